What follows belongs to an exercise in optimizing a design on an open flow for small area, a short achievable clock period and few clock cycles per item; a production flow would make more cautious choices.
At most, simulation tests tie the RTL to the original design; equivalence was not proved.
The runs stand in the order in which they began. Some may have run side by side, so a run need not build on the results above it, and the first need not be the original design.
The series may have gaps, and a smaller design here may also do less where the tests do not look.
Only the layout flow was run in runs 3 to 6; the RTL was not checked for function there.

<file path="flow/run.sh">
#!/bin/bash
# synth_recipe.tcl (not shown) runs the flow's synth.tcl, then flattens the netlist and writes it again
# the make line also repeats each setting of config.mk as NAME=value (left out here)
make -C /OpenROAD-flow-scripts/flow DESIGN_CONFIG=/design/flow/config.mk WORK_HOME=/design/flow/orfs CLKGATE_MAP_FILE= SYNTH_SCRIPT=/design/flow/synth_recipe.tcl finish
</file>
<file path="flow/config.mk">
export PLATFORM = sky130hd
export DESIGN_NAME = circ
export DESIGN_NICKNAME = circ
export VERILOG_FILES = /design/flow/design.v
export SDC_FILE = /design/flow/constraint.sdc
export NUM_CORES = 4
export LEC_CHECK = 0
export CAP_MARGIN = 20
export CORE_MARGIN = 2
export CORE_UTILIZATION = 40
export SLEW_MARGIN = 20
</file>
<file path="flow/constraint.sdc">
create_clock -name core_clock -period 80.0 [get_ports {clk}]
set_input_delay 16.0000 -clock core_clock [delete_from_list [all_inputs] [get_ports {clk}]]
set_output_delay 16.0000 -clock core_clock [all_outputs]
set_load 0.01 [all_outputs]
</file>
<file path="flow/design.v">
`timescale 1ns/10ps
module circ(clk, reset, pushin, Xin, Rin, pushout, Yout);
input clk,reset,pushin;
input [23:0] Xin,Rin;
output pushout;
output [23:0] Yout;
reg [23:0] Xl,Rl;
reg V1;
reg [47:0] X2,R2,diff,Diff;
reg V2;
reg V3;
reg [24:0] res;
reg [26:0] rv;
always @(posedge(clk) or posedge(reset)) begin
  if(reset) begin
    V1<=0;
    Xl<=0;
    Rl<=0;
  end else begin
    V1<= pushin;
    Xl<= Xin;
    Rl<= Rin;
  end
end
always @(posedge(clk) or posedge(reset)) begin
  if(reset) begin
    V2 <= 0;
    X2 <= 0;
    R2 <= 0;
  end else begin
    V2 <= V1;
    X2 <= Xl*Xl;
    R2 <= Rl*Rl;
  end
end
always @(posedge(clk) or posedge(reset)) begin
 if(reset) begin
  V3 <= 0;
  Diff <= 0;
 end else begin
  V3 <= V2;
  Diff <= R2-X2;
 end
end
integer ix;
always @(*) begin
 res=0;
 rv=0;
 diff=Diff;
 for(ix=0; ix < 24; ix=ix+1) begin 
   rv = { rv[24:0], diff[47:46] };
   diff={ diff[45:0],2'b0};
   if( { 1'b0,res[23:0],2'b1 } <= rv ) begin
     rv=rv - { 1'b0,res[23:0],2'b1 };
     res = { res[23:0],1'b1 };
   end else res= { res[23:0],1'b0 };
 end
end
assign pushout=V3;
assign Yout = res[23:0];
endmodule
</file>
==> results of run 1 <==
==> cell usage in the layout, fill, tap and decap left out, drive strengths merged, types with 125 or more instances in the layout <==
cell	synthesis	final
inv	1429	1433
dfrtp	193	193
nor3	125	125
xor2	161	161
buf	54	271
nand2b	129	129
nor2	434	435
xnor2	308	308
o21ai	409	409
a21o	255	255
ha	925	925
a21oi	616	616
o21bai	126	126
nand2	546	547
and2	372	372
fa	845	845
==> logic make-up (layout without fill, tap and decap cells) <==
group	after synthesis	after routing
AND/OR/NAND/NOR	2183	2186
multiplexers	98	98
adder cells (fa/ha/maj)	1770	1770
XOR/XNOR	470	470
other	1	5
AO/OA/AOI/OAI	1994	1994
buffers and inverters	1719	1813
flip-flops	193	193
==> repair_timing <==
action / 4_1_cts / 5_1_grt
setup endpoints to repair: 1 / 3
gates resized for setup: 21 / 178
gates cloned: 2 / 6
hold buffers: 0 / 0
endpoints found under the hold margin: 0 / 0
pin swaps: 2 / 31
buffers inserted: 8 / 46
==> routing by layer <==
| layer | track usage (%) | vias to the layer above |
|---|---|---|
| li1 | - | 28200 |
| met1 | 32.9 | 29700 |
| met2 | 45.0 | 1906 |
| met3 | 2.62 | 432 |
| met4 | 8.63 | 2 |
| met5 | 0 | - |
==> sequential cells by signal (all words and copies together), names as in the netlist <==
name  flops
V1        1
X2       47
V2        1
R2       47
Diff     48
V3        1
Xl       24
Rl       24
==> cell type report <==
| cell class | count | area [µm²] | share of cell area (%) |
|---|---|---|---|
| Sequential cell | 193 | 4830 | 6.40 |
| Multi-Input combinational cell | 6521 | 58800 | 77.9 |
| Timing Repair Buffer | 348 | 2940 | 3.90 |
| Tap cell | 2310 | 2890 | 3.83 |
| Timing Repair inverter | 1 | 7.51 | 0.00994 |
| Inverter | 1432 | 5430 | 7.19 |
| Clock buffer | 19 | 453 | 0.600 |
| Clock inverter | 13 | 154 | 0.204 |
| Antenna cell | 2 | 5.00 | 0.00663 |
==> metrics by stage <==
step	hold WS (ns)	util (%)	cell area, µm²	setup TNS, ns
6_report	0.353	43.9	75500	0
5_1_grt	0.360	43.9	75500	-0.277
4_1_cts	0.357	43.3	74400	0
3_5_place_dp	0.337	42.8	73700	-2.08
3_3_place_gp	0.334	42.8	73700	-0.710
2_1_floorplan	0.331	-	69600	0
==> worst paths after layout <==
kind                                    startpoint                to  slack, ns
worst max-delay path            Diff[45]$_DFF_PP0_           Yout[0]       4.42
worst min-delay path                  V1$_DFF_PP0_      V2$_DFF_PP0_       0.35
worst max register to register     Rl[7]$_DFF_PP0_  R2[47]$_DFF_PP0_      68.20
worst min register to register        V1$_DFF_PP0_      V2$_DFF_PP0_       0.35
max in group asynchronous                    reset  Xl[16]$_DFF_PP0_      62.64
min in group asynchronous                    reset   Rl[2]$_DFF_PP0_      15.93
==> critical path: cells and delay by family, from the launching register on <==
kind / cells / cell delay [ns]
AO/OA/AOI/OAI: 134 / 21.36
XOR/XNOR: 8 / 1.47
adder cells (fa/ha/maj): 23 / 7.71
buffers and inverters: 45 / 6.52
flip-flops: 1 / 0.44
multiplexers: 4 / 0.77
AND/OR/NAND/NOR: 125 / 20.64
==> results.yml, run 1 <==
outcome:
  outcome: "finished clean"
sta:
  maxSlewHeadroom_pct: 26.5
  setup_viol: 0
  fmax_mhz: 13.2
  worst_pin_slew_ns: 1.07
  final_hold_viol_count: 0
  skew_ns: 0.0209
  min_period_ns: 75.58
  timing.final.crit_share_pct: 94.5
  post_route_worst_setup_slack_ns: 4.42
  timing_max_transition_violations_final: 0
route:
  route.detailed.vias_per_inst: 5.56
  drt_pass_1_iters: 8
  routed_wire_length_per_instance_um: 21.1
  antenna_violating_nets_post_route: 0
  drt-met1-wl_um: 97000
  post-route-drc-count: 0
  top_signal_layer_used: "met5"
  wirelength_um: 229000
  met3_routed_wl_um: 11400
  drt-initial-drc-count: 4077
  dr_wl_met2_um: 112000
  routed-via-count: 60300
yosys:
  main_combinational_cell_family_by_area_after_synthesis: "adder cells"
  synthDominantCellAreaShare_pct: 24.3
  synth-simple-area-share_pct: 16.4
  synth_seq_cells: 193
  xor_and_xnor_area_share_after_synthesis_pct: 5.95
  synthesis.instances: 8428
  synth-edff-count: 0
  ys_top_cells_by_count: "1,417 x sky130_fd_sc_hd__inv_1, 925 x sky130_fd_sc_hd__ha_1, 845 x sky130_fd_sc_hd__fa_1, 610 x sky130_fd_sc_hd__a21oi_1, 540 x sky130_fd_sc_hd__nand2_1"
  dominantRegCellSynth: "sky130_fd_sc_hd__dfrtp_1"
  netlist_top_cells_area: "sky130_fd_sc_hd__fa_1 24%, sky130_fd_sc_hd__ha_1 17%, sky130_fd_sc_hd__inv_1 7.7%"
  post_synth_num_cell_types: 131
  post_synth_fa_ha_maj_area_fraction_pct: 41.0
  postSynthAreaPerCell_um2: 8.25
  compound_gate_portion_of_the_synthesized_area_pct: 18.8
  yosys.cell_count.top_type: "sky130_fd_sc_hd__inv_1"
  seq_area_frac_synth_pct: 6.95
  netlist.top_cell.by_area: "sky130_fd_sc_hd__fa_1"
  mappedNetlistArea_um2: 69500
  postSynth.asyncResetShare_pct: 100
  synth_mux_area_share_pct: 1.48
  synth.yosys.warnings: 1
clock_network:
  number_of_sinks_on_the_clock_net: 193
  htree_levels: 4
  max-clock-path-buffers: 2
  tritoncts: "yes"
  clockRootBuffer: "sky130_fd_sc_hd__clkbuf_16"
  clk-insertion-delay-late_ns: 0.54
  path_clk_slew_ns: 0.09
  cts-buffers-inserted: 17
global_routing:
  grt_first_pass_wirelength_um: 354000
  first_global_vias: 61400
  globalRouteOverflowTotal: 0
  grt_start_max_net_pins: 78
  grt_use_total_pct: 25.7
  antenna_found_initial: 9
final_layout:
  layout.nets: 10300
  final_cells: 10800
  nFillCells: 17200
  drive_above_1_share_pct: 7.01
  areaGrowthSynthToFinish_pct: 8.67
floorplan:
  chipHeight_um: 421
  boundaryPins: 76
  fp.dieArea_um2: 177000
  floorplan.core_area_um2: 172000
  placement_rows: 152
  initial_core_util_pct: 40.4
  die-width_um: 421
critical_path:
  timing.critical_path.from_type: "register"
  path_max_fanout: 34
  worst-endpoint-required_ns: 64.00
  criticalPathCategory: "register to primary output"
  cp.arrival_ns: 59.58
  crit_path_frequent_cell: "sky130_fd_sc_hd__a21oi_1"
  timing.critical_path.slowest_cell_delay_ns: 0.60
  timing.critical_path.slowest_stage_cell: "sky130_fd_sc_hd__or4_4"
  r2r_cells: 54
  critical_path.endpoint_type: "primary output"
place:
  place_hpwl_um: 182000
  dpl.cell_count: 10700
  gp_congestion: 0.984
  detailedPlace.worstSlack_ns: -2.08
  portBuffers: 75
flow_run:
  timing.max_cap.violations: 0
hold_path:
  min_delay_path_depth: 0
  hp-class: "register to register"
Testbench counts, summed over its fixed seeds: cycles 160,024, items 160,000.
Power of run 1 is not shown: default switching activity piles up to over one toggle a cycle in this logic, so the estimate is an artifact.
==> run 2: changes to the inputs <==
==> flow/design.v (replaced) <==
module circ(clk, reset, pushin, Xin, Rin, pushout, Yout);
  input clk, reset, pushin;
  input [23:0] Xin, Rin;
  output pushout;
  output [23:0] Yout;
  reg [5:0] v;
  always @(posedge clk or posedge reset)
    if (reset) v <= 0;
    else v <= {v[4:0], pushin};
  assign pushout = v[5];
  reg [23:0] X, R;
  always @(posedge clk) begin X <= Xin; R <= Rin; end
  wire p1 = R[0];
  wire p2 = ~X[0];
  wire p3 = (R[0] & R[1]);
  wire p4 = ~(X[0] & X[1]);
  wire p5 = R[1];
  wire p6 = ~X[1];
  wire p7 = (R[0] & R[2]);
  wire p8 = ~(X[0] & X[2]);
  wire p9 = (R[0] & R[3]);
  wire p10 = ~(X[0] & X[3]);
  wire p11 = (R[1] & R[2]);
  wire p12 = ~(X[1] & X[2]);
  wire p13 = R[2];
  wire p14 = ~X[2];
  wire p15 = (R[0] & R[4]);
  wire p16 = ~(X[0] & X[4]);
  wire p17 = (R[1] & R[3]);
  wire p18 = ~(X[1] & X[3]);
  wire p19 = (R[0] & R[5]);
  wire p20 = ~(X[0] & X[5]);
  wire p21 = (R[1] & R[4]);
  wire p22 = ~(X[1] & X[4]);
  wire p23 = (R[2] & R[3]);
  wire p24 = ~(X[2] & X[3]);
  wire p25 = R[3];
  wire p26 = ~X[3];
  wire p27 = (R[0] & R[6]);
  wire p28 = ~(X[0] & X[6]);
  wire p29 = (R[1] & R[5]);
  wire p30 = ~(X[1] & X[5]);
  wire p31 = (R[2] & R[4]);
  wire p32 = ~(X[2] & X[4]);
  wire p33 = (R[0] & R[7]);
  wire p34 = ~(X[0] & X[7]);
  wire p35 = (R[1] & R[6]);
  wire p36 = ~(X[1] & X[6]);
  wire p37 = (R[2] & R[5]);
  wire p38 = ~(X[2] & X[5]);
  wire p39 = (R[3] & R[4]);
  wire p40 = ~(X[3] & X[4]);
  wire p41 = R[4];
  wire p42 = ~X[4];
  wire p43 = (R[0] & R[8]);
  wire p44 = ~(X[0] & X[8]);
  wire p45 = (R[1] & R[7]);
  wire p46 = ~(X[1] & X[7]);
  wire p47 = (R[2] & R[6]);
  wire p48 = ~(X[2] & X[6]);
  wire p49 = (R[3] & R[5]);
  wire p50 = ~(X[3] & X[5]);
  wire p51 = (R[0] & R[9]);
  wire p52 = ~(X[0] & X[9]);
  wire p53 = (R[1] & R[8]);
  wire p54 = ~(X[1] & X[8]);
  wire p55 = (R[2] & R[7]);
  wire p56 = ~(X[2] & X[7]);
  wire p57 = (R[3] & R[6]);
  wire p58 = ~(X[3] & X[6]);
  wire p59 = (R[4] & R[5]);
  wire p60 = ~(X[4] & X[5]);
  wire p61 = R[5];
  wire p62 = ~X[5];
  wire p63 = (R[0] & R[10]);
  wire p64 = ~(X[0] & X[10]);
  wire p65 = (R[1] & R[9]);
  wire p66 = ~(X[1] & X[9]);
  wire p67 = (R[2] & R[8]);
  wire p68 = ~(X[2] & X[8]);
  wire p69 = (R[3] & R[7]);
  wire p70 = ~(X[3] & X[7]);
  wire p71 = (R[4] & R[6]);
  wire p72 = ~(X[4] & X[6]);
  wire p73 = (R[0] & R[11]);
  wire p74 = ~(X[0] & X[11]);
  wire p75 = (R[1] & R[10]);
  wire p76 = ~(X[1] & X[10]);
  wire p77 = (R[2] & R[9]);
  wire p78 = ~(X[2] & X[9]);
  wire p79 = (R[3] & R[8]);
  wire p80 = ~(X[3] & X[8]);
  wire p81 = (R[4] & R[7]);
  wire p82 = ~(X[4] & X[7]);
  wire p83 = (R[5] & R[6]);
  wire p84 = ~(X[5] & X[6]);
  wire p85 = R[6];
  wire p86 = ~X[6];
  wire p87 = (R[0] & R[12]);
  wire p88 = ~(X[0] & X[12]);
  wire p89 = (R[1] & R[11]);
  wire p90 = ~(X[1] & X[11]);
  wire p91 = (R[2] & R[10]);
  wire p92 = ~(X[2] & X[10]);
  wire p93 = (R[3] & R[9]);
  wire p94 = ~(X[3] & X[9]);
  wire p95 = (R[4] & R[8]);
  wire p96 = ~(X[4] & X[8]);
  wire p97 = (R[5] & R[7]);
  wire p98 = ~(X[5] & X[7]);
  wire p99 = (R[0] & R[13]);
  wire p100 = ~(X[0] & X[13]);
  wire p101 = (R[1] & R[12]);
  wire p102 = ~(X[1] & X[12]);
  wire p103 = (R[2] & R[11]);
  wire p104 = ~(X[2] & X[11]);
  wire p105 = (R[3] & R[10]);
  wire p106 = ~(X[3] & X[10]);
  wire p107 = (R[4] & R[9]);
  wire p108 = ~(X[4] & X[9]);
  wire p109 = (R[5] & R[8]);
  wire p110 = ~(X[5] & X[8]);
  wire p111 = (R[6] & R[7]);
  wire p112 = ~(X[6] & X[7]);
  wire p113 = R[7];
  wire p114 = ~X[7];
  wire p115 = (R[0] & R[14]);
  wire p116 = ~(X[0] & X[14]);
  wire p117 = (R[1] & R[13]);
  wire p118 = ~(X[1] & X[13]);
  wire p119 = (R[2] & R[12]);
  wire p120 = ~(X[2] & X[12]);
  wire p121 = (R[3] & R[11]);
  wire p122 = ~(X[3] & X[11]);
  wire p123 = (R[4] & R[10]);
  wire p124 = ~(X[4] & X[10]);
  wire p125 = (R[5] & R[9]);
  wire p126 = ~(X[5] & X[9]);
  wire p127 = (R[6] & R[8]);
  wire p128 = ~(X[6] & X[8]);
  wire p129 = (R[0] & R[15]);
  wire p130 = ~(X[0] & X[15]);
  wire p131 = (R[1] & R[14]);
  wire p132 = ~(X[1] & X[14]);
  wire p133 = (R[2] & R[13]);
  wire p134 = ~(X[2] & X[13]);
  wire p135 = (R[3] & R[12]);
  wire p136 = ~(X[3] & X[12]);
  wire p137 = (R[4] & R[11]);
  wire p138 = ~(X[4] & X[11]);
  wire p139 = (R[5] & R[10]);
  wire p140 = ~(X[5] & X[10]);
  wire p141 = (R[6] & R[9]);
  wire p142 = ~(X[6] & X[9]);
  wire p143 = (R[7] & R[8]);
  wire p144 = ~(X[7] & X[8]);
  wire p145 = R[8];
  wire p146 = ~X[8];
  wire p147 = (R[0] & R[16]);
  wire p148 = ~(X[0] & X[16]);
  wire p149 = (R[1] & R[15]);
  wire p150 = ~(X[1] & X[15]);
  wire p151 = (R[2] & R[14]);
  wire p152 = ~(X[2] & X[14]);
  wire p153 = (R[3] & R[13]);
  wire p154 = ~(X[3] & X[13]);
  wire p155 = (R[4] & R[12]);
  wire p156 = ~(X[4] & X[12]);
  wire p157 = (R[5] & R[11]);
  wire p158 = ~(X[5] & X[11]);
  wire p159 = (R[6] & R[10]);
  wire p160 = ~(X[6] & X[10]);
  wire p161 = (R[7] & R[9]);
  wire p162 = ~(X[7] & X[9]);
  wire p163 = (R[0] & R[17]);
  wire p164 = ~(X[0] & X[17]);
  wire p165 = (R[1] & R[16]);
  wire p166 = ~(X[1] & X[16]);
  wire p167 = (R[2] & R[15]);
  wire p168 = ~(X[2] & X[15]);
  wire p169 = (R[3] & R[14]);
  wire p170 = ~(X[3] & X[14]);
  wire p171 = (R[4] & R[13]);
  wire p172 = ~(X[4] & X[13]);
  wire p173 = (R[5] & R[12]);
  wire p174 = ~(X[5] & X[12]);
  wire p175 = (R[6] & R[11]);
  wire p176 = ~(X[6] & X[11]);
  wire p177 = (R[7] & R[10]);
  wire p178 = ~(X[7] & X[10]);
  wire p179 = (R[8] & R[9]);
  wire p180 = ~(X[8] & X[9]);
  wire p181 = R[9];
  wire p182 = ~X[9];
  wire p183 = (R[0] & R[18]);
  wire p184 = ~(X[0] & X[18]);
  wire p185 = (R[1] & R[17]);
  wire p186 = ~(X[1] & X[17]);
  wire p187 = (R[2] & R[16]);
  wire p188 = ~(X[2] & X[16]);
  wire p189 = (R[3] & R[15]);
  wire p190 = ~(X[3] & X[15]);
  wire p191 = (R[4] & R[14]);
  wire p192 = ~(X[4] & X[14]);
  wire p193 = (R[5] & R[13]);
  wire p194 = ~(X[5] & X[13]);
  wire p195 = (R[6] & R[12]);
  wire p196 = ~(X[6] & X[12]);
  wire p197 = (R[7] & R[11]);
  wire p198 = ~(X[7] & X[11]);
  wire p199 = (R[8] & R[10]);
  wire p200 = ~(X[8] & X[10]);
  wire p201 = (R[0] & R[19]);
  wire p202 = ~(X[0] & X[19]);
  wire p203 = (R[1] & R[18]);
  wire p204 = ~(X[1] & X[18]);
  wire p205 = (R[2] & R[17]);
  wire p206 = ~(X[2] & X[17]);
  wire p207 = (R[3] & R[16]);
  wire p208 = ~(X[3] & X[16]);
  wire p209 = (R[4] & R[15]);
  wire p210 = ~(X[4] & X[15]);
  wire p211 = (R[5] & R[14]);
  wire p212 = ~(X[5] & X[14]);
  wire p213 = (R[6] & R[13]);
  wire p214 = ~(X[6] & X[13]);
  wire p215 = (R[7] & R[12]);
  wire p216 = ~(X[7] & X[12]);
  wire p217 = (R[8] & R[11]);
  wire p218 = ~(X[8] & X[11]);
  wire p219 = (R[9] & R[10]);
  wire p220 = ~(X[9] & X[10]);
  wire p221 = R[10];
  wire p222 = ~X[10];
  wire p223 = (R[0] & R[20]);
  wire p224 = ~(X[0] & X[20]);
  wire p225 = (R[1] & R[19]);
  wire p226 = ~(X[1] & X[19]);
  wire p227 = (R[2] & R[18]);
  wire p228 = ~(X[2] & X[18]);
  wire p229 = (R[3] & R[17]);
  wire p230 = ~(X[3] & X[17]);
  wire p231 = (R[4] & R[16]);
  wire p232 = ~(X[4] & X[16]);
  wire p233 = (R[5] & R[15]);
  wire p234 = ~(X[5] & X[15]);
  wire p235 = (R[6] & R[14]);
  wire p236 = ~(X[6] & X[14]);
  wire p237 = (R[7] & R[13]);
  wire p238 = ~(X[7] & X[13]);
  wire p239 = (R[8] & R[12]);
  wire p240 = ~(X[8] & X[12]);
  wire p241 = (R[9] & R[11]);
  wire p242 = ~(X[9] & X[11]);
  wire p243 = (R[0] & R[21]);
  wire p244 = ~(X[0] & X[21]);
  wire p245 = (R[1] & R[20]);
  wire p246 = ~(X[1] & X[20]);
  wire p247 = (R[2] & R[19]);
  wire p248 = ~(X[2] & X[19]);
  wire p249 = (R[3] & R[18]);
  wire p250 = ~(X[3] & X[18]);
  wire p251 = (R[4] & R[17]);
  wire p252 = ~(X[4] & X[17]);
  wire p253 = (R[5] & R[16]);
  wire p254 = ~(X[5] & X[16]);
  wire p255 = (R[6] & R[15]);
  wire p256 = ~(X[6] & X[15]);
  wire p257 = (R[7] & R[14]);
  wire p258 = ~(X[7] & X[14]);
  wire p259 = (R[8] & R[13]);
  wire p260 = ~(X[8] & X[13]);
  wire p261 = (R[9] & R[12]);
  wire p262 = ~(X[9] & X[12]);
  wire p263 = (R[10] & R[11]);
  wire p264 = ~(X[10] & X[11]);
  wire p265 = R[11];
  wire p266 = ~X[11];
  wire p267 = (R[0] & R[22]);
  wire p268 = ~(X[0] & X[22]);
  wire p269 = (R[1] & R[21]);
  wire p270 = ~(X[1] & X[21]);
  wire p271 = (R[2] & R[20]);
  wire p272 = ~(X[2] & X[20]);
  wire p273 = (R[3] & R[19]);
  wire p274 = ~(X[3] & X[19]);
  wire p275 = (R[4] & R[18]);
  wire p276 = ~(X[4] & X[18]);
  wire p277 = (R[5] & R[17]);
  wire p278 = ~(X[5] & X[17]);
  wire p279 = (R[6] & R[16]);
  wire p280 = ~(X[6] & X[16]);
  wire p281 = (R[7] & R[15]);
  wire p282 = ~(X[7] & X[15]);
  wire p283 = (R[8] & R[14]);
  wire p284 = ~(X[8] & X[14]);
  wire p285 = (R[9] & R[13]);
  wire p286 = ~(X[9] & X[13]);
  wire p287 = (R[10] & R[12]);
  wire p288 = ~(X[10] & X[12]);
  wire p289 = (R[0] & R[23]);
  wire p290 = ~(X[0] & X[23]);
  wire p291 = (R[1] & R[22]);
  wire p292 = ~(X[1] & X[22]);
  wire p293 = (R[2] & R[21]);
  wire p294 = ~(X[2] & X[21]);
  wire p295 = (R[3] & R[20]);
  wire p296 = ~(X[3] & X[20]);
  wire p297 = (R[4] & R[19]);
  wire p298 = ~(X[4] & X[19]);
  wire p299 = (R[5] & R[18]);
  wire p300 = ~(X[5] & X[18]);
  wire p301 = (R[6] & R[17]);
  wire p302 = ~(X[6] & X[17]);
  wire p303 = (R[7] & R[16]);
  wire p304 = ~(X[7] & X[16]);
  wire p305 = (R[8] & R[15]);
  wire p306 = ~(X[8] & X[15]);
  wire p307 = (R[9] & R[14]);
  wire p308 = ~(X[9] & X[14]);
  wire p309 = (R[10] & R[13]);
  wire p310 = ~(X[10] & X[13]);
  wire p311 = (R[11] & R[12]);
  wire p312 = ~(X[11] & X[12]);
  wire p313 = R[12];
  wire p314 = ~X[12];
  wire p315 = (R[1] & R[23]);
  wire p316 = ~(X[1] & X[23]);
  wire p317 = (R[2] & R[22]);
  wire p318 = ~(X[2] & X[22]);
  wire p319 = (R[3] & R[21]);
  wire p320 = ~(X[3] & X[21]);
  wire p321 = (R[4] & R[20]);
  wire p322 = ~(X[4] & X[20]);
  wire p323 = (R[5] & R[19]);
  wire p324 = ~(X[5] & X[19]);
  wire p325 = (R[6] & R[18]);
  wire p326 = ~(X[6] & X[18]);
  wire p327 = (R[7] & R[17]);
  wire p328 = ~(X[7] & X[17]);
  wire p329 = (R[8] & R[16]);
  wire p330 = ~(X[8] & X[16]);
  wire p331 = (R[9] & R[15]);
  wire p332 = ~(X[9] & X[15]);
  wire p333 = (R[10] & R[14]);
  wire p334 = ~(X[10] & X[14]);
  wire p335 = (R[11] & R[13]);
  wire p336 = ~(X[11] & X[13]);
  wire p337 = (R[2] & R[23]);
  wire p338 = ~(X[2] & X[23]);
  wire p339 = (R[3] & R[22]);
  wire p340 = ~(X[3] & X[22]);
  wire p341 = (R[4] & R[21]);
  wire p342 = ~(X[4] & X[21]);
  wire p343 = (R[5] & R[20]);
  wire p344 = ~(X[5] & X[20]);
  wire p345 = (R[6] & R[19]);
  wire p346 = ~(X[6] & X[19]);
  wire p347 = (R[7] & R[18]);
  wire p348 = ~(X[7] & X[18]);
  wire p349 = (R[8] & R[17]);
  wire p350 = ~(X[8] & X[17]);
  wire p351 = (R[9] & R[16]);
  wire p352 = ~(X[9] & X[16]);
  wire p353 = (R[10] & R[15]);
  wire p354 = ~(X[10] & X[15]);
  wire p355 = (R[11] & R[14]);
  wire p356 = ~(X[11] & X[14]);
  wire p357 = (R[12] & R[13]);
  wire p358 = ~(X[12] & X[13]);
  wire p359 = R[13];
  wire p360 = ~X[13];
  wire p361 = (R[3] & R[23]);
  wire p362 = ~(X[3] & X[23]);
  wire p363 = (R[4] & R[22]);
  wire p364 = ~(X[4] & X[22]);
  wire p365 = (R[5] & R[21]);
  wire p366 = ~(X[5] & X[21]);
  wire p367 = (R[6] & R[20]);
  wire p368 = ~(X[6] & X[20]);
  wire p369 = (R[7] & R[19]);
  wire p370 = ~(X[7] & X[19]);
  wire p371 = (R[8] & R[18]);
  wire p372 = ~(X[8] & X[18]);
  wire p373 = (R[9] & R[17]);
  wire p374 = ~(X[9] & X[17]);
  wire p375 = (R[10] & R[16]);
  wire p376 = ~(X[10] & X[16]);
  wire p377 = (R[11] & R[15]);
  wire p378 = ~(X[11] & X[15]);
  wire p379 = (R[12] & R[14]);
  wire p380 = ~(X[12] & X[14]);
  wire p381 = (R[4] & R[23]);
  wire p382 = ~(X[4] & X[23]);
  wire p383 = (R[5] & R[22]);
  wire p384 = ~(X[5] & X[22]);
  wire p385 = (R[6] & R[21]);
  wire p386 = ~(X[6] & X[21]);
  wire p387 = (R[7] & R[20]);
  wire p388 = ~(X[7] & X[20]);
  wire p389 = (R[8] & R[19]);
  wire p390 = ~(X[8] & X[19]);
  wire p391 = (R[9] & R[18]);
  wire p392 = ~(X[9] & X[18]);
  wire p393 = (R[10] & R[17]);
  wire p394 = ~(X[10] & X[17]);
  wire p395 = (R[11] & R[16]);
  wire p396 = ~(X[11] & X[16]);
  wire p397 = (R[12] & R[15]);
  wire p398 = ~(X[12] & X[15]);
  wire p399 = (R[13] & R[14]);
  wire p400 = ~(X[13] & X[14]);
  wire p401 = R[14];
  wire p402 = ~X[14];
  wire p403 = (R[5] & R[23]);
  wire p404 = ~(X[5] & X[23]);
  wire p405 = (R[6] & R[22]);
  wire p406 = ~(X[6] & X[22]);
  wire p407 = (R[7] & R[21]);
  wire p408 = ~(X[7] & X[21]);
  wire p409 = (R[8] & R[20]);
  wire p410 = ~(X[8] & X[20]);
  wire p411 = (R[9] & R[19]);
  wire p412 = ~(X[9] & X[19]);
  wire p413 = (R[10] & R[18]);
  wire p414 = ~(X[10] & X[18]);
  wire p415 = (R[11] & R[17]);
  wire p416 = ~(X[11] & X[17]);
  wire p417 = (R[12] & R[16]);
  wire p418 = ~(X[12] & X[16]);
  wire p419 = (R[13] & R[15]);
  wire p420 = ~(X[13] & X[15]);
  wire p421 = (R[6] & R[23]);
  wire p422 = ~(X[6] & X[23]);
  wire p423 = (R[7] & R[22]);
  wire p424 = ~(X[7] & X[22]);
  wire p425 = (R[8] & R[21]);
  wire p426 = ~(X[8] & X[21]);
  wire p427 = (R[9] & R[20]);
  wire p428 = ~(X[9] & X[20]);
  wire p429 = (R[10] & R[19]);
  wire p430 = ~(X[10] & X[19]);
  wire p431 = (R[11] & R[18]);
  wire p432 = ~(X[11] & X[18]);
  wire p433 = (R[12] & R[17]);
  wire p434 = ~(X[12] & X[17]);
  wire p435 = (R[13] & R[16]);
  wire p436 = ~(X[13] & X[16]);
  wire p437 = (R[14] & R[15]);
  wire p438 = ~(X[14] & X[15]);
  wire p439 = R[15];
  wire p440 = ~X[15];
  wire p441 = (R[7] & R[23]);
  wire p442 = ~(X[7] & X[23]);
  wire p443 = (R[8] & R[22]);
  wire p444 = ~(X[8] & X[22]);
  wire p445 = (R[9] & R[21]);
  wire p446 = ~(X[9] & X[21]);
  wire p447 = (R[10] & R[20]);
  wire p448 = ~(X[10] & X[20]);
  wire p449 = (R[11] & R[19]);
  wire p450 = ~(X[11] & X[19]);
  wire p451 = (R[12] & R[18]);
  wire p452 = ~(X[12] & X[18]);
  wire p453 = (R[13] & R[17]);
  wire p454 = ~(X[13] & X[17]);
  wire p455 = (R[14] & R[16]);
  wire p456 = ~(X[14] & X[16]);
  wire p457 = (R[8] & R[23]);
  wire p458 = ~(X[8] & X[23]);
  wire p459 = (R[9] & R[22]);
  wire p460 = ~(X[9] & X[22]);
  wire p461 = (R[10] & R[21]);
  wire p462 = ~(X[10] & X[21]);
  wire p463 = (R[11] & R[20]);
  wire p464 = ~(X[11] & X[20]);
  wire p465 = (R[12] & R[19]);
  wire p466 = ~(X[12] & X[19]);
  wire p467 = (R[13] & R[18]);
  wire p468 = ~(X[13] & X[18]);
  wire p469 = (R[14] & R[17]);
  wire p470 = ~(X[14] & X[17]);
  wire p471 = (R[15] & R[16]);
  wire p472 = ~(X[15] & X[16]);
  wire p473 = R[16];
  wire p474 = ~X[16];
  wire p475 = (R[9] & R[23]);
  wire p476 = ~(X[9] & X[23]);
  wire p477 = (R[10] & R[22]);
  wire p478 = ~(X[10] & X[22]);
  wire p479 = (R[11] & R[21]);
  wire p480 = ~(X[11] & X[21]);
  wire p481 = (R[12] & R[20]);
  wire p482 = ~(X[12] & X[20]);
  wire p483 = (R[13] & R[19]);
  wire p484 = ~(X[13] & X[19]);
  wire p485 = (R[14] & R[18]);
  wire p486 = ~(X[14] & X[18]);
  wire p487 = (R[15] & R[17]);
  wire p488 = ~(X[15] & X[17]);
  wire p489 = (R[10] & R[23]);
  wire p490 = ~(X[10] & X[23]);
  wire p491 = (R[11] & R[22]);
  wire p492 = ~(X[11] & X[22]);
  wire p493 = (R[12] & R[21]);
  wire p494 = ~(X[12] & X[21]);
  wire p495 = (R[13] & R[20]);
  wire p496 = ~(X[13] & X[20]);
  wire p497 = (R[14] & R[19]);
  wire p498 = ~(X[14] & X[19]);
  wire p499 = (R[15] & R[18]);
  wire p500 = ~(X[15] & X[18]);
  wire p501 = (R[16] & R[17]);
  wire p502 = ~(X[16] & X[17]);
  wire p503 = R[17];
  wire p504 = ~X[17];
  wire p505 = (R[11] & R[23]);
  wire p506 = ~(X[11] & X[23]);
  wire p507 = (R[12] & R[22]);
  wire p508 = ~(X[12] & X[22]);
  wire p509 = (R[13] & R[21]);
  wire p510 = ~(X[13] & X[21]);
  wire p511 = (R[14] & R[20]);
  wire p512 = ~(X[14] & X[20]);
  wire p513 = (R[15] & R[19]);
  wire p514 = ~(X[15] & X[19]);
  wire p515 = (R[16] & R[18]);
  wire p516 = ~(X[16] & X[18]);
  wire p517 = (R[12] & R[23]);
  wire p518 = ~(X[12] & X[23]);
  wire p519 = (R[13] & R[22]);
  wire p520 = ~(X[13] & X[22]);
  wire p521 = (R[14] & R[21]);
  wire p522 = ~(X[14] & X[21]);
  wire p523 = (R[15] & R[20]);
  wire p524 = ~(X[15] & X[20]);
  wire p525 = (R[16] & R[19]);
  wire p526 = ~(X[16] & X[19]);
  wire p527 = (R[17] & R[18]);
  wire p528 = ~(X[17] & X[18]);
  wire p529 = R[18];
  wire p530 = ~X[18];
  wire p531 = (R[13] & R[23]);
  wire p532 = ~(X[13] & X[23]);
  wire p533 = (R[14] & R[22]);
  wire p534 = ~(X[14] & X[22]);
  wire p535 = (R[15] & R[21]);
  wire p536 = ~(X[15] & X[21]);
  wire p537 = (R[16] & R[20]);
  wire p538 = ~(X[16] & X[20]);
  wire p539 = (R[17] & R[19]);
  wire p540 = ~(X[17] & X[19]);
  wire p541 = (R[14] & R[23]);
  wire p542 = ~(X[14] & X[23]);
  wire p543 = (R[15] & R[22]);
  wire p544 = ~(X[15] & X[22]);
  wire p545 = (R[16] & R[21]);
  wire p546 = ~(X[16] & X[21]);
  wire p547 = (R[17] & R[20]);
  wire p548 = ~(X[17] & X[20]);
  wire p549 = (R[18] & R[19]);
  wire p550 = ~(X[18] & X[19]);
  wire p551 = R[19];
  wire p552 = ~X[19];
  wire p553 = (R[15] & R[23]);
  wire p554 = ~(X[15] & X[23]);
  wire p555 = (R[16] & R[22]);
  wire p556 = ~(X[16] & X[22]);
  wire p557 = (R[17] & R[21]);
  wire p558 = ~(X[17] & X[21]);
  wire p559 = (R[18] & R[20]);
  wire p560 = ~(X[18] & X[20]);
  wire p561 = (R[16] & R[23]);
  wire p562 = ~(X[16] & X[23]);
  wire p563 = (R[17] & R[22]);
  wire p564 = ~(X[17] & X[22]);
  wire p565 = (R[18] & R[21]);
  wire p566 = ~(X[18] & X[21]);
  wire p567 = (R[19] & R[20]);
  wire p568 = ~(X[19] & X[20]);
  wire p569 = R[20];
  wire p570 = ~X[20];
  wire p571 = (R[17] & R[23]);
  wire p572 = ~(X[17] & X[23]);
  wire p573 = (R[18] & R[22]);
  wire p574 = ~(X[18] & X[22]);
  wire p575 = (R[19] & R[21]);
  wire p576 = ~(X[19] & X[21]);
  wire p577 = (R[18] & R[23]);
  wire p578 = ~(X[18] & X[23]);
  wire p579 = (R[19] & R[22]);
  wire p580 = ~(X[19] & X[22]);
  wire p581 = (R[20] & R[21]);
  wire p582 = ~(X[20] & X[21]);
  wire p583 = R[21];
  wire p584 = ~X[21];
  wire p585 = (R[19] & R[23]);
  wire p586 = ~(X[19] & X[23]);
  wire p587 = (R[20] & R[22]);
  wire p588 = ~(X[20] & X[22]);
  wire p589 = (R[20] & R[23]);
  wire p590 = ~(X[20] & X[23]);
  wire p591 = (R[21] & R[22]);
  wire p592 = ~(X[21] & X[22]);
  wire p593 = R[22];
  wire p594 = ~X[22];
  wire p595 = (R[21] & R[23]);
  wire p596 = ~(X[21] & X[23]);
  wire p597 = (R[22] & R[23]);
  wire p598 = ~(X[22] & X[23]);
  wire p599 = R[23];
  wire p600 = ~X[23];
  wire s601, c602;
  fa us601 (.a(p163), .b(p164), .c(p165), .s(s601), .co(c602));
  wire s603, c604;
  ha us603 (.a(p183), .b(p184), .s(s603), .co(c604));
  wire s605, c606;
  fa us605 (.a(p201), .b(p202), .c(p203), .s(s605), .co(c606));
  wire s607, c608;
  fa us607 (.a(p204), .b(p205), .c(p206), .s(s607), .co(c608));
  wire s609, c610;
  ha us609 (.a(p207), .b(p208), .s(s609), .co(c610));
  wire s611, c612;
  fa us611 (.a(p223), .b(p224), .c(p225), .s(s611), .co(c612));
  wire s613, c614;
  fa us613 (.a(p226), .b(p227), .c(p228), .s(s613), .co(c614));
  wire s615, c616;
  ha us615 (.a(p229), .b(p230), .s(s615), .co(c616));
  wire s617, c618;
  fa us617 (.a(p243), .b(p244), .c(p245), .s(s617), .co(c618));
  wire s619, c620;
  fa us619 (.a(p246), .b(p247), .c(p248), .s(s619), .co(c620));
  wire s621, c622;
  fa us621 (.a(p249), .b(p250), .c(p251), .s(s621), .co(c622));
  wire s623, c624;
  fa us623 (.a(p252), .b(p253), .c(p254), .s(s623), .co(c624));
  wire s625, c626;
  ha us625 (.a(p255), .b(p256), .s(s625), .co(c626));
  wire s627, c628;
  fa us627 (.a(p267), .b(p268), .c(p269), .s(s627), .co(c628));
  wire s629, c630;
  fa us629 (.a(p270), .b(p271), .c(p272), .s(s629), .co(c630));
  wire s631, c632;
  fa us631 (.a(p273), .b(p274), .c(p275), .s(s631), .co(c632));
  wire s633, c634;
  fa us633 (.a(p276), .b(p277), .c(p278), .s(s633), .co(c634));
  wire s635, c636;
  ha us635 (.a(p279), .b(p280), .s(s635), .co(c636));
  wire s637, c638;
  fa us637 (.a(p289), .b(p290), .c(p291), .s(s637), .co(c638));
  wire s639, c640;
  fa us639 (.a(p292), .b(p293), .c(p294), .s(s639), .co(c640));
  wire s641, c642;
  fa us641 (.a(p295), .b(p296), .c(p297), .s(s641), .co(c642));
  wire s643, c644;
  fa us643 (.a(p298), .b(p299), .c(p300), .s(s643), .co(c644));
  wire s645, c646;
  fa us645 (.a(p301), .b(p302), .c(p303), .s(s645), .co(c646));
  wire s647, c648;
  fa us647 (.a(p304), .b(p305), .c(p306), .s(s647), .co(c648));
  wire s649, c650;
  ha us649 (.a(p307), .b(p308), .s(s649), .co(c650));
  wire s651, c652;
  fa us651 (.a(p315), .b(p316), .c(p317), .s(s651), .co(c652));
  wire s653, c654;
  fa us653 (.a(p318), .b(p319), .c(p320), .s(s653), .co(c654));
  wire s655, c656;
  fa us655 (.a(p321), .b(p322), .c(p323), .s(s655), .co(c656));
  wire s657, c658;
  fa us657 (.a(p324), .b(p325), .c(p326), .s(s657), .co(c658));
  wire s659, c660;
  fa us659 (.a(p327), .b(p328), .c(p329), .s(s659), .co(c660));
  wire s661, c662;
  fa us661 (.a(p337), .b(p338), .c(p339), .s(s661), .co(c662));
  wire s663, c664;
  fa us663 (.a(p340), .b(p341), .c(p342), .s(s663), .co(c664));
  wire s665, c666;
  fa us665 (.a(p343), .b(p344), .c(p345), .s(s665), .co(c666));
  wire s667, c668;
  fa us667 (.a(p346), .b(p347), .c(p348), .s(s667), .co(c668));
  wire s669, c670;
  fa us669 (.a(p349), .b(p350), .c(p351), .s(s669), .co(c670));
  wire s671, c672;
  fa us671 (.a(p361), .b(p362), .c(p363), .s(s671), .co(c672));
  wire s673, c674;
  fa us673 (.a(p364), .b(p365), .c(p366), .s(s673), .co(c674));
  wire s675, c676;
  fa us675 (.a(p367), .b(p368), .c(p369), .s(s675), .co(c676));
  wire s677, c678;
  fa us677 (.a(p381), .b(p382), .c(p383), .s(s677), .co(c678));
  wire s679, c680;
  fa us679 (.a(p384), .b(p385), .c(p386), .s(s679), .co(c680));
  wire s681, c682;
  fa us681 (.a(p387), .b(p388), .c(p389), .s(s681), .co(c682));
  wire s683, c684;
  fa us683 (.a(p403), .b(p404), .c(p405), .s(s683), .co(c684));
  wire s685, c686;
  fa us685 (.a(p421), .b(p422), .c(p423), .s(s685), .co(c686));
  wire s687, c688;
  fa us687 (.a(p73), .b(p74), .c(p75), .s(s687), .co(c688));
  wire s689, c690;
  ha us689 (.a(p87), .b(p88), .s(s689), .co(c690));
  wire s691, c692;
  fa us691 (.a(p99), .b(p100), .c(p101), .s(s691), .co(c692));
  wire s693, c694;
  fa us693 (.a(p102), .b(p103), .c(p104), .s(s693), .co(c694));
  wire s695, c696;
  ha us695 (.a(p105), .b(p106), .s(s695), .co(c696));
  wire s697, c698;
  fa us697 (.a(p115), .b(p116), .c(p117), .s(s697), .co(c698));
  wire s699, c700;
  fa us699 (.a(p118), .b(p119), .c(p120), .s(s699), .co(c700));
  wire s701, c702;
  ha us701 (.a(p121), .b(p122), .s(s701), .co(c702));
  wire s703, c704;
  fa us703 (.a(p129), .b(p130), .c(p131), .s(s703), .co(c704));
  wire s705, c706;
  fa us705 (.a(p132), .b(p133), .c(p134), .s(s705), .co(c706));
  wire s707, c708;
  fa us707 (.a(p135), .b(p136), .c(p137), .s(s707), .co(c708));
  wire s709, c710;
  fa us709 (.a(p138), .b(p139), .c(p140), .s(s709), .co(c710));
  wire s711, c712;
  ha us711 (.a(p141), .b(p142), .s(s711), .co(c712));
  wire s713, c714;
  fa us713 (.a(p147), .b(p148), .c(p149), .s(s713), .co(c714));
  wire s715, c716;
  fa us715 (.a(p150), .b(p151), .c(p152), .s(s715), .co(c716));
  wire s717, c718;
  fa us717 (.a(p153), .b(p154), .c(p155), .s(s717), .co(c718));
  wire s719, c720;
  fa us719 (.a(p156), .b(p157), .c(p158), .s(s719), .co(c720));
  wire s721, c722;
  ha us721 (.a(p159), .b(p160), .s(s721), .co(c722));
  wire s723, c724;
  fa us723 (.a(s601), .b(p166), .c(p167), .s(s723), .co(c724));
  wire s725, c726;
  fa us725 (.a(p168), .b(p169), .c(p170), .s(s725), .co(c726));
  wire s727, c728;
  fa us727 (.a(p171), .b(p172), .c(p173), .s(s727), .co(c728));
  wire s729, c730;
  fa us729 (.a(p174), .b(p175), .c(p176), .s(s729), .co(c730));
  wire s731, c732;
  fa us731 (.a(p177), .b(p178), .c(p179), .s(s731), .co(c732));
  wire s733, c734;
  ha us733 (.a(p180), .b(p181), .s(s733), .co(c734));
  wire s735, c736;
  fa us735 (.a(s603), .b(p185), .c(p186), .s(s735), .co(c736));
  wire s737, c738;
  fa us737 (.a(p187), .b(p188), .c(p189), .s(s737), .co(c738));
  wire s739, c740;
  fa us739 (.a(p190), .b(p191), .c(p192), .s(s739), .co(c740));
  wire s741, c742;
  fa us741 (.a(p193), .b(p194), .c(p195), .s(s741), .co(c742));
  wire s743, c744;
  fa us743 (.a(p196), .b(p197), .c(p198), .s(s743), .co(c744));
  wire s745 = p199 ^ p200 ^ 1'b1;
  wire c746 = (p199 & p200) | (p199 & 1'b1) | (p200 & 1'b1);
  wire s747, c748;
  fa us747 (.a(s605), .b(s607), .c(s609), .s(s747), .co(c748));
  wire s749, c750;
  fa us749 (.a(p209), .b(p210), .c(p211), .s(s749), .co(c750));
  wire s751, c752;
  fa us751 (.a(p212), .b(p213), .c(p214), .s(s751), .co(c752));
  wire s753, c754;
  fa us753 (.a(p215), .b(p216), .c(p217), .s(s753), .co(c754));
  wire s755, c756;
  fa us755 (.a(p218), .b(p219), .c(p220), .s(s755), .co(c756));
  wire s757 = p221 ^ p222 ^ 1'b1;
  wire c758 = (p221 & p222) | (p221 & 1'b1) | (p222 & 1'b1);
  wire s759, c760;
  fa us759 (.a(s611), .b(s613), .c(s615), .s(s759), .co(c760));
  wire s761, c762;
  fa us761 (.a(p231), .b(p232), .c(p233), .s(s761), .co(c762));
  wire s763, c764;
  fa us763 (.a(p234), .b(p235), .c(p236), .s(s763), .co(c764));
  wire s765, c766;
  fa us765 (.a(p237), .b(p238), .c(p239), .s(s765), .co(c766));
  wire s767, c768;
  fa us767 (.a(p240), .b(p241), .c(p242), .s(s767), .co(c768));
  wire s769 = 1'b1 ^ c606 ^ c608;
  wire c770 = (1'b1 & c606) | (1'b1 & c608) | (c606 & c608);
  wire s771, c772;
  fa us771 (.a(s617), .b(s619), .c(s621), .s(s771), .co(c772));
  wire s773, c774;
  fa us773 (.a(s623), .b(s625), .c(p257), .s(s773), .co(c774));
  wire s775, c776;
  fa us775 (.a(p258), .b(p259), .c(p260), .s(s775), .co(c776));
  wire s777, c778;
  fa us777 (.a(p261), .b(p262), .c(p263), .s(s777), .co(c778));
  wire s779, c780;
  fa us779 (.a(p264), .b(p265), .c(p266), .s(s779), .co(c780));
  wire s781 = 1'b1 ^ c612 ^ c614;
  wire c782 = (1'b1 & c612) | (1'b1 & c614) | (c612 & c614);
  wire s783, c784;
  fa us783 (.a(s627), .b(s629), .c(s631), .s(s783), .co(c784));
  wire s785, c786;
  fa us785 (.a(s633), .b(s635), .c(p281), .s(s785), .co(c786));
  wire s787, c788;
  fa us787 (.a(p282), .b(p283), .c(p284), .s(s787), .co(c788));
  wire s789, c790;
  fa us789 (.a(p285), .b(p286), .c(p287), .s(s789), .co(c790));
  wire s791 = p288 ^ 1'b1 ^ c618;
  wire c792 = (p288 & 1'b1) | (p288 & c618) | (1'b1 & c618);
  wire s793, c794;
  fa us793 (.a(c620), .b(c622), .c(c624), .s(s793), .co(c794));
  wire s795, c796;
  fa us795 (.a(s637), .b(s639), .c(s641), .s(s795), .co(c796));
  wire s797, c798;
  fa us797 (.a(s643), .b(s645), .c(s647), .s(s797), .co(c798));
  wire s799, c800;
  fa us799 (.a(s649), .b(p309), .c(p310), .s(s799), .co(c800));
  wire s801, c802;
  fa us801 (.a(p311), .b(p312), .c(p313), .s(s801), .co(c802));
  wire s803 = p314 ^ 1'b1 ^ c628;
  wire c804 = (p314 & 1'b1) | (p314 & c628) | (1'b1 & c628);
  wire s805, c806;
  fa us805 (.a(c630), .b(c632), .c(c634), .s(s805), .co(c806));
  wire s807, c808;
  fa us807 (.a(s651), .b(s653), .c(s655), .s(s807), .co(c808));
  wire s809, c810;
  fa us809 (.a(s657), .b(s659), .c(p330), .s(s809), .co(c810));
  wire s811, c812;
  fa us811 (.a(p331), .b(p332), .c(p333), .s(s811), .co(c812));
  wire s813, c814;
  fa us813 (.a(p334), .b(p335), .c(p336), .s(s813), .co(c814));
  wire s815, c816;
  fa us815 (.a(c638), .b(c640), .c(c642), .s(s815), .co(c816));
  wire s817, c818;
  fa us817 (.a(c644), .b(c646), .c(c648), .s(s817), .co(c818));
  wire s819, c820;
  fa us819 (.a(s661), .b(s663), .c(s665), .s(s819), .co(c820));
  wire s821, c822;
  fa us821 (.a(s667), .b(s669), .c(p352), .s(s821), .co(c822));
  wire s823, c824;
  fa us823 (.a(p353), .b(p354), .c(p355), .s(s823), .co(c824));
  wire s825, c826;
  fa us825 (.a(p356), .b(p357), .c(p358), .s(s825), .co(c826));
  wire s827, c828;
  fa us827 (.a(p359), .b(p360), .c(c652), .s(s827), .co(c828));
  wire s829, c830;
  fa us829 (.a(c654), .b(c656), .c(c658), .s(s829), .co(c830));
  wire s831, c832;
  fa us831 (.a(s671), .b(s673), .c(s675), .s(s831), .co(c832));
  wire s833, c834;
  fa us833 (.a(p370), .b(p371), .c(p372), .s(s833), .co(c834));
  wire s835, c836;
  fa us835 (.a(p373), .b(p374), .c(p375), .s(s835), .co(c836));
  wire s837, c838;
  fa us837 (.a(p376), .b(p377), .c(p378), .s(s837), .co(c838));
  wire s839, c840;
  fa us839 (.a(p379), .b(p380), .c(c662), .s(s839), .co(c840));
  wire s841, c842;
  fa us841 (.a(c664), .b(c666), .c(c668), .s(s841), .co(c842));
  wire s843, c844;
  fa us843 (.a(s677), .b(s679), .c(s681), .s(s843), .co(c844));
  wire s845, c846;
  fa us845 (.a(p390), .b(p391), .c(p392), .s(s845), .co(c846));
  wire s847, c848;
  fa us847 (.a(p393), .b(p394), .c(p395), .s(s847), .co(c848));
  wire s849, c850;
  fa us849 (.a(p396), .b(p397), .c(p398), .s(s849), .co(c850));
  wire s851, c852;
  fa us851 (.a(p399), .b(p400), .c(p401), .s(s851), .co(c852));
  wire s853, c854;
  fa us853 (.a(p402), .b(c672), .c(c674), .s(s853), .co(c854));
  wire s855, c856;
  fa us855 (.a(s683), .b(p406), .c(p407), .s(s855), .co(c856));
  wire s857, c858;
  fa us857 (.a(p408), .b(p409), .c(p410), .s(s857), .co(c858));
  wire s859, c860;
  fa us859 (.a(p411), .b(p412), .c(p413), .s(s859), .co(c860));
  wire s861, c862;
  fa us861 (.a(p414), .b(p415), .c(p416), .s(s861), .co(c862));
  wire s863, c864;
  fa us863 (.a(p417), .b(p418), .c(p419), .s(s863), .co(c864));
  wire s865, c866;
  fa us865 (.a(p420), .b(c678), .c(c680), .s(s865), .co(c866));
  wire s867, c868;
  fa us867 (.a(s685), .b(p424), .c(p425), .s(s867), .co(c868));
  wire s869, c870;
  fa us869 (.a(p426), .b(p427), .c(p428), .s(s869), .co(c870));
  wire s871, c872;
  fa us871 (.a(p429), .b(p430), .c(p431), .s(s871), .co(c872));
  wire s873, c874;
  fa us873 (.a(p432), .b(p433), .c(p434), .s(s873), .co(c874));
  wire s875, c876;
  fa us875 (.a(p435), .b(p436), .c(p437), .s(s875), .co(c876));
  wire s877, c878;
  fa us877 (.a(p438), .b(p439), .c(p440), .s(s877), .co(c878));
  wire s879, c880;
  fa us879 (.a(p441), .b(p442), .c(p443), .s(s879), .co(c880));
  wire s881, c882;
  fa us881 (.a(p444), .b(p445), .c(p446), .s(s881), .co(c882));
  wire s883, c884;
  fa us883 (.a(p447), .b(p448), .c(p449), .s(s883), .co(c884));
  wire s885, c886;
  fa us885 (.a(p450), .b(p451), .c(p452), .s(s885), .co(c886));
  wire s887, c888;
  fa us887 (.a(p453), .b(p454), .c(p455), .s(s887), .co(c888));
  wire s889, c890;
  fa us889 (.a(p457), .b(p458), .c(p459), .s(s889), .co(c890));
  wire s891, c892;
  fa us891 (.a(p460), .b(p461), .c(p462), .s(s891), .co(c892));
  wire s893, c894;
  fa us893 (.a(p463), .b(p464), .c(p465), .s(s893), .co(c894));
  wire s895, c896;
  fa us895 (.a(p466), .b(p467), .c(p468), .s(s895), .co(c896));
  wire s897, c898;
  fa us897 (.a(p469), .b(p470), .c(p471), .s(s897), .co(c898));
  wire s899, c900;
  fa us899 (.a(p475), .b(p476), .c(p477), .s(s899), .co(c900));
  wire s901, c902;
  fa us901 (.a(p478), .b(p479), .c(p480), .s(s901), .co(c902));
  wire s903, c904;
  fa us903 (.a(p481), .b(p482), .c(p483), .s(s903), .co(c904));
  wire s905, c906;
  fa us905 (.a(p489), .b(p490), .c(p491), .s(s905), .co(c906));
  wire s907, c908;
  fa us907 (.a(p492), .b(p493), .c(p494), .s(s907), .co(c908));
  wire s909, c910;
  fa us909 (.a(p495), .b(p496), .c(p497), .s(s909), .co(c910));
  wire s911, c912;
  fa us911 (.a(p505), .b(p506), .c(p507), .s(s911), .co(c912));
  wire s913, c914;
  fa us913 (.a(p517), .b(p518), .c(p519), .s(s913), .co(c914));
  wire s915, c916;
  fa us915 (.a(p33), .b(p34), .c(p35), .s(s915), .co(c916));
  wire s917, c918;
  ha us917 (.a(p43), .b(p44), .s(s917), .co(c918));
  wire s919, c920;
  fa us919 (.a(p51), .b(p52), .c(p53), .s(s919), .co(c920));
  wire s921, c922;
  fa us921 (.a(p54), .b(p55), .c(p56), .s(s921), .co(c922));
  wire s923, c924;
  ha us923 (.a(p57), .b(p58), .s(s923), .co(c924));
  wire s925, c926;
  fa us925 (.a(p63), .b(p64), .c(p65), .s(s925), .co(c926));
  wire s927, c928;
  fa us927 (.a(p66), .b(p67), .c(p68), .s(s927), .co(c928));
  wire s929, c930;
  ha us929 (.a(p69), .b(p70), .s(s929), .co(c930));
  wire s931, c932;
  fa us931 (.a(s687), .b(p76), .c(p77), .s(s931), .co(c932));
  wire s933, c934;
  fa us933 (.a(p78), .b(p79), .c(p80), .s(s933), .co(c934));
  wire s935, c936;
  fa us935 (.a(p81), .b(p82), .c(p83), .s(s935), .co(c936));
  wire s937, c938;
  ha us937 (.a(p84), .b(p85), .s(s937), .co(c938));
  wire s939, c940;
  fa us939 (.a(s689), .b(p89), .c(p90), .s(s939), .co(c940));
  wire s941, c942;
  fa us941 (.a(p91), .b(p92), .c(p93), .s(s941), .co(c942));
  wire s943, c944;
  fa us943 (.a(p94), .b(p95), .c(p96), .s(s943), .co(c944));
  wire s945 = p97 ^ p98 ^ 1'b1;
  wire c946 = (p97 & p98) | (p97 & 1'b1) | (p98 & 1'b1);
  wire s947, c948;
  fa us947 (.a(s691), .b(s693), .c(s695), .s(s947), .co(c948));
  wire s949, c950;
  fa us949 (.a(p107), .b(p108), .c(p109), .s(s949), .co(c950));
  wire s951, c952;
  fa us951 (.a(p110), .b(p111), .c(p112), .s(s951), .co(c952));
  wire s953 = p113 ^ p114 ^ 1'b1;
  wire c954 = (p113 & p114) | (p113 & 1'b1) | (p114 & 1'b1);
  wire s955, c956;
  fa us955 (.a(s697), .b(s699), .c(s701), .s(s955), .co(c956));
  wire s957, c958;
  fa us957 (.a(p123), .b(p124), .c(p125), .s(s957), .co(c958));
  wire s959, c960;
  fa us959 (.a(p126), .b(p127), .c(p128), .s(s959), .co(c960));
  wire s961 = 1'b1 ^ c692 ^ c694;
  wire c962 = (1'b1 & c692) | (1'b1 & c694) | (c692 & c694);
  wire s963, c964;
  fa us963 (.a(s703), .b(s705), .c(s707), .s(s963), .co(c964));
  wire s965, c966;
  fa us965 (.a(s709), .b(s711), .c(p143), .s(s965), .co(c966));
  wire s967, c968;
  fa us967 (.a(p144), .b(p145), .c(p146), .s(s967), .co(c968));
  wire s969 = 1'b1 ^ c698 ^ c700;
  wire c970 = (1'b1 & c698) | (1'b1 & c700) | (c698 & c700);
  wire s971, c972;
  fa us971 (.a(s713), .b(s715), .c(s717), .s(s971), .co(c972));
  wire s973, c974;
  fa us973 (.a(s719), .b(s721), .c(p161), .s(s973), .co(c974));
  wire s975 = p162 ^ 1'b1 ^ c704;
  wire c976 = (p162 & 1'b1) | (p162 & c704) | (1'b1 & c704);
  wire s977, c978;
  fa us977 (.a(c706), .b(c708), .c(c710), .s(s977), .co(c978));
  wire s979, c980;
  fa us979 (.a(s723), .b(s725), .c(s727), .s(s979), .co(c980));
  wire s981, c982;
  fa us981 (.a(s729), .b(s731), .c(s733), .s(s981), .co(c982));
  wire s983 = p182 ^ 1'b1 ^ c714;
  wire c984 = (p182 & 1'b1) | (p182 & c714) | (1'b1 & c714);
  wire s985, c986;
  fa us985 (.a(c716), .b(c718), .c(c720), .s(s985), .co(c986));
  wire s987, c988;
  fa us987 (.a(s735), .b(s737), .c(s739), .s(s987), .co(c988));
  wire s989, c990;
  fa us989 (.a(s741), .b(s743), .c(s745), .s(s989), .co(c990));
  wire s991, c992;
  fa us991 (.a(c602), .b(c724), .c(c726), .s(s991), .co(c992));
  wire s993, c994;
  fa us993 (.a(c728), .b(c730), .c(c732), .s(s993), .co(c994));
  wire s995, c996;
  fa us995 (.a(s747), .b(s749), .c(s751), .s(s995), .co(c996));
  wire s997, c998;
  fa us997 (.a(s753), .b(s755), .c(s757), .s(s997), .co(c998));
  wire s999, c1000;
  fa us999 (.a(c604), .b(c736), .c(c738), .s(s999), .co(c1000));
  wire s1001, c1002;
  fa us1001 (.a(c740), .b(c742), .c(c744), .s(s1001), .co(c1002));
  wire s1003, c1004;
  fa us1003 (.a(s759), .b(s761), .c(s763), .s(s1003), .co(c1004));
  wire s1005, c1006;
  fa us1005 (.a(s765), .b(s767), .c(s769), .s(s1005), .co(c1006));
  wire s1007, c1008;
  fa us1007 (.a(c610), .b(c748), .c(c750), .s(s1007), .co(c1008));
  wire s1009, c1010;
  fa us1009 (.a(c752), .b(c754), .c(c756), .s(s1009), .co(c1010));
  wire s1011, c1012;
  fa us1011 (.a(s771), .b(s773), .c(s775), .s(s1011), .co(c1012));
  wire s1013, c1014;
  fa us1013 (.a(s777), .b(s779), .c(s781), .s(s1013), .co(c1014));
  wire s1015, c1016;
  fa us1015 (.a(c616), .b(c760), .c(c762), .s(s1015), .co(c1016));
  wire s1017, c1018;
  fa us1017 (.a(c764), .b(c766), .c(c768), .s(s1017), .co(c1018));
  wire s1019, c1020;
  fa us1019 (.a(s783), .b(s785), .c(s787), .s(s1019), .co(c1020));
  wire s1021, c1022;
  fa us1021 (.a(s789), .b(s791), .c(s793), .s(s1021), .co(c1022));
  wire s1023, c1024;
  fa us1023 (.a(c626), .b(c772), .c(c774), .s(s1023), .co(c1024));
  wire s1025, c1026;
  fa us1025 (.a(c776), .b(c778), .c(c780), .s(s1025), .co(c1026));
  wire s1027, c1028;
  fa us1027 (.a(s795), .b(s797), .c(s799), .s(s1027), .co(c1028));
  wire s1029, c1030;
  fa us1029 (.a(s801), .b(s803), .c(s805), .s(s1029), .co(c1030));
  wire s1031, c1032;
  fa us1031 (.a(c636), .b(c784), .c(c786), .s(s1031), .co(c1032));
  wire s1033, c1034;
  fa us1033 (.a(c788), .b(c790), .c(c792), .s(s1033), .co(c1034));
  wire s1035, c1036;
  fa us1035 (.a(s807), .b(s809), .c(s811), .s(s1035), .co(c1036));
  wire s1037, c1038;
  fa us1037 (.a(s813), .b(s815), .c(s817), .s(s1037), .co(c1038));
  wire s1039, c1040;
  fa us1039 (.a(c650), .b(c796), .c(c798), .s(s1039), .co(c1040));
  wire s1041, c1042;
  fa us1041 (.a(c800), .b(c802), .c(c804), .s(s1041), .co(c1042));
  wire s1043, c1044;
  fa us1043 (.a(s819), .b(s821), .c(s823), .s(s1043), .co(c1044));
  wire s1045, c1046;
  fa us1045 (.a(s825), .b(s827), .c(s829), .s(s1045), .co(c1046));
  wire s1047, c1048;
  fa us1047 (.a(c660), .b(c808), .c(c810), .s(s1047), .co(c1048));
  wire s1049, c1050;
  fa us1049 (.a(c812), .b(c814), .c(c816), .s(s1049), .co(c1050));
  wire s1051, c1052;
  fa us1051 (.a(s831), .b(s833), .c(s835), .s(s1051), .co(c1052));
  wire s1053, c1054;
  fa us1053 (.a(s837), .b(s839), .c(s841), .s(s1053), .co(c1054));
  wire s1055, c1056;
  fa us1055 (.a(c670), .b(c820), .c(c822), .s(s1055), .co(c1056));
  wire s1057, c1058;
  fa us1057 (.a(c824), .b(c826), .c(c828), .s(s1057), .co(c1058));
  wire s1059, c1060;
  fa us1059 (.a(s843), .b(s845), .c(s847), .s(s1059), .co(c1060));
  wire s1061, c1062;
  fa us1061 (.a(s849), .b(s851), .c(s853), .s(s1061), .co(c1062));
  wire s1063, c1064;
  fa us1063 (.a(c676), .b(c832), .c(c834), .s(s1063), .co(c1064));
  wire s1065, c1066;
  fa us1065 (.a(c836), .b(c838), .c(c840), .s(s1065), .co(c1066));
  wire s1067, c1068;
  fa us1067 (.a(s855), .b(s857), .c(s859), .s(s1067), .co(c1068));
  wire s1069, c1070;
  fa us1069 (.a(s861), .b(s863), .c(s865), .s(s1069), .co(c1070));
  wire s1071, c1072;
  fa us1071 (.a(c682), .b(c844), .c(c846), .s(s1071), .co(c1072));
  wire s1073, c1074;
  fa us1073 (.a(c848), .b(c850), .c(c852), .s(s1073), .co(c1074));
  wire s1075, c1076;
  fa us1075 (.a(s867), .b(s869), .c(s871), .s(s1075), .co(c1076));
  wire s1077, c1078;
  fa us1077 (.a(s873), .b(s875), .c(s877), .s(s1077), .co(c1078));
  wire s1079, c1080;
  fa us1079 (.a(c684), .b(c856), .c(c858), .s(s1079), .co(c1080));
  wire s1081, c1082;
  fa us1081 (.a(c860), .b(c862), .c(c864), .s(s1081), .co(c1082));
  wire s1083, c1084;
  fa us1083 (.a(s879), .b(s881), .c(s883), .s(s1083), .co(c1084));
  wire s1085, c1086;
  fa us1085 (.a(s885), .b(s887), .c(p456), .s(s1085), .co(c1086));
  wire s1087, c1088;
  fa us1087 (.a(c686), .b(c868), .c(c870), .s(s1087), .co(c1088));
  wire s1089, c1090;
  fa us1089 (.a(c872), .b(c874), .c(c876), .s(s1089), .co(c1090));
  wire s1091, c1092;
  fa us1091 (.a(s889), .b(s891), .c(s893), .s(s1091), .co(c1092));
  wire s1093, c1094;
  fa us1093 (.a(s895), .b(s897), .c(p472), .s(s1093), .co(c1094));
  wire s1095, c1096;
  fa us1095 (.a(p473), .b(p474), .c(c880), .s(s1095), .co(c1096));
  wire s1097, c1098;
  fa us1097 (.a(c882), .b(c884), .c(c886), .s(s1097), .co(c1098));
  wire s1099, c1100;
  fa us1099 (.a(s899), .b(s901), .c(s903), .s(s1099), .co(c1100));
  wire s1101, c1102;
  fa us1101 (.a(p484), .b(p485), .c(p486), .s(s1101), .co(c1102));
  wire s1103, c1104;
  fa us1103 (.a(p487), .b(p488), .c(c890), .s(s1103), .co(c1104));
  wire s1105, c1106;
  fa us1105 (.a(c892), .b(c894), .c(c896), .s(s1105), .co(c1106));
  wire s1107, c1108;
  fa us1107 (.a(s905), .b(s907), .c(s909), .s(s1107), .co(c1108));
  wire s1109, c1110;
  fa us1109 (.a(p498), .b(p499), .c(p500), .s(s1109), .co(c1110));
  wire s1111, c1112;
  fa us1111 (.a(p501), .b(p502), .c(p503), .s(s1111), .co(c1112));
  wire s1113, c1114;
  fa us1113 (.a(p504), .b(c900), .c(c902), .s(s1113), .co(c1114));
  wire s1115, c1116;
  fa us1115 (.a(s911), .b(p508), .c(p509), .s(s1115), .co(c1116));
  wire s1117, c1118;
  fa us1117 (.a(p510), .b(p511), .c(p512), .s(s1117), .co(c1118));
  wire s1119, c1120;
  fa us1119 (.a(p513), .b(p514), .c(p515), .s(s1119), .co(c1120));
  wire s1121, c1122;
  fa us1121 (.a(p516), .b(c906), .c(c908), .s(s1121), .co(c1122));
  wire s1123, c1124;
  fa us1123 (.a(s913), .b(p520), .c(p521), .s(s1123), .co(c1124));
  wire s1125, c1126;
  fa us1125 (.a(p522), .b(p523), .c(p524), .s(s1125), .co(c1126));
  wire s1127, c1128;
  fa us1127 (.a(p525), .b(p526), .c(p527), .s(s1127), .co(c1128));
  wire s1129, c1130;
  fa us1129 (.a(p528), .b(p529), .c(p530), .s(s1129), .co(c1130));
  wire s1131, c1132;
  fa us1131 (.a(p531), .b(p532), .c(p533), .s(s1131), .co(c1132));
  wire s1133, c1134;
  fa us1133 (.a(p534), .b(p535), .c(p536), .s(s1133), .co(c1134));
  wire s1135, c1136;
  fa us1135 (.a(p537), .b(p538), .c(p539), .s(s1135), .co(c1136));
  wire s1137, c1138;
  fa us1137 (.a(p541), .b(p542), .c(p543), .s(s1137), .co(c1138));
  wire s1139, c1140;
  fa us1139 (.a(p544), .b(p545), .c(p546), .s(s1139), .co(c1140));
  wire s1141, c1142;
  fa us1141 (.a(p547), .b(p548), .c(p549), .s(s1141), .co(c1142));
  wire s1143, c1144;
  fa us1143 (.a(p553), .b(p554), .c(p555), .s(s1143), .co(c1144));
  wire s1145, c1146;
  fa us1145 (.a(p561), .b(p562), .c(p563), .s(s1145), .co(c1146));
  wire s1147, c1148;
  ha us1147 (.a(p9), .b(p10), .s(s1147), .co(c1148));
  wire s1149, c1150;
  fa us1149 (.a(p19), .b(p20), .c(p21), .s(s1149), .co(c1150));
  wire s1151, c1152;
  ha us1151 (.a(p22), .b(p23), .s(s1151), .co(c1152));
  wire s1153, c1154;
  fa us1153 (.a(p27), .b(p28), .c(p29), .s(s1153), .co(c1154));
  wire s1155, c1156;
  ha us1155 (.a(p30), .b(p31), .s(s1155), .co(c1156));
  wire s1157, c1158;
  fa us1157 (.a(s915), .b(p36), .c(p37), .s(s1157), .co(c1158));
  wire s1159, c1160;
  fa us1159 (.a(p38), .b(p39), .c(p40), .s(s1159), .co(c1160));
  wire s1161, c1162;
  ha us1161 (.a(p41), .b(p42), .s(s1161), .co(c1162));
  wire s1163, c1164;
  fa us1163 (.a(s917), .b(p45), .c(p46), .s(s1163), .co(c1164));
  wire s1165, c1166;
  fa us1165 (.a(p47), .b(p48), .c(p49), .s(s1165), .co(c1166));
  wire s1167 = p50 ^ 1'b1 ^ c916;
  wire c1168 = (p50 & 1'b1) | (p50 & c916) | (1'b1 & c916);
  wire s1169, c1170;
  fa us1169 (.a(s919), .b(s921), .c(s923), .s(s1169), .co(c1170));
  wire s1171, c1172;
  fa us1171 (.a(p59), .b(p60), .c(p61), .s(s1171), .co(c1172));
  wire s1173 = p62 ^ 1'b1 ^ c918;
  wire c1174 = (p62 & 1'b1) | (p62 & c918) | (1'b1 & c918);
  wire s1175, c1176;
  fa us1175 (.a(s925), .b(s927), .c(s929), .s(s1175), .co(c1176));
  wire s1177 = p71 ^ p72 ^ 1'b1;
  wire c1178 = (p71 & p72) | (p71 & 1'b1) | (p72 & 1'b1);
  wire s1179, c1180;
  fa us1179 (.a(c920), .b(c922), .c(c924), .s(s1179), .co(c1180));
  wire s1181, c1182;
  fa us1181 (.a(s931), .b(s933), .c(s935), .s(s1181), .co(c1182));
  wire s1183 = s937 ^ p86 ^ 1'b1;
  wire c1184 = (s937 & p86) | (s937 & 1'b1) | (p86 & 1'b1);
  wire s1185, c1186;
  fa us1185 (.a(c926), .b(c928), .c(c930), .s(s1185), .co(c1186));
  wire s1187, c1188;
  fa us1187 (.a(s939), .b(s941), .c(s943), .s(s1187), .co(c1188));
  wire s1189, c1190;
  fa us1189 (.a(s945), .b(c688), .c(c932), .s(s1189), .co(c1190));
  wire s1191, c1192;
  fa us1191 (.a(c934), .b(c936), .c(c938), .s(s1191), .co(c1192));
  wire s1193, c1194;
  fa us1193 (.a(s947), .b(s949), .c(s951), .s(s1193), .co(c1194));
  wire s1195, c1196;
  fa us1195 (.a(s953), .b(c690), .c(c940), .s(s1195), .co(c1196));
  wire s1197, c1198;
  fa us1197 (.a(c942), .b(c944), .c(c946), .s(s1197), .co(c1198));
  wire s1199, c1200;
  fa us1199 (.a(s955), .b(s957), .c(s959), .s(s1199), .co(c1200));
  wire s1201, c1202;
  fa us1201 (.a(s961), .b(c696), .c(c948), .s(s1201), .co(c1202));
  wire s1203, c1204;
  fa us1203 (.a(c950), .b(c952), .c(c954), .s(s1203), .co(c1204));
  wire s1205, c1206;
  fa us1205 (.a(s963), .b(s965), .c(s967), .s(s1205), .co(c1206));
  wire s1207, c1208;
  fa us1207 (.a(s969), .b(c702), .c(c956), .s(s1207), .co(c1208));
  wire s1209, c1210;
  fa us1209 (.a(c958), .b(c960), .c(c962), .s(s1209), .co(c1210));
  wire s1211, c1212;
  fa us1211 (.a(s971), .b(s973), .c(s975), .s(s1211), .co(c1212));
  wire s1213, c1214;
  fa us1213 (.a(s977), .b(c712), .c(c964), .s(s1213), .co(c1214));
  wire s1215, c1216;
  fa us1215 (.a(c966), .b(c968), .c(c970), .s(s1215), .co(c1216));
  wire s1217, c1218;
  fa us1217 (.a(s979), .b(s981), .c(s983), .s(s1217), .co(c1218));
  wire s1219, c1220;
  fa us1219 (.a(s985), .b(c722), .c(c972), .s(s1219), .co(c1220));
  wire s1221, c1222;
  fa us1221 (.a(c974), .b(c976), .c(c978), .s(s1221), .co(c1222));
  wire s1223, c1224;
  fa us1223 (.a(s987), .b(s989), .c(s991), .s(s1223), .co(c1224));
  wire s1225, c1226;
  fa us1225 (.a(s993), .b(c734), .c(c980), .s(s1225), .co(c1226));
  wire s1227, c1228;
  fa us1227 (.a(c982), .b(c984), .c(c986), .s(s1227), .co(c1228));
  wire s1229, c1230;
  fa us1229 (.a(s995), .b(s997), .c(s999), .s(s1229), .co(c1230));
  wire s1231, c1232;
  fa us1231 (.a(s1001), .b(c746), .c(c988), .s(s1231), .co(c1232));
  wire s1233, c1234;
  fa us1233 (.a(c990), .b(c992), .c(c994), .s(s1233), .co(c1234));
  wire s1235, c1236;
  fa us1235 (.a(s1003), .b(s1005), .c(s1007), .s(s1235), .co(c1236));
  wire s1237, c1238;
  fa us1237 (.a(s1009), .b(c758), .c(c996), .s(s1237), .co(c1238));
  wire s1239, c1240;
  fa us1239 (.a(c998), .b(c1000), .c(c1002), .s(s1239), .co(c1240));
  wire s1241, c1242;
  fa us1241 (.a(s1011), .b(s1013), .c(s1015), .s(s1241), .co(c1242));
  wire s1243, c1244;
  fa us1243 (.a(s1017), .b(c770), .c(c1004), .s(s1243), .co(c1244));
  wire s1245, c1246;
  fa us1245 (.a(c1006), .b(c1008), .c(c1010), .s(s1245), .co(c1246));
  wire s1247, c1248;
  fa us1247 (.a(s1019), .b(s1021), .c(s1023), .s(s1247), .co(c1248));
  wire s1249, c1250;
  fa us1249 (.a(s1025), .b(c782), .c(c1012), .s(s1249), .co(c1250));
  wire s1251, c1252;
  fa us1251 (.a(c1014), .b(c1016), .c(c1018), .s(s1251), .co(c1252));
  wire s1253, c1254;
  fa us1253 (.a(s1027), .b(s1029), .c(s1031), .s(s1253), .co(c1254));
  wire s1255, c1256;
  fa us1255 (.a(s1033), .b(c794), .c(c1020), .s(s1255), .co(c1256));
  wire s1257, c1258;
  fa us1257 (.a(c1022), .b(c1024), .c(c1026), .s(s1257), .co(c1258));
  wire s1259, c1260;
  fa us1259 (.a(s1035), .b(s1037), .c(s1039), .s(s1259), .co(c1260));
  wire s1261, c1262;
  fa us1261 (.a(s1041), .b(c806), .c(c1028), .s(s1261), .co(c1262));
  wire s1263, c1264;
  fa us1263 (.a(c1030), .b(c1032), .c(c1034), .s(s1263), .co(c1264));
  wire s1265, c1266;
  fa us1265 (.a(s1043), .b(s1045), .c(s1047), .s(s1265), .co(c1266));
  wire s1267, c1268;
  fa us1267 (.a(s1049), .b(c818), .c(c1036), .s(s1267), .co(c1268));
  wire s1269, c1270;
  fa us1269 (.a(c1038), .b(c1040), .c(c1042), .s(s1269), .co(c1270));
  wire s1271, c1272;
  fa us1271 (.a(s1051), .b(s1053), .c(s1055), .s(s1271), .co(c1272));
  wire s1273, c1274;
  fa us1273 (.a(s1057), .b(c830), .c(c1044), .s(s1273), .co(c1274));
  wire s1275, c1276;
  fa us1275 (.a(c1046), .b(c1048), .c(c1050), .s(s1275), .co(c1276));
  wire s1277, c1278;
  fa us1277 (.a(s1059), .b(s1061), .c(s1063), .s(s1277), .co(c1278));
  wire s1279, c1280;
  fa us1279 (.a(s1065), .b(c842), .c(c1052), .s(s1279), .co(c1280));
  wire s1281, c1282;
  fa us1281 (.a(c1054), .b(c1056), .c(c1058), .s(s1281), .co(c1282));
  wire s1283, c1284;
  fa us1283 (.a(s1067), .b(s1069), .c(s1071), .s(s1283), .co(c1284));
  wire s1285, c1286;
  fa us1285 (.a(s1073), .b(c854), .c(c1060), .s(s1285), .co(c1286));
  wire s1287, c1288;
  fa us1287 (.a(c1062), .b(c1064), .c(c1066), .s(s1287), .co(c1288));
  wire s1289, c1290;
  fa us1289 (.a(s1075), .b(s1077), .c(s1079), .s(s1289), .co(c1290));
  wire s1291, c1292;
  fa us1291 (.a(s1081), .b(c866), .c(c1068), .s(s1291), .co(c1292));
  wire s1293, c1294;
  fa us1293 (.a(c1070), .b(c1072), .c(c1074), .s(s1293), .co(c1294));
  wire s1295, c1296;
  fa us1295 (.a(s1083), .b(s1085), .c(s1087), .s(s1295), .co(c1296));
  wire s1297, c1298;
  fa us1297 (.a(s1089), .b(c878), .c(c1076), .s(s1297), .co(c1298));
  wire s1299, c1300;
  fa us1299 (.a(c1078), .b(c1080), .c(c1082), .s(s1299), .co(c1300));
  wire s1301, c1302;
  fa us1301 (.a(s1091), .b(s1093), .c(s1095), .s(s1301), .co(c1302));
  wire s1303, c1304;
  fa us1303 (.a(s1097), .b(c888), .c(c1084), .s(s1303), .co(c1304));
  wire s1305, c1306;
  fa us1305 (.a(c1086), .b(c1088), .c(c1090), .s(s1305), .co(c1306));
  wire s1307, c1308;
  fa us1307 (.a(s1099), .b(s1101), .c(s1103), .s(s1307), .co(c1308));
  wire s1309, c1310;
  fa us1309 (.a(s1105), .b(c898), .c(c1092), .s(s1309), .co(c1310));
  wire s1311, c1312;
  fa us1311 (.a(c1094), .b(c1096), .c(c1098), .s(s1311), .co(c1312));
  wire s1313, c1314;
  fa us1313 (.a(s1107), .b(s1109), .c(s1111), .s(s1313), .co(c1314));
  wire s1315, c1316;
  fa us1315 (.a(s1113), .b(c904), .c(c1100), .s(s1315), .co(c1316));
  wire s1317, c1318;
  fa us1317 (.a(c1102), .b(c1104), .c(c1106), .s(s1317), .co(c1318));
  wire s1319, c1320;
  fa us1319 (.a(s1115), .b(s1117), .c(s1119), .s(s1319), .co(c1320));
  wire s1321, c1322;
  fa us1321 (.a(s1121), .b(c910), .c(c1108), .s(s1321), .co(c1322));
  wire s1323, c1324;
  fa us1323 (.a(c1110), .b(c1112), .c(c1114), .s(s1323), .co(c1324));
  wire s1325, c1326;
  fa us1325 (.a(s1123), .b(s1125), .c(s1127), .s(s1325), .co(c1326));
  wire s1327, c1328;
  fa us1327 (.a(s1129), .b(c912), .c(c1116), .s(s1327), .co(c1328));
  wire s1329, c1330;
  fa us1329 (.a(c1118), .b(c1120), .c(c1122), .s(s1329), .co(c1330));
  wire s1331, c1332;
  fa us1331 (.a(s1131), .b(s1133), .c(s1135), .s(s1331), .co(c1332));
  wire s1333, c1334;
  fa us1333 (.a(p540), .b(c914), .c(c1124), .s(s1333), .co(c1334));
  wire s1335, c1336;
  fa us1335 (.a(c1126), .b(c1128), .c(c1130), .s(s1335), .co(c1336));
  wire s1337, c1338;
  fa us1337 (.a(s1137), .b(s1139), .c(s1141), .s(s1337), .co(c1338));
  wire s1339, c1340;
  fa us1339 (.a(p550), .b(p551), .c(p552), .s(s1339), .co(c1340));
  wire s1341, c1342;
  fa us1341 (.a(c1132), .b(c1134), .c(c1136), .s(s1341), .co(c1342));
  wire s1343, c1344;
  fa us1343 (.a(s1143), .b(p556), .c(p557), .s(s1343), .co(c1344));
  wire s1345, c1346;
  fa us1345 (.a(p558), .b(p559), .c(p560), .s(s1345), .co(c1346));
  wire s1347, c1348;
  fa us1347 (.a(c1138), .b(c1140), .c(c1142), .s(s1347), .co(c1348));
  wire s1349, c1350;
  fa us1349 (.a(s1145), .b(p564), .c(p565), .s(s1349), .co(c1350));
  wire s1351, c1352;
  fa us1351 (.a(p566), .b(p567), .c(p568), .s(s1351), .co(c1352));
  wire s1353, c1354;
  fa us1353 (.a(p569), .b(p570), .c(c1144), .s(s1353), .co(c1354));
  wire s1355, c1356;
  fa us1355 (.a(p571), .b(p572), .c(p573), .s(s1355), .co(c1356));
  wire s1357, c1358;
  fa us1357 (.a(p574), .b(p575), .c(p576), .s(s1357), .co(c1358));
  wire s1359, c1360;
  fa us1359 (.a(p577), .b(p578), .c(p579), .s(s1359), .co(c1360));
  wire s1361, c1362;
  fa us1361 (.a(p580), .b(p581), .c(p582), .s(s1361), .co(c1362));
  wire s1363, c1364;
  ha us1363 (.a(p3), .b(p4), .s(s1363), .co(c1364));
  wire s1365, c1366;
  fa us1365 (.a(s1147), .b(p11), .c(p12), .s(s1365), .co(c1366));
  wire s1367, c1368;
  fa us1367 (.a(p15), .b(p16), .c(p17), .s(s1367), .co(c1368));
  wire s1369 = p18 ^ 1'b1;
  wire c1370 = p18 & 1'b1;
  wire s1371, c1372;
  fa us1371 (.a(s1149), .b(s1151), .c(p24), .s(s1371), .co(c1372));
  wire s1373 = p25 ^ p26 ^ 1'b1;
  wire c1374 = (p25 & p26) | (p25 & 1'b1) | (p26 & 1'b1);
  wire s1375, c1376;
  fa us1375 (.a(s1153), .b(s1155), .c(p32), .s(s1375), .co(c1376));
  wire s1377 = 1'b1 ^ c1150 ^ c1152;
  wire c1378 = (1'b1 & c1150) | (1'b1 & c1152) | (c1150 & c1152);
  wire s1379, c1380;
  fa us1379 (.a(s1157), .b(s1159), .c(s1161), .s(s1379), .co(c1380));
  wire s1381 = 1'b1 ^ c1154 ^ c1156;
  wire c1382 = (1'b1 & c1154) | (1'b1 & c1156) | (c1154 & c1156);
  wire s1383, c1384;
  fa us1383 (.a(s1163), .b(s1165), .c(s1167), .s(s1383), .co(c1384));
  wire s1385, c1386;
  fa us1385 (.a(c1158), .b(c1160), .c(c1162), .s(s1385), .co(c1386));
  wire s1387, c1388;
  fa us1387 (.a(s1169), .b(s1171), .c(s1173), .s(s1387), .co(c1388));
  wire s1389, c1390;
  fa us1389 (.a(c1164), .b(c1166), .c(c1168), .s(s1389), .co(c1390));
  wire s1391, c1392;
  fa us1391 (.a(s1175), .b(s1177), .c(s1179), .s(s1391), .co(c1392));
  wire s1393, c1394;
  fa us1393 (.a(c1170), .b(c1172), .c(c1174), .s(s1393), .co(c1394));
  wire s1395, c1396;
  fa us1395 (.a(s1181), .b(s1183), .c(s1185), .s(s1395), .co(c1396));
  wire s1397, c1398;
  fa us1397 (.a(c1176), .b(c1178), .c(c1180), .s(s1397), .co(c1398));
  wire s1399, c1400;
  fa us1399 (.a(s1187), .b(s1189), .c(s1191), .s(s1399), .co(c1400));
  wire s1401, c1402;
  fa us1401 (.a(c1182), .b(c1184), .c(c1186), .s(s1401), .co(c1402));
  wire s1403, c1404;
  fa us1403 (.a(s1193), .b(s1195), .c(s1197), .s(s1403), .co(c1404));
  wire s1405, c1406;
  fa us1405 (.a(c1188), .b(c1190), .c(c1192), .s(s1405), .co(c1406));
  wire s1407, c1408;
  fa us1407 (.a(s1199), .b(s1201), .c(s1203), .s(s1407), .co(c1408));
  wire s1409, c1410;
  fa us1409 (.a(c1194), .b(c1196), .c(c1198), .s(s1409), .co(c1410));
  wire s1411, c1412;
  fa us1411 (.a(s1205), .b(s1207), .c(s1209), .s(s1411), .co(c1412));
  wire s1413, c1414;
  fa us1413 (.a(c1200), .b(c1202), .c(c1204), .s(s1413), .co(c1414));
  wire s1415, c1416;
  fa us1415 (.a(s1211), .b(s1213), .c(s1215), .s(s1415), .co(c1416));
  wire s1417, c1418;
  fa us1417 (.a(c1206), .b(c1208), .c(c1210), .s(s1417), .co(c1418));
  wire s1419, c1420;
  fa us1419 (.a(s1217), .b(s1219), .c(s1221), .s(s1419), .co(c1420));
  wire s1421, c1422;
  fa us1421 (.a(c1212), .b(c1214), .c(c1216), .s(s1421), .co(c1422));
  wire s1423, c1424;
  fa us1423 (.a(s1223), .b(s1225), .c(s1227), .s(s1423), .co(c1424));
  wire s1425, c1426;
  fa us1425 (.a(c1218), .b(c1220), .c(c1222), .s(s1425), .co(c1426));
  wire s1427, c1428;
  fa us1427 (.a(s1229), .b(s1231), .c(s1233), .s(s1427), .co(c1428));
  wire s1429, c1430;
  fa us1429 (.a(c1224), .b(c1226), .c(c1228), .s(s1429), .co(c1430));
  wire s1431, c1432;
  fa us1431 (.a(s1235), .b(s1237), .c(s1239), .s(s1431), .co(c1432));
  wire s1433, c1434;
  fa us1433 (.a(c1230), .b(c1232), .c(c1234), .s(s1433), .co(c1434));
  wire s1435, c1436;
  fa us1435 (.a(s1241), .b(s1243), .c(s1245), .s(s1435), .co(c1436));
  wire s1437, c1438;
  fa us1437 (.a(c1236), .b(c1238), .c(c1240), .s(s1437), .co(c1438));
  wire s1439, c1440;
  fa us1439 (.a(s1247), .b(s1249), .c(s1251), .s(s1439), .co(c1440));
  wire s1441, c1442;
  fa us1441 (.a(c1242), .b(c1244), .c(c1246), .s(s1441), .co(c1442));
  wire s1443, c1444;
  fa us1443 (.a(s1253), .b(s1255), .c(s1257), .s(s1443), .co(c1444));
  wire s1445, c1446;
  fa us1445 (.a(c1248), .b(c1250), .c(c1252), .s(s1445), .co(c1446));
  wire s1447, c1448;
  fa us1447 (.a(s1259), .b(s1261), .c(s1263), .s(s1447), .co(c1448));
  wire s1449, c1450;
  fa us1449 (.a(c1254), .b(c1256), .c(c1258), .s(s1449), .co(c1450));
  wire s1451, c1452;
  fa us1451 (.a(s1265), .b(s1267), .c(s1269), .s(s1451), .co(c1452));
  wire s1453, c1454;
  fa us1453 (.a(c1260), .b(c1262), .c(c1264), .s(s1453), .co(c1454));
  wire s1455, c1456;
  fa us1455 (.a(s1271), .b(s1273), .c(s1275), .s(s1455), .co(c1456));
  wire s1457, c1458;
  fa us1457 (.a(c1266), .b(c1268), .c(c1270), .s(s1457), .co(c1458));
  wire s1459, c1460;
  fa us1459 (.a(s1277), .b(s1279), .c(s1281), .s(s1459), .co(c1460));
  wire s1461, c1462;
  fa us1461 (.a(c1272), .b(c1274), .c(c1276), .s(s1461), .co(c1462));
  wire s1463, c1464;
  fa us1463 (.a(s1283), .b(s1285), .c(s1287), .s(s1463), .co(c1464));
  wire s1465, c1466;
  fa us1465 (.a(c1278), .b(c1280), .c(c1282), .s(s1465), .co(c1466));
  wire s1467, c1468;
  fa us1467 (.a(s1289), .b(s1291), .c(s1293), .s(s1467), .co(c1468));
  wire s1469, c1470;
  fa us1469 (.a(c1284), .b(c1286), .c(c1288), .s(s1469), .co(c1470));
  wire s1471, c1472;
  fa us1471 (.a(s1295), .b(s1297), .c(s1299), .s(s1471), .co(c1472));
  wire s1473, c1474;
  fa us1473 (.a(c1290), .b(c1292), .c(c1294), .s(s1473), .co(c1474));
  wire s1475, c1476;
  fa us1475 (.a(s1301), .b(s1303), .c(s1305), .s(s1475), .co(c1476));
  wire s1477, c1478;
  fa us1477 (.a(c1296), .b(c1298), .c(c1300), .s(s1477), .co(c1478));
  wire s1479, c1480;
  fa us1479 (.a(s1307), .b(s1309), .c(s1311), .s(s1479), .co(c1480));
  wire s1481, c1482;
  fa us1481 (.a(c1302), .b(c1304), .c(c1306), .s(s1481), .co(c1482));
  wire s1483, c1484;
  fa us1483 (.a(s1313), .b(s1315), .c(s1317), .s(s1483), .co(c1484));
  wire s1485, c1486;
  fa us1485 (.a(c1308), .b(c1310), .c(c1312), .s(s1485), .co(c1486));
  wire s1487, c1488;
  fa us1487 (.a(s1319), .b(s1321), .c(s1323), .s(s1487), .co(c1488));
  wire s1489, c1490;
  fa us1489 (.a(c1314), .b(c1316), .c(c1318), .s(s1489), .co(c1490));
  wire s1491, c1492;
  fa us1491 (.a(s1325), .b(s1327), .c(s1329), .s(s1491), .co(c1492));
  wire s1493, c1494;
  fa us1493 (.a(c1320), .b(c1322), .c(c1324), .s(s1493), .co(c1494));
  wire s1495, c1496;
  fa us1495 (.a(s1331), .b(s1333), .c(s1335), .s(s1495), .co(c1496));
  wire s1497, c1498;
  fa us1497 (.a(c1326), .b(c1328), .c(c1330), .s(s1497), .co(c1498));
  wire s1499, c1500;
  fa us1499 (.a(s1337), .b(s1339), .c(s1341), .s(s1499), .co(c1500));
  wire s1501, c1502;
  fa us1501 (.a(c1332), .b(c1334), .c(c1336), .s(s1501), .co(c1502));
  wire s1503, c1504;
  fa us1503 (.a(s1343), .b(s1345), .c(s1347), .s(s1503), .co(c1504));
  wire s1505, c1506;
  fa us1505 (.a(c1338), .b(c1340), .c(c1342), .s(s1505), .co(c1506));
  wire s1507, c1508;
  fa us1507 (.a(s1349), .b(s1351), .c(s1353), .s(s1507), .co(c1508));
  wire s1509, c1510;
  fa us1509 (.a(c1344), .b(c1346), .c(c1348), .s(s1509), .co(c1510));
  wire s1511, c1512;
  fa us1511 (.a(s1355), .b(s1357), .c(c1146), .s(s1511), .co(c1512));
  wire s1513, c1514;
  fa us1513 (.a(c1350), .b(c1352), .c(c1354), .s(s1513), .co(c1514));
  wire s1515, c1516;
  fa us1515 (.a(s1359), .b(s1361), .c(p583), .s(s1515), .co(c1516));
  wire s1517, c1518;
  fa us1517 (.a(p584), .b(c1356), .c(c1358), .s(s1517), .co(c1518));
  wire s1519, c1520;
  fa us1519 (.a(p585), .b(p586), .c(p587), .s(s1519), .co(c1520));
  wire s1521, c1522;
  fa us1521 (.a(p588), .b(c1360), .c(c1362), .s(s1521), .co(c1522));
  wire s1523, c1524;
  fa us1523 (.a(p589), .b(p590), .c(p591), .s(s1523), .co(c1524));
  wire s1525, c1526;
  fa us1525 (.a(p592), .b(p593), .c(p594), .s(s1525), .co(c1526));
  wire s1527, c1528;
  ha us1527 (.a(s1363), .b(p5), .s(s1527), .co(c1528));
  wire s1529 = p7 ^ p8 ^ 1'b1;
  wire c1530 = (p7 & p8) | (p7 & 1'b1) | (p8 & 1'b1);
  wire s1531, c1532;
  fa us1531 (.a(s1365), .b(p13), .c(p14), .s(s1531), .co(c1532));
  wire s1533, c1534;
  fa us1533 (.a(s1367), .b(s1369), .c(c1148), .s(s1533), .co(c1534));
  wire s1535, c1536;
  fa us1535 (.a(s1371), .b(s1373), .c(c1368), .s(s1535), .co(c1536));
  wire s1537, c1538;
  fa us1537 (.a(s1375), .b(s1377), .c(c1372), .s(s1537), .co(c1538));
  wire s1539, c1540;
  fa us1539 (.a(s1379), .b(s1381), .c(c1376), .s(s1539), .co(c1540));
  wire s1541, c1542;
  fa us1541 (.a(s1383), .b(s1385), .c(c1380), .s(s1541), .co(c1542));
  wire s1543, c1544;
  fa us1543 (.a(s1387), .b(s1389), .c(c1384), .s(s1543), .co(c1544));
  wire s1545, c1546;
  fa us1545 (.a(s1391), .b(s1393), .c(c1388), .s(s1545), .co(c1546));
  wire s1547, c1548;
  fa us1547 (.a(s1395), .b(s1397), .c(c1392), .s(s1547), .co(c1548));
  wire s1549, c1550;
  fa us1549 (.a(s1399), .b(s1401), .c(c1396), .s(s1549), .co(c1550));
  wire s1551, c1552;
  fa us1551 (.a(s1403), .b(s1405), .c(c1400), .s(s1551), .co(c1552));
  wire s1553, c1554;
  fa us1553 (.a(s1407), .b(s1409), .c(c1404), .s(s1553), .co(c1554));
  wire s1555, c1556;
  fa us1555 (.a(s1411), .b(s1413), .c(c1408), .s(s1555), .co(c1556));
  wire s1557, c1558;
  fa us1557 (.a(s1415), .b(s1417), .c(c1412), .s(s1557), .co(c1558));
  wire s1559, c1560;
  fa us1559 (.a(s1419), .b(s1421), .c(c1416), .s(s1559), .co(c1560));
  wire s1561, c1562;
  fa us1561 (.a(s1423), .b(s1425), .c(c1420), .s(s1561), .co(c1562));
  wire s1563, c1564;
  fa us1563 (.a(s1427), .b(s1429), .c(c1424), .s(s1563), .co(c1564));
  wire s1565, c1566;
  fa us1565 (.a(s1431), .b(s1433), .c(c1428), .s(s1565), .co(c1566));
  wire s1567, c1568;
  fa us1567 (.a(s1435), .b(s1437), .c(c1432), .s(s1567), .co(c1568));
  wire s1569, c1570;
  fa us1569 (.a(s1439), .b(s1441), .c(c1436), .s(s1569), .co(c1570));
  wire s1571, c1572;
  fa us1571 (.a(s1443), .b(s1445), .c(c1440), .s(s1571), .co(c1572));
  wire s1573, c1574;
  fa us1573 (.a(s1447), .b(s1449), .c(c1444), .s(s1573), .co(c1574));
  wire s1575, c1576;
  fa us1575 (.a(s1451), .b(s1453), .c(c1448), .s(s1575), .co(c1576));
  wire s1577, c1578;
  fa us1577 (.a(s1455), .b(s1457), .c(c1452), .s(s1577), .co(c1578));
  wire s1579, c1580;
  fa us1579 (.a(s1459), .b(s1461), .c(c1456), .s(s1579), .co(c1580));
  wire s1581, c1582;
  fa us1581 (.a(s1463), .b(s1465), .c(c1460), .s(s1581), .co(c1582));
  wire s1583, c1584;
  fa us1583 (.a(s1467), .b(s1469), .c(c1464), .s(s1583), .co(c1584));
  wire s1585, c1586;
  fa us1585 (.a(s1471), .b(s1473), .c(c1468), .s(s1585), .co(c1586));
  wire s1587, c1588;
  fa us1587 (.a(s1475), .b(s1477), .c(c1472), .s(s1587), .co(c1588));
  wire s1589, c1590;
  fa us1589 (.a(s1479), .b(s1481), .c(c1476), .s(s1589), .co(c1590));
  wire s1591, c1592;
  fa us1591 (.a(s1483), .b(s1485), .c(c1480), .s(s1591), .co(c1592));
  wire s1593, c1594;
  fa us1593 (.a(s1487), .b(s1489), .c(c1484), .s(s1593), .co(c1594));
  wire s1595, c1596;
  fa us1595 (.a(s1491), .b(s1493), .c(c1488), .s(s1595), .co(c1596));
  wire s1597, c1598;
  fa us1597 (.a(s1495), .b(s1497), .c(c1492), .s(s1597), .co(c1598));
  wire s1599, c1600;
  fa us1599 (.a(s1499), .b(s1501), .c(c1496), .s(s1599), .co(c1600));
  wire s1601, c1602;
  fa us1601 (.a(s1503), .b(s1505), .c(c1500), .s(s1601), .co(c1602));
  wire s1603, c1604;
  fa us1603 (.a(s1507), .b(s1509), .c(c1504), .s(s1603), .co(c1604));
  wire s1605, c1606;
  fa us1605 (.a(s1511), .b(s1513), .c(c1508), .s(s1605), .co(c1606));
  wire s1607, c1608;
  fa us1607 (.a(s1515), .b(s1517), .c(c1512), .s(s1607), .co(c1608));
  wire s1609, c1610;
  fa us1609 (.a(s1519), .b(s1521), .c(c1516), .s(s1609), .co(c1610));
  wire s1611, c1612;
  fa us1611 (.a(s1523), .b(s1525), .c(c1520), .s(s1611), .co(c1612));
  wire s1613, c1614;
  fa us1613 (.a(p595), .b(p596), .c(c1524), .s(s1613), .co(c1614));
  wire s1615, c1616;
  fa us1615 (.a(p597), .b(p598), .c(p599), .s(s1615), .co(c1616));
  wire s1617, c1618;
  ha us1617 (.a(p1), .b(p2), .s(s1617), .co(c1618));
  wire s1619, c1620;
  ha us1619 (.a(s1527), .b(p6), .s(s1619), .co(c1620));
  wire s1621, c1622;
  fa us1621 (.a(s1529), .b(c1364), .c(c1528), .s(s1621), .co(c1622));
  wire s1623 = s1531 ^ 1'b1 ^ c1530;
  wire c1624 = (s1531 & 1'b1) | (s1531 & c1530) | (1'b1 & c1530);
  wire s1625, c1626;
  fa us1625 (.a(s1533), .b(c1366), .c(c1532), .s(s1625), .co(c1626));
  wire s1627, c1628;
  fa us1627 (.a(s1535), .b(c1370), .c(c1534), .s(s1627), .co(c1628));
  wire s1629, c1630;
  fa us1629 (.a(s1537), .b(c1374), .c(c1536), .s(s1629), .co(c1630));
  wire s1631, c1632;
  fa us1631 (.a(s1539), .b(c1378), .c(c1538), .s(s1631), .co(c1632));
  wire s1633, c1634;
  fa us1633 (.a(s1541), .b(c1382), .c(c1540), .s(s1633), .co(c1634));
  wire s1635, c1636;
  fa us1635 (.a(s1543), .b(c1386), .c(c1542), .s(s1635), .co(c1636));
  wire s1637, c1638;
  fa us1637 (.a(s1545), .b(c1390), .c(c1544), .s(s1637), .co(c1638));
  wire s1639, c1640;
  fa us1639 (.a(s1547), .b(c1394), .c(c1546), .s(s1639), .co(c1640));
  wire s1641, c1642;
  fa us1641 (.a(s1549), .b(c1398), .c(c1548), .s(s1641), .co(c1642));
  wire s1643, c1644;
  fa us1643 (.a(s1551), .b(c1402), .c(c1550), .s(s1643), .co(c1644));
  wire s1645, c1646;
  fa us1645 (.a(s1553), .b(c1406), .c(c1552), .s(s1645), .co(c1646));
  wire s1647, c1648;
  fa us1647 (.a(s1555), .b(c1410), .c(c1554), .s(s1647), .co(c1648));
  wire s1649, c1650;
  fa us1649 (.a(s1557), .b(c1414), .c(c1556), .s(s1649), .co(c1650));
  wire s1651, c1652;
  fa us1651 (.a(s1559), .b(c1418), .c(c1558), .s(s1651), .co(c1652));
  wire s1653, c1654;
  fa us1653 (.a(s1561), .b(c1422), .c(c1560), .s(s1653), .co(c1654));
  wire s1655, c1656;
  fa us1655 (.a(s1563), .b(c1426), .c(c1562), .s(s1655), .co(c1656));
  wire s1657, c1658;
  fa us1657 (.a(s1565), .b(c1430), .c(c1564), .s(s1657), .co(c1658));
  wire s1659, c1660;
  fa us1659 (.a(s1567), .b(c1434), .c(c1566), .s(s1659), .co(c1660));
  wire s1661, c1662;
  fa us1661 (.a(s1569), .b(c1438), .c(c1568), .s(s1661), .co(c1662));
  wire s1663, c1664;
  fa us1663 (.a(s1571), .b(c1442), .c(c1570), .s(s1663), .co(c1664));
  wire s1665, c1666;
  fa us1665 (.a(s1573), .b(c1446), .c(c1572), .s(s1665), .co(c1666));
  wire s1667, c1668;
  fa us1667 (.a(s1575), .b(c1450), .c(c1574), .s(s1667), .co(c1668));
  wire s1669, c1670;
  fa us1669 (.a(s1577), .b(c1454), .c(c1576), .s(s1669), .co(c1670));
  wire s1671, c1672;
  fa us1671 (.a(s1579), .b(c1458), .c(c1578), .s(s1671), .co(c1672));
  wire s1673, c1674;
  fa us1673 (.a(s1581), .b(c1462), .c(c1580), .s(s1673), .co(c1674));
  wire s1675, c1676;
  fa us1675 (.a(s1583), .b(c1466), .c(c1582), .s(s1675), .co(c1676));
  wire s1677, c1678;
  fa us1677 (.a(s1585), .b(c1470), .c(c1584), .s(s1677), .co(c1678));
  wire s1679, c1680;
  fa us1679 (.a(s1587), .b(c1474), .c(c1586), .s(s1679), .co(c1680));
  wire s1681, c1682;
  fa us1681 (.a(s1589), .b(c1478), .c(c1588), .s(s1681), .co(c1682));
  wire s1683, c1684;
  fa us1683 (.a(s1591), .b(c1482), .c(c1590), .s(s1683), .co(c1684));
  wire s1685, c1686;
  fa us1685 (.a(s1593), .b(c1486), .c(c1592), .s(s1685), .co(c1686));
  wire s1687, c1688;
  fa us1687 (.a(s1595), .b(c1490), .c(c1594), .s(s1687), .co(c1688));
  wire s1689, c1690;
  fa us1689 (.a(s1597), .b(c1494), .c(c1596), .s(s1689), .co(c1690));
  wire s1691, c1692;
  fa us1691 (.a(s1599), .b(c1498), .c(c1598), .s(s1691), .co(c1692));
  wire s1693, c1694;
  fa us1693 (.a(s1601), .b(c1502), .c(c1600), .s(s1693), .co(c1694));
  wire s1695, c1696;
  fa us1695 (.a(s1603), .b(c1506), .c(c1602), .s(s1695), .co(c1696));
  wire s1697, c1698;
  fa us1697 (.a(s1605), .b(c1510), .c(c1604), .s(s1697), .co(c1698));
  wire s1699, c1700;
  fa us1699 (.a(s1607), .b(c1514), .c(c1606), .s(s1699), .co(c1700));
  wire s1701, c1702;
  fa us1701 (.a(s1609), .b(c1518), .c(c1608), .s(s1701), .co(c1702));
  wire s1703, c1704;
  fa us1703 (.a(s1611), .b(c1522), .c(c1610), .s(s1703), .co(c1704));
  wire s1705, c1706;
  fa us1705 (.a(s1613), .b(c1526), .c(c1612), .s(s1705), .co(c1706));
  wire s1707, c1708;
  fa us1707 (.a(s1615), .b(p600), .c(c1614), .s(s1707), .co(c1708));
  wire [47:0] ta = {c1616, s1707, s1705, s1703, s1701, s1699, s1697, s1695, s1693, s1691, s1689, s1687, s1685, s1683, s1681, s1679, s1677, s1675, s1673, s1671, s1669, s1667, s1665, s1663, s1661, s1659, s1657, s1655, s1653, s1651, s1649, s1647, s1645, s1643, s1641, s1639, s1637, s1635, s1633, s1631, s1629, s1627, s1625, s1623, s1621, s1619, 1'b1, s1617};
  wire [47:0] tb = {c1708, c1706, c1704, c1702, c1700, c1698, c1696, c1694, c1692, c1690, c1688, c1686, c1684, c1682, c1680, c1678, c1676, c1674, c1672, c1670, c1668, c1666, c1664, c1662, c1660, c1658, c1656, c1654, c1652, c1650, c1648, c1646, c1644, c1642, c1640, c1638, c1636, c1634, c1632, c1630, c1628, c1626, c1624, c1622, c1620, 1'b1, c1618, 1'b1};
  wire [47:0] dsum = ta + tb;
  reg [47:0] D0;
  always @(posedge clk) D0 <= dsum;
  wire [2:0] t0 = {1'b0, D0[47:46]};
  wire [2:0] T0 = 3'd1;
  wire [3:0] df0 = {1'b0, t0} - {1'b0, T0};
  wire s0 = ~df0[3];
  wire [1:0] r0 = s0 ? df0[1:0] : t0[1:0];
  wire q0 = s0;
  wire [3:0] t1 = {r0, D0[45:44]};
  wire [3:0] T1 = {1'b0, q0, 2'b01};
  wire [4:0] df1 = {1'b0, t1} - {1'b0, T1};
  wire s1 = ~df1[4];
  wire [2:0] r1 = s1 ? df1[2:0] : t1[2:0];
  wire [1:0] q1 = {q0, s1};
  wire [4:0] t2 = {r1, D0[43:42]};
  wire [4:0] T2 = {1'b0, q1, 2'b01};
  wire [5:0] df2 = {1'b0, t2} - {1'b0, T2};
  wire s2 = ~df2[5];
  wire [3:0] r2 = s2 ? df2[3:0] : t2[3:0];
  wire [2:0] q2 = {q1, s2};
  wire [5:0] t3 = {r2, D0[41:40]};
  wire [5:0] T3 = {1'b0, q2, 2'b01};
  wire [6:0] df3 = {1'b0, t3} - {1'b0, T3};
  wire s3 = ~df3[6];
  wire [4:0] r3 = s3 ? df3[4:0] : t3[4:0];
  wire [3:0] q3 = {q2, s3};
  wire [6:0] t4 = {r3, D0[39:38]};
  wire [6:0] T4 = {1'b0, q3, 2'b01};
  wire [7:0] df4 = {1'b0, t4} - {1'b0, T4};
  wire s4 = ~df4[7];
  wire [5:0] r4 = s4 ? df4[5:0] : t4[5:0];
  wire [4:0] q4 = {q3, s4};
  wire [7:0] t5 = {r4, D0[37:36]};
  wire [7:0] T5 = {1'b0, q4, 2'b01};
  wire [8:0] df5 = {1'b0, t5} - {1'b0, T5};
  wire s5 = ~df5[8];
  wire [6:0] r5 = s5 ? df5[6:0] : t5[6:0];
  wire [5:0] q5 = {q4, s5};
  wire [8:0] t6 = {r5, D0[35:34]};
  wire [8:0] T6 = {1'b0, q5, 2'b01};
  wire [9:0] df6 = {1'b0, t6} - {1'b0, T6};
  wire s6 = ~df6[9];
  wire [7:0] r6 = s6 ? df6[7:0] : t6[7:0];
  wire [6:0] q6 = {q5, s6};
  reg [7:0] RR6;
  reg [6:0] QQ6;
  always @(posedge clk) begin RR6 <= r6; QQ6 <= q6; end
  reg [33:0] DD6;
  always @(posedge clk) DD6 <= D0[33:0];
  wire [9:0] t7 = {RR6, DD6[33:32]};
  wire [9:0] T7 = {1'b0, QQ6, 2'b01};
  wire [10:0] df7 = {1'b0, t7} - {1'b0, T7};
  wire s7 = ~df7[10];
  wire [8:0] r7 = s7 ? df7[8:0] : t7[8:0];
  wire [7:0] q7 = {QQ6, s7};
  wire [10:0] t8 = {r7, DD6[31:30]};
  wire [10:0] T8 = {1'b0, q7, 2'b01};
  wire [11:0] df8 = {1'b0, t8} - {1'b0, T8};
  wire s8 = ~df8[11];
  wire [9:0] r8 = s8 ? df8[9:0] : t8[9:0];
  wire [8:0] q8 = {q7, s8};
  wire [11:0] t9 = {r8, DD6[29:28]};
  wire [11:0] T9 = {1'b0, q8, 2'b01};
  wire [12:0] df9 = {1'b0, t9} - {1'b0, T9};
  wire s9 = ~df9[12];
  wire [10:0] r9 = s9 ? df9[10:0] : t9[10:0];
  wire [9:0] q9 = {q8, s9};
  wire [12:0] t10 = {r9, DD6[27:26]};
  wire [12:0] T10 = {1'b0, q9, 2'b01};
  wire [13:0] df10 = {1'b0, t10} - {1'b0, T10};
  wire s10 = ~df10[13];
  wire [11:0] r10 = s10 ? df10[11:0] : t10[11:0];
  wire [10:0] q10 = {q9, s10};
  wire [13:0] t11 = {r10, DD6[25:24]};
  wire [13:0] T11 = {1'b0, q10, 2'b01};
  wire [14:0] df11 = {1'b0, t11} - {1'b0, T11};
  wire s11 = ~df11[14];
  wire [12:0] r11 = s11 ? df11[12:0] : t11[12:0];
  wire [11:0] q11 = {q10, s11};
  wire [14:0] t12 = {r11, DD6[23:22]};
  wire [14:0] T12 = {1'b0, q11, 2'b01};
  wire [15:0] df12 = {1'b0, t12} - {1'b0, T12};
  wire s12 = ~df12[15];
  wire [13:0] r12 = s12 ? df12[13:0] : t12[13:0];
  wire [12:0] q12 = {q11, s12};
  reg [13:0] RR12;
  reg [12:0] QQ12;
  always @(posedge clk) begin RR12 <= r12; QQ12 <= q12; end
  reg [21:0] DD12;
  always @(posedge clk) DD12 <= DD6[21:0];
  wire [15:0] t13 = {RR12, DD12[21:20]};
  wire [15:0] T13 = {1'b0, QQ12, 2'b01};
  wire [16:0] df13 = {1'b0, t13} - {1'b0, T13};
  wire s13 = ~df13[16];
  wire [14:0] r13 = s13 ? df13[14:0] : t13[14:0];
  wire [13:0] q13 = {QQ12, s13};
  wire [16:0] t14 = {r13, DD12[19:18]};
  wire [16:0] T14 = {1'b0, q13, 2'b01};
  wire [17:0] df14 = {1'b0, t14} - {1'b0, T14};
  wire s14 = ~df14[17];
  wire [15:0] r14 = s14 ? df14[15:0] : t14[15:0];
  wire [14:0] q14 = {q13, s14};
  wire [17:0] t15 = {r14, DD12[17:16]};
  wire [17:0] T15 = {1'b0, q14, 2'b01};
  wire [18:0] df15 = {1'b0, t15} - {1'b0, T15};
  wire s15 = ~df15[18];
  wire [16:0] r15 = s15 ? df15[16:0] : t15[16:0];
  wire [15:0] q15 = {q14, s15};
  wire [18:0] t16 = {r15, DD12[15:14]};
  wire [18:0] T16 = {1'b0, q15, 2'b01};
  wire [19:0] df16 = {1'b0, t16} - {1'b0, T16};
  wire s16 = ~df16[19];
  wire [17:0] r16 = s16 ? df16[17:0] : t16[17:0];
  wire [16:0] q16 = {q15, s16};
  wire [19:0] t17 = {r16, DD12[13:12]};
  wire [19:0] T17 = {1'b0, q16, 2'b01};
  wire [20:0] df17 = {1'b0, t17} - {1'b0, T17};
  wire s17 = ~df17[20];
  wire [18:0] r17 = s17 ? df17[18:0] : t17[18:0];
  wire [17:0] q17 = {q16, s17};
  wire [20:0] t18 = {r17, DD12[11:10]};
  wire [20:0] T18 = {1'b0, q17, 2'b01};
  wire [21:0] df18 = {1'b0, t18} - {1'b0, T18};
  wire s18 = ~df18[21];
  wire [19:0] r18 = s18 ? df18[19:0] : t18[19:0];
  wire [18:0] q18 = {q17, s18};
  reg [19:0] RR18;
  reg [18:0] QQ18;
  always @(posedge clk) begin RR18 <= r18; QQ18 <= q18; end
  reg [9:0] DD18;
  always @(posedge clk) DD18 <= DD12[9:0];
  wire [21:0] t19 = {RR18, DD18[9:8]};
  wire [21:0] T19 = {1'b0, QQ18, 2'b01};
  wire [22:0] df19 = {1'b0, t19} - {1'b0, T19};
  wire s19 = ~df19[22];
  wire [20:0] r19 = s19 ? df19[20:0] : t19[20:0];
  wire [19:0] q19 = {QQ18, s19};
  wire [22:0] t20 = {r19, DD18[7:6]};
  wire [22:0] T20 = {1'b0, q19, 2'b01};
  wire [23:0] df20 = {1'b0, t20} - {1'b0, T20};
  wire s20 = ~df20[23];
  wire [21:0] r20 = s20 ? df20[21:0] : t20[21:0];
  wire [20:0] q20 = {q19, s20};
  wire [23:0] t21 = {r20, DD18[5:4]};
  wire [23:0] T21 = {1'b0, q20, 2'b01};
  wire [24:0] df21 = {1'b0, t21} - {1'b0, T21};
  wire s21 = ~df21[24];
  wire [22:0] r21 = s21 ? df21[22:0] : t21[22:0];
  wire [21:0] q21 = {q20, s21};
  wire [24:0] t22 = {r21, DD18[3:2]};
  wire [24:0] T22 = {1'b0, q21, 2'b01};
  wire [25:0] df22 = {1'b0, t22} - {1'b0, T22};
  wire s22 = ~df22[25];
  wire [23:0] r22 = s22 ? df22[23:0] : t22[23:0];
  wire [22:0] q22 = {q21, s22};
  wire [25:0] t23 = {r22, DD18[1:0]};
  wire [25:0] T23 = {1'b0, q22, 2'b01};
  wire [26:0] df23 = {1'b0, t23} - {1'b0, T23};
  wire s23 = ~df23[26];
  wire [23:0] q23 = {q22, s23};
  reg [23:0] Y;
  always @(posedge clk) Y <= q23;
  assign Yout = Y;
endmodule
module fa(a, b, c, s, co);
  input a, b, c;
  output s, co;
  assign s = a ^ b ^ c;
  assign co = (a & b) | (a & c) | (b & c);
endmodule
module ha(a, b, s, co);
  input a, b;
  output s, co;
  assign s = a ^ b;
  assign co = a & b;
endmodule
--- a/flow/config.mk
+++ b/flow/config.mk
@@ -9,3 +9,5 @@
 export CORE_MARGIN = 2
 export CORE_UTILIZATION = 40
 export SLEW_MARGIN = 20
+export SYNTH_HIERARCHICAL = 1
+export SYNTH_MINIMUM_KEEP_SIZE = 0
==> results.yml, run 2 <==
sta:
  maxSlewHeadroom_pct: 32.3
  min_period_ns: 18.47
  fmax_mhz: 54.1
  worst_pin_slew_ns: 1.01
  skew_ns: 0.0257
  final_hold_viol_count: 0
  setup_viol: 0
  rsz0062_at_grt: "false"
  fin_tns_setup_ns: 0
  timing_max_transition_violations_final: 0
  timing.final.crit_share_pct: 23.1
clock_network:
  number_of_sinks_on_the_clock_net: 273
  clockRootBuffer: "sky130_fd_sc_hd__clkbuf_16"
  holdBufCountCts: 0
  postCtsResizedCells: 0
  cts-buffers-inserted: 36
  path_clk_slew_ns: 0.06
  tritoncts: "yes"
  max-clock-path-buffers: 3
  clk-insertion-delay-late_ns: 0.59
  cts_post_setup_buffers_inserted: 0
  htree_levels: 2
yosys:
  ys_top_cells_by_count: "536 x sky130_fd_sc_hd__nand2_1, 508 x sky130_fd_sc_hd__fa_1, 386 x sky130_fd_sc_hd__ha_1, 301 x sky130_fd_sc_hd__and2_1, 296 x sky130_fd_sc_hd__a21oi_1"
  yosys.cell_count.top_type: "sky130_fd_sc_hd__nand2_1"
  postSynthAreaPerCell_um2: 8.79
  seq_area_frac_synth_pct: 14.2
  netlist_top_cells_area: "sky130_fd_sc_hd__fa_1 26%, sky130_fd_sc_hd__dfxtp_1 14%, sky130_fd_sc_hd__ha_1 13%"
  synth.yosys.warnings: 7
  synth_seq_cells: 273
  synthDominantCellAreaShare_pct: 26.3
  mappedNetlistArea_um2: 38600
  netlist.top_cell.by_area: "sky130_fd_sc_hd__fa_1"
  synthesis.instances: 4393
  postSynth.asyncResetShare_pct: 2.20
  dominantRegCellSynth: "sky130_fd_sc_hd__dfxtp_1"
  synth-edff-count: 0
  post_synth_num_cell_types: 86
floorplan:
  initial_core_util_pct: 40.5
  boundaryPins: 76
  placement_rows: 113
  fp.dieArea_um2: 99100
  floorplan.core_area_um2: 95300
  chipHeight_um: 315
  die-width_um: 315
final_layout:
  final_cell_mix: "536 x sky130_fd_sc_hd__nand2_1, 508 x sky130_fd_sc_hd__fa_1, 386 x sky130_fd_sc_hd__ha_1"
  areaGrowthSynthToFinish_pct: 8.87
  drive_above_1_share_pct: 4.69
  largest-register: "D0"
  n_antenna_cell: 0
  largest_register_ffs: 48
  layout.nets: 5353
  biggestRegsByFlops: "D0: 48 flops, DD6: 34 flops"
  layout_commonest_cell: "sky130_fd_sc_hd__nand2_1"
hold_path:
  hp-class: "register to register"
  worst_hold_startpoint: "D0[13]$_DFF_P_"
critical_path:
  startpoint: "QQ12[11]$_DFF_P_"
  internal_reg_to_reg_setup_slack_ns: 61.53
  crit_path_frequent_cell: "sky130_fd_sc_hd__a21oi_1"
  timing.critical_path.slowest_cell_delay_ns: 0.96
  timing.critical_path.from_type: "register"
  timing.rr.end: "RR18[13]$_DFF_P_"
  criticalPathCategory: "register to register"
  cp.arrival_ns: 18.95
  critical_path.endpoint_type: "register"
  timing.critical_path.slowest_stage_cell: "sky130_fd_sc_hd__inv_1"
  r2r_cells: 69
  worst-endpoint-required_ns: 80.48
  timing.critical_path.to: "RR18[13]$_DFF_P_"
  path_max_fanout: 36
  crit-reg2reg-launch: "QQ12[11]$_DFF_P_"
place:
  portBuffers: 75
  gp_congestion: 0.917
  place_hpwl_um: 83600
route:
  routed_wire_length_per_instance_um: 19.5
  met3_routed_wl_um: 6390
  dr_wl_met2_um: 51600
  routed-via-count: 31700
  wirelength_um: 111000
  route.detailed.vias_per_inst: 5.56
  top_signal_layer_used: "met5"
  post-route-drc-count: 0
  drt-initial-drc-count: 2254
  drt_pass_1_iters: 6
  drt-met1-wl_um: 49400
  antenna_violating_nets_post_route: 0
global_routing:
  grt_use_total_pct: 22.4
  first_global_vias: 32000
  globalRouteOverflowTotal: 0
  antenna_found_initial: 3
  grt_first_pass_wirelength_um: 176000
  grt_start_max_net_pins: 45
outcome:
  outcome: "finished clean"
flow_run:
  timing.max_cap.violations: 0
[run 2: cell types whose count changed after synthesis, sizes merged, moves of 187 or more]
cell	before	now
inv	1429	290
nor2	434	240
ha	925	386
a21oi	616	297
fa	845	508
dfrtp	193	6
dfxtp	0	267
[run 2: metal layers]
metal | vias to the layer above | track usage [%]
met5 | - | 0
met2 | 980 | 37.4
li1 | 15000 | -
met3 | 205 | 3.03
met4 | 2 | 7.36
met1 | 15500 | 29.9
[run 2: per-module statistics from Yosys (local to each module, per instance)]
module	area (µm²)	times used	cells inside
circ	28200	1	3861
fa	20.0	508	1
ha	12.5	24	1
[run 2: cell type report]
| type | count | area, µm² |
|---|---|---|
| well taps | 1265 | 1580 |
| inverters | 290 | 1090 |
| fillers | 9447 | 53200 |
| multi-input cells | 3675 | 31500 |
| flip-flops and latches | 273 | 5500 |
| repair buffers | 132 | 1180 |
| clock buffers | 43 | 998 |
| clock inverters | 21 | 243 |
[run 2: through the flow]
step / worst slack, ns / hold WS (ns) / utilization, % / instances / cell area [µm²]
after global placement: 62.23 / 0.310 / 42.8 / 5635 / 40800
after detailed placement: 61.95 / 0.312 / 42.8 / 5635 / 40800
after CTS: 61.91 / 0.304 / 44.1 / 5699 / 42000
final: 61.53 / 0.306 / 44.1 / 5699 / 42000
after global routing: 59.87 / 0.317 / 44.1 / 5699 / 42000
after floorplan: 63.62 / 0.310 / - / 4393 / 38600
[run 2: cell families after synthesis]
group,Yosys count,synth area share (%)
AOI/OAI and AO/OA,984,16.1
xor gates and xnor gates,268,6.08
buffers and inverters,445,4.38
muxes,68,1.90
adders and majority gates,894,38.8
DFF,273,14.2
and+or+nand+nor,1461,18.5
[run 2: worst max-delay path: cells and delay by family, from the launching register on]
kind | cells | cell delay [ns]
muxes | 1 | 0.33
adders and majority gates | 6 | 2.30
AOI/OAI and AO/OA | 39 | 8.64
buffers and inverters | 9 | 3.66
and+or+nand+nor | 14 | 3.04
DFF | 1 | 0.30
[run 2: worst min-delay path by stage]
stage	slack [ns]	endpoint	cells past startpoint
4_1_cts	0.30	DD6[13]$_DFF_P_	0
2_1_floorplan	0.31	DD12[0]$_DFF_P_	0
3_3_place_gp	0.31	DD6[3]$_DFF_P_	0
5_1_grt	0.32	DD6[13]$_DFF_P_	0
3_5_place_dp	0.31	DD12[0]$_DFF_P_	0
6_report	0.31	DD6[13]$_DFF_P_	0
Testbench counts for the RTL of run 2, summed over its fixed seeds: cycles 160,048, items 160,000.
Power of run 2 is left out for the same reason.
==> run 3: changes to the inputs <==
--- a/flow/design.v
+++ b/flow/design.v
@@ -1721,127 +1721,130 @@
   wire [47:0] ta = {c1616, s1707, s1705, s1703, s1701, s1699, s1697, s1695, s1693, s1691, s1689, s1687, s1685, s1683, s1681, s1679, s1677, s1675, s1673, s1671, s1669, s1667, s1665, s1663, s1661, s1659, s1657, s1655, s1653, s1651, s1649, s1647, s1645, s1643, s1641, s1639, s1637, s1635, s1633, s1631, s1629, s1627, s1625, s1623, s1621, s1619, 1'b1, s1617};
   wire [47:0] tb = {c1708, c1706, c1704, c1702, c1700, c1698, c1696, c1694, c1692, c1690, c1688, c1686, c1684, c1682, c1680, c1678, c1676, c1674, c1672, c1670, c1668, c1666, c1664, c1662, c1660, c1658, c1656, c1654, c1652, c1650, c1648, c1646, c1644, c1642, c1640, c1638, c1636, c1634, c1632, c1630, c1628, c1626, c1624, c1622, c1620, 1'b1, c1618, 1'b1};
   wire [47:0] dsum = ta + tb;
-  reg [47:0] D0;
-  always @(posedge clk) D0 <= dsum;
-  wire [2:0] t0 = {1'b0, D0[47:46]};
+  wire [2:0] t0 = {1'b0, dsum[47:46]};
   wire [2:0] T0 = 3'd1;
   wire [3:0] df0 = {1'b0, t0} - {1'b0, T0};
   wire s0 = ~df0[3];
   wire [1:0] r0 = s0 ? df0[1:0] : t0[1:0];
   wire q0 = s0;
-  wire [3:0] t1 = {r0, D0[45:44]};
+  wire [3:0] t1 = {r0, dsum[45:44]};
   wire [3:0] T1 = {1'b0, q0, 2'b01};
   wire [4:0] df1 = {1'b0, t1} - {1'b0, T1};
   wire s1 = ~df1[4];
   wire [2:0] r1 = s1 ? df1[2:0] : t1[2:0];
   wire [1:0] q1 = {q0, s1};
-  wire [4:0] t2 = {r1, D0[43:42]};
+  wire [4:0] t2 = {r1, dsum[43:42]};
   wire [4:0] T2 = {1'b0, q1, 2'b01};
   wire [5:0] df2 = {1'b0, t2} - {1'b0, T2};
   wire s2 = ~df2[5];
   wire [3:0] r2 = s2 ? df2[3:0] : t2[3:0];
   wire [2:0] q2 = {q1, s2};
-  wire [5:0] t3 = {r2, D0[41:40]};
-  wire [5:0] T3 = {1'b0, q2, 2'b01};
+  reg [3:0] RR2;
+  reg [2:0] QQ2;
+  always @(posedge clk) begin RR2 <= r2; QQ2 <= q2; end
+  reg [41:0] DD2;
+  always @(posedge clk) DD2 <= dsum[41:0];
+  wire [5:0] t3 = {RR2, DD2[41:40]};
+  wire [5:0] T3 = {1'b0, QQ2, 2'b01};
   wire [6:0] df3 = {1'b0, t3} - {1'b0, T3};
   wire s3 = ~df3[6];
   wire [4:0] r3 = s3 ? df3[4:0] : t3[4:0];
-  wire [3:0] q3 = {q2, s3};
-  wire [6:0] t4 = {r3, D0[39:38]};
+  wire [3:0] q3 = {QQ2, s3};
+  wire [6:0] t4 = {r3, DD2[39:38]};
   wire [6:0] T4 = {1'b0, q3, 2'b01};
   wire [7:0] df4 = {1'b0, t4} - {1'b0, T4};
   wire s4 = ~df4[7];
   wire [5:0] r4 = s4 ? df4[5:0] : t4[5:0];
   wire [4:0] q4 = {q3, s4};
-  wire [7:0] t5 = {r4, D0[37:36]};
+  wire [7:0] t5 = {r4, DD2[37:36]};
   wire [7:0] T5 = {1'b0, q4, 2'b01};
   wire [8:0] df5 = {1'b0, t5} - {1'b0, T5};
   wire s5 = ~df5[8];
   wire [6:0] r5 = s5 ? df5[6:0] : t5[6:0];
   wire [5:0] q5 = {q4, s5};
-  wire [8:0] t6 = {r5, D0[35:34]};
+  wire [8:0] t6 = {r5, DD2[35:34]};
   wire [8:0] T6 = {1'b0, q5, 2'b01};
   wire [9:0] df6 = {1'b0, t6} - {1'b0, T6};
   wire s6 = ~df6[9];
   wire [7:0] r6 = s6 ? df6[7:0] : t6[7:0];
   wire [6:0] q6 = {q5, s6};
-  reg [7:0] RR6;
-  reg [6:0] QQ6;
-  always @(posedge clk) begin RR6 <= r6; QQ6 <= q6; end
-  reg [33:0] DD6;
-  always @(posedge clk) DD6 <= D0[33:0];
-  wire [9:0] t7 = {RR6, DD6[33:32]};
-  wire [9:0] T7 = {1'b0, QQ6, 2'b01};
+  wire [9:0] t7 = {r6, DD2[33:32]};
+  wire [9:0] T7 = {1'b0, q6, 2'b01};
   wire [10:0] df7 = {1'b0, t7} - {1'b0, T7};
   wire s7 = ~df7[10];
   wire [8:0] r7 = s7 ? df7[8:0] : t7[8:0];
-  wire [7:0] q7 = {QQ6, s7};
-  wire [10:0] t8 = {r7, DD6[31:30]};
+  wire [7:0] q7 = {q6, s7};
+  wire [10:0] t8 = {r7, DD2[31:30]};
   wire [10:0] T8 = {1'b0, q7, 2'b01};
   wire [11:0] df8 = {1'b0, t8} - {1'b0, T8};
   wire s8 = ~df8[11];
   wire [9:0] r8 = s8 ? df8[9:0] : t8[9:0];
   wire [8:0] q8 = {q7, s8};
-  wire [11:0] t9 = {r8, DD6[29:28]};
-  wire [11:0] T9 = {1'b0, q8, 2'b01};
+  reg [9:0] RR8;
+  reg [8:0] QQ8;
+  always @(posedge clk) begin RR8 <= r8; QQ8 <= q8; end
+  reg [29:0] DD8;
+  always @(posedge clk) DD8 <= DD2[29:0];
+  wire [11:0] t9 = {RR8, DD8[29:28]};
+  wire [11:0] T9 = {1'b0, QQ8, 2'b01};
   wire [12:0] df9 = {1'b0, t9} - {1'b0, T9};
   wire s9 = ~df9[12];
   wire [10:0] r9 = s9 ? df9[10:0] : t9[10:0];
-  wire [9:0] q9 = {q8, s9};
-  wire [12:0] t10 = {r9, DD6[27:26]};
+  wire [9:0] q9 = {QQ8, s9};
+  wire [12:0] t10 = {r9, DD8[27:26]};
   wire [12:0] T10 = {1'b0, q9, 2'b01};
   wire [13:0] df10 = {1'b0, t10} - {1'b0, T10};
   wire s10 = ~df10[13];
   wire [11:0] r10 = s10 ? df10[11:0] : t10[11:0];
   wire [10:0] q10 = {q9, s10};
-  wire [13:0] t11 = {r10, DD6[25:24]};
+  wire [13:0] t11 = {r10, DD8[25:24]};
   wire [13:0] T11 = {1'b0, q10, 2'b01};
   wire [14:0] df11 = {1'b0, t11} - {1'b0, T11};
   wire s11 = ~df11[14];
   wire [12:0] r11 = s11 ? df11[12:0] : t11[12:0];
   wire [11:0] q11 = {q10, s11};
-  wire [14:0] t12 = {r11, DD6[23:22]};
+  wire [14:0] t12 = {r11, DD8[23:22]};
   wire [14:0] T12 = {1'b0, q11, 2'b01};
   wire [15:0] df12 = {1'b0, t12} - {1'b0, T12};
   wire s12 = ~df12[15];
   wire [13:0] r12 = s12 ? df12[13:0] : t12[13:0];
   wire [12:0] q12 = {q11, s12};
-  reg [13:0] RR12;
-  reg [12:0] QQ12;
-  always @(posedge clk) begin RR12 <= r12; QQ12 <= q12; end
-  reg [21:0] DD12;
-  always @(posedge clk) DD12 <= DD6[21:0];
-  wire [15:0] t13 = {RR12, DD12[21:20]};
-  wire [15:0] T13 = {1'b0, QQ12, 2'b01};
+  wire [15:0] t13 = {r12, DD8[21:20]};
+  wire [15:0] T13 = {1'b0, q12, 2'b01};
   wire [16:0] df13 = {1'b0, t13} - {1'b0, T13};
   wire s13 = ~df13[16];
   wire [14:0] r13 = s13 ? df13[14:0] : t13[14:0];
-  wire [13:0] q13 = {QQ12, s13};
-  wire [16:0] t14 = {r13, DD12[19:18]};
-  wire [16:0] T14 = {1'b0, q13, 2'b01};
+  wire [13:0] q13 = {q12, s13};
+  reg [14:0] RR13;
+  reg [13:0] QQ13;
+  always @(posedge clk) begin RR13 <= r13; QQ13 <= q13; end
+  reg [19:0] DD13;
+  always @(posedge clk) DD13 <= DD8[19:0];
+  wire [16:0] t14 = {RR13, DD13[19:18]};
+  wire [16:0] T14 = {1'b0, QQ13, 2'b01};
   wire [17:0] df14 = {1'b0, t14} - {1'b0, T14};
   wire s14 = ~df14[17];
   wire [15:0] r14 = s14 ? df14[15:0] : t14[15:0];
-  wire [14:0] q14 = {q13, s14};
-  wire [17:0] t15 = {r14, DD12[17:16]};
+  wire [14:0] q14 = {QQ13, s14};
+  wire [17:0] t15 = {r14, DD13[17:16]};
   wire [17:0] T15 = {1'b0, q14, 2'b01};
   wire [18:0] df15 = {1'b0, t15} - {1'b0, T15};
   wire s15 = ~df15[18];
   wire [16:0] r15 = s15 ? df15[16:0] : t15[16:0];
   wire [15:0] q15 = {q14, s15};
-  wire [18:0] t16 = {r15, DD12[15:14]};
+  wire [18:0] t16 = {r15, DD13[15:14]};
   wire [18:0] T16 = {1'b0, q15, 2'b01};
   wire [19:0] df16 = {1'b0, t16} - {1'b0, T16};
   wire s16 = ~df16[19];
   wire [17:0] r16 = s16 ? df16[17:0] : t16[17:0];
   wire [16:0] q16 = {q15, s16};
-  wire [19:0] t17 = {r16, DD12[13:12]};
+  wire [19:0] t17 = {r16, DD13[13:12]};
   wire [19:0] T17 = {1'b0, q16, 2'b01};
   wire [20:0] df17 = {1'b0, t17} - {1'b0, T17};
   wire s17 = ~df17[20];
   wire [18:0] r17 = s17 ? df17[18:0] : t17[18:0];
   wire [17:0] q17 = {q16, s17};
-  wire [20:0] t18 = {r17, DD12[11:10]};
+  wire [20:0] t18 = {r17, DD13[11:10]};
   wire [20:0] T18 = {1'b0, q17, 2'b01};
   wire [21:0] df18 = {1'b0, t18} - {1'b0, T18};
   wire s18 = ~df18[21];
@@ -1851,7 +1854,7 @@
   reg [18:0] QQ18;
   always @(posedge clk) begin RR18 <= r18; QQ18 <= q18; end
   reg [9:0] DD18;
-  always @(posedge clk) DD18 <= DD12[9:0];
+  always @(posedge clk) DD18 <= DD13[9:0];
   wire [21:0] t19 = {RR18, DD18[9:8]};
   wire [21:0] T19 = {1'b0, QQ18, 2'b01};
   wire [22:0] df19 = {1'b0, t19} - {1'b0, T19};
@@ -1891,6 +1894,22 @@
   assign s = a ^ b ^ c;
   assign co = (a & b) | (a & c) | (b & c);
 endmodule
+module cellp(t, q, ci, sel, con, r);
+  input t, q, ci, sel;
+  output con, r;
+  wire p = ~(t ^ q);
+  wire g = t & ~q;
+  assign con = ~(g | (p & ci));
+  assign r = sel ? (p ^ ci) : t;
+endmodule
+module celln(t, q, cin, sel, co, r);
+  input t, q, cin, sel;
+  output co, r;
+  wire p = ~(t ^ q);
+  wire g = t & ~q;
+  assign co = g | (p & ~cin);
+  assign r = sel ? ~(p ^ cin) : t;
+endmodule
 module ha(a, b, s, co);
   input a, b;
   output s, co;
--- a/flow/config.mk
+++ b/flow/config.mk
@@ -5,9 +5,9 @@
 export SDC_FILE = /design/flow/constraint.sdc
 export NUM_CORES = 4
 export LEC_CHECK = 0
-export CAP_MARGIN = 20
+export CAP_MARGIN = 60
 export CORE_MARGIN = 2
 export CORE_UTILIZATION = 40
-export SLEW_MARGIN = 20
+export SLEW_MARGIN = 70
 export SYNTH_HIERARCHICAL = 1
 export SYNTH_MINIMUM_KEEP_SIZE = 0
==> results.yml, run 3 <==
clock_network:
  cts-buffers-inserted: 35
  postCtsResizedCells: 0
  number_of_sinks_on_the_clock_net: 274
  htree_levels: 2
  tritoncts: "yes"
  clk-insertion-delay-late_ns: 0.59
  path_clk_slew_ns: 0.06
  holdBufCountCts: 0
  max-clock-path-buffers: 3
  clockRootBuffer: "sky130_fd_sc_hd__clkbuf_16"
  cts_post_setup_buffers_inserted: 0
final_layout:
  n_antenna_cell: 0
  largest-register: "DD2"
  biggestRegsByFlops: "DD2: 42 flops, DD8: 30 flops"
  layout_commonest_cell: "sky130_fd_sc_hd__nand2_1"
  drive_above_1_share_pct: 6.80
  final_cell_mix: "521 x sky130_fd_sc_hd__nand2_1, 508 x sky130_fd_sc_hd__fa_1, 386 x sky130_fd_sc_hd__ha_1"
  areaGrowthSynthToFinish_pct: 10.1
  final_cells: 5616
  largest_register_ffs: 42
  layout.nets: 5271
outcome:
  outcome: "finished clean"
critical_path:
  timing.critical_path.slowest_stage_cell: "sky130_fd_sc_hd__clkdlybuf4s50_1"
  worst-endpoint-required_ns: 64.00
  timing.critical_path.cells: "clkdlybuf4s50_1"
  critical_path.endpoint_type: "primary output"
  cp.buffers_inverters: 1
  timing.critical_path.slowest_cell_delay_ns: 0.53
  path_max_fanout: 1
  criticalPathCategory: "register to primary output"
  cp.arrival_ns: 1.44
  cpLargestDelayFamily: "buffers and inverters"
  timing.critical_path.from_type: "register"
sta:
  worst_pin_slew_ns: 0.458
  fmax_mhz: 57.4
  post_route_worst_setup_slack_ns: 62.56
  timing_max_transition_violations_final: 0
  final_hold_viol_count: 0
  skew_ns: 0.0199
  timing.final.crit_share_pct: 21.8
  maxSlewHeadroom_pct: 69.4
  fin_tns_setup_ns: 0
  rsz0062_at_grt: "false"
  min_period_ns: 17.44
  setup_viol: 0
yosys:
  synthesis.instances: 4290
  synth.yosys.warnings: 7
  ys_top_cells_by_count: "525 x sky130_fd_sc_hd__nand2_1, 508 x sky130_fd_sc_hd__fa_1, 386 x sky130_fd_sc_hd__ha_1, 310 x sky130_fd_sc_hd__a21oi_1, 295 x sky130_fd_sc_hd__and2_1"
  netlist.top_cell.by_area: "sky130_fd_sc_hd__fa_1"
  mappedNetlistArea_um2: 38400
  yosys.cell_count.top_type: "sky130_fd_sc_hd__nand2_1"
  seq_area_frac_synth_pct: 14.4
  synthDominantCellAreaShare_pct: 26.5
  postSynthAreaPerCell_um2: 8.94
  netlist_top_cells_area: "sky130_fd_sc_hd__fa_1 27%, sky130_fd_sc_hd__dfxtp_1 14%, sky130_fd_sc_hd__ha_1 13%"
  dominantRegCellSynth: "sky130_fd_sc_hd__dfxtp_1"
  synth_seq_cells: 274
  postSynth.asyncResetShare_pct: 2.19
  post_synth_num_cell_types: 104
  synth-edff-count: 0
flow_run:
  timing.max_cap.violations: 0
global_routing:
  grt_use_total_pct: 21.7
  grt_first_pass_wirelength_um: 170000
  antenna_found_initial: 5
  grt_start_max_net_pins: 37
  first_global_vias: 31100
  globalRouteOverflowTotal: 0
place:
  place_hpwl_um: 81100
  portBuffers: 75
  detailedPlace.worstSlack_ns: 63.17
  dpl.cell_count: 5552
  gp_congestion: 0.891
route:
  post-route-drc-count: 0
  routed-via-count: 30900
  antenna_violating_nets_post_route: 0
  wirelength_um: 107000
  drt-initial-drc-count: 1963
  routed_wire_length_per_instance_um: 19.0
  route.detailed.vias_per_inst: 5.50
  drt_pass_1_iters: 5
floorplan:
  placement_rows: 113
  initial_core_util_pct: 40.4
  chipHeight_um: 314
  fp.dieArea_um2: 98400
  die-width_um: 314
  floorplan.core_area_um2: 95000
  boundaryPins: 76
hold_path:
  hp-class: "register to register"
run 3: cell count changes in the layout (fill, tap and decap cells not counted), moves of 11 or more:
| cell | delta |
|---|---|
| sky130_fd_sc_hd__a31oi_1 | -11 |
| sky130_fd_sc_hd__o21ai_0 | -41 |
| sky130_fd_sc_hd__nand2_1 | -15 |
| sky130_fd_sc_hd__a21o_1 | +21 |
| sky130_fd_sc_hd__nand3_1 | -16 |
| sky130_fd_sc_hd__nand2b_1 | -13 |
| sky130_fd_sc_hd__o31ai_1 | -17 |
| sky130_fd_sc_hd__a21oi_1 | +12 |
| sky130_fd_sc_hd__and3_1 | +14 |
| sky130_fd_sc_hd__nor3_1 | -18 |
| sky130_fd_sc_hd__o21ai_1 | +12 |
| sky130_fd_sc_hd__inv_1 | -23 |
run 3: Yosys stat by module, one instance, submodules excluded:
| module | times used | area, µm² |
|---|---|---|
| circ | 1 | 27900 |
| ha | 24 | 12.5 |
| fa | 508 | 20.0 |
run 3: path summary, 6_finish.rpt:
| kind | endpoint | start | slack (ns) | cells past startpoint |
|---|---|---|---|---|
| max in group asynchronous | v[0]$_DFF_PP0_ | reset | 64.21 | 2 |
| min | DD13[12]$_DFF_P_ | DD8[12]$_DFF_P_ | 0.32 | 0 |
| min in group asynchronous | v[2]$_DFF_PP0_ | reset | 15.61 | 2 |
| max reg2reg | Y[0]$_DFF_P_ | QQ18[7]$_DFF_P_ | 66.25 | 56 |
| max | pushout | v[5]$_DFF_PP0_ | 62.56 | 1 |
| min reg2reg | DD13[12]$_DFF_P_ | DD8[12]$_DFF_P_ | 0.32 | 0 |
run 3: cells by family (layout without fill, tap and decap cells):
group / Yosys count / after routing / share of synthesized area, %
mux: 73 / 73 / 2.07
simple gates: 1391 / 1391 / 17.7
xor+xnor: 274 / 274 / 6.25
compound gates: 967 / 967 / 16.4
flops: 274 / 274 / 14.4
buf+inv: 417 / 478 / 4.14
fa+ha+maj: 894 / 894 / 39.1
run 3: metal layers:
layer / global-route usage, % / wire [µm] / vias up
met3: 3.52 / 6450 / 183
met4: 6.30 / 2690 / 2
met2: 35.0 / 48700 / 852
met5: 0 / 9 / -
met1: 30.0 / 48600 / 15100
li1: - / - / 14700
run 3: through the flow:
| step | util [%] | hold WS, ns | instance area (µm²) |
|---|---|---|---|
| floorplan | - | 0.310 | 38400 |
| global placement | 42.7 | 0.310 | 40600 |
| detailed placement | 43.1 | 0.312 | 40900 |
| CTS | 44.3 | 0.325 | 42100 |
| global route | 44.5 | 0.330 | 42200 |
| finish | 44.5 | 0.320 | 42200 |
run 3: cell type report:
type	count	area (µm²)
Fill cell	9392	52800
Multi-Input combinational cell	3599	31600
Sequential cell	274	5520
Tap cell	1265	1580
Timing Repair Buffer	143	1340
Inverter	273	1030
Clock buffer	45	973
Clock inverter	17	179
Power of run 3 is left out for the same reason.
==> run 4: changes to the inputs <==
--- a/flow/config.mk
+++ b/flow/config.mk
@@ -5,9 +5,9 @@
 export SDC_FILE = /design/flow/constraint.sdc
 export NUM_CORES = 4
 export LEC_CHECK = 0
-export CAP_MARGIN = 60
+export CAP_MARGIN = 20
 export CORE_MARGIN = 2
 export CORE_UTILIZATION = 40
-export SLEW_MARGIN = 70
+export SLEW_MARGIN = 20
 export SYNTH_HIERARCHICAL = 1
 export SYNTH_MINIMUM_KEEP_SIZE = 0
==> results.yml, run 4 <==
clock_network:
  postCtsResizedCells: 0
  max-clock-path-buffers: 3
  number_of_sinks_on_the_clock_net: 274
  htree_levels: 2
  clockRootBuffer: "sky130_fd_sc_hd__clkbuf_16"
  clk-insertion-delay-late_ns: 0.60
  cts-buffers-inserted: 36
  cts_post_setup_buffers_inserted: 0
  tritoncts: "yes"
  holdBufCountCts: 0
  path_clk_slew_ns: 0.06
yosys:
  synth_mux_area_share_pct: 2.07
  postSynth.asyncResetShare_pct: 2.19
  synth_seq_cells: 274
  post_synth_num_cell_types: 104
  post_synth_fa_ha_maj_area_fraction_pct: 39.1
  compound_gate_portion_of_the_synthesized_area_pct: 16.4
  synth-edff-count: 0
  synth-simple-area-share_pct: 17.7
  mappedNetlistArea_um2: 38400
  postSynthAreaPerCell_um2: 8.94
  synthDominantCellAreaShare_pct: 26.5
  main_combinational_cell_family_by_area_after_synthesis: "adder cells"
  xor_and_xnor_area_share_after_synthesis_pct: 6.25
  netlist.top_cell.by_area: "sky130_fd_sc_hd__fa_1"
  ys_top_cells_by_count: "525 x sky130_fd_sc_hd__nand2_1, 508 x sky130_fd_sc_hd__fa_1, 386 x sky130_fd_sc_hd__ha_1, 310 x sky130_fd_sc_hd__a21oi_1, 295 x sky130_fd_sc_hd__and2_1"
  dominantRegCellSynth: "sky130_fd_sc_hd__dfxtp_1"
  netlist_top_cells_area: "sky130_fd_sc_hd__fa_1 27%, sky130_fd_sc_hd__dfxtp_1 14%, sky130_fd_sc_hd__ha_1 13%"
  yosys.cell_count.top_type: "sky130_fd_sc_hd__nand2_1"
  synthesis.instances: 4290
  synth.yosys.warnings: 7
  seq_area_frac_synth_pct: 14.4
final_layout:
  final_cell_mix: "525 x sky130_fd_sc_hd__nand2_1, 508 x sky130_fd_sc_hd__fa_1, 386 x sky130_fd_sc_hd__ha_1"
  biggestRegsByFlops: "DD2: 42 flops, DD8: 30 flops"
  layout.nets: 5260
  multi_input_gate_area_in_the_final_layout_um2: 31300
  sequential_cell_area_um2: 5520
  largest_register_ffs: 42
  drive_above_1_share_pct: 5.60
  largest-register: "DD2"
  areaGrowthSynthToFinish_pct: 8.95
  nFillCells: 9451
  layout_commonest_cell: "sky130_fd_sc_hd__nand2_1"
  n_antenna_cell: 0
  final_cell_area_um2: 41800
sta:
  final_hold_viol_count: 0
  setup_viol: 0
  min_period_ns: 17.43
  maxSlewHeadroom_pct: 23.8
  fmax_mhz: 57.4
  timing_max_transition_violations_final: 0
  skew_ns: 0.0239
  worst_pin_slew_ns: 1.11
  timing.final.crit_share_pct: 21.8
  fin_tns_setup_ns: 0
  rsz0062_at_grt: "false"
floorplan:
  floorplan.core_area_um2: 95000
  placement_rows: 113
  chipHeight_um: 314
  fp.dieArea_um2: 98400
  initial_core_util_pct: 40.4
  boundaryPins: 76
  die-width_um: 314
global_routing:
  grt_start_max_net_pins: 37
  grt_first_pass_wirelength_um: 170000
  globalRouteOverflowTotal: 0
  first_global_vias: 30700
  grt_use_total_pct: 21.7
  antenna_found_initial: 5
critical_path:
  cp.buffers_inverters: 1
  cp.arrival_ns: 1.43
  timing.critical_path.from_type: "register"
  startpoint: "v[5]$_DFF_PP0_"
  critical_path.endpoint_type: "primary output"
  criticalPathCategory: "register to primary output"
  timing.critical_path.slowest_cell_delay_ns: 0.52
  timing.critical_path.slowest_stage_cell: "sky130_fd_sc_hd__clkdlybuf4s50_1"
  worst-endpoint-required_ns: 64.00
  timing.critical_path.cells: "clkdlybuf4s50_1"
  cpLargestDelayFamily: "buffers and inverters"
  crit-reg2reg-launch: "QQ13[1]$_DFF_P_"
  path_max_fanout: 1
hold_path:
  hp-class: "register to register"
  worst_hold_startpoint: "DD13[8]$_DFF_P_"
outcome:
  outcome: "finished clean"
route:
  met3_routed_wl_um: 6320
  route.detailed.vias_per_inst: 5.47
  routed-via-count: 30600
  routed_wire_length_per_instance_um: 19.0
  wirelength_um: 107000
  drt-met1-wl_um: 49000
  top_signal_layer_used: "met4"
  drt_pass_1_iters: 5
  dr_wl_met2_um: 48800
  drt-initial-drc-count: 1841
  antenna_violating_nets_post_route: 0
  post-route-drc-count: 0
place:
  place_hpwl_um: 80500
  place_area_um2: 40600
  gp_congestion: 0.891
  portBuffers: 75
flow_run:
  timing.max_cap.violations: 0
[run 4: cell count changes in the layout (fill, tap and decap cells not counted), moves of 4 or more]
cell,before,now
sky130_fd_sc_hd__o311ai_0,1,6
sky130_fd_sc_hd__nor3_1,58,62
sky130_fd_sc_hd__nand2_1,521,525
sky130_fd_sc_hd__a2111oi_0,2,6
sky130_fd_sc_hd__nor3_2,6,2
sky130_fd_sc_hd__o21ai_1,19,13
sky130_fd_sc_hd__o31ai_2,7,2
sky130_fd_sc_hd__buf_16,4,0
sky130_fd_sc_hd__a211oi_1,19,24
sky130_fd_sc_hd__dfxtp_1,263,267
sky130_fd_sc_hd__o31ai_1,20,27
sky130_fd_sc_hd__o21ai_0,180,188
sky130_fd_sc_hd__clkbuf_8,6,2
[run 4: path summary, 6_finish.rpt]
kind | end | slack (ns) | cells past startpoint
max | pushout | 62.57 | 1
min | DD18[8]$_DFF_P_ | 0.32 | 0
max reg2reg | RR18[15]$_DFF_P_ | 65.00 | 60
min reg2reg | DD18[8]$_DFF_P_ | 0.32 | 0
max in group asynchronous | v[5]$_DFF_PP0_ | 64.21 | 2
min in group asynchronous | v[4]$_DFF_PP0_ | 15.61 | 2
[run 4: per-module statistics from Yosys, one instance, submodules excluded]
module | times used | cell area, µm² | flops+latches | cells inside
ha | 24 | 12.5 | 0 | 1
fa | 508 | 20.0 | 0 | 1
circ | 1 | 27900 | 274 | 3758
[run 4: through the flow]
step                      hold WS [ns]  worst slack [ns]  util (%)  instances
after global routing             0.327             62.52      44.0       5608
after floorplan                  0.310             63.62         -       4290
after global placement           0.310             63.17      42.7       5542
final                            0.322             62.57      44.0       5608
after CTS                        0.323             62.51      44.0       5608
after detailed placement         0.312             63.17      42.7       5542
[run 4: cell families (layout without fill, tap and decap cells)]
logic type | after synthesis | after routing
AO/OA/AOI/OAI | 967 | 967
XOR/XNOR | 274 | 274
adder cells (fa/ha/maj) | 894 | 894
buffers and inverters | 417 | 470
flip-flops | 274 | 274
multiplexers | 73 | 73
AND/OR/NAND/NOR | 1391 | 1391
[run 4: layer usage]
metal / up-vias / track usage [%]
met4: 0 / 5.60
met3: 168 / 3.47
met5: - / 0
met1: 15000 / 30.3
li1: 14700 / -
met2: 819 / 35.1
[run 4: final cells by class]
cell class,instances,area share (%)
flip-flops and latches,274,13.2
clock buffers,41,2.25
multi-input cells,3599,74.8
inverters,273,2.45
well taps,1265,3.79
clock inverters,25,0.727
repair buffers,131,2.80
Power of run 4 is left out for the same reason.
==> run 5: too many edits to list; what changed since run 4 <==
flow/design.v: 1918 -> 4289 lines; modules unchanged: 4
  circ: edited, 1890 -> 4261 lines, shown in part
==> module circ, changes in run 5, first 64 of 3530 lines <==
@@ -3,612 +3,612 @@
   input [23:0] Xin, Rin;
   output pushout;
   output [23:0] Yout;
-  reg [5:0] v;
+  reg [4:0] v;
   always @(posedge clk or posedge reset)
     if (reset) v <= 0;
-    else v <= {v[4:0], pushin};
-  assign pushout = v[5];
-  reg [23:0] X, R;
-  always @(posedge clk) begin X <= Xin; R <= Rin; end
-  wire p1 = R[0];
+    else v <= {v[3:0], pushin};
+  assign pushout = v[4];
+  reg [23:0] X, Rn;
+  always @(posedge clk) begin X <= Xin; Rn <= ~Rin; end
+  wire p1 = ~Rn[0];
   wire p2 = ~X[0];
-  wire p3 = (R[0] & R[1]);
+  wire p3 = ~(Rn[0] | Rn[1]);
   wire p4 = ~(X[0] & X[1]);
-  wire p5 = R[1];
+  wire p5 = ~Rn[1];
   wire p6 = ~X[1];
-  wire p7 = (R[0] & R[2]);
+  wire p7 = ~(Rn[0] | Rn[2]);
   wire p8 = ~(X[0] & X[2]);
-  wire p9 = (R[0] & R[3]);
+  wire p9 = ~(Rn[0] | Rn[3]);
   wire p10 = ~(X[0] & X[3]);
-  wire p11 = (R[1] & R[2]);
+  wire p11 = ~(Rn[1] | Rn[2]);
   wire p12 = ~(X[1] & X[2]);
-  wire p13 = R[2];
+  wire p13 = ~Rn[2];
   wire p14 = ~X[2];
-  wire p15 = (R[0] & R[4]);
+  wire p15 = ~(Rn[0] | Rn[4]);
   wire p16 = ~(X[0] & X[4]);
-  wire p17 = (R[1] & R[3]);
+  wire p17 = ~(Rn[1] | Rn[3]);
   wire p18 = ~(X[1] & X[3]);
-  wire p19 = (R[0] & R[5]);
+  wire p19 = ~(Rn[0] | Rn[5]);
   wire p20 = ~(X[0] & X[5]);
-  wire p21 = (R[1] & R[4]);
+  wire p21 = ~(Rn[1] | Rn[4]);
   wire p22 = ~(X[1] & X[4]);
-  wire p23 = (R[2] & R[3]);
+  wire p23 = ~(Rn[2] | Rn[3]);
   wire p24 = ~(X[2] & X[3]);
-  wire p25 = R[3];
+  wire p25 = ~Rn[3];
   wire p26 = ~X[3];
-  wire p27 = (R[0] & R[6]);
+  wire p27 = ~(Rn[0] | Rn[6]);
   wire p28 = ~(X[0] & X[6]);
-  wire p29 = (R[1] & R[5]);
+  wire p29 = ~(Rn[1] | Rn[5]);
   wire p30 = ~(X[1] & X[5]);
-  wire p31 = (R[2] & R[4]);
+  wire p31 = ~(Rn[2] | Rn[4]);
   wire p32 = ~(X[2] & X[4]);
--- a/flow/config.mk
+++ b/flow/config.mk
@@ -5,6 +5,7 @@
 export SDC_FILE = /design/flow/constraint.sdc
 export NUM_CORES = 4
 export LEC_CHECK = 0
+export ABC_AREA = 1
 export CAP_MARGIN = 20
 export CORE_MARGIN = 2
 export CORE_UTILIZATION = 40
==> results.yml, run 5 <==
critical_path:
  cp.arrival_ns: 1.45
  critical_path.endpoint_type: "primary output"
  path_depth: 1
  crit-reg2reg-launch: "X[19]$_DFF_P_"
  timing.critical_path.slowest_cell_delay_ns: 0.53
  internal_reg_to_reg_setup_slack_ns: 65.96
  timing.critical_path.slowest_stage_cell: "sky130_fd_sc_hd__clkdlybuf4s50_1"
  cp.buffers_inverters: 1
  timing.rr.end: "RR6[2]$_DFF_P_"
  timing.critical_path.cells: "clkdlybuf4s50_1"
  timing.critical_path.from_type: "register"
  path_max_fanout: 1
  startpoint: "Y[15]$_DFF_P_"
  worst-endpoint-required_ns: 64.00
  cpLargestDelayFamily: "buffers and inverters"
  criticalPathCategory: "register to primary output"
  r2r_cells: 63
  timing.critical_path.to: "Yout[15]"
route:
  drt-initial-drc-count: 1357
  post-route-drc-count: 0
  routed-via-count: 28300
  routed_wire_length_per_instance_um: 16.9
  antenna_violating_nets_post_route: 0
  route.detailed.vias_per_inst: 5.14
  drt_pass_1_iters: 6
  wirelength_um: 92800
floorplan:
  fp.dieArea_um2: 90800
  chipHeight_um: 301
  die-width_um: 301
  initial_core_util_pct: 40.2
  placement_rows: 109
  boundaryPins: 76
  floorplan.core_area_um2: 88000
sta:
  timing.final.crit_share_pct: 21.8
  fin_tns_setup_ns: 0
  worst_pin_slew_ns: 1.03
  setup_viol: 0
  timing_max_transition_violations_final: 0
  fmax_mhz: 57.3
  final_hold_viol_count: 0
  min_period_ns: 17.45
  rsz0062_at_grt: "false"
  maxSlewHeadroom_pct: 30.6
  skew_ns: 0.0248
clock_network:
  number_of_sinks_on_the_clock_net: 224
  path_clk_slew_ns: 0.07
  cts_post_setup_buffers_inserted: 0
  htree_levels: 1
  postCtsResizedCells: 0
  holdBufCountCts: 0
  clk-insertion-delay-late_ns: 0.61
  cts-buffers-inserted: 28
  max-clock-path-buffers: 3
  tritoncts: "yes"
  clockRootBuffer: "sky130_fd_sc_hd__clkbuf_16"
final_layout:
  areaGrowthSynthToFinish_pct: 8.57
  largest-register: "DD6"
  layout.nets: 5308
  drive_above_1_share_pct: 6.96
  layout_commonest_cell: "sky130_fd_sc_hd__nand2_1"
  largest_register_ffs: 34
  final_cell_mix: "968 x sky130_fd_sc_hd__nand2_1, 552 x sky130_fd_sc_hd__fa_1, 528 x sky130_fd_sc_hd__inv_1"
global_routing:
  grt_use_total_pct: 20.7
  grt_first_pass_wirelength_um: 151000
  grt_start_max_net_pins: 38
  antenna_found_initial: 2
  first_global_vias: 28900
  globalRouteOverflowTotal: 0
yosys:
  ys_top_cells_by_count: "968 x sky130_fd_sc_hd__nand2_1, 552 x sky130_fd_sc_hd__fa_1, 529 x sky130_fd_sc_hd__inv_1, 387 x sky130_fd_sc_hd__ha_1, 371 x sky130_fd_sc_hd__nor2_1"
  postSynth.asyncResetShare_pct: 2.23
  seq_area_frac_synth_pct: 12.8
  postSynthAreaPerCell_um2: 8.21
  yosys.cell_count.top_type: "sky130_fd_sc_hd__nand2_1"
  synth-edff-count: 0
  netlist_top_cells_area: "sky130_fd_sc_hd__fa_1 31%, sky130_fd_sc_hd__ha_1 14%, sky130_fd_sc_hd__dfxtp_1 12%"
  synth.yosys.warnings: 7
  mappedNetlistArea_um2: 35300
  netlist.top_cell.by_area: "sky130_fd_sc_hd__fa_1"
  synthesis.instances: 4305
  synthDominantCellAreaShare_pct: 31.3
  dominantRegCellSynth: "sky130_fd_sc_hd__dfxtp_1"
  post_synth_num_cell_types: 70
  synth_seq_cells: 224
place:
  portBuffers: 75
  gp_congestion: 0.879
  place_hpwl_um: 70200
hold_path:
  hp-class: "register to register"
outcome:
  outcome: "finished clean"
flow_run:
  timing.max_cap.violations: 0
-- run 5: changes by cell type after synthesis, sizes merged, moves of 107 or more --
| cell | delta |
|---|---|
| xnor2 | -108 |
| a21o | -128 |
| nand2 | +524 |
| nor2 | +147 |
| inv | +273 |
| and2 | -292 |
| nand3 | +107 |
-- run 5: per-module statistics from Yosys (local to each module, per instance) --
module,cells inside,flops+latches
fa,1,0
ha,1,0
circ,3773,224
-- run 5: how the worst min path moves through the flow --
stage | startpoint | to | slack (ns) | cells after the start
after global routing | DD6[17]$_DFF_P_ | DD13[17]$_DFF_P_ | 0.33 | 0
after global placement | DD6[19]$_DFF_P_ | DD13[19]$_DFF_P_ | 0.31 | 0
final | DD6[17]$_DFF_P_ | DD13[17]$_DFF_P_ | 0.31 | 0
after CTS | DD6[17]$_DFF_P_ | DD13[17]$_DFF_P_ | 0.31 | 0
after detailed placement | DD6[4]$_DFF_P_ | DD13[4]$_DFF_P_ | 0.31 | 0
after floorplan | DD6[0]$_DFF_P_ | DD13[0]$_DFF_P_ | 0.31 | 0
-- run 5: through the flow --
step / setup WS [ns] / hold WS, ns / std cells / util (%) / cell area (µm²)
floorplan: 63.62 / 0.310 / 4305 / - / 35300
global placement: 63.18 / 0.310 / 5453 / 42.4 / 37300
global route: 62.47 / 0.327 / 5505 / 43.6 / 38400
detailed placement: 63.18 / 0.312 / 5453 / 42.4 / 37300
finish: 62.55 / 0.313 / 5506 / 43.6 / 38400
CTS: 62.49 / 0.308 / 5505 / 43.6 / 38400
-- run 5: per-layer routing --
layer / vias up / routed length, µm / GRT usage (%)
met5: - / 0 / 0
met4: 0 / 3300 / 6.76
met3: 207 / 4750 / 2.64
met2: 782 / 45700 / 36.7
met1: 13700 / 39000 / 26.0
li1: 13600 / - / -
-- run 5: kinds of logic after synthesis --
| group | Yosys count | share of synthesized area, % |
|---|---|---|
| compound gates | 568 | 9.11 |
| xor+xnor | 200 | 5.02 |
| fa+ha+maj | 939 | 45.0 |
| buf+inv | 687 | 7.48 |
| flops | 224 | 12.8 |
| mux | 6 | 0.170 |
| simple gates | 1681 | 20.5 |
-- run 5: cell type report --
class | instances | area [µm²]
Inverter | 546 | 2050
Clock buffer | 34 | 763
Multi-Input combinational cell | 3394 | 28200
Clock inverter | 18 | 279
Antenna cell | 1 | 2.50
Fill cell | 8788 | 49600
Timing Repair Buffer | 124 | 1120
Tap cell | 1165 | 1460
Sequential cell | 224 | 4510
Power of run 5 is left out for the same reason.
==> run 6: changes to the inputs <==
--- a/flow/design.v
+++ b/flow/design.v
@@ -1940,8 +1940,13 @@
   wire s5 = g1882;
   wire [6:0] r5 = s5 ? df5[6:0] : t5[6:0];
   wire [5:0] q5 = {q4, s5};
-  wire [8:0] t6 = {r5, dsum[35:34]};
-  wire [8:0] T6 = {1'b0, q5, 2'b01};
+  reg [6:0] RR5;
+  reg [5:0] QQ5;
+  always @(posedge clk) begin RR5 <= r5; QQ5 <= q5; end
+  reg [35:0] DD5;
+  always @(posedge clk) DD5 <= dsum[35:0];
+  wire [8:0] t6 = {RR5, DD5[35:34]};
+  wire [8:0] T6 = {1'b0, QQ5, 2'b01};
   wire g1892 = t6[0] & ~T6[0];
   wire h1893 = t6[0] ^ ~T6[0];
   wire g1894 = t6[1] & ~T6[1];
@@ -1999,14 +2004,9 @@
   wire [9:0] df6 = {1'b0, y1945, y1944, y1943, y1942, y1941, y1940, y1939, y1938, y1937};
   wire s6 = g1935;
   wire [7:0] r6 = s6 ? df6[7:0] : t6[7:0];
-  wire [6:0] q6 = {q5, s6};
-  reg [7:0] RR6;
-  reg [6:0] QQ6;
-  always @(posedge clk) begin RR6 <= r6; QQ6 <= q6; end
-  reg [33:0] DD6;
-  always @(posedge clk) DD6 <= dsum[33:0];
-  wire [9:0] t7 = {RR6, DD6[33:32]};
-  wire [9:0] T7 = {1'b0, QQ6, 2'b01};
+  wire [6:0] q6 = {QQ5, s6};
+  wire [9:0] t7 = {r6, DD5[33:32]};
+  wire [9:0] T7 = {1'b0, q6, 2'b01};
   wire g1946 = t7[0] & ~T7[0];
   wire h1947 = t7[0] ^ ~T7[0];
   wire g1948 = t7[1] & ~T7[1];
@@ -2071,8 +2071,8 @@
   wire [10:0] df7 = {1'b0, y2006, y2005, y2004, y2003, y2002, y2001, y2000, y1999, y1998, y1997};
   wire s7 = g1995;
   wire [8:0] r7 = s7 ? df7[8:0] : t7[8:0];
-  wire [7:0] q7 = {QQ6, s7};
-  wire [10:0] t8 = {r7, DD6[31:30]};
+  wire [7:0] q7 = {q6, s7};
+  wire [10:0] t8 = {r7, DD5[31:30]};
   wire [10:0] T8 = {1'b0, q7, 2'b01};
   wire g2007 = t8[0] & ~T8[0];
   wire h2008 = t8[0] ^ ~T8[0];
@@ -2146,7 +2146,7 @@
   wire s8 = g2062;
   wire [9:0] r8 = s8 ? df8[9:0] : t8[9:0];
   wire [8:0] q8 = {q7, s8};
-  wire [11:0] t9 = {r8, DD6[29:28]};
+  wire [11:0] t9 = {r8, DD5[29:28]};
   wire [11:0] T9 = {1'b0, q8, 2'b01};
   wire g2075 = t9[0] & ~T9[0];
   wire h2076 = t9[0] ^ ~T9[0];
@@ -2229,7 +2229,7 @@
   wire s9 = g2138;
   wire [10:0] r9 = s9 ? df9[10:0] : t9[10:0];
   wire [9:0] q9 = {q8, s9};
-  wire [12:0] t10 = {r9, DD6[27:26]};
+  wire [12:0] t10 = {r9, DD5[27:26]};
   wire [12:0] T10 = {1'b0, q9, 2'b01};
   wire g2152 = t10[0] & ~T10[0];
   wire h2153 = t10[0] ^ ~T10[0];
@@ -2319,7 +2319,7 @@
   wire s10 = g2221;
   wire [11:0] r10 = s10 ? df10[11:0] : t10[11:0];
   wire [10:0] q10 = {q9, s10};
-  wire [13:0] t11 = {r10, DD6[25:24]};
+  wire [13:0] t11 = {r10, DD5[25:24]};
   wire [13:0] T11 = {1'b0, q10, 2'b01};
   wire g2236 = t11[0] & ~T11[0];
   wire h2237 = t11[0] ^ ~T11[0];
@@ -2418,7 +2418,7 @@
   wire s11 = g2313;
   wire [12:0] r11 = s11 ? df11[12:0] : t11[12:0];
   wire [11:0] q11 = {q10, s11};
-  wire [14:0] t12 = {r11, DD6[23:22]};
+  wire [14:0] t12 = {r11, DD5[23:22]};
   wire [14:0] T12 = {1'b0, q11, 2'b01};
   wire g2329 = t12[0] & ~T12[0];
   wire h2330 = t12[0] ^ ~T12[0];
@@ -2526,8 +2526,13 @@
   wire s12 = g2414;
   wire [13:0] r12 = s12 ? df12[13:0] : t12[13:0];
   wire [12:0] q12 = {q11, s12};
-  wire [15:0] t13 = {r12, DD6[21:20]};
-  wire [15:0] T13 = {1'b0, q12, 2'b01};
+  reg [13:0] RR12;
+  reg [12:0] QQ12;
+  always @(posedge clk) begin RR12 <= r12; QQ12 <= q12; end
+  reg [21:0] DD12;
+  always @(posedge clk) DD12 <= DD5[21:0];
+  wire [15:0] t13 = {RR12, DD12[21:20]};
+  wire [15:0] T13 = {1'b0, QQ12, 2'b01};
   wire g2431 = t13[0] & ~T13[0];
   wire h2432 = t13[0] ^ ~T13[0];
   wire g2433 = t13[1] & ~T13[1];
@@ -2644,14 +2649,9 @@
   wire [16:0] df13 = {1'b0, y2543, y2542, y2541, y2540, y2539, y2538, y2537, y2536, y2535, y2534, y2533, y2532, y2531, y2530, y2529, y2528};
   wire s13 = g2526;
   wire [14:0] r13 = s13 ? df13[14:0] : t13[14:0];
-  wire [13:0] q13 = {q12, s13};
-  reg [14:0] RR13;
-  reg [13:0] QQ13;
-  always @(posedge clk) begin RR13 <= r13; QQ13 <= q13; end
-  reg [19:0] DD13;
-  always @(posedge clk) DD13 <= DD6[19:0];
-  wire [16:0] t14 = {RR13, DD13[19:18]};
-  wire [16:0] T14 = {1'b0, QQ13, 2'b01};
+  wire [13:0] q13 = {QQ12, s13};
+  wire [16:0] t14 = {r13, DD12[19:18]};
+  wire [16:0] T14 = {1'b0, q13, 2'b01};
   wire g2544 = t14[0] & ~T14[0];
   wire h2545 = t14[0] ^ ~T14[0];
   wire g2546 = t14[1] & ~T14[1];
@@ -2773,8 +2773,8 @@
   wire [17:0] df14 = {1'b0, y2661, y2660, y2659, y2658, y2657, y2656, y2655, y2654, y2653, y2652, y2651, y2650, y2649, y2648, y2647, y2646, y2645};
   wire s14 = g2643;
   wire [15:0] r14 = s14 ? df14[15:0] : t14[15:0];
-  wire [14:0] q14 = {QQ13, s14};
-  wire [17:0] t15 = {r14, DD13[17:16]};
+  wire [14:0] q14 = {q13, s14};
+  wire [17:0] t15 = {r14, DD12[17:16]};
   wire [17:0] T15 = {1'b0, q14, 2'b01};
   wire g2662 = t15[0] & ~T15[0];
   wire h2663 = t15[0] ^ ~T15[0];
@@ -2905,7 +2905,7 @@
   wire s15 = g2767;
   wire [16:0] r15 = s15 ? df15[16:0] : t15[16:0];
   wire [15:0] q15 = {q14, s15};
-  wire [18:0] t16 = {r15, DD13[15:14]};
+  wire [18:0] t16 = {r15, DD12[15:14]};
   wire [18:0] T16 = {1'b0, q15, 2'b01};
   wire g2787 = t16[0] & ~T16[0];
   wire h2788 = t16[0] ^ ~T16[0];
@@ -3043,7 +3043,7 @@
   wire s16 = g2898;
   wire [17:0] r16 = s16 ? df16[17:0] : t16[17:0];
   wire [16:0] q16 = {q15, s16};
-  wire [19:0] t17 = {r16, DD13[13:12]};
+  wire [19:0] t17 = {r16, DD12[13:12]};
   wire [19:0] T17 = {1'b0, q16, 2'b01};
   wire g2919 = t17[0] & ~T17[0];
   wire h2920 = t17[0] ^ ~T17[0];
@@ -3190,7 +3190,7 @@
   wire s17 = g3038;
   wire [18:0] r17 = s17 ? df17[18:0] : t17[18:0];
   wire [17:0] q17 = {q16, s17};
-  wire [20:0] t18 = {r17, DD13[11:10]};
+  wire [20:0] t18 = {r17, DD12[11:10]};
   wire [20:0] T18 = {1'b0, q17, 2'b01};
   wire g3060 = t18[0] & ~T18[0];
   wire h3061 = t18[0] ^ ~T18[0];
@@ -3348,7 +3348,7 @@
   reg [18:0] QQ18;
   always @(posedge clk) begin RR18 <= r18; QQ18 <= q18; end
   reg [9:0] DD18;
-  always @(posedge clk) DD18 <= DD13[9:0];
+  always @(posedge clk) DD18 <= DD12[9:0];
   wire [21:0] t19 = {RR18, DD18[9:8]};
   wire [21:0] T19 = {1'b0, QQ18, 2'b01};
   wire g3208 = t19[0] & ~T19[0];
==> results.yml, run 6 <==
yosys:
  netlist_top_cells_area: "sky130_fd_sc_hd__fa_1 31%, sky130_fd_sc_hd__ha_1 14%, sky130_fd_sc_hd__dfxtp_1 12%"
  synthDominantCellAreaShare_pct: 31.2
  ys_top_cells_by_count: "920 x sky130_fd_sc_hd__nand2_1, 552 x sky130_fd_sc_hd__fa_1, 524 x sky130_fd_sc_hd__inv_1, 387 x sky130_fd_sc_hd__ha_1, 379 x sky130_fd_sc_hd__nor2_1"
  yosys.cell_count.top_type: "sky130_fd_sc_hd__nand2_1"
  postSynth.asyncResetShare_pct: 2.23
  synth-edff-count: 0
  synth_seq_cells: 224
  synthesis.instances: 4275
  synth.yosys.warnings: 7
  netlist.top_cell.by_area: "sky130_fd_sc_hd__fa_1"
  seq_area_frac_synth_pct: 12.7
  mappedNetlistArea_um2: 35400
  post_synth_num_cell_types: 70
  dominantRegCellSynth: "sky130_fd_sc_hd__dfxtp_1"
  postSynthAreaPerCell_um2: 8.29
critical_path:
  timing.critical_path.slowest_cell_delay_ns: 0.53
  cp.buffers_inverters: 1
  timing.critical_path.slowest_stage_cell: "sky130_fd_sc_hd__clkdlybuf4s50_1"
  path_depth: 1
  crit-reg2reg-launch: "QQ12[7]$_DFF_P_"
  startpoint: "v[4]$_DFF_PP0_"
  cpLargestDelayFamily: "buffers and inverters"
  cp.arrival_ns: 1.49
  path_max_fanout: 1
  worst-endpoint-required_ns: 64.00
  internal_reg_to_reg_setup_slack_ns: 65.66
  criticalPathCategory: "register to primary output"
  timing.critical_path.cells: "clkdlybuf4s50_1"
  r2r_cells: 67
  timing.critical_path.from_type: "register"
  critical_path.endpoint_type: "primary output"
clock_network:
  tritoncts: "yes"
  path_clk_slew_ns: 0.05
  clk-insertion-delay-late_ns: 0.64
  cts-buffers-inserted: 30
  clockRootBuffer: "sky130_fd_sc_hd__clkbuf_16"
  cts_post_setup_buffers_inserted: 0
  holdBufCountCts: 0
  number_of_sinks_on_the_clock_net: 224
  postCtsResizedCells: 0
  max-clock-path-buffers: 3
  htree_levels: 1
sta:
  min_period_ns: 17.49
  fin_tns_setup_ns: 0
  worst_hold_margin_ns: 0.324
  fmax_mhz: 57.2
  post_route_worst_setup_slack_ns: 62.51
  timing_max_transition_violations_final: 0
  timing.final.crit_share_pct: 21.9
  rsz0062_at_grt: "false"
  setup_viol: 0
  final_hold_viol_count: 0
  skew_ns: 0.0356
  maxSlewHeadroom_pct: 35.0
  worst_pin_slew_ns: 0.969
place:
  place_hpwl_um: 71600
  detailedPlace.worstSlack_ns: 63.17
  portBuffers: 75
  gp_congestion: 0.852
  place_area_um2: 37400
floorplan:
  die-width_um: 302
  chipHeight_um: 302
  floorplan.core_area_um2: 88100
  placement_rows: 109
  boundaryPins: 76
  initial_core_util_pct: 40.2
  fp.dieArea_um2: 91000
outcome:
  outcome: "finished clean"
global_routing:
  grt_util_met2_pct: 36.6
  grt_start_max_net_pins: 39
  antenna_found_initial: 1
  globalRouteOverflowTotal: 0
  gr-max-usage-layer: "met2"
  first_global_vias: 29000
  grt_use_total_pct: 21.3
  global_route.usage.met3_pct: 3.24
  grt_util_met1_pct: 27.4
  grt_first_pass_wirelength_um: 154000
final_layout:
  layout_commonest_cell: "sky130_fd_sc_hd__nand2_1"
  final_cell_area_um2: 38500
  sequential_cell_area_um2: 4510
  nFillCells: 8747
  drive_above_1_share_pct: 7.74
  multi_input_gate_area_in_the_final_layout_um2: 28200
  areaGrowthSynthToFinish_pct: 8.57
  layout.nets: 5284
  final_cell_mix: "920 x sky130_fd_sc_hd__nand2_1, 552 x sky130_fd_sc_hd__fa_1, 524 x sky130_fd_sc_hd__inv_1"
  n_antenna_cell: 0
  largest-register: "DD5"
  largest_register_ffs: 36
flow_run:
  timing.max_cap.violations: 0
hold_path:
  hp-class: "register to register"
  min_delay_path_depth: 0
  worst_hold_startpoint: "DD5[17]$_DFF_P_"
route:
  post-route-drc-count: 0
  routed-via-count: 28200
  drt_pass_1_iters: 5
  antenna_violating_nets_post_route: 0
  drt-initial-drc-count: 1656
  wirelength_um: 95000
  routed_wire_length_per_instance_um: 17.3
  route.detailed.vias_per_inst: 5.14
## run 6: worst reg2reg max path: cells and delay by family (launching register included)
kind	cells	cell delay, ns
compound gates	23	4.89
fa+ha+maj	6	2.05
simple gates	30	4.01
buf+inv	8	2.77
flops	1	0.54
## run 6: Yosys stat by module (local to each module, per instance)
module	cells inside	area (µm²)	flip-flops and latches
fa	1	20.0	0
circ	3743	25000	224
ha	1	12.5	0
## run 6: stage by stage
step | cells | utilization, %
2_1_floorplan | 4275 | -
3_3_place_gp | 5427 | 42.4
5_1_grt | 5481 | 43.7
4_1_cts | 5481 | 43.7
3_5_place_dp | 5427 | 42.4
6_report | 5481 | 43.7
## run 6: worst paths after layout
| check | endpoint |
|---|---|
| hold / removal | DD12[17]$_DFF_P_ |
| max in group asynchronous | v[2]$_DFF_PP0_ |
| setup / recovery | pushout |
| min in group asynchronous | v[3]$_DFF_PP0_ |
| hold reg to reg | DD12[17]$_DFF_P_ |
| setup reg to reg | RR18[13]$_DFF_P_ |
## run 6: final cells by class
| cell class | instances | area share (%) |
|---|---|---|
| Clock inverter | 19 | 0.780 |
| Clock buffer | 35 | 2.10 |
| Multi-Input combinational cell | 3366 | 73.3 |
| Timing Repair Buffer | 126 | 2.95 |
| Inverter | 546 | 5.36 |
| Sequential cell | 224 | 11.7 |
| Tap cell | 1165 | 3.79 |
## run 6: logic make-up (layout without fill, tap and decap cells)
kind of cell    after synthesis  in the layout  share of synthesized area, %
compound gates              580            580                          9.25
simple gates               1639           1639                          20.3
flops                       224            224                          12.7
buf+inv                     685            726                          7.69
xor+xnor                    206            206                          5.11
mux                           2              2                        0.0565
fa+ha+maj                   939            939                          44.8
## run 6: per-layer routing
metal  wire (µm)  vias up
li1            -    13500
met1       41000    13600
met2       45100      779
met3        5640      189
met4        3190        0
met5           0        -
Power of run 6 is left out for the same reason.
## Run 7: large edit since run 6, in outline
flow/design.v: 4289 -> 4610 lines; modules unchanged: 4
  circ: edited, 4261 -> 4582 lines, shown in part
==> module circ, changes in run 7, first 35 of 5303 lines <==
@@ -1720,1628 +1720,1949 @@
   fa us1707 (.a(s1615), .b(p600), .c(c1614), .s(s1707), .co(c1708));
   wire [47:0] ta = {c1616, s1707, s1705, s1703, s1701, s1699, s1697, s1695, s1693, s1691, s1689, s1687, s1685, s1683, s1681, s1679, s1677, s1675, s1673, s1671, s1669, s1667, s1665, s1663, s1661, s1659, s1657, s1655, s1653, s1651, s1649, s1647, s1645, s1643, s1641, s1639, s1637, s1635, s1633, s1631, s1629, s1627, s1625, s1623, s1621, s1619, 1'b1, s1617};
   wire [47:0] tb = {c1708, c1706, c1704, c1702, c1700, c1698, c1696, c1694, c1692, c1690, c1688, c1686, c1684, c1682, c1680, c1678, c1676, c1674, c1672, c1670, c1668, c1666, c1664, c1662, c1660, c1658, c1656, c1654, c1652, c1650, c1648, c1646, c1644, c1642, c1640, c1638, c1636, c1634, c1632, c1630, c1628, c1626, c1624, c1622, c1620, 1'b1, c1618, 1'b1};
-  wire [47:0] dsum = ta + tb;
+  wire g1709 = ta[0] & tb[0];
+  wire h1710 = ta[0] ^ tb[0];
+  wire g1711 = ta[1] & tb[1];
+  wire h1712 = ta[1] ^ tb[1];
+  wire g1713 = ta[2] & tb[2];
+  wire h1714 = ta[2] ^ tb[2];
+  wire g1715 = ta[3] & tb[3];
+  wire h1716 = ta[3] ^ tb[3];
+  wire g1717 = ta[4] & tb[4];
+  wire h1718 = ta[4] ^ tb[4];
+  wire g1719 = ta[5] & tb[5];
+  wire h1720 = ta[5] ^ tb[5];
+  wire g1721 = ta[6] & tb[6];
+  wire h1722 = ta[6] ^ tb[6];
+  wire g1723 = ta[7] & tb[7];
+  wire h1724 = ta[7] ^ tb[7];
+  wire g1725 = ta[8] & tb[8];
+  wire h1726 = ta[8] ^ tb[8];
+  wire g1727 = ta[9] & tb[9];
+  wire h1728 = ta[9] ^ tb[9];
+  wire g1729 = ta[10] & tb[10];
+  wire h1730 = ta[10] ^ tb[10];
+  wire g1731 = ta[11] & tb[11];
+  wire h1732 = ta[11] ^ tb[11];
+  wire g1733 = ta[12] & tb[12];
+  wire h1734 = ta[12] ^ tb[12];
+  wire g1735 = ta[13] & tb[13];
+  wire h1736 = ta[13] ^ tb[13];
+  wire g1737 = ta[14] & tb[14];
+  wire h1738 = ta[14] ^ tb[14];
--- a/flow/config.mk
+++ b/flow/config.mk
@@ -9,6 +9,7 @@
 export CAP_MARGIN = 20
 export CORE_MARGIN = 2
 export CORE_UTILIZATION = 40
+export CTS_BUF_LIST = sky130_fd_sc_hd__clkbuf_4 sky130_fd_sc_hd__clkbuf_8
 export SLEW_MARGIN = 20
 export SYNTH_HIERARCHICAL = 1
 export SYNTH_MINIMUM_KEEP_SIZE = 0
==> results.yml, run 7 <==
outcome:
  outcome: "finished clean"
sta:
  worst_pin_slew_ns: 1.02
  skew_ns: 0.0325
  timing_max_transition_violations_final: 0
  final_hold_viol_count: 0
  timing.final.crit_share_pct: 21.9
  maxSlewHeadroom_pct: 31.3
  rsz0062_at_grt: "false"
  setup_viol: 0
  post_route_worst_setup_slack_ns: 62.52
  fin_tns_setup_ns: 0
  min_period_ns: 17.48
  fmax_mhz: 57.2
global_routing:
  globalRouteOverflowTotal: 0
  antenna_found_initial: 3
  grt_first_pass_wirelength_um: 149000
  grt_use_total_pct: 21.0
  grt_util_met2_pct: 35.6
  grt_util_met1_pct: 27.7
  gr-max-usage-layer: "met2"
  first_global_vias: 27900
  global_route.usage.met3_pct: 3.49
  grt_start_max_net_pins: 41
yosys:
  yosys.cell_count.top_type: "sky130_fd_sc_hd__nand2_1"
  synth.yosys.warnings: 7
  postSynth.asyncResetShare_pct: 2.23
  netlist_top_cells_area: "sky130_fd_sc_hd__fa_1 33%, sky130_fd_sc_hd__ha_1 14%, sky130_fd_sc_hd__dfxtp_1 13%"
  synthDominantCellAreaShare_pct: 33.3
  ys_top_cells_by_count: "890 x sky130_fd_sc_hd__nand2_1, 574 x sky130_fd_sc_hd__fa_1, 504 x sky130_fd_sc_hd__inv_1, 387 x sky130_fd_sc_hd__ha_1, 368 x sky130_fd_sc_hd__nor2_1"
  dominantRegCellSynth: "sky130_fd_sc_hd__dfxtp_1"
  postSynthAreaPerCell_um2: 8.39
  seq_area_frac_synth_pct: 13.1
  synthesis.instances: 4111
  post_synth_num_cell_types: 63
  netlist.top_cell.by_area: "sky130_fd_sc_hd__fa_1"
  synth_seq_cells: 224
  synth-edff-count: 0
  mappedNetlistArea_um2: 34500
route:
  routed_wire_length_per_instance_um: 17.3
  routed-via-count: 27400
  antenna_violating_nets_post_route: 0
  drt-initial-drc-count: 1637
  drt_pass_1_iters: 7
  post-route-drc-count: 0
  wirelength_um: 92300
  route.detailed.vias_per_inst: 5.14
clock_network:
  path_clk_slew_ns: 0.06
  clockRootBuffer: "sky130_fd_sc_hd__clkbuf_8"
  max-clock-path-buffers: 3
  holdBufCountCts: 0
  clk-insertion-delay-late_ns: 0.66
  postCtsResizedCells: 0
  cts_post_setup_buffers_inserted: 0
  cts-buffers-inserted: 47
  tritoncts: "yes"
  number_of_sinks_on_the_clock_net: 224
  htree_levels: 2
floorplan:
  chipHeight_um: 298
  die-width_um: 298
  floorplan.core_area_um2: 85300
  initial_core_util_pct: 40.4
  boundaryPins: 76
  placement_rows: 107
  fp.dieArea_um2: 88600
hold_path:
  hp-class: "register to register"
final_layout:
  n_antenna_cell: 0
  drive_above_1_share_pct: 6.26
  areaGrowthSynthToFinish_pct: 8.86
  nFillCells: 8473
  largest-register: "DD4"
  layout_commonest_cell: "sky130_fd_sc_hd__nand2_1"
  final_cell_mix: "890 x sky130_fd_sc_hd__nand2_1, 574 x sky130_fd_sc_hd__fa_1, 503 x sky130_fd_sc_hd__inv_1"
  largest_register_ffs: 38
  layout.nets: 5160
critical_path:
  path_max_fanout: 1
  timing.critical_path.slowest_stage_cell: "sky130_fd_sc_hd__clkdlybuf4s50_1"
  cp.arrival_ns: 1.48
  timing.critical_path.from_type: "register"
  criticalPathCategory: "register to primary output"
  cpLargestDelayFamily: "buffers and inverters"
  worst-endpoint-required_ns: 64.00
  timing.critical_path.slowest_cell_delay_ns: 0.53
  critical_path.endpoint_type: "primary output"
  timing.critical_path.cells: "clkdlybuf4s50_1"
  cp.buffers_inverters: 1
flow_run:
  timing.max_cap.violations: 0
place:
  portBuffers: 75
  place_hpwl_um: 68400
  detailedPlace.worstSlack_ns: 63.17
  gp_congestion: 0.847
run 7: changes by cell type after synthesis, sizes merged, moves of 7 or more:
| cell | delta |
|---|---|
| xor2 | -16 |
| fa | +22 |
| o21ai | -29 |
| nand2 | -73 |
| inv | -33 |
| a21boi | -10 |
| nand3 | +18 |
| xnor2 | -8 |
| a31oi | -7 |
| nor2 | -9 |
| a21oi | -33 |
run 7: stage by stage:
stage,hold slack [ns],area [µm²],util [%],cells
6_report,0.314,37500,44.0,5328
5_1_grt,0.324,37500,44.0,5328
3_5_place_dp,0.312,36500,42.8,5243
2_1_floorplan,0.310,34500,-,4111
3_3_place_gp,0.310,36500,42.8,5243
4_1_cts,0.316,37500,44.0,5328
run 7: cells by family after synthesis:
kind of cell             synth area share (%)
XOR/XNOR                                 4.64
multiplexers                            0.145
AND/OR/NAND/NOR                          19.2
adder cells (fa/ha/maj)                  47.4
buffers and inverters                    7.31
AO/OA/AOI/OAI                            8.29
flip-flops                               13.1
run 7: routing by layer:
metal,share of wire [%],wire [µm],vias to the layer above
met5,0.015,14,-
met2,47,43800,816
met4,2.7,2450,2
met3,6.5,5960,180
met1,43,40100,13300
li1,-,-,13100
run 7: final timing paths:
path                       slack [ns]  depth (start not counted)              end           start
hold reg to reg                  0.31                          0  DD12[6]$_DFF_P_  DD4[6]$_DFF_P_
max in group asynchronous       64.26                          2   v[0]$_DFF_PP0_           reset
setup reg to reg                64.58                         77  RR12[1]$_DFF_P_  QQ4[2]$_DFF_P_
setup / recovery                62.52                          1          Yout[0]    Y[0]$_DFF_P_
min in group asynchronous       15.56                          2   v[4]$_DFF_PP0_           reset
hold / removal                   0.31                          0  DD12[6]$_DFF_P_  DD4[6]$_DFF_P_
run 7: cell type report:
type                    count  area [µm²]  share of cell area [%]
multi-input cells        3236       27500                    73.1
flip-flops and latches    224        4510                    12.0
repair buffers            129        1160                    3.08
inverters                 510        1920                    5.10
well taps                1144        1430                    3.81
clock buffers              63         805                    2.14
clock inverters            22         268                   0.713
run 7: per-module statistics from Yosys (local to each module, per instance):
module  flip-flops and latches  cell area [µm²]  times used  cells inside
circ                       224            24000           1          3579
fa                           0             20.0         508             1
ha                           0             12.5          24             1
Testbench counts for the RTL of run 7, summed over its fixed seeds: cycles 160,040, items 160,000.
Power of run 7 is left out for the same reason.
==> run 8: changes to the inputs <==
--- a/flow/config.mk
+++ b/flow/config.mk
@@ -8,8 +8,7 @@
 export ABC_AREA = 1
 export CAP_MARGIN = 20
 export CORE_MARGIN = 2
-export CORE_UTILIZATION = 40
-export CTS_BUF_LIST = sky130_fd_sc_hd__clkbuf_4 sky130_fd_sc_hd__clkbuf_8
+export CORE_UTILIZATION = 65
 export SLEW_MARGIN = 20
 export SYNTH_HIERARCHICAL = 1
 export SYNTH_MINIMUM_KEEP_SIZE = 0
==> results.yml, run 8 <==
critical_path:
  crit-reg2reg-launch: "QQ4[2]$_DFF_P_"
  timing.critical_path.from_type: "register"
  timing.critical_path.slowest_cell_delay_ns: 0.53
  timing.critical_path.cells: "clkdlybuf4s50_1"
  cp.arrival_ns: 1.41
  startpoint: "Y[6]$_DFF_P_"
  timing.critical_path.slowest_stage_cell: "sky130_fd_sc_hd__clkdlybuf4s50_1"
  worst-endpoint-required_ns: 64.00
  critical_path.endpoint_type: "primary output"
  path_max_fanout: 1
  cpLargestDelayFamily: "buffers and inverters"
  internal_reg_to_reg_setup_slack_ns: 64.57
  criticalPathCategory: "register to primary output"
  cp.buffers_inverters: 1
route:
  drt-initial-drc-count: 1719
  routed-via-count: 27500
  post-route-drc-count: 0
  routed_wire_length_per_instance_um: 18.3
  route.detailed.vias_per_inst: 5.70
  wirelength_um: 88500
  antenna_violating_nets_post_route: 0
  drt_pass_1_iters: 6
sta:
  setup_viol: 0
  skew_ns: 0.0347
  final_hold_viol_count: 0
  min_period_ns: 17.41
  maxSlewHeadroom_pct: 34.5
  timing_max_transition_violations_final: 0
  fmax_mhz: 57.4
  fin_tns_setup_ns: 0
  rsz0062_at_grt: "false"
  worst_pin_slew_ns: 0.982
  timing.final.crit_share_pct: 21.8
place:
  dpl.cell_count: 4785
  place_hpwl_um: 67000
  gp_congestion: 0.932
  portBuffers: 75
clock_network:
  tritoncts: "yes"
  clockRootBuffer: "sky130_fd_sc_hd__clkbuf_16"
  number_of_sinks_on_the_clock_net: 224
  clk-insertion-delay-late_ns: 0.59
  postCtsResizedCells: 0
  cts-buffers-inserted: 26
  max-clock-path-buffers: 3
  holdBufCountCts: 0
  htree_levels: 1
  cts_post_setup_buffers_inserted: 0
  path_clk_slew_ns: 0.06
yosys:
  ys_top_cells_by_count: "890 x sky130_fd_sc_hd__nand2_1, 574 x sky130_fd_sc_hd__fa_1, 504 x sky130_fd_sc_hd__inv_1, 387 x sky130_fd_sc_hd__ha_1, 368 x sky130_fd_sc_hd__nor2_1"
  synth_seq_cells: 224
  postSynth.asyncResetShare_pct: 2.23
  netlist.top_cell.by_area: "sky130_fd_sc_hd__fa_1"
  mappedNetlistArea_um2: 34500
  netlist_top_cells_area: "sky130_fd_sc_hd__fa_1 33%, sky130_fd_sc_hd__ha_1 14%, sky130_fd_sc_hd__dfxtp_1 13%"
  synth.yosys.warnings: 7
  dominantRegCellSynth: "sky130_fd_sc_hd__dfxtp_1"
  seq_area_frac_synth_pct: 13.1
  synthDominantCellAreaShare_pct: 33.3
  synthesis.instances: 4111
  yosys.cell_count.top_type: "sky130_fd_sc_hd__nand2_1"
  synth-edff-count: 0
  post_synth_num_cell_types: 63
  postSynthAreaPerCell_um2: 8.39
floorplan:
  fp.dieArea_um2: 54900
  die-width_um: 234
  boundaryPins: 76
  chipHeight_um: 234
  initial_core_util_pct: 65.6
  placement_rows: 84
  floorplan.core_area_um2: 52600
global_routing:
  grt_start_max_net_pins: 35
  globalRouteOverflowTotal: 0
  first_global_vias: 28400
  antenna_found_initial: 5
  grt_first_pass_wirelength_um: 145000
  grt_use_total_pct: 33.7
final_layout:
  final_cell_mix: "890 x sky130_fd_sc_hd__nand2_1, 574 x sky130_fd_sc_hd__fa_1, 504 x sky130_fd_sc_hd__inv_1"
  largest_register_ffs: 38
  final_cells: 4834
  layout.nets: 5137
  drive_above_1_share_pct: 5.36
  largest-register: "DD4"
  areaGrowthSynthToFinish_pct: 6.81
  layout_commonest_cell: "sky130_fd_sc_hd__nand2_1"
hold_path:
  worst_hold_startpoint: "DD12[7]$_DFF_P_"
  hp-class: "register to register"
flow_run:
  timing.max_cap.violations: 0
outcome:
  outcome: "finished clean"
[run 8: cell type report]
class / count / area (µm²)
diodes: 2 / 5.00
clock buffers: 28 / 678
clock inverters: 19 / 265
fillers: 4326 / 15700
inverters: 510 / 1920
multi-input cells: 3236 / 27500
flip-flops and latches: 224 / 4510
well taps: 688 / 861
repair buffers: 127 / 1140
[run 8: per-layer routing]
| metal | up-vias | wire length [µm] | track usage (%) |
|---|---|---|---|
| met2 | 1104 | 42400 | 57.9 |
| met5 | - | 32 | 0 |
| met1 | 13100 | 35600 | 42.3 |
| met3 | 264 | 7290 | 7.30 |
| li1 | 13000 | - | - |
| met4 | 6 | 3200 | 11.0 |
[run 8: cells by family (layout without fill, tap and decap cells)]
| kind of cell | count (synthesis) | in the layout | synth area share [%] |
|---|---|---|---|
| simple gates | 1574 | 1574 | 19.2 |
| fa+ha+maj | 961 | 961 | 47.4 |
| buf+inv | 651 | 684 | 7.31 |
| compound gates | 514 | 514 | 8.29 |
| flops | 224 | 224 | 13.1 |
| xor+xnor | 182 | 182 | 4.64 |
| mux | 5 | 5 | 0.145 |
| other cells | 0 | 2 | 0 |
[run 8: metrics by stage]
stage / worst slack, ns / util, % / hold slack (ns) / instance area (µm²)
after floorplan: 63.62 / - / 0.310 / 34500
after global placement: 63.18 / 68.3 / 0.310 / 35900
after detailed placement: 63.16 / 68.3 / 0.312 / 35900
after CTS: 62.55 / 70.1 / 0.327 / 36800
after global routing: 62.51 / 70.1 / 0.330 / 36800
final: 62.59 / 70.1 / 0.324 / 36800
[run 8: final timing paths]
| path | depth (start not counted) | endpoint |
|---|---|---|
| hold / removal | 0 | DD18[7]$_DFF_P_ |
| max in group asynchronous | 2 | v[2]$_DFF_PP0_ |
| min in group asynchronous | 2 | v[0]$_DFF_PP0_ |
| setup / recovery | 1 | Yout[6] |
| hold reg to reg | 0 | DD18[7]$_DFF_P_ |
| setup reg to reg | 77 | RR12[13]$_DFF_P_ |
[run 8: modules after synthesis (local to each module, per instance)]
module	area, µm²	cells inside	flip-flops and latches
circ	24000	3579	224
fa	20.0	1	0
ha	12.5	1	0
Power of run 8 is left out for the same reason.
==> run 9: changes to the inputs <==
--- a/flow/config.mk
+++ b/flow/config.mk
@@ -6,9 +6,9 @@
 export NUM_CORES = 4
 export LEC_CHECK = 0
 export ABC_AREA = 1
-export CAP_MARGIN = 20
+export CAP_MARGIN = 0
 export CORE_MARGIN = 2
 export CORE_UTILIZATION = 65
-export SLEW_MARGIN = 20
+export SLEW_MARGIN = 0
 export SYNTH_HIERARCHICAL = 1
 export SYNTH_MINIMUM_KEEP_SIZE = 0
==> results.yml, run 9 <==
sta:
  setup_viol: 0
  timing.final.crit_share_pct: 21.8
  min_period_ns: 17.41
  maxSlewHeadroom_pct: 34.5
  fmax_mhz: 57.4
  final_hold_viol_count: 0
  timing_max_transition_violations_final: 0
  worst_pin_slew_ns: 0.982
  rsz0062_at_grt: "false"
  skew_ns: 0.0347
  fin_tns_setup_ns: 0
  post_route_worst_setup_slack_ns: 62.59
yosys:
  synth_mux_area_share_pct: 0.145
  main_combinational_cell_family_by_area_after_synthesis: "adder cells"
  synth-edff-count: 0
  mappedNetlistArea_um2: 34500
  postSynth.asyncResetShare_pct: 2.23
  netlist_top_cells_area: "sky130_fd_sc_hd__fa_1 33%, sky130_fd_sc_hd__ha_1 14%, sky130_fd_sc_hd__dfxtp_1 13%"
  postSynthAreaPerCell_um2: 8.39
  ys_top_cells_by_count: "890 x sky130_fd_sc_hd__nand2_1, 574 x sky130_fd_sc_hd__fa_1, 504 x sky130_fd_sc_hd__inv_1, 387 x sky130_fd_sc_hd__ha_1, 368 x sky130_fd_sc_hd__nor2_1"
  synth.yosys.warnings: 7
  post_synth_fa_ha_maj_area_fraction_pct: 47.4
  post_synth_num_cell_types: 63
  dominantRegCellSynth: "sky130_fd_sc_hd__dfxtp_1"
  synthDominantCellAreaShare_pct: 33.3
  synth_seq_cells: 224
  synthesis.instances: 4111
  synth-simple-area-share_pct: 19.2
  xor_and_xnor_area_share_after_synthesis_pct: 4.64
  netlist.top_cell.by_area: "sky130_fd_sc_hd__fa_1"
  compound_gate_portion_of_the_synthesized_area_pct: 8.29
  seq_area_frac_synth_pct: 13.1
  yosys.cell_count.top_type: "sky130_fd_sc_hd__nand2_1"
place:
  place_hpwl_um: 67000
  portBuffers: 75
  detailedPlace.worstSlack_ns: 63.16
  gp_congestion: 0.932
clock_network:
  cts_post_setup_buffers_inserted: 0
  number_of_sinks_on_the_clock_net: 224
  clockRootBuffer: "sky130_fd_sc_hd__clkbuf_16"
  max-clock-path-buffers: 3
  cts-buffers-inserted: 26
  htree_levels: 1
  clk-insertion-delay-late_ns: 0.59
  tritoncts: "yes"
  postCtsResizedCells: 0
  path_clk_slew_ns: 0.06
  holdBufCountCts: 0
final_layout:
  final_cell_mix: "890 x sky130_fd_sc_hd__nand2_1, 574 x sky130_fd_sc_hd__fa_1, 504 x sky130_fd_sc_hd__inv_1"
  sequential_cell_area_um2: 4510
  largest-register: "DD4"
  nFillCells: 4326
  layout_commonest_cell: "sky130_fd_sc_hd__nand2_1"
  drive_above_1_share_pct: 5.36
  areaGrowthSynthToFinish_pct: 6.81
  layout.nets: 5137
  multi_input_gate_area_in_the_final_layout_um2: 27500
  largest_register_ffs: 38
  final_core_util_pct: 70.1
critical_path:
  timing.critical_path.slowest_stage_cell: "sky130_fd_sc_hd__clkdlybuf4s50_1"
  internal_reg_to_reg_setup_slack_ns: 64.57
  cpLargestDelayFamily: "buffers and inverters"
  cp.buffers_inverters: 1
  path_max_fanout: 1
  cp.arrival_ns: 1.41
  timing.critical_path.cells: "clkdlybuf4s50_1"
  critical_path.endpoint_type: "primary output"
  timing.critical_path.from_type: "register"
  worst-endpoint-required_ns: 64.00
  timing.critical_path.slowest_cell_delay_ns: 0.53
  criticalPathCategory: "register to primary output"
global_routing:
  grt_util_met2_pct: 57.9
  grt_first_pass_wirelength_um: 145000
  grt_start_max_net_pins: 35
  global_route.usage.met3_pct: 7.30
  grt_util_met1_pct: 42.3
  antenna_found_initial: 5
  grt_use_total_pct: 33.7
  first_global_vias: 28400
  globalRouteOverflowTotal: 0
  gr-max-usage-layer: "met2"
floorplan:
  die-width_um: 234
  boundaryPins: 76
  placement_rows: 84
  floorplan.core_area_um2: 52600
  fp.dieArea_um2: 54900
  chipHeight_um: 234
  initial_core_util_pct: 65.6
route:
  antenna_violating_nets_post_route: 0
  routed_wire_length_per_instance_um: 18.3
  drt-initial-drc-count: 1719
  routed-via-count: 27500
  route.detailed.vias_per_inst: 5.70
  wirelength_um: 88500
  post-route-drc-count: 0
  drt_pass_1_iters: 6
outcome:
  outcome: "finished clean"
hold_path:
  hp-class: "register to register"
flow_run:
  timing.max_cap.violations: 0
[run 9: layout make-up]
| class | count | share of cell area (%) |
|---|---|---|
| clock buffers | 28 | 1.84 |
| well taps | 688 | 2.34 |
| multi-input cells | 3236 | 74.5 |
| flip-flops and latches | 224 | 12.2 |
| repair buffers | 127 | 3.10 |
| diodes | 2 | 0.0136 |
| clock inverters | 19 | 0.720 |
| inverters | 510 | 5.20 |
[run 9: logic make-up after synthesis]
logic type	Yosys count
and+or+nand+nor	1574
adders and majority gates	961
buffers and inverters	651
AOI/OAI and AO/OA	514
DFF	224
xor gates and xnor gates	182
muxes	5
[run 9: worst paths after layout]
path	endpoint	start	cells past startpoint
min in group asynchronous	v[0]$_DFF_PP0_	reset	2
setup / recovery	Yout[6]	Y[6]$_DFF_P_	1
max in group asynchronous	v[2]$_DFF_PP0_	reset	2
hold reg to reg	DD18[7]$_DFF_P_	DD12[7]$_DFF_P_	0
setup reg to reg	RR12[13]$_DFF_P_	QQ4[2]$_DFF_P_	77
hold / removal	DD18[7]$_DFF_P_	DD12[7]$_DFF_P_	0
[run 9: per-stage QoR]
| step | hold slack [ns] | instance area [µm²] | std cells |
|---|---|---|---|
| 4_1_cts | 0.327 | 36800 | 4832 |
| 5_1_grt | 0.330 | 36800 | 4833 |
| 3_3_place_gp | 0.310 | 35900 | 4785 |
| 3_5_place_dp | 0.312 | 35900 | 4785 |
| 2_1_floorplan | 0.310 | 34500 | 4111 |
| 6_report | 0.324 | 36800 | 4834 |
[run 9: metal layers]
metal | wire [µm] | vias up
li1 | - | 13000
met1 | 35600 | 13100
met2 | 42400 | 1104
met3 | 7290 | 264
met4 | 3200 | 6
met5 | 32 | -
[run 9: Yosys stat by module (local to each module, per instance)]
| module | cells inside | copies in the design |
|---|---|---|
| circ | 3579 | 1 |
| fa | 1 | 508 |
| ha | 1 | 24 |
Power of run 9 is left out for the same reason.
==> run 10: changes to the inputs <==
==> flow/flow/run.sh (new file) <==
#!/bin/bash
# Own flow: the standard layout (standard.sh, unchanged synthesis and steps),
# except that the port buffers that ORFS's buffer_ports inserts on every input
# and output are sky130_fd_sc_hd__buf_2 cells instead of the default choice.
# All of make's output goes to standard.log in the work folder; each ORFS step
# keeps its own log under orfs/logs/.
set -euo pipefail
export BUFFER_PORTS_ARGS="-buffer_cell sky130_fd_sc_hd__buf_2"
bash standard.sh finish > standard.log 2>&1
==> flow/standard.sh (new file) <==
#!/bin/bash
# synth_recipe.tcl (not shown) runs the flow's synth.tcl, then flattens the netlist and writes it again
# the make line also repeats each setting of config.mk as NAME=value (left out here)
make -C /OpenROAD-flow-scripts/flow DESIGN_CONFIG=/design/flow/config.mk WORK_HOME=/design/flow/orfs CLKGATE_MAP_FILE= SYNTH_SCRIPT=/design/flow/synth_recipe.tcl "${@:-finish}"
--- a/flow/config.mk
+++ b/flow/config.mk
@@ -6,9 +6,9 @@
 export NUM_CORES = 4
 export LEC_CHECK = 0
 export ABC_AREA = 1
-export CAP_MARGIN = 0
+export CAP_MARGIN = 20
 export CORE_MARGIN = 2
 export CORE_UTILIZATION = 65
-export SLEW_MARGIN = 0
+export SLEW_MARGIN = 20
 export SYNTH_HIERARCHICAL = 1
 export SYNTH_MINIMUM_KEEP_SIZE = 0
removed: flow/run.sh
==> results.yml, run 10 <==
yosys:
  post_synth_num_cell_types: 63
  compound_gate_portion_of_the_synthesized_area_pct: 8.29
  xor_and_xnor_area_share_after_synthesis_pct: 4.64
  seq_area_frac_synth_pct: 13.1
  synth_seq_cells: 224
  ys_top_cells_by_count: "890 x sky130_fd_sc_hd__nand2_1, 574 x sky130_fd_sc_hd__fa_1, 504 x sky130_fd_sc_hd__inv_1, 387 x sky130_fd_sc_hd__ha_1, 368 x sky130_fd_sc_hd__nor2_1"
  synthDominantCellAreaShare_pct: 33.3
  dominantRegCellSynth: "sky130_fd_sc_hd__dfxtp_1"
  synthesis.instances: 4111
  postSynthAreaPerCell_um2: 8.39
  main_combinational_cell_family_by_area_after_synthesis: "adder cells"
  mappedNetlistArea_um2: 34500
  synth_mux_area_share_pct: 0.145
  synth-edff-count: 0
  netlist_top_cells_area: "sky130_fd_sc_hd__fa_1 33%, sky130_fd_sc_hd__ha_1 14%, sky130_fd_sc_hd__dfxtp_1 13%"
  synth-simple-area-share_pct: 19.2
  postSynth.asyncResetShare_pct: 2.23
  yosys.cell_count.top_type: "sky130_fd_sc_hd__nand2_1"
  netlist.top_cell.by_area: "sky130_fd_sc_hd__fa_1"
  synth.yosys.warnings: 7
  post_synth_fa_ha_maj_area_fraction_pct: 47.4
global_routing:
  grt_use_total_pct: 33.4
  first_global_vias: 28000
  grt_start_max_net_pins: 35
  grt_first_pass_wirelength_um: 143000
  antenna_found_initial: 4
  globalRouteOverflowTotal: 0
clock_network:
  postCtsResizedCells: 0
  clockRootBuffer: "sky130_fd_sc_hd__clkbuf_16"
  htree_levels: 1
  number_of_sinks_on_the_clock_net: 224
  tritoncts: "yes"
  cts_post_setup_buffers_inserted: 0
  holdBufCountCts: 0
  path_clk_slew_ns: 0.06
  clk-insertion-delay-late_ns: 0.60
  cts-buffers-inserted: 27
  max-clock-path-buffers: 3
critical_path:
  timing.critical_path.from_type: "register"
  cpLargestDelayFamily: "flip-flops"
  cp.buffers_inverters: 1
  criticalPathCategory: "register to primary output"
  timing.critical_path.cells: "buf_2"
  timing.critical_path.slowest_cell_delay_ns: 0.36
  timing.critical_path.slowest_stage_cell: "sky130_fd_sc_hd__dfrtp_1"
  worst-endpoint-required_ns: 64.00
  cp.arrival_ns: 1.06
  critical_path.endpoint_type: "primary output"
  path_max_fanout: 1
route:
  routed-via-count: 27600
  route.detailed.vias_per_inst: 5.70
  post-route-drc-count: 0
  antenna_violating_nets_post_route: 0
  routed_wire_length_per_instance_um: 18.5
  wirelength_um: 89600
  drt_pass_1_iters: 5
  drt-initial-drc-count: 1592
place:
  portBuffers: 75
  gp_congestion: 0.907
  place_area_um2: 35500
  place_hpwl_um: 67100
  detailedPlace.worstSlack_ns: 63.53
hold_path:
  hp-class: "register to register"
final_layout:
  final_cell_mix: "890 x sky130_fd_sc_hd__nand2_1, 574 x sky130_fd_sc_hd__fa_1, 504 x sky130_fd_sc_hd__inv_1"
  drive_above_1_share_pct: 7.16
  areaGrowthSynthToFinish_pct: 5.81
  final_cell_area_um2: 36500
  largest_register_ffs: 38
  largest-register: "DD4"
  layout.nets: 5137
  layout_commonest_cell: "sky130_fd_sc_hd__nand2_1"
  final_core_util_pct: 69.4
sta:
  timing.final.crit_share_pct: 21.3
  rsz0062_at_grt: "false"
  setup_viol: 0
  maxSlewHeadroom_pct: 32.5
  fin_tns_setup_ns: 0
  worst_pin_slew_ns: 1.01
  timing_max_transition_violations_final: 0
  min_period_ns: 17.06
  final_hold_viol_count: 0
  skew_ns: 0.0345
  fmax_mhz: 58.6
  post_route_worst_setup_slack_ns: 62.94
floorplan:
  initial_core_util_pct: 65.6
  floorplan.core_area_um2: 52600
  chipHeight_um: 234
  fp.dieArea_um2: 54900
  boundaryPins: 76
  placement_rows: 84
  die-width_um: 234
outcome:
  outcome: "finished clean"
flow_run:
  timing.max_cap.violations: 0
## run 10: cell counts after synthesis
No cell type changed its count.
## run 10: final cells by class
| type | count | area [µm²] |
|---|---|---|
| Clock buffer | 33 | 728 |
| Fill cell | 4515 | 16100 |
| Multi-Input combinational cell | 3236 | 27500 |
| Clock inverter | 17 | 250 |
| Inverter | 510 | 1920 |
| Antenna cell | 3 | 7.51 |
| Timing Repair Buffer | 126 | 758 |
| Sequential cell | 224 | 4510 |
| Tap cell | 688 | 861 |
## run 10: cells by family (layout without fill, tap and decap cells)
group	Yosys count	after routing
AOI/OAI and AO/OA	514	514
xor gates and xnor gates	182	182
adders and majority gates	961	961
buffers and inverters	651	686
DFF	224	224
muxes	5	5
other	0	3
and+or+nand+nor	1574	1574
## run 10: modules after synthesis, one instance, submodules excluded
module / times used / area [µm²] / flops+latches / cells inside
circ: 1 / 24000 / 224 / 3579
fa: 508 / 20.0 / 0 / 1
ha: 24 / 12.5 / 0 / 1
## run 10: path summary, 6_finish.rpt
check	slack (ns)	start	cells after the start	to
min in group asynchronous	15.31	reset	2	v[0]$_DFF_PP0_
hold / removal	0.32	DD12[3]$_DFF_P_	0	DD18[3]$_DFF_P_
hold reg to reg	0.32	DD12[3]$_DFF_P_	0	DD18[3]$_DFF_P_
max in group asynchronous	64.53	reset	2	v[2]$_DFF_PP0_
setup / recovery	62.94	v[4]$_DFF_PP0_	1	pushout
setup reg to reg	64.50	QQ4[2]$_DFF_P_	77	RR12[7]$_DFF_P_
## run 10: per-stage QoR
stage | instances | hold WS [ns]
after floorplan | 4111 | 0.310
after global placement | 4784 | 0.310
after detailed placement | 4784 | 0.312
after CTS | 4834 | 0.323
after global routing | 4835 | 0.331
final | 4837 | 0.323
## run 10: layer usage
metal	track usage, %	up-vias	part of all wire [%]
met5	0	-	0.022
met4	11.8	4	3.8
met3	6.69	248	7.9
met2	58.1	1049	48
met1	41.3	13300	40
li1	-	13000	-
Power of run 10 is left out for the same reason.
==> run 11: changes to the inputs <==
==> flow/run.sh (new file) <==
#!/bin/bash
# synth_recipe.tcl (not shown) runs the flow's synth.tcl, then flattens the netlist and writes it again
# the make line also repeats each setting of config.mk as NAME=value (left out here)
make -C /OpenROAD-flow-scripts/flow DESIGN_CONFIG=/design/flow/config.mk WORK_HOME=/design/flow/orfs CLKGATE_MAP_FILE= SYNTH_SCRIPT=/design/flow/synth_recipe.tcl finish
--- a/flow/config.mk
+++ b/flow/config.mk
@@ -9,6 +9,8 @@
 export CAP_MARGIN = 20
 export CORE_MARGIN = 2
 export CORE_UTILIZATION = 65
+export CTS_CLUSTER_DIAMETER = 100
+export CTS_CLUSTER_SIZE = 30
 export SLEW_MARGIN = 20
 export SYNTH_HIERARCHICAL = 1
 export SYNTH_MINIMUM_KEEP_SIZE = 0
removed: flow/flow/run.sh
removed: flow/standard.sh
==> results.yml, run 11 <==
critical_path:
  cpLargestDelayFamily: "buffers and inverters"
  internal_reg_to_reg_setup_slack_ns: 64.54
  critical_path.endpoint_type: "primary output"
  path_max_fanout: 1
  timing.critical_path.cells: "clkdlybuf4s50_1"
  cp.arrival_ns: 1.41
  timing.critical_path.from_type: "register"
  worst-endpoint-required_ns: 64.00
  cp.buffers_inverters: 1
  timing.rr.end: "RR12[13]$_DFF_P_"
  timing.critical_path.slowest_cell_delay_ns: 0.53
  criticalPathCategory: "register to primary output"
  crit-reg2reg-launch: "QQ4[2]$_DFF_P_"
  timing.critical_path.slowest_stage_cell: "sky130_fd_sc_hd__clkdlybuf4s50_1"
  r2r_cells: 77
final_layout:
  largest-register: "DD4"
  sequential_cell_area_um2: 4510
  layout.nets: 5126
  final_cell_mix: "890 x sky130_fd_sc_hd__nand2_1, 574 x sky130_fd_sc_hd__fa_1, 504 x sky130_fd_sc_hd__inv_1"
  multi_input_gate_area_in_the_final_layout_um2: 27500
  final_cell_area_um2: 36400
  drive_above_1_share_pct: 4.85
  areaGrowthSynthToFinish_pct: 5.62
  layout_commonest_cell: "sky130_fd_sc_hd__nand2_1"
  largest_register_ffs: 38
  nFillCells: 4398
sta:
  worst_pin_slew_ns: 0.992
  timing.final.crit_share_pct: 21.8
  skew_ns: 0.0245
  final_hold_viol_count: 0
  worst_hold_margin_ns: 0.335
  timing_max_transition_violations_final: 0
  fin_tns_setup_ns: 0
  rsz0062_at_grt: "false"
  maxSlewHeadroom_pct: 33.8
  fmax_mhz: 57.4
  min_period_ns: 17.41
  setup_viol: 0
route:
  post-route-drc-count: 0
  drt-initial-drc-count: 1643
  routed_wire_length_per_instance_um: 18.3
  wirelength_um: 87900
  route.detailed.vias_per_inst: 5.68
  routed-via-count: 27300
  antenna_violating_nets_post_route: 0
  drt_pass_1_iters: 5
yosys:
  postSynthAreaPerCell_um2: 8.39
  synthesis.instances: 4111
  synth_seq_cells: 224
  synthDominantCellAreaShare_pct: 33.3
  ys_top_cells_by_count: "890 x sky130_fd_sc_hd__nand2_1, 574 x sky130_fd_sc_hd__fa_1, 504 x sky130_fd_sc_hd__inv_1, 387 x sky130_fd_sc_hd__ha_1, 368 x sky130_fd_sc_hd__nor2_1"
  synth.yosys.warnings: 7
  postSynth.asyncResetShare_pct: 2.23
  synth-edff-count: 0
  yosys.cell_count.top_type: "sky130_fd_sc_hd__nand2_1"
  dominantRegCellSynth: "sky130_fd_sc_hd__dfxtp_1"
  netlist.top_cell.by_area: "sky130_fd_sc_hd__fa_1"
  post_synth_num_cell_types: 63
  seq_area_frac_synth_pct: 13.1
  netlist_top_cells_area: "sky130_fd_sc_hd__fa_1 33%, sky130_fd_sc_hd__ha_1 14%, sky130_fd_sc_hd__dfxtp_1 13%"
  mappedNetlistArea_um2: 34500
clock_network:
  cts-buffers-inserted: 15
  htree_levels: 1
  cts_post_setup_buffers_inserted: 0
  tritoncts: "yes"
  number_of_sinks_on_the_clock_net: 224
  holdBufCountCts: 0
  clk-insertion-delay-late_ns: 0.55
  path_clk_slew_ns: 0.11
  clockRootBuffer: "sky130_fd_sc_hd__clkbuf_16"
  max-clock-path-buffers: 3
  postCtsResizedCells: 0
floorplan:
  fp.dieArea_um2: 54900
  die-width_um: 234
  initial_core_util_pct: 65.6
  boundaryPins: 76
  chipHeight_um: 234
  floorplan.core_area_um2: 52600
  placement_rows: 84
global_routing:
  first_global_vias: 28100
  antenna_found_initial: 4
  grt_use_total_pct: 33.4
  globalRouteOverflowTotal: 0
  grt_first_pass_wirelength_um: 144000
  grt_start_max_net_pins: 35
flow_run:
  timing.max_cap.violations: 0
hold_path:
  worst_hold_startpoint: "DD4[8]$_DFF_P_"
  hold_path_end: "DD12[8]$_DFF_P_"
  hp-class: "register to register"
  min_delay_path_depth: 0
place:
  portBuffers: 75
  gp_congestion: 0.932
  place_hpwl_um: 67000
  place_area_um2: 35900
outcome:
  outcome: "finished clean"
==> run 11: cell type report <==
type	count	share of cell area, %
antenna	3	0.0206
timing repair buffer	127	3.13
clock inverter	9	0.381
inverter	510	5.26
sequential	224	12.4
tap	688	2.36
multi-input combinational	3236	75.4
clock buffer	17	1.08
==> run 11: per-stage QoR <==
| stage | setup slack, ns | util [%] | instances |
|---|---|---|---|
| 2_1_floorplan | 63.62 | - | 4111 |
| 3_3_place_gp | 63.18 | 68.3 | 4785 |
| 3_5_place_dp | 63.16 | 68.3 | 4785 |
| 4_1_cts | 62.55 | 69.3 | 4811 |
| 5_1_grt | 62.52 | 69.3 | 4811 |
| 6_report | 62.59 | 69.3 | 4814 |
==> run 11: how the worst max path moves through the flow <==
stage                         startpoint  endpoint  slack, ns  cells past startpoint
final                       Y[6]$_DFF_P_   Yout[6]      62.59                      1
after detailed placement    Y[6]$_DFF_P_   Yout[6]      63.16                      1
after floorplan           v[4]$_DFF_PP0_   pushout      63.62                      0
after global routing        Y[6]$_DFF_P_   Yout[6]      62.52                      1
after global placement    v[4]$_DFF_PP0_   pushout      63.18                      1
after CTS                   Y[6]$_DFF_P_   Yout[6]      62.55                      1
==> run 11: routing by layer <==
layer | vias up | global-route usage (%) | part of all wire, %
met1 | 13100 | 42.4 | 41
li1 | 13000 | - | -
met4 | 4 | 10.7 | 3.5
met2 | 1027 | 57.5 | 48
met3 | 232 | 6.75 | 8.0
met5 | - | 0 | 0.025
==> run 11: cells by family after synthesis <==
| group | count (synthesis) | share of synthesized area (%) |
|---|---|---|
| compound gates | 514 | 8.29 |
| xor+xnor | 182 | 4.64 |
| fa+ha+maj | 961 | 47.4 |
| buf+inv | 651 | 7.31 |
| flops | 224 | 13.1 |
| mux | 5 | 0.145 |
| simple gates | 1574 | 19.2 |
==> run 11: Yosys stat by module, one instance, submodules excluded <==
module  flops+latches  cells inside  times used  cell area, µm²
ha                  0             1          24            12.5
fa                  0             1         508            20.0
circ              224          3579           1           24000
Power of run 11 is left out for the same reason.
==> run 12: changes to the inputs <==
--- a/flow/config.mk
+++ b/flow/config.mk
@@ -9,8 +9,8 @@
 export CAP_MARGIN = 20
 export CORE_MARGIN = 2
 export CORE_UTILIZATION = 65
-export CTS_CLUSTER_DIAMETER = 100
-export CTS_CLUSTER_SIZE = 30
+export CTS_CLUSTER_DIAMETER = 80
+export CTS_CLUSTER_SIZE = 40
 export SLEW_MARGIN = 20
 export SYNTH_HIERARCHICAL = 1
 export SYNTH_MINIMUM_KEEP_SIZE = 0
==> results.yml, run 12 <==
outcome:
  outcome: "finished clean"
critical_path:
  worst-endpoint-required_ns: 64.00
  internal_reg_to_reg_setup_slack_ns: 64.64
  cp.arrival_ns: 1.43
  r2r_cells: 77
  timing.critical_path.cells: "clkdlybuf4s50_1"
  timing.critical_path.from_type: "register"
  timing.rr.end: "RR12[13]$_DFF_P_"
  criticalPathCategory: "register to primary output"
  timing.critical_path.slowest_cell_delay_ns: 0.53
  cpLargestDelayFamily: "buffers and inverters"
  path_max_fanout: 1
  crit-reg2reg-launch: "QQ4[2]$_DFF_P_"
  critical_path.endpoint_type: "primary output"
  cp.buffers_inverters: 1
  timing.critical_path.slowest_stage_cell: "sky130_fd_sc_hd__clkdlybuf4s50_1"
global_routing:
  antenna_found_initial: 5
  grt_use_total_pct: 33.4
  first_global_vias: 28200
  grt_first_pass_wirelength_um: 144000
  grt_start_max_net_pins: 35
  globalRouteOverflowTotal: 0
final_layout:
  layout.nets: 5129
  final_cell_area_um2: 36500
  largest-register: "DD4"
  layout_commonest_cell: "sky130_fd_sc_hd__nand2_1"
  drive_above_1_share_pct: 4.96
  areaGrowthSynthToFinish_pct: 5.95
  sequential_cell_area_um2: 4510
  final_cell_mix: "890 x sky130_fd_sc_hd__nand2_1, 574 x sky130_fd_sc_hd__fa_1, 504 x sky130_fd_sc_hd__inv_1"
  largest_register_ffs: 38
  nFillCells: 4383
  multi_input_gate_area_in_the_final_layout_um2: 27500
yosys:
  postSynthAreaPerCell_um2: 8.39
  post_synth_num_cell_types: 63
  synth-edff-count: 0
  dominantRegCellSynth: "sky130_fd_sc_hd__dfxtp_1"
  netlist.top_cell.by_area: "sky130_fd_sc_hd__fa_1"
  synth.yosys.warnings: 7
  seq_area_frac_synth_pct: 13.1
  synth_seq_cells: 224
  synthDominantCellAreaShare_pct: 33.3
  netlist_top_cells_area: "sky130_fd_sc_hd__fa_1 33%, sky130_fd_sc_hd__ha_1 14%, sky130_fd_sc_hd__dfxtp_1 13%"
  mappedNetlistArea_um2: 34500
  yosys.cell_count.top_type: "sky130_fd_sc_hd__nand2_1"
  postSynth.asyncResetShare_pct: 2.23
  synthesis.instances: 4111
  ys_top_cells_by_count: "890 x sky130_fd_sc_hd__nand2_1, 574 x sky130_fd_sc_hd__fa_1, 504 x sky130_fd_sc_hd__inv_1, 387 x sky130_fd_sc_hd__ha_1, 368 x sky130_fd_sc_hd__nor2_1"
floorplan:
  placement_rows: 84
  boundaryPins: 76
  die-width_um: 234
  floorplan.core_area_um2: 52600
  fp.dieArea_um2: 54900
  initial_core_util_pct: 65.6
  chipHeight_um: 234
place:
  detailedPlace.worstSlack_ns: 63.16
  gp_congestion: 0.932
  portBuffers: 75
  place_hpwl_um: 67000
  place_area_um2: 35900
hold_path:
  worst_hold_startpoint: "DD4[8]$_DFF_P_"
  hold_path_end: "DD12[8]$_DFF_P_"
  min_delay_path_depth: 0
  hp-class: "register to register"
sta:
  fmax_mhz: 57.4
  worst_pin_slew_ns: 0.980
  fin_tns_setup_ns: 0
  post_route_worst_setup_slack_ns: 62.57
  rsz0062_at_grt: "false"
  skew_ns: 0.0451
  final_hold_viol_count: 0
  timing.final.crit_share_pct: 21.8
  timing_max_transition_violations_final: 0
  maxSlewHeadroom_pct: 34.6
  setup_viol: 0
  min_period_ns: 17.43
clock_network:
  path_clk_slew_ns: 0.10
  cts-buffers-inserted: 18
  cts_post_setup_buffers_inserted: 0
  tritoncts: "yes"
  number_of_sinks_on_the_clock_net: 224
  postCtsResizedCells: 0
  htree_levels: 1
  holdBufCountCts: 0
  clk-insertion-delay-late_ns: 0.56
  max-clock-path-buffers: 3
  clockRootBuffer: "sky130_fd_sc_hd__clkbuf_16"
route:
  routed_wire_length_per_instance_um: 18.2
  wirelength_um: 87900
  post-route-drc-count: 0
  drt_pass_1_iters: 5
  routed-via-count: 27500
  drt-initial-drc-count: 1757
  route.detailed.vias_per_inst: 5.70
  antenna_violating_nets_post_route: 0
flow_run:
  timing.max_cap.violations: 0
## run 12: final cells by class
cell class / instances / area share, %
Antenna cell: 1 / 0.00685
Clock buffer: 21 / 1.29
Clock inverter: 11 / 0.486
Inverter: 510 / 5.25
Multi-Input combinational cell: 3236 / 75.2
Sequential cell: 224 / 12.3
Tap cell: 688 / 2.36
Timing Repair Buffer: 127 / 3.12
## run 12: per-stage QoR
step	utilization [%]	std cells	hold WS, ns
floorplan	-	4111	0.310
global placement	68.3	4785	0.310
detailed placement	68.3	4785	0.312
CTS	69.5	4817	0.336
global route	69.5	4817	0.341
finish	69.5	4818	0.335
## run 12: cell families after synthesis
kind of cell             share of synthesized area, %
AO/OA/AOI/OAI                                    8.29
AND/OR/NAND/NOR                                  19.2
XOR/XNOR                                         4.64
flip-flops                                       13.1
adder cells (fa/ha/maj)                          47.4
buffers and inverters                            7.31
multiplexers                                    0.145
## run 12: per-module statistics from Yosys, one instance, submodules excluded
module | flops+latches | cells | times used
circ | 224 | 3579 | 1
ha | 0 | 1 | 24
fa | 0 | 1 | 508
## run 12: worst max-delay path by stage
stage | cells past startpoint | start | slack, ns | end
6_report | 1 | v[4]$_DFF_PP0_ | 62.57 | pushout
5_1_grt | 1 | Y[22]$_DFF_P_ | 62.51 | Yout[22]
4_1_cts | 1 | v[4]$_DFF_PP0_ | 62.54 | pushout
3_5_place_dp | 1 | Y[6]$_DFF_P_ | 63.16 | Yout[6]
3_3_place_gp | 1 | v[4]$_DFF_PP0_ | 63.18 | pushout
2_1_floorplan | 0 | v[4]$_DFF_PP0_ | 63.62 | pushout
## run 12: per-layer routing
metal  vias up  routed length [µm]  track usage, %
met1     13100               35300            42.2
met3       248                7300            7.06
met2      1099               42100            57.3
met4         8                3120            11.0
li1      13000                   -               -
met5         -                  44               0
Power of run 12 is left out for the same reason.
==> run 13: changes to the inputs <==
--- a/flow/config.mk
+++ b/flow/config.mk
@@ -8,9 +8,9 @@
 export ABC_AREA = 1
 export CAP_MARGIN = 20
 export CORE_MARGIN = 2
-export CORE_UTILIZATION = 65
-export CTS_CLUSTER_DIAMETER = 80
-export CTS_CLUSTER_SIZE = 40
+export CORE_UTILIZATION = 80
+export CTS_CLUSTER_DIAMETER = 100
+export CTS_CLUSTER_SIZE = 30
 export SLEW_MARGIN = 20
 export SYNTH_HIERARCHICAL = 1
 export SYNTH_MINIMUM_KEEP_SIZE = 0
==> results.yml, run 13 <==
outcome:
  outcome: "finished clean"
final_layout:
  layout_commonest_cell: "sky130_fd_sc_hd__nand2_1"
  layout.nets: 5123
  nFillCells: 2637
  largest_register_ffs: 38
  final_cell_area_um2: 36200
  final_cell_mix: "890 x sky130_fd_sc_hd__nand2_1, 574 x sky130_fd_sc_hd__fa_1, 503 x sky130_fd_sc_hd__inv_1"
  largest-register: "DD4"
  sequential_cell_area_um2: 4510
  multi_input_gate_area_in_the_final_layout_um2: 27500
  areaGrowthSynthToFinish_pct: 4.91
  drive_above_1_share_pct: 4.74
yosys:
  synth_seq_cells: 224
  netlist.top_cell.by_area: "sky130_fd_sc_hd__fa_1"
  postSynthAreaPerCell_um2: 8.39
  post_synth_num_cell_types: 63
  seq_area_frac_synth_pct: 13.1
  dominantRegCellSynth: "sky130_fd_sc_hd__dfxtp_1"
  yosys.cell_count.top_type: "sky130_fd_sc_hd__nand2_1"
  netlist_top_cells_area: "sky130_fd_sc_hd__fa_1 33%, sky130_fd_sc_hd__ha_1 14%, sky130_fd_sc_hd__dfxtp_1 13%"
  synthDominantCellAreaShare_pct: 33.3
  postSynth.asyncResetShare_pct: 2.23
  synth-edff-count: 0
  synth.yosys.warnings: 7
  ys_top_cells_by_count: "890 x sky130_fd_sc_hd__nand2_1, 574 x sky130_fd_sc_hd__fa_1, 504 x sky130_fd_sc_hd__inv_1, 387 x sky130_fd_sc_hd__ha_1, 368 x sky130_fd_sc_hd__nor2_1"
  synthesis.instances: 4111
  mappedNetlistArea_um2: 34500
clock_network:
  cts_post_setup_buffers_inserted: 0
  path_clk_slew_ns: 0.12
  clk-insertion-delay-late_ns: 0.54
  number_of_sinks_on_the_clock_net: 224
  postCtsResizedCells: 0
  cts-buffers-inserted: 14
  tritoncts: "yes"
  holdBufCountCts: 0
  clockRootBuffer: "sky130_fd_sc_hd__clkbuf_16"
  htree_levels: 1
  max-clock-path-buffers: 3
floorplan:
  boundaryPins: 76
  die-width_um: 212
  placement_rows: 76
  initial_core_util_pct: 80.6
  floorplan.core_area_um2: 42800
  chipHeight_um: 212
  fp.dieArea_um2: 44800
route:
  drt_pass_1_iters: 10
  wirelength_um: 92300
  post-route-drc-count: 0
  route.detailed.vias_per_inst: 6.25
  routed-via-count: 29100
  routed_wire_length_per_instance_um: 19.8
  antenna_violating_nets_post_route: 0
  drt-initial-drc-count: 2753
critical_path:
  timing.critical_path.slowest_cell_delay_ns: 0.54
  timing.critical_path.slowest_stage_cell: "sky130_fd_sc_hd__clkdlybuf4s50_1"
  cp.arrival_ns: 1.42
  worst-endpoint-required_ns: 64.00
  cp.buffers_inverters: 1
  cpLargestDelayFamily: "buffers and inverters"
  timing.critical_path.from_type: "register"
  path_max_fanout: 1
  timing.critical_path.cells: "clkdlybuf4s50_1"
  critical_path.endpoint_type: "primary output"
  criticalPathCategory: "register to primary output"
sta:
  fin_tns_setup_ns: 0
  worst_pin_slew_ns: 1.22
  rsz0062_at_grt: "false"
  min_period_ns: 17.42
  setup_viol: 0
  fmax_mhz: 57.4
  timing_max_transition_violations_final: 0
  timing.final.crit_share_pct: 21.8
  final_hold_viol_count: 0
  maxSlewHeadroom_pct: 18.8
  skew_ns: 0.0422
global_routing:
  first_global_vias: 30400
  globalRouteOverflowTotal: 0
  grt_start_max_net_pins: 41
  grt_use_total_pct: 42.5
  antenna_found_initial: 1
  grt_first_pass_wirelength_um: 149000
place:
  place_hpwl_um: 67900
  portBuffers: 75
  place_area_um2: 35700
  gp_congestion: 0.959
hold_path:
  hp-class: "register to register"
flow_run:
  timing.max_cap.violations: 0
run 13: final cells by class:
type                    count  area share (%)
multi-input cells        3236            75.9
clock buffers              17            1.09
well taps                 546            1.89
flip-flops and latches    224            12.5
repair buffers            125            3.11
inverters                 510            5.30
clock inverters             6           0.252
diodes                      1         0.00692
run 13: Yosys stat by module (local to each module, per instance):
module / copies in the design / cells
fa: 508 / 1
ha: 24 / 1
circ: 1 / 3579
run 13: through the flow:
step / worst slack (ns) / hold WS (ns) / util, % / std cells
2_1_floorplan: 63.62 / 0.310 / - / 4111
3_3_place_gp: 63.18 / 0.310 / 83.4 / 4641
3_5_place_dp: 63.15 / 0.312 / 83.4 / 4641
4_1_cts: 62.56 / 0.332 / 84.6 / 4664
5_1_grt: 62.54 / 0.341 / 84.6 / 4664
6_report: 62.58 / 0.327 / 84.6 / 4665
run 13: cell families after synthesis:
logic type               count (synthesis)  synth area share, %
buffers and inverters                  651                 7.31
AO/OA/AOI/OAI                          514                 8.29
adder cells (fa/ha/maj)                961                 47.4
XOR/XNOR                               182                 4.64
AND/OR/NAND/NOR                       1574                 19.2
flip-flops                             224                 13.1
multiplexers                             5                0.145
run 13: worst paths after layout:
path	startpoint	to	slack, ns	cells after the start
min	DD4[12]$_DFF_P_	DD12[12]$_DFF_P_	0.33	0
min reg2reg	DD4[12]$_DFF_P_	DD12[12]$_DFF_P_	0.33	0
max	Y[6]$_DFF_P_	Yout[6]	62.58	1
max reg2reg	QQ4[2]$_DFF_P_	RR12[7]$_DFF_P_	64.58	78
min in group asynchronous	reset	v[0]$_DFF_PP0_	15.65	2
max in group asynchronous	reset	v[1]$_DFF_PP0_	64.19	2
run 13: layer usage:
metal	vias to the layer above	track usage, %	wire length [µm]
li1	13000	-	-
met1	13800	50.1	32600
met2	1858	71.6	43600
met3	564	10.6	10100
met4	0	23.7	5990
met5	-	0	0
run 13: worst reg2reg max path, delay by kind of cell, from the launching register on:
family	cells	cell delay, ns
and+or+nand+nor	32	3.82
DFF	1	0.50
buffers and inverters	14	3.55
adders and majority gates	8	2.73
AOI/OAI and AO/OA	24	4.69
Power of run 13 is left out for the same reason.
==> run 14: changes to the inputs <==
==> flow/flow/run.sh (new file) <==
#!/bin/bash
# Own flow: the standard layout (standard.sh, unchanged synthesis and steps),
# except that the port buffers that ORFS's buffer_ports inserts on every input
# and output are sky130_fd_sc_hd__buf_2 cells instead of the default choice.
# All of make's output goes to standard.log in the work folder; each ORFS step
# keeps its own log under orfs/logs/.
set -euo pipefail
export BUFFER_PORTS_ARGS="-buffer_cell sky130_fd_sc_hd__buf_2"
bash standard.sh finish > standard.log 2>&1
==> flow/standard.sh (new file) <==
#!/bin/bash
# synth_recipe.tcl (not shown) runs the flow's synth.tcl, then flattens the netlist and writes it again
# the make line also repeats each setting of config.mk as NAME=value (left out here)
make -C /OpenROAD-flow-scripts/flow DESIGN_CONFIG=/design/flow/config.mk WORK_HOME=/design/flow/orfs CLKGATE_MAP_FILE= SYNTH_SCRIPT=/design/flow/synth_recipe.tcl "${@:-finish}"
--- a/flow/config.mk
+++ b/flow/config.mk
@@ -8,7 +8,7 @@
 export ABC_AREA = 1
 export CAP_MARGIN = 20
 export CORE_MARGIN = 2
-export CORE_UTILIZATION = 80
+export CORE_UTILIZATION = 65
 export CTS_CLUSTER_DIAMETER = 100
 export CTS_CLUSTER_SIZE = 30
 export SLEW_MARGIN = 20
removed: flow/run.sh
==> results.yml, run 14 <==
critical_path:
  startpoint: "v[4]$_DFF_PP0_"
  worst-endpoint-required_ns: 64.00
  timing.critical_path.cells: "buf_2"
  timing.critical_path.slowest_cell_delay_ns: 0.37
  crit-reg2reg-launch: "QQ4[2]$_DFF_P_"
  timing.rr.end: "RR12[13]$_DFF_P_"
  timing.critical_path.slowest_stage_cell: "sky130_fd_sc_hd__dfrtp_1"
  path_max_fanout: 1
  cpLargestDelayFamily: "flip-flops"
  timing.critical_path.from_type: "register"
  cp.arrival_ns: 1.04
  critical_path.endpoint_type: "primary output"
  criticalPathCategory: "register to primary output"
  cp.buffers_inverters: 1
  internal_reg_to_reg_setup_slack_ns: 64.57
  r2r_cells: 77
  timing.critical_path.to: "pushout"
  path_depth: 1
route:
  route.detailed.vias_per_inst: 5.69
  wirelength_um: 88700
  routed_wire_length_per_instance_um: 18.4
  drt_pass_1_iters: 5
  post-route-drc-count: 0
  antenna_violating_nets_post_route: 0
  routed-via-count: 27400
  drt-initial-drc-count: 1651
global_routing:
  globalRouteOverflowTotal: 0
  grt_start_max_net_pins: 35
  first_global_vias: 27700
  antenna_found_initial: 4
  grt_first_pass_wirelength_um: 143000
  grt_use_total_pct: 33.2
clock_network:
  clk-insertion-delay-late_ns: 0.54
  holdBufCountCts: 0
  number_of_sinks_on_the_clock_net: 224
  cts_post_setup_buffers_inserted: 0
  clockRootBuffer: "sky130_fd_sc_hd__clkbuf_16"
  path_clk_slew_ns: 0.11
  max-clock-path-buffers: 3
  htree_levels: 1
  tritoncts: "yes"
  postCtsResizedCells: 0
  cts-buffers-inserted: 17
yosys:
  postSynthAreaPerCell_um2: 8.39
  yosys.cell_count.top_type: "sky130_fd_sc_hd__nand2_1"
  synthDominantCellAreaShare_pct: 33.3
  postSynth.asyncResetShare_pct: 2.23
  synth_seq_cells: 224
  synthesis.instances: 4111
  netlist.top_cell.by_area: "sky130_fd_sc_hd__fa_1"
  netlist_top_cells_area: "sky130_fd_sc_hd__fa_1 33%, sky130_fd_sc_hd__ha_1 14%, sky130_fd_sc_hd__dfxtp_1 13%"
  synth.yosys.warnings: 7
  ys_top_cells_by_count: "890 x sky130_fd_sc_hd__nand2_1, 574 x sky130_fd_sc_hd__fa_1, 504 x sky130_fd_sc_hd__inv_1, 387 x sky130_fd_sc_hd__ha_1, 368 x sky130_fd_sc_hd__nor2_1"
  mappedNetlistArea_um2: 34500
  dominantRegCellSynth: "sky130_fd_sc_hd__dfxtp_1"
  post_synth_num_cell_types: 63
  synth-edff-count: 0
  seq_area_frac_synth_pct: 13.1
floorplan:
  initial_core_util_pct: 65.6
  fp.dieArea_um2: 54900
  placement_rows: 84
  die-width_um: 234
  chipHeight_um: 234
  boundaryPins: 76
  floorplan.core_area_um2: 52600
sta:
  worst_pin_slew_ns: 1.01
  setup_viol: 0
  maxSlewHeadroom_pct: 32.7
  skew_ns: 0.0310
  timing_max_transition_violations_final: 0
  fin_tns_setup_ns: 0
  min_period_ns: 17.04
  timing.final.crit_share_pct: 21.3
  post_route_worst_setup_slack_ns: 62.96
  final_hold_viol_count: 0
  rsz0062_at_grt: "false"
  fmax_mhz: 58.7
place:
  gp_congestion: 0.907
  detailedPlace.worstSlack_ns: 63.53
  portBuffers: 75
  place_hpwl_um: 67100
final_layout:
  largest-register: "DD4"
  layout_commonest_cell: "sky130_fd_sc_hd__nand2_1"
  areaGrowthSynthToFinish_pct: 4.81
  largest_register_ffs: 38
  final_cell_mix: "890 x sky130_fd_sc_hd__nand2_1, 574 x sky130_fd_sc_hd__fa_1, 504 x sky130_fd_sc_hd__inv_1"
  drive_above_1_share_pct: 6.76
  layout.nets: 5127
outcome:
  outcome: "finished clean"
flow_run:
  timing.max_cap.violations: 0
hold_path:
  hp-class: "register to register"
-- run 14: final cells by class --
cell class                      count  area (µm²)
Antenna cell                        2        5.00
Clock buffer                       19         453
Clock inverter                     10         183
Fill cell                        4574       16400
Inverter                          510        1920
Multi-Input combinational cell   3236       27500
Sequential cell                   224        4510
Tap cell                          688         861
Timing Repair Buffer              126         758
-- run 14: logic make-up after synthesis --
family          Yosys count  synth area share (%)
xor+xnor                182                  4.64
buf+inv                 651                  7.31
mux                       5                 0.145
fa+ha+maj               961                  47.4
compound gates          514                  8.29
flops                   224                  13.1
simple gates           1574                  19.2
-- run 14: how the worst min path moves through the flow --
stage                               start                to  slack (ns)  cells after the start
after floorplan            DD4[0]$_DFF_P_   DD12[0]$_DFF_P_        0.31                      0
after global placement     DD4[5]$_DFF_P_   DD12[5]$_DFF_P_        0.31                      0
after detailed placement  DD4[10]$_DFF_P_  DD12[10]$_DFF_P_        0.31                      0
after CTS                 DD4[20]$_DFF_P_  DD12[20]$_DFF_P_        0.33                      0
after global routing      DD4[20]$_DFF_P_  DD12[20]$_DFF_P_        0.33                      0
final                     DD4[20]$_DFF_P_  DD12[20]$_DFF_P_        0.33                      0
-- run 14: worst register-to-register path: cells and delay by family (launching register included) --
| family | cells | cell delay [ns] |
|---|---|---|
| simple gates | 32 | 3.75 |
| buf+inv | 14 | 3.54 |
| flops | 1 | 0.51 |
| fa+ha+maj | 8 | 2.78 |
| compound gates | 23 | 4.73 |
-- run 14: stage by stage --
stage                     util (%)  cells  hold WS (ns)  instance area [µm²]
after CTS                     68.8   4813         0.331                36100
after global routing          68.8   4813         0.331                36100
after floorplan                  -   4111         0.310                34500
final                         68.8   4815         0.328                36100
after detailed placement      67.6   4784         0.312                35500
after global placement        67.6   4784         0.310                35500
-- run 14: layer usage --
metal | up-vias | track usage, % | part of all wire, %
met4 | 6 | 11.1 | 3.5
met1 | 13200 | 41.5 | 40
met2 | 1036 | 57.9 | 48
met5 | - | 0 | 0.038
li1 | 13000 | - | -
met3 | 219 | 6.42 | 8.3
-- run 14: modules after synthesis (local to each module, per instance) --
module	flops+latches	copies in the design
circ	224	1
fa	0	508
ha	0	24
Power of run 14 is left out for the same reason.
==> run 15: changes to the inputs <==
==> flow/run.sh (new file) <==
#!/bin/bash
# synth_recipe.tcl (not shown) runs the flow's synth.tcl, then flattens the netlist and writes it again
# the make line also repeats each setting of config.mk as NAME=value (left out here)
make -C /OpenROAD-flow-scripts/flow DESIGN_CONFIG=/design/flow/config.mk WORK_HOME=/design/flow/orfs CLKGATE_MAP_FILE= SYNTH_SCRIPT=/design/flow/synth_recipe.tcl finish
--- a/flow/config.mk
+++ b/flow/config.mk
@@ -11,6 +11,8 @@
 export CORE_UTILIZATION = 65
 export CTS_CLUSTER_DIAMETER = 100
 export CTS_CLUSTER_SIZE = 30
+export GPL_ROUTABILITY_DRIVEN = 0
+export GPL_TIMING_DRIVEN = 0
 export SLEW_MARGIN = 20
 export SYNTH_HIERARCHICAL = 1
 export SYNTH_MINIMUM_KEEP_SIZE = 0
removed: flow/flow/run.sh
removed: flow/standard.sh
==> results.yml, run 15 <==
sta:
  setup_viol: 0
  rsz0062_at_grt: "false"
  maxSlewHeadroom_pct: 36.6
  min_period_ns: 17.45
  worst_pin_slew_ns: 0.951
  skew_ns: 0.0225
  timing.final.crit_share_pct: 21.8
  final_hold_viol_count: 0
  fin_tns_setup_ns: 0
  timing_max_transition_violations_final: 0
  fmax_mhz: 57.3
  post_route_worst_setup_slack_ns: 62.55
clock_network:
  clk-insertion-delay-late_ns: 0.54
  htree_levels: 1
  max-clock-path-buffers: 3
  number_of_sinks_on_the_clock_net: 224
  clockRootBuffer: "sky130_fd_sc_hd__clkbuf_16"
  cts-buffers-inserted: 15
  cts_post_setup_buffers_inserted: 0
  holdBufCountCts: 0
  postCtsResizedCells: 0
  path_clk_slew_ns: 0.11
  tritoncts: "yes"
place:
  detailedPlace.worstSlack_ns: 63.13
  portBuffers: 75
  place_hpwl_um: 75800
yosys:
  seq_area_frac_synth_pct: 13.1
  postSynthAreaPerCell_um2: 8.39
  netlist.top_cell.by_area: "sky130_fd_sc_hd__fa_1"
  dominantRegCellSynth: "sky130_fd_sc_hd__dfxtp_1"
  synthesis.instances: 4111
  ys_top_cells_by_count: "890 x sky130_fd_sc_hd__nand2_1, 574 x sky130_fd_sc_hd__fa_1, 504 x sky130_fd_sc_hd__inv_1, 387 x sky130_fd_sc_hd__ha_1, 368 x sky130_fd_sc_hd__nor2_1"
  mappedNetlistArea_um2: 34500
  post_synth_num_cell_types: 63
  synth.yosys.warnings: 7
  netlist_top_cells_area: "sky130_fd_sc_hd__fa_1 33%, sky130_fd_sc_hd__ha_1 14%, sky130_fd_sc_hd__dfxtp_1 13%"
  yosys.cell_count.top_type: "sky130_fd_sc_hd__nand2_1"
  synth-edff-count: 0
  synthDominantCellAreaShare_pct: 33.3
  postSynth.asyncResetShare_pct: 2.23
  synth_seq_cells: 224
route:
  route.detailed.vias_per_inst: 5.67
  antenna_violating_nets_post_route: 0
  drt_pass_1_iters: 6
  wirelength_um: 90500
  post-route-drc-count: 0
  routed_wire_length_per_instance_um: 18.5
  drt-initial-drc-count: 1651
  routed-via-count: 27800
global_routing:
  first_global_vias: 28400
  grt_use_total_pct: 34.3
  globalRouteOverflowTotal: 0
  grt_start_max_net_pins: 32
  antenna_found_initial: 0
  grt_first_pass_wirelength_um: 146000
hold_path:
  hp-class: "register to register"
floorplan:
  initial_core_util_pct: 65.6
  die-width_um: 234
  fp.dieArea_um2: 54900
  chipHeight_um: 234
  placement_rows: 84
  floorplan.core_area_um2: 52600
  boundaryPins: 76
final_layout:
  drive_above_1_share_pct: 3.97
  layout_commonest_cell: "sky130_fd_sc_hd__nand2_1"
  largest-register: "DD4"
  areaGrowthSynthToFinish_pct: 6.21
  n_antenna_cell: 0
  largest_register_ffs: 38
  final_cell_mix: "890 x sky130_fd_sc_hd__nand2_1, 574 x sky130_fd_sc_hd__fa_1, 504 x sky130_fd_sc_hd__inv_1"
  layout.nets: 5215
critical_path:
  critical_path.endpoint_type: "primary output"
  timing.critical_path.cells: "clkdlybuf4s50_1"
  timing.critical_path.slowest_cell_delay_ns: 0.56
  timing.critical_path.slowest_stage_cell: "sky130_fd_sc_hd__clkdlybuf4s50_1"
  cp.arrival_ns: 1.45
  worst-endpoint-required_ns: 64.00
  path_max_fanout: 1
  timing.critical_path.from_type: "register"
  cp.buffers_inverters: 1
  criticalPathCategory: "register to primary output"
  cpLargestDelayFamily: "buffers and inverters"
flow_run:
  timing.max_cap.violations: 0
outcome:
  outcome: "finished clean"
## run 15: Yosys stat by module (local to each module, per instance)
module | cells | flip-flops and latches | copies in the design | cell area, µm²
ha | 1 | 0 | 24 | 12.5
circ | 3579 | 224 | 1 | 24000
fa | 1 | 0 | 508 | 20.0
## run 15: per-stage QoR
step,hold WS (ns),area (µm²),instances,util [%]
global route,0.318,36600,4898,69.7
CTS,0.322,36600,4898,69.7
finish,0.318,36600,4898,69.7
floorplan,0.310,34500,4111,-
detailed placement,0.312,36100,4874,68.7
global placement,0.310,36100,4874,68.7
## run 15: per-layer routing
metal	part of all wire, %	GRT usage (%)	routed length (µm)	vias up
li1	-	-	-	13200
met1	40	42.7	36500	13300
met2	49	59.7	43900	1025
met3	6.5	5.30	5880	246
met4	4.6	13.7	4150	0
met5	0	0	0	-
## run 15: cell type report
cell class                 count  area [µm²]
buffer                       141         603
fill                        4458       15900
timing repair buffer          75         751
tap                          688         861
multi-input combinational   3236       27500
inverter                     510        1920
clock buffer                  16         379
sequential                   224        4510
clock inverter                 8         151
## run 15: kinds of logic after synthesis
logic type | after synthesis | synth area share, %
multiplexers | 5 | 0.145
AND/OR/NAND/NOR | 1574 | 19.2
AO/OA/AOI/OAI | 514 | 8.29
adder cells (fa/ha/maj) | 961 | 47.4
flip-flops | 224 | 13.1
buffers and inverters | 651 | 7.31
XOR/XNOR | 182 | 4.64
## run 15: worst paths after layout
check                                from              end  slack, ns  depth (start not counted)
min                        DD4[9]$_DFF_P_  DD12[9]$_DFF_P_       0.32                          0
max in group asynchronous           reset   v[1]$_DFF_PP0_      64.18                          2
min reg2reg                DD4[9]$_DFF_P_  DD12[9]$_DFF_P_       0.32                          0
max reg2reg                QQ4[1]$_DFF_P_  RR12[8]$_DFF_P_      63.31                         83
min in group asynchronous           reset   v[0]$_DFF_PP0_      15.64                          2
max                          Y[7]$_DFF_P_          Yout[7]      62.55                          1
Power of run 15 is left out for the same reason.
==> run 16: too many edits to list; what changed since run 15 <==
flow/design.v: 4610 -> 4405 lines; modules unchanged: 4
  circ: edited, 4582 -> 4372 lines, shown in part
  xo: new, 5 lines
==> module circ as of run 16, first 63 of 4372 lines <==
module circ(clk, reset, pushin, Xin, Rin, pushout, Yout);
  input clk, reset, pushin;
  input [23:0] Xin, Rin;
  output pushout;
  output [23:0] Yout;
  reg [4:0] v;
  always @(posedge clk or posedge reset)
    if (reset) v <= 0;
    else v <= {v[3:0], pushin};
  assign pushout = v[4];
  reg [23:0] X, Rn;
  always @(posedge clk) begin X <= Xin; Rn <= ~Rin; end
  wire p1 = ~Rn[0];
  wire p2 = ~X[0];
  wire p3 = ~(Rn[0] | Rn[1]);
  wire p4 = ~(X[0] & X[1]);
  wire p5 = ~Rn[1];
  wire p6 = ~X[1];
  wire p7 = ~(Rn[0] | Rn[2]);
  wire p8 = ~(X[0] & X[2]);
  wire p9 = ~(Rn[0] | Rn[3]);
  wire p10 = ~(X[0] & X[3]);
  wire p11 = ~(Rn[1] | Rn[2]);
  wire p12 = ~(X[1] & X[2]);
  wire p13 = ~Rn[2];
  wire p14 = ~X[2];
  wire p15 = ~(Rn[0] | Rn[4]);
  wire p16 = ~(X[0] & X[4]);
  wire p17 = ~(Rn[1] | Rn[3]);
  wire p18 = ~(X[1] & X[3]);
  wire p19 = ~(Rn[0] | Rn[5]);
  wire p20 = ~(X[0] & X[5]);
  wire p21 = ~(Rn[1] | Rn[4]);
  wire p22 = ~(X[1] & X[4]);
  wire p23 = ~(Rn[2] | Rn[3]);
  wire p24 = ~(X[2] & X[3]);
  wire p25 = ~Rn[3];
  wire p26 = ~X[3];
  wire p27 = ~(Rn[0] | Rn[6]);
  wire p28 = ~(X[0] & X[6]);
  wire p29 = ~(Rn[1] | Rn[5]);
  wire p30 = ~(X[1] & X[5]);
  wire p31 = ~(Rn[2] | Rn[4]);
  wire p32 = ~(X[2] & X[4]);
  wire p33 = ~(Rn[0] | Rn[7]);
  wire p34 = ~(X[0] & X[7]);
  wire p35 = ~(Rn[1] | Rn[6]);
  wire p36 = ~(X[1] & X[6]);
  wire p37 = ~(Rn[2] | Rn[5]);
  wire p38 = ~(X[2] & X[5]);
  wire p39 = ~(Rn[3] | Rn[4]);
  wire p40 = ~(X[3] & X[4]);
  wire p41 = ~Rn[4];
  wire p42 = ~X[4];
  wire p43 = ~(Rn[0] | Rn[8]);
  wire p44 = ~(X[0] & X[8]);
  wire p45 = ~(Rn[1] | Rn[7]);
  wire p46 = ~(X[1] & X[7]);
  wire p47 = ~(Rn[2] | Rn[6]);
  wire p48 = ~(X[2] & X[6]);
  wire p49 = ~(Rn[3] | Rn[5]);
  wire p50 = ~(X[3] & X[5]);
  wire p51 = ~(Rn[0] | Rn[9]);
==> module xo as of run 16 <==
module xo(a, b, y);
  input a, b;
  output y;
  assign y = a ^ b;
endmodule
removed: flow/run.sh
==> flow/flow/run.sh (new file) <==
#!/bin/bash
# Own flow: the standard layout (standard.sh, unchanged synthesis and steps),
# except that the port buffers that ORFS's buffer_ports inserts on every input
# and output are sky130_fd_sc_hd__buf_2 cells instead of the default choice.
# All of make's output goes to standard.log in the work folder; each ORFS step
# keeps its own log under orfs/logs/.
set -euo pipefail
export BUFFER_PORTS_ARGS="-buffer_cell sky130_fd_sc_hd__buf_2"
bash standard.sh finish > standard.log 2>&1
==> flow/standard.sh (new file) <==
#!/bin/bash
# synth_recipe.tcl (not shown) runs the flow's synth.tcl, then flattens the netlist and writes it again
# the make line also repeats each setting of config.mk as NAME=value (left out here)
make -C /OpenROAD-flow-scripts/flow DESIGN_CONFIG=/design/flow/config.mk WORK_HOME=/design/flow/orfs CLKGATE_MAP_FILE= SYNTH_SCRIPT=/design/flow/synth_recipe.tcl "${@:-finish}"
--- a/flow/config.mk
+++ b/flow/config.mk
@@ -11,8 +11,6 @@
 export CORE_UTILIZATION = 65
 export CTS_CLUSTER_DIAMETER = 100
 export CTS_CLUSTER_SIZE = 30
-export GPL_ROUTABILITY_DRIVEN = 0
-export GPL_TIMING_DRIVEN = 0
 export SLEW_MARGIN = 20
 export SYNTH_HIERARCHICAL = 1
 export SYNTH_MINIMUM_KEEP_SIZE = 0
==> results.yml, run 16 <==
floorplan:
  placement_rows: 83
  boundaryPins: 76
  floorplan.core_area_um2: 51400
  initial_core_util_pct: 65.9
  die-width_um: 232
  fp.dieArea_um2: 54000
  chipHeight_um: 232
clock_network:
  holdBufCountCts: 0
  tritoncts: "yes"
  cts-buffers-inserted: 15
  clockRootBuffer: "sky130_fd_sc_hd__clkbuf_16"
  cts_post_setup_buffers_inserted: 0
  number_of_sinks_on_the_clock_net: 224
  max-clock-path-buffers: 3
  htree_levels: 1
  clk-insertion-delay-late_ns: 0.54
  postCtsResizedCells: 0
  path_clk_slew_ns: 0.10
yosys:
  netlist.top_cell.by_area: "sky130_fd_sc_hd__fa_1"
  mappedNetlistArea_um2: 33900
  yosys.cell_count.top_type: "sky130_fd_sc_hd__nand2_1"
  synth-edff-count: 0
  seq_area_frac_synth_pct: 13.3
  synthDominantCellAreaShare_pct: 30.0
  post_synth_num_cell_types: 53
  synth.yosys.warnings: 7
  postSynth.asyncResetShare_pct: 2.23
  netlist_top_cells_area: "sky130_fd_sc_hd__fa_1 30%, sky130_fd_sc_hd__ha_1 20%, sky130_fd_sc_hd__dfxtp_1 13%"
  synthesis.instances: 3982
  dominantRegCellSynth: "sky130_fd_sc_hd__dfxtp_1"
  postSynthAreaPerCell_um2: 8.51
  ys_top_cells_by_count: "1,000 x sky130_fd_sc_hd__nand2_1, 536 x sky130_fd_sc_hd__ha_1, 508 x sky130_fd_sc_hd__fa_1, 495 x sky130_fd_sc_hd__nor2_1, 329 x sky130_fd_sc_hd__inv_1"
  synth_seq_cells: 224
route:
  post-route-drc-count: 0
  antenna_violating_nets_post_route: 0
  routed-via-count: 27600
  routed_wire_length_per_instance_um: 19.1
  wirelength_um: 89200
  route.detailed.vias_per_inst: 5.89
  drt-initial-drc-count: 1968
  drt_pass_1_iters: 7
critical_path:
  worst-endpoint-required_ns: 64.00
  cp.arrival_ns: 1.04
  crit-reg2reg-launch: "QN4[3]$_DFF_P_"
  criticalPathCategory: "register to primary output"
  timing.critical_path.cells: "buf_2"
  timing.critical_path.from_type: "register"
  critical_path.endpoint_type: "primary output"
  path_max_fanout: 1
  timing.critical_path.slowest_cell_delay_ns: 0.38
  cp.buffers_inverters: 1
  timing.critical_path.slowest_stage_cell: "sky130_fd_sc_hd__dfrtp_1"
  cpLargestDelayFamily: "flip-flops"
  startpoint: "v[4]$_DFF_PP0_"
sta:
  fin_tns_setup_ns: 0
  worst_pin_slew_ns: 0.983
  setup_viol: 0
  fmax_mhz: 58.7
  worst_hold_margin_ns: 0.331
  min_period_ns: 17.04
  timing_max_transition_violations_final: 0
  post_route_worst_setup_slack_ns: 62.96
  rsz0062_at_grt: "false"
  maxSlewHeadroom_pct: 34.4
  skew_ns: 0.0270
  timing.final.crit_share_pct: 21.3
  final_hold_viol_count: 0
final_layout:
  largest_register_ffs: 38
  layout.nets: 5082
  multi_input_gate_area_in_the_final_layout_um2: 27400
  areaGrowthSynthToFinish_pct: 4.37
  drive_above_1_share_pct: 6.13
  final_cell_mix: "1,000 x sky130_fd_sc_hd__nand2_1, 536 x sky130_fd_sc_hd__ha_1, 508 x sky130_fd_sc_hd__fa_1"
  nFillCells: 4142
  largest-register: "DD4"
  layout_commonest_cell: "sky130_fd_sc_hd__nand2_1"
  sequential_cell_area_um2: 4510
  final_cells: 4677
global_routing:
  globalRouteOverflowTotal: 0
  grt_start_max_net_pins: 34
  antenna_found_initial: 1
  first_global_vias: 28900
  grt_first_pass_wirelength_um: 145000
  grt_use_total_pct: 33.9
place:
  gp_congestion: 0.918
  place_hpwl_um: 66800
  detailedPlace.worstSlack_ns: 63.30
  dpl.cell_count: 4650
  portBuffers: 75
flow_run:
  timing.max_cap.violations: 0
hold_path:
  worst_hold_startpoint: "DD4[14]$_DFF_P_"
  hp-class: "register to register"
outcome:
  outcome: "finished clean"
==> run 16: cell type report <==
cell class,instances,area share [%]
multi-input cells,3280,77.6
flip-flops and latches,224,12.8
inverters,341,3.63
well taps,680,2.41
repair buffers,125,2.12
clock buffers,15,1.06
clock inverters,11,0.442
diodes,1,0.00708
==> run 16: path summary, 6_finish.rpt <==
kind,endpoint,slack [ns],cells past startpoint
max in group asynchronous,v[4]$_DFF_PP0_,64.50,2
min in group asynchronous,v[0]$_DFF_PP0_,15.33,2
worst min-delay path,DD12[14]$_DFF_P_,0.33,0
worst min register to register,DD12[14]$_DFF_P_,0.33,0
worst max register to register,RR12[4]$_DFF_P_,63.25,84
worst max-delay path,pushout,62.96,1
==> run 16: kinds of logic (layout without fill, tap and decap cells) <==
group | after synthesis | after routing | share of synthesized area, %
adder cells (fa/ha/maj) | 1044 | 1044 | 49.8
flip-flops | 224 | 224 | 13.3
buffers and inverters | 480 | 492 | 5.74
XOR/XNOR | 165 | 165 | 4.27
multiplexers | 4 | 4 | 0.118
other | 1 | 4 | 0.0111
AO/OA/AOI/OAI | 350 | 350 | 6.12
AND/OR/NAND/NOR | 1714 | 1714 | 20.6
==> run 16: metrics by stage <==
stage	util (%)	area (µm²)
2_1_floorplan	-	33900
3_3_place_gp	67.7	34800
3_5_place_dp	67.7	34800
4_1_cts	68.8	35400
5_1_grt	68.8	35400
6_report	68.8	35400
==> run 16: Yosys stat by module, one instance, submodules excluded <==
| module | times used | cell area [µm²] |
|---|---|---|
| fa | 508 | 20.0 |
| ha | 348 | 12.5 |
| circ | 1 | 19400 |
==> run 16: metal layers <==
layer	GRT usage [%]	routed length, µm	share of wire [%]	vias up
met1	40.9	34200	38	13400
met3	5.40	7220	8.1	282
met5	0	0	0	-
met4	13.4	3850	4.3	0
li1	-	-	-	12700
met2	60.3	43900	49	1199
Testbench counts for the RTL of run 16, summed over its fixed seeds: cycles 160,040, items 160,000.
Power of run 16 is left out for the same reason.
==> run 17: changes to the inputs <==
--- a/flow/design.v
+++ b/flow/design.v
@@ -2209,13 +2209,8 @@
   wire s4 = g2153;
   wire [5:0] r4 = s4 ? df4[5:0] : t4[5:0];
   wire [4:0] q4 = {q3, s4};
-  reg [5:0] RR4;
-  reg [4:0] QN4;
-  always @(posedge clk) begin RR4 <= r4; QN4 <= ~q4; end
-  reg [37:0] DD4;
-  always @(posedge clk) DD4 <= dsum[37:0];
-  wire [7:0] t5 = {RR4, DD4[37:36]};
-  wire [7:0] T5 = {1'b0, (~QN4), 2'b01};
+  wire [7:0] t5 = {r4, dsum[37:36]};
+  wire [7:0] T5 = {1'b0, q4, 2'b01};
   wire [7:0] nb5 = ~T5;
   wire g2162 = t5[0] & 1'b0;
   wire h2163 = t5[0] ^ 1'b0;
@@ -2267,9 +2262,14 @@
   wire [8:0] df5 = {1'b0, h2208, h2207, h2206, h2205, h2204, h2203, h2202, h2201};
   wire s5 = g2191;
   wire [6:0] r5 = s5 ? df5[6:0] : t5[6:0];
-  wire [5:0] q5 = {(~QN4), s5};
-  wire [8:0] t6 = {r5, DD4[35:34]};
-  wire [8:0] T6 = {1'b0, q5, 2'b01};
+  wire [5:0] q5 = {q4, s5};
+  reg [6:0] RR5;
+  reg [5:0] QN5;
+  always @(posedge clk) begin RR5 <= r5; QN5 <= ~q5; end
+  reg [35:0] DD5;
+  always @(posedge clk) DD5 <= dsum[35:0];
+  wire [8:0] t6 = {RR5, DD5[35:34]};
+  wire [8:0] T6 = {1'b0, (~QN5), 2'b01};
   wire [8:0] nb6 = ~T6;
   wire g2209 = t6[0] & 1'b0;
   wire h2210 = t6[0] ^ 1'b0;
@@ -2326,8 +2326,8 @@
   wire [9:0] df6 = {1'b0, h2260, h2259, h2258, h2257, h2256, h2255, h2254, h2253, h2252};
   wire s6 = g2250;
   wire [7:0] r6 = s6 ? df6[7:0] : t6[7:0];
-  wire [6:0] q6 = {q5, s6};
-  wire [9:0] t7 = {r6, DD4[33:32]};
+  wire [6:0] q6 = {(~QN5), s6};
+  wire [9:0] t7 = {r6, DD5[33:32]};
   wire [9:0] T7 = {1'b0, q6, 2'b01};
   wire [9:0] nb7 = ~T7;
   wire g2261 = t7[0] & 1'b0;
@@ -2393,7 +2393,7 @@
   wire s7 = g2300;
   wire [8:0] r7 = s7 ? df7[8:0] : t7[8:0];
   wire [7:0] q7 = {q6, s7};
-  wire [10:0] t8 = {r7, DD4[31:30]};
+  wire [10:0] t8 = {r7, DD5[31:30]};
   wire [10:0] T8 = {1'b0, q7, 2'b01};
   wire [10:0] nb8 = ~T8;
   wire g2320 = t8[0] & 1'b0;
@@ -2464,7 +2464,7 @@
   wire s8 = g2371;
   wire [9:0] r8 = s8 ? df8[9:0] : t8[9:0];
   wire [8:0] q8 = {q7, s8};
-  wire [11:0] t9 = {r8, DD4[29:28]};
+  wire [11:0] t9 = {r8, DD5[29:28]};
   wire [11:0] T9 = {1'b0, q8, 2'b01};
   wire [11:0] nb9 = ~T9;
   wire g2384 = t9[0] & 1'b0;
@@ -2544,7 +2544,7 @@
   wire s9 = g2429;
   wire [10:0] r9 = s9 ? df9[10:0] : t9[10:0];
   wire [9:0] q9 = {q8, s9};
-  wire [12:0] t10 = {r9, DD4[27:26]};
+  wire [12:0] t10 = {r9, DD5[27:26]};
   wire [12:0] T10 = {1'b0, q9, 2'b01};
   wire [12:0] nb10 = ~T10;
   wire g2457 = t10[0] & 1'b0;
@@ -2629,7 +2629,7 @@
   wire s10 = g2520;
   wire [11:0] r10 = s10 ? df10[11:0] : t10[11:0];
   wire [10:0] q10 = {q9, s10};
-  wire [13:0] t11 = {r10, DD4[25:24]};
+  wire [13:0] t11 = {r10, DD5[25:24]};
   wire [13:0] T11 = {1'b0, q10, 2'b01};
   wire [13:0] nb11 = ~T11;
   wire g2535 = t11[0] & 1'b0;
@@ -2721,7 +2721,7 @@
   wire s11 = g2592;
   wire [12:0] r11 = s11 ? df11[12:0] : t11[12:0];
   wire [11:0] q11 = {q10, s11};
-  wire [14:0] t12 = {r11, DD4[23:22]};
+  wire [14:0] t12 = {r11, DD5[23:22]};
   wire [14:0] T12 = {1'b0, q11, 2'b01};
   wire [14:0] nb12 = ~T12;
   wire g2620 = t12[0] & 1'b0;
@@ -2822,7 +2822,7 @@
   reg [12:0] QN12;
   always @(posedge clk) begin RR12 <= r12; QN12 <= ~q12; end
   reg [21:0] DD12;
-  always @(posedge clk) DD12 <= DD4[21:0];
+  always @(posedge clk) DD12 <= DD5[21:0];
   wire [15:0] t13 = {RR12, DD12[21:20]};
   wire [15:0] T13 = {1'b0, (~QN12), 2'b01};
   wire [15:0] nb13 = ~T13;
==> results.yml, run 17 <==
clock_network:
  cts-buffers-inserted: 15
  path_clk_slew_ns: 0.09
  max-clock-path-buffers: 3
  postCtsResizedCells: 0
  clockRootBuffer: "sky130_fd_sc_hd__clkbuf_16"
  number_of_sinks_on_the_clock_net: 224
  htree_levels: 1
  tritoncts: "yes"
  cts_post_setup_buffers_inserted: 0
  clk-insertion-delay-late_ns: 0.54
  holdBufCountCts: 0
sta:
  fin_tns_setup_ns: 0
  timing.final.crit_share_pct: 21.3
  skew_ns: 0.0341
  min_period_ns: 17.01
  rsz0062_at_grt: "false"
  maxSlewHeadroom_pct: 32.0
  fmax_mhz: 58.8
  timing_max_transition_violations_final: 0
  setup_viol: 0
  worst_pin_slew_ns: 1.02
  post_route_worst_setup_slack_ns: 62.99
  worst_hold_margin_ns: 0.335
  final_hold_viol_count: 0
global_routing:
  grt_first_pass_wirelength_um: 145000
  globalRouteOverflowTotal: 0
  antenna_found_initial: 1
  first_global_vias: 29600
  grt_start_max_net_pins: 35
  grt_use_total_pct: 33.7
critical_path:
  critical_path.endpoint_type: "primary output"
  timing.critical_path.slowest_cell_delay_ns: 0.36
  cp.arrival_ns: 1.01
  criticalPathCategory: "register to primary output"
  timing.critical_path.slowest_stage_cell: "sky130_fd_sc_hd__dfrtp_1"
  worst-endpoint-required_ns: 64.00
  path_max_fanout: 1
  timing.critical_path.from_type: "register"
  cpLargestDelayFamily: "flip-flops"
  timing.critical_path.cells: "buf_2"
  cp.buffers_inverters: 1
route:
  met3_routed_wl_um: 6650
  post-route-drc-count: 0
  drt_pass_1_iters: 8
  routed-via-count: 27900
  drt-met1-wl_um: 33500
  route.detailed.vias_per_inst: 5.92
  dr_wl_met2_um: 44400
  drt-initial-drc-count: 1767
  top_signal_layer_used: "met4"
  antenna_violating_nets_post_route: 0
  routed_wire_length_per_instance_um: 18.9
  wirelength_um: 89000
final_layout:
  final_cell_mix: "998 x sky130_fd_sc_hd__nand2_1, 536 x sky130_fd_sc_hd__ha_1, 508 x sky130_fd_sc_hd__fa_1"
  largest-register: "DD5"
  drive_above_1_share_pct: 6.01
  areaGrowthSynthToFinish_pct: 4.45
  layout.nets: 5115
  largest_register_ffs: 36
  layout_commonest_cell: "sky130_fd_sc_hd__nand2_1"
  final_core_util_pct: 69.1
yosys:
  synth-edff-count: 0
  netlist.top_cell.by_area: "sky130_fd_sc_hd__fa_1"
  postSynthAreaPerCell_um2: 8.47
  seq_area_frac_synth_pct: 13.2
  post_synth_num_cell_types: 52
  synthesis.instances: 4019
  postSynth.asyncResetShare_pct: 2.23
  synthDominantCellAreaShare_pct: 29.9
  mappedNetlistArea_um2: 34100
  netlist_top_cells_area: "sky130_fd_sc_hd__fa_1 30%, sky130_fd_sc_hd__ha_1 20%, sky130_fd_sc_hd__dfxtp_1 13%"
  dominantRegCellSynth: "sky130_fd_sc_hd__dfxtp_1"
  yosys.cell_count.top_type: "sky130_fd_sc_hd__nand2_1"
  synth.yosys.warnings: 7
  ys_top_cells_by_count: "998 x sky130_fd_sc_hd__nand2_1, 536 x sky130_fd_sc_hd__ha_1, 508 x sky130_fd_sc_hd__fa_1, 486 x sky130_fd_sc_hd__nor2_1, 342 x sky130_fd_sc_hd__inv_1"
  synth_seq_cells: 224
floorplan:
  floorplan.core_area_um2: 51500
  placement_rows: 83
  chipHeight_um: 233
  initial_core_util_pct: 66.1
  fp.dieArea_um2: 54200
  die-width_um: 233
  boundaryPins: 76
outcome:
  outcome: "finished clean"
place:
  detailedPlace.worstSlack_ns: 63.54
  gp_congestion: 0.893
  portBuffers: 75
  place_hpwl_um: 66900
flow_run:
  timing.max_cap.violations: 0
hold_path:
  hp-class: "register to register"
-- run 17: metrics by stage --
step                std cells  cell area (µm²)
floorplan                4021            34100
global placement         4683            35000
detailed placement       4683            35000
CTS                      4708            35600
global route             4708            35600
finish                   4709            35600
-- run 17: layout make-up --
class / instances / area, µm²
Antenna cell: 1 / 2.50
Clock buffer: 16 / 389
Clock inverter: 9 / 165
Fill cell: 4210 / 15900
Inverter: 351 / 1320
Multi-Input combinational cell: 3302 / 27600
Sequential cell: 224 / 4510
Tap cell: 680 / 851
Timing Repair Buffer: 126 / 758
-- run 17: path summary, 6_finish.rpt --
| check | from | end | slack, ns | cells after the start |
|---|---|---|---|---|
| max | v[4]$_DFF_PP0_ | pushout | 62.99 | 1 |
| min | DD12[6]$_DFF_P_ | DD18[6]$_DFF_P_ | 0.33 | 0 |
| max reg2reg | QN12[7]$_DFF_P_ | RR18[3]$_DFF_P_ | 65.15 | 61 |
| min reg2reg | DD12[6]$_DFF_P_ | DD18[6]$_DFF_P_ | 0.33 | 0 |
| max in group asynchronous | reset | v[4]$_DFF_PP0_ | 64.49 | 2 |
| min in group asynchronous | reset | v[1]$_DFF_PP0_ | 15.35 | 2 |
-- run 17: logic make-up (layout without fill, tap and decap cells) --
kind of cell    after synthesis  after routing  synth area share (%)
compound gates              346            346                  6.11
flops                       224            224                  13.2
simple gates               1740           1740                  20.9
other cells                   1              4                0.0110
mux                           4              4                 0.118
fa+ha+maj                  1044           1044                  49.6
xor+xnor                    165            165                  4.24
buf+inv                     495            502                  5.81
-- run 17: modules after synthesis, one instance, submodules excluded --
module,copies in the design,cells inside,cell area (µm²)
ha,348,1,12.5
circ,1,3163,19500
fa,508,1,20.0
-- run 17: metal layers --
metal  global-route usage, %  vias to the layer above
met3                    5.27                      307
met2                    60.9                     1191
met1                    39.1                    13500
met4                    15.5                        0
li1                        -                    12900
met5                       0                        -
Testbench counts for the RTL of run 17, summed over its fixed seeds: cycles 160,040, items 160,000.
Power of run 17 is left out for the same reason.
==> run 18: changes to the inputs <==
--- a/flow/config.mk
+++ b/flow/config.mk
@@ -9,8 +9,8 @@
 export CAP_MARGIN = 20
 export CORE_MARGIN = 2
 export CORE_UTILIZATION = 65
-export CTS_CLUSTER_DIAMETER = 100
-export CTS_CLUSTER_SIZE = 30
+export CTS_CLUSTER_DIAMETER = 120
+export CTS_CLUSTER_SIZE = 34
 export SLEW_MARGIN = 20
 export SYNTH_HIERARCHICAL = 1
 export SYNTH_MINIMUM_KEEP_SIZE = 0
==> results.yml, run 18 <==
yosys:
  netlist.top_cell.by_area: "sky130_fd_sc_hd__fa_1"
  synth_seq_cells: 224
  dominantRegCellSynth: "sky130_fd_sc_hd__dfxtp_1"
  synthesis.instances: 4019
  mappedNetlistArea_um2: 34100
  synth-edff-count: 0
  ys_top_cells_by_count: "998 x sky130_fd_sc_hd__nand2_1, 536 x sky130_fd_sc_hd__ha_1, 508 x sky130_fd_sc_hd__fa_1, 486 x sky130_fd_sc_hd__nor2_1, 342 x sky130_fd_sc_hd__inv_1"
  netlist_top_cells_area: "sky130_fd_sc_hd__fa_1 30%, sky130_fd_sc_hd__ha_1 20%, sky130_fd_sc_hd__dfxtp_1 13%"
  postSynth.asyncResetShare_pct: 2.23
  post_synth_num_cell_types: 52
  seq_area_frac_synth_pct: 13.2
  yosys.cell_count.top_type: "sky130_fd_sc_hd__nand2_1"
  postSynthAreaPerCell_um2: 8.47
  synth.yosys.warnings: 7
  synthDominantCellAreaShare_pct: 29.9
route:
  antenna_violating_nets_post_route: 0
  routed_wire_length_per_instance_um: 18.9
  post-route-drc-count: 0
  drt-initial-drc-count: 1805
  drt_pass_1_iters: 6
  wirelength_um: 89200
  route.detailed.vias_per_inst: 5.94
  routed-via-count: 28000
floorplan:
  chipHeight_um: 233
  fp.dieArea_um2: 54200
  initial_core_util_pct: 66.1
  placement_rows: 83
  boundaryPins: 76
  floorplan.core_area_um2: 51500
  die-width_um: 233
clock_network:
  clk-insertion-delay-late_ns: 0.55
  holdBufCountCts: 0
  htree_levels: 1
  cts-buffers-inserted: 14
  number_of_sinks_on_the_clock_net: 224
  tritoncts: "yes"
  cts_post_setup_buffers_inserted: 0
  postCtsResizedCells: 0
  path_clk_slew_ns: 0.11
  max-clock-path-buffers: 3
  clockRootBuffer: "sky130_fd_sc_hd__clkbuf_16"
place:
  gp_congestion: 0.893
  portBuffers: 75
  place_hpwl_um: 66900
global_routing:
  grt_util_met1_pct: 39.5
  global_route.usage.met3_pct: 5.02
  grt_first_pass_wirelength_um: 146000
  grt_util_met2_pct: 60.9
  grt_start_max_net_pins: 35
  gr-max-usage-layer: "met2"
  first_global_vias: 29800
  grt_use_total_pct: 33.9
  antenna_found_initial: 1
  globalRouteOverflowTotal: 0
sta:
  maxSlewHeadroom_pct: 34.7
  worst_pin_slew_ns: 0.976
  fmax_mhz: 58.7
  final_hold_viol_count: 0
  setup_viol: 0
  timing_max_transition_violations_final: 0
  worst_hold_margin_ns: 0.336
  fin_tns_setup_ns: 0
  rsz0062_at_grt: "false"
  timing.final.crit_share_pct: 21.3
  skew_ns: 0.0351
  min_period_ns: 17.04
critical_path:
  timing.critical_path.slowest_cell_delay_ns: 0.37
  worst-endpoint-required_ns: 64.00
  criticalPathCategory: "register to primary output"
  startpoint: "v[4]$_DFF_PP0_"
  timing.critical_path.slowest_stage_cell: "sky130_fd_sc_hd__dfrtp_1"
  critical_path.endpoint_type: "primary output"
  cp.buffers_inverters: 1
  timing.critical_path.from_type: "register"
  path_max_fanout: 1
  cpLargestDelayFamily: "flip-flops"
  timing.critical_path.cells: "buf_2"
  crit-reg2reg-launch: "X[22]$_DFF_P_"
  cp.arrival_ns: 1.04
hold_path:
  hp-class: "register to register"
  worst_hold_startpoint: "DD5[20]$_DFF_P_"
final_layout:
  layout_commonest_cell: "sky130_fd_sc_hd__nand2_1"
  final_cell_mix: "998 x sky130_fd_sc_hd__nand2_1, 536 x sky130_fd_sc_hd__ha_1, 508 x sky130_fd_sc_hd__fa_1"
  drive_above_1_share_pct: 5.98
  largest_register_ffs: 36
  largest-register: "DD5"
  areaGrowthSynthToFinish_pct: 4.48
  layout.nets: 5114
outcome:
  outcome: "finished clean"
flow_run:
  timing.max_cap.violations: 0
==> run 18: final cells by class <==
cell class	instances	area (µm²)
clock buffers	15	375
repair buffers	126	758
inverters	351	1320
well taps	680	851
multi-input cells	3302	27600
flip-flops and latches	224	4510
fillers	4206	15900
diodes	1	2.50
clock inverters	9	190
==> run 18: path summary, 6_finish.rpt <==
check                                         to  slack, ns  depth (start not counted)
max in group asynchronous         v[0]$_DFF_PP0_      64.52                          2
worst min register to register  DD12[20]$_DFF_P_       0.34                          0
worst max-delay path                     pushout      62.96                          1
worst min-delay path            DD12[20]$_DFF_P_       0.34                          0
min in group asynchronous         v[3]$_DFF_PP0_      15.32                          2
worst max register to register    RR5[3]$_DFF_P_      65.23                         62
==> run 18: cell families (layout without fill, tap and decap cells) <==
family                   Yosys count  count (layout)  share of synthesized area, %
flip-flops                       224             224                          13.2
XOR/XNOR                         165             165                          4.24
AO/OA/AOI/OAI                    346             346                          6.11
adder cells (fa/ha/maj)         1044            1044                          49.6
other                              1               4                        0.0110
multiplexers                       4               4                         0.118
buffers and inverters            495             501                          5.81
AND/OR/NAND/NOR                 1740            1740                          20.9
==> run 18: metal layers <==
layer / wire length [µm] / vias to the layer above
met5: 0 / -
met4: 4400 / 0
met3: 6970 / 329
met2: 44400 / 1281
met1: 33400 / 13500
li1: - / 12800
==> run 18: per-module statistics from Yosys (local to each module, per instance) <==
module  times used  cells inside
fa             508             1
ha             348             1
circ             1          3163
==> run 18: through the flow <==
stage               worst slack, ns  cells  utilization (%)  area (µm²)
global placement              63.54   4683             68.0       35000
detailed placement            63.54   4683             68.0       35000
finish                        62.96   4708             69.1       35600
floorplan                     63.62   4021                -       34100
global route                  62.92   4707             69.1       35600
CTS                           62.93   4707             69.1       35600
Power of run 18 is left out for the same reason.
==> run 19: changes to the inputs <==
--- a/flow/config.mk
+++ b/flow/config.mk
@@ -9,8 +9,9 @@
 export CAP_MARGIN = 20
 export CORE_MARGIN = 2
 export CORE_UTILIZATION = 65
-export CTS_CLUSTER_DIAMETER = 120
-export CTS_CLUSTER_SIZE = 34
+export CTS_BUF_LIST = sky130_fd_sc_hd__clkbuf_8 sky130_fd_sc_hd__clkbuf_16
+export CTS_CLUSTER_DIAMETER = 100
+export CTS_CLUSTER_SIZE = 30
 export SLEW_MARGIN = 20
 export SYNTH_HIERARCHICAL = 1
 export SYNTH_MINIMUM_KEEP_SIZE = 0
==> results.yml, run 19 <==
outcome:
  outcome: "finished clean"
sta:
  setup_viol: 0
  timing_max_transition_violations_final: 0
  fmax_mhz: 58.8
  fin_tns_setup_ns: 0
  rsz0062_at_grt: "false"
  min_period_ns: 17.01
  maxSlewHeadroom_pct: 32.0
  worst_pin_slew_ns: 1.02
  timing.final.crit_share_pct: 21.3
  skew_ns: 0.0341
  final_hold_viol_count: 0
flow_run:
  timing.max_cap.violations: 0
yosys:
  ys_top_cells_by_count: "998 x sky130_fd_sc_hd__nand2_1, 536 x sky130_fd_sc_hd__ha_1, 508 x sky130_fd_sc_hd__fa_1, 486 x sky130_fd_sc_hd__nor2_1, 342 x sky130_fd_sc_hd__inv_1"
  post_synth_num_cell_types: 52
  mappedNetlistArea_um2: 34100
  yosys.cell_count.top_type: "sky130_fd_sc_hd__nand2_1"
  postSynth.asyncResetShare_pct: 2.23
  postSynthAreaPerCell_um2: 8.47
  netlist_top_cells_area: "sky130_fd_sc_hd__fa_1 30%, sky130_fd_sc_hd__ha_1 20%, sky130_fd_sc_hd__dfxtp_1 13%"
  dominantRegCellSynth: "sky130_fd_sc_hd__dfxtp_1"
  synth_seq_cells: 224
  synthDominantCellAreaShare_pct: 29.9
  seq_area_frac_synth_pct: 13.2
  netlist.top_cell.by_area: "sky130_fd_sc_hd__fa_1"
  synth-edff-count: 0
  synthesis.instances: 4019
  synth.yosys.warnings: 7
clock_network:
  cts_post_setup_buffers_inserted: 0
  postCtsResizedCells: 0
  htree_levels: 1
  clk-insertion-delay-late_ns: 0.54
  max-clock-path-buffers: 3
  number_of_sinks_on_the_clock_net: 224
  cts-buffers-inserted: 15
  path_clk_slew_ns: 0.09
  holdBufCountCts: 0
  clockRootBuffer: "sky130_fd_sc_hd__clkbuf_16"
  tritoncts: "yes"
final_layout:
  layout.nets: 5115
  areaGrowthSynthToFinish_pct: 4.45
  drive_above_1_share_pct: 6.01
  layout_commonest_cell: "sky130_fd_sc_hd__nand2_1"
  largest_register_ffs: 36
  largest-register: "DD5"
  final_cell_mix: "998 x sky130_fd_sc_hd__nand2_1, 536 x sky130_fd_sc_hd__ha_1, 508 x sky130_fd_sc_hd__fa_1"
critical_path:
  cp.arrival_ns: 1.01
  timing.critical_path.slowest_stage_cell: "sky130_fd_sc_hd__dfrtp_1"
  timing.critical_path.cells: "buf_2"
  criticalPathCategory: "register to primary output"
  timing.critical_path.from_type: "register"
  cpLargestDelayFamily: "flip-flops"
  critical_path.endpoint_type: "primary output"
  cp.buffers_inverters: 1
  worst-endpoint-required_ns: 64.00
  path_max_fanout: 1
  timing.critical_path.slowest_cell_delay_ns: 0.36
route:
  antenna_violating_nets_post_route: 0
  drt_pass_1_iters: 8
  wirelength_um: 89000
  route.detailed.vias_per_inst: 5.92
  drt-initial-drc-count: 1767
  routed-via-count: 27900
  routed_wire_length_per_instance_um: 18.9
  post-route-drc-count: 0
floorplan:
  floorplan.core_area_um2: 51500
  boundaryPins: 76
  fp.dieArea_um2: 54200
  die-width_um: 233
  initial_core_util_pct: 66.1
  placement_rows: 83
  chipHeight_um: 233
hold_path:
  hp-class: "register to register"
global_routing:
  grt_start_max_net_pins: 35
  globalRouteOverflowTotal: 0
  first_global_vias: 29600
  grt_use_total_pct: 33.7
  antenna_found_initial: 1
  grt_first_pass_wirelength_um: 145000
place:
  place_hpwl_um: 66900
  portBuffers: 75
  gp_congestion: 0.893
## run 19: changes by cell type in the layout (fill, tap and decap cells not counted), sizes merged
| cell | delta |
|---|---|
| bufinv | +1 |
| clkbuf | +1 |
| clkinv | -2 |
| inv | +1 |
## run 19: metrics by stage
stage,area (µm²),instances,hold WS (ns),util [%],setup slack (ns)
2_1_floorplan,34100,4021,0.310,-,63.62
6_report,35600,4709,0.335,69.1,62.99
3_3_place_gp,35000,4683,0.312,68.0,63.54
4_1_cts,35600,4708,0.336,69.1,62.97
3_5_place_dp,35000,4683,0.312,68.0,63.54
5_1_grt,35600,4708,0.339,69.1,62.96
## run 19: worst reg2reg max path, delay by kind of cell (launching register included)
family / cells / cell delay (ns)
simple gates: 30 / 5.35
fa+ha+maj: 6 / 2.07
compound gates: 22 / 6.22
flops: 1 / 0.62
buf+inv: 3 / 0.52
## run 19: cell families (layout without fill, tap and decap cells)
group                    after synthesis  after routing  synth area share [%]
AND/OR/NAND/NOR                     1740           1740                  20.9
adder cells (fa/ha/maj)             1044           1044                  49.6
buffers and inverters                495            502                  5.81
AO/OA/AOI/OAI                        346            346                  6.11
flip-flops                           224            224                  13.2
XOR/XNOR                             165            165                  4.24
multiplexers                           4              4                 0.118
other                                  1              4                0.0110
## run 19: routing by layer
metal | up-vias | wire (µm) | global-route usage [%]
met5 | - | 0 | 0
met4 | 0 | 4450 | 15.5
met3 | 307 | 6650 | 5.27
met2 | 1191 | 44400 | 60.9
met1 | 13500 | 33500 | 39.1
li1 | 12900 | - | -
## run 19: final timing paths
path	cells past startpoint	from	to	slack, ns
min	0	DD12[6]$_DFF_P_	DD18[6]$_DFF_P_	0.33
max reg2reg	61	QN12[7]$_DFF_P_	RR18[3]$_DFF_P_	65.15
min reg2reg	0	DD12[6]$_DFF_P_	DD18[6]$_DFF_P_	0.33
max in group asynchronous	2	reset	v[4]$_DFF_PP0_	64.49
max	1	v[4]$_DFF_PP0_	pushout	62.99
min in group asynchronous	2	reset	v[1]$_DFF_PP0_	15.35
## run 19: area by class of cell
cell class | instances | area, µm²
Fill cell | 4210 | 15900
Clock buffer | 16 | 389
Clock inverter | 9 | 165
Timing Repair Buffer | 126 | 758
Inverter | 351 | 1320
Sequential cell | 224 | 4510
Multi-Input combinational cell | 3302 | 27600
Tap cell | 680 | 851
Antenna cell | 1 | 2.50
## run 19: per-module statistics from Yosys (local to each module, per instance)
module / cell area, µm² / copies in the design
fa: 20.0 / 508
ha: 12.5 / 348
circ: 19500 / 1
Power of run 19 is left out for the same reason.
==> run 20: changes to the inputs <==
==> flow/flow/run.sh (replaced) <==
#!/bin/bash
# Own flow: the standard layout (standard.sh: unchanged synthesis and steps),
# except that the port buffers that ORFS's buffer_ports inserts on every input
# and output are sky130_fd_sc_hd__buf_2 cells, and clock tree synthesis gets
# explicit arguments. All of make's output goes to standard.log in the work
# folder; each ORFS step keeps its own log under orfs/logs/.
set -euo pipefail
export BUFFER_PORTS_ARGS="-buffer_cell sky130_fd_sc_hd__buf_2"
export CTS_ARGS="-sink_clustering_enable -repair_clock_nets -sink_clustering_size 30 -sink_clustering_max_diameter 100 -distance_between_buffers 1000"
bash standard.sh finish > standard.log 2>&1
--- a/flow/config.mk
+++ b/flow/config.mk
@@ -9,7 +9,6 @@
 export CAP_MARGIN = 20
 export CORE_MARGIN = 2
 export CORE_UTILIZATION = 65
-export CTS_BUF_LIST = sky130_fd_sc_hd__clkbuf_8 sky130_fd_sc_hd__clkbuf_16
 export CTS_CLUSTER_DIAMETER = 100
 export CTS_CLUSTER_SIZE = 30
 export SLEW_MARGIN = 20
==> results.yml, run 20 <==
critical_path:
  criticalPathCategory: "register to primary output"
  timing.critical_path.slowest_stage_cell: "sky130_fd_sc_hd__dfrtp_1"
  crit-reg2reg-launch: "QN12[7]$_DFF_P_"
  r2r_cells: 61
  timing.rr.end: "RR18[3]$_DFF_P_"
  internal_reg_to_reg_setup_slack_ns: 65.15
  path_max_fanout: 1
  critical_path.endpoint_type: "primary output"
  startpoint: "v[4]$_DFF_PP0_"
  timing.critical_path.cells: "buf_2"
  timing.critical_path.from_type: "register"
  cpLargestDelayFamily: "flip-flops"
  timing.critical_path.to: "pushout"
  cp.buffers_inverters: 1
  timing.critical_path.slowest_cell_delay_ns: 0.36
  path_depth: 1
  cp.arrival_ns: 1.01
  worst-endpoint-required_ns: 64.00
yosys:
  seq_area_frac_synth_pct: 13.2
  main_combinational_cell_family_by_area_after_synthesis: "adder cells"
  post_synth_fa_ha_maj_area_fraction_pct: 49.6
  compound_gate_portion_of_the_synthesized_area_pct: 6.11
  synth.yosys.warnings: 7
  netlist_top_cells_area: "sky130_fd_sc_hd__fa_1 30%, sky130_fd_sc_hd__ha_1 20%, sky130_fd_sc_hd__dfxtp_1 13%"
  yosys.cell_count.top_type: "sky130_fd_sc_hd__nand2_1"
  postSynth.asyncResetShare_pct: 2.23
  post_synth_num_cell_types: 52
  synth-edff-count: 0
  synthesis.instances: 4019
  xor_and_xnor_area_share_after_synthesis_pct: 4.24
  synth_mux_area_share_pct: 0.118
  ys_top_cells_by_count: "998 x sky130_fd_sc_hd__nand2_1, 536 x sky130_fd_sc_hd__ha_1, 508 x sky130_fd_sc_hd__fa_1, 486 x sky130_fd_sc_hd__nor2_1, 342 x sky130_fd_sc_hd__inv_1"
  netlist.top_cell.by_area: "sky130_fd_sc_hd__fa_1"
  synthDominantCellAreaShare_pct: 29.9
  postSynthAreaPerCell_um2: 8.47
  mappedNetlistArea_um2: 34100
  dominantRegCellSynth: "sky130_fd_sc_hd__dfxtp_1"
  synth-simple-area-share_pct: 20.9
  synth_seq_cells: 224
route:
  routed-via-count: 27900
  routed_wire_length_per_instance_um: 18.9
  drt_pass_1_iters: 8
  post-route-drc-count: 0
  wirelength_um: 89000
  route.detailed.vias_per_inst: 5.92
  antenna_violating_nets_post_route: 0
  drt-initial-drc-count: 1767
floorplan:
  floorplan.core_area_um2: 51500
  fp.dieArea_um2: 54200
  die-width_um: 233
  chipHeight_um: 233
  placement_rows: 83
  initial_core_util_pct: 66.1
  boundaryPins: 76
sta:
  timing.final.crit_share_pct: 21.3
  timing_max_transition_violations_final: 0
  fin_tns_setup_ns: 0
  worst_pin_slew_ns: 1.02
  min_period_ns: 17.01
  fmax_mhz: 58.8
  maxSlewHeadroom_pct: 32.0
  skew_ns: 0.0341
  worst_hold_margin_ns: 0.335
  setup_viol: 0
  post_route_worst_setup_slack_ns: 62.99
  rsz0062_at_grt: "false"
  final_hold_viol_count: 0
global_routing:
  grt_first_pass_wirelength_um: 145000
  grt_start_max_net_pins: 35
  grt_use_total_pct: 33.7
  globalRouteOverflowTotal: 0
  antenna_found_initial: 1
  global_route.usage.met3_pct: 5.27
  first_global_vias: 29600
  grt_util_met1_pct: 39.1
  gr-max-usage-layer: "met2"
  grt_util_met2_pct: 60.9
clock_network:
  clk-insertion-delay-late_ns: 0.54
  tritoncts: "yes"
  max-clock-path-buffers: 3
  cts-buffers-inserted: 15
  holdBufCountCts: 0
  htree_levels: 1
  number_of_sinks_on_the_clock_net: 224
  postCtsResizedCells: 0
  path_clk_slew_ns: 0.09
  cts_post_setup_buffers_inserted: 0
  clockRootBuffer: "sky130_fd_sc_hd__clkbuf_16"
place:
  place_hpwl_um: 66900
  gp_congestion: 0.893
  detailedPlace.worstSlack_ns: 63.54
  portBuffers: 75
final_layout:
  drive_above_1_share_pct: 6.01
  layout.nets: 5115
  layout_commonest_cell: "sky130_fd_sc_hd__nand2_1"
  largest_register_ffs: 36
  largest-register: "DD5"
  final_cell_mix: "998 x sky130_fd_sc_hd__nand2_1, 536 x sky130_fd_sc_hd__ha_1, 508 x sky130_fd_sc_hd__fa_1"
  final_core_util_pct: 69.1
  areaGrowthSynthToFinish_pct: 4.45
hold_path:
  worst_hold_startpoint: "DD12[6]$_DFF_P_"
  min_delay_path_depth: 0
  hp-class: "register to register"
flow_run:
  timing.max_cap.violations: 0
outcome:
  outcome: "finished clean"
-- run 20: cell counts in the layout (fill, tap and decap cells not counted) --
Identical to the previous run, type by type.
-- run 20: per-stage QoR --
step	std cells	instance area (µm²)
floorplan	4021	34100
global placement	4683	35000
detailed placement	4683	35000
CTS	4708	35600
global route	4708	35600
finish	4709	35600
-- run 20: area by class of cell --
cell class	count	area [µm²]
Sequential cell	224	4510
Timing Repair Buffer	126	758
Antenna cell	1	2.50
Tap cell	680	851
Clock inverter	9	165
Clock buffer	16	389
Fill cell	4210	15900
Inverter	351	1320
Multi-Input combinational cell	3302	27600
-- run 20: how the worst min path moves through the flow --
stage	to	slack, ns
after floorplan	DD12[0]$_DFF_P_	0.31
after global placement	DD12[12]$_DFF_P_	0.31
after detailed placement	DD12[15]$_DFF_P_	0.31
after CTS	DD18[6]$_DFF_P_	0.34
after global routing	DD18[2]$_DFF_P_	0.34
final	DD18[6]$_DFF_P_	0.33
-- run 20: per-module statistics from Yosys, one instance, submodules excluded --
module | times used | area (µm²)
fa | 508 | 20.0
ha | 348 | 12.5
circ | 1 | 19500
-- run 20: cell families (layout without fill, tap and decap cells) --
logic type / after synthesis / count (layout)
compound gates: 346 / 346
xor+xnor: 165 / 165
fa+ha+maj: 1044 / 1044
buf+inv: 495 / 502
flops: 224 / 224
mux: 4 / 4
other cells: 1 / 4
simple gates: 1740 / 1740
-- run 20: per-layer routing --
metal / vias to the layer above / part of all wire [%] / routed length [µm]
met4: 0 / 5.0 / 4450
met5: - / 0 / 0
met1: 13500 / 38 / 33500
met3: 307 / 7.5 / 6650
li1: 12900 / - / -
met2: 1191 / 50 / 44400
Power of run 20 is left out for the same reason.
==> run 21: changes to the inputs <==
--- a/flow/flow/run.sh
+++ b/flow/flow/run.sh
@@ -6,5 +6,5 @@
 # folder; each ORFS step keeps its own log under orfs/logs/.
 set -euo pipefail
 export BUFFER_PORTS_ARGS="-buffer_cell sky130_fd_sc_hd__buf_2"
-export CTS_ARGS="-sink_clustering_enable -repair_clock_nets -sink_clustering_size 30 -sink_clustering_max_diameter 100 -distance_between_buffers 1000"
+export CTS_ARGS="-sink_clustering_enable -repair_clock_nets -sink_clustering_size 30 -sink_clustering_max_diameter 100 -sink_clustering_levels 1"
 bash standard.sh finish > standard.log 2>&1
==> results.yml, run 21 <==
sta:
  setup_viol: 0
  timing.final.crit_share_pct: 21.3
  fin_tns_setup_ns: 0
  maxSlewHeadroom_pct: 32.0
  skew_ns: 0.0341
  worst_pin_slew_ns: 1.02
  rsz0062_at_grt: "false"
  min_period_ns: 17.01
  worst_hold_margin_ns: 0.335
  final_hold_viol_count: 0
  timing_max_transition_violations_final: 0
  fmax_mhz: 58.8
critical_path:
  path_depth: 1
  critical_path.endpoint_type: "primary output"
  timing.rr.end: "RR18[3]$_DFF_P_"
  cpLargestDelayFamily: "flip-flops"
  internal_reg_to_reg_setup_slack_ns: 65.15
  criticalPathCategory: "register to primary output"
  startpoint: "v[4]$_DFF_PP0_"
  cp.arrival_ns: 1.01
  r2r_cells: 61
  crit-reg2reg-launch: "QN12[7]$_DFF_P_"
  cp.buffers_inverters: 1
  worst-endpoint-required_ns: 64.00
  timing.critical_path.from_type: "register"
  path_max_fanout: 1
  timing.critical_path.slowest_cell_delay_ns: 0.36
  timing.critical_path.cells: "buf_2"
  timing.critical_path.slowest_stage_cell: "sky130_fd_sc_hd__dfrtp_1"
hold_path:
  worst_hold_startpoint: "DD12[6]$_DFF_P_"
  hp-class: "register to register"
  min_delay_path_depth: 0
  hold_path_end: "DD18[6]$_DFF_P_"
final_layout:
  nFillCells: 4210
  largest-register: "DD5"
  layout.nets: 5115
  final_cells: 4709
  layout_commonest_cell: "sky130_fd_sc_hd__nand2_1"
  final_cell_mix: "998 x sky130_fd_sc_hd__nand2_1, 536 x sky130_fd_sc_hd__ha_1, 508 x sky130_fd_sc_hd__fa_1"
  drive_above_1_share_pct: 6.01
  areaGrowthSynthToFinish_pct: 4.45
  largest_register_ffs: 36
global_routing:
  grt_util_met2_pct: 60.9
  first_global_vias: 29600
  globalRouteOverflowTotal: 0
  antenna_found_initial: 1
  grt_use_total_pct: 33.7
  grt_start_max_net_pins: 35
  global_route.usage.met3_pct: 5.27
  gr-max-usage-layer: "met2"
  grt_util_met1_pct: 39.1
  grt_first_pass_wirelength_um: 145000
clock_network:
  holdBufCountCts: 0
  clockRootBuffer: "sky130_fd_sc_hd__clkbuf_16"
  number_of_sinks_on_the_clock_net: 224
  cts-buffers-inserted: 15
  path_clk_slew_ns: 0.09
  max-clock-path-buffers: 3
  tritoncts: "yes"
  clk-insertion-delay-late_ns: 0.54
  postCtsResizedCells: 0
  htree_levels: 1
  cts_post_setup_buffers_inserted: 0
yosys:
  yosys.cell_count.top_type: "sky130_fd_sc_hd__nand2_1"
  seq_area_frac_synth_pct: 13.2
  netlist.top_cell.by_area: "sky130_fd_sc_hd__fa_1"
  dominantRegCellSynth: "sky130_fd_sc_hd__dfxtp_1"
  netlist_top_cells_area: "sky130_fd_sc_hd__fa_1 30%, sky130_fd_sc_hd__ha_1 20%, sky130_fd_sc_hd__dfxtp_1 13%"
  synth.yosys.warnings: 7
  postSynth.asyncResetShare_pct: 2.23
  synthesis.instances: 4019
  postSynthAreaPerCell_um2: 8.47
  mappedNetlistArea_um2: 34100
  ys_top_cells_by_count: "998 x sky130_fd_sc_hd__nand2_1, 536 x sky130_fd_sc_hd__ha_1, 508 x sky130_fd_sc_hd__fa_1, 486 x sky130_fd_sc_hd__nor2_1, 342 x sky130_fd_sc_hd__inv_1"
  post_synth_num_cell_types: 52
  synthDominantCellAreaShare_pct: 29.9
  synth-edff-count: 0
  synth_seq_cells: 224
floorplan:
  fp.dieArea_um2: 54200
  boundaryPins: 76
  floorplan.core_area_um2: 51500
  chipHeight_um: 233
  initial_core_util_pct: 66.1
  placement_rows: 83
  die-width_um: 233
route:
  routed_wire_length_per_instance_um: 18.9
  route.detailed.vias_per_inst: 5.92
  wirelength_um: 89000
  drt_pass_1_iters: 8
  routed-via-count: 27900
  antenna_violating_nets_post_route: 0
  drt-initial-drc-count: 1767
  post-route-drc-count: 0
outcome:
  outcome: "finished clean"
place:
  dpl.cell_count: 4683
  gp_congestion: 0.893
  portBuffers: 75
  place_hpwl_um: 66900
flow_run:
  timing.max_cap.violations: 0
-- run 21: final cells by class --
| cell class | instances | area (µm²) | share of cell area, % |
|---|---|---|---|
| flip-flops and latches | 224 | 4510 | 12.7 |
| diodes | 1 | 2.50 | 0.00703 |
| well taps | 680 | 851 | 2.39 |
| multi-input cells | 3302 | 27600 | 77.5 |
| repair buffers | 126 | 758 | 2.13 |
| clock buffers | 16 | 389 | 1.09 |
| inverters | 351 | 1320 | 3.71 |
| clock inverters | 9 | 165 | 0.464 |
-- run 21: how the worst max path moves through the flow --
stage                     slack [ns]       to
final                          62.99  pushout
after global routing           62.96  pushout
after CTS                      62.97  pushout
after detailed placement       63.54  pushout
after global placement         63.54  pushout
after floorplan                63.62  pushout
-- run 21: cell families (layout without fill, tap and decap cells) --
family,after synthesis,count (layout),synth area share [%]
simple gates,1740,1740,20.9
fa+ha+maj,1044,1044,49.6
buf+inv,495,502,5.81
compound gates,346,346,6.11
flops,224,224,13.2
xor+xnor,165,165,4.24
mux,4,4,0.118
other cells,1,4,0.0110
-- run 21: metrics by stage --
step / setup WS, ns / utilization, % / cell area [µm²]
after detailed placement: 63.54 / 68.0 / 35000
after global routing: 62.96 / 69.1 / 35600
final: 62.99 / 69.1 / 35600
after global placement: 63.54 / 68.0 / 35000
after CTS: 62.97 / 69.1 / 35600
after floorplan: 63.62 / - / 34100
-- run 21: routing by layer --
metal	vias up	wire length, µm
li1	12900	-
met1	13500	33500
met2	1191	44400
met3	307	6650
met4	0	4450
met5	-	0
-- run 21: per-module statistics from Yosys (local to each module, per instance) --
module / area, µm² / flops+latches
ha: 12.5 / 0
circ: 19500 / 224
fa: 20.0 / 0
Power of run 21 is left out for the same reason.
==> run 22: changes to the inputs <==
--- a/flow/flow/run.sh
+++ b/flow/flow/run.sh
@@ -6,5 +6,5 @@
 # folder; each ORFS step keeps its own log under orfs/logs/.
 set -euo pipefail
 export BUFFER_PORTS_ARGS="-buffer_cell sky130_fd_sc_hd__buf_2"
-export CTS_ARGS="-sink_clustering_enable -repair_clock_nets -sink_clustering_size 30 -sink_clustering_max_diameter 100 -sink_clustering_levels 1"
+export CTS_ARGS="-sink_clustering_enable -repair_clock_nets -sink_clustering_size 30 -sink_clustering_max_diameter 100 -dont_use_dummy_load"
 bash standard.sh finish > standard.log 2>&1
==> results.yml, run 22 <==
outcome:
  outcome: "finished clean"
global_routing:
  grt_first_pass_wirelength_um: 145000
  grt_start_max_net_pins: 35
  grt_use_total_pct: 33.6
  globalRouteOverflowTotal: 0
  antenna_found_initial: 1
  first_global_vias: 29600
clock_network:
  holdBufCountCts: 0
  max-clock-path-buffers: 3
  postCtsResizedCells: 0
  cts_post_setup_buffers_inserted: 0
  path_clk_slew_ns: 0.09
  htree_levels: 1
  tritoncts: "yes"
  cts-buffers-inserted: 15
  number_of_sinks_on_the_clock_net: 224
  clockRootBuffer: "sky130_fd_sc_hd__clkbuf_16"
  clk-insertion-delay-late_ns: 0.54
final_layout:
  layout.nets: 5115
  drive_above_1_share_pct: 5.77
  largest-register: "DD5"
  nFillCells: 4230
  areaGrowthSynthToFinish_pct: 3.92
  largest_register_ffs: 36
  layout_commonest_cell: "sky130_fd_sc_hd__nand2_1"
  final_cell_mix: "998 x sky130_fd_sc_hd__nand2_1, 536 x sky130_fd_sc_hd__ha_1, 508 x sky130_fd_sc_hd__fa_1"
yosys:
  synthesis.instances: 4019
  mappedNetlistArea_um2: 34100
  postSynth.asyncResetShare_pct: 2.23
  synth-edff-count: 0
  netlist.top_cell.by_area: "sky130_fd_sc_hd__fa_1"
  synth.yosys.warnings: 7
  postSynthAreaPerCell_um2: 8.47
  seq_area_frac_synth_pct: 13.2
  synthDominantCellAreaShare_pct: 29.9
  ys_top_cells_by_count: "998 x sky130_fd_sc_hd__nand2_1, 536 x sky130_fd_sc_hd__ha_1, 508 x sky130_fd_sc_hd__fa_1, 486 x sky130_fd_sc_hd__nor2_1, 342 x sky130_fd_sc_hd__inv_1"
  post_synth_num_cell_types: 52
  yosys.cell_count.top_type: "sky130_fd_sc_hd__nand2_1"
  netlist_top_cells_area: "sky130_fd_sc_hd__fa_1 30%, sky130_fd_sc_hd__ha_1 20%, sky130_fd_sc_hd__dfxtp_1 13%"
  dominantRegCellSynth: "sky130_fd_sc_hd__dfxtp_1"
  synth_seq_cells: 224
place:
  portBuffers: 75
  place_hpwl_um: 66900
  gp_congestion: 0.893
floorplan:
  floorplan.core_area_um2: 51500
  die-width_um: 233
  placement_rows: 83
  initial_core_util_pct: 66.1
  chipHeight_um: 233
  boundaryPins: 76
  fp.dieArea_um2: 54200
critical_path:
  internal_reg_to_reg_setup_slack_ns: 65.10
  criticalPathCategory: "register to primary output"
  cp.arrival_ns: 0.99
  cp.buffers_inverters: 1
  timing.critical_path.cells: "buf_2"
  timing.critical_path.slowest_stage_cell: "sky130_fd_sc_hd__dfrtp_1"
  timing.critical_path.from_type: "register"
  cpLargestDelayFamily: "flip-flops"
  worst-endpoint-required_ns: 64.00
  path_max_fanout: 1
  timing.critical_path.slowest_cell_delay_ns: 0.36
  critical_path.endpoint_type: "primary output"
sta:
  rsz0062_at_grt: "false"
  final_hold_viol_count: 0
  setup_viol: 0
  fin_tns_setup_ns: 0
  timing.final.crit_share_pct: 21.2
  min_period_ns: 16.99
  fmax_mhz: 58.8
  timing_max_transition_violations_final: 0
  maxSlewHeadroom_pct: 33.7
  skew_ns: 0.0554
  worst_pin_slew_ns: 0.992
route:
  drt-initial-drc-count: 1783
  antenna_violating_nets_post_route: 0
  post-route-drc-count: 0
  route.detailed.vias_per_inst: 5.94
  wirelength_um: 89000
  drt_pass_1_iters: 5
  routed_wire_length_per_instance_um: 18.9
  routed-via-count: 27900
hold_path:
  hp-class: "register to register"
flow_run:
  timing.max_cap.violations: 0
-- run 22: cell types whose count changed in the layout (fill, tap and decap cells not counted), sizes merged --
cell,before,now
bufinv,1,0
clkbuf,16,15
clkinv,3,0
clkinvlp,1,0
inv,355,351
-- run 22: cells by family (layout without fill, tap and decap cells) --
| kind of cell | count (synthesis) | count (layout) | share of synthesized area, % |
|---|---|---|---|
| other | 1 | 4 | 0.0110 |
| adder cells (fa/ha/maj) | 1044 | 1044 | 49.6 |
| multiplexers | 4 | 4 | 0.118 |
| AO/OA/AOI/OAI | 346 | 346 | 6.11 |
| AND/OR/NAND/NOR | 1740 | 1740 | 20.9 |
| XOR/XNOR | 165 | 165 | 4.24 |
| buffers and inverters | 495 | 492 | 5.81 |
| flip-flops | 224 | 224 | 13.2 |
-- run 22: Yosys stat by module, one instance, submodules excluded --
module	flops+latches	cells inside	cell area [µm²]	copies in the design
circ	224	3163	19500	1
fa	0	1	20.0	508
ha	0	1	12.5	348
-- run 22: cell type report --
class | instances | area [µm²] | share of cell area (%)
diodes | 1 | 2.50 | 0.00707
clock buffers | 15 | 375 | 1.06
inverters | 351 | 1320 | 3.73
multi-input cells | 3302 | 27600 | 77.9
flip-flops and latches | 224 | 4510 | 12.7
well taps | 680 | 851 | 2.40
repair buffers | 126 | 758 | 2.14
-- run 22: worst paths after layout --
path / start / cells after the start / endpoint
worst max register to register: QN12[7]$_DFF_P_ / 61 / RR18[17]$_DFF_P_
min in group asynchronous: reset / 2 / v[1]$_DFF_PP0_
worst min-delay path: DD12[6]$_DFF_P_ / 0 / DD18[6]$_DFF_P_
max in group asynchronous: reset / 2 / v[4]$_DFF_PP0_
worst max-delay path: v[4]$_DFF_PP0_ / 1 / pushout
worst min register to register: DD12[6]$_DFF_P_ / 0 / DD18[6]$_DFF_P_
-- run 22: per-stage QoR --
| step | util [%] | cells | hold slack [ns] | cell area [µm²] | setup slack (ns) |
|---|---|---|---|---|---|
| 2_1_floorplan | - | 4021 | 0.310 | 34100 | 63.62 |
| 3_3_place_gp | 68.0 | 4683 | 0.312 | 35000 | 63.54 |
| 3_5_place_dp | 68.0 | 4683 | 0.312 | 35000 | 63.54 |
| 4_1_cts | 68.7 | 4698 | 0.334 | 35400 | 62.98 |
| 5_1_grt | 68.7 | 4698 | 0.338 | 35400 | 62.96 |
| 6_report | 68.7 | 4699 | 0.333 | 35400 | 63.01 |
-- run 22: per-layer routing --
metal | global-route usage (%) | routed length, µm
met5 | 0 | 0
met4 | 15.3 | 4400
met3 | 5.29 | 6370
met2 | 60.9 | 44300
met1 | 39.0 | 33900
Power of run 22 is left out for the same reason.
==> run 23: changes to the inputs <==
--- a/flow/design.v
+++ b/flow/design.v
@@ -3,11 +3,13 @@
   input [23:0] Xin, Rin;
   output pushout;
   output [23:0] Yout;
-  reg [4:0] v;
+  reg [3:0] v;
+  reg vout;
   always @(posedge clk or posedge reset)
     if (reset) v <= 0;
-    else v <= {v[3:0], pushin};
-  assign pushout = v[4];
+    else v <= {v[2:0], pushin};
+  always @(posedge clk) vout <= v[3];
+  assign pushout = vout;
   reg [23:0] X, Rn;
   always @(posedge clk) begin X <= Xin; Rn <= ~Rin; end
   wire p1 = ~Rn[0];
==> results.yml, run 23 <==
flow_run:
  timing.max_cap.violations: 0
sta:
  skew_ns: 0.0664
  timing_max_transition_violations_final: 0
  worst_pin_slew_ns: 0.885
  fmax_mhz: 58.9
  maxSlewHeadroom_pct: 40.8
  setup_viol: 0
  min_period_ns: 16.97
  rsz0062_at_grt: "false"
  fin_tns_setup_ns: 0
  final_hold_viol_count: 0
  timing.final.crit_share_pct: 21.2
hold_path:
  worst_hold_startpoint: "DD5[0]$_DFF_P_"
  min_delay_path_depth: 0
  hp-class: "register to register"
final_layout:
  layout.nets: 5125
  sequential_cell_area_um2: 4500
  layout_commonest_cell: "sky130_fd_sc_hd__nand2_1"
  multi_input_gate_area_in_the_final_layout_um2: 27600
  n_antenna_cell: 0
  drive_above_1_share_pct: 5.71
  areaGrowthSynthToFinish_pct: 3.93
  final_cell_mix: "1,020 x sky130_fd_sc_hd__nand2_1, 536 x sky130_fd_sc_hd__ha_1, 508 x sky130_fd_sc_hd__fa_1"
  largest_register_ffs: 36
  largest-register: "DD5"
  nFillCells: 4169
clock_network:
  tritoncts: "yes"
  holdBufCountCts: 0
  cts_post_setup_buffers_inserted: 0
  cts-buffers-inserted: 15
  clockRootBuffer: "sky130_fd_sc_hd__clkbuf_16"
  htree_levels: 1
  clk-insertion-delay-late_ns: 0.54
  number_of_sinks_on_the_clock_net: 224
  path_clk_slew_ns: 0.10
  postCtsResizedCells: 0
  max-clock-path-buffers: 3
floorplan:
  initial_core_util_pct: 66.0
  chipHeight_um: 233
  fp.dieArea_um2: 54300
  placement_rows: 83
  floorplan.core_area_um2: 51600
  boundaryPins: 76
  die-width_um: 233
yosys:
  post_synth_num_cell_types: 53
  postSynthAreaPerCell_um2: 8.46
  dominantRegCellSynth: "sky130_fd_sc_hd__dfxtp_1"
  synth-edff-count: 0
  synth.yosys.warnings: 7
  synthesis.instances: 4028
  synthDominantCellAreaShare_pct: 29.8
  mappedNetlistArea_um2: 34100
  synth_seq_cells: 224
  postSynth.asyncResetShare_pct: 1.79
  netlist.top_cell.by_area: "sky130_fd_sc_hd__fa_1"
  netlist_top_cells_area: "sky130_fd_sc_hd__fa_1 30%, sky130_fd_sc_hd__ha_1 20%, sky130_fd_sc_hd__dfxtp_1 13%"
  yosys.cell_count.top_type: "sky130_fd_sc_hd__nand2_1"
  seq_area_frac_synth_pct: 13.2
  ys_top_cells_by_count: "1,020 x sky130_fd_sc_hd__nand2_1, 536 x sky130_fd_sc_hd__ha_1, 508 x sky130_fd_sc_hd__fa_1, 485 x sky130_fd_sc_hd__nor2_1, 337 x sky130_fd_sc_hd__inv_1"
critical_path:
  timing.critical_path.from_type: "register"
  worst-endpoint-required_ns: 64.00
  criticalPathCategory: "register to primary output"
  cpLargestDelayFamily: "flip-flops"
  r2r_cells: 63
  crit-reg2reg-launch: "QN12[7]$_DFF_P_"
  cp.arrival_ns: 0.97
  critical_path.endpoint_type: "primary output"
  path_max_fanout: 1
  cp.buffers_inverters: 1
  timing.critical_path.cells: "buf_2"
  timing.critical_path.slowest_stage_cell: "sky130_fd_sc_hd__dfxtp_1"
  timing.critical_path.slowest_cell_delay_ns: 0.32
  path_depth: 1
  startpoint: "Y[18]$_DFF_P_"
global_routing:
  globalRouteOverflowTotal: 0
  grt_first_pass_wirelength_um: 143000
  first_global_vias: 29400
  grt_use_total_pct: 33.4
  antenna_found_initial: 1
  grt_start_max_net_pins: 41
place:
  gp_congestion: 0.913
  portBuffers: 75
  place_hpwl_um: 66900
route:
  post-route-drc-count: 0
  wirelength_um: 88500
  drt_pass_1_iters: 6
  drt-initial-drc-count: 1552
  routed_wire_length_per_instance_um: 18.8
  route.detailed.vias_per_inst: 5.92
  routed-via-count: 27900
  antenna_violating_nets_post_route: 0
outcome:
  outcome: "finished clean"
-- run 23: path summary, 6_finish.rpt --
kind | slack [ns] | end
max | 63.03 | Yout[18]
min | 0.29 | DD12[0]$_DFF_P_
max reg2reg | 64.77 | RR18[11]$_DFF_P_
min reg2reg | 0.29 | DD12[0]$_DFF_P_
max in group asynchronous | 64.51 | v[0]$_DFF_PP0_
min in group asynchronous | 15.33 | v[1]$_DFF_PP0_
-- run 23: kinds of logic (layout without fill, tap and decap cells) --
family | Yosys count | in the layout | synth area share (%)
buffers and inverters | 497 | 495 | 5.84
adders and majority gates | 1044 | 1044 | 49.5
muxes | 4 | 4 | 0.118
AOI/OAI and AO/OA | 338 | 338 | 5.96
DFF | 224 | 224 | 13.2
xor gates and xnor gates | 164 | 164 | 4.22
and+or+nand+nor | 1756 | 1756 | 21.1
other | 1 | 3 | 0.0110
-- run 23: layer usage --
layer | track usage (%) | vias up | wire length (µm)
met3 | 4.91 | 345 | 6380
met4 | 17.5 | 2 | 4840
met2 | 60.2 | 1165 | 43900
li1 | - | 12800 | -
met5 | 0 | - | 14
met1 | 38.2 | 13500 | 33300
-- run 23: per-module statistics from Yosys, one instance, submodules excluded --
module / cells / times used / flops+latches / cell area, µm²
circ: 3172 / 1 / 224 / 19500
ha: 1 / 348 / 0 / 12.5
fa: 1 / 508 / 0 / 20.0
-- run 23: metrics by stage --
step | std cells | setup slack, ns | utilization (%) | hold WS (ns) | cell area (µm²)
final | 4708 | 63.03 | 68.6 | 0.290 | 35400
after detailed placement | 4693 | 63.59 | 67.9 | 0.313 | 35000
after global placement | 4693 | 63.60 | 67.9 | 0.310 | 35000
after global routing | 4708 | 62.97 | 68.6 | 0.295 | 35400
after CTS | 4708 | 63.00 | 68.6 | 0.297 | 35400
after floorplan | 4030 | 63.67 | - | 0.310 | 34100
-- run 23: cell type report --
| type | instances | area share [%] |
|---|---|---|
| Clock buffer | 15 | 1.06 |
| Inverter | 353 | 3.74 |
| Multi-Input combinational cell | 3309 | 77.9 |
| Sequential cell | 224 | 12.7 |
| Tap cell | 680 | 2.40 |
| Timing Repair Buffer | 127 | 2.16 |
Testbench counts for the RTL of run 23, summed over its fixed seeds: cycles 160,040, items 160,000.
Power of run 23 is left out for the same reason.

[re-timing with driven ports]
How much do the figures lean on ideal ports? The routed layouts below were timed once more, with nothing changed but the port constraints.
Step 1 (the two cells are an assumption about what drives the block):
set clk [get_ports {clk}]
set_driving_cell -lib_cell sky130_fd_sc_hd__clkbuf_16 $clk
set_driving_cell -lib_cell sky130_fd_sc_hd__buf_2 [delete_from_list [all_inputs] $clk]
Step 2 adds t to the input delays and takes it off the output delays; t is the mean of the earliest and latest rising clock arrival at the registers after step 1. Input paths then give back, and output paths get back, about the clock's delay inside the block.
Slacks: no drivers / after step 1 / after step 2; pairs: no drivers / after step 1.
| run | t (ns) | setup WS [ns] | hold WS [ns] | slew at the worst register clock pin (ns) | cell pins on the clock port's net |
|---|---|---|---|---|---|
| run 1 | 0.601 | 4.420 / 4.351 / 4.952 | 0.353 / 0.353 / 0.353 | 0.10 / 0.10 | 1 |
| run 2 | 0.641 | 61.529 / 61.529 / 61.529 | 0.306 / 0.306 / 0.306 | 0.06 / 0.06 | 1 |
| run 3 | 0.647 | 62.565 / 62.501 / 63.147 | 0.320 / 0.320 / 0.320 | 0.06 / 0.06 | 1 |
| run 4 | 0.646 | 62.566 / 62.503 / 63.149 | 0.322 / 0.322 / 0.322 | 0.07 / 0.07 | 1 |
| run 5 | 0.667 | 62.550 / 62.484 / 63.152 | 0.313 / 0.313 / 0.313 | 0.07 / 0.07 | 1 |
| run 6 | 0.692 | 62.514 / 62.444 / 63.136 | 0.324 / 0.324 / 0.324 | 0.07 / 0.07 | 1 |
| run 7 | 0.706 | 62.519 / 62.456 / 63.162 | 0.314 / 0.314 / 0.314 | 0.08 / 0.08 | 1 |
| run 8 | 0.638 | 62.587 / 62.523 / 63.161 | 0.324 / 0.324 / 0.324 | 0.07 / 0.07 | 1 |
| run 9 | 0.638 | 62.587 / 62.523 / 63.161 | 0.324 / 0.324 / 0.324 | 0.07 / 0.07 | 1 |
| run 10 | 0.641 | 62.942 / 62.883 / 63.524 | 0.323 / 0.323 / 0.323 | 0.07 / 0.07 | 1 |
| run 11 | 0.598 | 62.587 / 62.525 / 63.123 | 0.335 / 0.335 / 0.335 | 0.11 / 0.11 | 1 |
| run 12 | 0.604 | 62.570 / 62.508 / 63.112 | 0.335 / 0.335 / 0.335 | 0.10 / 0.10 | 1 |
| run 13 | 0.581 | 62.583 / 62.522 / 63.103 | 0.327 / 0.327 / 0.327 | 0.12 / 0.12 | 1 |
| run 14 | 0.587 | 62.964 / 62.904 / 63.491 | 0.328 / 0.328 / 0.328 | 0.11 / 0.11 | 1 |
| run 15 | 0.589 | 62.553 / 62.492 / 63.081 | 0.318 / 0.318 / 0.318 | 0.11 / 0.11 | 1 |
| run 16 | 0.594 | 62.956 / 62.894 / 63.254 | 0.331 / 0.331 / 0.331 | 0.11 / 0.11 | 1 |
| run 17 | 0.585 | 62.994 / 62.930 / 63.515 | 0.335 / 0.335 / 0.335 | 0.10 / 0.10 | 1 |
| run 18 | 0.587 | 62.956 / 62.897 / 63.484 | 0.336 / 0.336 / 0.336 | 0.12 / 0.12 | 1 |
| run 19 | 0.585 | 62.994 / 62.930 / 63.515 | 0.335 / 0.335 / 0.335 | 0.10 / 0.10 | 1 |
| run 20 | 0.585 | 62.994 / 62.930 / 63.515 | 0.335 / 0.335 / 0.335 | 0.10 / 0.10 | 1 |
| run 21 | 0.585 | 62.994 / 62.930 / 63.515 | 0.335 / 0.335 / 0.335 | 0.10 / 0.10 | 1 |
| run 22 | 0.569 | 63.007 / 62.946 / 63.515 | 0.333 / 0.333 / 0.333 | 0.10 / 0.10 | 1 |
| run 23 | 0.564 | 63.029 / 62.971 / 63.535 | 0.290 / 0.290 / 0.290 | 0.11 / 0.11 | 1 |
After both steps every run listed still meets setup and hold.
